What follows belongs to an exercise in optimizing a design on an open flow for small area and a short achievable clock period; a production flow would make more cautious choices.
RTL that was checked went through simulation tests only; none was proved equivalent to the original.
Runs are listed by start time; runs that overlapped did not see each other's results, and the first one shown may already differ from the original design.
Some runs may be left out. An edit can pass the tests and still lose a function that they never use.
The RTL of runs 3, 4 and 8 to 15 was laid out without a check of its function.
Power figures rest on the tool's default switching activity, not on a simulated workload. No driver is modelled on the clock port, so clocking that relies on it looks cheaper here than on a real chip.

File: flow/config.mk
export PLATFORM = sky130hd
export DESIGN_NAME = HWA
export DESIGN_NICKNAME = HWA
export VERILOG_FILES = /design/flow/design.v
export SDC_FILE = /design/flow/constraint.sdc
export NUM_CORES = 4
export LEC_CHECK = 0
export CAP_MARGIN = 20
export CORE_MARGIN = 2
export CORE_UTILIZATION = 40
export SLEW_MARGIN = 20
export SYNTH_MEMORY_MAX_BITS = 32768
File: flow/constraint.sdc
create_clock -name core_clock -period 6.5 [get_ports {clock_d}]
set_input_delay 1.3000 -clock core_clock [delete_from_list [all_inputs] [get_ports {clock_d}]]
set_output_delay 1.3000 -clock core_clock [all_outputs]
set_load 0.01 [all_outputs]
File: flow/design.v
module VDC(
    input                   reset,
    input                   clock,
    output logic [12-1: 0]  out_re, 
    output logic [12-1: 0]  out  
);
logic [12-1:0]    count,next_count;
assign next_count = count + 1;
always_comb begin
    for (int i = 0; i < 12; ++i) begin
        out_re[i] = count[12-1-i];
    end
end
assign out = count;
always_ff @(posedge clock) begin
    if(reset) begin
        count <= 0;
    end 
    else begin
        count <= next_count;
    end
end
endmodule
module HWA(
    input [12:0]                in, 
    input                       clock_d, 
    input                       clock_s, 
    output logic [12:0]         out, 
    output logic                done
);
localparam [18:0] sign_b = 19'b0011001100011001100;
logic [5-1:0] mapping [0:4096-1];
initial $readmemh("hwa_mapping.hex", mapping);
logic [12-1:0]       mux_in_large [2*19-1:0];
logic [12-1:0]       next_mux_in_large [2*19-1:0];  
logic [12-1:0]       mux_in [18:0];  
logic [12-1:0]       sel_bits;  
logic [5-1:0] idx;
logic [12-1:0]       R_y;  
logic                reset;  
logic [12:0]         next_out;  
logic                SN_in;
logic                xored_in;
VDC vdc( .reset(reset), .clock(clock_d), .out_re(R_y),.out(sel_bits));
assign idx = mapping[sel_bits];
assign SN_in = (mux_in[idx] > R_y);
assign xored_in = SN_in ^ sign_b[idx];  
always_comb begin
    next_out = out + xored_in;
    for (int i = 1; i < 2*19; i = i + 1)
        next_mux_in_large[i] = mux_in_large[i-1];
    next_mux_in_large[0] = in[12-1:0];
end
genvar gi;
for (gi=0; gi<19; gi=gi+1) begin : genbit
    assign mux_in[gi] = mux_in_large[(gi+1)*2-1];
end
assign done = (sel_bits==4096-1);
assign reset = clock_s;
always_ff @(posedge clock_d) begin
    if(clock_s) begin  
        for (int i = 0; i < 2*19; i = i + 1)
            mux_in_large[i] <= next_mux_in_large[i];
        out         <= 0;
    end
    else begin
        out <= next_out;
    end
end
endmodule
File: flow/hwa_mapping.hex
12
12
12
10
10
10
10
10
10
10
10
10
10
10
10
10
10
10
10
10
10
10
10
10
0e
0e
0e
0e
0e
0e
0e
0e
0e
0e
0e
0e
0e
0e
0e
0e
0e
0e
0e
0e
0e
0e
0e
0e
0e
0e
0e
0e
0e
0e
0e
0e
0e
0e
0e
0e
0e
0e
0e
0e
0e
0e
0e
0e
0e
0e
0e
0e
0e
0e
0e
0e
0e
0e
0e
0e
0e
0e
0e
0e
0e
0e
0e
0e
0e
0e
0e
0e
0e
0e
0e
0e
0e
0e
0e
0e
0e
0e
0c
0c
0c
0c
0c
0c
0c
0c
0c
0c
0c
0c
0c
0c
0c
0c
0c
0c
0c
0c
0c
0c
0c
0c
0c
0c
0c
0c
0c
0c
0c
0c
0c
0c
0c
0c
0c
0c
0c
0c
0c
0c
0c
0c
0c
0c
0c
0c
0c
0c
0c
0c
0c
0c
0c
0c
0c
0c
0c
0c
0c
0c
0c
0c
0c
0c
0c
0c
0c
0c
0c
0c
0c
0c
0c
0c
0c
0c
0c
0c
0c
0c
0c
0c
0c
0c
0c
0c
0c
0c
0c
0c
0c
0c
0c
0c
0c
0c
0c
0c
0c
0c
0c
0c
0c
0c
0c
0c
0c
0c
0c
0c
0c
0c
0c
0c
0c
0c
0c
0c
0c
0c
0c
0c
0c
0c
0c
0c
0c
0c
0c
0c
0c
0c
0c
0c
0c
0c
0c
0c
0c
0c
0c
0c
0c
0c
0c
0c
0c
0c
0c
0c
0c
0c
0c
0c
0c
0c
0c
0c
0c
0c
0c
0c
0c
0c
0c
0c
0c
0c
0c
0c
0c
0c
0c
0c
0c
0c
0c
0c
0c
0c
0c
0c
0c
0c
0c
0c
0c
0c
0c
0c
0c
0c
0c
0c
0c
0c
0c
0c
0c
0c
0c
0c
0c
0c
0c
0c
0c
0c
0c
0c
0c
0c
0c
0c
0c
0c
0c
0c
0c
0c
0c
0c
0c
0c
0c
0c
0c
0c
0c
0c
0c
0c
0c
0c
0c
0a
0a
0a
0a
0a
0a
0a
0a
0a
0a
0a
0a
0a
0a
0a
0a
0a
0a
0a
0a
0a
0a
0a
0a
0a
0a
0a
0a
0a
0a
0a
0a
0a
0a
0a
0a
0a
0a
0a
0a
0a
0a
0a
0a
0a
0a
0a
0a
0a
0a
0a
0a
0a
0a
0a
0a
0a
0a
0a
0a
0a
0a
0a
0a
0a
0a
0a
0a
0a
0a
0a
0a
0a
0a
0a
0a
0a
0a
0a
0a
0a
0a
0a
0a
0a
0a
0a
0a
0a
0a
0a
0a
0a
0a
0a
0a
0a
0a
0a
0a
0a
0a
0a
0a
0a
0a
0a
0a
0a
0a
0a
0a
0a
0a
0a
0a
0a
0a
0a
0a
0a
0a
0a
0a
0a
0a
0a
0a
0a
0a
0a
0a
0a
0a
0a
0a
0a
0a
0a
0a
0a
0a
0a
0a
0a
0a
0a
0a
0a
0a
0a
0a
0a
0a
0a
0a
0a
0a
0a
0a
0a
0a
0a
0a
0a
0a
0a
0a
0a
0a
0a
0a
0a
0a
0a
0a
0a
0a
0a
0a
0a
0a
0a
0a
0a
0a
0a
0a
0a
0a
0a
0a
0a
0a
0a
0a
0a
0a
0a
0a
0a
0a
0a
0a
0a
0a
0a
0a
0a
0a
0a
0a
0a
0a
0a
0a
0a
0a
0a
0a
0a
0a
0a
0a
0a
0a
0a
0a
0a
0a
0a
0a
0a
0a
0a
0a
0a
0a
0a
0a
0a
0a
0a
0a
0a
0a
0a
0a
0a
0a
0a
0a
0a
0a
0a
0a
0a
0a
0a
0a
0a
0a
0a
0a
0a
0a
0a
0a
0a
0a
0a
0a
0a
0a
0a
0a
0a
0a
0a
0a
0a
0a
0a
0a
0a
0a
0a
0a
0a
0a
0a
0a
0a
0a
0a
0a
0a
0a
0a
0a
0a
0a
0a
0a
0a
0a
0a
0a
0a
0a
0a
0a
0a
0a
0a
0a
0a
0a
0a
0a
0a
0a
0a
0a
0a
0a
0a
0a
0a
0a
0a
0a
0a
0a
0a
0a
0a
0a
0a
0a
0a
0a
0a
0a
0a
0a
0a
0a
0a
0a
0a
0a
0a
0a
0a
0a
0a
0a
0a
0a
0a
0a
0a
0a
0a
0a
0a
0a
0a
0a
0a
0a
0a
0a
0a
0a
0a
0a
0a
0a
0a
0a
0a
0a
0a
0a
0a
0a
0a
0a
0a
0a
0a
0a
0a
0a
0a
0a
0a
0a
0a
0a
0a
0a
0a
0a
0a
0a
0a
0a
0a
0a
0a
0a
0a
0a
0a
0a
0a
0a
0a
0a
0a
0a
0a
0a
0a
0a
0a
0a
0a
0a
0a
0a
0a
0a
0a
0a
0a
0a
0a
0a
0a
0a
0a
0a
0a
0a
0a
0a
0a
0a
0a
0a
0a
0a
0a
0a
0a
0a
0a
0a
0a
0a
0a
0a
0a
0a
0a
0a
0a
0a
0a
0a
0a
0a
0a
0a
0a
0a
0a
0a
0a
0a
0a
0a
0a
0a
0a
0a
0a
0a
0a
0a
0a
0a
0a
0a
0a
0a
0a
0a
0a
0a
0a
0a
0a
0a
0a
0a
0a
0a
0a
0a
0a
0a
0a
0a
0a
0a
0a
0a
0a
0a
0a
0a
0a
0a
0a
0a
0a
0a
0a
0a
0a
0a
0a
0a
0a
0a
0a
0a
0a
0a
0a
0a
0a
0a
0a
0a
0a
0a
0a
0a
0a
0a
0a
0a
0a
0a
0a
0a
0a
0a
0a
0a
0a
0a
0a
0a
0a
0a
0a
0a
0a
0a
0a
0a
0a
0a
0a
0a
0a
0a
0a
0a
0a
0a
0a
0a
0a
0a
0a
0a
0a
0a
0a
0a
0a
0a
0a
0a
0a
0a
0a
0a
0a
0a
0a
0a
0a
0a
0a
0a
0a
0a
0a
0a
0a
0a
0a
0a
0a
0a
0a
0a
0a
0a
0a
0a
0a
0a
0a
0a
0a
0a
0a
0a
0a
0a
0a
0a
0a
0a
0a
0a
0a
0a
0a
0a
0a
0a
0a
0a
0a
0a
0a
0a
0a
0a
0a
0a
0a
0a
0a
0a
0a
0a
0a
0a
0a
0a
0a
0a
0a
0a
0a
0a
0a
0a
0a
0a
0a
0a
0a
0a
0a
0a
0a
0a
0a
0a
0a
0a
0a
0a
0a
0a
0a
0a
0a
0a
0a
0a
0a
0a
0a
0a
0a
0a
0a
0a
0a
0a
0a
0a
0a
0a
0a
0a
0a
0a
0a
0a
0a
0a
0a
0a
0a
0a
0a
0a
0a
0a
0a
0a
0a
0a
0a
0a
0a
0a
0a
0a
0a
0a
0a
0a
0a
0a
0a
0a
0a
0a
0a
0a
0a
0a
0a
0a
0a
0a
0a
0a
0a
0a
0a
0a
0a
0a
0a
0a
0a
0a
0a
0a
0a
0a
0a
0a
0a
0a
0a
0a
0a
0a
0a
0a
0a
0a
0a
0a
0a
0a
0a
0a
0a
0a
0a
0a
0a
0a
0a
0a
0a
0a
0a
0a
0a
0a
0a
0a
0a
0a
0a
0a
0a
0a
0a
0a
0a
0a
0a
0a
0a
0a
0a
0a
0a
0a
0a
0a
0a
0a
0a
0a
0a
0a
0a
0a
0a
0a
0a
0a
0a
0a
0a
0a
0a
0a
0a
0a
0a
0a
0a
0a
0a
0a
0a
0a
0a
0a
0a
0a
0a
0a
0a
0a
0a
0a
0a
0a
0a
0a
0a
0a
0a
0a
0a
0a
0a
0a
0a
0a
0a
0a
0a
0a
0a
0a
0a
0a
0a
0a
0a
0a
0a
0a
0a
0a
0a
0a
0a
0a
0a
0a
0a
0a
0a
0a
0a
0a
0a
0a
0a
0a
0a
0a
0a
0a
0a
0a
0a
0a
0a
0a
0a
0a
0a
0a
0a
0a
0a
0a
0a
0a
0a
0a
0a
0a
0a
0a
0a
09
09
09
09
09
09
09
09
09
09
09
09
09
09
09
09
09
09
09
09
09
09
09
09
09
09
09
09
09
09
09
09
09
09
09
09
09
09
09
09
09
09
09
09
09
09
09
09
09
09
09
09
09
09
09
09
09
09
09
09
09
09
09
09
09
09
09
09
09
09
09
09
09
09
09
09
09
09
09
09
09
09
09
09
09
09
09
09
09
09
09
09
09
09
09
09
09
09
09
09
09
09
09
09
09
09
09
09
09
09
09
09
09
09
09
09
09
09
09
09
09
09
09
09
09
09
09
09
09
09
09
09
09
09
09
09
09
09
09
09
09
09
09
09
09
09
09
09
09
09
09
09
09
09
09
09
09
09
09
09
09
09
09
09
09
09
09
09
09
09
09
09
09
09
09
09
09
09
09
09
09
09
09
09
09
09
09
09
09
09
09
09
09
09
09
09
09
09
09
09
09
09
09
09
09
09
09
09
09
09
09
09
09
09
09
09
09
09
09
09
09
09
09
09
09
09
09
09
09
09
09
09
09
09
09
09
09
09
09
09
09
09
09
09
09
09
09
09
09
09
09
09
09
09
09
09
09
09
09
09
09
09
09
09
09
09
09
09
09
09
09
09
09
09
09
09
09
09
09
09
09
09
09
09
09
09
09
09
09
09
09
09
09
09
09
09
09
09
09
09
09
09
09
09
09
09
09
09
09
09
09
09
09
09
09
09
09
09
09
09
09
09
09
09
09
09
09
09
09
09
09
09
09
09
09
09
09
09
09
09
09
09
09
09
09
09
09
09
09
09
09
09
09
09
09
09
09
09
09
09
09
09
09
09
09
09
09
09
09
09
09
09
09
09
09
09
09
09
09
09
09
09
09
09
09
09
09
09
09
09
09
09
09
09
09
09
09
09
09
09
09
09
09
09
09
09
09
09
09
09
09
09
09
09
09
09
09
09
09
09
09
09
09
09
09
09
09
09
09
09
09
09
09
09
09
09
09
09
09
09
09
09
09
09
09
09
09
09
09
09
09
09
09
09
09
09
09
09
09
09
09
09
09
09
09
09
09
09
09
09
09
09
09
09
09
09
09
09
09
09
09
09
09
09
09
09
09
09
09
09
09
09
09
09
09
09
09
09
09
09
09
09
09
09
09
09
09
09
09
09
09
09
09
09
09
09
09
09
09
09
09
09
09
09
09
09
09
09
09
09
09
09
09
09
09
09
09
09
09
09
09
09
09
09
09
09
09
09
09
09
09
09
09
09
09
09
09
09
09
09
09
09
09
09
09
09
09
09
09
09
09
09
09
09
09
09
09
09
09
09
09
09
09
09
09
09
09
09
09
09
09
09
09
09
09
09
09
09
09
09
09
09
09
09
09
09
09
09
09
09
09
09
09
09
09
09
09
09
09
09
09
09
09
09
09
09
09
09
09
09
09
09
09
09
09
09
09
09
09
09
09
09
09
09
09
09
09
09
09
09
09
09
09
09
09
09
09
09
09
09
09
09
09
09
09
09
09
09
09
09
09
09
09
09
09
09
09
09
09
09
09
09
09
09
09
09
09
09
09
09
09
09
09
09
09
09
09
09
09
09
09
09
09
09
09
09
09
09
09
09
09
09
09
09
09
09
09
09
09
09
09
09
09
09
09
09
09
09
09
09
09
09
09
09
09
09
09
09
09
09
09
09
09
09
09
09
09
09
09
09
09
09
09
09
09
09
09
09
09
09
09
09
09
09
09
09
09
09
09
09
09
09
09
09
09
09
09
09
09
09
09
09
09
09
09
09
09
09
09
09
09
09
09
09
09
09
09
09
09
09
09
09
09
09
09
09
09
09
09
09
09
09
09
09
09
09
09
09
09
09
09
09
09
09
09
09
09
09
09
09
09
09
09
09
09
09
09
09
09
09
09
09
09
09
09
09
09
09
09
09
09
09
09
09
09
09
09
09
09
09
09
09
09
09
09
09
09
09
09
09
09
09
09
09
09
09
09
09
09
09
09
09
09
09
09
09
09
09
09
09
09
09
09
09
09
09
09
09
09
09
09
09
09
09
09
09
09
09
09
09
09
09
09
09
09
09
09
09
09
09
09
09
09
09
09
09
09
09
09
09
09
09
09
09
09
09
09
09
09
09
09
09
09
09
09
09
09
09
09
09
09
09
09
09
09
09
09
09
09
09
09
09
09
09
09
09
09
09
09
09
09
09
09
09
09
09
09
09
09
09
09
09
09
09
09
09
09
09
09
09
09
09
09
09
09
09
09
09
09
09
09
09
09
09
09
09
09
09
09
09
09
09
09
09
09
09
09
09
09
09
09
09
09
09
09
09
09
09
09
09
09
09
09
09
09
09
09
09
09
09
09
09
09
09
09
09
09
09
09
09
09
09
09
09
09
09
09
09
09
09
09
09
09
09
09
09
09
09
09
09
09
09
09
09
09
09
09
09
09
09
09
09
09
09
09
09
09
09
09
09
09
09
09
09
09
09
09
09
09
09
09
09
09
09
09
09
09
09
09
09
09
09
09
09
09
09
09
09
09
09
09
09
09
09
09
09
09
09
09
09
09
09
09
09
09
09
09
09
09
09
09
09
09
09
09
09
09
09
09
09
09
09
09
09
09
09
09
09
09
09
09
09
09
09
09
09
09
09
09
09
09
09
09
09
09
09
09
09
09
09
09
09
09
09
09
09
09
09
09
09
09
09
09
09
09
09
09
09
09
09
09
09
09
09
09
09
09
09
09
09
09
09
09
09
09
09
09
09
09
09
09
09
09
09
09
09
09
09
09
09
09
09
09
09
09
09
09
09
09
09
09
09
09
09
09
09
09
09
09
09
09
09
09
09
09
09
09
09
09
09
09
09
09
09
09
09
09
09
09
09
09
09
09
09
09
09
09
09
09
09
09
09
09
09
09
09
09
09
09
09
09
09
09
09
09
09
09
09
09
09
09
09
09
09
09
09
09
09
09
09
09
09
09
09
09
09
09
09
09
09
09
09
09
09
09
09
09
09
09
09
09
09
09
09
09
09
09
09
09
09
09
09
09
09
09
09
09
09
09
09
09
09
09
09
09
09
09
09
09
09
09
09
09
09
09
09
09
09
09
09
09
09
09
09
09
09
09
09
09
09
09
09
09
09
09
09
09
09
09
09
09
09
09
09
09
09
09
09
09
09
09
09
09
09
09
09
09
09
09
09
09
09
09
09
09
09
09
09
09
09
09
09
09
09
09
09
09
09
09
09
09
09
09
09
09
09
09
09
09
09
09
09
09
09
09
09
09
09
09
09
09
09
09
09
09
09
09
09
09
09
09
09
09
09
09
09
09
09
09
09
09
09
09
09
09
09
09
09
09
09
09
09
09
09
09
09
09
09
09
09
09
09
09
09
09
09
09
09
09
09
09
09
09
09
09
09
09
09
09
09
09
09
09
09
09
09
09
09
09
09
09
09
09
09
09
09
09
09
09
09
09
09
09
08
08
08
08
08
08
08
08
08
08
08
08
08
08
08
08
08
08
08
08
08
08
08
08
08
08
08
08
08
08
08
08
08
08
08
08
08
08
08
08
08
08
08
08
08
08
08
08
08
08
08
08
08
08
08
08
08
08
08
08
08
08
08
08
08
08
08
08
08
08
08
08
08
08
08
08
08
08
08
08
08
08
08
08
08
08
08
08
08
08
08
08
08
08
08
08
08
08
08
08
08
08
08
08
08
08
08
08
08
08
08
08
08
08
08
08
08
08
08
08
08
08
08
08
08
08
08
08
08
08
08
08
08
08
08
08
08
08
08
08
08
08
08
08
08
08
08
08
08
08
08
08
08
08
08
08
08
08
08
08
08
08
08
08
08
08
08
08
08
08
08
08
08
08
08
08
08
08
08
08
08
08
08
08
08
08
08
08
08
08
08
08
08
08
08
08
08
08
08
08
08
08
08
08
08
08
08
08
08
08
08
08
08
08
08
08
08
08
08
08
08
08
08
08
08
08
08
08
08
08
08
08
08
08
08
08
08
08
08
08
08
08
08
08
08
08
08
08
08
08
08
08
08
08
08
08
08
08
08
08
08
08
08
08
08
08
08
08
08
08
08
08
08
08
08
08
08
08
08
08
08
08
08
08
08
08
08
08
08
08
08
08
08
08
08
08
08
08
08
08
08
08
08
08
08
08
08
08
08
08
08
08
08
08
08
08
08
08
08
08
08
08
08
08
08
08
08
08
08
08
08
08
08
08
08
08
08
08
08
08
08
08
08
08
08
08
08
08
08
08
08
08
08
08
08
08
08
08
08
08
08
08
08
08
08
08
08
08
08
08
08
08
08
08
08
08
08
08
08
08
08
08
08
08
08
08
08
08
08
08
08
08
08
08
08
08
08
08
08
08
08
08
08
08
08
08
08
08
08
08
08
08
08
08
08
08
08
08
08
08
08
08
08
08
08
08
08
08
08
08
08
08
08
08
08
08
08
08
08
08
08
08
08
08
08
08
08
08
08
08
08
08
08
08
08
08
08
08
08
08
08
08
08
08
08
08
08
08
08
08
08
08
08
08
08
08
08
08
08
08
08
08
08
08
08
08
08
08
08
08
08
08
08
08
08
08
08
08
08
08
08
08
08
08
08
08
08
08
08
08
08
08
08
08
08
08
08
08
08
08
08
08
08
08
08
08
08
08
08
08
08
08
08
08
08
08
08
08
08
08
08
08
08
08
08
08
08
08
08
08
08
08
08
08
08
08
08
08
08
08
08
08
08
08
08
08
08
08
08
08
08
08
08
08
08
08
08
08
08
08
08
08
08
08
08
08
08
08
08
08
08
08
08
08
08
08
08
08
08
08
08
08
08
08
08
08
08
08
08
08
08
08
08
08
08
08
08
08
08
08
08
08
08
08
08
08
08
08
08
08
08
08
08
08
08
08
08
08
08
08
08
08
08
08
08
08
08
08
08
08
08
08
08
08
08
08
08
08
08
08
08
08
08
08
08
08
08
08
08
08
08
08
08
08
08
08
08
08
08
08
08
08
08
08
08
08
08
08
08
08
08
08
08
08
08
08
08
08
08
08
08
08
08
08
08
08
08
08
08
08
08
08
08
08
08
08
08
08
08
08
08
08
08
08
08
08
08
08
08
08
08
08
08
08
08
08
08
08
08
08
08
08
08
08
08
08
08
08
08
08
08
08
08
08
08
08
08
08
08
08
08
08
08
08
08
08
08
08
08
08
08
08
08
08
08
08
08
08
08
08
08
08
08
08
08
08
08
08
08
08
08
08
08
08
08
08
08
08
08
08
08
08
08
08
08
08
08
08
08
08
08
08
08
08
08
08
08
08
08
08
08
08
08
08
08
08
08
08
08
08
08
08
08
08
08
08
08
08
08
08
08
08
08
08
08
08
08
08
08
08
08
08
08
08
08
08
08
08
08
08
08
08
08
08
08
08
08
08
08
08
08
08
08
08
08
08
08
08
08
08
08
08
08
08
08
08
08
08
08
08
08
08
08
08
08
08
08
08
08
08
08
08
08
08
08
08
08
08
08
08
08
08
08
08
08
08
08
08
08
08
08
08
08
08
08
08
08
08
08
08
08
08
08
08
08
08
08
08
08
08
08
08
06
06
06
06
06
06
06
06
06
06
06
06
06
06
06
06
06
06
06
06
06
06
06
06
06
06
06
06
06
06
06
06
06
06
06
06
06
06
06
06
06
06
06
06
06
06
06
06
06
06
06
06
06
06
06
06
06
06
06
06
06
06
06
06
06
06
06
06
06
06
06
06
06
06
06
06
06
06
06
06
06
06
06
06
06
06
06
06
06
06
06
06
06
06
06
06
06
06
06
06
06
06
06
06
06
06
06
06
06
06
06
06
06
06
06
06
06
06
06
06
06
06
06
06
06
06
06
06
06
06
06
06
06
06
06
06
06
06
06
06
06
06
06
06
06
06
06
06
06
06
06
06
06
06
06
06
06
06
06
06
06
06
06
06
06
06
06
06
06
06
06
06
06
06
06
06
06
06
06
06
06
06
06
06
06
06
06
06
06
06
06
06
06
06
06
06
06
06
06
06
06
06
06
06
06
06
06
06
06
06
06
06
06
06
06
06
06
06
06
06
06
06
06
06
06
06
06
06
06
06
06
06
06
06
06
06
06
04
04
04
04
04
04
04
04
04
04
04
04
04
04
04
04
04
04
04
04
04
04
04
04
04
04
04
04
04
04
04
04
04
04
04
04
04
04
04
04
04
04
04
04
04
04
04
04
04
04
04
04
04
04
04
04
04
04
04
04
04
04
04
04
04
04
04
04
04
04
04
04
04
04
04
04
04
04
02
02
02
02
02
02
02
02
02
02
02
02
02
02
02
02
02
02
02
02
02
00
00
00
File: flow/run.sh
#!/bin/bash
# synth_recipe.tcl (not shown) runs the flow's synth.tcl, then flattens the netlist and writes it again
# the make line also repeats each setting of config.mk as NAME=value (left out here)
make -C /OpenROAD-flow-scripts/flow DESIGN_CONFIG=/design/flow/config.mk WORK_HOME=/design/flow/orfs CLKGATE_MAP_FILE= SYNTH_SCRIPT=/design/flow/synth_recipe.tcl finish
==> results of run 1 <==
==> worst max-delay path by stage <==
stage                            startpoint                 end  slack [ns]  cells past startpoint
after CTS                 idx[4]$_SDFF_PP0_  out[12]$_SDFF_PP0_        1.11                     17
final                     idx[4]$_SDFF_PP0_  out[12]$_SDFF_PP0_        1.09                     17
after floorplan              idx[0]$_DFF_P_  out[12]$_SDFF_PP0_        2.67                     20
after detailed placement  idx[4]$_SDFF_PP0_  out[12]$_SDFF_PP0_        1.12                     17
after global placement    idx[4]$_SDFF_PP0_  out[12]$_SDFF_PP0_        1.19                     17
after global routing      idx[4]$_SDFF_PP0_  out[12]$_SDFF_PP0_        0.68                     17
==> per-stage QoR <==
stage               power (W)  area [um2]    util  hold slack, ns
floorplan            0.003854       17430       -          0.4003
detailed placement   0.004028       18560  0.4310          0.4045
global route         0.006913       20110  0.4669          0.4179
global placement     0.004017       18560  0.4310          0.4008
finish               0.006679       20110  0.4669          0.4089
CTS                  0.006758       20110  0.4669          0.4044
==> cells in the mapped netlist, types with 16 or more instances <==
| cell | n |
|---|---|
| sky130_fd_sc_hd__edfxtp_1 | 456 |
| sky130_fd_sc_hd__nor2_1 | 52 |
| sky130_fd_sc_hd__a22oi_1 | 45 |
| sky130_fd_sc_hd__dfxtp_1 | 30 |
| sky130_fd_sc_hd__clkbuf_1 | 27 |
| sky130_fd_sc_hd__a221oi_1 | 23 |
| sky130_fd_sc_hd__nand2_1 | 23 |
| sky130_fd_sc_hd__a21oi_1 | 20 |
| sky130_fd_sc_hd__ha_1 | 19 |
| sky130_fd_sc_hd__o21ai_0 | 17 |
| sky130_fd_sc_hd__a22o_1 | 16 |
| sky130_fd_sc_hd__inv_1 | 16 |
| sky130_fd_sc_hd__nand4_1 | 16 |
==> power groups by stage <==
stage / clock (W) / combinational (W) / sequential (W)
CTS: 0.00279 / 0.000260 / 0.00371
global route: 0.00290 / 0.000287 / 0.00372
global placement: 0 / 0.000254 / 0.00376
finish: 0.00271 / 0.000259 / 0.00371
detailed placement: 0 / 0.000259 / 0.00377
floorplan: 0 / 0.000122 / 0.00373
==> logic make-up (layout without fill, tap and decap cells) <==
kind of cell,after synthesis,in the layout,synth area share
AO/OA/AOI/OAI,173,173,0.07424
XOR/XNOR,17,17,0.008545
adder cells (fa/ha/maj),19,19,0.01364
buffers and inverters,52,160,0.01242
flip-flops,486,486,0.8203
multiplexers,17,17,0.01012
AND/OR/NAND/NOR,185,185,0.06075
==> registers in the layout (all words and copies together) (netlist names) <==
name          flops
out              13
idx               5
vdc.count        12
mux_in_large    456
==> area by class of cell <==
type	instances	area, um2	area share
inverters	16	60.06	0.002986
clock inverters	26	215.2	0.01070
clock buffers	64	1335	0.06637
well taps	585	732.0	0.03639
flip-flops and latches	486	14290	0.7106
repair buffers	54	490.5	0.02438
multi-input cells	411	2988	0.1485
==> worst max-delay path, delay by kind of cell (launching register included) <==
kind	cells	cell delay, ns
xor gates and xnor gates	1	0.27
and+or+nand+nor	6	2.01
AOI/OAI and AO/OA	7	1.57
adders and majority gates	3	0.87
DFF	1	0.60
==> layer usage <==
| metal | up-vias | GRT usage | wire length, um |
|---|---|---|---|
| li1 | 3968 | - | - |
| met1 | 4491 | 0.2370 | 16380 |
| met2 | 303 | 0.2338 | 15870 |
| met3 | 56 | 0.03824 | 2411 |
| met4 | 0 | 0.04244 | 743 |
| met5 | - | 0 | 0 |
==> impl_metrics.tcl, run 1 <==
set metrics [dict create \
    worst-endpoint-required_ns 6.99 \
    worstHoldEndpoint "mux_in_large[21][7]$_DFFE_PP_" \
    yosys_most_used_dff "sky130_fd_sc_hd__edfxtp_1" \
    final_cells 1642 \
    placement.setup.worst_slack_ns 1.116 \
    fp-row-count 76 \
    power.net_switching_w 0.001396 \
    period_minus_slack_ns 5.410 \
    r2r-end "out[12]$_SDFF_PP0_" \
    grt-ovfl-total 0 \
    final_cell_mix "456 x sky130_fd_sc_hd__edfxtp_1, 52 x sky130_fd_sc_hd__nor2_1, 51 x sky130_fd_sc_hd__clkbuf_16" \
    cts.repair.resized 0 \
    cts-buffers-inserted 49 \
    design.final.nets 1052 \
    worstRegToRegCells 17 \
    classification_of_the_worst_setup_path "register to register" \
    drt.antenna.violating_nets 0 \
    worstPathCellList "nand2b_1 -> nor3b_2 -> a222oi_1 -> nand3_1 -> nor3_1 -> a21oi_1 -> ha_1 -> a21o_1 -> a21o_1 -> a21oi_1 -> a31oi_1 -> xnor2_1 -> ha_1 -> ha_1 -> nand3_1 -> or3_1 -> a21oi_1" \
    antenna_found_initial 0 \
    syn_nets 983 \
    clock_pin_slew_worst_setup_and_hold_paths_ns 0.06 \
    power.internal_w 0.005284 \
    mappedNetlistArea_mm2 0.01743 \
    holdBufCountCts 0 \
    placed_cells_incl_taps 1552 \
    total_routing_usage_gr 0.1588 \
    h_tree_levels 2 \
    worst-r2r-setup-slack_ns 1.09 \
    worstSkewPairLatency_ns 0.58 \
    grt_max_degree 170 \
    finalHoldViolCount 0 \
    die_x_um 212.7 \
    finalWeightedCongestion 0.8479 \
    detail_route.wirelength_um 35400 \
    synth.yosys.warnings 5 \
    max_stage_delay_ns 0.96 \
    first_iter_violations 1041 \
    cp-end-kind "register" \
    clock_tree.buffer_depth 3 \
    io_pins 29 \
    timing.rr.start "idx[4]$_SDFF_PP0_" \
    hp-class "register to register" \
    netlist_instances 949 \
    final_min_period_over_clock_period 0.8323 \
    setup_viol 0 \
    drive_gt1_frac 0.1202 \
    timing.fmax_mhz 184.8 \
    cts.repair_timing.setup_buffer_count 0 \
    num_vias 8818 \
    dieHeight_um 212.7 \
    power.combinational.fraction 0.039 \
    synth_top_cells_by_area "sky130_fd_sc_hd__edfxtp_1 79%, sky130_fd_sc_hd__dfxtp_1 3.4%, sky130_fd_sc_hd__a22oi_1 1.9%" \
    timing.critical_path.slowest_stage_cell "sky130_fd_sc_hd__nor3b_2" \
    route.detailed.vias_per_inst 5.370 \
    core_area_mm2 0.04308 \
    route.detailed.drc 0 \
    max_slew.worst_pin.slew_ns 1.126 \
    floorplan.die_area_mm2 0.04525 \
    area_growth_pct 15.43 \
    grt_first_pass_wirelength_um 53080 \
    layout_commonest_cell "sky130_fd_sc_hd__edfxtp_1" \
    tritoncts_num_sinks 486 \
    max-slew-margin-rel 0.2462 \
    hold_path.startpoint "mux_in_large[20][7]$_DFFE_PP_" \
    ys_ff_latch 486 \
    switching_share 0.2089 \
    synthDominantAreaCellType "sky130_fd_sc_hd__edfxtp_1" \
    routedWlPerCell_um 21.56 \
    rsz0062_at_grt "no" \
    synth-edff-count 456 \
    min_path_cells 0 \
    crit_arrival_ns 5.90 \
    max_slew_violations 0 \
    cts_tree "done" \
    pwr_density_cell_mw_per_mm2 332.1 \
    hpwlAfterDp_um 21750 \
    final.setup_skew_ns 0.02529 \
    final.setup.worst_slack_ns 1.090 \
    floorplan.initialDensity 0.4045 \
    synthDistinctLibCells 69 \
    max-vdd-ir-drop_v 0.0002085 \
    synthArstFlopShare 0 \
    clock-root-buffer "sky130_fd_sc_hd__clkbuf_16" \
    netlist.area_leader.share 0.7858 \
    finalSetupTns_ns 0 \
    synth.yosys.seq_area_share 0.8203 \
    drv_cap 0 \
    firstDrtPassIters 5 \
    final.fill_count 3612 \
    leakage_nw 6.610 \
    num_antenna_cells 0 \
    place.port_buffers 27 \
    syn-mean-instance-area_um2 18.36 \
    worstSetupStartpointType "register" \
    worst-path-max-fanout 22 \
    clkPwrFrac 0.406 \
    seqPwrFrac 0.555 \
    via_count_of_the_first_global_routing_pass 8627 \
    outcome "complete, no violations" \
]
==> run 2: changes to the inputs <==
==> flow/design.v (replaced) <==
module VDC(
    input               clock,
    input               reset,    
    output logic [11:0] cnt,
    output logic [11:0] rev
);
always_comb
    for (int i = 0; i < 12; i++) rev[i] = cnt[11-i];
always_ff @(posedge clock)
    if (reset) cnt <= 12'd1;
    else       cnt <= cnt + 12'd1;
endmodule
module HWA(
    input [12:0]        in,
    input               clock_d,
    input               clock_s,
    output logic [12:0] out,
    output logic        done
);
localparam [18:0] sign_b = 19'b0011001100011001100;
logic [11:0] l12 [0:21];
logic [9:0]  l10 [22:25];
logic [7:0]  l8  [26:29];
logic [5:0]  l6  [30:33];
logic [1:0]  l2  [34:37];
logic [11:0] q;       
logic [11:0] rq;      
logic        bit_r;   
VDC vdc(.clock(clock_d), .reset(clock_s), .cnt(q), .rev(rq));
logic       nz10;     
logic [1:0] r34;
assign nz10 = |l6[33][3:0];
assign r34  = (l6[33][5:4] == 2'd3) ? 2'd3 : l6[33][5:4] + {1'b0, nz10};
logic [11:0] tapv;
logic        sgn;
always_comb begin
    if      (q <= 12'd2)    begin tapv = {l2[37], 10'b0};      sgn = sign_b[18]; end
    else if (q <= 12'd23)   begin tapv = {l6[33], 6'b0};       sgn = sign_b[16]; end
    else if (q <= 12'd101)  begin tapv = {l8[29], 4'b0};       sgn = sign_b[14]; end
    else if (q <= 12'd338)  begin tapv = {l10[25], 2'b0};      sgn = sign_b[12]; end
    else if (q <= 12'd1281) begin tapv = l12[21];              sgn = sign_b[10]; end
    else if (q <= 12'd2814) begin tapv = l12[19];              sgn = sign_b[9];  end
    else if (q <= 12'd3756) begin tapv = l12[17];              sgn = sign_b[8];  end
    else if (q <= 12'd3993) begin tapv = l12[13];              sgn = sign_b[6];  end
    else if (q <= 12'd4071) begin tapv = l12[9];               sgn = sign_b[4];  end
    else if (q <= 12'd4092) begin tapv = l12[5];               sgn = sign_b[2];  end
    else                    begin tapv = l12[1];               sgn = sign_b[0];  end
end
always_ff @(posedge clock_d) begin
    if (clock_s) begin
        l12[0] <= in[11:0];
        for (int j = 1; j < 22; j++) l12[j] <= l12[j-1];
        l10[22] <= {l12[21][11:3], |l12[21][2:0]};
        for (int j = 23; j < 26; j++) l10[j] <= l10[j-1];
        l8[26] <= {l10[25][9:3], |l10[25][2:0]};
        for (int j = 27; j < 30; j++) l8[j] <= l8[j-1];
        l6[30] <= {l8[29][7:3], |l8[29][2:0]};
        for (int j = 31; j < 34; j++) l6[j] <= l6[j-1];
        l2[34] <= r34;
        for (int j = 35; j < 38; j++) l2[j] <= l2[j-1];
    end
end
always_ff @(posedge clock_d) begin
    if (clock_s) begin
        out   <= 13'd0;
        done  <= 1'b0;
        bit_r <= |l2[36];                  
    end else begin
        out   <= out + {12'd0, bit_r};
        done  <= (q == 12'd4095);
        bit_r <= (tapv > rq) ^ sgn;
    end
end
endmodule
removed: flow/hwa_mapping.hex
==> run 2 against run 1 <==
  * Synthesized cell count down 24%
  * Critical path type unchanged
  * Synthesized area down 20%
  * Clock power down 18%
  * Die area down 20%
  * Utilization down 0.28 points
  * Routed wire length down 41%
  * Combinational power down 39%
  * Worst setup slack better by 1.3 ns
  * Worst hold slack better by 0.0018 ns
  * Largest cell class unchanged
  * Fmax up 31%
  * Via count down 29%
==> impl_metrics.tcl, run 2 <==
set metrics [dict create \
    timing.fmax_mhz 242.1 \
    dieHeight_um 190.5 \
    cp-end-kind "register" \
    worstPathCellList "nand2_1 -> o311ai_2 -> a2111oi_4 -> nor2_1 -> a221oi_1 -> a32oi_1 -> ha_1 -> nand4_1 -> or3_1 -> o211a_1 -> o31a_1" \
    period_minus_slack_ns 4.130 \
    area_growth_pct 14.69 \
    worstHoldEndpoint "l10[25][4]$_DFFE_PP_" \
    worst-endpoint-required_ns 6.91 \
    antenna_found_initial 0 \
    worst-r2r-setup-slack_ns 2.37 \
    ys_ff_latch 395 \
    grt_first_pass_wirelength_um 32950 \
    max_slew.worst_pin.slew_ns 1.114 \
    synthDistinctLibCells 58 \
    hold_path.startpoint "l10[24][4]$_DFFE_PP_" \
    layout_commonest_cell "sky130_fd_sc_hd__edfxtp_1" \
    final_min_period_over_clock_period 0.6354 \
    yosys_most_used_dff "sky130_fd_sc_hd__edfxtp_1" \
    synth-edff-count 368 \
    netlist_instances 725 \
    max_stage_delay_ns 1.04 \
    hp-class "register to register" \
    clock_tree.buffer_depth 3 \
    setup_viol 0 \
    finalHoldViolCount 0 \
    detail_route.wirelength_um 20980 \
    outcome "complete, no violations" \
    clock_pin_slew_worst_setup_and_hold_paths_ns 0.06 \
    classification_of_the_worst_setup_path "register to register" \
    grt-ovfl-total 0 \
    cts-buffers-inserted 40 \
    synth.yosys.warnings 7 \
    final.setup.worst_slack_ns 2.370 \
    largest-register "l12" \
    final_cell_mix "368 x sky130_fd_sc_hd__edfxtp_1, 41 x sky130_fd_sc_hd__clkbuf_16, 37 x sky130_fd_sc_hd__nor2_1" \
    largest_register_ff_count 264 \
    syn_nets 760 \
    num_vias 6295 \
    max_slew_violations 0 \
    via_count_of_the_first_global_routing_pass 6003 \
    io_pins 29 \
    cts.repair.resized 0 \
    grt_max_degree 181 \
    tritoncts_num_sinks 395 \
    synthArstFlopShare 0 \
    crit_arrival_ns 4.54 \
    finalSetupTns_ns 0 \
    mappedNetlistArea_mm2 0.01391 \
    r2r-end "bit_r$_DFF_P_" \
    fp-row-count 68 \
    floorplan.die_area_mm2 0.03628 \
    cts_tree "done" \
    final.setup_skew_ns 0.01599 \
    pwr_density_cell_mw_per_mm2 337.6 \
    finalWeightedCongestion 0.8136 \
    die_x_um 190.5 \
    synth.yosys.seq_area_share 0.8333 \
    total_routing_usage_gr 0.1155 \
    finalPower_w 0.005385 \
    hpwlAfterDp_um 12220 \
    synth.top_cells.by_count "368 x sky130_fd_sc_hd__edfxtp_1, 37 x sky130_fd_sc_hd__nor2_1, 27 x sky130_fd_sc_hd__dfxtp_1" \
    worstSetupStartpointType "register" \
    max-vdd-ir-drop_v 0.0002000 \
    design.final.nets 807 \
    holdBufCountCts 0 \
    worst-path-max-fanout 13 \
    place.port_buffers 27 \
    worstSkewPairLatency_ns 0.53 \
    first_iter_violations 567 \
    routedWlPerCell_um 16.69 \
    floorplan.initialDensity 0.4047 \
    min_path_cells 0 \
    synth_top_cells_by_area "sky130_fd_sc_hd__edfxtp_1 79%, sky130_fd_sc_hd__dfxtp_1 3.9%, sky130_fd_sc_hd__ha_1 1.8%" \
    num_antenna_cells 0 \
    syn-mean-instance-area_um2 19.19 \
    firstDrtPassIters 5 \
    drive_gt1_frac 0.1072 \
    worstRegToRegCells 11 \
    drt.antenna.violating_nets 0 \
    synthDominantAreaCellType "sky130_fd_sc_hd__edfxtp_1" \
    leakage_nw 5.263 \
    h_tree_levels 2 \
    placement.setup.worst_slack_ns 2.145 \
    route.detailed.drc 0 \
    most_instantiated_library_cell_after_synthesis "sky130_fd_sc_hd__edfxtp_1" \
    clock-root-buffer "sky130_fd_sc_hd__clkbuf_16" \
    timing.rr.start "vdc.cnt[5]$_SDFF_PP0_" \
    netlist.area_leader.share 0.7945 \
    rsz0062_at_grt "no" \
    biggestRegsByFlops "l12: 264 flops, l10: 40 flops, l8: 32 flops" \
    timing.critical_path.slowest_stage_cell "sky130_fd_sc_hd__a2111oi_4" \
    drv_cap 0 \
    max-slew-margin-rel 0.2571 \
    cts.repair_timing.setup_buffer_count 0 \
    core_area_mm2 0.03437 \
    route.detailed.vias_per_inst 5.008 \
]
==> run 2: final cells by class <==
type	count	area, um2
Fill cell	2931	18420
Sequential cell	395	11590
Multi-Input combinational cell	293	2118
Clock buffer	56	1142
Tap cell	455	569.3
Timing Repair Buffer	31	330.3
Clock inverter	16	160.2
Inverter	11	41.29
==> run 2: worst max-delay path, delay by kind of cell, from the launching register on <==
kind | cells | cell delay (ns)
AOI/OAI and AO/OA | 6 | 2.14
and+or+nand+nor | 4 | 1.09
adders and majority gates | 1 | 0.34
DFF | 1 | 0.43
==> run 2: cell families after synthesis <==
| group | after synthesis | share of synthesized area |
|---|---|---|
| muxes | 12 | 0.008636 |
| AOI/OAI and AO/OA | 122 | 0.06792 |
| buffers and inverters | 37 | 0.01520 |
| and+or+nand+nor | 125 | 0.04812 |
| DFF | 395 | 0.8333 |
| adders and majority gates | 20 | 0.01799 |
| xor gates and xnor gates | 14 | 0.008815 |
==> run 2: metrics by stage <==
step	hold slack, ns	std cells	utilization	instance area, um2
6_report	0.4107	1257	0.4641	15950
5_1_grt	0.4192	1257	0.4641	15950
4_1_cts	0.4136	1257	0.4639	15950
3_5_place_dp	0.4045	1185	0.4260	14640
3_3_place_gp	0.4007	1185	0.4260	14640
2_1_floorplan	0.4003	725	-	13910
==> run 2: power by group <==
part           switching (W)  internal [W]
clock               0.000910       0.00132
combinational      0.0000975     0.0000603
sequential         0.0000565       0.00294
==> run 2: how the worst max path moves through the flow <==
stage	start	to	slack, ns	depth (start not counted)
2_1_floorplan	vdc.cnt[0]$_SDFF_PP1_	bit_r$_DFF_P_	3.28	16
3_3_place_gp	vdc.cnt[0]$_SDFF_PP1_	bit_r$_DFF_P_	2.21	14
3_5_place_dp	vdc.cnt[0]$_SDFF_PP1_	bit_r$_DFF_P_	2.14	14
4_1_cts	vdc.cnt[0]$_SDFF_PP1_	bit_r$_DFF_P_	2.11	14
5_1_grt	vdc.cnt[9]$_SDFF_PP0_	bit_r$_DFF_P_	2.00	13
6_report	vdc.cnt[5]$_SDFF_PP0_	bit_r$_DFF_P_	2.37	11
==> run 2: routing by layer <==
metal,track usage,part of all wire
met1,0.1777,0.50
met2,0.1670,0.43
met3,0.02116,0.045
met4,0.03548,0.024
met5,0,0
==> run 3: changes to the inputs <==
==> flow/design.v (replaced) <==
module VDC(
    input               clock,
    input               reset,    
    output logic [11:0] cnt,
    output logic [11:0] rev,
    output logic [11:0] nxt,      
    output logic        last      
);
logic [11:0] carry;
always_comb begin
    for (int i = 0; i < 12; i++) rev[i] = cnt[11-i];
end
assign carry[0] = 1'b1;
for (genvar i = 1; i < 12; i++) begin : g_carry
    assign carry[i] = &cnt[i-1:0];
end
assign nxt  = cnt ^ carry;
assign last = &cnt;
always_ff @(posedge clock)
    if (reset) cnt <= 12'd1;
    else       cnt <= nxt;
endmodule
module HWA(
    input [12:0]        in,
    input               clock_d,
    input               clock_s,
    output logic [12:0] out,
    output logic        done
);
localparam [10:0] SGN = 11'b01010001010;    
logic [11:0] l12 [0:21];
logic [9:0]  l10 [22:25];
logic [7:0]  l8  [26:29];
logic [5:0]  l6  [30:33];
logic [1:0]  l2  [34:37];
logic [11:0] q;       
logic [11:0] rq;      
logic        qlast;   
logic [10:0] seg;     
logic        bit_r;   
VDC vdc(.clock(clock_d), .reset(clock_s), .cnt(q), .rev(rq), .nxt(q1), .last(qlast));
logic       nz10;     
logic [1:0] r34;
assign nz10 = |l6[33][3:0];
assign r34  = (l6[33][5:4] == 2'd3) ? 2'd3 : l6[33][5:4] + {1'b0, nz10};
logic [11:0] q1;
logic [10:0] seg_n;
always_comb begin
    logic [10:0] ge;      
    ge[0]  = 1'b1;
    ge[1]  = q1 >= 12'd3;
    ge[2]  = q1 >= 12'd24;
    ge[3]  = q1 >= 12'd102;
    ge[4]  = q1 >= 12'd339;
    ge[5]  = q1 >= 12'd1282;
    ge[6]  = q1 >= 12'd2815;
    ge[7]  = q1 >= 12'd3757;
    ge[8]  = q1 >= 12'd3994;
    ge[9]  = q1 >= 12'd4072;
    ge[10] = q1 >= 12'd4093;
    for (int s = 0; s < 10; s++) seg_n[s] = ge[s] & ~ge[s+1];
    seg_n[10] = ge[10];
end
logic [11:0] tapv;
always_comb
    tapv = ({12{seg[0]}}  & {l2[37], 10'b0})
         | ({12{seg[1]}}  & {l6[33], 6'b0})
         | ({12{seg[2]}}  & {l8[29], 4'b0})
         | ({12{seg[3]}}  & {l10[25], 2'b0})
         | ({12{seg[4]}}  & l12[21])
         | ({12{seg[5]}}  & l12[19])
         | ({12{seg[6]}}  & l12[17])
         | ({12{seg[7]}}  & l12[13])
         | ({12{seg[8]}}  & l12[9])
         | ({12{seg[9]}}  & l12[5])
         | ({12{seg[10]}} & l12[1]);
logic gt;
always_comb begin
    gt = 1'b0;
    for (int i = 0; i < 12; i++)
        gt = (tapv[i] & ~rq[i]) | ((tapv[i] | ~rq[i]) & gt);
end
logic [12:0] acc_carry;
assign acc_carry[0] = bit_r;
for (genvar i = 1; i < 13; i++) begin : g_acc_carry
    assign acc_carry[i] = bit_r & (&out[i-1:0]);
end
always_ff @(posedge clock_d) begin
    if (clock_s) begin
        l12[0] <= in[11:0];
        for (int j = 1; j < 22; j++) l12[j] <= l12[j-1];
        l10[22] <= {l12[21][11:3], |l12[21][2:0]};
        for (int j = 23; j < 26; j++) l10[j] <= l10[j-1];
        l8[26] <= {l10[25][9:3], |l10[25][2:0]};
        for (int j = 27; j < 30; j++) l8[j] <= l8[j-1];
        l6[30] <= {l8[29][7:3], |l8[29][2:0]};
        for (int j = 31; j < 34; j++) l6[j] <= l6[j-1];
        l2[34] <= r34;
        for (int j = 35; j < 38; j++) l2[j] <= l2[j-1];
    end
end
always_ff @(posedge clock_d) begin
    if (clock_s) begin
        out   <= 13'd0;
        done  <= 1'b0;
        seg   <= 11'd1;                    
        bit_r <= |l2[36];                  
    end else begin
        out   <= out ^ acc_carry;
        done  <= qlast;
        seg   <= seg_n;
        bit_r <= gt ^ |(seg & SGN);
    end
end
endmodule
--- a/flow/config.mk
+++ b/flow/config.mk
@@ -8,5 +8,6 @@
 export CAP_MARGIN = 20
 export CORE_MARGIN = 2
 export CORE_UTILIZATION = 40
+export CTS_BUF_LIST = sky130_fd_sc_hd__clkbuf_4 sky130_fd_sc_hd__clkbuf_8
 export SLEW_MARGIN = 20
 export SYNTH_MEMORY_MAX_BITS = 32768
==> run 3 against run 2 <==
  * Clock power about the same
  * Global-route usage is 0.93 points higher
  * Worst hold slack worse by 0.011 ns
  * Sequential cell count increased by 11
  * Clock skew is 0.0054 ns higher
  * Synthesized cell count down 8.0%
  * Non-clock buffer count stayed put
  * Via count fell by 2.4%
  * First-iteration DRC count fell by 9.5%
  * Critical endpoint unchanged
  * Largest cell class unchanged
==> impl_metrics.tcl, run 3 <==
set metrics [dict create \
    syn-mean-instance-area_um2 20.32 \
    leakage_nw 5.291 \
    clock_tree.buffer_depth 3 \
    synth-edff-count 368 \
    seqPwrFrac 0.570 \
    syn_nets 690 \
    core_area_mm2 0.03345 \
    synth_top_cells_by_area "sky130_fd_sc_hd__edfxtp_1 82%, sky130_fd_sc_hd__dfxtp_1 5.6%, sky130_fd_sc_hd__a22oi_1 1.7%" \
    route.detailed.vias_per_inst 4.904 \
    max_stage_delay_ns 0.93 \
    grt-ovfl-total 0 \
    drive_gt1_frac 0.1578 \
    num_antenna_cells 0 \
    dieHeight_um 188.1 \
    cts-buffers-inserted 67 \
    worst-r2r-setup-slack_ns 3.17 \
    worstRegToRegCells 10 \
    clock_pin_slew_worst_setup_and_hold_paths_ns 0.07 \
    timing.critical_path.slowest_stage_cell "sky130_fd_sc_hd__dfxtp_1" \
    io_pins 29 \
    finalHoldViolCount 0 \
    max_slew_violations 0 \
    final_min_period_over_clock_period 0.5121 \
    power.internal_w 0.004295 \
    min_path_cells 0 \
    seqCellArea_mm2 0.01181 \
    netlist.area_leader.share 0.8154 \
    final.setup_skew_ns 0.02142 \
    timing.rr.start "seg[7]$_SDFF_PP0_" \
    max-vdd-ir-drop_v 0.0001625 \
    max-slew-margin-rel 0.3236 \
    ys_ff_latch 406 \
    synth.yosys.seq_area_share 0.8716 \
    largest-register "l12" \
    cp-end-kind "register" \
    pwr_density_cell_mw_per_mm2 344.2 \
    final.hold.worst_slack_ns 0.3999 \
    routedWlPerCell_um 17.62 \
    synthArstFlopShare 0 \
    largest_register_ff_count 264 \
    floorplan.initialDensity 0.4052 \
    firstDrtPassIters 5 \
    worstHoldEndpoint "l6[32][0]$_DFFE_PP_" \
    multi_input_comb_area_mm2 0.001598 \
    power.net_switching_w 0.001099 \
    worstSetupStartpointType "register" \
    tritoncts_num_sinks 406 \
    design.final.nets 776 \
    finalWeightedCongestion 0.8143 \
    synth.top_cells.by_count "368 x sky130_fd_sc_hd__edfxtp_1, 38 x sky130_fd_sc_hd__dfxtp_1, 38 x sky130_fd_sc_hd__nor2_1" \
    power.combinational.fraction 0.023 \
    num_vias 6145 \
    worstSkewPairLatency_ns 0.56 \
    fp-row-count 67 \
    final_cell_mix "368 x sky130_fd_sc_hd__edfxtp_1, 72 x sky130_fd_sc_hd__clkbuf_8, 38 x sky130_fd_sc_hd__nor2_1, 38 x sky130_fd_sc_hd__dfxtp_1, 31 x sky130_fd_sc_hd__a22oi_1" \
    placed_cells_incl_taps 1132 \
    timing.fmax_mhz 300.4 \
    synthDistinctLibCells 57 \
    final_cells 1253 \
    yosys_most_used_dff "sky130_fd_sc_hd__edfxtp_1" \
    max_slew.worst_pin.slew_ns 1.015 \
    cts.repair_timing.setup_buffer_count 0 \
    biggestRegsByFlops "l12: 264 flops, l10: 40 flops, l8: 32 flops" \
    netlist_instances 667 \
    crit_arrival_ns 3.76 \
    setup_viol 0 \
    via_count_of_the_first_global_routing_pass 6115 \
    h_tree_levels 3 \
    antenna_found_initial 0 \
    layout_commonest_cell "sky130_fd_sc_hd__edfxtp_1" \
    hold_path.startpoint "l6[31][0]$_DFFE_PP_" \
    die_x_um 188.1 \
    grt_max_degree 185 \
    mappedNetlistArea_mm2 0.01355 \
    clkPwrFrac 0.407 \
    cts_tree "done" \
    switching_share 0.2037 \
    most_instantiated_library_cell_after_synthesis "sky130_fd_sc_hd__edfxtp_1" \
    hp-class "register to register" \
    outcome "complete, no violations" \
    rsz0062_at_grt "no" \
    r2r-end "bit_r$_DFF_P_" \
    route.detailed.drc 0 \
    synth.yosys.warnings 7 \
    floorplan.die_area_mm2 0.03537 \
    clock-root-buffer "sky130_fd_sc_hd__clkbuf_8" \
    first_iter_violations 513 \
    detail_route.wirelength_um 22070 \
    worst-path-max-fanout 13 \
    final.fill_count 2810 \
    classification_of_the_worst_setup_path "register to register" \
    drt.antenna.violating_nets 0 \
    grt_first_pass_wirelength_um 33760 \
    worstPathCellList "a222oi_1 -> and3_1 -> maj3_2 -> o211ai_1 -> a21oi_1 -> a2111oi_2 -> a2111oi_1 -> nor4_1 -> or4_1 -> o211ai_2" \
    synthDominantAreaCellType "sky130_fd_sc_hd__edfxtp_1" \
    area_growth_pct 15.64 \
    period_minus_slack_ns 3.329 \
    finalSetupTns_ns 0 \
    total_routing_usage_gr 0.1248 \
    drv_cap 0 \
    cts.repair.resized 0 \
    worst-endpoint-required_ns 6.93 \
    holdBufCountCts 0 \
    hpwlAfterDp_um 11940 \
    finalPower_w 0.005394 \
    place.port_buffers 27 \
]
-- run 3: cell types whose count changed after synthesis, moves of 11 or more --
cell and delta:
sky130_fd_sc_hd__o221ai_1 -13, sky130_fd_sc_hd__a21o_1 -11, sky130_fd_sc_hd__mux2i_1 -12, sky130_fd_sc_hd__a22oi_1 +29, sky130_fd_sc_hd__a21oi_1 -14, sky130_fd_sc_hd__dfxtp_1 +11, sky130_fd_sc_hd__a211oi_1 -14, sky130_fd_sc_hd__ha_1 -12
-- run 3: layer usage --
layer | wire length [um] | vias to the layer above | global-route usage
met1 | 10790 | 3103 | 0.1821
li1 | - | 2850 | -
met2 | 9676 | 153 | 0.1793
met4 | 448 | 0 | 0.04967
met5 | 0 | - | 0
met3 | 1161 | 39 | 0.03238
-- run 3: final cells by class --
cell class                 count  share of cell area
clock buffer                  95             0.07425
clock inverter                26             0.01142
inverter                      11            0.002635
multi-input combinational    236              0.1020
sequential                   406              0.7537
tap                          448             0.03577
timing repair buffer          31             0.02028
-- run 3: worst max path at each step --
stage	from	to	slack (ns)	depth (start not counted)
detailed placement	seg[6]$_SDFF_PP0_	bit_r$_DFF_P_	3.21	10
finish	seg[7]$_SDFF_PP0_	bit_r$_DFF_P_	3.17	10
global placement	seg[7]$_SDFF_PP0_	bit_r$_DFF_P_	3.25	10
CTS	seg[6]$_SDFF_PP0_	bit_r$_DFF_P_	3.20	10
floorplan	seg[5]$_SDFF_PP0_	bit_r$_DFF_P_	4.07	11
global route	seg[7]$_SDFF_PP0_	bit_r$_DFF_P_	2.95	10
-- run 3: cell families (layout without fill, tap and decap cells) --
logic type | count (synthesis) | in the layout | synth area share
AO/OA/AOI/OAI | 90 | 90 | 0.05299
XOR/XNOR | 20 | 20 | 0.01293
adder cells (fa/ha/maj) | 9 | 9 | 0.008217
buffers and inverters | 25 | 163 | 0.01052
flip-flops | 406 | 406 | 0.8716
AND/OR/NAND/NOR | 117 | 117 | 0.04376
-- run 3: worst max-delay path: cells and delay by family, from the launching register on --
| kind | cells | cell delay (ns) |
|---|---|---|
| AOI/OAI and AO/OA | 6 | 1.22 |
| DFF | 1 | 0.93 |
| and+or+nand+nor | 3 | 0.76 |
| adders and majority gates | 1 | 0.30 |
-- run 3: through the flow --
| step | setup WS [ns] | cell area, um2 | utilization |
|---|---|---|---|
| global placement | 3.249 | 14330 | 0.4284 |
| global route | 2.947 | 15670 | 0.4685 |
| floorplan | 4.075 | 13550 | - |
| CTS | 3.197 | 15670 | 0.4685 |
| finish | 3.171 | 15670 | 0.4685 |
| detailed placement | 3.208 | 14330 | 0.4284 |
-- run 3: power groups by stage --
stage | registers, W | logic (W) | clock network (W)
2_1_floorplan | 0.00310 | 0.0000515 | 0
3_3_place_gp | 0.00312 | 0.000122 | 0
3_5_place_dp | 0.00313 | 0.000125 | 0
4_1_cts | 0.00308 | 0.000126 | 0.00228
5_1_grt | 0.00309 | 0.000139 | 0.00239
6_report | 0.00307 | 0.000124 | 0.00220
==> run 4: changes to the inputs <==
--- a/flow/config.mk
+++ b/flow/config.mk
@@ -8,6 +8,5 @@
 export CAP_MARGIN = 20
 export CORE_MARGIN = 2
 export CORE_UTILIZATION = 40
-export CTS_BUF_LIST = sky130_fd_sc_hd__clkbuf_4 sky130_fd_sc_hd__clkbuf_8
 export SLEW_MARGIN = 20
 export SYNTH_MEMORY_MAX_BITS = 32768
==> run 4 against run 3 <==
  * Still clean
  * Worst hold slack improved by 0.0091 ns
  * Routed wire length decreased by 2.4%
  * Critical path type unchanged
  * Clock power about the same
==> impl_metrics.tcl, run 4 <==
set metrics [dict create \
    design.final.nets 750 \
    worstSetupStartpointType "register" \
    grt-ovfl-total 0 \
    tritoncts_num_sinks 406 \
    dieHeight_um 188.1 \
    fraction_of_synthesized_cell_area_in_xor_and_xnor_cells 0.01293 \
    final_cell_mix "368 x sky130_fd_sc_hd__edfxtp_1, 43 x sky130_fd_sc_hd__clkbuf_16, 38 x sky130_fd_sc_hd__nor2_1, 38 x sky130_fd_sc_hd__dfxtp_1, 31 x sky130_fd_sc_hd__a22oi_1" \
    synth_top_cells_by_area "sky130_fd_sc_hd__edfxtp_1 82%, sky130_fd_sc_hd__dfxtp_1 5.6%, sky130_fd_sc_hd__a22oi_1 1.7%" \
    final.setup_skew_ns 0.01058 \
    h_tree_levels 2 \
    synthesized_area_fraction_occupied_by_ao_oa_aoi_and_oai_cells 0.05300 \
    largest-register "l12" \
    hpwlAfterDp_um 11940 \
    worst-endpoint-required_ns 6.89 \
    antenna_found_initial 0 \
    io_pins 29 \
    synth-edff-count 368 \
    netlist_instances 667 \
    drt.antenna.violating_nets 0 \
    layout_commonest_cell "sky130_fd_sc_hd__edfxtp_1" \
    grt_max_degree 185 \
    finalWeightedCongestion 0.8143 \
    pwr_density_cell_mw_per_mm2 345.7 \
    syn-mean-instance-area_um2 20.32 \
    syn_nets 690 \
    ys_ff_latch 406 \
    num_vias 5905 \
    synth.top_cells.by_count "368 x sky130_fd_sc_hd__edfxtp_1, 38 x sky130_fd_sc_hd__dfxtp_1, 38 x sky130_fd_sc_hd__nor2_1" \
    fp-row-count 67 \
    worst-r2r-setup-slack_ns 3.21 \
    cts.repair.resized 0 \
    netlist.area_leader.share 0.8154 \
    worstSkewPairLatency_ns 0.53 \
    finalSetupTns_ns 0 \
    final.hold.worst_slack_ns 0.4090 \
    detail_route.wirelength_um 21540 \
    grt_first_pass_wirelength_um 32990 \
    num_antenna_cells 0 \
    routedWlPerCell_um 17.86 \
    cts-buffers-inserted 41 \
    period_minus_slack_ns 3.294 \
    biggestRegsByFlops "l12: 264 flops, l10: 40 flops, l8: 32 flops" \
    first_iter_violations 586 \
    clock_tree.buffer_depth 3 \
    drv_cap 0 \
    clock-root-buffer "sky130_fd_sc_hd__clkbuf_16" \
    setup_viol 0 \
    yosys_most_used_dff "sky130_fd_sc_hd__edfxtp_1" \
    synth.yosys.seq_area_share 0.8716 \
    route.detailed.vias_per_inst 4.896 \
    firstDrtPassIters 7 \
    largest_register_ff_count 264 \
    max_slew.worst_pin.slew_ns 0.9549 \
    cp-end-kind "register" \
    area_growth_pct 15.01 \
    outcome "complete, no violations" \
    place.port_buffers 27 \
    synthDistinctLibCells 57 \
    adder_cell_fraction_of_synth_area 0.008217 \
    cts_tree "done" \
    timing.critical_path.slowest_stage_cell "sky130_fd_sc_hd__dfxtp_1" \
    mappedNetlistArea_mm2 0.01355 \
    floorplan.initialDensity 0.4052 \
    worst-path-max-fanout 13 \
    hp-class "register to register" \
    clock_pin_slew_worst_setup_and_hold_paths_ns 0.06 \
    max-vdd-ir-drop_v 0.0001998 \
    post_synth_and_or_nand_nor_area_fraction 0.04376 \
    max_slew_violations 0 \
    holdBufCountCts 0 \
    cts.repair_timing.setup_buffer_count 0 \
    classification_of_the_worst_setup_path "register to register" \
    max_stage_delay_ns 0.91 \
    crit_arrival_ns 3.68 \
    synthArstFlopShare 0 \
    drive_gt1_frac 0.09763 \
    total_routing_usage_gr 0.1217 \
    synth_top_family_by_area "compound AO/OA/AOI/OAI gates" \
    core_area_mm2 0.03345 \
    synth.yosys.warnings 7 \
    route.detailed.drc 0 \
    synthMuxAreaShare 0 \
    via_count_of_the_first_global_routing_pass 5848 \
    synthDominantAreaCellType "sky130_fd_sc_hd__edfxtp_1" \
    die_x_um 188.1 \
    finalHoldViolCount 0 \
    final_min_period_over_clock_period 0.5068 \
    timing.fmax_mhz 303.6 \
    most_instantiated_library_cell_after_synthesis "sky130_fd_sc_hd__edfxtp_1" \
    leakage_nw 5.193 \
    rsz0062_at_grt "no" \
    max-slew-margin-rel 0.3634 \
    worstPathCellList "a22oi_1 -> a31o_1 -> maj3_2 -> o211ai_1 -> a21oi_1 -> a2111oi_2 -> a2111oi_1 -> nor4_1 -> or4_1 -> o211ai_2" \
    floorplan.die_area_mm2 0.03537 \
]
## run 4: layout make-up
cell class,count,area [um2]
Clock buffer,56,1145
Inverter,11,41.29
Multi-Input combinational cell,236,1598
Sequential cell,406,11810
Timing Repair Buffer,31,317.8
Fill cell,2794,17860
Clock inverter,18,112.6
Tap cell,448,560.5
## run 4: logic make-up after synthesis
logic type / after synthesis
buffers and inverters: 25
AOI/OAI and AO/OA: 90
xor gates and xnor gates: 20
adders and majority gates: 9
DFF: 406
and+or+nand+nor: 117
## run 4: worst paths after layout
kind                        start                   end  cells after the start
max             seg[7]$_SDFF_PP0_         bit_r$_DFF_P_                     10
min          l10[24][1]$_DFFE_PP_  l10[25][1]$_DFFE_PP_                      0
max reg2reg     seg[7]$_SDFF_PP0_         bit_r$_DFF_P_                     10
min reg2reg  l10[24][1]$_DFFE_PP_  l10[25][1]$_DFFE_PP_                      0
## run 4: worst max-delay path, delay by kind of cell, from the launching register on
family / cells / cell delay (ns)
compound gates: 7 / 1.38
flops: 1 / 0.91
simple gates: 2 / 0.55
fa+ha+maj: 1 / 0.31
## run 4: power breakdown
group	switching, W	total (W)	internal, W
sequential	0.0000607	0.00307	0.00301
clock	0.000920	0.00219	0.00127
combinational	0.0000809	0.000124	0.0000431
## run 4: routing by layer
| layer | up-vias | GRT usage | share of wire |
|---|---|---|---|
| met1 | 2986 | 0.1838 | 0.50 |
| li1 | 2775 | - | - |
| met4 | 0 | 0.04300 | 0.025 |
| met3 | 43 | 0.02508 | 0.045 |
| met2 | 101 | 0.1751 | 0.43 |
| met5 | - | 0 | 0 |
## run 4: through the flow
step / power (W) / setup slack (ns) / instance area, um2 / util / instances
after floorplan: 0.003149 / 4.075 / 13550 / - / 667
after global placement: 0.003243 / 3.249 / 14330 / 0.4284 / 1132
after detailed placement: 0.003251 / 3.208 / 14330 / 0.4284 / 1132
after CTS: 0.005463 / 3.194 / 15590 / 0.4660 / 1206
after global routing: 0.005587 / 2.923 / 15590 / 0.4660 / 1206
final: 0.005388 / 3.206 / 15590 / 0.4660 / 1206
==> run 5: changes to the inputs <==
--- a/flow/design.v
+++ b/flow/design.v
@@ -36,49 +36,64 @@
 logic [11:0] q;       
 logic [11:0] rq;      
 logic        qlast;   
-logic [10:0] seg;     
+logic [10:0] seg2;    
+logic [11:0] tapv;    
+logic        sgn;     
 logic        bit_r;   
-VDC vdc(.clock(clock_d), .reset(clock_s), .cnt(q), .rev(rq), .nxt(q1), .last(qlast));
+VDC vdc(.clock(clock_d), .reset(clock_s), .cnt(q), .rev(rq), .nxt(), .last(qlast));
 logic       nz10;     
 logic [1:0] r34;
 assign nz10 = |l6[33][3:0];
 assign r34  = (l6[33][5:4] == 2'd3) ? 2'd3 : l6[33][5:4] + {1'b0, nz10};
-logic [11:0] q1;
 logic [10:0] seg_n;
 always_comb begin
-    logic [10:0] ge;      
+    logic [11:0] ge;      
     ge[0]  = 1'b1;
-    ge[1]  = q1 >= 12'd3;
-    ge[2]  = q1 >= 12'd24;
-    ge[3]  = q1 >= 12'd102;
-    ge[4]  = q1 >= 12'd339;
-    ge[5]  = q1 >= 12'd1282;
-    ge[6]  = q1 >= 12'd2815;
-    ge[7]  = q1 >= 12'd3757;
-    ge[8]  = q1 >= 12'd3994;
-    ge[9]  = q1 >= 12'd4072;
-    ge[10] = q1 >= 12'd4093;
-    for (int s = 0; s < 10; s++) seg_n[s] = ge[s] & ~ge[s+1];
-    seg_n[10] = ge[10];
+    ge[1]  = q >= 12'd1;
+    ge[2]  = q >= 12'd22;
+    ge[3]  = q >= 12'd100;
+    ge[4]  = q >= 12'd337;
+    ge[5]  = q >= 12'd1280;
+    ge[6]  = q >= 12'd2813;
+    ge[7]  = q >= 12'd3755;
+    ge[8]  = q >= 12'd3992;
+    ge[9]  = q >= 12'd4070;
+    ge[10] = q >= 12'd4091;
+    ge[11] = q >= 12'd4094;   
+    for (int s = 0; s < 11; s++) seg_n[s] = ge[s] & ~ge[s+1];
+    seg_n[0] = seg_n[0] | ge[11];
 end
-logic [11:0] tapv;
+logic [11:0] tapv_n;
 always_comb
-    tapv = ({12{seg[0]}}  & {l2[37], 10'b0})
-         | ({12{seg[1]}}  & {l6[33], 6'b0})
-         | ({12{seg[2]}}  & {l8[29], 4'b0})
-         | ({12{seg[3]}}  & {l10[25], 2'b0})
-         | ({12{seg[4]}}  & l12[21])
-         | ({12{seg[5]}}  & l12[19])
-         | ({12{seg[6]}}  & l12[17])
-         | ({12{seg[7]}}  & l12[13])
-         | ({12{seg[8]}}  & l12[9])
-         | ({12{seg[9]}}  & l12[5])
-         | ({12{seg[10]}} & l12[1]);
+    tapv_n = ({12{seg2[0]}}  & {l2[37], 10'b0})
+           | ({12{seg2[1]}}  & {l6[33], 6'b0})
+           | ({12{seg2[2]}}  & {l8[29], 4'b0})
+           | ({12{seg2[3]}}  & {l10[25], 2'b0})
+           | ({12{seg2[4]}}  & l12[21])
+           | ({12{seg2[5]}}  & l12[19])
+           | ({12{seg2[6]}}  & l12[17])
+           | ({12{seg2[7]}}  & l12[13])
+           | ({12{seg2[8]}}  & l12[9])
+           | ({12{seg2[9]}}  & l12[5])
+           | ({12{seg2[10]}} & l12[1]);
 logic gt;
 always_comb begin
-    gt = 1'b0;
-    for (int i = 0; i < 12; i++)
-        gt = (tapv[i] & ~rq[i]) | ((tapv[i] | ~rq[i]) & gt);
+    logic [11:0] g1, e1;
+    logic [5:0]  g2, e2;
+    logic [2:0]  g3, e3;
+    for (int i = 0; i < 12; i++) begin
+        g1[i] = tapv[i] & ~rq[i];
+        e1[i] = ~(tapv[i] ^ rq[i]);
+    end
+    for (int i = 0; i < 6; i++) begin
+        g2[i] = g1[2*i+1] | (e1[2*i+1] & g1[2*i]);
+        e2[i] = e1[2*i+1] & e1[2*i];
+    end
+    for (int i = 0; i < 3; i++) begin
+        g3[i] = g2[2*i+1] | (e2[2*i+1] & g2[2*i]);
+        e3[i] = e2[2*i+1] & e2[2*i];
+    end
+    gt = g3[2] | (e3[2] & g3[1]) | (e3[2] & e3[1] & g3[0]);
 end
 logic [12:0] acc_carry;
 assign acc_carry[0] = bit_r;
@@ -103,13 +118,17 @@
     if (clock_s) begin
         out   <= 13'd0;
         done  <= 1'b0;
-        seg   <= 11'd1;                    
+        seg2  <= 11'd1;                    
+        tapv  <= {l2[36], 10'b0};          
+        sgn   <= SGN[0];
         bit_r <= |l2[36];                  
     end else begin
         out   <= out ^ acc_carry;
         done  <= qlast;
-        seg   <= seg_n;
-        bit_r <= gt ^ |(seg & SGN);
+        seg2  <= seg_n;
+        tapv  <= tapv_n;
+        sgn   <= |(seg2 & SGN);
+        bit_r <= gt ^ sgn;
     end
 end
 endmodule
--- a/flow/config.mk
+++ b/flow/config.mk
@@ -8,5 +8,7 @@
 export CAP_MARGIN = 20
 export CORE_MARGIN = 2
 export CORE_UTILIZATION = 40
+export CTS_CLUSTER_DIAMETER = 100
+export CTS_CLUSTER_SIZE = 28
 export SLEW_MARGIN = 20
 export SYNTH_MEMORY_MAX_BITS = 32768
==> run 5 against run 4 <==
  * Clock power is 41% lower
  * Combinational power decreased by about 10%
  * Worst hold slack improved by 0.0074 ns
  * Sequential power increased by 3%
  * Cell count down 2.0%
  * First-iteration DRC count rose by 2.4%
  * Clock skew increased by 0.013 ns
  * Worst setup slack better by 0.48 ns
  * Routed wire length shrank 0.60%
  * Power down 15%
  * Cell area decreased by 2.4%
  * Largest power group unchanged
  * Highest routed layer unchanged
==> impl_metrics.tcl, run 5 <==
set metrics [dict create \
    cts.repair_timing.setup_buffer_count 0 \
    worstSkewPairLatency_ns 0.53 \
    grt_first_pass_wirelength_um 32930 \
    finalSetupTns_ns 0 \
    synth_top_family_by_area "compound AO/OA/AOI/OAI gates" \
    max_slew_violations 0 \
    timing.critical_path.slowest_stage_cell "sky130_fd_sc_hd__clkdlybuf4s50_1" \
    drt.antenna.violating_nets 0 \
    yosys_most_used_dff "sky130_fd_sc_hd__edfxtp_1" \
    worst-r2r-setup-slack_ns 4.15 \
    holdBufCountCts 0 \
    route.detailed.vias_per_inst 4.964 \
    timing.critical_path.buf_inv 1 \
    synth.yosys.seq_area_share 0.8693 \
    outcome "complete, no violations" \
    adder_cell_fraction_of_synth_area 0.01802 \
    floorplan.die_area_mm2 0.03622 \
    r2r-end "bit_r$_DFF_P_" \
    most_instantiated_library_cell_after_synthesis "sky130_fd_sc_hd__edfxtp_1" \
    core_area_mm2 0.03437 \
    final.setup_skew_ns 0.02371 \
    finalHoldViolCount 0 \
    clock_pin_slew_worst_setup_and_hold_paths_ns 0.11 \
    post_synth_and_or_nand_nor_area_fraction 0.03892 \
    syn-mean-instance-area_um2 20.30 \
    tritoncts_num_sinks 419 \
    synthMuxAreaShare 0.0007208 \
    cts-buffers-inserted 18 \
    crit_arrival_ns 1.52 \
    antenna_found_initial 0 \
    worstPathCellList "clkdlybuf4s50_1" \
    synthArstFlopShare 0 \
    die_x_um 190.3 \
    biggestRegsByFlops "l12: 264 flops, l10: 40 flops, l8: 32 flops" \
    synth_top_cells_by_area "sky130_fd_sc_hd__edfxtp_1 80%, sky130_fd_sc_hd__dfxtp_1 7.4%, sky130_fd_sc_hd__ha_1 1.8%" \
    max-vdd-ir-drop_v 0.0001942 \
    largest_register_ff_count 264 \
    timing.fmax_mhz 354.7 \
    classification_of_the_worst_setup_path "register to primary output" \
    setup_viol 0 \
    timing.rr.start "vdc.cnt[9]$_SDFF_PP0_" \
    max_stage_delay_ns 0.57 \
    grt_max_degree 159 \
    cp-end-kind "primary output" \
    worstHoldEndpoint "l6[31][3]$_DFFE_PP_" \
    clock-root-buffer "sky130_fd_sc_hd__clkbuf_16" \
    leakage_nw 4.929 \
    cts.repair.resized 0 \
    layout.cell_area.non_filler_mm2 0.01520 \
    fp-row-count 68 \
    drive_gt1_frac 0.04677 \
    largest-register "l12" \
    hpwlAfterDp_um 12010 \
    total_routing_usage_gr 0.1178 \
    max_slew.worst_pin.slew_ns 0.9523 \
    layout_commonest_cell "sky130_fd_sc_hd__edfxtp_1" \
    finalWeightedCongestion 0.8054 \
    netlist.area_leader.share 0.7957 \
    num_antenna_cells 0 \
    floorplan.initialDensity 0.4040 \
    min_path_cells 0 \
    worst-path-max-fanout 6 \
    final.setup.worst_slack_ns 3.681 \
    worstSetupStartpointType "register" \
    period_minus_slack_ns 2.819 \
    place.port_buffers 27 \
    placement.setup.worst_slack_ns 3.440 \
    final.hold.worst_slack_ns 0.4164 \
    crit_family "buffers and inverters" \
    detail_route.wirelength_um 21410 \
    hp-class "register to register" \
    dieHeight_um 190.3 \
    synthDominantAreaCellType "sky130_fd_sc_hd__edfxtp_1" \
    synth-edff-count 368 \
    area_growth_pct 9.487 \
    synthDistinctLibCells 49 \
    cts_tree "done" \
    routedWlPerCell_um 18.11 \
    route.detailed.drc 0 \
    fraction_of_synthesized_cell_area_in_xor_and_xnor_cells 0.01135 \
    syn_nets 719 \
    num_vias 5867 \
    synthesized_area_fraction_occupied_by_ao_oa_aoi_and_oai_cells 0.05154 \
    synth.yosys.warnings 7 \
    final_min_period_over_clock_period 0.4337 \
    ys_ff_latch 419 \
    netlist_instances 684 \
    mappedNetlistArea_mm2 0.01389 \
    hold_path.startpoint "l6[30][3]$_DFFE_PP_" \
    final_cell_mix "368 x sky130_fd_sc_hd__edfxtp_1, 51 x sky130_fd_sc_hd__dfxtp_1, 33 x sky130_fd_sc_hd__nor2_1" \
    grt-ovfl-total 0 \
    firstDrtPassIters 4 \
    design.final.nets 750 \
    worst-endpoint-required_ns 5.20 \
    h_tree_levels 1 \
    clock_tree.buffer_depth 3 \
    placedInstanceArea_mm2 0.01469 \
    post-route-util 0.4423 \
    synth.top_cells.by_count "368 x sky130_fd_sc_hd__edfxtp_1, 51 x sky130_fd_sc_hd__dfxtp_1, 33 x sky130_fd_sc_hd__nor2_1" \
    via_count_of_the_first_global_routing_pass 5624 \
    pwr_density_cell_mw_per_mm2 299.6 \
    io_pins 29 \
    worstRegToRegCells 7 \
    rsz0062_at_grt "no" \
    max-slew-margin-rel 0.3643 \
    first_iter_violations 600 \
    drv_cap 0 \
]
run 5: metrics by stage:
stage	std cells	power, W
2_1_floorplan	684	0.003224
3_3_place_gp	1150	0.003318
3_5_place_dp	1150	0.003326
4_1_cts	1182	0.004618
5_1_grt	1182	0.004727
6_report	1182	0.004555
run 5: routing by layer:
layer / share of wire / GRT usage
met5: 0 / 0
met1: 0.51 / 0.1833
met2: 0.43 / 0.1727
met4: 0.019 / 0.02922
met3: 0.042 / 0.01951
run 5: cell families after synthesis:
logic type | after synthesis
AOI/OAI and AO/OA | 93
xor gates and xnor gates | 18
adders and majority gates | 20
buffers and inverters | 34
DFF | 419
muxes | 1
and+or+nand+nor | 99
run 5: layout make-up:
class	count	area [um2]
Clock inverter	1	16.27
Inverter	14	52.55
Sequential cell	419	12070
Fill cell	2945	19170
Timing Repair Buffer	31	317.8
Clock buffer	31	503.0
Multi-Input combinational cell	231	1674
Tap cell	455	569.3
run 5: worst max-delay path by stage:
stage / from / endpoint / slack (ns) / depth (start not counted)
6_report: out[7]$_SDFF_PP0_ / out[7] / 3.68 / 1
5_1_grt: out[7]$_SDFF_PP0_ / out[7] / 3.61 / 1
4_1_cts: out[7]$_SDFF_PP0_ / out[7] / 3.64 / 1
3_5_place_dp: clock_s / l12[5][11]$_DFFE_PP_ / 3.44 / 2
3_3_place_gp: clock_s / l12[0][10]$_DFFE_PP_ / 3.47 / 2
2_1_floorplan: clock_s / seg2[10]$_SDFF_PP0_ / 4.52 / 3
run 5: report_power, final:
group	internal, W	switching (W)
clock network	0.000541	0.000753
registers	0.00309	0.0000629
logic	0.0000386	0.0000724
total	0.00367	0.000888
==> run 6: changes to the inputs <==
--- a/flow/config.mk
+++ b/flow/config.mk
@@ -10,5 +10,6 @@
 export CORE_UTILIZATION = 40
 export CTS_CLUSTER_DIAMETER = 100
 export CTS_CLUSTER_SIZE = 28
+export SETUP_SLACK_MARGIN = 4.1
 export SLEW_MARGIN = 20
 export SYNTH_MEMORY_MAX_BITS = 32768
==> run 6 against run 5 <==
  * Still clean
  * Synthesized area unchanged
  * Utilization up 0.27 points
  * Critical path depth unchanged
  * Clock power about the same
  * Routed wire length up 0.70%
  * Clock skew down 0.0015 ns
  * Die area unchanged
  * Power about the same
  * Via count up 0.90%
  * Largest cell class unchanged
==> impl_metrics.tcl, run 6 <==
set metrics [dict create \
    worstSetupStartpointType "register" \
    io_pins 29 \
    synth_top_cells_by_area "sky130_fd_sc_hd__edfxtp_1 80%, sky130_fd_sc_hd__dfxtp_1 7.4%, sky130_fd_sc_hd__ha_1 1.8%" \
    h_tree_levels 1 \
    num_antenna_cells 0 \
    worst-path-max-fanout 1 \
    antenna_found_initial 0 \
    tritoncts_num_sinks 419 \
    cts_tree "done" \
    rsz0062_at_grt "no" \
    area_growth_pct 10.16 \
    critPathLaunch "done$_SDFF_PP0_" \
    worst-endpoint-required_ns 5.20 \
    dieHeight_um 190.3 \
    grt_max_degree 159 \
    final_min_period_over_clock_period 0.3569 \
    design.final.nets 766 \
    ys_ff_latch 419 \
    routedWlPerCell_um 18.00 \
    layout_commonest_cell "sky130_fd_sc_hd__edfxtp_1" \
    pwr_density_cell_mw_per_mm2 298.0 \
    timing.rr.start "vdc.cnt[9]$_SDFF_PP0_" \
    final.setup_skew_ns 0.02221 \
    hpwlAfterDp_um 12010 \
    synthDistinctLibCells 49 \
    floorplan.die_area_mm2 0.03622 \
    place.port_buffers 27 \
    finalWeightedCongestion 0.8054 \
    final_cell_mix "368 x sky130_fd_sc_hd__edfxtp_1, 37 x sky130_fd_sc_hd__dfxtp_1, 33 x sky130_fd_sc_hd__nor2_1" \
    largest_register_ff_count 264 \
    drt.antenna.violating_nets 0 \
    multi_input_comb_area_mm2 0.001679 \
    core_area_mm2 0.03437 \
    netlist.area_leader.share 0.7957 \
    clock-root-buffer "sky130_fd_sc_hd__clkbuf_16" \
    hp-class "register to register" \
    layout.cell_area.non_filler_mm2 0.01530 \
    clock_pin_slew_worst_setup_and_hold_paths_ns 0.11 \
    crit_family "flip-flops" \
    synth.yosys.seq_area_share 0.8693 \
    finalHoldViolCount 0 \
    total_routing_usage_gr 0.1188 \
    cp-end-kind "primary output" \
    syn_nets 719 \
    max-vdd-ir-drop_v 0.0001930 \
    route.detailed.vias_per_inst 4.942 \
    min_path_cells 0 \
    worstSkewPairLatency_ns 0.53 \
    num_vias 5920 \
    detail_route.wirelength_um 21560 \
    final.fill_count 2938 \
    grt-ovfl-total 0 \
    period_minus_slack_ns 2.320 \
    route.detailed.drc 0 \
    worstPathCellList "buf_2" \
    max_stage_delay_ns 0.36 \
    max-slew-margin-rel 0.3745 \
    synth-edff-count 368 \
    mappedNetlistArea_mm2 0.01389 \
    synthArstFlopShare 0 \
    grt_first_pass_wirelength_um 33240 \
    placedInstanceArea_mm2 0.01469 \
    timing.fmax_mhz 431.0 \
    finalSetupTns_ns 0 \
    post-route-util 0.4451 \
    worstRegToRegCells 7 \
    via_count_of_the_first_global_routing_pass 5710 \
    netlist_instances 684 \
    classification_of_the_worst_setup_path "register to primary output" \
    synth.top_cells.by_count "368 x sky130_fd_sc_hd__edfxtp_1, 51 x sky130_fd_sc_hd__dfxtp_1, 33 x sky130_fd_sc_hd__nor2_1" \
    worstHoldEndpoint "l6[31][3]$_DFFE_PP_" \
    clock_tree.buffer_depth 3 \
    final.setup.worst_slack_ns 4.180 \
    synthDominantAreaCellType "sky130_fd_sc_hd__edfxtp_1" \
    most_instantiated_library_cell_after_synthesis "sky130_fd_sc_hd__edfxtp_1" \
    largest-register "l12" \
    hold_path.startpoint "l6[30][3]$_DFFE_PP_" \
    fp-row-count 68 \
    placement.setup.worst_slack_ns 3.440 \
    r2r-end "bit_r$_DFF_P_" \
    timing.critical_path.buf_inv 1 \
    cts-buffers-inserted 18 \
    synth.yosys.warnings 7 \
    syn-mean-instance-area_um2 20.30 \
    outcome "complete, no violations" \
    crit_arrival_ns 1.02 \
    first_iter_violations 581 \
    floorplan.initialDensity 0.4040 \
    die_x_um 190.3 \
    drv_cap 0 \
    worst-r2r-setup-slack_ns 4.35 \
    setup_viol 0 \
    biggestRegsByFlops "l12: 264 flops, l10: 40 flops, l8: 32 flops" \
    firstDrtPassIters 5 \
    drive_gt1_frac 0.1063 \
    seqCellArea_mm2 0.01209 \
    max_slew_violations 0 \
    leakage_nw 5.061 \
    timing.critical_path.slowest_stage_cell "sky130_fd_sc_hd__dfxtp_2" \
    yosys_most_used_dff "sky130_fd_sc_hd__edfxtp_1" \
    max_slew.worst_pin.slew_ns 0.9370 \
]
run 6: changes by cell type in the layout (fill, tap and decap cells not counted), sizes merged:
cell	previous run	this run
clkbuf	31	32
buf	5	34
clkdlybuf4s50	26	12
run 6: cells by family (layout without fill, tap and decap cells):
family | after synthesis | count (layout) | share of synthesized area
xor gates and xnor gates | 18 | 18 | 0.01135
buffers and inverters | 34 | 93 | 0.01018
AOI/OAI and AO/OA | 93 | 93 | 0.05154
and+or+nand+nor | 99 | 99 | 0.03892
muxes | 1 | 1 | 0.0007208
adders and majority gates | 20 | 20 | 0.01802
DFF | 419 | 419 | 0.8693
run 6: metrics by stage:
step	power (W)	hold slack, ns	std cells
final	0.004559	0.4168	1198
after global routing	0.004731	0.4242	1198
after CTS	0.004620	0.4175	1195
after detailed placement	0.003326	0.4045	1150
after global placement	0.003318	0.4001	1150
after floorplan	0.003224	0.4002	684
run 6: worst max path at each step:
stage / to / slack (ns) / depth (start not counted)
after global placement: l12[0][10]$_DFFE_PP_ / 3.47 / 2
after global routing: seg2[1]$_SDFF_PP0_ / 4.11 / 4
after detailed placement: l12[5][11]$_DFFE_PP_ / 3.44 / 2
final: done / 4.18 / 1
after floorplan: seg2[10]$_SDFF_PP0_ / 4.52 / 3
after CTS: seg2[1]$_SDFF_PP0_ / 4.02 / 4
run 6: metal layers:
layer / GRT usage / part of all wire / vias to the layer above / wire [um]
met5: 0 / 0 / - / 0
met4: 0.02922 / 0.019 / 0 / 414
met3: 0.01951 / 0.035 / 31 / 765
met2: 0.1761 / 0.44 / 97 / 9453
met1: 0.1834 / 0.51 / 3007 / 10930
li1: - / - / 2785 / -
run 6: where the power goes:
group          leakage [nW]  total [W]  internal [W]  switching, W
clock                 0.247    0.00129      0.000541      0.000753
sequential             4.01    0.00315       0.00309     0.0000607
combinational         0.799   0.000116     0.0000409     0.0000753
total                  5.06    0.00456       0.00367      0.000889
run 6: area by class of cell:
| cell class | instances | share of cell area |
|---|---|---|
| Tap cell | 455 | 0.03721 |
| Inverter | 14 | 0.003435 |
| Clock buffer | 31 | 0.03288 |
| Timing Repair Buffer | 47 | 0.02527 |
| Clock inverter | 1 | 0.001063 |
| Multi-Input combinational cell | 231 | 0.1098 |
| Sequential cell | 419 | 0.7904 |
run 6: what timing repair did:
action	4_1_cts	5_1_grt
setup endpoints to repair	92	221
buffers inserted	13	3
gates resized for setup	61	14
hold buffers	0	0
==> run 7: changes to the inputs <==
--- a/flow/config.mk
+++ b/flow/config.mk
@@ -7,9 +7,9 @@
 export LEC_CHECK = 0
 export CAP_MARGIN = 20
 export CORE_MARGIN = 2
-export CORE_UTILIZATION = 40
+export CORE_UTILIZATION = 65
 export CTS_CLUSTER_DIAMETER = 100
 export CTS_CLUSTER_SIZE = 28
-export SETUP_SLACK_MARGIN = 4.1
+export SETUP_SLACK_MARGIN = 4.2
 export SLEW_MARGIN = 20
 export SYNTH_MEMORY_MAX_BITS = 32768
==> run 7 against run 6 <==
  * Worst setup slack better by 0.018 ns
  * Sequential share of layout area is 0.31 points higher
  * Cell count is 15% lower
  * Utilization is 28 points higher
  * Critical endpoint is now out[8]
==> impl_metrics.tcl, run 7 <==
set metrics [dict create \
    design.final.nets 769 \
    drt.antenna.violating_nets 0 \
    adder_cell_fraction_of_synth_area 0.01802 \
    max_stage_delay_ns 0.36 \
    netlist.area_leader.share 0.7957 \
    place.port_buffers 27 \
    ys_ff_latch 419 \
    max-slew-margin-rel 0.3572 \
    synthDistinctLibCells 49 \
    routedWlPerCell_um 21.37 \
    num_antenna_cells 0 \
    synth_top_family_by_area "compound AO/OA/AOI/OAI gates" \
    grt_max_degree 98 \
    worstSkewPairLatency_ns 0.54 \
    drv_cap 0 \
    mappedNetlistArea_mm2 0.01389 \
    outcome "complete, no violations" \
    worstSetupStartpointType "register" \
    via_count_of_the_first_global_routing_pass 5836 \
    synth.top_cells.by_count "368 x sky130_fd_sc_hd__edfxtp_1, 51 x sky130_fd_sc_hd__dfxtp_1, 33 x sky130_fd_sc_hd__nor2_1" \
    power.net_switching_w 0.0008777 \
    crit_family "flip-flops" \
    drive_gt1_frac 0.1086 \
    layout.cell_area.non_filler_mm2 0.01524 \
    max-vdd-ir-drop_v 0.0002583 \
    clock-root-buffer "sky130_fd_sc_hd__clkbuf_16" \
    period_minus_slack_ns 2.302 \
    crit_arrival_ns 1.00 \
    grt_first_pass_wirelength_um 33470 \
    firstDrtPassIters 5 \
    area_growth_pct 9.749 \
    synthArstFlopShare 0 \
    pwr_density_cell_mw_per_mm2 298.7 \
    final.fill_count 1239 \
    worst-endpoint-required_ns 5.20 \
    hp-class "register to register" \
    syn-mean-instance-area_um2 20.30 \
    synthDominantAreaCellType "sky130_fd_sc_hd__edfxtp_1" \
    placedInstanceArea_mm2 0.01445 \
    largest_register_ff_count 264 \
    core_area_mm2 0.02102 \
    holdBufCountCts 0 \
    synthesized_area_fraction_occupied_by_ao_oa_aoi_and_oai_cells 0.05154 \
    final.setup_skew_ns 0.02179 \
    worstPathCellList "buf_6" \
    num_vias 6120 \
    synth_top_cells_by_area "sky130_fd_sc_hd__edfxtp_1 80%, sky130_fd_sc_hd__dfxtp_1 7.4%, sky130_fd_sc_hd__ha_1 1.8%" \
    rsz0062_at_grt "yes" \
    finalSetupTns_ns 0 \
    yosys_most_used_dff "sky130_fd_sc_hd__edfxtp_1" \
    largest-register "l12" \
    max_slew.worst_pin.slew_ns 0.9629 \
    fraction_of_synthesized_cell_area_in_xor_and_xnor_cells 0.01135 \
    floorplan.die_area_mm2 0.02255 \
    detail_route.wirelength_um 21820 \
    timing.critical_path.buf_inv 1 \
    tritoncts_num_sinks 419 \
    layout_commonest_cell "sky130_fd_sc_hd__edfxtp_1" \
    total_routing_usage_gr 0.2001 \
    floorplan.initialDensity 0.6606 \
    cts-buffers-inserted 18 \
    seqPwrFrac 0.692 \
    syn_nets 719 \
    antenna_found_initial 0 \
    fp-row-count 53 \
    clkPwrFrac 0.280 \
    clock_pin_slew_worst_setup_and_hold_paths_ns 0.10 \
    power.combinational.fraction 0.028 \
    synth.yosys.seq_area_share 0.8693 \
    grt-ovfl-total 0 \
    switching_share 0.1928 \
    dieHeight_um 150.2 \
    finalHoldViolCount 0 \
    final_min_period_over_clock_period 0.3541 \
    setup_viol 0 \
    clock_tree.buffer_depth 3 \
    timing.critical_path.slowest_stage_cell "sky130_fd_sc_hd__dfxtp_4" \
    leakage_nw 5.117 \
    worst-path-max-fanout 2 \
    biggestRegsByFlops "l12: 264 flops, l10: 40 flops, l8: 32 flops" \
    netlist_instances 684 \
    finalWeightedCongestion 0.8174 \
    max_slew_violations 0 \
    most_instantiated_library_cell_after_synthesis "sky130_fd_sc_hd__edfxtp_1" \
    cp-end-kind "primary output" \
    timing.fmax_mhz 434.5 \
    route.detailed.vias_per_inst 5.994 \
    route.detailed.drc 0 \
    die_x_um 150.2 \
    final_cell_mix "368 x sky130_fd_sc_hd__edfxtp_1, 37 x sky130_fd_sc_hd__dfxtp_1, 33 x sky130_fd_sc_hd__nor2_1" \
    hpwlAfterDp_um 11870 \
    synth.yosys.warnings 7 \
    synth-edff-count 368 \
    post_synth_and_or_nand_nor_area_fraction 0.03892 \
    io_pins 29 \
    synthMuxAreaShare 0.0007208 \
    first_iter_violations 623 \
    h_tree_levels 1 \
    cts_tree "done" \
    classification_of_the_worst_setup_path "register to primary output" \
    power.internal_w 0.003675 \
]
==> run 7: cell counts after synthesis <==
No cell type changed its count.
==> run 7: repair_timing <==
action | in CTS | in global routing
endpoints found under the setup margin | 295 | 15
cloned | 2 | 0
setup buffers | 13 | 6
pin swaps | 0 | 1
resized for setup | 86 | 7
==> run 7: per-stage QoR <==
stage / util / std cells / total power (W) / hold WS (ns) / worst slack (ns)
5_1_grt: 0.7250 / 1021 / 0.004713 / 0.4321 / 4.168
3_5_place_dp: 0.6872 / 968 / 0.003324 / 0.4045 / 3.093
4_1_cts: 0.7211 / 1015 / 0.004595 / 0.4249 / 4.173
2_1_floorplan: - / 684 / 0.003224 / 0.4002 / 4.524
3_3_place_gp: 0.6872 / 968 / 0.003311 / 0.4007 / 3.201
6_report: 0.7250 / 1021 / 0.004553 / 0.4139 / 4.198
==> run 7: logic make-up (layout without fill, tap and decap cells) <==
group                      after synthesis  count (layout)
DFF                                    419             419
and+or+nand+nor                         99              99
AOI/OAI and AO/OA                       93              93
adders and majority gates               20              20
muxes                                    1               1
xor gates and xnor gates                18              18
buffers and inverters                   34              96
==> run 7: cell type report <==
class	count	area [um2]	area share
clock buffers	31	499.2	0.03276
clock inverters	1	16.27	0.001067
inverters	14	52.55	0.003448
multi-input cells	231	1679	0.1102
flip-flops and latches	419	12090	0.7935
well taps	275	344.1	0.02258
repair buffers	50	555.5	0.03645
==> run 7: per-layer routing <==
metal | track usage | wire length (um) | vias to the layer above | share of wire
met1 | 0.3094 | 9890 | 3115 | 0.45
met3 | 0.02697 | 1228 | 37 | 0.056
met2 | 0.3066 | 10120 | 184 | 0.46
met4 | 0.05943 | 579 | 0 | 0.027
li1 | - | - | 2784 | -
met5 | 0 | 0 | - | 0
==> run 7: worst paths after layout <==
kind	slack [ns]	cells after the start	to	start
worst max-delay path	4.20	1	out[8]	out[8]$_SDFF_PP0_
worst min register to register	0.41	0	l12[8][6]$_DFFE_PP_	l12[7][6]$_DFFE_PP_
worst max register to register	4.41	7	bit_r$_DFF_P_	vdc.cnt[6]$_SDFF_PP0_
worst min-delay path	0.41	0	l12[8][6]$_DFFE_PP_	l12[7][6]$_DFFE_PP_
==> run 7: power groups by stage <==
stage | clock, W | combinational (W) | sequential (W)
after global routing | 0.00140 | 0.000144 | 0.00317
after global placement | 0 | 0.000105 | 0.00321
after CTS | 0.00131 | 0.000129 | 0.00315
after detailed placement | 0 | 0.000112 | 0.00321
after floorplan | 0 | 0.0000416 | 0.00318
final | 0.00127 | 0.000130 | 0.00315
==> run 8: changes to the inputs <==
--- a/flow/design.v
+++ b/flow/design.v
@@ -40,6 +40,8 @@
 logic [11:0] tapv;    
 logic        sgn;     
 logic        bit_r;   
+logic        s_r;     
+logic [11:0] in_r;    
 VDC vdc(.clock(clock_d), .reset(clock_s), .cnt(q), .rev(rq), .nxt(), .last(qlast));
 logic       nz10;     
 logic [1:0] r34;
@@ -64,8 +66,12 @@
     seg_n[0] = seg_n[0] | ge[11];
 end
 logic [11:0] tapv_n;
+logic [1:0] l37;      
+logic [1:0] l36;      
+assign l37 = s_r ? l2[36] : l2[37];
+assign l36 = s_r ? l2[35] : l2[36];
 always_comb
-    tapv_n = ({12{seg2[0]}}  & {l2[37], 10'b0})
+    tapv_n = ({12{seg2[0]}}  & {l37, 10'b0})
            | ({12{seg2[1]}}  & {l6[33], 6'b0})
            | ({12{seg2[2]}}  & {l8[29], 4'b0})
            | ({12{seg2[3]}}  & {l10[25], 2'b0})
@@ -101,8 +107,12 @@
     assign acc_carry[i] = bit_r & (&out[i-1:0]);
 end
 always_ff @(posedge clock_d) begin
-    if (clock_s) begin
-        l12[0] <= in[11:0];
+    s_r  <= clock_s;
+    in_r <= in[11:0];
+end
+always_ff @(posedge clock_d) begin
+    if (s_r) begin
+        l12[0] <= in_r;
         for (int j = 1; j < 22; j++) l12[j] <= l12[j-1];
         l10[22] <= {l12[21][11:3], |l12[21][2:0]};
         for (int j = 23; j < 26; j++) l10[j] <= l10[j-1];
@@ -119,9 +129,9 @@
         out   <= 13'd0;
         done  <= 1'b0;
         seg2  <= 11'd1;                    
-        tapv  <= {l2[36], 10'b0};          
+        tapv  <= {l36, 10'b0};             
         sgn   <= SGN[0];
-        bit_r <= |l2[36];                  
+        bit_r <= |l36;                     
     end else begin
         out   <= out ^ acc_carry;
         done  <= qlast;
==> flow/config.mk (replaced) <==
export PLATFORM = sky130hd
export DESIGN_NAME = HWA
export DESIGN_NICKNAME = HWA
export VERILOG_FILES = /design/flow/design.v
export SDC_FILE = /design/flow/constraint.sdc
export NUM_CORES = 4
export LEC_CHECK = 0
export CAP_MARGIN = 20
export CORE_MARGIN = 2
export CORE_UTILIZATION = 40
export CTS_CLUSTER_DIAMETER = 80
export CTS_CLUSTER_SIZE = 20
export SETUP_SLACK_MARGIN = 4.4
export SLEW_MARGIN = 20
export SYNTH_MEMORY_MAX_BITS = 32768
==> run 8 against run 7 <==
  * Still clean on timing, DRC and antenna
  * Power is 8.2% higher
  * First-iteration DRC count is 0.80% lower
  * Combinational power hardly changed
  * Utilization is 27 points lower
  * Clock-buffer cell count is 13 higher
  * Worst hold slack worse by 0.0055 ns
  * Sequential power is 3% higher
  * Global-route usage is 8.0 points lower
  * Sequential cell count is 13 higher
  * Die area is 64% higher
  * Register-to-register slack better by 0.11 ns
  * Critical path depth stayed put
  * Largest cell class unchanged
==> impl_metrics.tcl, run 8 <==
set metrics [dict create \
    outcome "complete, no violations" \
    classification_of_the_worst_setup_path "register to primary output" \
    setup_viol 0 \
    worst-r2r-setup-slack_ns 4.52 \
    grt-ovfl-total 0 \
    route.detailed.vias_per_inst 4.977 \
    rsz0062_at_grt "yes" \
    synthDominantAreaCellType "sky130_fd_sc_hd__edfxtp_1" \
    syn-mean-instance-area_um2 19.99 \
    via_count_of_the_first_global_routing_pass 5785 \
    route.detailed.drc 0 \
    detail_route.wirelength_um 22120 \
    floorplan.die_area_mm2 0.03689 \
    drv_cap 0 \
    clock_tree.buffer_depth 3 \
    synthDistinctLibCells 52 \
    synthMuxAreaShare 0.003714 \
    final_cell_mix "364 x sky130_fd_sc_hd__edfxtp_1, 51 x sky130_fd_sc_hd__dfxtp_1, 34 x sky130_fd_sc_hd__nor2_1" \
    synthArstFlopShare 0 \
    max-slew-margin-rel 0.2995 \
    most_instantiated_library_cell_after_synthesis "sky130_fd_sc_hd__edfxtp_1" \
    core_area_mm2 0.03471 \
    worst-path-max-fanout 2 \
    design.final.nets 798 \
    yosys_most_used_dff "sky130_fd_sc_hd__edfxtp_1" \
    io_pins 29 \
    ys_ff_latch 432 \
    timing.critical_path.slowest_stage_cell "sky130_fd_sc_hd__dfxtp_4" \
    hp-class "register to register" \
    worstSetupStartpointType "register" \
    crit_family "flip-flops" \
    clock_pin_slew_worst_setup_and_hold_paths_ns 0.08 \
    netlist.area_leader.share 0.7725 \
    fraction_of_synthesized_cell_area_in_xor_and_xnor_cells 0.009904 \
    largest_register_ff_count 264 \
    total_routing_usage_gr 0.1204 \
    antenna_found_initial 0 \
    clock-root-buffer "sky130_fd_sc_hd__clkbuf_16" \
    worstSkewPairLatency_ns 0.55 \
    max_slew_violations 0 \
    holdBufCountCts 0 \
    tritoncts_num_sinks 432 \
    hpwlAfterDp_um 12130 \
    finalPower_w 0.004928 \
    crit_arrival_ns 1.00 \
    h_tree_levels 1 \
    pwr_density_cell_mw_per_mm2 310.0 \
    finalSetupTns_ns 0 \
    max_stage_delay_ns 0.35 \
    synthesized_area_fraction_occupied_by_ao_oa_aoi_and_oai_cells 0.04872 \
    grt_max_degree 181 \
    first_iter_violations 618 \
    place.port_buffers 27 \
    floorplan.initialDensity 0.4076 \
    final.setup_skew_ns 0.01882 \
    num_antenna_cells 0 \
    synth_top_cells_by_area "sky130_fd_sc_hd__edfxtp_1 77%, sky130_fd_sc_hd__dfxtp_1 9.6%, sky130_fd_sc_hd__ha_1 1.8%" \
    area_growth_pct 12.33 \
    final_min_period_over_clock_period 0.3537 \
    synth.yosys.warnings 7 \
    netlist_instances 708 \
    syn_nets 743 \
    mappedNetlistArea_mm2 0.01415 \
    period_minus_slack_ns 2.299 \
    cp-end-kind "primary output" \
    biggestRegsByFlops "l12: 264 flops, l10: 40 flops, l8: 32 flops" \
    num_vias 6157 \
    cts-buffers-inserted 25 \
    synth.yosys.seq_area_share 0.8687 \
    grt_first_pass_wirelength_um 33870 \
    die_x_um 192.1 \
    post_synth_and_or_nand_nor_area_fraction 0.04147 \
    final.hold.worst_slack_ns 0.4085 \
    synth_top_family_by_area "compound AO/OA/AOI/OAI gates" \
    leakage_nw 5.301 \
    firstDrtPassIters 4 \
    worstPathCellList "buf_6" \
    fp-row-count 68 \
    cts_tree "done" \
    max_slew.worst_pin.slew_ns 1.051 \
    synth.top_cells.by_count "364 x sky130_fd_sc_hd__edfxtp_1, 68 x sky130_fd_sc_hd__dfxtp_1, 34 x sky130_fd_sc_hd__nor2_1" \
    drt.antenna.violating_nets 0 \
    dieHeight_um 192.1 \
    routedWlPerCell_um 17.89 \
    finalHoldViolCount 0 \
    adder_cell_fraction_of_synth_area 0.01769 \
    drive_gt1_frac 0.1164 \
    timing.critical_path.buf_inv 1 \
    synth-edff-count 364 \
    layout_commonest_cell "sky130_fd_sc_hd__edfxtp_1" \
    largest-register "l12" \
    worst-endpoint-required_ns 5.20 \
    timing.fmax_mhz 435.0 \
    max-vdd-ir-drop_v 0.0002876 \
    finalWeightedCongestion 0.8147 \
]
## run 8: timing repair
item,CTS,global route
cloned,0,0
setup buffers,11,5
pin swaps,1,0
setup endpoints to repair,15,15
resized for setup,88,10
## run 8: cell type report
| class | count | area (um2) |
|---|---|---|
| fillers | 2969 | 18820 |
| flip-flops and latches | 432 | 12330 |
| multi-input cells | 239 | 1768 |
| clock buffers | 44 | 696.9 |
| well taps | 455 | 569.3 |
| repair buffers | 47 | 445.4 |
| inverters | 18 | 71.32 |
| clock inverters | 2 | 17.52 |
## run 8: cells by family (layout without fill, tap and decap cells)
logic type               count (synthesis)  after routing
flip-flops                             432            432
adder cells (fa/ha/maj)                 20             20
AO/OA/AOI/OAI                           93             93
multiplexers                             5              5
buffers and inverters                   37            111
XOR/XNOR                                16             16
AND/OR/NAND/NOR                        105            105
## run 8: stage by stage
stage | setup slack, ns | instance area (um2) | util | instances
finish | 4.201 | 15890 | 0.4579 | 1237
global route | 4.161 | 15890 | 0.4579 | 1237
CTS | 4.181 | 15810 | 0.4553 | 1232
detailed placement | 3.937 | 14970 | 0.4311 | 1175
global placement | 3.961 | 14970 | 0.4311 | 1175
floorplan | 2.782 | 14160 | - | 708
## run 8: path summary, 6_finish.rpt
kind	start	end	cells past startpoint
hold / removal	in_r[3]$_DFF_P_	l12[0][3]$_DFFE_PP_	0
setup reg to reg	vdc.cnt[8]$_SDFF_PP0_	bit_r$_DFF_P_	7
hold reg to reg	in_r[3]$_DFF_P_	l12[0][3]$_DFFE_PP_	0
setup / recovery	out[0]$_SDFF_PP0_	out[0]	1
## run 8: power by group
group / internal, W / total, W / switching, W / leakage, nW
sequential: 0.00317 / 0.00324 / 0.0000691 / 4.12
combinational: 0.0000513 / 0.000132 / 0.0000811 / 0.841
clock: 0.000734 / 0.00155 / 0.000820 / 0.340
## run 8: routing by layer
layer,share of wire,global-route usage,vias to the layer above
li1,-,-,2885
met1,0.49,0.1885,3092
met2,0.43,0.1708,138
met3,0.051,0.02174,42
met4,0.028,0.03670,0
met5,0,0,-
==> run 9: changes to the inputs <==
--- a/flow/config.mk
+++ b/flow/config.mk
@@ -8,8 +8,8 @@
 export CAP_MARGIN = 20
 export CORE_MARGIN = 2
 export CORE_UTILIZATION = 40
-export CTS_CLUSTER_DIAMETER = 80
-export CTS_CLUSTER_SIZE = 20
-export SETUP_SLACK_MARGIN = 4.4
+export CTS_CLUSTER_DIAMETER = 100
+export CTS_CLUSTER_SIZE = 28
+export SETUP_SLACK_MARGIN = 4.3
 export SLEW_MARGIN = 20
 export SYNTH_MEMORY_MAX_BITS = 32768
==> run 9 against run 8 <==
  * Sequential share of layout area rose by 1.1 points
  * Worst hold slack improved by 0.0054 ns
  * Sequential cell count did not move
  * Synthesized cell count did not move
  * Critical path type unchanged
  * Non-clock buffer count fell by 5
  * Critical endpoint unchanged
  * Critical path depth did not move
  * Clock-buffer cell count fell by 12
  * Clock skew rose by 0.00066 ns
  * Utilization fell by 0.65 points
  * Routed wire length fell by 1.0%
  * Via count fell by 0.89%
  * Worst setup slack got worse by 0.0033 ns
  * Still clean
==> impl_metrics.tcl, run 9 <==
set metrics [dict create \
    outcome "complete, no violations" \
    worst-r2r-setup-slack_ns 4.44 \
    grt_max_degree 181 \
    detail_route.wirelength_um 21900 \
    first_iter_violations 633 \
    power.combinational.fraction 0.028 \
    grt_first_pass_wirelength_um 33560 \
    setup_viol 0 \
    netlist_instances 708 \
    holdBufCountCts 0 \
    floorplan.die_area_mm2 0.03689 \
    route.detailed.drc 0 \
    multi_input_comb_area_mm2 0.001750 \
    antenna_found_initial 0 \
    synth_top_cells_by_area "sky130_fd_sc_hd__edfxtp_1 77%, sky130_fd_sc_hd__dfxtp_1 9.6%, sky130_fd_sc_hd__ha_1 1.8%" \
    timing.critical_path.slowest_stage_cell "sky130_fd_sc_hd__dfxtp_4" \
    drt.antenna.violating_nets 0 \
    routedWlPerCell_um 17.95 \
    power.net_switching_w 0.0009395 \
    synth.yosys.warnings 7 \
    r2r-end "bit_r$_DFF_P_" \
    max_stage_delay_ns 0.36 \
    max-slew-margin-rel 0.3035 \
    largest-register "l12" \
    worst-endpoint-required_ns 5.20 \
    max_slew.worst_pin.slew_ns 1.045 \
    die_x_um 192.1 \
    cts_tree "done" \
    synthDistinctLibCells 52 \
    timing.critical_path.buf_inv 1 \
    mappedNetlistArea_mm2 0.01415 \
    syn-mean-instance-area_um2 19.99 \
    final.setup_skew_ns 0.01948 \
    synthDominantAreaCellType "sky130_fd_sc_hd__edfxtp_1" \
    clock-root-buffer "sky130_fd_sc_hd__clkbuf_16" \
    switching_share 0.1985 \
    syn_nets 743 \
    synth.yosys.seq_area_share 0.8687 \
    num_vias 6102 \
    largest_register_ff_count 264 \
    cp-end-kind "primary output" \
    hp-class "register to register" \
    placed_cells_incl_taps 1175 \
    worst_setup_path_endpoint "out[0]" \
    clock_tree.buffer_depth 3 \
    final_cells 1220 \
    leakage_nw 5.199 \
    dieHeight_um 192.1 \
    design.final.nets 787 \
    worstSetupStartpointType "register" \
    place.port_buffers 27 \
    netlist.area_leader.share 0.7725 \
    classification_of_the_worst_setup_path "register to primary output" \
    worst-path-max-fanout 2 \
    total_routing_usage_gr 0.1191 \
    crit_family "flip-flops" \
    max-vdd-ir-drop_v 0.0001934 \
    grt-ovfl-total 0 \
    final.fill_count 2974 \
    placement.setup.worst_slack_ns 3.937 \
    clkPwrFrac 0.287 \
    num_antenna_cells 0 \
    yosys_most_used_dff "sky130_fd_sc_hd__edfxtp_1" \
    timing.fmax_mhz 434.4 \
    most_instantiated_library_cell_after_synthesis "sky130_fd_sc_hd__edfxtp_1" \
    critPathLaunch "out[0]$_SDFF_PP0_" \
    hpwlAfterDp_um 12130 \
    pwr_density_cell_mw_per_mm2 302.0 \
    critical_path_depth 1 \
    finalWeightedCongestion 0.8147 \
    period_minus_slack_ns 2.302 \
    timing.rr.start "vdc.cnt[9]$_SDFF_PP0_" \
    final_min_period_over_clock_period 0.3542 \
    finalPower_w 0.004732 \
    floorplan.initialDensity 0.4076 \
    fp-row-count 68 \
    rsz0062_at_grt "yes" \
    drv_cap 0 \
    biggestRegsByFlops "l12: 264 flops, l10: 40 flops, l8: 32 flops" \
    layout_commonest_cell "sky130_fd_sc_hd__edfxtp_1" \
    finalHoldViolCount 0 \
    clock_pin_slew_worst_setup_and_hold_paths_ns 0.10 \
    area_growth_pct 10.73 \
    synth-edff-count 364 \
    route.detailed.vias_per_inst 5.002 \
    synth.top_cells.by_count "364 x sky130_fd_sc_hd__edfxtp_1, 68 x sky130_fd_sc_hd__dfxtp_1, 34 x sky130_fd_sc_hd__nor2_1" \
    power.internal_w 0.003793 \
    firstDrtPassIters 5 \
    ys_ff_latch 432 \
    max_slew_violations 0 \
    seqCellArea_mm2 0.01232 \
    io_pins 29 \
    worstRegToRegCells 7 \
    synthArstFlopShare 0 \
    tritoncts_num_sinks 432 \
    drive_gt1_frac 0.09935 \
    finalSetupTns_ns 0 \
    crit_arrival_ns 1.00 \
    h_tree_levels 1 \
    final_cell_mix "364 x sky130_fd_sc_hd__edfxtp_1, 53 x sky130_fd_sc_hd__dfxtp_1, 34 x sky130_fd_sc_hd__nor2_1" \
    final.setup.worst_slack_ns 4.198 \
    seqPwrFrac 0.685 \
    via_count_of_the_first_global_routing_pass 5729 \
    cts-buffers-inserted 19 \
    worstSkewPairLatency_ns 0.54 \
    worstPathCellList "buf_6" \
    core_area_mm2 0.03471 \
]
[run 9: timing repair]
| action | CTS | global route |
|---|---|---|
| gates resized for setup | 87 | 6 |
| buffers inserted | 11 | 0 |
| pin swaps | 0 | 1 |
| cloned | 0 | 0 |
| endpoints found under the setup margin | 15 | 15 |
[run 9: area by class of cell]
cell class,count,area share
flip-flops and latches,432,0.7865
clock inverters,2,0.001597
multi-input cells,239,0.1117
inverters,18,0.004312
well taps,455,0.03634
repair buffers,42,0.02603
clock buffers,32,0.03346
[run 9: stage by stage]
| step | util | instance area, um2 | hold WS, ns |
|---|---|---|---|
| after global placement | 0.4311 | 14970 | 0.3863 |
| after CTS | 0.4504 | 15640 | 0.4058 |
| final | 0.4513 | 15670 | 0.4139 |
| after global routing | 0.4513 | 15670 | 0.4080 |
| after floorplan | - | 14160 | 0.3855 |
| after detailed placement | 0.4311 | 14970 | 0.3906 |
[run 9: kinds of logic (layout without fill, tap and decap cells)]
family                   count (synthesis)  count (layout)  share of synthesized area
multiplexers                             5               5                   0.003714
XOR/XNOR                                16              16                   0.009903
AND/OR/NAND/NOR                        105             105                    0.04147
AO/OA/AOI/OAI                           93              93                    0.04872
flip-flops                             432             432                     0.8687
adder cells (fa/ha/maj)                 20              20                    0.01769
buffers and inverters                   37              94                   0.009815
[run 9: how the worst min path moves through the flow]
stage,startpoint,endpoint,slack [ns],cells past startpoint
after detailed placement,in_r[9]$_DFF_P_,l12[0][9]$_DFFE_PP_,0.39,0
after floorplan,in_r[0]$_DFF_P_,l12[0][0]$_DFFE_PP_,0.39,0
final,l12[2][1]$_DFFE_PP_,l12[3][1]$_DFFE_PP_,0.41,0
after global placement,in_r[6]$_DFF_P_,l12[0][6]$_DFFE_PP_,0.39,0
after global routing,l12[2][1]$_DFFE_PP_,l12[3][1]$_DFFE_PP_,0.41,0
after CTS,l12[16][1]$_DFFE_PP_,l12[17][1]$_DFFE_PP_,0.41,0
[run 9: power by group through the flow]
stage,clock (W),sequential (W),combinational [W]
final,0.00136,0.00324,0.000132
after global routing,0.00151,0.00326,0.000150
after CTS,0.00143,0.00324,0.000131
after detailed placement,0,0.00331,0.000120
after global placement,0,0.00330,0.000118
after floorplan,0,0.00331,0.0000508
[run 9: layer usage]
layer,track usage,up-vias,routed length (um)
met1,0.1856,3087,10780
met4,0.03259,0,468
li1,-,2856,-
met5,0,-,0
met2,0.1731,129,9481
met3,0.01955,30,1161
==> run 10: changes to the inputs <==
--- a/flow/design.v
+++ b/flow/design.v
@@ -36,42 +36,35 @@
 logic [11:0] q;       
 logic [11:0] rq;      
 logic        qlast;   
-logic [10:0] seg2;    
 logic [11:0] tapv;    
 logic        sgn;     
 logic        bit_r;   
-logic        s_r;     
-logic [11:0] in_r;    
 VDC vdc(.clock(clock_d), .reset(clock_s), .cnt(q), .rev(rq), .nxt(), .last(qlast));
 logic       nz10;     
 logic [1:0] r34;
 assign nz10 = |l6[33][3:0];
 assign r34  = (l6[33][5:4] == 2'd3) ? 2'd3 : l6[33][5:4] + {1'b0, nz10};
-logic [10:0] seg_n;
+logic [10:0] seg2;
 always_comb begin
     logic [11:0] ge;      
     ge[0]  = 1'b1;
-    ge[1]  = q >= 12'd1;
-    ge[2]  = q >= 12'd22;
-    ge[3]  = q >= 12'd100;
-    ge[4]  = q >= 12'd337;
-    ge[5]  = q >= 12'd1280;
-    ge[6]  = q >= 12'd2813;
-    ge[7]  = q >= 12'd3755;
-    ge[8]  = q >= 12'd3992;
-    ge[9]  = q >= 12'd4070;
-    ge[10] = q >= 12'd4091;
-    ge[11] = q >= 12'd4094;   
-    for (int s = 0; s < 11; s++) seg_n[s] = ge[s] & ~ge[s+1];
-    seg_n[0] = seg_n[0] | ge[11];
+    ge[1]  = q >= 12'd2;
+    ge[2]  = q >= 12'd23;
+    ge[3]  = q >= 12'd101;
+    ge[4]  = q >= 12'd338;
+    ge[5]  = q >= 12'd1281;
+    ge[6]  = q >= 12'd2814;
+    ge[7]  = q >= 12'd3756;
+    ge[8]  = q >= 12'd3993;
+    ge[9]  = q >= 12'd4071;
+    ge[10] = q >= 12'd4092;
+    ge[11] = q == 12'd4095;   
+    for (int s = 0; s < 11; s++) seg2[s] = ge[s] & ~ge[s+1];
+    seg2[0] = seg2[0] | ge[11];
 end
 logic [11:0] tapv_n;
-logic [1:0] l37;      
-logic [1:0] l36;      
-assign l37 = s_r ? l2[36] : l2[37];
-assign l36 = s_r ? l2[35] : l2[36];
 always_comb
-    tapv_n = ({12{seg2[0]}}  & {l37, 10'b0})
+    tapv_n = ({12{seg2[0]}}  & {l2[37], 10'b0})
            | ({12{seg2[1]}}  & {l6[33], 6'b0})
            | ({12{seg2[2]}}  & {l8[29], 4'b0})
            | ({12{seg2[3]}}  & {l10[25], 2'b0})
@@ -107,12 +100,8 @@
     assign acc_carry[i] = bit_r & (&out[i-1:0]);
 end
 always_ff @(posedge clock_d) begin
-    s_r  <= clock_s;
-    in_r <= in[11:0];
-end
-always_ff @(posedge clock_d) begin
-    if (s_r) begin
-        l12[0] <= in_r;
+    if (clock_s) begin
+        l12[0] <= in[11:0];
         for (int j = 1; j < 22; j++) l12[j] <= l12[j-1];
         l10[22] <= {l12[21][11:3], |l12[21][2:0]};
         for (int j = 23; j < 26; j++) l10[j] <= l10[j-1];
@@ -128,14 +117,12 @@
     if (clock_s) begin
         out   <= 13'd0;
         done  <= 1'b0;
-        seg2  <= 11'd1;                    
-        tapv  <= {l36, 10'b0};             
+        tapv  <= {l2[36], 10'b0};          
         sgn   <= SGN[0];
-        bit_r <= |l36;                     
+        bit_r <= |l2[36];                  
     end else begin
         out   <= out ^ acc_carry;
         done  <= qlast;
-        seg2  <= seg_n;
         tapv  <= tapv_n;
         sgn   <= |(seg2 & SGN);
         bit_r <= gt ^ sgn;
--- a/flow/config.mk
+++ b/flow/config.mk
@@ -10,6 +10,6 @@
 export CORE_UTILIZATION = 40
 export CTS_CLUSTER_DIAMETER = 100
 export CTS_CLUSTER_SIZE = 28
-export SETUP_SLACK_MARGIN = 4.3
+export SETUP_SLACK_MARGIN = 4.1
 export SLEW_MARGIN = 20
 export SYNTH_MEMORY_MAX_BITS = 32768
==> run 10 against run 9 <==
  * Non-clock buffer count rose by 18
  * Worst hold slack is essentially flat
  * Register-to-register slack got worse by 0.22 ns
  * Fmax shrank 1.1%
  * Via count rose by 2.1%
  * Die area down 2.0%
  * Clock-buffer cell count is 2 lower
  * Synthesized area shrank 2.0%
  * Critical path type unchanged
  * Largest cell class unchanged
  * Highest routed layer unchanged
==> impl_metrics.tcl, run 10 <==
set metrics [dict create \
    outcome "complete, no violations" \
    syn_nets 733 \
    holdBufCountCts 0 \
    clock_pin_slew_worst_setup_and_hold_paths_ns 0.10 \
    die_x_um 190.2 \
    synthDistinctLibCells 56 \
    fp-row-count 68 \
    hold_path.startpoint "l10[22][8]$_DFFE_PP_" \
    final_cell_mix "368 x sky130_fd_sc_hd__edfxtp_1, 33 x sky130_fd_sc_hd__nor2_1, 27 x sky130_fd_sc_hd__buf_4" \
    crit_arrival_ns 1.03 \
    finalSetupTns_ns 0 \
    area_growth_pct 12.31 \
    timing.rr.start "vdc.cnt[5]$_SDFF_PP0_" \
    pwr_density_cell_mw_per_mm2 290.2 \
    firstDrtPassIters 6 \
    routedWlPerCell_um 18.24 \
    timing.critical_path.buf_inv 1 \
    drt.antenna.violating_nets 0 \
    tritoncts_num_sinks 408 \
    rsz0062_at_grt "no" \
    synth_top_cells_by_area "sky130_fd_sc_hd__edfxtp_1 80%, sky130_fd_sc_hd__dfxtp_1 5.8%, sky130_fd_sc_hd__ha_1 1.7%" \
    layout_commonest_cell "sky130_fd_sc_hd__edfxtp_1" \
    worst-endpoint-required_ns 5.20 \
    grt_first_pass_wirelength_um 33490 \
    drive_gt1_frac 0.1582 \
    placed_cells_incl_taps 1168 \
    grt-ovfl-total 0 \
    via_count_of_the_first_global_routing_pass 5844 \
    finalPower_w 0.004518 \
    total_routing_usage_gr 0.1203 \
    design.final.nets 793 \
    syn-mean-instance-area_um2 19.83 \
    dieHeight_um 190.2 \
    clock_tree.buffer_depth 3 \
    synth.top_cells.by_count "368 x sky130_fd_sc_hd__edfxtp_1, 40 x sky130_fd_sc_hd__dfxtp_1, 33 x sky130_fd_sc_hd__nor2_1" \
    final.setup_skew_ns 0.01875 \
    place.port_buffers 27 \
    synth.yosys.warnings 7 \
    crit_family "flip-flops" \
    detail_route.wirelength_um 22360 \
    worstHoldEndpoint "l10[23][8]$_DFFE_PP_" \
    num_vias 6232 \
    floorplan.initialDensity 0.4034 \
    synthArstFlopShare 0 \
    max-vdd-ir-drop_v 0.0002298 \
    max-slew-margin-rel 0.5412 \
    largest_register_ff_count 264 \
    max_slew.worst_pin.slew_ns 0.6882 \
    antenna_found_initial 0 \
    io_pins 29 \
    drv_cap 0 \
    hp-class "register to register" \
    finalWeightedCongestion 0.8333 \
    worstRegToRegCells 6 \
    min_path_cells 0 \
    mappedNetlistArea_mm2 0.01386 \
    timing.critical_path.slowest_stage_cell "sky130_fd_sc_hd__dfxtp_2" \
    r2r-end "tapv[11]$_DFF_P_" \
    route.detailed.vias_per_inst 5.083 \
    leakage_nw 5.174 \
    hpwlAfterDp_um 13030 \
    worstPathCellList "buf_2" \
    cp-end-kind "primary output" \
    biggestRegsByFlops "l12: 264 flops, l10: 40 flops, l8: 32 flops" \
    worst-r2r-setup-slack_ns 4.22 \
    worstSetupStartpointType "register" \
    finalHoldViolCount 0 \
    cts_tree "done" \
    period_minus_slack_ns 2.329 \
    final.setup.worst_slack_ns 4.171 \
    netlist.area_leader.share 0.7970 \
    synth-edff-count 368 \
    final_min_period_over_clock_period 0.3583 \
    h_tree_levels 1 \
    netlist_instances 699 \
    cts-buffers-inserted 18 \
    synth.yosys.seq_area_share 0.8548 \
    setup_viol 0 \
    classification_of_the_worst_setup_path "register to primary output" \
    max_slew_violations 0 \
    first_iter_violations 794 \
    final_cells 1226 \
    num_antenna_cells 0 \
    largest-register "l12" \
    worstSkewPairLatency_ns 0.53 \
    ys_ff_latch 408 \
    placement.setup.worst_slack_ns 3.207 \
    floorplan.die_area_mm2 0.03617 \
    most_instantiated_library_cell_after_synthesis "sky130_fd_sc_hd__edfxtp_1" \
    timing.fmax_mhz 429.4 \
    worst-path-max-fanout 4 \
    max_stage_delay_ns 0.37 \
    synthDominantAreaCellType "sky130_fd_sc_hd__edfxtp_1" \
    core_area_mm2 0.03437 \
    grt_max_degree 80 \
    yosys_most_used_dff "sky130_fd_sc_hd__edfxtp_1" \
    route.detailed.drc 0 \
    clock-root-buffer "sky130_fd_sc_hd__clkbuf_16" \
]
==> run 10: cell count changes after synthesis, sizes merged, moves of 6 or more <==
cell,previous run,this run
and3,1,10
a22oi,26,4
buf,2,12
clkbuf,17,8
dfxtp,68,40
nand2,15,21
==> run 10: where the power goes <==
| group | internal (W) | switching [W] |
|---|---|---|
| Combinational | 0.0000570 | 0.0000925 |
| Clock | 0.000539 | 0.000749 |
| Sequential | 0.00302 | 0.0000621 |
==> run 10: cell type report <==
class | instances | area, um2
Clock buffer | 30 | 495.5
Clock inverter | 2 | 32.53
Fill cell | 2958 | 18800
Inverter | 16 | 62.56
Multi-Input combinational cell | 255 | 2009
Sequential cell | 408 | 11880
Tap cell | 455 | 569.3
Timing Repair Buffer | 60 | 518.0
==> run 10: worst max-delay path by stage <==
stage,start,to,cells past startpoint
after floorplan,clock_s,tapv[10]$_DFF_P_,4
after global placement,clock_s,bit_r$_DFF_P_,6
after detailed placement,clock_s,bit_r$_DFF_P_,6
after CTS,vdc.cnt[1]$_SDFF_PP0_,tapv[11]$_DFF_P_,9
after global routing,vdc.cnt[5]$_SDFF_PP0_,tapv[11]$_DFF_P_,6
final,out[4]$_SDFF_PP0_,out[4],1
==> run 10: repair_timing <==
action,4_1_cts,5_1_grt
setup endpoints to repair,106,21
buffers inserted,18,7
endpoints found under the hold margin,0,0
pin swaps,6,8
gates cloned,1,0
resized for setup,84,30
==> run 10: cell families after synthesis <==
| logic type | synth area share |
|---|---|
| buf+inv | 0.01281 |
| compound gates | 0.05722 |
| fa+ha+maj | 0.01715 |
| xor+xnor | 0.01137 |
| flops | 0.8548 |
| simple gates | 0.04666 |
==> run 10: metrics by stage <==
step | area [um2] | hold WS (ns) | utilization
finish | 15570 | 0.4136 | 0.4530
global route | 15570 | 0.4115 | 0.4530
CTS | 15490 | 0.4138 | 0.4508
detailed placement | 14670 | 0.4045 | 0.4267
global placement | 14670 | 0.4004 | 0.4267
floorplan | 13860 | 0.4003 | -
==> run 10: metal layers <==
metal | vias up | GRT usage | share of wire
li1 | 2867 | - | -
met1 | 3186 | 0.1801 | 0.47
met2 | 145 | 0.1830 | 0.45
met3 | 34 | 0.02011 | 0.055
met4 | 0 | 0.03309 | 0.022
met5 | - | 0 | 0
==> run 11: changes to the inputs <==
--- a/flow/design.v
+++ b/flow/design.v
@@ -70,11 +70,11 @@
            | ({12{seg2[3]}}  & {l10[25], 2'b0})
            | ({12{seg2[4]}}  & l12[21])
            | ({12{seg2[5]}}  & l12[19])
-           | ({12{seg2[6]}}  & l12[17])
-           | ({12{seg2[7]}}  & l12[13])
-           | ({12{seg2[8]}}  & l12[9])
-           | ({12{seg2[9]}}  & l12[5])
-           | ({12{seg2[10]}} & l12[1]);
+           | ({12{seg2[6]}}  & {l12[17][11:1], 1'b0})
+           | ({12{seg2[7]}}  & {l12[13][11:3], 3'b0})
+           | ({12{seg2[8]}}  & {l12[9][11:5], 5'b0})
+           | ({12{seg2[9]}}  & {l12[5][11:7], 7'b0})
+           | ({12{seg2[10]}} & {l12[1][11:10], 10'b0});
 logic gt;
 always_comb begin
     logic [11:0] g1, e1;
==> run 11 against run 10 <==
  * Clock skew down 0.0087 ns
  * Worst hold slack better by 0.0045 ns
  * Highest routed layer unchanged
  * Cell area down 1.6%
  * Routed wire length down 13%
  * First-iteration DRC count down 19%
  * Sequential cell count unchanged
  * Utilization up 0.15 points
  * Cell count down 2.9%
  * Fmax down 1.4%
  * Still clean on timing, DRC and antenna
  * Critical path depth unchanged
==> impl_metrics.tcl, run 11 <==
set metrics [dict create \
    route.detailed.vias_per_inst 4.897 \
    io_pins 29 \
    cts_tree "done" \
    via_count_of_the_first_global_routing_pass 5513 \
    crit_family "flip-flops" \
    worstSetupStartpointType "register" \
    cp-end-kind "primary output" \
    first_iter_violations 641 \
    yosys_most_used_dff "sky130_fd_sc_hd__edfxtp_1" \
    seqPwrFrac 0.678 \
    antenna_found_initial 0 \
    num_antenna_cells 0 \
    setup_viol 0 \
    rsz0062_at_grt "no" \
    final_cell_mix "368 x sky130_fd_sc_hd__edfxtp_1, 28 x sky130_fd_sc_hd__nor2_1, 22 x sky130_fd_sc_hd__nand2_1, 22 x sky130_fd_sc_hd__dfxtp_1, 22 x sky130_fd_sc_hd__buf_4" \
    grt_first_pass_wirelength_um 30730 \
    largest_register_ff_count 264 \
    switching_share 0.1927 \
    synth_top_cells_by_area "sky130_fd_sc_hd__edfxtp_1 80%, sky130_fd_sc_hd__dfxtp_1 5.8%, sky130_fd_sc_hd__ha_1 1.8%" \
    clock_pin_slew_worst_setup_and_hold_paths_ns 0.10 \
    clock_tree.buffer_depth 3 \
    layout.cell_area.non_filler_mm2 0.01532 \
    final.setup_skew_ns 0.01007 \
    max_stage_delay_ns 0.34 \
    design.final.nets 765 \
    drt.antenna.violating_nets 0 \
    ys_ff_latch 408 \
    tritoncts_num_sinks 408 \
    crit_arrival_ns 1.06 \
    drive_gt1_frac 0.1415 \
    total_routing_usage_gr 0.1081 \
    synthArstFlopShare 0 \
    biggestRegsByFlops "l12: 264 flops, l10: 40 flops, l8: 32 flops" \
    synthDistinctLibCells 66 \
    timing.critical_path.buf_inv 1 \
    cts-buffers-inserted 18 \
    final.setup.worst_slack_ns 4.139 \
    worstPathCellList "clkdlybuf4s15_2" \
    timing.critical_path.slowest_stage_cell "sky130_fd_sc_hd__dfxtp_2" \
    floorplan.die_area_mm2 0.03592 \
    synth.top_cells.by_count "368 x sky130_fd_sc_hd__edfxtp_1, 40 x sky130_fd_sc_hd__dfxtp_1, 28 x sky130_fd_sc_hd__nor2_1" \
    syn_nets 709 \
    power.combinational.fraction 0.029 \
    firstDrtPassIters 7 \
    max_slew_violations 0 \
    largest-register "l12" \
    grt-ovfl-total 0 \
    place.port_buffers 27 \
    pwr_density_cell_mw_per_mm2 296.3 \
    worst-path-max-fanout 2 \
    synth-edff-count 368 \
    power.internal_w 0.003664 \
    dieHeight_um 189.5 \
    synth.yosys.warnings 7 \
    worst-endpoint-required_ns 5.20 \
    syn-mean-instance-area_um2 20.43 \
    placement.setup.worst_slack_ns 3.477 \
    core_area_mm2 0.03370 \
    hpwlAfterDp_um 11150 \
    finalWeightedCongestion 0.7745 \
    netlist.area_leader.share 0.8026 \
    max-slew-margin-rel 0.5156 \
    leakage_nw 5.089 \
    period_minus_slack_ns 2.361 \
    finalHoldViolCount 0 \
    hp-class "register to register" \
    drv_cap 0 \
    most_instantiated_library_cell_after_synthesis "sky130_fd_sc_hd__edfxtp_1" \
    classification_of_the_worst_setup_path "register to primary output" \
    max-vdd-ir-drop_v 0.0001993 \
    placedInstanceArea_mm2 0.01455 \
    worstSkewPairLatency_ns 0.52 \
    grt_max_degree 134 \
    floorplan.initialDensity 0.4086 \
    final_min_period_over_clock_period 0.3633 \
    finalSetupTns_ns 0 \
    die_x_um 189.5 \
    clkPwrFrac 0.293 \
    netlist_instances 674 \
    area_growth_pct 11.24 \
    mappedNetlistArea_mm2 0.01377 \
    fp-row-count 67 \
    layout_commonest_cell "sky130_fd_sc_hd__edfxtp_1" \
    route.detailed.drc 0 \
    power.net_switching_w 0.0008748 \
    h_tree_levels 1 \
    max_slew.worst_pin.slew_ns 0.7266 \
    num_vias 5827 \
    post-route-util 0.4545 \
    routedWlPerCell_um 16.38 \
    synthDominantAreaCellType "sky130_fd_sc_hd__edfxtp_1" \
    detail_route.wirelength_um 19490 \
    synth.yosys.seq_area_share 0.8608 \
    clock-root-buffer "sky130_fd_sc_hd__clkbuf_16" \
    timing.fmax_mhz 423.5 \
    outcome "complete, no violations" \
]
## run 11: changes by cell type after synthesis, moves of 4 or more
cell and delta:
sky130_fd_sc_hd__a22o_1 -5, sky130_fd_sc_hd__and2_1 -5, sky130_fd_sc_hd__a22oi_1 +7, sky130_fd_sc_hd__a31oi_1 -4, sky130_fd_sc_hd__buf_6 +4, sky130_fd_sc_hd__nand4_1 -4
sky130_fd_sc_hd__clkbuf_1 -5, sky130_fd_sc_hd__nor2_1 -5, sky130_fd_sc_hd__a41oi_1 -4, sky130_fd_sc_hd__and3_1 -5
## run 11: layout make-up
| type | instances | area [um2] |
|---|---|---|
| clock buffer | 30 | 516.7 |
| clock inverter | 2 | 38.79 |
| fill | 2881 | 18380 |
| inverter | 15 | 56.30 |
| multi-input combinational | 234 | 1792 |
| sequential | 408 | 11880 |
| tap | 448 | 560.5 |
| timing repair buffer | 53 | 475.5 |
## run 11: logic make-up after synthesis
kind of cell | Yosys count | share of synthesized area
flops | 408 | 0.8608
simple gates | 110 | 0.04544
buf+inv | 32 | 0.01345
mux | 1 | 0.0007270
fa+ha+maj | 20 | 0.01818
xor+xnor | 15 | 0.009542
compound gates | 88 | 0.05189
## run 11: final timing paths
check	from	to	slack [ns]	depth (start not counted)
hold reg to reg	l12[8][6]$_DFFE_PP_	l12[9][6]$_DFFE_PP_	0.42	0
setup / recovery	out[12]$_SDFF_PP0_	out[12]	4.14	1
hold / removal	l12[8][6]$_DFFE_PP_	l12[9][6]$_DFFE_PP_	0.42	0
setup reg to reg	vdc.cnt[5]$_SDFF_PP0_	tapv[6]$_SDFF_PP0_	4.26	6
## run 11: metal layers
layer	GRT usage	part of all wire	vias up
met5	0	0	-
met4	0.03637	0.027	0
met3	0.01705	0.038	30
met2	0.1589	0.44	115
met1	0.1645	0.49	2919
li1	-	-	2763
## run 11: power by group through the flow
stage	combinational [W]	sequential (W)	clock, W
after floorplan	0.0000582	0.00311	0
after global placement	0.000128	0.00313	0
after detailed placement	0.000131	0.00314	0
after CTS	0.000134	0.00308	0.00140
after global routing	0.000150	0.00309	0.00148
final	0.000133	0.00308	0.00133
## run 11: what timing repair did
| item | CTS | global route |
|---|---|---|
| pin swaps | 1 | 2 |
| resized for setup | 60 | 21 |
| hold buffers | 0 | 0 |
| buffers inserted | 11 | 9 |
| endpoints found under the setup margin | 188 | 22 |
## run 11: metrics by stage
stage | std cells | hold WS, ns | power, W
floorplan | 674 | 0.4003 | 0.003169
global placement | 1138 | 0.4000 | 0.003260
detailed placement | 1138 | 0.4045 | 0.003270
CTS | 1181 | 0.4195 | 0.004613
global route | 1190 | 0.4319 | 0.004724
finish | 1190 | 0.4181 | 0.004539
==> run 12: changes to the inputs <==
==> flow/config.mk (replaced) <==
export PLATFORM = sky130hd
export DESIGN_NAME = HWA
export DESIGN_NICKNAME = HWA
export VERILOG_FILES = /design/flow/design.v
export SDC_FILE = /design/flow/constraint.sdc
export NUM_CORES = 4
export LEC_CHECK = 0
export CAP_MARGIN = 0
export CORE_MARGIN = 2
export CORE_UTILIZATION = 40
export CTS_CLUSTER_DIAMETER = 100
export CTS_CLUSTER_SIZE = 28
export SETUP_SLACK_MARGIN = 4.2
export SLEW_MARGIN = 0
export SYNTH_MEMORY_MAX_BITS = 32768
==> run 12 against run 11 <==
  * Still clean
  * Clock-buffer cell count is 1 higher
  * Utilization is 0.30 points higher
  * Clock skew up 0.0073 ns
  * Sequential power about the same
  * First-iteration DRC count shrank 19%
  * Cell area is 0.65% higher
  * Synthesized area unchanged
  * Sequential share of layout area down 0.47 points
  * Combinational power grew 12%
  * Global-route usage is 0.28 points higher
  * Critical path depth unchanged
  * Fmax increased by 2.7%
  * Largest power group unchanged
==> impl_metrics.tcl, run 12 <==
set metrics [dict create \
    area_growth_pct 11.97 \
    setup_viol 0 \
    drt.antenna.violating_nets 0 \
    first_iter_violations 522 \
    floorplan.die_area_mm2 0.03592 \
    floorplan.initialDensity 0.4086 \
    cts-buffers-inserted 18 \
    min_path_cells 0 \
    finalSetupTns_ns 0 \
    worstPathCellList "buf_6" \
    max_slew_violations 0 \
    netlist.area_leader.share 0.8026 \
    leakage_nw 5.119 \
    maxUsedRoutingLayer "met4" \
    worst-endpoint-required_ns 5.20 \
    total_routing_usage_gr 0.1109 \
    io_pins 29 \
    final_min_period_over_clock_period 0.3536 \
    crit_arrival_ns 1.00 \
    outcome "complete, no violations" \
    route.met2.wl_um 8948 \
    synthDistinctLibCells 66 \
    cts_tree "done" \
    worstSkewPairLatency_ns 0.52 \
    timing.fmax_mhz 435.1 \
    critical_path_depth 1 \
    max-slew-margin-rel 0.6273 \
    synth.yosys.warnings 7 \
    worstRegToRegCells 6 \
    worstSetupStartpointType "register" \
    clock_pin_slew_worst_setup_and_hold_paths_ns 0.11 \
    synth_top_cells_by_area "sky130_fd_sc_hd__edfxtp_1 80%, sky130_fd_sc_hd__dfxtp_1 5.8%, sky130_fd_sc_hd__ha_1 1.8%" \
    final.setup.worst_slack_ns 4.201 \
    ys_ff_latch 408 \
    clock_tree.buffer_depth 3 \
    timing.critical_path.buf_inv 1 \
    core_area_mm2 0.03370 \
    rsz0062_at_grt "yes" \
    syn_nets 709 \
    drive_gt1_frac 0.1530 \
    largest-register "l12" \
    m1WireLength_um 9560 \
    timing.critical_path.slowest_stage_cell "sky130_fd_sc_hd__dfxtp_4" \
    dieHeight_um 189.5 \
    fraction_of_synthesized_cell_area_in_xor_and_xnor_cells 0.009542 \
    layout_commonest_cell "sky130_fd_sc_hd__edfxtp_1" \
    max_stage_delay_ns 0.37 \
    syn-mean-instance-area_um2 20.43 \
    final_cell_mix "368 x sky130_fd_sc_hd__edfxtp_1, 28 x sky130_fd_sc_hd__nor2_1, 25 x sky130_fd_sc_hd__buf_4" \
    pwr_density_cell_mw_per_mm2 293.1 \
    netlist_instances 674 \
    fp-row-count 67 \
    die_x_um 189.5 \
    grt-ovfl-total 0 \
    firstDrtPassIters 7 \
    grt_first_pass_wirelength_um 31260 \
    num_antenna_cells 0 \
    route.detailed.drc 0 \
    clock-root-buffer "sky130_fd_sc_hd__clkbuf_16" \
    antenna_found_initial 0 \
    route.detailed.vias_per_inst 4.946 \
    crit_family "flip-flops" \
    synth-edff-count 368 \
    routedWlPerCell_um 16.71 \
    cp-end-kind "primary output" \
    place.port_buffers 27 \
    final.setup_skew_ns 0.01732 \
    drv_cap 0 \
    detail_route.wirelength_um 19940 \
    period_minus_slack_ns 2.299 \
    finalWeightedCongestion 0.7939 \
    biggestRegsByFlops "l12: 264 flops, l10: 40 flops, l8: 32 flops" \
    classification_of_the_worst_setup_path "register to primary output" \
    tritoncts_num_sinks 408 \
    met3RoutedLength_um 1076 \
    hp-class "register to register" \
    yosys_most_used_dff "sky130_fd_sc_hd__edfxtp_1" \
    synthArstFlopShare 0 \
    final.fill_count 2892 \
    max-vdd-ir-drop_v 0.0002262 \
    max_slew.worst_pin.slew_ns 0.5591 \
    mappedNetlistArea_mm2 0.01377 \
    post_synth_and_or_nand_nor_area_fraction 0.04544 \
    adder_cell_fraction_of_synth_area 0.01818 \
    via_count_of_the_first_global_routing_pass 5665 \
    finalHoldViolCount 0 \
    synth.yosys.seq_area_share 0.8608 \
    largest_register_ff_count 264 \
    finalPower_w 0.004518 \
    design.final.nets 768 \
    synth_top_family_by_area "compound AO/OA/AOI/OAI gates" \
    synthDominantAreaCellType "sky130_fd_sc_hd__edfxtp_1" \
    synthesized_area_fraction_occupied_by_ao_oa_aoi_and_oai_cells 0.05189 \
    h_tree_levels 1 \
    worst-path-max-fanout 4 \
    hpwlAfterDp_um 11260 \
    grt_max_degree 100 \
    most_instantiated_library_cell_after_synthesis "sky130_fd_sc_hd__edfxtp_1" \
    num_vias 5900 \
    synth.top_cells.by_count "368 x sky130_fd_sc_hd__edfxtp_1, 40 x sky130_fd_sc_hd__dfxtp_1, 28 x sky130_fd_sc_hd__nor2_1" \
    synthMuxAreaShare 0.0007270 \
    placement.setup.worst_slack_ns 3.348 \
]
run 12: final timing paths:
path | from | endpoint | slack, ns
min reg2reg | l12[2][1]$_DFFE_PP_ | l12[3][1]$_DFFE_PP_ | 0.42
max | out[1]$_SDFF_PP0_ | out[1] | 4.20
max reg2reg | vdc.cnt[2]$_SDFF_PP0_ | tapv[6]$_SDFF_PP0_ | 4.34
min | l12[2][1]$_DFFE_PP_ | l12[3][1]$_DFFE_PP_ | 0.42
run 12: what timing repair did:
action	4_1_cts	5_1_grt
pin swaps	3	4
endpoints found under the setup margin	218	41
buffers inserted	15	7
hold buffers	0	0
gates cloned	1	0
resized for setup	82	27
run 12: cell families (layout without fill, tap and decap cells):
logic type,count (synthesis),in the layout
fa+ha+maj,20,20
compound gates,88,88
simple gates,110,110
flops,408,408
mux,1,1
xor+xnor,15,15
buf+inv,32,103
run 12: final cells by class:
type                    instances  area [um2]  share of cell area
inverters                      15       56.30            0.003652
multi-input cells             234        1804              0.1170
clock inverters                 1       16.27            0.001055
repair buffers                 56       576.8             0.03742
clock buffers                  31       520.5             0.03376
flip-flops and latches        408       11880              0.7707
well taps                     448       560.5             0.03636
run 12: metal layers:
layer  up-vias  GRT usage
met3        26    0.01909
met2       146     0.1636
met1      2975     0.1697
met5         -          0
met4         0    0.03160
li1       2753          -
run 12: where the power goes:
| part | internal [W] | switching (W) |
|---|---|---|
| clock | 0.000560 | 0.000731 |
| combinational | 0.0000590 | 0.0000899 |
| sequential | 0.00302 | 0.0000580 |
| total | 0.00364 | 0.000879 |
run 12: metrics by stage:
stage | cells | util | instance area (um2) | hold WS [ns]
floorplan | 674 | - | 13770 | 0.4003
global placement | 1138 | 0.4312 | 14530 | 0.4005
detailed placement | 1138 | 0.4312 | 14530 | 0.4045
CTS | 1186 | 0.4533 | 15270 | 0.4216
global route | 1193 | 0.4575 | 15420 | 0.4230
finish | 1193 | 0.4575 | 15420 | 0.4166
==> run 13: changes to the inputs <==
--- a/flow/design.v
+++ b/flow/design.v
@@ -36,6 +36,7 @@
 logic [11:0] q;       
 logic [11:0] rq;      
 logic        qlast;   
+logic [10:0] seg2;    
 logic [11:0] tapv;    
 logic        sgn;     
 logic        bit_r;   
@@ -44,23 +45,23 @@
 logic [1:0] r34;
 assign nz10 = |l6[33][3:0];
 assign r34  = (l6[33][5:4] == 2'd3) ? 2'd3 : l6[33][5:4] + {1'b0, nz10};
-logic [10:0] seg2;
+logic [10:0] seg_n;
 always_comb begin
     logic [11:0] ge;      
     ge[0]  = 1'b1;
-    ge[1]  = q >= 12'd2;
-    ge[2]  = q >= 12'd23;
-    ge[3]  = q >= 12'd101;
-    ge[4]  = q >= 12'd338;
-    ge[5]  = q >= 12'd1281;
-    ge[6]  = q >= 12'd2814;
-    ge[7]  = q >= 12'd3756;
-    ge[8]  = q >= 12'd3993;
-    ge[9]  = q >= 12'd4071;
-    ge[10] = q >= 12'd4092;
-    ge[11] = q == 12'd4095;   
-    for (int s = 0; s < 11; s++) seg2[s] = ge[s] & ~ge[s+1];
-    seg2[0] = seg2[0] | ge[11];
+    ge[1]  = q >= 12'd1;
+    ge[2]  = q >= 12'd22;
+    ge[3]  = q >= 12'd100;
+    ge[4]  = q >= 12'd337;
+    ge[5]  = q >= 12'd1280;
+    ge[6]  = q >= 12'd2813;
+    ge[7]  = q >= 12'd3755;
+    ge[8]  = q >= 12'd3992;
+    ge[9]  = q >= 12'd4070;
+    ge[10] = q >= 12'd4091;
+    ge[11] = q >= 12'd4094;   
+    for (int s = 0; s < 11; s++) seg_n[s] = ge[s] & ~ge[s+1];
+    seg_n[0] = seg_n[0] | ge[11];
 end
 logic [11:0] tapv_n;
 always_comb
@@ -117,12 +118,14 @@
     if (clock_s) begin
         out   <= 13'd0;
         done  <= 1'b0;
+        seg2  <= 11'd1;                    
         tapv  <= {l2[36], 10'b0};          
         sgn   <= SGN[0];
         bit_r <= |l2[36];                  
     end else begin
         out   <= out ^ acc_carry;
         done  <= qlast;
+        seg2  <= seg_n;
         tapv  <= tapv_n;
         sgn   <= |(seg2 & SGN);
         bit_r <= gt ^ sgn;
==> flow/config.mk (replaced) <==
export PLATFORM = sky130hd
export DESIGN_NAME = HWA
export DESIGN_NICKNAME = HWA
export VERILOG_FILES = /design/flow/design.v
export SDC_FILE = /design/flow/constraint.sdc
export NUM_CORES = 4
export LEC_CHECK = 0
export CAP_MARGIN = 20
export CORE_MARGIN = 2
export CORE_UTILIZATION = 40
export CTS_CLUSTER_DIAMETER = 100
export CTS_CLUSTER_SIZE = 28
export SETUP_SLACK_MARGIN = 4.1
export SLEW_MARGIN = 20
export SYNTH_MEMORY_MAX_BITS = 32768
==> run 13 against run 12 <==
  * Fmax decreased by 1.7%
  * Still clean on timing, DRC and antenna
  * Worst setup slack lost 0.039 ns
  * Critical path depth unchanged
  * Utilization fell by 0.81 points
  * Synthesized area decreased by 0.30%
  * Worst hold slack better by 0.0022 ns
  * Non-clock buffer count decreased by 12
  * Highest routed layer unchanged
  * Routed wire length shrank 2.3%
  * Sequential power rose by 2%
  * Sequential cell count rose by 11
  * Combinational power is 17% lower
==> impl_metrics.tcl, run 13 <==
set metrics [dict create \
    final.setup_skew_ns 0.01157 \
    timing.rr.start "vdc.cnt[9]$_SDFF_PP0_" \
    finalWeightedCongestion 0.8285 \
    hpwlAfterDp_um 10850 \
    io_pins 29 \
    synthDistinctLibCells 47 \
    crit_family "flip-flops" \
    crit_arrival_ns 1.04 \
    most_instantiated_library_cell_after_synthesis "sky130_fd_sc_hd__edfxtp_1" \
    biggestRegsByFlops "l12: 264 flops, l10: 40 flops, l8: 32 flops" \
    post-route-util 0.4493 \
    timing.fmax_mhz 427.7 \
    ys_ff_latch 419 \
    critPathLaunch "out[3]$_SDFF_PP0_" \
    max_slew.worst_pin.slew_ns 0.7521 \
    cp-end-kind "primary output" \
    drv_cap 0 \
    design.final.nets 756 \
    h_tree_levels 1 \
    firstDrtPassIters 5 \
    first_iter_violations 568 \
    synthDominantAreaCellType "sky130_fd_sc_hd__edfxtp_1" \
    pwr_density_cell_mw_per_mm2 301.8 \
    detail_route.wirelength_um 19480 \
    synth.yosys.seq_area_share 0.8794 \
    mappedNetlistArea_mm2 0.01373 \
    synth_top_cells_by_area "sky130_fd_sc_hd__edfxtp_1 81%, sky130_fd_sc_hd__dfxtp_1 7.4%, sky130_fd_sc_hd__ha_1 1.8%" \
    floorplan.die_area_mm2 0.03582 \
    timing.critical_path.buf_inv 1 \
    route.detailed.drc 0 \
    placedInstanceArea_mm2 0.01456 \
    synthArstFlopShare 0 \
    dieHeight_um 189.3 \
    fp-row-count 67 \
    largest-register "l12" \
    grt-ovfl-total 0 \
    timing.critical_path.slowest_stage_cell "sky130_fd_sc_hd__dfxtp_4" \
    largest_register_ff_count 264 \
    cts_tree "done" \
    worst-path-max-fanout 6 \
    antenna_found_initial 0 \
    max-slew-margin-rel 0.4979 \
    cts-buffers-inserted 18 \
    core_area_mm2 0.03370 \
    clock-root-buffer "sky130_fd_sc_hd__clkbuf_16" \
    synth.top_cells.by_count "368 x sky130_fd_sc_hd__edfxtp_1, 51 x sky130_fd_sc_hd__dfxtp_1, 36 x sky130_fd_sc_hd__nor2_1" \
    grt_max_degree 117 \
    outcome "complete, no violations" \
    max-vdd-ir-drop_v 0.0002321 \
    setup_viol 0 \
    die_x_um 189.3 \
    final_cells 1181 \
    yosys_most_used_dff "sky130_fd_sc_hd__edfxtp_1" \
    worstSetupStartpointType "register" \
    area_growth_pct 10.31 \
    max_slew_violations 0 \
    min_path_cells 0 \
    synth-edff-count 368 \
    leakage_nw 5.038 \
    placement.setup.worst_slack_ns 3.388 \
    worstPathCellList "clkbuf_2" \
    routedWlPerCell_um 16.49 \
    num_vias 5716 \
    worst-r2r-setup-slack_ns 4.20 \
    floorplan.initialDensity 0.4073 \
    clock_pin_slew_worst_setup_and_hold_paths_ns 0.10 \
    placed_cells_incl_taps 1136 \
    worstRegToRegCells 7 \
    final_min_period_over_clock_period 0.3597 \
    drt.antenna.violating_nets 0 \
    total_routing_usage_gr 0.1075 \
    worst_setup_path_endpoint "out[3]" \
    tritoncts_num_sinks 419 \
    holdBufCountCts 0 \
    rsz0062_at_grt "yes" \
    num_antenna_cells 0 \
    final_cell_mix "368 x sky130_fd_sc_hd__edfxtp_1, 38 x sky130_fd_sc_hd__dfxtp_1, 36 x sky130_fd_sc_hd__nor2_1" \
    period_minus_slack_ns 2.338 \
    drive_gt1_frac 0.09277 \
    finalHoldViolCount 0 \
    r2r-end "bit_r$_DFF_P_" \
    layout.cell_area.non_filler_mm2 0.01514 \
    hp-class "register to register" \
    syn-mean-instance-area_um2 20.46 \
    worstSkewPairLatency_ns 0.52 \
    clock_tree.buffer_depth 3 \
    max_stage_delay_ns 0.39 \
    final.setup.worst_slack_ns 4.162 \
    netlist.area_leader.share 0.8050 \
    via_count_of_the_first_global_routing_pass 5587 \
    route.detailed.vias_per_inst 4.840 \
    worst-endpoint-required_ns 5.20 \
    critical_path_depth 1 \
    classification_of_the_worst_setup_path "register to primary output" \
    place.port_buffers 27 \
    finalSetupTns_ns 0 \
    netlist_instances 671 \
    syn_nets 706 \
    synth.yosys.warnings 7 \
    layout_commonest_cell "sky130_fd_sc_hd__edfxtp_1" \
    grt_first_pass_wirelength_um 30500 \
]
## run 13: cell types whose count changed after synthesis, sizes merged, moves of 5 or more
cell / previous run / this run
buf: 14 / 6
nor2: 30 / 36
clkbuf: 3 / 8
nand3: 11 / 5
a22oi: 11 / 26
nand2: 23 / 13
dfxtp: 40 / 51
## run 13: power breakdown
| part | internal, W | switching [W] | total, W | leakage, nW |
|---|---|---|---|---|
| Combinational | 0.0000442 | 0.0000783 | 0.000123 | 0.775 |
| Sequential | 0.00309 | 0.0000552 | 0.00314 | 4.01 |
| Clock | 0.000557 | 0.000749 | 0.00131 | 0.249 |
| Total | 0.00369 | 0.000882 | 0.00457 | 5.04 |
## run 13: layout make-up
class	count	area (um2)
inverter	14	52.55
clock buffer	32	524.3
multi-input combinational	224	1548
fill	2891	18560
tap	448	560.5
timing repair buffer	44	366.6
sequential	419	12090
## run 13: kinds of logic after synthesis
group | count (synthesis) | share of synthesized area
fa+ha+maj | 20 | 0.01823
buf+inv | 28 | 0.008386
compound gates | 78 | 0.04056
xor+xnor | 19 | 0.01212
simple gates | 106 | 0.04056
flops | 419 | 0.8794
mux | 1 | 0.0007292
## run 13: worst min-delay path by stage
stage                              start              endpoint  slack [ns]
floorplan           l10[22][0]$_DFFE_PP_  l10[23][0]$_DFFE_PP_        0.40
global placement    l12[12][7]$_DFFE_PP_  l12[13][7]$_DFFE_PP_        0.40
detailed placement  l10[22][1]$_DFFE_PP_  l10[23][1]$_DFFE_PP_        0.40
CTS                 l12[18][7]$_DFFE_PP_  l12[19][7]$_DFFE_PP_        0.41
global route         l8[28][1]$_DFFE_PP_   l8[29][1]$_DFFE_PP_        0.42
finish              l12[18][7]$_DFFE_PP_  l12[19][7]$_DFFE_PP_        0.42
## run 13: what timing repair did
item,CTS,global route
cloned,0,0
gates resized for setup,68,6
buffers inserted,12,1
endpoints found under the setup margin,75,4
## run 13: stage by stage
stage	power (W)	hold WS, ns
after global routing	0.004757	0.4232
after detailed placement	0.003325	0.4045
after global placement	0.003316	0.4006
after floorplan	0.003226	0.4003
final	0.004570	0.4188
after CTS	0.004637	0.4135
## run 13: metal layers
layer / track usage / share of wire
met3: 0.01909 / 0.038
met5: 0 / 0
met1: 0.1589 / 0.49
met2: 0.1644 / 0.45
met4: 0.03131 / 0.025
==> run 14: changes to the inputs <==
--- a/flow/design.v
+++ b/flow/design.v
@@ -36,9 +36,8 @@
 logic [11:0] q;       
 logic [11:0] rq;      
 logic        qlast;   
-logic [10:0] seg2;    
+logic [10:0] seg1;    
 logic [11:0] tapv;    
-logic        sgn;     
 logic        bit_r;   
 VDC vdc(.clock(clock_d), .reset(clock_s), .cnt(q), .rev(rq), .nxt(), .last(qlast));
 logic       nz10;     
@@ -49,33 +48,32 @@
 always_comb begin
     logic [11:0] ge;      
     ge[0]  = 1'b1;
-    ge[1]  = q >= 12'd1;
-    ge[2]  = q >= 12'd22;
-    ge[3]  = q >= 12'd100;
-    ge[4]  = q >= 12'd337;
-    ge[5]  = q >= 12'd1280;
-    ge[6]  = q >= 12'd2813;
-    ge[7]  = q >= 12'd3755;
-    ge[8]  = q >= 12'd3992;
-    ge[9]  = q >= 12'd4070;
-    ge[10] = q >= 12'd4091;
-    ge[11] = q >= 12'd4094;   
+    ge[1]  = q >= 12'd2;
+    ge[2]  = q >= 12'd23;
+    ge[3]  = q >= 12'd101;
+    ge[4]  = q >= 12'd338;
+    ge[5]  = q >= 12'd1281;
+    ge[6]  = q >= 12'd2814;
+    ge[7]  = q >= 12'd3756;
+    ge[8]  = q >= 12'd3993;
+    ge[9]  = q >= 12'd4071;
+    ge[10] = q >= 12'd4092;
+    ge[11] = q == 12'd4095;   
     for (int s = 0; s < 11; s++) seg_n[s] = ge[s] & ~ge[s+1];
     seg_n[0] = seg_n[0] | ge[11];
 end
-logic [11:0] tapv_n;
 always_comb
-    tapv_n = ({12{seg2[0]}}  & {l2[37], 10'b0})
-           | ({12{seg2[1]}}  & {l6[33], 6'b0})
-           | ({12{seg2[2]}}  & {l8[29], 4'b0})
-           | ({12{seg2[3]}}  & {l10[25], 2'b0})
-           | ({12{seg2[4]}}  & l12[21])
-           | ({12{seg2[5]}}  & l12[19])
-           | ({12{seg2[6]}}  & {l12[17][11:1], 1'b0})
-           | ({12{seg2[7]}}  & {l12[13][11:3], 3'b0})
-           | ({12{seg2[8]}}  & {l12[9][11:5], 5'b0})
-           | ({12{seg2[9]}}  & {l12[5][11:7], 7'b0})
-           | ({12{seg2[10]}} & {l12[1][11:10], 10'b0});
+    tapv   = ({12{seg1[0]}}  & {l2[37], 10'b0})
+           | ({12{seg1[1]}}  & {l6[33], 6'b0})
+           | ({12{seg1[2]}}  & {l8[29], 4'b0})
+           | ({12{seg1[3]}}  & {l10[25], 2'b0})
+           | ({12{seg1[4]}}  & l12[21])
+           | ({12{seg1[5]}}  & l12[19])
+           | ({12{seg1[6]}}  & {l12[17][11:1], 1'b0})
+           | ({12{seg1[7]}}  & {l12[13][11:3], 3'b0})
+           | ({12{seg1[8]}}  & {l12[9][11:5], 5'b0})
+           | ({12{seg1[9]}}  & {l12[5][11:7], 7'b0})
+           | ({12{seg1[10]}} & {l12[1][11:10], 10'b0});
 logic gt;
 always_comb begin
     logic [11:0] g1, e1;
@@ -118,17 +116,13 @@
     if (clock_s) begin
         out   <= 13'd0;
         done  <= 1'b0;
-        seg2  <= 11'd1;                    
-        tapv  <= {l2[36], 10'b0};          
-        sgn   <= SGN[0];
+        seg1  <= 11'd1;                    
         bit_r <= |l2[36];                  
     end else begin
         out   <= out ^ acc_carry;
         done  <= qlast;
-        seg2  <= seg_n;
-        tapv  <= tapv_n;
-        sgn   <= |(seg2 & SGN);
-        bit_r <= gt ^ sgn;
+        seg1  <= seg_n;
+        bit_r <= gt ^ |(seg1 & SGN);
     end
 end
 endmodule
==> run 14 against run 13 <==
  * Utilization is 0.19 points higher
  * Sequential cell count is 13 lower
  * Fmax is 7.0% lower
  * Clock skew is 0.0027 ns higher
  * Combinational power is 6% higher
  * Clock power hardly changed
  * Synthesized cell count is 3.7% lower
  * Cell area is 0.82% lower
  * Critical path type is now register to register
==> impl_metrics.tcl, run 14 <==
set metrics [dict create \
    outcome "complete, no violations" \
    syn_nets 680 \
    clkPwrFrac 0.289 \
    ys_ff_latch 406 \
    route.detailed.vias_per_inst 4.943 \
    max-slew-margin-rel 0.4680 \
    max_slew.worst_pin.slew_ns 0.7979 \
    grt_max_degree 202 \
    finalSetupTns_ns 0 \
    detail_route.wirelength_um 20110 \
    power.net_switching_w 0.0008769 \
    layout_commonest_cell "sky130_fd_sc_hd__edfxtp_1" \
    grt-ovfl-total 0 \
    switching_share 0.1954 \
    die_x_um 187.1 \
    largest-register "l12" \
    synth.top_cells.by_count "368 x sky130_fd_sc_hd__edfxtp_1, 38 x sky130_fd_sc_hd__dfxtp_1, 28 x sky130_fd_sc_hd__nor2_1" \
    synth_top_cells_by_area "sky130_fd_sc_hd__edfxtp_1 82%, sky130_fd_sc_hd__dfxtp_1 5.7%, sky130_fd_sc_hd__ha_1 1.8%" \
    pwr_density_cell_mw_per_mm2 298.8 \
    cts-buffers-inserted 18 \
    layout.cell_area.non_filler_mm2 0.01502 \
    clock_pin_slew_worst_setup_and_hold_paths_ns 0.11 \
    clock-root-buffer "sky130_fd_sc_hd__clkbuf_16" \
    timing.rr.start "seg1[5]$_SDFF_PP0_" \
    via_count_of_the_first_global_routing_pass 5640 \
    drt.antenna.violating_nets 0 \
    cp-end-kind "register" \
    max-vdd-ir-drop_v 0.0001466 \
    drive_gt1_frac 0.1309 \
    r2r-end "bit_r$_DFF_P_" \
    netlist_instances 646 \
    classification_of_the_worst_setup_path "register to register" \
    period_minus_slack_ns 2.514 \
    setup_viol 0 \
    worstRegToRegCells 10 \
    worstSetupStartpointType "register" \
    area_growth_pct 11.95 \
    worst-r2r-setup-slack_ns 3.99 \
    final_min_period_over_clock_period 0.3868 \
    syn-mean-instance-area_um2 20.77 \
    timing.fmax_mhz 397.8 \
    seqPwrFrac 0.681 \
    floorplan.initialDensity 0.4031 \
    yosys_most_used_dff "sky130_fd_sc_hd__edfxtp_1" \
    holdBufCountCts 0 \
    finalHoldViolCount 0 \
    worstHoldEndpoint "l12[4][6]$_DFFE_PP_" \
    synth.yosys.seq_area_share 0.8804 \
    max_stage_delay_ns 0.44 \
    place.port_buffers 27 \
    route.detailed.drc 0 \
    worstPathCellList "a22o_1 -> a221oi_1 -> and3_1 -> nand2_1 -> ha_1 -> nand4_1 -> nor3_2 -> a221oi_2 -> and3_2 -> o31a_1" \
    num_vias 5764 \
    worst-endpoint-required_ns 6.90 \
    io_pins 29 \
    final.hold.worst_slack_ns 0.4147 \
    dieHeight_um 187.1 \
    worst-path-max-fanout 12 \
    hpwlAfterDp_um 10750 \
    netlist.area_leader.share 0.8237 \
    synth.yosys.warnings 7 \
    placedInstanceArea_mm2 0.01424 \
    cts_tree "done" \
    synth-edff-count 368 \
    total_routing_usage_gr 0.1117 \
    power.internal_w 0.003611 \
    first_iter_violations 564 \
    final_cell_mix "368 x sky130_fd_sc_hd__edfxtp_1, 28 x sky130_fd_sc_hd__nor2_1, 23 x sky130_fd_sc_hd__buf_4" \
    worstSkewPairLatency_ns 0.52 \
    crit_arrival_ns 2.91 \
    placement.setup.worst_slack_ns 3.571 \
    routedWlPerCell_um 17.24 \
    design.final.nets 740 \
    synthDominantAreaCellType "sky130_fd_sc_hd__edfxtp_1" \
    drv_cap 0 \
    hold_path.startpoint "l12[3][6]$_DFFE_PP_" \
    final.setup_skew_ns 0.01430 \
    placed_cells_incl_taps 1109 \
    rsz0062_at_grt "yes" \
    h_tree_levels 1 \
    most_instantiated_library_cell_after_synthesis "sky130_fd_sc_hd__edfxtp_1" \
    finalWeightedCongestion 0.8402 \
    leakage_nw 5.069 \
    tritoncts_num_sinks 406 \
    mappedNetlistArea_mm2 0.01342 \
    clock_tree.buffer_depth 3 \
    firstDrtPassIters 5 \
    grt_first_pass_wirelength_um 31310 \
    num_antenna_cells 0 \
    antenna_found_initial 0 \
    final_cells 1166 \
    final.fill_count 2810 \
    biggestRegsByFlops "l12: 264 flops, l10: 40 flops, l8: 32 flops" \
    synthArstFlopShare 0 \
    min_path_cells 0 \
    final.setup.worst_slack_ns 3.986 \
    hp-class "register to register" \
    floorplan.die_area_mm2 0.03502 \
    largest_register_ff_count 264 \
    max_slew_violations 0 \
    fp-row-count 67 \
    synthDistinctLibCells 49 \
    core_area_mm2 0.03328 \
    power.combinational.fraction 0.029 \
    timing.critical_path.slowest_stage_cell "sky130_fd_sc_hd__dfxtp_4" \
]
run 14: changes by cell type after synthesis, sizes merged, moves of 4 or more:
cell | previous run | this run
a31oi | 7 | 1
nand2 | 13 | 19
dfxtp | 51 | 38
a22oi | 26 | 19
o21ai | 9 | 5
nand3 | 5 | 12
nor2 | 36 | 28
run 14: logic make-up after synthesis:
logic type | share of synthesized area
DFF | 0.8804
AOI/OAI and AO/OA | 0.04020
adders and majority gates | 0.01772
and+or+nand+nor | 0.04160
xor gates and xnor gates | 0.01175
buffers and inverters | 0.008300
run 14: final cells by class:
class                      instances  area, um2  share of cell area
clock buffer                      31      520.5             0.03466
clock inverter                     1      16.27            0.001083
inverter                          15      56.30            0.003749
multi-input combinational        211       1535              0.1022
sequential                       406      11850              0.7892
tap                              448      560.5             0.03732
timing repair buffer              54      476.7             0.03174
run 14: how the worst max path moves through the flow:
stage | startpoint | to | slack (ns) | depth (start not counted)
after global placement | clock_s | l12[17][7]$_DFFE_PP_ | 3.65 | 2
final | seg1[5]$_SDFF_PP0_ | bit_r$_DFF_P_ | 3.99 | 10
after global routing | seg1[6]$_SDFF_PP0_ | bit_r$_DFF_P_ | 3.86 | 9
after detailed placement | clock_s | l8[28][3]$_DFFE_PP_ | 3.57 | 2
after CTS | seg1[6]$_SDFF_PP0_ | bit_r$_DFF_P_ | 3.96 | 9
after floorplan | seg1[4]$_SDFF_PP0_ | bit_r$_DFF_P_ | 4.14 | 9
run 14: repair_timing:
action | in CTS | in global routing
resized for setup | 74 | 11
buffers inserted | 24 | 0
endpoints found under the hold margin | 0 | 0
pin swaps | 7 | 2
endpoints found under the setup margin | 15 | 160
cloned | 0 | 1
run 14: stage by stage:
stage | utilization | total power (W)
after detailed placement | 0.4278 | 0.003244
after global routing | 0.4513 | 0.004654
after CTS | 0.4513 | 0.004550
after floorplan | - | 0.003144
final | 0.4513 | 0.004488
after global placement | 0.4278 | 0.003232
run 14: power groups by stage:
stage          registers (W)  clock network, W   logic, W
6_report             0.00306           0.00130   0.000130
5_1_grt              0.00307           0.00143   0.000145
4_1_cts              0.00306           0.00136   0.000130
3_5_place_dp         0.00312                 0   0.000120
3_3_place_gp         0.00312                 0   0.000115
2_1_floorplan        0.00310                 0  0.0000479
run 14: worst max-delay path: cells and delay by family (launching register included):
kind	cells	cell delay [ns]
compound gates	4	0.87
simple gates	5	0.75
flops	1	0.44
fa+ha+maj	1	0.33
run 14: metal layers:
layer  part of all wire  routed length, um  global-route usage  vias up
met5                  0                  0                   0        -
met4              0.020                395             0.02564        0
met3              0.050               1000             0.01670       34
met2               0.47               9456              0.1753      154
met1               0.46               9253              0.1663     2923
li1                   -                  -                   -     2653
==> run 15: changes to the inputs <==
--- a/flow/design.v
+++ b/flow/design.v
@@ -36,8 +36,9 @@
 logic [11:0] q;       
 logic [11:0] rq;      
 logic        qlast;   
-logic [10:0] seg1;    
+logic [10:0] seg2;    
 logic [11:0] tapv;    
+logic        sgn;     
 logic        bit_r;   
 VDC vdc(.clock(clock_d), .reset(clock_s), .cnt(q), .rev(rq), .nxt(), .last(qlast));
 logic       nz10;     
@@ -48,50 +49,51 @@
 always_comb begin
     logic [11:0] ge;      
     ge[0]  = 1'b1;
-    ge[1]  = q >= 12'd2;
-    ge[2]  = q >= 12'd23;
-    ge[3]  = q >= 12'd101;
-    ge[4]  = q >= 12'd338;
-    ge[5]  = q >= 12'd1281;
-    ge[6]  = q >= 12'd2814;
-    ge[7]  = q >= 12'd3756;
-    ge[8]  = q >= 12'd3993;
-    ge[9]  = q >= 12'd4071;
-    ge[10] = q >= 12'd4092;
-    ge[11] = q == 12'd4095;   
+    ge[1]  = q >= 12'd1;
+    ge[2]  = q >= 12'd22;
+    ge[3]  = q >= 12'd100;
+    ge[4]  = q >= 12'd337;
+    ge[5]  = q >= 12'd1280;
+    ge[6]  = q >= 12'd2813;
+    ge[7]  = q >= 12'd3755;
+    ge[8]  = q >= 12'd3992;
+    ge[9]  = q >= 12'd4070;
+    ge[10] = q >= 12'd4091;
+    ge[11] = q >= 12'd4094;   
     for (int s = 0; s < 11; s++) seg_n[s] = ge[s] & ~ge[s+1];
     seg_n[0] = seg_n[0] | ge[11];
 end
+logic [11:0] tapv_n;
 always_comb
-    tapv   = ({12{seg1[0]}}  & {l2[37], 10'b0})
-           | ({12{seg1[1]}}  & {l6[33], 6'b0})
-           | ({12{seg1[2]}}  & {l8[29], 4'b0})
-           | ({12{seg1[3]}}  & {l10[25], 2'b0})
-           | ({12{seg1[4]}}  & l12[21])
-           | ({12{seg1[5]}}  & l12[19])
-           | ({12{seg1[6]}}  & {l12[17][11:1], 1'b0})
-           | ({12{seg1[7]}}  & {l12[13][11:3], 3'b0})
-           | ({12{seg1[8]}}  & {l12[9][11:5], 5'b0})
-           | ({12{seg1[9]}}  & {l12[5][11:7], 7'b0})
-           | ({12{seg1[10]}} & {l12[1][11:10], 10'b0});
+    tapv_n = ({12{seg2[0]}}  & {l2[37], 10'b0})
+           | ({12{seg2[1]}}  & {l6[33], 6'b0})
+           | ({12{seg2[2]}}  & {l8[29], 4'b0})
+           | ({12{seg2[3]}}  & {l10[25], 2'b0})
+           | ({12{seg2[4]}}  & l12[21])
+           | ({12{seg2[5]}}  & l12[19])
+           | ({12{seg2[6]}}  & {l12[17][11:1], 1'b0})
+           | ({12{seg2[7]}}  & {l12[13][11:3], 3'b0})
+           | ({12{seg2[8]}}  & {l12[9][11:5], 5'b0})
+           | ({12{seg2[9]}}  & {l12[5][11:7], 7'b0})
+           | ({12{seg2[10]}} & {l12[1][11:10], 10'b0});
 logic gt;
 always_comb begin
-    logic [11:0] g1, e1;
-    logic [5:0]  g2, e2;
-    logic [2:0]  g3, e3;
+    logic [11:0] g1, p1;
+    logic [5:0]  g2, p2;
+    logic [2:0]  g3, p3;
     for (int i = 0; i < 12; i++) begin
         g1[i] = tapv[i] & ~rq[i];
-        e1[i] = ~(tapv[i] ^ rq[i]);
+        p1[i] = tapv[i] | ~rq[i];
     end
     for (int i = 0; i < 6; i++) begin
-        g2[i] = g1[2*i+1] | (e1[2*i+1] & g1[2*i]);
-        e2[i] = e1[2*i+1] & e1[2*i];
+        g2[i] = g1[2*i+1] | (p1[2*i+1] & g1[2*i]);
+        p2[i] = g1[2*i+1] | (p1[2*i+1] & p1[2*i]);
     end
     for (int i = 0; i < 3; i++) begin
-        g3[i] = g2[2*i+1] | (e2[2*i+1] & g2[2*i]);
-        e3[i] = e2[2*i+1] & e2[2*i];
+        g3[i] = g2[2*i+1] | (p2[2*i+1] & g2[2*i]);
+        p3[i] = g2[2*i+1] | (p2[2*i+1] & p2[2*i]);
     end
-    gt = g3[2] | (e3[2] & g3[1]) | (e3[2] & e3[1] & g3[0]);
+    gt = g3[2] | (p3[2] & g3[1]) | (p3[2] & p3[1] & g3[0]);
 end
 logic [12:0] acc_carry;
 assign acc_carry[0] = bit_r;
@@ -116,13 +118,17 @@
     if (clock_s) begin
         out   <= 13'd0;
         done  <= 1'b0;
-        seg1  <= 11'd1;                    
+        seg2  <= 11'd1;                    
+        tapv  <= {l2[36], 10'b0};          
+        sgn   <= SGN[0];
         bit_r <= |l2[36];                  
     end else begin
         out   <= out ^ acc_carry;
         done  <= qlast;
-        seg1  <= seg_n;
-        bit_r <= gt ^ |(seg1 & SGN);
+        seg2  <= seg_n;
+        tapv  <= tapv_n;
+        sgn   <= |(seg2 & SGN);
+        bit_r <= gt ^ sgn;
     end
 end
 endmodule
==> flow/config.mk (replaced) <==
export PLATFORM = sky130hd
export DESIGN_NAME = HWA
export DESIGN_NICKNAME = HWA
export VERILOG_FILES = /design/flow/design.v
export SDC_FILE = /design/flow/constraint.sdc
export NUM_CORES = 4
export LEC_CHECK = 0
export CAP_MARGIN = 0
export CORE_MARGIN = 2
export CORE_UTILIZATION = 40
export CTS_CLUSTER_DIAMETER = 100
export CTS_CLUSTER_SIZE = 28
export SETUP_SLACK_MARGIN = 4.2
export SLEW_MARGIN = 0
export SYNTH_MEMORY_MAX_BITS = 32768
==> run 15 against run 14 <==
  * Sequential power is 3% higher
  * Clock-buffer cell count is 5 lower
  * Routed wire length fell by 1.2%
  * Register-to-register slack gained 0.69 ns
  * Critical endpoint is now out[7]
  * Highest routed layer unchanged
==> impl_metrics.tcl, run 15 <==
set metrics [dict create \
    timing.rr.start "vdc.cnt[0]$_SDFF_PP1_" \
    finalPower_w 0.004588 \
    first_iter_violations 581 \
    mappedNetlistArea_mm2 0.01373 \
    clkPwrFrac 0.288 \
    finalWeightedCongestion 0.7525 \
    syn-mean-instance-area_um2 20.34 \
    clock_tree.buffer_depth 3 \
    max-vdd-ir-drop_v 0.0002265 \
    drt.antenna.violating_nets 0 \
    core_area_mm2 0.03370 \
    die_x_um 189.3 \
    power.net_switching_w 0.0008959 \
    max_slew.worst_pin.slew_ns 0.7264 \
    classification_of_the_worst_setup_path "register to primary output" \
    worstSkewPairLatency_ns 0.51 \
    max_stage_delay_ns 0.33 \
    via_count_of_the_first_global_routing_pass 5477 \
    seqPwrFrac 0.685 \
    layout_commonest_cell "sky130_fd_sc_hd__edfxtp_1" \
    detail_route.wirelength_um 19870 \
    timing.critical_path.buf_inv 1 \
    cts_tree "done" \
    holdBufCountCts 0 \
    netlist_instances 675 \
    use_met1 0.1665 \
    total_routing_usage_gr 0.1090 \
    io_pins 29 \
    rsz0062_at_grt "yes" \
    antenna_found_initial 0 \
    netlist.area_leader.share 0.8048 \
    outcome "complete, no violations" \
    route.detailed.drc 0 \
    floorplan.initialDensity 0.4074 \
    worstHoldEndpoint "l12[5][0]$_DFFE_PP_" \
    synth.yosys.warnings 7 \
    grt-ovfl-total 0 \
    final_min_period_over_clock_period 0.3514 \
    h_tree_levels 1 \
    leakage_nw 5.065 \
    synthArstFlopShare 0 \
    timing.critical_path.slowest_stage_cell "sky130_fd_sc_hd__dfxtp_2" \
    worstSetupStartpointType "register" \
    ys_ff_latch 419 \
    clock-root-buffer "sky130_fd_sc_hd__clkbuf_16" \
    power.internal_w 0.003692 \
    crit_family "flip-flops" \
    synth.yosys.seq_area_share 0.8792 \
    finalSetupTns_ns 0 \
    crit_arrival_ns 0.98 \
    num_antenna_cells 0 \
    period_minus_slack_ns 2.284 \
    hold_path.startpoint "l12[4][0]$_DFFE_PP_" \
    grt_use_met3 0.01928 \
    worstPathCellList "buf_2" \
    clock_pin_slew_worst_setup_and_hold_paths_ns 0.10 \
    max_slew_violations 0 \
    synth-edff-count 368 \
    busiest_layer "met1" \
    hpwlAfterDp_um 10600 \
    num_vias 5821 \
    finalHoldViolCount 0 \
    largest_register_ff_count 264 \
    pwr_density_cell_mw_per_mm2 300.1 \
    final.setup_skew_ns 0.01761 \
    yosys_most_used_dff "sky130_fd_sc_hd__edfxtp_1" \
    synth_top_cells_by_area "sky130_fd_sc_hd__edfxtp_1 80%, sky130_fd_sc_hd__dfxtp_1 7.4%, sky130_fd_sc_hd__a22oi_1 1.5%" \
    r2r-end "vdc.cnt[8]$_SDFF_PP0_" \
    design.final.nets 749 \
    place.port_buffers 27 \
    routedWlPerCell_um 16.84 \
    worst-endpoint-required_ns 5.20 \
    cp-end-kind "primary output" \
    floorplan.die_area_mm2 0.03583 \
    firstDrtPassIters 5 \
    hp-class "register to register" \
    most_instantiated_library_cell_after_synthesis "sky130_fd_sc_hd__edfxtp_1" \
    placement.setup.worst_slack_ns 3.292 \
    final.fill_count 2860 \
    worstRegToRegCells 6 \
    worst-path-max-fanout 2 \
    setup_viol 0 \
    cts-buffers-inserted 19 \
    synthDistinctLibCells 54 \
    grt_max_degree 135 \
    area_growth_pct 11.34 \
    fp-row-count 67 \
    min_path_cells 0 \
    tritoncts_num_sinks 419 \
    timing.fmax_mhz 437.8 \
    drive_gt1_frac 0.1093 \
    power.combinational.fraction 0.027 \
    syn_nets 699 \
    grt_first_pass_wirelength_um 30860 \
    synth.top_cells.by_count "368 x sky130_fd_sc_hd__edfxtp_1, 51 x sky130_fd_sc_hd__dfxtp_1, 36 x sky130_fd_sc_hd__nor2_1" \
    biggestRegsByFlops "l12: 264 flops, l10: 40 flops, l8: 32 flops" \
    grt_util_met2 0.1613 \
    final.setup.worst_slack_ns 4.216 \
    synthDominantAreaCellType "sky130_fd_sc_hd__edfxtp_1" \
    largest-register "l12" \
    max-slew-margin-rel 0.5151 \
    final_cell_mix "368 x sky130_fd_sc_hd__edfxtp_1, 37 x sky130_fd_sc_hd__dfxtp_1, 36 x sky130_fd_sc_hd__nor2_1" \
    route.detailed.vias_per_inst 4.933 \
    switching_share 0.1953 \
    dieHeight_um 189.3 \
    drv_cap 0 \
    worst-r2r-setup-slack_ns 4.68 \
]
run 15: cell families (layout without fill, tap and decap cells):
logic type | after synthesis | after routing | share of synthesized area
XOR/XNOR | 19 | 19 | 0.01212
buffers and inverters | 29 | 86 | 0.009841
flip-flops | 419 | 419 | 0.8792
adder cells (fa/ha/maj) | 13 | 13 | 0.01121
AND/OR/NAND/NOR | 115 | 115 | 0.04483
AO/OA/AOI/OAI | 80 | 80 | 0.04283
run 15: metrics by stage:
stage	util	hold WS (ns)	instance area, um2	instances
global route	0.4536	0.4110	15290	1180
CTS	0.4522	0.4069	15240	1176
finish	0.4536	0.4045	15290	1180
detailed placement	0.4308	0.4045	14520	1134
floorplan	-	0.4003	13730	675
global placement	0.4308	0.4004	14520	1134
run 15: worst reg2reg max path, cell delays in order, from the launching register on:
cell	delay, ns
sky130_fd_sc_hd__dfxtp_1	0.45
sky130_fd_sc_hd__ha_1	0.25
sky130_fd_sc_hd__nand3_1	0.14
sky130_fd_sc_hd__nor2_1	0.33
sky130_fd_sc_hd__and3_1	0.21
sky130_fd_sc_hd__ha_1	0.22
sky130_fd_sc_hd__nor2b_1	0.12
run 15: routing by layer:
metal | vias to the layer above | share of wire
met4 | 0 | 0.024
met1 | 2968 | 0.49
met2 | 117 | 0.44
met3 | 27 | 0.046
met5 | - | 0
li1 | 2709 | -
run 15: cell type report:
class                           instances  area (um2)  share of cell area
Clock inverter                          2       31.28            0.002046
Clock buffer                           26       501.7             0.03282
Inverter                               10       37.54            0.002455
Multi-Input combinational cell        227        1524             0.09969
Timing Repair Buffer                   48       543.0             0.03552
Tap cell                              448       560.5             0.03667
Sequential cell                       419       12090              0.7908
run 15: what timing repair did:
action,CTS,global route
resized for setup,86,2
buffers inserted,13,3
cloned,1,1
endpoints found under the setup margin,302,76
run 15: power groups by stage:
stage          clock, W  sequential [W]  combinational [W]
6_report        0.00132         0.00314           0.000123
5_1_grt         0.00148         0.00316           0.000137
4_1_cts         0.00138         0.00315           0.000122
3_5_place_dp          0         0.00321           0.000110
3_3_place_gp          0         0.00320           0.000106
2_1_floorplan         0         0.00318          0.0000394
run 15: worst max path at each step:
| stage | from | endpoint | slack [ns] | depth (start not counted) |
|---|---|---|---|---|
| global route | out[10]$_SDFF_PP0_ | out[10] | 4.17 | 1 |
| global placement | clock_s | bit_r$_DFF_P_ | 3.33 | 5 |
| detailed placement | clock_s | bit_r$_DFF_P_ | 3.29 | 5 |
| CTS | out[7]$_SDFF_PP0_ | out[7] | 4.10 | 1 |
| finish | out[7]$_SDFF_PP0_ | out[7] | 4.22 | 1 |
| floorplan | clock_s | out[10]$_SDFF_PP0_ | 4.22 | 4 |
==> run 16: changes to the inputs <==
--- a/flow/design.v
+++ b/flow/design.v
@@ -36,9 +36,8 @@
 logic [11:0] q;       
 logic [11:0] rq;      
 logic        qlast;   
-logic [10:0] seg2;    
+logic [10:0] seg1;    
 logic [11:0] tapv;    
-logic        sgn;     
 logic        bit_r;   
 VDC vdc(.clock(clock_d), .reset(clock_s), .cnt(q), .rev(rq), .nxt(), .last(qlast));
 logic       nz10;     
@@ -49,33 +48,32 @@
 always_comb begin
     logic [11:0] ge;      
     ge[0]  = 1'b1;
-    ge[1]  = q >= 12'd1;
-    ge[2]  = q >= 12'd22;
-    ge[3]  = q >= 12'd100;
-    ge[4]  = q >= 12'd337;
-    ge[5]  = q >= 12'd1280;
-    ge[6]  = q >= 12'd2813;
-    ge[7]  = q >= 12'd3755;
-    ge[8]  = q >= 12'd3992;
-    ge[9]  = q >= 12'd4070;
-    ge[10] = q >= 12'd4091;
-    ge[11] = q >= 12'd4094;   
+    ge[1]  = q >= 12'd2;
+    ge[2]  = q >= 12'd23;
+    ge[3]  = q >= 12'd101;
+    ge[4]  = q >= 12'd338;
+    ge[5]  = q >= 12'd1281;
+    ge[6]  = q >= 12'd2814;
+    ge[7]  = q >= 12'd3756;
+    ge[8]  = q >= 12'd3993;
+    ge[9]  = q >= 12'd4071;
+    ge[10] = q >= 12'd4092;
+    ge[11] = q == 12'd4095;   
     for (int s = 0; s < 11; s++) seg_n[s] = ge[s] & ~ge[s+1];
     seg_n[0] = seg_n[0] | ge[11];
 end
-logic [11:0] tapv_n;
 always_comb
-    tapv_n = ({12{seg2[0]}}  & {l2[37], 10'b0})
-           | ({12{seg2[1]}}  & {l6[33], 6'b0})
-           | ({12{seg2[2]}}  & {l8[29], 4'b0})
-           | ({12{seg2[3]}}  & {l10[25], 2'b0})
-           | ({12{seg2[4]}}  & l12[21])
-           | ({12{seg2[5]}}  & l12[19])
-           | ({12{seg2[6]}}  & {l12[17][11:1], 1'b0})
-           | ({12{seg2[7]}}  & {l12[13][11:3], 3'b0})
-           | ({12{seg2[8]}}  & {l12[9][11:5], 5'b0})
-           | ({12{seg2[9]}}  & {l12[5][11:7], 7'b0})
-           | ({12{seg2[10]}} & {l12[1][11:10], 10'b0});
+    tapv   = ({12{seg1[0]}}  & {l2[37], 10'b0})
+           | ({12{seg1[1]}}  & {l6[33], 6'b0})
+           | ({12{seg1[2]}}  & {l8[29], 4'b0})
+           | ({12{seg1[3]}}  & {l10[25], 2'b0})
+           | ({12{seg1[4]}}  & l12[21])
+           | ({12{seg1[5]}}  & l12[19])
+           | ({12{seg1[6]}}  & {l12[17][11:1], 1'b0})
+           | ({12{seg1[7]}}  & {l12[13][11:3], 3'b0})
+           | ({12{seg1[8]}}  & {l12[9][11:5], 5'b0})
+           | ({12{seg1[9]}}  & {l12[5][11:7], 7'b0})
+           | ({12{seg1[10]}} & {l12[1][11:10], 10'b0});
 logic gt;
 always_comb begin
     logic [11:0] g1, p1;
@@ -118,17 +116,13 @@
     if (clock_s) begin
         out   <= 13'd0;
         done  <= 1'b0;
-        seg2  <= 11'd1;                    
-        tapv  <= {l2[36], 10'b0};          
-        sgn   <= SGN[0];
+        seg1  <= 11'd1;                    
         bit_r <= |l2[36];                  
     end else begin
         out   <= out ^ acc_carry;
         done  <= qlast;
-        seg2  <= seg_n;
-        tapv  <= tapv_n;
-        sgn   <= |(seg2 & SGN);
-        bit_r <= gt ^ sgn;
+        seg1  <= seg_n;
+        bit_r <= gt ^ |(seg1 & SGN);
     end
 end
 endmodule
==> run 16 against run 15 <==
  * Still clean
  * Power down 2.6%
  * Global-route usage about the same
  * First-iteration DRC count up 12%
  * Worst setup slack worse by 0.023 ns
  * Clock skew about the same
  * Combinational power up 11%
  * Critical path type unchanged
==> impl_metrics.tcl, run 16 <==
set metrics [dict create \
    finalSetupTns_ns 0 \
    grt_first_pass_wirelength_um 30520 \
    finalPower_w 0.004470 \
    clock-root-buffer "sky130_fd_sc_hd__clkbuf_16" \
    synthArstFlopShare 0 \
    num_antenna_cells 0 \
    syn-mean-instance-area_um2 20.33 \
    synth.yosys.warnings 7 \
    fp-row-count 67 \
    leakage_nw 4.930 \
    layout_commonest_cell "sky130_fd_sc_hd__edfxtp_1" \
    worstPathCellList "buf_6" \
    clock_tree.buffer_depth 3 \
    ys_ff_latch 406 \
    syn_nets 682 \
    biggestRegsByFlops "l12: 264 flops, l10: 40 flops, l8: 32 flops" \
    timing.fmax_mhz 433.3 \
    crit_arrival_ns 1.01 \
    final_min_period_over_clock_period 0.3551 \
    hpwlAfterDp_um 10780 \
    largest-register "l12" \
    synth_top_cells_by_area "sky130_fd_sc_hd__edfxtp_1 82%, sky130_fd_sc_hd__dfxtp_1 5.7%, sky130_fd_sc_hd__a22oi_1 1.3%" \
    max-vdd-ir-drop_v 0.0001438 \
    cp-end-kind "primary output" \
    firstDrtPassIters 6 \
    rsz0062_at_grt "yes" \
    worst-path-max-fanout 5 \
    hp-class "register to register" \
    finalHoldViolCount 0 \
    worst-endpoint-required_ns 5.20 \
    timing.critical_path.buf_inv 1 \
    floorplan.die_area_mm2 0.03498 \
    max_stage_delay_ns 0.38 \
    synth.yosys.seq_area_share 0.8814 \
    cts_tree "done" \
    h_tree_levels 1 \
    max-slew-margin-rel 0.5900 \
    timing.critical_path.slowest_stage_cell "sky130_fd_sc_hd__dfxtp_4" \
    max_slew_violations 0 \
    route.detailed.drc 0 \
    via_count_of_the_first_global_routing_pass 5481 \
    synth.top_cells.by_count "368 x sky130_fd_sc_hd__edfxtp_1, 39 x sky130_fd_sc_hd__nor2_1, 38 x sky130_fd_sc_hd__dfxtp_1" \
    dieHeight_um 187.0 \
    clock_pin_slew_worst_setup_and_hold_paths_ns 0.10 \
    tritoncts_num_sinks 406 \
    netlist.area_leader.share 0.8246 \
    setup_viol 0 \
    synthDistinctLibCells 48 \
    routedWlPerCell_um 16.59 \
    finalWeightedCongestion 0.8873 \
    first_iter_violations 653 \
    grt-ovfl-total 0 \
    most_instantiated_library_cell_after_synthesis "sky130_fd_sc_hd__edfxtp_1" \
    grt_max_degree 99 \
    pwr_density_cell_mw_per_mm2 299.4 \
    detail_route.wirelength_um 19310 \
    drive_gt1_frac 0.1187 \
    final_cell_mix "368 x sky130_fd_sc_hd__edfxtp_1, 39 x sky130_fd_sc_hd__nor2_1, 23 x sky130_fd_sc_hd__a22oi_1, 23 x sky130_fd_sc_hd__nand2_1" \
    netlist_instances 659 \
    max_slew.worst_pin.slew_ns 0.6149 \
    yosys_most_used_dff "sky130_fd_sc_hd__edfxtp_1" \
    area_growth_pct 11.44 \
    synthDominantAreaCellType "sky130_fd_sc_hd__edfxtp_1" \
    core_area_mm2 0.03328 \
    final.setup_skew_ns 0.01795 \
    antenna_found_initial 0 \
    design.final.nets 727 \
    io_pins 29 \
    holdBufCountCts 0 \
    classification_of_the_worst_setup_path "register to primary output" \
    place.port_buffers 27 \
    route.detailed.vias_per_inst 4.913 \
    period_minus_slack_ns 2.308 \
    drt.antenna.violating_nets 0 \
    die_x_um 187.0 \
    synth-edff-count 368 \
    floorplan.initialDensity 0.4026 \
    cts-buffers-inserted 18 \
    drv_cap 0 \
    worstSkewPairLatency_ns 0.53 \
    mappedNetlistArea_mm2 0.01340 \
    num_vias 5719 \
    worstSetupStartpointType "register" \
    outcome "complete, no violations" \
    crit_family "flip-flops" \
    total_routing_usage_gr 0.1092 \
    largest_register_ff_count 264 \
]
-- run 16: final timing paths --
| kind | start | to | slack [ns] | cells past startpoint |
|---|---|---|---|---|
| max reg2reg | l6[33][2]$_DFFE_PP_ | bit_r$_DFF_P_ | 4.31 | 9 |
| min reg2reg | l12[15][5]$_DFFE_PP_ | l12[16][5]$_DFFE_PP_ | 0.40 | 0 |
| min | l12[15][5]$_DFFE_PP_ | l12[16][5]$_DFFE_PP_ | 0.40 | 0 |
| max | out[3]$_SDFF_PP0_ | out[3] | 4.19 | 1 |
-- run 16: where the power goes --
| part | internal (W) | switching (W) | leakage [nW] |
|---|---|---|---|
| Sequential | 0.00300 | 0.0000603 | 3.91 |
| Combinational | 0.0000534 | 0.0000836 | 0.769 |
| Clock | 0.000539 | 0.000730 | 0.250 |
| Total | 0.00360 | 0.000874 | 4.93 |
-- run 16: cell type report --
| class | count | area (um2) |
|---|---|---|
| sequential | 406 | 11850 |
| clock inverter | 2 | 32.53 |
| multi-input combinational | 226 | 1498 |
| inverter | 7 | 26.28 |
| clock buffer | 30 | 495.5 |
| tap | 448 | 560.5 |
| timing repair buffer | 45 | 475.5 |
| fill | 2822 | 18350 |
-- run 16: layer usage --
metal  track usage  vias to the layer above  wire length (um)
met1        0.1636                     2897              9115
met3       0.01764                       28               881
met4       0.03053                        0               429
met5             0                        -                 0
met2        0.1666                      124              8885
li1              -                     2670                 -
-- run 16: worst register-to-register path: cells and delay by family (launching register included) --
kind | cells | cell delay, ns
AND/OR/NAND/NOR | 2 | 0.25
buffers and inverters | 1 | 0.17
flip-flops | 1 | 0.44
AO/OA/AOI/OAI | 6 | 1.28
-- run 16: repair_timing --
item / in CTS / in global routing
gates resized for setup: 82 / 23
gates cloned: 1 / 0
pin swaps: 1 / 4
buffers inserted: 10 / 4
endpoints found under the setup margin: 303 / 14
-- run 16: per-stage QoR --
stage / instances / instance area, um2 / hold slack (ns) / setup slack, ns / utilization
final: 1164 / 14930 / 0.4022 / 4.192 / 0.4487
after global routing: 1164 / 14930 / 0.4166 / 4.152 / 0.4487
after detailed placement: 1117 / 14170 / 0.4045 / 3.410 / 0.4257
after floorplan: 659 / 13400 / 0.4003 / 4.484 / -
after CTS: 1160 / 14820 / 0.4035 / 4.028 / 0.4454
after global placement: 1117 / 14170 / 0.4006 / 3.490 / 0.4257
-- run 16: cell families after synthesis --
logic type,share of synthesized area
flip-flops,0.8814
AND/OR/NAND/NOR,0.04314
AO/OA/AOI/OAI,0.04594
buffers and inverters,0.009617
XOR/XNOR,0.01242
adder cells (fa/ha/maj),0.007470
==> run 17: changes to the inputs <==
--- a/flow/config.mk
+++ b/flow/config.mk
@@ -5,6 +5,7 @@
 export SDC_FILE = /design/flow/constraint.sdc
 export NUM_CORES = 4
 export LEC_CHECK = 0
+export ABC_AREA = 1
 export CAP_MARGIN = 0
 export CORE_MARGIN = 2
 export CORE_UTILIZATION = 40
==> run 17 against run 16 <==
  * Synthesized area is 2.2% higher
  * Sequential cell count stayed put
  * Fmax is 0.27% higher
  * Critical endpoint is now done
  * Largest cell class unchanged
==> impl_metrics.tcl, run 17 <==
set metrics [dict create \
    outcome "complete, no violations" \
    design.final.nets 879 \
    routedWlPerCell_um 14.47 \
    synth.yosys.seq_area_share 0.8628 \
    placed_cells_incl_taps 1271 \
    seqCellArea_mm2 0.01183 \
    worstPathCellList "buf_6" \
    yosys_most_used_dff "sky130_fd_sc_hd__edfxtp_1" \
    synthArstFlopShare 0 \
    multi_input_comb_area_mm2 0.001587 \
    layout_commonest_cell "sky130_fd_sc_hd__edfxtp_1" \
    first_iter_violations 391 \
    place.port_buffers 27 \
    num_vias 6075 \
    clock_pin_slew_worst_setup_and_hold_paths_ns 0.10 \
    rsz0062_at_grt "yes" \
    fp-row-count 67 \
    synth-edff-count 368 \
    largest-register "l12" \
    placement.setup.worst_slack_ns 3.430 \
    max_stage_delay_ns 0.37 \
    timing.fmax_mhz 434.5 \
    biggestRegsByFlops "l12: 264 flops, l10: 40 flops, l8: 32 flops" \
    cts_tree "done" \
    grt-ovfl-total 0 \
    finalWeightedCongestion 0.8733 \
    worst-path-max-fanout 1 \
    layout.cell_area.non_filler_mm2 0.01519 \
    final_min_period_over_clock_period 0.3541 \
    final.setup.worst_slack_ns 4.198 \
    synth.top_cells.by_count "368 x sky130_fd_sc_hd__edfxtp_1, 172 x sky130_fd_sc_hd__nand2_1, 50 x sky130_fd_sc_hd__nor2_1" \
    maxUsedRoutingLayer "met4" \
    worst-endpoint-required_ns 5.20 \
    pwr_density_cell_mw_per_mm2 295.9 \
    route.met2.wl_um 8292 \
    total_routing_usage_gr 0.1070 \
    cp-end-kind "primary output" \
    via_count_of_the_first_global_routing_pass 5777 \
    syn_nets 829 \
    cts-buffers-inserted 18 \
    netlist_instances 806 \
    max_slew.worst_pin.slew_ns 0.6967 \
    m1WireLength_um 9666 \
    dieHeight_um 189.0 \
    num_antenna_cells 0 \
    floorplan.initialDensity 0.4072 \
    leakage_nw 5.381 \
    setup_viol 0 \
    detail_route.wirelength_um 19040 \
    classification_of_the_worst_setup_path "register to primary output" \
    grt_first_pass_wirelength_um 30650 \
    h_tree_levels 1 \
    timing.critical_path.buf_inv 1 \
    drv_cap 0 \
    hpwlAfterDp_um 11110 \
    synthDominantAreaCellType "sky130_fd_sc_hd__edfxtp_1" \
    finalSetupTns_ns 0 \
    drive_gt1_frac 0.09793 \
    holdBufCountCts 0 \
    netlist.area_leader.share 0.8072 \
    antenna_found_initial 0 \
    ys_ff_latch 406 \
    period_minus_slack_ns 2.302 \
    synthDistinctLibCells 36 \
    final_cells 1316 \
    max-vdd-ir-drop_v 0.0001991 \
    syn-mean-instance-area_um2 16.98 \
    final.fill_count 2901 \
    largest_register_ff_count 264 \
    route.detailed.vias_per_inst 4.616 \
    timing.critical_path.slowest_stage_cell "sky130_fd_sc_hd__dfxtp_2" \
    critPathLaunch "done$_SDFF_PP0_" \
    finalHoldViolCount 0 \
    worstSkewPairLatency_ns 0.53 \
    max-slew-margin-rel 0.5349 \
    grt_max_degree 88 \
    met3RoutedLength_um 639 \
    worstSetupStartpointType "register" \
    most_instantiated_library_cell_after_synthesis "sky130_fd_sc_hd__edfxtp_1" \
    hp-class "register to register" \
    drt.antenna.violating_nets 0 \
    clock_tree.buffer_depth 3 \
    tritoncts_num_sinks 406 \
    route.detailed.drc 0 \
    area_growth_pct 10.93 \
    synth_top_cells_by_area "sky130_fd_sc_hd__edfxtp_1 81%, sky130_fd_sc_hd__dfxtp_1 5.6%, sky130_fd_sc_hd__nand2_1 4.7%" \
    placedInstanceArea_mm2 0.01445 \
    io_pins 29 \
    finalPower_w 0.004494 \
    max_slew_violations 0 \
    firstDrtPassIters 5 \
    final_cell_mix "368 x sky130_fd_sc_hd__edfxtp_1, 172 x sky130_fd_sc_hd__nand2_1, 50 x sky130_fd_sc_hd__nor2_1" \
    hold_path.startpoint "l12[14][1]$_DFFE_PP_" \
    final.setup_skew_ns 0.02175 \
    crit_arrival_ns 1.00 \
    crit_family "flip-flops" \
    die_x_um 189.0 \
    synth.yosys.warnings 7 \
    mappedNetlistArea_mm2 0.01369 \
    floorplan.die_area_mm2 0.03572 \
    clock-root-buffer "sky130_fd_sc_hd__clkbuf_16" \
    core_area_mm2 0.03362 \
    timing.rr.start "seg1[7]$_SDFF_PP0_" \
]
-- run 17: cell types whose count changed after synthesis, moves of 7 or more --
cell                       change
sky130_fd_sc_hd__a21oi_1       +9
sky130_fd_sc_hd__a222oi_1      -7
sky130_fd_sc_hd__a22oi_1      -24
sky130_fd_sc_hd__clkbuf_1     -14
sky130_fd_sc_hd__inv_1        +40
sky130_fd_sc_hd__nand2_1     +149
sky130_fd_sc_hd__nand3_1      +14
sky130_fd_sc_hd__nor2_1       +11
sky130_fd_sc_hd__xor2_1        -8
-- run 17: report_power, final --
group	switching, W	internal [W]
sequential	0.0000513	0.00300
combinational	0.0000874	0.0000464
clock	0.000729	0.000577
total	0.000868	0.00363
-- run 17: per-stage QoR --
| step | util | hold WS [ns] |
|---|---|---|
| after global placement | 0.4298 | 0.4005 |
| after floorplan | - | 0.4003 |
| after detailed placement | 0.4298 | 0.4045 |
| after global routing | 0.4517 | 0.4112 |
| final | 0.4517 | 0.4150 |
| after CTS | 0.4491 | 0.4124 |
-- run 17: routing by layer --
metal,vias up,global-route usage
met5,-,0
met4,0,0.02945
met3,31,0.01520
met2,93,0.1599
met1,2983,0.1643
li1,2968,-
-- run 17: timing repair --
item	in CTS	in global routing
gates resized for setup	77	16
buffers inserted	8	4
endpoints found under the setup margin	317	113
cloned	1	0
-- run 17: worst paths after layout --
kind / endpoint / slack, ns / cells past startpoint
setup / recovery: done / 4.20 / 1
hold / removal: l12[15][1]$_DFFE_PP_ / 0.41 / 0
setup reg to reg: bit_r$_DFF_P_ / 4.61 / 13
hold reg to reg: l12[15][1]$_DFFE_PP_ / 0.41 / 0
-- run 17: cell type report --
class                   instances  area share
well taps                     448     0.03691
clock inverters                 3    0.003790
clock buffers                  29     0.03238
inverters                      48     0.01186
repair buffers                 43     0.03147
flip-flops and latches        406      0.7791
multi-input cells             339      0.1045
-- run 17: worst register-to-register path, stage by stage (launching register included) --
cell	delay [ns]
sky130_fd_sc_hd__dfxtp_1	0.74
sky130_fd_sc_hd__nand2_2	0.08
sky130_fd_sc_hd__nand3_1	0.19
sky130_fd_sc_hd__nor2_2	0.06
sky130_fd_sc_hd__nand3_1	0.11
sky130_fd_sc_hd__nand2_1	0.06
sky130_fd_sc_hd__nand2_1	0.08
sky130_fd_sc_hd__nand2_1	0.05
sky130_fd_sc_hd__nand2_1	0.08
sky130_fd_sc_hd__nand3_1	0.10
sky130_fd_sc_hd__nand2_1	0.08
sky130_fd_sc_hd__nand2_1	0.05
sky130_fd_sc_hd__nand3_1	0.06
sky130_fd_sc_hd__nand2_1	0.06
-- run 17: cell families after synthesis --
family / count (synthesis) / synth area share
simple gates: 287 / 0.08829
xor+xnor: 5 / 0.003199
fa+ha+maj: 8 / 0.007312
compound gates: 39 / 0.01709
buf+inv: 61 / 0.02129
flops: 406 / 0.8628
==> run 18: changes to the inputs <==
==> flow/config.mk (replaced) <==
export PLATFORM = sky130hd
export DESIGN_NAME = HWA
export DESIGN_NICKNAME = HWA
export VERILOG_FILES = /design/flow/design.v
export SDC_FILE = /design/flow/constraint.sdc
export NUM_CORES = 4
export LEC_CHECK = 0
export CAP_MARGIN = 0
export CORE_MARGIN = 2
export CORE_UTILIZATION = 40
export CTS_CLUSTER_DIAMETER = 100
export CTS_CLUSTER_SIZE = 32
export SETUP_SLACK_MARGIN = 4.15
export SLEW_MARGIN = 0
export SYNTH_MEMORY_MAX_BITS = 32768
==> run 18 against run 17 <==
  * Still clean
  * Cell area is 3.0% lower
  * Fmax decreased by 0.19%
  * Critical path depth unchanged
  * First-iteration DRC count is 78% higher
  * Largest power group unchanged
  * Highest routed layer unchanged
==> impl_metrics.tcl, run 18 <==
set metrics [dict create \
    outcome "complete, no violations" \
    h_tree_levels 1 \
    hp-class "register to register" \
    post-route-util 0.4427 \
    finalPower_w 0.004402 \
    leakage_nw 4.874 \
    worstRegToRegCells 8 \
    syn-mean-instance-area_um2 20.33 \
    drv_cap 0 \
    floorplan.die_area_mm2 0.03498 \
    place.port_buffers 27 \
    synthArstFlopShare 0 \
    worstPathCellList "buf_6" \
    grt-ovfl-total 0 \
    num_antenna_cells 0 \
    design.final.nets 721 \
    period_minus_slack_ns 2.306 \
    synthDominantAreaCellType "sky130_fd_sc_hd__edfxtp_1" \
    cp-end-kind "primary output" \
    holdBufCountCts 0 \
    cts_tree "done" \
    clock_tree.buffer_depth 3 \
    io_pins 29 \
    worstSetupStartpointType "register" \
    max_slew.worst_pin.slew_ns 0.5877 \
    worst-r2r-setup-slack_ns 4.20 \
    mappedNetlistArea_mm2 0.01340 \
    finalSetupTns_ns 0 \
    yosys_most_used_dff "sky130_fd_sc_hd__edfxtp_1" \
    tritoncts_num_sinks 406 \
    final.setup_skew_ns 0.01409 \
    max_slew_violations 0 \
    biggestRegsByFlops "l12: 264 flops, l10: 40 flops, l8: 32 flops" \
    cts-buffers-inserted 16 \
    synth_top_cells_by_area "sky130_fd_sc_hd__edfxtp_1 82%, sky130_fd_sc_hd__dfxtp_1 5.7%, sky130_fd_sc_hd__a22oi_1 1.3%" \
    grt_max_degree 99 \
    floorplan.initialDensity 0.4026 \
    placement.setup.worst_slack_ns 3.410 \
    critical_path_depth 1 \
    area_growth_pct 9.944 \
    rsz0062_at_grt "yes" \
    routedWlPerCell_um 16.59 \
    core_area_mm2 0.03328 \
    route.detailed.drc 0 \
    first_iter_violations 696 \
    total_routing_usage_gr 0.1080 \
    layout_commonest_cell "sky130_fd_sc_hd__edfxtp_1" \
    worst-path-max-fanout 5 \
    drt.antenna.violating_nets 0 \
    setup_viol 0 \
    largest_register_ff_count 264 \
    largest-register "l12" \
    synth.yosys.seq_area_share 0.8814 \
    final_min_period_over_clock_period 0.3548 \
    crit_arrival_ns 1.01 \
    netlist_instances 659 \
    pwr_density_cell_mw_per_mm2 298.8 \
    num_vias 5726 \
    antenna_found_initial 0 \
    syn_nets 682 \
    synth.top_cells.by_count "368 x sky130_fd_sc_hd__edfxtp_1, 39 x sky130_fd_sc_hd__nor2_1, 38 x sky130_fd_sc_hd__dfxtp_1" \
    die_x_um 187.0 \
    route.detailed.vias_per_inst 4.953 \
    crit_family "flip-flops" \
    worst_setup_path_endpoint "out[3]" \
    timing.critical_path.buf_inv 1 \
    clock-root-buffer "sky130_fd_sc_hd__clkbuf_16" \
    worst-endpoint-required_ns 5.20 \
    worstSkewPairLatency_ns 0.51 \
    clock_pin_slew_worst_setup_and_hold_paths_ns 0.11 \
    hpwlAfterDp_um 10780 \
    timing.fmax_mhz 433.7 \
    classification_of_the_worst_setup_path "register to primary output" \
    final_cell_mix "368 x sky130_fd_sc_hd__edfxtp_1, 39 x sky130_fd_sc_hd__nor2_1, 24 x sky130_fd_sc_hd__a22oi_1" \
    layout.cell_area.non_filler_mm2 0.01473 \
    drive_gt1_frac 0.1017 \
    detail_route.wirelength_um 19180 \
    finalHoldViolCount 0 \
    placedInstanceArea_mm2 0.01417 \
    synthDistinctLibCells 48 \
    most_instantiated_library_cell_after_synthesis "sky130_fd_sc_hd__edfxtp_1" \
    synth.yosys.warnings 7 \
    via_count_of_the_first_global_routing_pass 5461 \
    max-slew-margin-rel 0.6082 \
    timing.rr.start "seg1[4]$_SDFF_PP0_" \
    ys_ff_latch 406 \
    final.fill_count 2830 \
    critPathLaunch "out[3]$_SDFF_PP0_" \
    grt_first_pass_wirelength_um 30260 \
    max-vdd-ir-drop_v 0.0002043 \
    final.setup.worst_slack_ns 4.194 \
    netlist.area_leader.share 0.8246 \
    max_stage_delay_ns 0.38 \
    r2r-end "bit_r$_DFF_P_" \
    synth-edff-count 368 \
    fp-row-count 67 \
    timing.critical_path.slowest_stage_cell "sky130_fd_sc_hd__dfxtp_4" \
    dieHeight_um 187.0 \
    finalWeightedCongestion 0.8873 \
    firstDrtPassIters 6 \
]
==> run 18: cell count changes after synthesis, moves of 5 or more <==
cell / before / now
sky130_fd_sc_hd__nor2b_1: 0 / 6
sky130_fd_sc_hd__nand2_1: 172 / 23
sky130_fd_sc_hd__and3_1: 1 / 6
sky130_fd_sc_hd__clkbuf_1: 1 / 15
sky130_fd_sc_hd__nand3_1: 27 / 13
sky130_fd_sc_hd__xor2_1: 0 / 8
sky130_fd_sc_hd__nor2_2: 6 / 0
sky130_fd_sc_hd__nand2_2: 6 / 0
sky130_fd_sc_hd__a222oi_1: 0 / 7
sky130_fd_sc_hd__xnor2_1: 5 / 11
sky130_fd_sc_hd__inv_1: 47 / 7
sky130_fd_sc_hd__nor2_1: 50 / 39
sky130_fd_sc_hd__a21oi_1: 18 / 9
sky130_fd_sc_hd__a22oi_1: 0 / 24
==> run 18: worst min path at each step <==
stage | start | to | slack (ns) | cells after the start
2_1_floorplan | l10[22][0]$_DFFE_PP_ | l10[23][0]$_DFFE_PP_ | 0.40 | 0
3_3_place_gp | l12[16][10]$_DFFE_PP_ | l12[17][10]$_DFFE_PP_ | 0.40 | 0
3_5_place_dp | l10[24][8]$_DFFE_PP_ | l10[25][8]$_DFFE_PP_ | 0.40 | 0
4_1_cts | l12[4][3]$_DFFE_PP_ | l12[5][3]$_DFFE_PP_ | 0.43 | 0
5_1_grt | l12[2][10]$_DFFE_PP_ | l12[3][10]$_DFFE_PP_ | 0.43 | 0
6_report | l10[24][8]$_DFFE_PP_ | l10[25][8]$_DFFE_PP_ | 0.42 | 0
==> run 18: area by class of cell <==
cell class / instances / area [um2] / area share
Inverter: 7 / 26.28 / 0.001783
Clock inverter: 1 / 11.26 / 0.0007643
Multi-Input combinational cell: 226 / 1460 / 0.09911
Clock buffer: 27 / 462.9 / 0.03142
Sequential cell: 406 / 11840 / 0.8035
Timing Repair Buffer: 41 / 374.1 / 0.02539
Tap cell: 448 / 560.5 / 0.03805
==> run 18: metrics by stage <==
stage          cells  hold slack [ns]
6_report        1156           0.4200
5_1_grt         1156           0.4336
4_1_cts         1156           0.4311
3_5_place_dp    1117           0.4045
3_3_place_gp    1117           0.4006
2_1_floorplan    659           0.4003
==> run 18: layer usage <==
layer / track usage / vias up / routed length [um]
li1: - / 2654 / -
met4: 0.02625 / 0 / 430
met1: 0.1627 / 2927 / 9153
met5: 0 / - / 0
met2: 0.1660 / 121 / 8760
met3: 0.01689 / 24 / 830
==> run 18: power by group <==
group / total, W / leakage [nW] / switching, W / internal, W
clock: 0.00121 / 0.227 / 0.000708 / 0.000502
sequential: 0.00306 / 3.91 / 0.0000587 / 0.00301
combinational: 0.000128 / 0.737 / 0.0000823 / 0.0000457
==> run 18: cell families (layout without fill, tap and decap cells) <==
kind of cell,Yosys count,in the layout,share of synthesized area
flip-flops,406,406,0.8814
AND/OR/NAND/NOR,118,118,0.04314
AO/OA/AOI/OAI,81,81,0.04594
buffers and inverters,27,76,0.009617
XOR/XNOR,19,19,0.01242
adder cells (fa/ha/maj),8,8,0.007470
==> run 18: timing repair <==
action                                 CTS  global route
gates resized for setup                 73             8
setup endpoints to repair              271           151
cloned                                   1             0
setup buffers                           10             0
endpoints found under the hold margin    0             0
==> run 19: changes to the inputs <==
==> flow/flow/run.sh (new file) <==
#!/bin/bash
# The standard layout (standard.sh), with the port buffers placed as the
# smallest buffer; timing repair upsizes the ones on critical paths.
# ORFS writes each step's log under orfs/logs/; the make output goes to standard.log.
set -o pipefail
bash standard.sh "BUFFER_PORTS_ARGS=-buffer_cell sky130_fd_sc_hd__buf_1" finish > standard.log 2>&1
==> flow/standard.sh (new file) <==
#!/bin/bash
# synth_recipe.tcl (not shown) runs the flow's synth.tcl, then flattens the netlist and writes it again
# the make line also repeats each setting of config.mk as NAME=value (left out here)
make -C /OpenROAD-flow-scripts/flow DESIGN_CONFIG=/design/flow/config.mk WORK_HOME=/design/flow/orfs CLKGATE_MAP_FILE= SYNTH_SCRIPT=/design/flow/synth_recipe.tcl "${@:-finish}"
--- a/flow/config.mk
+++ b/flow/config.mk
@@ -9,7 +9,7 @@
 export CORE_MARGIN = 2
 export CORE_UTILIZATION = 40
 export CTS_CLUSTER_DIAMETER = 100
-export CTS_CLUSTER_SIZE = 32
-export SETUP_SLACK_MARGIN = 4.15
+export CTS_CLUSTER_SIZE = 28
+export SETUP_SLACK_MARGIN = 4.2
 export SLEW_MARGIN = 0
 export SYNTH_MEMORY_MAX_BITS = 32768
removed: flow/run.sh
==> run 19 against run 18 <==
  * Cell area is 0.87% higher
  * Synthesized cell count stayed put
  * Clock power is 5% higher
  * Routed wire length hardly changed
  * Die area stayed put
==> impl_metrics.tcl, run 19 <==
set metrics [dict create \
    outcome "complete, no violations" \
    max-slew-margin-rel 0.5659 \
    floorplan.die_area_mm2 0.03498 \
    tritoncts_num_sinks 406 \
    syn_nets 682 \
    antenna_found_initial 0 \
    route.met2.wl_um 8409 \
    cts_tree "done" \
    place.port_buffers 27 \
    adder_cell_fraction_of_synth_area 0.007470 \
    worstSetupStartpointType "register" \
    fp-row-count 67 \
    core_area_mm2 0.03328 \
    classification_of_the_worst_setup_path "register to primary output" \
    drive_gt1_frac 0.1155 \
    synthArstFlopShare 0 \
    num_vias 5760 \
    via_count_of_the_first_global_routing_pass 5399 \
    crit_arrival_ns 1.00 \
    timing.fmax_mhz 434.3 \
    seqCellArea_mm2 0.01185 \
    max_slew_violations 0 \
    detail_route.wirelength_um 19160 \
    clock-root-buffer "sky130_fd_sc_hd__clkbuf_16" \
    hpwlAfterDp_um 10440 \
    synth.top_cells.by_count "368 x sky130_fd_sc_hd__edfxtp_1, 39 x sky130_fd_sc_hd__nor2_1, 38 x sky130_fd_sc_hd__dfxtp_1" \
    crit_family "flip-flops" \
    die_x_um 187.0 \
    pwr_density_cell_mw_per_mm2 300.4 \
    placement.setup.worst_slack_ns 3.480 \
    met3RoutedLength_um 821 \
    finalHoldViolCount 0 \
    layout_commonest_cell "sky130_fd_sc_hd__edfxtp_1" \
    grt_first_pass_wirelength_um 29500 \
    largest-register "l12" \
    finalSetupTns_ns 0 \
    route.detailed.drc 0 \
    clock_tree.buffer_depth 3 \
    synth_top_family_by_area "compound AO/OA/AOI/OAI gates" \
    cp-end-kind "primary output" \
    fraction_of_synthesized_cell_area_in_xor_and_xnor_cells 0.01242 \
    final.fill_count 2844 \
    synthesized_area_fraction_occupied_by_ao_oa_aoi_and_oai_cells 0.04594 \
    leakage_nw 4.898 \
    synth.yosys.seq_area_share 0.8814 \
    worstSkewPairLatency_ns 0.52 \
    holdBufCountCts 0 \
    worst-endpoint-required_ns 5.20 \
    grt-ovfl-total 0 \
    multi_input_comb_area_mm2 0.001488 \
    max_slew.worst_pin.slew_ns 0.6512 \
    final_cell_mix "368 x sky130_fd_sc_hd__edfxtp_1, 39 x sky130_fd_sc_hd__nor2_1, 24 x sky130_fd_sc_hd__a22oi_1" \
    rsz0062_at_grt "yes" \
    design.final.nets 727 \
    dieHeight_um 187.0 \
    synthDominantAreaCellType "sky130_fd_sc_hd__edfxtp_1" \
    worstPathCellList "buf_6" \
    max-vdd-ir-drop_v 0.0002600 \
    setup_viol 0 \
    num_antenna_cells 0 \
    synthDistinctLibCells 48 \
    drv_cap 0 \
    hp-class "register to register" \
    final.setup.worst_slack_ns 4.198 \
    drt.antenna.violating_nets 0 \
    routedWlPerCell_um 16.54 \
    cts-buffers-inserted 18 \
    synthMuxAreaShare 0 \
    largest_register_ff_count 264 \
    synth-edff-count 368 \
    post_synth_and_or_nand_nor_area_fraction 0.04314 \
    most_instantiated_library_cell_after_synthesis "sky130_fd_sc_hd__edfxtp_1" \
    final.hold.worst_slack_ns 0.4078 \
    grt_max_degree 170 \
    m1WireLength_um 9492 \
    area_growth_pct 10.91 \
    finalWeightedCongestion 0.8139 \
    h_tree_levels 1 \
    yosys_most_used_dff "sky130_fd_sc_hd__edfxtp_1" \
    timing.critical_path.buf_inv 1 \
    mappedNetlistArea_mm2 0.01340 \
    route.detailed.vias_per_inst 4.974 \
    maxUsedRoutingLayer "met4" \
    worst-path-max-fanout 4 \
    io_pins 29 \
    final_min_period_over_clock_period 0.3542 \
    floorplan.initialDensity 0.4026 \
    ys_ff_latch 406 \
    clock_pin_slew_worst_setup_and_hold_paths_ns 0.10 \
    period_minus_slack_ns 2.302 \
    final.setup_skew_ns 0.01806 \
    synth_top_cells_by_area "sky130_fd_sc_hd__edfxtp_1 82%, sky130_fd_sc_hd__dfxtp_1 5.7%, sky130_fd_sc_hd__a22oi_1 1.3%" \
    total_routing_usage_gr 0.1055 \
    max_stage_delay_ns 0.37 \
    netlist_instances 659 \
    first_iter_violations 676 \
    syn-mean-instance-area_um2 20.33 \
    netlist.area_leader.share 0.8246 \
    synth.yosys.warnings 7 \
    timing.critical_path.slowest_stage_cell "sky130_fd_sc_hd__dfxtp_4" \
    firstDrtPassIters 5 \
    biggestRegsByFlops "l12: 264 flops, l10: 40 flops, l8: 32 flops" \
]
run 19: cell counts after synthesis:
No cell type changed its count.
run 19: per-layer routing:
layer,vias up,track usage
met2,112,0.1551
met5,-,0
met3,29,0.01764
met4,0,0.02839
met1,2946,0.1629
li1,2673,-
run 19: logic make-up (layout without fill, tap and decap cells):
logic type | count (synthesis) | in the layout
xor+xnor | 19 | 19
fa+ha+maj | 8 | 8
buf+inv | 27 | 78
flops | 406 | 406
simple gates | 118 | 118
compound gates | 81 | 81
run 19: repair_timing:
| item | CTS | global route |
|---|---|---|
| gates resized for setup | 43 | 19 |
| pin swaps | 1 | 5 |
| setup endpoints to repair | 256 | 316 |
| setup buffers | 11 | 2 |
| gates cloned | 0 | 2 |
run 19: final timing paths:
kind	cells after the start	from	slack [ns]	endpoint
worst max-delay path	1	out[7]$_SDFF_PP0_	4.20	out[7]
worst min-delay path	0	l8[27][3]$_DFFE_PP_	0.41	l8[28][3]$_DFFE_PP_
worst max register to register	8	l6[33][4]$_DFFE_PP_	4.21	bit_r$_DFF_P_
worst min register to register	0	l8[27][3]$_DFFE_PP_	0.41	l8[28][3]$_DFFE_PP_
run 19: report_power, final:
group / total [W] / internal, W / switching (W)
logic: 0.000131 / 0.0000479 / 0.0000832
clock network: 0.00127 / 0.000547 / 0.000724
registers: 0.00306 / 0.00300 / 0.0000574
total: 0.00446 / 0.00360 / 0.000865
run 19: layout make-up:
| class | instances | share of cell area |
|---|---|---|
| Clock inverter | 1 | 0.001094 |
| Multi-Input combinational cell | 226 | 0.1001 |
| Clock buffer | 25 | 0.03351 |
| Tap cell | 448 | 0.03772 |
| Sequential cell | 406 | 0.7970 |
| Inverter | 7 | 0.001768 |
| Timing Repair Buffer | 45 | 0.02879 |
run 19: through the flow:
step	power [W]	utilization	std cells	area (um2)
5_1_grt	0.004650	0.4466	1158	14860
3_5_place_dp	0.003234	0.4210	1117	14010
6_report	0.004464	0.4466	1158	14860
3_3_place_gp	0.003225	0.4210	1117	14010
2_1_floorplan	0.003146	-	659	13400
4_1_cts	0.004533	0.4423	1154	14720
==> run 20: changes to the inputs <==
--- a/flow/design.v
+++ b/flow/design.v
@@ -31,7 +31,7 @@
 logic [11:0] l12 [0:21];
 logic [9:0]  l10 [22:25];
 logic [7:0]  l8  [26:29];
-logic [5:0]  l6  [30:33];
+logic [4:0]  l5  [30:33];
 logic [1:0]  l2  [34:37];
 logic [11:0] q;       
 logic [11:0] rq;      
@@ -40,10 +40,10 @@
 logic [11:0] tapv;    
 logic        bit_r;   
 VDC vdc(.clock(clock_d), .reset(clock_s), .cnt(q), .rev(rq), .nxt(), .last(qlast));
-logic       nz10;     
+logic [4:0] e30;
+assign e30 = (&l8[29][7:3]) ? 5'd31 : l8[29][7:3] + {4'd0, |l8[29][2:0]};
 logic [1:0] r34;
-assign nz10 = |l6[33][3:0];
-assign r34  = (l6[33][5:4] == 2'd3) ? 2'd3 : l6[33][5:4] + {1'b0, nz10};
+assign r34 = (&l5[33][4:3]) ? 2'd3 : l5[33][4:3] + {1'b0, |l5[33][2:0]};
 logic [10:0] seg_n;
 always_comb begin
     logic [11:0] ge;      
@@ -64,7 +64,7 @@
 end
 always_comb
     tapv   = ({12{seg1[0]}}  & {l2[37], 10'b0})
-           | ({12{seg1[1]}}  & {l6[33], 6'b0})
+           | ({12{seg1[1]}}  & {l5[33], 7'b0})
            | ({12{seg1[2]}}  & {l8[29], 4'b0})
            | ({12{seg1[3]}}  & {l10[25], 2'b0})
            | ({12{seg1[4]}}  & l12[21])
@@ -106,8 +106,8 @@
         for (int j = 23; j < 26; j++) l10[j] <= l10[j-1];
         l8[26] <= {l10[25][9:3], |l10[25][2:0]};
         for (int j = 27; j < 30; j++) l8[j] <= l8[j-1];
-        l6[30] <= {l8[29][7:3], |l8[29][2:0]};
-        for (int j = 31; j < 34; j++) l6[j] <= l6[j-1];
+        l5[30] <= e30;
+        for (int j = 31; j < 34; j++) l5[j] <= l5[j-1];
         l2[34] <= r34;
         for (int j = 35; j < 38; j++) l2[j] <= l2[j-1];
     end
==> flow/run.sh (new file) <==
#!/bin/bash
# synth_recipe.tcl (not shown) runs the flow's synth.tcl, then flattens the netlist and writes it again
# the make line also repeats each setting of config.mk as NAME=value (left out here)
make -C /OpenROAD-flow-scripts/flow DESIGN_CONFIG=/design/flow/config.mk WORK_HOME=/design/flow/orfs CLKGATE_MAP_FILE= SYNTH_SCRIPT=/design/flow/synth_recipe.tcl finish
removed: flow/flow/run.sh
removed: flow/standard.sh
==> run 20 against run 19 <==
  * Worst setup slack worse by 0.038 ns
  * Largest cell class unchanged
  * Fmax is 1.6% lower
  * Die area is 0.63% lower
  * Non-clock buffer count is 9 higher
  * Synthesized cell count is 1.4% lower
  * Synthesized area is 0.64% lower
  * Routed wire length is 2.4% higher
  * Sequential share of layout area is 1.0 points lower
  * Clock power is 3% higher
  * Clock skew is 0.010 ns higher
==> impl_metrics.tcl, run 20 <==
set metrics [dict create \
    timing.critical_path.slowest_stage_cell "sky130_fd_sc_hd__dfxtp_2" \
    tritoncts_num_sinks 402 \
    finalSetupTns_ns 0 \
    timing.fmax_mhz 427.2 \
    floorplan.die_area_mm2 0.03476 \
    placed_cells_incl_taps 1104 \
    route.detailed.drc 0 \
    antenna_found_initial 0 \
    ys_ff_latch 402 \
    synth_top_family_by_area "compound AO/OA/AOI/OAI gates" \
    fraction_of_synthesized_cell_area_in_xor_and_xnor_cells 0.01250 \
    clock-root-buffer "sky130_fd_sc_hd__clkbuf_16" \
    clock_tree.buffer_depth 3 \
    io_pins 29 \
    hp-class "register to register" \
    worstSkewPairLatency_ns 0.52 \
    place.port_buffers 27 \
    worstHoldEndpoint "l12[15][8]$_DFFE_PP_" \
    period_minus_slack_ns 2.341 \
    hpwlAfterDp_um 10960 \
    synth.top_cells.by_count "364 x sky130_fd_sc_hd__edfxtp_1, 38 x sky130_fd_sc_hd__dfxtp_1, 37 x sky130_fd_sc_hd__nor2_1" \
    post_synth_and_or_nand_nor_area_fraction 0.04285 \
    syn-mean-instance-area_um2 20.48 \
    holdBufCountCts 0 \
    drv_cap 0 \
    final.setup_skew_ns 0.02854 \
    synth-edff-count 364 \
    classification_of_the_worst_setup_path "register to primary output" \
    worstSetupStartpointType "register" \
    finalHoldViolCount 0 \
    timing.rr.start "seg1[3]$_SDFF_PP0_" \
    route.detailed.vias_per_inst 4.991 \
    fp-row-count 66 \
    first_iter_violations 556 \
    netlist.area_leader.share 0.8210 \
    syn_nets 675 \
    leakage_nw 4.973 \
    die_x_um 186.4 \
    crit_arrival_ns 1.04 \
    adder_cell_fraction_of_synth_area 0.01250 \
    synth.yosys.seq_area_share 0.8781 \
    pwr_density_cell_mw_per_mm2 299.8 \
    synthDominantAreaCellType "sky130_fd_sc_hd__edfxtp_1" \
    final_min_period_over_clock_period 0.3601 \
    grt_max_degree 110 \
    setup_viol 0 \
    worst-endpoint-required_ns 5.20 \
    num_antenna_cells 0 \
    synthDistinctLibCells 55 \
    largest-register "l12" \
    final.fill_count 2714 \
    rsz0062_at_grt "yes" \
    cts_tree "done" \
    final_cell_mix "364 x sky130_fd_sc_hd__edfxtp_1, 37 x sky130_fd_sc_hd__nor2_1, 21 x sky130_fd_sc_hd__buf_4" \
    drive_gt1_frac 0.1297 \
    most_instantiated_library_cell_after_synthesis "sky130_fd_sc_hd__edfxtp_1" \
    routedWlPerCell_um 16.93 \
    design.final.nets 730 \
    biggestRegsByFlops "l12: 264 flops, l10: 40 flops, l8: 32 flops" \
    worstRegToRegCells 8 \
    synth.yosys.warnings 7 \
    synth_top_cells_by_area "sky130_fd_sc_hd__edfxtp_1 82%, sky130_fd_sc_hd__dfxtp_1 5.7%, sky130_fd_sc_hd__nor2_1 1.0%" \
    min_path_cells 0 \
    yosys_most_used_dff "sky130_fd_sc_hd__edfxtp_1" \
    cts-buffers-inserted 18 \
    floorplan.initialDensity 0.4082 \
    timing.critical_path.buf_inv 1 \
    layout_commonest_cell "sky130_fd_sc_hd__edfxtp_1" \
    grt_first_pass_wirelength_um 30550 \
    crit_family "flip-flops" \
    r2r-end "bit_r$_DFF_P_" \
    max_slew_violations 0 \
    hold_path.startpoint "l12[14][8]$_DFFE_PP_" \
    core_area_mm2 0.03262 \
    max_stage_delay_ns 0.38 \
    max-vdd-ir-drop_v 0.0002178 \
    worstPathCellList "clkbuf_2" \
    detail_route.wirelength_um 19620 \
    mappedNetlistArea_mm2 0.01331 \
    clock_pin_slew_worst_setup_and_hold_paths_ns 0.10 \
    num_vias 5784 \
    worst-r2r-setup-slack_ns 4.27 \
    synthMuxAreaShare 0 \
    final_cells 1159 \
    worst-path-max-fanout 5 \
    finalWeightedCongestion 0.8859 \
    total_routing_usage_gr 0.1087 \
    h_tree_levels 1 \
    largest_register_ff_count 264 \
    via_count_of_the_first_global_routing_pass 5560 \
    firstDrtPassIters 6 \
    drt.antenna.violating_nets 0 \
    synthArstFlopShare 0 \
    synthesized_area_fraction_occupied_by_ao_oa_aoi_and_oai_cells 0.04483 \
    netlist_instances 650 \
    dieHeight_um 186.4 \
    outcome "complete, no violations" \
    area_growth_pct 12.01 \
    grt-ovfl-total 0 \
    max_slew.worst_pin.slew_ns 0.6133 \
    cp-end-kind "primary output" \
    max-slew-margin-rel 0.5912 \
]
## run 20: changes by cell type after synthesis, moves of 4 or more
| cell | previous run | this run |
|---|---|---|
| sky130_fd_sc_hd__a22oi_1 | 24 | 15 |
| sky130_fd_sc_hd__and3_1 | 6 | 12 |
| sky130_fd_sc_hd__clkbuf_1 | 15 | 10 |
| sky130_fd_sc_hd__nand2_1 | 23 | 18 |
| sky130_fd_sc_hd__a221oi_1 | 2 | 6 |
| sky130_fd_sc_hd__buf_2 | 1 | 5 |
| sky130_fd_sc_hd__edfxtp_1 | 368 | 364 |
| sky130_fd_sc_hd__nand3_1 | 13 | 9 |
| sky130_fd_sc_hd__nand4_1 | 7 | 3 |
| sky130_fd_sc_hd__o21ai_0 | 7 | 3 |
## run 20: power by group
part	total [W]	leakage (nW)	switching (W)	internal [W]
clock	0.00131	0.262	0.000734	0.000572
combinational	0.000131	0.835	0.0000789	0.0000525
sequential	0.00303	3.88	0.0000592	0.00297
total	0.00447	4.97	0.000872	0.00360
## run 20: final cells by class
type,instances,area (um2),area share
clock buffers,31,530.5,0.03557
clock inverters,1,16.27,0.001091
inverters,7,26.28,0.001762
multi-input cells,222,1529,0.1025
flip-flops and latches,402,11730,0.7866
well taps,442,553.0,0.03708
repair buffers,54,528.0,0.03541
## run 20: cell families after synthesis
group | Yosys count
flops | 402
simple gates | 113
compound gates | 76
buf+inv | 26
xor+xnor | 19
fa+ha+maj | 14
## run 20: timing repair
action / in CTS / in global routing
buffers inserted: 12 / 11
gates cloned: 0 / 0
setup endpoints to repair: 199 / 144
resized for setup: 91 / 16
pin swaps: 0 / 8
## run 20: layer usage
metal / wire (um) / GRT usage / up-vias
met1: 9249 / 0.1584 / 2923
met5: 0 / 0 / -
met2: 8936 / 0.1676 / 169
met3: 953 / 0.01975 / 32
met4: 477 / 0.03262 / 0
li1: - / - / 2660
## run 20: per-stage QoR
stage / area [um2] / power [W] / hold slack (ns) / setup WS [ns] / util
2_1_floorplan: 13310 / 0.003117 / 0.4003 / 4.394 / -
3_3_place_gp: 14090 / 0.003201 / 0.4008 / 3.342 / 0.4319
3_5_place_dp: 14090 / 0.003215 / 0.4045 / 3.268 / 0.4319
5_1_grt: 14910 / 0.004637 / 0.4196 / 4.119 / 0.4572
6_report: 14910 / 0.004471 / 0.4073 / 4.159 / 0.4572
4_1_cts: 14760 / 0.004519 / 0.4110 / 4.037 / 0.4525
## run 20: worst max path at each step
stage	from	endpoint	slack, ns	cells past startpoint
2_1_floorplan	clock_s	bit_r$_DFF_P_	4.39	4
6_report	out[5]$_SDFF_PP0_	out[5]	4.16	1
5_1_grt	out[5]$_SDFF_PP0_	out[5]	4.12	1
3_3_place_gp	clock_s	l10[25][9]$_DFFE_PP_	3.34	2
3_5_place_dp	clock_s	l12[12][9]$_DFFE_PP_	3.27	2
4_1_cts	out[5]$_SDFF_PP0_	out[5]	4.04	1
==> run 21: changes to the inputs <==
--- a/flow/config.mk
+++ b/flow/config.mk
@@ -7,7 +7,7 @@
 export LEC_CHECK = 0
 export CAP_MARGIN = 0
 export CORE_MARGIN = 2
-export CORE_UTILIZATION = 40
+export CORE_UTILIZATION = 50
 export CTS_CLUSTER_DIAMETER = 100
 export CTS_CLUSTER_SIZE = 28
 export SETUP_SLACK_MARGIN = 4.2
==> run 21 against run 20 <==
  * Worst hold slack improved by 0.0055 ns
  * Via count is 0.86% lower
  * Utilization rose by 11 points
  * Die area fell by 20%
  * Sequential share of layout area grew 0.94 points
  * First-iteration DRC count is 6.7% higher
  * Clock-buffer cell count is the same
  * Power down 0.41%
  * Routed wire length up 0.47%
  * Clock skew down 0.0082 ns
  * Critical endpoint is now bit_r$_DFF_P_
  * Largest cell class unchanged
  * Highest routed layer unchanged
==> impl_metrics.tcl, run 21 <==
set metrics [dict create \
    outcome "complete, no violations" \
    final.setup.worst_slack_ns 4.208 \
    max-slew-margin-rel 0.6369 \
    design.final.nets 725 \
    grt_first_pass_wirelength_um 30560 \
    hpwlAfterDp_um 10790 \
    num_vias 5734 \
    layout_commonest_cell "sky130_fd_sc_hd__edfxtp_1" \
    floorplan.die_area_mm2 0.02795 \
    worst-r2r-setup-slack_ns 4.21 \
    final.setup_skew_ns 0.02036 \
    final_min_period_over_clock_period 0.3526 \
    netlist.area_leader.share 0.8210 \
    syn_nets 675 \
    mappedNetlistArea_mm2 0.01331 \
    largest-register "l12" \
    finalWeightedCongestion 0.7726 \
    cts_tree "done" \
    area_growth_pct 10.69 \
    final.fill_count 1985 \
    fp-row-count 59 \
    most_instantiated_library_cell_after_synthesis "sky130_fd_sc_hd__edfxtp_1" \
    worstPathCellList "a222oi_1 -> nand3_1 -> a221o_1 -> maj3_2 -> o2111a_1 -> o31ai_2 -> a21oi_2 -> o31a_1" \
    total_routing_usage_gr 0.1386 \
    io_pins 29 \
    worst-endpoint-required_ns 6.92 \
    final_cell_mix "364 x sky130_fd_sc_hd__edfxtp_1, 37 x sky130_fd_sc_hd__nor2_1, 21 x sky130_fd_sc_hd__clkbuf_16" \
    clock_tree.buffer_depth 3 \
    first_iter_violations 593 \
    yosys_most_used_dff "sky130_fd_sc_hd__edfxtp_1" \
    worstSetupStartpointType "register" \
    firstDrtPassIters 15 \
    drive_gt1_frac 0.1194 \
    clock-root-buffer "sky130_fd_sc_hd__clkbuf_16" \
    setup_viol 0 \
    classification_of_the_worst_setup_path "register to register" \
    grt-ovfl-total 0 \
    worst-path-max-fanout 2 \
    crit_family "compound AO/OA/AOI/OAI gates" \
    floorplan.initialDensity 0.5095 \
    period_minus_slack_ns 2.292 \
    grt_max_degree 188 \
    synthArstFlopShare 0 \
    timing.critical_path.slowest_stage_cell "sky130_fd_sc_hd__edfxtp_1" \
    routedWlPerCell_um 18.82 \
    max-vdd-ir-drop_v 0.0001994 \
    antenna_found_initial 0 \
    syn-mean-instance-area_um2 20.48 \
    cts-buffers-inserted 18 \
    drt.antenna.violating_nets 0 \
    synth.yosys.seq_area_share 0.8781 \
    synth-edff-count 364 \
    leakage_nw 4.955 \
    worstSkewPairLatency_ns 0.52 \
    max_slew.worst_pin.slew_ns 0.5447 \
    finalHoldViolCount 0 \
    detail_route.wirelength_um 19710 \
    hp-class "register to register" \
    cp-end-kind "register" \
    route.detailed.vias_per_inst 5.477 \
    placement.setup.worst_slack_ns 3.578 \
    synth_top_cells_by_area "sky130_fd_sc_hd__edfxtp_1 82%, sky130_fd_sc_hd__dfxtp_1 5.7%, sky130_fd_sc_hd__nor2_1 1.0%" \
    synth.top_cells.by_count "364 x sky130_fd_sc_hd__edfxtp_1, 38 x sky130_fd_sc_hd__dfxtp_1, 37 x sky130_fd_sc_hd__nor2_1" \
    timing.critical_path.buf_inv 0 \
    crit_arrival_ns 2.71 \
    route.detailed.drc 0 \
    max_slew_violations 0 \
    synth.yosys.warnings 7 \
    max_stage_delay_ns 0.40 \
    num_antenna_cells 0 \
    biggestRegsByFlops "l12: 264 flops, l10: 40 flops, l8: 32 flops" \
    h_tree_levels 1 \
    netlist_instances 650 \
    drv_cap 0 \
    clock_pin_slew_worst_setup_and_hold_paths_ns 0.11 \
    place.port_buffers 27 \
    finalSetupTns_ns 0 \
    dieHeight_um 167.2 \
    pwr_density_cell_mw_per_mm2 302.1 \
    rsz0062_at_grt "yes" \
    via_count_of_the_first_global_routing_pass 5630 \
    largest_register_ff_count 264 \
    tritoncts_num_sinks 402 \
    core_area_mm2 0.02613 \
    timing.fmax_mhz 436.3 \
    synthDominantAreaCellType "sky130_fd_sc_hd__edfxtp_1" \
    synthDistinctLibCells 55 \
    ys_ff_latch 402 \
    die_x_um 167.2 \
    holdBufCountCts 0 \
]
-- run 21: final timing paths --
path,from,end,depth (start not counted)
setup / recovery,l10[25][5]$_DFFE_PP_,bit_r$_DFF_P_,8
hold / removal,l12[7][6]$_DFFE_PP_,l12[8][6]$_DFFE_PP_,0
setup reg to reg,l10[25][5]$_DFFE_PP_,bit_r$_DFF_P_,8
hold reg to reg,l12[7][6]$_DFFE_PP_,l12[8][6]$_DFFE_PP_,0
-- run 21: per-stage QoR --
step	total power (W)	hold slack (ns)	instances	cell area, um2	util
2_1_floorplan	0.003117	0.4003	650	13310	-
3_3_place_gp	0.003201	0.4005	995	13950	0.5339
3_5_place_dp	0.003215	0.4045	995	13950	0.5339
4_1_cts	0.004517	0.4154	1044	14650	0.5605
5_1_grt	0.004627	0.4219	1047	14740	0.5640
6_report	0.004453	0.4129	1047	14740	0.5640
-- run 21: layer usage --
layer	share of wire	wire, um	up-vias	track usage
met5	0	0	-	0
met4	0.026	515	0	0.04423
met3	0.044	864	41	0.02269
met2	0.47	9239	149	0.2147
met1	0.46	9090	2900	0.2051
li1	-	-	2644	-
-- run 21: logic make-up (layout without fill, tap and decap cells) --
kind of cell / Yosys count / after routing / synth area share
flops: 402 / 402 / 0.8781
simple gates: 113 / 113 / 0.04285
compound gates: 76 / 76 / 0.04483
buf+inv: 26 / 88 / 0.009210
xor+xnor: 19 / 19 / 0.01250
fa+ha+maj: 14 / 14 / 0.01250
-- run 21: layout make-up --
type	count	area (um2)	area share
Sequential cell	402	11730	0.7960
Multi-Input combinational cell	222	1506	0.1022
Clock buffer	31	520.5	0.03532
Timing Repair Buffer	49	514.2	0.03489
Tap cell	335	419.2	0.02844
Inverter	7	26.28	0.001783
Clock inverter	1	20.02	0.001358
-- run 21: power by group --
part           total, W  internal [W]  switching, W
Clock           0.00129      0.000563      0.000725
Combinational  0.000131     0.0000523     0.0000784
Sequential      0.00303       0.00297     0.0000590
-- run 21: repair_timing --
item / 4_1_cts / 5_1_grt
gates cloned: 0 / 2
buffers inserted: 17 / 1
pin swaps: 1 / 3
endpoints found under the hold margin: 0 / 0
setup endpoints to repair: 204 / 207
resized for setup: 91 / 6
==> run 22: changes to the inputs <==
--- a/flow/config.mk
+++ b/flow/config.mk
@@ -7,7 +7,7 @@
 export LEC_CHECK = 0
 export CAP_MARGIN = 0
 export CORE_MARGIN = 2
-export CORE_UTILIZATION = 50
+export CORE_UTILIZATION = 45
 export CTS_CLUSTER_DIAMETER = 100
 export CTS_CLUSTER_SIZE = 28
 export SETUP_SLACK_MARGIN = 4.2
==> run 22 against run 21 <==
  * Still clean on timing, DRC and antenna
  * Sequential power is essentially flat
  * Synthesized area is the same
  * Sequential cell count is the same
  * Clock skew grew 0.00085 ns
  * Synthesized cell count is the same
  * Worst setup slack lost 0.017 ns
  * Global-route usage shrank 1.5 points
  * Cell area grew 0.61%
  * Non-clock buffer count grew 2
==> impl_metrics.tcl, run 22 <==
set metrics [dict create \
    netlist_instances 650 \
    power.internal_w 0.003573 \
    worst-r2r-setup-slack_ns 4.19 \
    biggestRegsByFlops "l12: 264 flops, l10: 40 flops, l8: 32 flops" \
    pwr_density_cell_mw_per_mm2 300.8 \
    period_minus_slack_ns 2.309 \
    final.setup.worst_slack_ns 4.191 \
    max-vdd-ir-drop_v 0.0002295 \
    final.setup_skew_ns 0.02121 \
    timing.fmax_mhz 433.1 \
    total_routing_usage_gr 0.1232 \
    setup_viol 0 \
    holdBufCountCts 0 \
    hold_path.startpoint "l12[10][7]$_DFFE_PP_" \
    finalPower_w 0.004460 \
    max_slew.worst_pin.slew_ns 0.4791 \
    tritoncts_num_sinks 402 \
    final.hold.worst_slack_ns 0.4098 \
    switching_share 0.1988 \
    timing.rr.start "seg1[4]$_SDFF_PP0_" \
    classification_of_the_worst_setup_path "register to register" \
    die_x_um 176.0 \
    finalSetupTns_ns 0 \
    io_pins 29 \
    synthDominantAreaCellType "sky130_fd_sc_hd__edfxtp_1" \
    rsz0062_at_grt "yes" \
    hp-class "register to register" \
    drt.antenna.violating_nets 0 \
    h_tree_levels 1 \
    crit_arrival_ns 2.71 \
    worstSkewPairLatency_ns 0.53 \
    floorplan.initialDensity 0.4601 \
    place.port_buffers 27 \
    worstPathCellList "a22o_1 -> a221oi_1 -> and3_1 -> o31ai_1 -> a21oi_1 -> maj3_1 -> and3_1 -> o31a_1" \
    netlist.area_leader.share 0.8210 \
    detail_route.wirelength_um 19550 \
    worstHoldEndpoint "l12[11][7]$_DFFE_PP_" \
    largest-register "l12" \
    fp-row-count 62 \
    max_stage_delay_ns 0.48 \
    timing.critical_path.mode_cell "sky130_fd_sc_hd__and3_1" \
    num_vias 5831 \
    power.combinational.fraction 0.031 \
    design.final.nets 727 \
    most_instantiated_library_cell_after_synthesis "sky130_fd_sc_hd__edfxtp_1" \
    via_count_of_the_first_global_routing_pass 5520 \
    post_synth_and_or_nand_nor_area_fraction 0.04285 \
    drive_gt1_frac 0.1218 \
    synth-edff-count 364 \
    dieHeight_um 176.0 \
    synth.top_cells.by_count "364 x sky130_fd_sc_hd__edfxtp_1, 38 x sky130_fd_sc_hd__dfxtp_1, 37 x sky130_fd_sc_hd__nor2_1" \
    synthDistinctLibCells 55 \
    finalWeightedCongestion 0.8898 \
    cts_tree "done" \
    syn-mean-instance-area_um2 20.48 \
    timing.critical_path.buf_inv 0 \
    min_path_cells 0 \
    routedWlPerCell_um 17.80 \
    clock_pin_slew_worst_setup_and_hold_paths_ns 0.10 \
    grt_max_degree 185 \
    grt_first_pass_wirelength_um 30070 \
    r2r-end "bit_r$_DFF_P_" \
    synthMuxAreaShare 0 \
    synthArstFlopShare 0 \
    first_iter_violations 586 \
    firstDrtPassIters 5 \
    floorplan.die_area_mm2 0.03098 \
    antenna_found_initial 0 \
    num_antenna_cells 0 \
    grt-ovfl-total 0 \
    fraction_of_synthesized_cell_area_in_xor_and_xnor_cells 0.01250 \
    timing.critical_path.slowest_stage_cell "sky130_fd_sc_hd__dfxtp_4" \
    largest_register_ff_count 264 \
    worstSetupStartpointType "register" \
    cts-buffers-inserted 18 \
    syn_nets 675 \
    area_growth_pct 11.37 \
    max-slew-margin-rel 0.6806 \
    crit_family "compound AO/OA/AOI/OAI gates" \
    route.detailed.vias_per_inst 5.311 \
    adder_cell_fraction_of_synth_area 0.01250 \
    synth.yosys.warnings 7 \
    worstRegToRegCells 8 \
    outcome "complete, no violations" \
    worst-path-max-fanout 12 \
    leakage_nw 4.960 \
    synth.yosys.seq_area_share 0.8781 \
    synth_top_cells_by_area "sky130_fd_sc_hd__edfxtp_1 82%, sky130_fd_sc_hd__dfxtp_1 5.7%, sky130_fd_sc_hd__nor2_1 1.0%" \
    yosys_most_used_dff "sky130_fd_sc_hd__edfxtp_1" \
    clkPwrFrac 0.289 \
    drv_cap 0 \
    layout_commonest_cell "sky130_fd_sc_hd__edfxtp_1" \
    core_area_mm2 0.02894 \
    placement.setup.worst_slack_ns 3.635 \
    ys_ff_latch 402 \
    max_slew_violations 0 \
    synth_top_family_by_area "compound AO/OA/AOI/OAI gates" \
    power.net_switching_w 0.0008867 \
    finalHoldViolCount 0 \
    final_min_period_over_clock_period 0.3552 \
    mappedNetlistArea_mm2 0.01331 \
    route.detailed.drc 0 \
    final_cell_mix "364 x sky130_fd_sc_hd__edfxtp_1, 37 x sky130_fd_sc_hd__nor2_1, 20 x sky130_fd_sc_hd__clkbuf_16, 20 x sky130_fd_sc_hd__buf_4, 18 x sky130_fd_sc_hd__nand2_1" \
    synthesized_area_fraction_occupied_by_ao_oa_aoi_and_oai_cells 0.04483 \
    cp-end-kind "register" \
    worst-endpoint-required_ns 6.90 \
    hpwlAfterDp_um 10720 \
    post-route-util 0.5125 \
    clock_tree.buffer_depth 3 \
    clock-root-buffer "sky130_fd_sc_hd__clkbuf_16" \
    seqPwrFrac 0.680 \
]
==> run 22: routing by layer <==
layer	part of all wire	wire length, um	GRT usage	vias to the layer above
met4	0.033	653	0.04339	0
li1	-	-	-	2659
met5	0	0	0	-
met3	0.039	757	0.01938	44
met1	0.47	9209	0.1786	2990
met2	0.46	8927	0.1923	138
==> run 22: metrics by stage <==
stage          instances  area (um2)
4_1_cts             1091       14660
2_1_floorplan        650       13310
6_report            1098       14830
5_1_grt             1098       14830
3_5_place_dp        1044       14010
3_3_place_gp        1044       14010
==> run 22: how the worst max path moves through the flow <==
stage                     slack [ns]  depth (start not counted)                    to                  from
final                           4.19                          8         bit_r$_DFF_P_    seg1[4]$_SDFF_PP0_
after global routing            4.10                          8         bit_r$_DFF_P_  l10[25][5]$_DFFE_PP_
after CTS                       4.12                          1                out[5]     out[5]$_SDFF_PP0_
after detailed placement        3.63                          2  l12[5][10]$_DFFE_PP_               clock_s
after global placement          3.71                          2   l8[27][6]$_DFFE_PP_               clock_s
after floorplan                 4.39                          4         bit_r$_DFF_P_               clock_s
==> run 22: cell families after synthesis <==
group | after synthesis
buffers and inverters | 26
AND/OR/NAND/NOR | 113
AO/OA/AOI/OAI | 76
XOR/XNOR | 19
flip-flops | 402
adder cells (fa/ha/maj) | 14
==> run 22: layout make-up <==
type	instances	area (um2)
fillers	2266	14110
repair buffers	51	548.0
multi-input cells	222	1510
inverters	7	26.28
well taps	384	480.5
clock inverters	2	36.28
clock buffers	30	495.5
flip-flops and latches	402	11730
==> run 22: power groups by stage <==
stage,clock (W),sequential [W],combinational [W]
final,0.00129,0.00303,0.000137
after global routing,0.00143,0.00305,0.000150
after CTS,0.00134,0.00304,0.000124
after detailed placement,0,0.00310,0.000119
after global placement,0,0.00309,0.000113
after floorplan,0,0.00307,0.0000487
==> run 22: timing repair <==
item | CTS | global route
cloned | 0 | 2
setup endpoints to repair | 15 | 230
buffers inserted | 15 | 5
gates resized for setup | 85 | 16
pin swaps | 3 | 5
==> run 23: changes to the inputs <==
--- a/flow/config.mk
+++ b/flow/config.mk
@@ -7,7 +7,7 @@
 export LEC_CHECK = 0
 export CAP_MARGIN = 0
 export CORE_MARGIN = 2
-export CORE_UTILIZATION = 45
+export CORE_UTILIZATION = 55
 export CTS_CLUSTER_DIAMETER = 100
 export CTS_CLUSTER_SIZE = 28
 export SETUP_SLACK_MARGIN = 4.2
==> run 23 against run 22 <==
  * Fmax is 1.1% higher
  * Synthesized cell count stayed put
  * Sequential share of layout area up 0.23 points
  * First-iteration DRC count is 1.9% higher
  * Die area is 18% lower
  * Cell area fell by 0.30%
  * Synthesized area unchanged
==> impl_metrics.tcl, run 23 <==
set metrics [dict create \
    final_min_period_over_clock_period 0.3514 \
    netlist_instances 650 \
    netlist.area_leader.share 0.8210 \
    finalWeightedCongestion 0.7906 \
    synth.top_cells.by_count "364 x sky130_fd_sc_hd__edfxtp_1, 38 x sky130_fd_sc_hd__dfxtp_1, 37 x sky130_fd_sc_hd__nor2_1" \
    yosys_most_used_dff "sky130_fd_sc_hd__edfxtp_1" \
    pwr_density_cell_mw_per_mm2 302.1 \
    biggestRegsByFlops "l12: 264 flops, l10: 40 flops, l8: 32 flops" \
    tritoncts_num_sinks 402 \
    routedWlPerCell_um 18.90 \
    max_slew.worst_pin.slew_ns 0.6751 \
    synth-edff-count 364 \
    total_routing_usage_gr 0.1523 \
    route.detailed.drc 0 \
    layout.cell_area.non_filler_mm2 0.01478 \
    first_iter_violations 597 \
    detail_route.wirelength_um 19640 \
    num_vias 5787 \
    finalHoldViolCount 0 \
    area_growth_pct 11.04 \
    io_pins 29 \
    layout_commonest_cell "sky130_fd_sc_hd__edfxtp_1" \
    cts-buffers-inserted 18 \
    place.port_buffers 27 \
    route.detailed.vias_per_inst 5.570 \
    grt_first_pass_wirelength_um 30300 \
    hp-class "register to register" \
    max_slew_violations 0 \
    most_instantiated_library_cell_after_synthesis "sky130_fd_sc_hd__edfxtp_1" \
    final_cells 1039 \
    synth_top_cells_by_area "sky130_fd_sc_hd__edfxtp_1 82%, sky130_fd_sc_hd__dfxtp_1 5.7%, sky130_fd_sc_hd__nor2_1 1.0%" \
    worst-endpoint-required_ns 6.90 \
    design.final.nets 732 \
    floorplan.initialDensity 0.5639 \
    crit_arrival_ns 2.69 \
    period_minus_slack_ns 2.284 \
    synthDistinctLibCells 55 \
    grt_max_degree 136 \
    final.setup_skew_ns 0.01964 \
    classification_of_the_worst_setup_path "register to register" \
    largest_register_ff_count 264 \
    floorplan.die_area_mm2 0.02547 \
    syn-mean-instance-area_um2 20.48 \
    ys_ff_latch 402 \
    timing.fmax_mhz 437.9 \
    firstDrtPassIters 5 \
    h_tree_levels 1 \
    via_count_of_the_first_global_routing_pass 5391 \
    finalSetupTns_ns 0 \
    dieHeight_um 159.6 \
    hpwlAfterDp_um 10480 \
    grt-ovfl-total 0 \
    max-vdd-ir-drop_v 0.0001990 \
    drv_cap 0 \
    final.hold.worst_slack_ns 0.4162 \
    core_area_mm2 0.02361 \
    placed_cells_incl_taps 979 \
    drt.antenna.violating_nets 0 \
    synthDominantAreaCellType "sky130_fd_sc_hd__edfxtp_1" \
    final_cell_mix "364 x sky130_fd_sc_hd__edfxtp_1, 37 x sky130_fd_sc_hd__nor2_1, 25 x sky130_fd_sc_hd__buf_4" \
    fp-row-count 56 \
    drive_gt1_frac 0.1280 \
    outcome "complete, no violations" \
    synth.yosys.seq_area_share 0.8781 \
    antenna_found_initial 1 \
    mappedNetlistArea_mm2 0.01331 \
    synthArstFlopShare 0 \
    post-route-util 0.6261 \
    largest-register "l12" \
    max-slew-margin-rel 0.5500 \
    rsz0062_at_grt "yes" \
    synth.yosys.warnings 7 \
    placedInstanceArea_mm2 0.01393 \
    syn_nets 675 \
    clock_tree.buffer_depth 3 \
    worstSkewPairLatency_ns 0.53 \
    worst-path-max-fanout 8 \
    setup_viol 0 \
    cp-end-kind "register" \
    worstSetupStartpointType "register" \
    leakage_nw 4.996 \
    clock-root-buffer "sky130_fd_sc_hd__clkbuf_16" \
    die_x_um 159.6 \
    clock_pin_slew_worst_setup_and_hold_paths_ns 0.10 \
    cts_tree "done" \
]
==> run 23: cell counts after synthesis <==
No cell type changed its count.
==> run 23: path summary, 6_finish.rpt <==
kind / from / cells past startpoint / slack (ns) / endpoint
worst min register to register: l12[20][3]$_DFFE_PP_ / 0 / 0.42 / l12[21][3]$_DFFE_PP_
worst max-delay path: seg1[2]$_SDFF_PP0_ / 8 / 4.22 / bit_r$_DFF_P_
worst max register to register: seg1[2]$_SDFF_PP0_ / 8 / 4.22 / bit_r$_DFF_P_
worst min-delay path: l12[20][3]$_DFFE_PP_ / 0 / 0.42 / l12[21][3]$_DFFE_PP_
==> run 23: area by class of cell <==
cell class / instances / area [um2]
tap: 319 / 399.1
timing repair buffer: 56 / 579.3
antenna: 1 / 2.502
clock buffer: 29 / 513.0
sequential: 402 / 11730
fill: 1680 / 8828
clock inverter: 3 / 25.02
inverter: 7 / 26.28
multi-input combinational: 222 / 1509
==> run 23: worst max-delay path: stages, from the launching register on <==
cell	delay, ns
sky130_fd_sc_hd__dfxtp_2	0.50
sky130_fd_sc_hd__a22oi_1	0.13
sky130_fd_sc_hd__and3_1	0.22
sky130_fd_sc_hd__maj3_1	0.33
sky130_fd_sc_hd__a41oi_1	0.18
sky130_fd_sc_hd__o31a_1	0.25
sky130_fd_sc_hd__o31ai_4	0.10
sky130_fd_sc_hd__and3_1	0.18
sky130_fd_sc_hd__o31a_1	0.28
==> run 23: metal layers <==
metal | vias to the layer above | GRT usage | wire (um)
met1 | 2965 | 0.2376 | 9457
met4 | 0 | 0.05083 | 520
met2 | 128 | 0.2204 | 8737
li1 | 2664 | - | -
met5 | - | 0 | 0
met3 | 30 | 0.02761 | 924
==> run 23: where the power goes <==
group	internal, W	total (W)	leakage [nW]	switching [W]
Clock	0.000558	0.00130	0.255	0.000738
Combinational	0.0000574	0.000137	0.865	0.0000794
Sequential	0.00297	0.00303	3.88	0.0000590
==> run 23: stage by stage <==
| stage | total power, W | setup WS, ns |
|---|---|---|
| finish | 0.004466 | 4.216 |
| global route | 0.004630 | 4.152 |
| CTS | 0.004511 | 4.119 |
| detailed placement | 0.003213 | 3.381 |
| global placement | 0.003201 | 3.455 |
| floorplan | 0.003117 | 4.394 |
==> run 23: timing repair <==
item                       CTS  global route
setup endpoints to repair  294           107
cloned                       1             1
resized for setup           85            12
setup buffers               18             7
hold buffers                 0             0
pin swaps                    2             6
==> run 23: cell families after synthesis <==
kind of cell	Yosys count	share of synthesized area
and+or+nand+nor	113	0.04285
adders and majority gates	14	0.01250
buffers and inverters	26	0.009210
DFF	402	0.8781
xor gates and xnor gates	19	0.01250
AOI/OAI and AO/OA	76	0.04483
==> run 24: changes to the inputs <==
--- a/flow/config.mk
+++ b/flow/config.mk
@@ -7,9 +7,9 @@
 export LEC_CHECK = 0
 export CAP_MARGIN = 0
 export CORE_MARGIN = 2
-export CORE_UTILIZATION = 55
+export CORE_UTILIZATION = 50
 export CTS_CLUSTER_DIAMETER = 100
 export CTS_CLUSTER_SIZE = 28
-export SETUP_SLACK_MARGIN = 4.2
+export SETUP_SLACK_MARGIN = 4.3
 export SLEW_MARGIN = 0
 export SYNTH_MEMORY_MAX_BITS = 32768
==> run 24 against run 23 <==
  * Still clean
  * Utilization is 5.9 points lower
  * Clock power hardly changed
  * Routed wire length is 0.36% higher
  * Largest cell class unchanged
  * Largest power group unchanged
==> impl_metrics.tcl, run 24 <==
set metrics [dict create \
    total_routing_usage_gr 0.1412 \
    timing.critical_path.slowest_stage_cell "sky130_fd_sc_hd__dfxtp_4" \
    largest_register_ff_count 264 \
    crit_arrival_ns 0.99 \
    setup_viol 0 \
    switching_share 0.1943 \
    synth.yosys.warnings 7 \
    tritoncts_num_sinks 402 \
    final.setup_skew_ns 0.02064 \
    max_stage_delay_ns 0.37 \
    netlist_instances 650 \
    timing.critical_path.buf_inv 1 \
    via_count_of_the_first_global_routing_pass 5643 \
    synth-edff-count 364 \
    leakage_nw 4.993 \
    max_slew_violations 0 \
    crit_family "flip-flops" \
    clock-root-buffer "sky130_fd_sc_hd__clkbuf_16" \
    classification_of_the_worst_setup_path "register to primary output" \
    layout_commonest_cell "sky130_fd_sc_hd__edfxtp_1" \
    seqPwrFrac 0.680 \
    final_min_period_over_clock_period 0.3525 \
    max_slew.worst_pin.slew_ns 0.5398 \
    syn_nets 675 \
    power.internal_w 0.003592 \
    final_cells 1052 \
    grt_first_pass_wirelength_um 31030 \
    holdBufCountCts 0 \
    synth_top_cells_by_area "sky130_fd_sc_hd__edfxtp_1 82%, sky130_fd_sc_hd__dfxtp_1 5.7%, sky130_fd_sc_hd__nor2_1 1.0%" \
    max-slew-margin-rel 0.6401 \
    route.detailed.vias_per_inst 5.488 \
    final.fill_count 1979 \
    clkPwrFrac 0.290 \
    drt.antenna.violating_nets 0 \
    core_area_mm2 0.02613 \
    hpwlAfterDp_um 10790 \
    first_iter_violations 539 \
    worst-endpoint-required_ns 5.20 \
    drive_gt1_frac 0.1311 \
    floorplan.die_area_mm2 0.02795 \
    mappedNetlistArea_mm2 0.01331 \
    hp-class "register to register" \
    cts-buffers-inserted 18 \
    synth.yosys.seq_area_share 0.8781 \
    num_antenna_cells 0 \
    synthDominantAreaCellType "sky130_fd_sc_hd__edfxtp_1" \
    power.combinational.fraction 0.030 \
    worstSetupStartpointType "register" \
    grt-ovfl-total 0 \
    design.final.nets 730 \
    area_growth_pct 11.34 \
    cts_tree "done" \
    place.port_buffers 27 \
    worstSkewPairLatency_ns 0.52 \
    routedWlPerCell_um 18.74 \
    finalHoldViolCount 0 \
    num_vias 5773 \
    placed_cells_incl_taps 995 \
    max-vdd-ir-drop_v 0.0001993 \
    detail_route.wirelength_um 19710 \
    worst-path-max-fanout 2 \
    synth.top_cells.by_count "364 x sky130_fd_sc_hd__edfxtp_1, 38 x sky130_fd_sc_hd__dfxtp_1, 37 x sky130_fd_sc_hd__nor2_1" \
    biggestRegsByFlops "l12: 264 flops, l10: 40 flops, l8: 32 flops" \
    fp-row-count 59 \
    period_minus_slack_ns 2.291 \
    largest-register "l12" \
    worstPathCellList "buf_6" \
    clock_pin_slew_worst_setup_and_hold_paths_ns 0.11 \
    finalWeightedCongestion 0.7726 \
    outcome "complete, no violations" \
    die_x_um 167.2 \
    route.detailed.drc 0 \
    most_instantiated_library_cell_after_synthesis "sky130_fd_sc_hd__edfxtp_1" \
    firstDrtPassIters 16 \
    drv_cap 0 \
    io_pins 29 \
    syn-mean-instance-area_um2 20.48 \
    h_tree_levels 1 \
    power.net_switching_w 0.0008663 \
    floorplan.initialDensity 0.5095 \
    rsz0062_at_grt "yes" \
    netlist.area_leader.share 0.8210 \
    antenna_found_initial 0 \
    synthArstFlopShare 0 \
    dieHeight_um 167.2 \
    worst-r2r-setup-slack_ns 4.26 \
    synthDistinctLibCells 55 \
    ys_ff_latch 402 \
    clock_tree.buffer_depth 3 \
    grt_max_degree 95 \
    cp-end-kind "primary output" \
    yosys_most_used_dff "sky130_fd_sc_hd__edfxtp_1" \
    post-route-util 0.5673 \
    final_cell_mix "364 x sky130_fd_sc_hd__edfxtp_1, 36 x sky130_fd_sc_hd__nor2_1, 23 x sky130_fd_sc_hd__buf_4" \
    pwr_density_cell_mw_per_mm2 300.8 \
    timing.fmax_mhz 436.4 \
    finalSetupTns_ns 0 \
]
-- run 24: path summary, 6_finish.rpt --
kind / startpoint / end / depth (start not counted)
setup / recovery: out[5]$_SDFF_PP0_ / out[5] / 1
hold / removal: l12[7][6]$_DFFE_PP_ / l12[8][6]$_DFFE_PP_ / 0
setup reg to reg: seg1[3]$_SDFF_PP0_ / bit_r$_DFF_P_ / 9
hold reg to reg: l12[7][6]$_DFFE_PP_ / l12[8][6]$_DFFE_PP_ / 0
-- run 24: per-stage QoR --
step	setup slack, ns	area (um2)	power (W)	hold WS (ns)
6_report	4.209	14820	0.004458	0.4131
5_1_grt	4.151	14820	0.004629	0.4219
4_1_cts	4.187	14770	0.004522	0.4154
3_5_place_dp	3.578	13950	0.003215	0.4045
3_3_place_gp	3.643	13950	0.003201	0.4005
2_1_floorplan	4.394	13310	0.003117	0.4003
-- run 24: metal layers --
metal,GRT usage,vias to the layer above,part of all wire
met3,0.02033,33,0.037
met1,0.2085,2949,0.47
met4,0.04045,0,0.022
li1,-,2659,-
met2,0.2233,132,0.47
met5,0,-,0
-- run 24: cell type report --
cell class,instances,area (um2),area share
clock buffer,31,520.5,0.03511
clock inverter,1,20.02,0.001350
inverter,7,26.28,0.001772
multi-input combinational,222,1519,0.1025
sequential,402,11740,0.7919
tap,335,419.2,0.02827
timing repair buffer,54,580.6,0.03916
-- run 24: cell families after synthesis --
logic type	count (synthesis)	share of synthesized area
buffers and inverters	26	0.009210
AOI/OAI and AO/OA	76	0.04483
DFF	402	0.8781
and+or+nand+nor	113	0.04285
adders and majority gates	14	0.01250
xor gates and xnor gates	19	0.01250
-- run 24: what timing repair did --
item                       CTS  global route
setup endpoints to repair  275           110
buffers inserted            19             4
gates resized for setup     99             9
pin swaps                    6             3
cloned                       2             0
-- run 24: power groups by stage --
stage	registers [W]	clock network [W]	logic, W
CTS	0.00304	0.00135	0.000134
global route	0.00305	0.00143	0.000148
detailed placement	0.00310	0	0.000118
floorplan	0.00307	0	0.0000487
global placement	0.00309	0	0.000113
finish	0.00303	0.00129	0.000134
==> run 25: changes to the inputs <==
--- a/flow/config.mk
+++ b/flow/config.mk
@@ -7,7 +7,7 @@
 export LEC_CHECK = 0
 export CAP_MARGIN = 0
 export CORE_MARGIN = 2
-export CORE_UTILIZATION = 50
+export CORE_UTILIZATION = 40
 export CTS_CLUSTER_DIAMETER = 100
 export CTS_CLUSTER_SIZE = 28
 export SETUP_SLACK_MARGIN = 4.3
==> run 25 against run 24 <==
  * First-iteration DRC count grew 13%
  * Critical path depth is the same
  * Via count up 0.57%
  * Register-to-register slack better by 0.02 ns
  * Clock skew is 0.0079 ns higher
  * Critical endpoint is now out[0]
  * Combinational power decreased by 3%
  * Critical path type unchanged
  * Highest routed layer unchanged
  * Sequential share of layout area is 0.69 points lower
  * Cell count rose by 10%
  * Still clean
  * Sequential cell count unchanged
  * Cell area grew 0.85%
  * Non-clock buffer count rose by 3
  * Synthesized cell count is the same
==> impl_metrics.tcl, run 25 <==
set metrics [dict create \
    outcome "complete, no violations" \
    synthArstFlopShare 0 \
    max_slew.worst_pin.slew_ns 0.5727 \
    grt-ovfl-total 0 \
    most_instantiated_library_cell_after_synthesis "sky130_fd_sc_hd__edfxtp_1" \
    worstSkewPairLatency_ns 0.52 \
    switching_share 0.1946 \
    layout.cell_area.non_filler_mm2 0.01495 \
    syn_nets 675 \
    detail_route.wirelength_um 19670 \
    ys_ff_latch 402 \
    grt_use_met3 0.02200 \
    place.port_buffers 27 \
    worstSetupStartpointType "register" \
    max_slew_violations 0 \
    clock_pin_slew_worst_setup_and_hold_paths_ns 0.11 \
    grt_first_pass_wirelength_um 30770 \
    yosys_most_used_dff "sky130_fd_sc_hd__edfxtp_1" \
    clock_tree.buffer_depth 3 \
    largest-register "l12" \
    firstDrtPassIters 5 \
    synthDistinctLibCells 55 \
    busiest_layer "met2" \
    netlist.area_leader.share 0.8210 \
    power.net_switching_w 0.0008691 \
    via_count_of_the_first_global_routing_pass 5615 \
    layout_commonest_cell "sky130_fd_sc_hd__edfxtp_1" \
    synth_top_cells_by_area "sky130_fd_sc_hd__edfxtp_1 82%, sky130_fd_sc_hd__dfxtp_1 5.7%, sky130_fd_sc_hd__nor2_1 1.0%" \
    floorplan.die_area_mm2 0.03476 \
    max-slew-margin-rel 0.6182 \
    mappedNetlistArea_mm2 0.01331 \
    netlist_instances 650 \
    total_routing_usage_gr 0.1098 \
    holdBufCountCts 0 \
    synth.top_cells.by_count "364 x sky130_fd_sc_hd__edfxtp_1, 38 x sky130_fd_sc_hd__dfxtp_1, 37 x sky130_fd_sc_hd__nor2_1" \
    classification_of_the_worst_setup_path "register to primary output" \
    worst-endpoint-required_ns 5.20 \
    design.final.nets 733 \
    placed_cells_incl_taps 1104 \
    antenna_found_initial 0 \
    clkPwrFrac 0.292 \
    power.combinational.fraction 0.029 \
    final_cells 1162 \
    rsz0062_at_grt "yes" \
    final.fill_count 2703 \
    worstHoldEndpoint "l12[15][8]$_DFFE_PP_" \
    dieHeight_um 186.4 \
    synthDominantAreaCellType "sky130_fd_sc_hd__edfxtp_1" \
    route.detailed.drc 0 \
    die_x_um 186.4 \
    core_area_mm2 0.03262 \
    finalWeightedCongestion 0.8859 \
    synth.yosys.warnings 7 \
    biggestRegsByFlops "l12: 264 flops, l10: 40 flops, l8: 32 flops" \
    grt_max_degree 110 \
    io_pins 29 \
    min_path_cells 0 \
    crit_arrival_ns 0.98 \
    power.internal_w 0.003598 \
    setup_viol 0 \
    syn-mean-instance-area_um2 20.48 \
    pwr_density_cell_mw_per_mm2 298.8 \
    max-vdd-ir-drop_v 0.0002178 \
    synth-edff-count 364 \
    seqPwrFrac 0.679 \
    synth.yosys.seq_area_share 0.8781 \
    final_cell_mix "364 x sky130_fd_sc_hd__edfxtp_1, 37 x sky130_fd_sc_hd__nor2_1, 25 x sky130_fd_sc_hd__buf_4" \
    h_tree_levels 1 \
    cp-end-kind "primary output" \
    hp-class "register to register" \
    use_met1 0.1577 \
    num_antenna_cells 0 \
    fp-row-count 66 \
    num_vias 5806 \
    r2r-end "bit_r$_DFF_P_" \
    cts-buffers-inserted 18 \
    final.setup_skew_ns 0.02852 \
    timing.critical_path.slowest_stage_cell "sky130_fd_sc_hd__dfxtp_2" \
    route.detailed.vias_per_inst 4.997 \
    first_iter_violations 607 \
    crit_family "flip-flops" \
    final_min_period_over_clock_period 0.3505 \
    largest_register_ff_count 264 \
    multi_input_comb_area_mm2 0.001518 \
    worst-path-max-fanout 2 \
    hold_path.startpoint "l12[14][8]$_DFFE_PP_" \
    timing.critical_path.buf_inv 1 \
    worstPathCellList "buf_6" \
    timing.rr.start "seg1[3]$_SDFF_PP0_" \
    area_growth_pct 12.29 \
    clock-root-buffer "sky130_fd_sc_hd__clkbuf_16" \
    seqCellArea_mm2 0.01174 \
    floorplan.initialDensity 0.4082 \
    period_minus_slack_ns 2.278 \
    drv_cap 0 \
    finalHoldViolCount 0 \
    grt_util_met2 0.1685 \
    worst-r2r-setup-slack_ns 4.28 \
    hpwlAfterDp_um 10960 \
    drive_gt1_frac 0.1375 \
    leakage_nw 4.994 \
    drt.antenna.violating_nets 0 \
    routedWlPerCell_um 16.92 \
    finalSetupTns_ns 0 \
    tritoncts_num_sinks 402 \
    cts_tree "done" \
    worstRegToRegCells 8 \
    placedInstanceArea_mm2 0.01409 \
    timing.fmax_mhz 439.0 \
    max_stage_delay_ns 0.35 \
]
==> run 25: kinds of logic (layout without fill, tap and decap cells) <==
kind of cell             after synthesis  count (layout)  share of synthesized area
adder cells (fa/ha/maj)               14              14                    0.01250
AND/OR/NAND/NOR                      113             113                    0.04285
XOR/XNOR                              19              19                    0.01250
AO/OA/AOI/OAI                         76              76                    0.04483
flip-flops                           402             402                     0.8781
buffers and inverters                 26              96                   0.009210
==> run 25: final cells by class <==
type | count | share of cell area
tap | 442 | 0.03699
timing repair buffer | 57 | 0.03816
clock inverter | 1 | 0.001088
multi-input combinational | 222 | 0.1015
inverter | 7 | 0.001757
clock buffer | 31 | 0.03548
sequential | 402 | 0.7850
==> run 25: how the worst max path moves through the flow <==
stage,startpoint,end,cells after the start
finish,out[0]$_SDFF_PP0_,out[0],1
detailed placement,clock_s,l12[12][9]$_DFFE_PP_,2
global route,seg1[5]$_SDFF_PP0_,bit_r$_DFF_P_,10
floorplan,clock_s,bit_r$_DFF_P_,4
global placement,clock_s,l10[25][9]$_DFFE_PP_,2
CTS,out[5]$_SDFF_PP0_,out[5],1
==> run 25: routing by layer <==
layer,wire (um),share of wire
met3,1038,0.053
met2,8838,0.45
met1,9190,0.47
met4,598,0.030
met5,0,0
==> run 25: metrics by stage <==
stage	worst slack, ns	hold WS (ns)	utilization	total power, W
final	4.222	0.4074	0.4583	0.004467
after global routing	4.153	0.4196	0.4583	0.004635
after CTS	4.201	0.4110	0.4575	0.004521
after detailed placement	3.268	0.4045	0.4319	0.003215
after global placement	3.342	0.4008	0.4319	0.003201
after floorplan	4.394	0.4003	-	0.003117
==> run 25: repair_timing <==
action,4_1_cts,5_1_grt
setup endpoints to repair,307,27
gates resized for setup,109,6
buffers inserted,25,1
pin swaps,10,1
==> run 25: power groups by stage <==
stage | Clock (W) | Sequential [W] | Combinational [W]
2_1_floorplan | 0 | 0.00307 | 0.0000487
3_3_place_gp | 0 | 0.00309 | 0.000113
3_5_place_dp | 0 | 0.00310 | 0.000119
4_1_cts | 0.00136 | 0.00304 | 0.000130
5_1_grt | 0.00144 | 0.00305 | 0.000143
6_report | 0.00130 | 0.00303 | 0.000130
==> run 26: changes to the inputs <==
--- a/flow/config.mk
+++ b/flow/config.mk
@@ -10,6 +10,6 @@
 export CORE_UTILIZATION = 40
 export CTS_CLUSTER_DIAMETER = 100
 export CTS_CLUSTER_SIZE = 28
-export SETUP_SLACK_MARGIN = 4.3
+export SETUP_SLACK_MARGIN = 4.4
 export SLEW_MARGIN = 0
 export SYNTH_MEMORY_MAX_BITS = 32768
==> run 26 against run 25 <==
  * Still clean
  * Synthesized cell count is the same
  * Utilization grew 0.12 points
  * Worst hold slack gained 0.0076 ns
  * Sequential share of layout area shrank 0.18 points
  * Worst setup slack lost 0.033 ns
  * Fmax shrank 1.4%
  * Clock power is essentially flat
  * Sequential cell count is the same
==> impl_metrics.tcl, run 26 <==
set metrics [dict create \
    synthDominantAreaCellType "sky130_fd_sc_hd__edfxtp_1" \
    worst-path-max-fanout 4 \
    grt-ovfl-total 0 \
    netlist.area_leader.share 0.8210 \
    tritoncts_num_sinks 402 \
    final.hold.worst_slack_ns 0.4149 \
    max-vdd-ir-drop_v 0.0001813 \
    routedWlPerCell_um 17.28 \
    via_count_of_the_first_global_routing_pass 5785 \
    clock-root-buffer "sky130_fd_sc_hd__clkbuf_16" \
    detail_route.wirelength_um 20030 \
    final.fill_count 2701 \
    outcome "complete, no violations" \
    rsz0062_at_grt "yes" \
    num_antenna_cells 0 \
    route.detailed.drc 0 \
    first_iter_violations 651 \
    cts-buffers-inserted 18 \
    clock_tree.buffer_depth 3 \
    total_routing_usage_gr 0.1130 \
    worstPathCellList "buf_6" \
    timing.critical_path.buf_inv 1 \
    drive_gt1_frac 0.1353 \
    finalPower_w 0.004477 \
    mappedNetlistArea_mm2 0.01331 \
    grt_first_pass_wirelength_um 31750 \
    placedInstanceArea_mm2 0.01408 \
    route.detailed.vias_per_inst 4.993 \
    cp-end-kind "primary output" \
    yosys_most_used_dff "sky130_fd_sc_hd__edfxtp_1" \
    setup_viol 0 \
    core_area_mm2 0.03262 \
    cts_tree "done" \
    finalHoldViolCount 0 \
    holdBufCountCts 0 \
    worstSetupStartpointType "register" \
    place.port_buffers 27 \
    crit_arrival_ns 1.01 \
    synth.top_cells.by_count "364 x sky130_fd_sc_hd__edfxtp_1, 38 x sky130_fd_sc_hd__dfxtp_1, 37 x sky130_fd_sc_hd__nor2_1" \
    synth-edff-count 364 \
    syn_nets 675 \
    synthArstFlopShare 0 \
    largest-register "l12" \
    finalSetupTns_ns 0 \
    syn-mean-instance-area_um2 20.48 \
    fp-row-count 66 \
    max_slew_violations 0 \
    synth.yosys.warnings 7 \
    drt.antenna.violating_nets 0 \
    final.setup_skew_ns 0.01893 \
    timing.critical_path.slowest_stage_cell "sky130_fd_sc_hd__dfxtp_4" \
    biggestRegsByFlops "l12: 264 flops, l10: 40 flops, l8: 32 flops" \
    design.final.nets 730 \
    synth_top_cells_by_area "sky130_fd_sc_hd__edfxtp_1 82%, sky130_fd_sc_hd__dfxtp_1 5.7%, sky130_fd_sc_hd__nor2_1 1.0%" \
    firstDrtPassIters 5 \
    most_instantiated_library_cell_after_synthesis "sky130_fd_sc_hd__edfxtp_1" \
    leakage_nw 5.003 \
    clock_pin_slew_worst_setup_and_hold_paths_ns 0.10 \
    area_growth_pct 12.59 \
    io_pins 29 \
    worstSkewPairLatency_ns 0.53 \
    timing.fmax_mhz 432.7 \
    max_slew.worst_pin.slew_ns 0.4690 \
    h_tree_levels 1 \
    hpwlAfterDp_um 10920 \
    classification_of_the_worst_setup_path "register to primary output" \
    antenna_found_initial 0 \
    hp-class "register to register" \
    largest_register_ff_count 264 \
    num_vias 5787 \
    layout_commonest_cell "sky130_fd_sc_hd__edfxtp_1" \
    max-slew-margin-rel 0.6873 \
    floorplan.die_area_mm2 0.03476 \
    drv_cap 0 \
    seqCellArea_mm2 0.01174 \
    multi_input_comb_area_mm2 0.001531 \
    dieHeight_um 186.4 \
    pwr_density_cell_mw_per_mm2 298.7 \
    post-route-util 0.4596 \
    final_min_period_over_clock_period 0.3556 \
    floorplan.initialDensity 0.4082 \
    period_minus_slack_ns 2.311 \
    crit_family "flip-flops" \
    layout.cell_area.non_filler_mm2 0.01499 \
    synth.yosys.seq_area_share 0.8781 \
    grt_max_degree 76 \
    worst-endpoint-required_ns 5.20 \
    ys_ff_latch 402 \
    netlist_instances 650 \
    finalWeightedCongestion 0.8928 \
    die_x_um 186.4 \
    synthDistinctLibCells 55 \
    max_stage_delay_ns 0.37 \
    final_cell_mix "364 x sky130_fd_sc_hd__edfxtp_1, 36 x sky130_fd_sc_hd__nor2_1, 22 x sky130_fd_sc_hd__buf_4" \
]
==> run 26: changes by cell type in the layout (fill, tap and decap cells not counted), sizes merged <==
cell,previous run,this run
bufbuf,0,2
buf,45,40
==> run 26: cells by family after synthesis <==
family / count (synthesis) / synth area share
xor gates and xnor gates: 19 / 0.01250
buffers and inverters: 26 / 0.009210
AOI/OAI and AO/OA: 76 / 0.04483
and+or+nand+nor: 113 / 0.04285
DFF: 402 / 0.8781
adders and majority gates: 14 / 0.01250
==> run 26: what timing repair did <==
action                                  4_1_cts  5_1_grt
cloned                                        2        0
endpoints found under the setup margin      294       19
pin swaps                                     7        4
gates resized for setup                     105       12
setup buffers                                20        2
==> run 26: worst paths after layout <==
path                  startpoint             endpoint  slack (ns)  depth (start not counted)
max            out[6]$_SDFF_PP0_               out[6]        4.19                          1
min          l12[7][7]$_DFFE_PP_  l12[8][7]$_DFFE_PP_        0.41                          0
max reg2reg   seg1[3]$_SDFF_PP0_        bit_r$_DFF_P_        4.28                          9
min reg2reg  l12[7][7]$_DFFE_PP_  l12[8][7]$_DFFE_PP_        0.41                          0
==> run 26: area by class of cell <==
| type | instances | share of cell area |
|---|---|---|
| sequential | 402 | 0.7832 |
| multi-input combinational | 222 | 0.1022 |
| timing repair buffer | 54 | 0.03990 |
| tap | 442 | 0.03689 |
| clock buffer | 31 | 0.03472 |
| inverter | 7 | 0.001753 |
| clock inverter | 1 | 0.001335 |
==> run 26: per-stage QoR <==
step                      worst slack, ns  instances
after floorplan                     4.462        650
final                               4.189       1159
after CTS                           4.173       1157
after global placement              3.379       1103
after detailed placement            3.278       1103
after global routing                4.148       1159
==> run 26: report_power, final <==
group | total, W | internal [W] | switching, W
combinational | 0.000138 | 0.0000584 | 0.0000799
clock | 0.00131 | 0.000563 | 0.000743
sequential | 0.00303 | 0.00297 | 0.0000590
total | 0.00448 | 0.00360 | 0.000882
==> run 26: routing by layer <==
| layer | track usage | share of wire |
|---|---|---|
| met4 | 0.03354 | 0.025 |
| met1 | 0.1614 | 0.47 |
| met2 | 0.1777 | 0.47 |
| met5 | 0 | 0 |
| met3 | 0.02144 | 0.038 |
==> run 27: changes to the inputs <==
--- a/flow/config.mk
+++ b/flow/config.mk
@@ -10,6 +10,6 @@
 export CORE_UTILIZATION = 40
 export CTS_CLUSTER_DIAMETER = 100
 export CTS_CLUSTER_SIZE = 28
-export SETUP_SLACK_MARGIN = 4.4
+export SETUP_SLACK_MARGIN = 4.5
 export SLEW_MARGIN = 0
 export SYNTH_MEMORY_MAX_BITS = 32768
==> run 27 against run 26 <==
  * Still clean on timing, DRC and antenna
  * Worst setup slack improved by 0.033 ns
  * Cell area rose by 0.58%
  * Power barely moved
  * Utilization rose by 0.26 points
  * Cell count rose by 0.43%
  * Sequential cell count did not move
  * Critical path depth did not move
  * First-iteration DRC count fell by 3.2%
  * Critical endpoint is now out[7]
==> impl_metrics.tcl, run 27 <==
set metrics [dict create \
    cp-end-kind "primary output" \
    first_iter_violations 630 \
    period_minus_slack_ns 2.278 \
    firstDrtPassIters 5 \
    clock_tree.buffer_depth 3 \
    finalHoldViolCount 0 \
    grt_first_pass_wirelength_um 32150 \
    cts-buffers-inserted 18 \
    clock_pin_slew_worst_setup_and_hold_paths_ns 0.11 \
    final_min_period_over_clock_period 0.3505 \
    crit_arrival_ns 0.98 \
    most_instantiated_library_cell_after_synthesis "sky130_fd_sc_hd__edfxtp_1" \
    max_slew_violations 0 \
    finalSetupTns_ns 0 \
    setup_viol 0 \
    critical_path_depth 1 \
    synthDistinctLibCells 55 \
    final.hold.worst_slack_ns 0.4183 \
    netlist.area_leader.share 0.8210 \
    synth.top_cells.by_count "364 x sky130_fd_sc_hd__edfxtp_1, 38 x sky130_fd_sc_hd__dfxtp_1, 37 x sky130_fd_sc_hd__nor2_1" \
    crit_family "flip-flops" \
    yosys_most_used_dff "sky130_fd_sc_hd__edfxtp_1" \
    cts_tree "done" \
    rsz0062_at_grt "yes" \
    layout_commonest_cell "sky130_fd_sc_hd__edfxtp_1" \
    leakage_nw 5.050 \
    max_slew.worst_pin.slew_ns 0.4982 \
    timing.rr.start "seg1[4]$_SDFF_PP0_" \
    synthArstFlopShare 0 \
    largest_register_ff_count 264 \
    worst-r2r-setup-slack_ns 4.23 \
    synth-edff-count 364 \
    drv_cap 0 \
    worst_setup_path_endpoint "out[7]" \
    synth.yosys.seq_area_share 0.8781 \
    grt-ovfl-total 0 \
    max-slew-margin-rel 0.6679 \
    synthDominantAreaCellType "sky130_fd_sc_hd__edfxtp_1" \
    clock-root-buffer "sky130_fd_sc_hd__clkbuf_16" \
    drt.antenna.violating_nets 0 \
    synth.yosys.warnings 7 \
    largest-register "l12" \
    worstSkewPairLatency_ns 0.53 \
    fp-row-count 66 \
    routedWlPerCell_um 17.69 \
    finalWeightedCongestion 0.8527 \
    pwr_density_cell_mw_per_mm2 297.0 \
    dieHeight_um 186.4 \
    syn_nets 675 \
    floorplan.die_area_mm2 0.03476 \
    core_area_mm2 0.03262 \
    r2r-end "bit_r$_DFF_P_" \
    design.final.nets 735 \
    critPathLaunch "out[7]$_SDFF_PP0_" \
    timing.critical_path.slowest_stage_cell "sky130_fd_sc_hd__dfxtp_2" \
    detail_route.wirelength_um 20590 \
    worst-endpoint-required_ns 5.20 \
    final_cell_mix "364 x sky130_fd_sc_hd__edfxtp_1, 36 x sky130_fd_sc_hd__nor2_1, 24 x sky130_fd_sc_hd__buf_4" \
    final.setup_skew_ns 0.02163 \
    syn-mean-instance-area_um2 20.48 \
    classification_of_the_worst_setup_path "register to primary output" \
    biggestRegsByFlops "l12: 264 flops, l10: 40 flops, l8: 32 flops" \
    die_x_um 186.4 \
    worstSetupStartpointType "register" \
    final.setup.worst_slack_ns 4.222 \
    holdBufCountCts 0 \
    num_antenna_cells 0 \
    worst-path-max-fanout 2 \
    total_routing_usage_gr 0.1161 \
    netlist_instances 650 \
    h_tree_levels 1 \
    grt_max_degree 78 \
    via_count_of_the_first_global_routing_pass 5684 \
    max_stage_delay_ns 0.34 \
    antenna_found_initial 0 \
    worstRegToRegCells 8 \
    route.detailed.vias_per_inst 5.009 \
    hp-class "register to register" \
    drive_gt1_frac 0.1537 \
    io_pins 29 \
    synth_top_cells_by_area "sky130_fd_sc_hd__edfxtp_1 82%, sky130_fd_sc_hd__dfxtp_1 5.7%, sky130_fd_sc_hd__nor2_1 1.0%" \
    max-vdd-ir-drop_v 0.0001789 \
    ys_ff_latch 402 \
    area_growth_pct 13.24 \
    tritoncts_num_sinks 402 \
    timing.fmax_mhz 439.0 \
    mappedNetlistArea_mm2 0.01331 \
    place.port_buffers 27 \
    outcome "complete, no violations" \
    num_vias 5831 \
    timing.critical_path.buf_inv 1 \
    floorplan.initialDensity 0.4082 \
    worstPathCellList "buf_6" \
    route.detailed.drc 0 \
    placement.setup.worst_slack_ns 3.301 \
    hpwlAfterDp_um 10650 \
]
## run 27: cell counts after synthesis
Identical to the previous run, type by type.
## run 27: cell families after synthesis
kind of cell / share of synthesized area
adders and majority gates: 0.01250
AOI/OAI and AO/OA: 0.04483
DFF: 0.8781
buffers and inverters: 0.009210
xor gates and xnor gates: 0.01250
and+or+nand+nor: 0.04285
## run 27: area by class of cell
type / count / area, um2
fill: 2684 / 17540
sequential: 402 / 11740
multi-input combinational: 222 / 1551
timing repair buffer: 59 / 669.4
tap: 442 / 553.0
clock buffer: 30 / 516.7
inverter: 7 / 26.28
clock inverter: 2 / 22.52
## run 27: how the worst min path moves through the flow
stage,depth (start not counted),slack [ns],to,from
floorplan,0,0.40,l10[23][0]$_DFFE_PP_,l10[22][0]$_DFFE_PP_
finish,0,0.42,l10[23][7]$_DFFE_PP_,l10[22][7]$_DFFE_PP_
global placement,0,0.40,l12[5][3]$_DFFE_PP_,l12[4][3]$_DFFE_PP_
CTS,0,0.42,l10[23][7]$_DFFE_PP_,l10[22][7]$_DFFE_PP_
global route,0,0.43,l5[32][0]$_DFFE_PP_,l5[31][0]$_DFFE_PP_
detailed placement,0,0.40,l10[25][6]$_DFFE_PP_,l10[24][6]$_DFFE_PP_
## run 27: per-layer routing
metal  part of all wire  up-vias  track usage  wire length (um)
met5                  0        -            0                 0
met4              0.024        0      0.03046               488
met3              0.051       37      0.02012              1055
met2               0.46      155       0.1814              9409
met1               0.47     2975       0.1699              9636
li1                   -     2664            -                 -
## run 27: repair_timing
item,in CTS,in global routing
endpoints found under the setup margin,268,48
hold endpoints to repair,0,0
cloned,3,0
setup buffers,27,0
pin swaps,12,3
resized for setup,109,13
## run 27: metrics by stage
stage / cell area, um2 / total power (W) / std cells / util
floorplan: 13330 / 0.003118 / 650 / -
global placement: 14090 / 0.003200 / 1102 / 0.4318
detailed placement: 14090 / 0.003215 / 1102 / 0.4318
CTS: 15050 / 0.004539 / 1164 / 0.4613
global route: 15080 / 0.004648 / 1164 / 0.4622
finish: 15080 / 0.004478 / 1164 / 0.4622
## run 27: where the power goes
part | total, W | internal [W] | switching, W
clock network | 0.00131 | 0.000562 | 0.000744
registers | 0.00303 | 0.00297 | 0.0000595
logic | 0.000138 | 0.0000580 | 0.0000800
==> run 28: changes to the inputs <==
==> flow/flow/run.sh (new file) <==
#!/bin/bash
# The standard layout (standard.sh) with two changes: the port buffers are
# placed as the smallest buffer (timing repair upsizes the ones that need it),
# and clock tree synthesis adds no dummy loads.
# ORFS writes each step's log under orfs/logs/; the make output goes to standard.log.
set -o pipefail
bash standard.sh \
  "BUFFER_PORTS_ARGS=-buffer_cell sky130_fd_sc_hd__buf_1" \
  "CTS_ARGS=-sink_clustering_enable -repair_clock_nets -sink_clustering_size 28 -sink_clustering_max_diameter 100 -dont_use_dummy_load" \
  finish > standard.log 2>&1
==> flow/standard.sh (new file) <==
#!/bin/bash
# synth_recipe.tcl (not shown) runs the flow's synth.tcl, then flattens the netlist and writes it again
# the make line also repeats each setting of config.mk as NAME=value (left out here)
make -C /OpenROAD-flow-scripts/flow DESIGN_CONFIG=/design/flow/config.mk WORK_HOME=/design/flow/orfs CLKGATE_MAP_FILE= SYNTH_SCRIPT=/design/flow/synth_recipe.tcl "${@:-finish}"
--- a/flow/config.mk
+++ b/flow/config.mk
@@ -10,6 +10,6 @@
 export CORE_UTILIZATION = 40
 export CTS_CLUSTER_DIAMETER = 100
 export CTS_CLUSTER_SIZE = 28
-export SETUP_SLACK_MARGIN = 4.5
+export SETUP_SLACK_MARGIN = 4.3
 export SLEW_MARGIN = 0
 export SYNTH_MEMORY_MAX_BITS = 32768
removed: flow/run.sh
==> run 28 against run 27 <==
  * Cell count fell by 1.6%
  * Still clean on timing, DRC and antenna
  * Die area did not move
  * Worst setup slack improved by 0.0072 ns
  * Non-clock buffer count fell by 5
  * Largest cell class unchanged
  * Clock power fell by 8%
  * Worst hold slack got worse by 0.052 ns
==> impl_metrics.tcl, run 28 <==
set metrics [dict create \
    fp-row-count 66 \
    dieHeight_um 186.4 \
    timing.critical_path.slowest_stage_cell "sky130_fd_sc_hd__dfxtp_2" \
    timing.rr.start "seg1[5]$_SDFF_PP0_" \
    clock-root-buffer "sky130_fd_sc_hd__clkbuf_16" \
    max_stage_delay_ns 0.37 \
    classification_of_the_worst_setup_path "register to primary output" \
    worstSetupStartpointType "register" \
    layout_commonest_cell "sky130_fd_sc_hd__edfxtp_1" \
    setup_viol 0 \
    synth_top_cells_by_area "sky130_fd_sc_hd__edfxtp_1 82%, sky130_fd_sc_hd__dfxtp_1 5.7%, sky130_fd_sc_hd__nor2_1 1.0%" \
    grt_first_pass_wirelength_um 30950 \
    floorplan.die_area_mm2 0.03476 \
    grt_max_degree 88 \
    placedInstanceArea_mm2 0.01392 \
    largest_register_ff_count 264 \
    drt.antenna.violating_nets 0 \
    cp-end-kind "primary output" \
    worst-endpoint-required_ns 5.20 \
    outcome "complete, no violations" \
    total_routing_usage_gr 0.1112 \
    final_cell_mix "364 x sky130_fd_sc_hd__edfxtp_1, 36 x sky130_fd_sc_hd__nor2_1, 23 x sky130_fd_sc_hd__buf_4" \
    min_path_cells 0 \
    max_slew.worst_pin.slew_ns 0.4797 \
    finalHoldViolCount 0 \
    place.port_buffers 27 \
    worst-r2r-setup-slack_ns 4.28 \
    h_tree_levels 1 \
    synth.yosys.seq_area_share 0.8781 \
    tritoncts_num_sinks 402 \
    synth.top_cells.by_count "364 x sky130_fd_sc_hd__edfxtp_1, 38 x sky130_fd_sc_hd__dfxtp_1, 37 x sky130_fd_sc_hd__nor2_1" \
    crit_arrival_ns 0.97 \
    hold_path.startpoint "l12[2][8]$_DFFE_PP_" \
    hp-class "register to register" \
    synthDistinctLibCells 55 \
    finalSetupTns_ns 0 \
    timing.fmax_mhz 440.4 \
    finalWeightedCongestion 0.8583 \
    syn_nets 675 \
    biggestRegsByFlops "l12: 264 flops, l10: 40 flops, l8: 32 flops" \
    largest-register "l12" \
    final_min_period_over_clock_period 0.3494 \
    timing.critical_path.buf_inv 1 \
    via_count_of_the_first_global_routing_pass 5640 \
    r2r-end "bit_r$_DFF_P_" \
    max-slew-margin-rel 0.6802 \
    synth-edff-count 364 \
    routedWlPerCell_um 17.09 \
    worstHoldEndpoint "l12[3][8]$_DFFE_PP_" \
    drv_cap 0 \
    area_growth_pct 11.11 \
    pwr_density_cell_mw_per_mm2 294.8 \
    final.setup_skew_ns 0.04391 \
    worstSkewPairLatency_ns 0.53 \
    netlist.area_leader.share 0.8210 \
    rsz0062_at_grt "yes" \
    synthArstFlopShare 0 \
    synth.yosys.warnings 7 \
    io_pins 29 \
    layout.cell_area.non_filler_mm2 0.01479 \
    clock_pin_slew_worst_setup_and_hold_paths_ns 0.10 \
    synthDominantAreaCellType "sky130_fd_sc_hd__edfxtp_1" \
    most_instantiated_library_cell_after_synthesis "sky130_fd_sc_hd__edfxtp_1" \
    core_area_mm2 0.03262 \
    crit_family "flip-flops" \
    num_antenna_cells 0 \
    route.detailed.drc 0 \
    hpwlAfterDp_um 10600 \
    firstDrtPassIters 6 \
    route.detailed.vias_per_inst 5.010 \
    ys_ff_latch 402 \
    grt-ovfl-total 0 \
    period_minus_slack_ns 2.271 \
    cts_tree "done" \
    num_vias 5736 \
    netlist_instances 650 \
    mappedNetlistArea_mm2 0.01331 \
    max_slew_violations 0 \
    worst-path-max-fanout 3 \
    syn-mean-instance-area_um2 20.48 \
    design.final.nets 730 \
    first_iter_violations 628 \
    die_x_um 186.4 \
    detail_route.wirelength_um 19570 \
    clock_tree.buffer_depth 3 \
    drive_gt1_frac 0.1280 \
    worstPathCellList "buf_6" \
    leakage_nw 4.925 \
    cts-buffers-inserted 18 \
    antenna_found_initial 0 \
    worstRegToRegCells 8 \
    yosys_most_used_dff "sky130_fd_sc_hd__edfxtp_1" \
    max-vdd-ir-drop_v 0.0001624 \
    floorplan.initialDensity 0.4082 \
]
-- run 28: cells by family after synthesis --
kind of cell | synth area share
and+or+nand+nor | 0.04285
AOI/OAI and AO/OA | 0.04483
buffers and inverters | 0.009210
adders and majority gates | 0.01250
DFF | 0.8781
xor gates and xnor gates | 0.01250
-- run 28: metal layers --
layer | vias up | global-route usage | wire length, um
li1 | 2637 | - | -
met1 | 2921 | 0.1585 | 9019
met2 | 143 | 0.1742 | 9034
met3 | 35 | 0.02106 | 1002
met4 | 0 | 0.03477 | 515
met5 | - | 0 | 0
-- run 28: timing repair --
action / in CTS / in global routing
cloned: 2 / 0
pin swaps: 6 / 3
endpoints found under the hold margin: 0 / 0
resized for setup: 61 / 4
setup endpoints to repair: 348 / 17
hold buffers: 0 / 0
buffers inserted: 21 / 2
-- run 28: final cells by class --
cell class,instances,area (um2)
Multi-Input combinational cell,222,1513
Fill cell,2688,17830
Inverter,7,26.28
Clock buffer,18,450.4
Timing Repair Buffer,54,515.5
Sequential cell,402,11740
Tap cell,442,553.0
-- run 28: where the power goes --
group | switching (W) | internal, W | total (W)
registers | 0.0000586 | 0.00297 | 0.00303
logic | 0.0000787 | 0.0000512 | 0.000130
clock network | 0.000698 | 0.000500 | 0.00120
total | 0.000835 | 0.00353 | 0.00436
-- run 28: worst max-delay path by stage --
| stage | startpoint | to | slack, ns | cells past startpoint |
|---|---|---|---|---|
| final | out[9]$_SDFF_PP0_ | out[9] | 4.23 | 1 |
| after global routing | l10[25][5]$_DFFE_PP_ | bit_r$_DFF_P_ | 4.13 | 8 |
| after CTS | out[9]$_SDFF_PP0_ | out[9] | 4.21 | 1 |
| after detailed placement | clock_s | seg1[9]$_SDFF_PP0_ | 3.16 | 4 |
| after global placement | clock_s | seg1[9]$_SDFF_PP0_ | 3.32 | 4 |
| after floorplan | clock_s | bit_r$_DFF_P_ | 4.39 | 4 |
-- run 28: stage by stage --
step                      setup WS [ns]  utilization  hold WS [ns]  cells  total power [W]
final                             4.229       0.4535        0.3667   1145         0.004361
after global routing              4.127       0.4535        0.3813   1145         0.004529
after CTS                         4.209       0.4529        0.3649   1143         0.004421
after floorplan                   4.394            -        0.4003    650         0.003117
after detailed placement          3.163       0.4266        0.4045   1102         0.003205
after global placement            3.319       0.4266        0.4008   1102         0.003190
==> run 29: changes to the inputs <==
--- a/flow/config.mk
+++ b/flow/config.mk
@@ -7,7 +7,7 @@
 export LEC_CHECK = 0
 export CAP_MARGIN = 0
 export CORE_MARGIN = 2
-export CORE_UTILIZATION = 40
+export CORE_UTILIZATION = 50
 export CTS_CLUSTER_DIAMETER = 100
 export CTS_CLUSTER_SIZE = 28
 export SETUP_SLACK_MARGIN = 4.3
==> run 29 against run 28 <==
  * Worst hold slack gained 0.0053 ns
  * First-iteration DRC count down 6.5%
  * Sequential share of layout area grew 0.53 points
  * Clock-buffer cell count is the same
  * Via count shrank 0.49%
  * Critical path type unchanged
  * Critical endpoint is now out[4]
==> impl_metrics.tcl, run 29 <==
set metrics [dict create \
    outcome "complete, no violations" \
    multi_input_comb_area_mm2 0.001531 \
    cts-buffers-inserted 18 \
    floorplan.initialDensity 0.5095 \
    final_min_period_over_clock_period 0.3499 \
    dieHeight_um 167.2 \
    io_pins 29 \
    pwr_density_cell_mw_per_mm2 296.6 \
    place.port_buffers 27 \
    hp-class "register to register" \
    drt.antenna.violating_nets 0 \
    netlist_instances 650 \
    max_slew.worst_pin.slew_ns 0.4554 \
    drive_gt1_frac 0.1392 \
    die_x_um 167.2 \
    route.detailed.vias_per_inst 5.488 \
    final.fill_count 1992 \
    timing.fmax_mhz 439.7 \
    rsz0062_at_grt "yes" \
    via_count_of_the_first_global_routing_pass 5541 \
    crit_arrival_ns 0.97 \
    netlist.area_leader.share 0.8210 \
    ys_ff_latch 402 \
    syn-mean-instance-area_um2 20.48 \
    design.final.nets 731 \
    hpwlAfterDp_um 10470 \
    worstSkewPairLatency_ns 0.52 \
    largest_register_ff_count 264 \
    route.detailed.drc 0 \
    classification_of_the_worst_setup_path "register to primary output" \
    finalPower_w 0.004359 \
    synthArstFlopShare 0 \
    routedWlPerCell_um 18.84 \
    synthDistinctLibCells 55 \
    mappedNetlistArea_mm2 0.01331 \
    holdBufCountCts 0 \
    switching_share 0.1912 \
    max_stage_delay_ns 0.34 \
    syn_nets 675 \
    area_growth_pct 10.38 \
    layout_commonest_cell "sky130_fd_sc_hd__edfxtp_1" \
    first_iter_violations 587 \
    grt_max_degree 88 \
    grt_first_pass_wirelength_um 30570 \
    timing.critical_path.slowest_stage_cell "sky130_fd_sc_hd__dfxtp_2" \
    clock_pin_slew_worst_setup_and_hold_paths_ns 0.10 \
    largest-register "l12" \
    synthDominantAreaCellType "sky130_fd_sc_hd__edfxtp_1" \
    total_routing_usage_gr 0.1393 \
    synth_top_cells_by_area "sky130_fd_sc_hd__edfxtp_1 82%, sky130_fd_sc_hd__dfxtp_1 5.7%, sky130_fd_sc_hd__nor2_1 1.0%" \
    worst-endpoint-required_ns 5.20 \
    cts_tree "done" \
    finalWeightedCongestion 0.7808 \
    cp-end-kind "primary output" \
    final.setup_skew_ns 0.04120 \
    power.net_switching_w 0.0008332 \
    seqPwrFrac 0.696 \
    worstPathCellList "buf_6" \
    detail_route.wirelength_um 19590 \
    grt-ovfl-total 0 \
    timing.critical_path.buf_inv 1 \
    leakage_nw 4.939 \
    final_cell_mix "364 x sky130_fd_sc_hd__edfxtp_1, 36 x sky130_fd_sc_hd__nor2_1, 22 x sky130_fd_sc_hd__buf_4" \
    finalSetupTns_ns 0 \
    synth.yosys.warnings 7 \
    worst-r2r-setup-slack_ns 4.32 \
    finalHoldViolCount 0 \
    power.combinational.fraction 0.030 \
    max-slew-margin-rel 0.6964 \
    worst-path-max-fanout 2 \
    worstSetupStartpointType "register" \
    drv_cap 0 \
    final_cells 1040 \
    biggestRegsByFlops "l12: 264 flops, l10: 40 flops, l8: 32 flops" \
    max_slew_violations 0 \
    max-vdd-ir-drop_v 0.0002095 \
    most_instantiated_library_cell_after_synthesis "sky130_fd_sc_hd__edfxtp_1" \
    core_area_mm2 0.02613 \
    synth.yosys.seq_area_share 0.8781 \
    seqCellArea_mm2 0.01174 \
    fp-row-count 59 \
    tritoncts_num_sinks 402 \
    h_tree_levels 1 \
    placed_cells_incl_taps 995 \
    antenna_found_initial 1 \
    clkPwrFrac 0.274 \
    num_vias 5708 \
    clock_tree.buffer_depth 3 \
    clock-root-buffer "sky130_fd_sc_hd__clkbuf_16" \
    period_minus_slack_ns 2.274 \
    floorplan.die_area_mm2 0.02795 \
    synth.top_cells.by_count "364 x sky130_fd_sc_hd__edfxtp_1, 38 x sky130_fd_sc_hd__dfxtp_1, 37 x sky130_fd_sc_hd__nor2_1" \
    crit_family "flip-flops" \
    power.internal_w 0.003526 \
    setup_viol 0 \
    synth-edff-count 364 \
    yosys_most_used_dff "sky130_fd_sc_hd__edfxtp_1" \
    firstDrtPassIters 16 \
]
[run 29: power by group through the flow]
stage / Clock, W / Sequential [W] / Combinational, W
3_3_place_gp: 0 / 0.00309 / 0.000104
4_1_cts: 0.00126 / 0.00304 / 0.000131
3_5_place_dp: 0 / 0.00310 / 0.000108
5_1_grt: 0.00134 / 0.00305 / 0.000145
6_report: 0.00120 / 0.00303 / 0.000130
2_1_floorplan: 0 / 0.00307 / 0.0000487
[run 29: final cells by class]
| class | count | area share |
|---|---|---|
| Timing Repair Buffer | 55 | 0.03610 |
| Multi-Input combinational cell | 222 | 0.1042 |
| Clock buffer | 18 | 0.03065 |
| Sequential cell | 402 | 0.7986 |
| Tap cell | 335 | 0.02852 |
| Inverter | 7 | 0.001788 |
| Antenna cell | 1 | 0.0001703 |
[run 29: worst paths after layout]
path	start	to	cells past startpoint
setup reg to reg	seg1[3]$_SDFF_PP0_	bit_r$_DFF_P_	8
hold reg to reg	l12[18][7]$_DFFE_PP_	l12[19][7]$_DFFE_PP_	0
setup / recovery	out[4]$_SDFF_PP0_	out[4]	1
hold / removal	l12[18][7]$_DFFE_PP_	l12[19][7]$_DFFE_PP_	0
[run 29: repair_timing]
| item | CTS | global route |
|---|---|---|
| pin swaps | 9 | 6 |
| resized for setup | 63 | 11 |
| cloned | 2 | 0 |
| setup buffers | 23 | 1 |
| endpoints found under the setup margin | 357 | 18 |
[run 29: logic make-up after synthesis]
kind of cell	share of synthesized area
DFF	0.8781
xor gates and xnor gates	0.01250
adders and majority gates	0.01250
and+or+nand+nor	0.04285
AOI/OAI and AO/OA	0.04483
buffers and inverters	0.009210
[run 29: stage by stage]
step / hold WS [ns] / setup WS (ns) / instance area [um2] / utilization
floorplan: 0.4003 / 4.394 / 13310 / -
global placement: 0.4007 / 3.354 / 13780 / 0.5274
detailed placement: 0.4045 / 3.258 / 13780 / 0.5274
CTS: 0.3714 / 4.197 / 14660 / 0.5610
global route: 0.3877 / 4.175 / 14690 / 0.5623
finish: 0.3720 / 4.226 / 14700 / 0.5624
[run 29: routing by layer]
layer | vias up | track usage | wire length [um]
met2 | 138 | 0.2143 | 8993
met5 | - | 0 | 0
met3 | 28 | 0.02789 | 1159
met4 | 0 | 0.04234 | 431
li1 | 2642 | - | -
met1 | 2900 | 0.2045 | 9006
==> run 30: changes to the inputs <==
--- a/flow/design.v
+++ b/flow/design.v
@@ -38,6 +38,8 @@
 logic        qlast;   
 logic [10:0] seg1;    
 logic [11:0] tapv;    
+logic        gt_r;    
+logic        sgn_r;   
 logic        bit_r;   
 VDC vdc(.clock(clock_d), .reset(clock_s), .cnt(q), .rev(rq), .nxt(), .last(qlast));
 logic [4:0] e30;
@@ -93,6 +95,7 @@
     end
     gt = g3[2] | (p3[2] & g3[1]) | (p3[2] & p3[1] & g3[0]);
 end
+assign bit_r = gt_r ^ sgn_r;
 logic [12:0] acc_carry;
 assign acc_carry[0] = bit_r;
 for (genvar i = 1; i < 13; i++) begin : g_acc_carry
@@ -117,12 +120,14 @@
         out   <= 13'd0;
         done  <= 1'b0;
         seg1  <= 11'd1;                    
-        bit_r <= |l2[36];                  
+        gt_r  <= |l2[36];                  
+        sgn_r <= SGN[0];
     end else begin
         out   <= out ^ acc_carry;
         done  <= qlast;
         seg1  <= seg_n;
-        bit_r <= gt ^ |(seg1 & SGN);
+        gt_r  <= gt;
+        sgn_r <= |(seg1 & SGN);
     end
 end
 endmodule
--- a/flow/config.mk
+++ b/flow/config.mk
@@ -7,7 +7,7 @@
 export LEC_CHECK = 0
 export CAP_MARGIN = 0
 export CORE_MARGIN = 2
-export CORE_UTILIZATION = 50
+export CORE_UTILIZATION = 40
 export CTS_CLUSTER_DIAMETER = 100
 export CTS_CLUSTER_SIZE = 28
 export SETUP_SLACK_MARGIN = 4.3
==> run 30 against run 29 <==
  * Via count shrank 0.12%
  * Clock skew is essentially flat
  * First-iteration DRC count shrank 6.6%
==> impl_metrics.tcl, run 30 <==
set metrics [dict create \
    outcome "complete, no violations" \
    worstSetupStartpointType "register" \
    cts-buffers-inserted 18 \
    num_antenna_cells 0 \
    num_vias 5701 \
    hold_path.startpoint "l12[0][11]$_DFFE_PP_" \
    route.detailed.drc 0 \
    final_cell_mix "364 x sky130_fd_sc_hd__edfxtp_1, 33 x sky130_fd_sc_hd__nor2_1, 21 x sky130_fd_sc_hd__a22oi_1" \
    dieHeight_um 186.8 \
    route.detailed.vias_per_inst 4.988 \
    synth.yosys.seq_area_share 0.8758 \
    leakage_nw 4.890 \
    worstRegToRegCells 7 \
    floorplan.die_area_mm2 0.03491 \
    largest_register_ff_count 264 \
    fp-row-count 66 \
    timing.critical_path.buf_inv 1 \
    floorplan.initialDensity 0.4089 \
    max_slew.worst_pin.slew_ns 0.9483 \
    hp-class "register to register" \
    detail_route.wirelength_um 19400 \
    hpwlAfterDp_um 10870 \
    use_met1 0.1588 \
    grt_first_pass_wirelength_um 30730 \
    placed_cells_incl_taps 1109 \
    routedWlPerCell_um 16.97 \
    place.port_buffers 27 \
    mappedNetlistArea_mm2 0.01337 \
    clock_pin_slew_worst_setup_and_hold_paths_ns 0.10 \
    grt-ovfl-total 0 \
    first_iter_violations 548 \
    cp-end-kind "primary output" \
    via_count_of_the_first_global_routing_pass 5731 \
    setup_viol 0 \
    tritoncts_num_sinks 403 \
    synth.yosys.warnings 7 \
    max_stage_delay_ns 0.34 \
    drv_cap 0 \
    drive_gt1_frac 0.1127 \
    design.final.nets 728 \
    crit_arrival_ns 0.96 \
    h_tree_levels 1 \
    final_min_period_over_clock_period 0.3482 \
    worst-path-max-fanout 2 \
    grt_max_degree 188 \
    synth-edff-count 364 \
    final.fill_count 2772 \
    layout_commonest_cell "sky130_fd_sc_hd__edfxtp_1" \
    syn_nets 679 \
    max_slew_violations 0 \
    synthDistinctLibCells 50 \
    worst-r2r-setup-slack_ns 4.38 \
    grt_use_met3 0.01820 \
    largest-register "l12" \
    synthDominantAreaCellType "sky130_fd_sc_hd__edfxtp_1" \
    synth.top_cells.by_count "364 x sky130_fd_sc_hd__edfxtp_1, 39 x sky130_fd_sc_hd__dfxtp_1, 33 x sky130_fd_sc_hd__nor2_1" \
    max-vdd-ir-drop_v 0.0001756 \
    crit_family "flip-flops" \
    finalHoldViolCount 0 \
    total_routing_usage_gr 0.1089 \
    ys_ff_latch 403 \
    antenna_found_initial 0 \
    busiest_layer "met2" \
    timing.rr.start "seg1[3]$_SDFF_PP0_" \
    min_path_cells 0 \
    biggestRegsByFlops "l12: 264 flops, l10: 40 flops, l8: 32 flops" \
    synthArstFlopShare 0 \
    period_minus_slack_ns 2.264 \
    finalWeightedCongestion 0.8407 \
    final_cells 1143 \
    max-slew-margin-rel 0.3678 \
    worstSkewPairLatency_ns 0.52 \
    pwr_density_cell_mw_per_mm2 297.7 \
    final.setup_skew_ns 0.04110 \
    placement.setup.worst_slack_ns 3.478 \
    synth_top_cells_by_area "sky130_fd_sc_hd__edfxtp_1 82%, sky130_fd_sc_hd__dfxtp_1 5.8%, sky130_fd_sc_hd__a22oi_1 1.2%" \
    syn-mean-instance-area_um2 20.45 \
    classification_of_the_worst_setup_path "register to primary output" \
    worstPathCellList "buf_6" \
    cts_tree "done" \
    drt.antenna.violating_nets 0 \
    netlist.area_leader.share 0.8174 \
    die_x_um 186.8 \
    yosys_most_used_dff "sky130_fd_sc_hd__edfxtp_1" \
    r2r-end "gt_r$_DFF_P_" \
    clock_tree.buffer_depth 3 \
    area_growth_pct 9.806 \
    finalPower_w 0.004371 \
    timing.critical_path.slowest_stage_cell "sky130_fd_sc_hd__dfxtp_2" \
    core_area_mm2 0.03270 \
    most_instantiated_library_cell_after_synthesis "sky130_fd_sc_hd__edfxtp_1" \
    worstHoldEndpoint "l12[1][11]$_DFFE_PP_" \
    firstDrtPassIters 5 \
    grt_util_met2 0.1691 \
    io_pins 29 \
    netlist_instances 654 \
    clock-root-buffer "sky130_fd_sc_hd__clkbuf_16" \
    finalSetupTns_ns 0 \
    timing.fmax_mhz 441.8 \
    final.setup.worst_slack_ns 4.236 \
    rsz0062_at_grt "yes" \
    worst-endpoint-required_ns 5.20 \
]
[run 30: cell types whose count changed after synthesis, moves of 4 or more]
cell,change
sky130_fd_sc_hd__a22oi_1,+6
sky130_fd_sc_hd__clkbuf_8,+4
sky130_fd_sc_hd__nor2_1,-4
sky130_fd_sc_hd__and3_1,-6
sky130_fd_sc_hd__buf_2,-4
sky130_fd_sc_hd__nand4_1,+5
[run 30: report_power, final]
part | internal (W) | switching (W)
registers | 0.00298 | 0.0000578
logic | 0.0000468 | 0.0000772
clock network | 0.000500 | 0.000704
total | 0.00353 | 0.000839
[run 30: final cells by class]
class	instances	area, um2	area share
sequential	403	11740	0.7996
timing repair buffer	48	412.9	0.02812
clock buffer	18	450.4	0.03068
tap	442	553.0	0.03767
inverter	10	37.54	0.002556
multi-input combinational	222	1489	0.1014
[run 30: timing repair]
item | CTS | global route
setup buffers | 12 | 4
pin swaps | 0 | 1
endpoints found under the setup margin | 85 | 87
hold buffers | 0 | 0
endpoints found under the hold margin | 0 | 0
cloned | 0 | 0
gates resized for setup | 49 | 8
[run 30: metrics by stage]
stage                 util  instance area, um2  hold slack [ns]
global route        0.4490               14680           0.3830
finish              0.4490               14680           0.3790
floorplan                -               13370           0.3918
global placement    0.4263               13940           0.4006
CTS                 0.4470               14620           0.3908
detailed placement  0.4263               13940           0.4045
[run 30: cells by family (layout without fill, tap and decap cells)]
family / Yosys count / count (layout) / share of synthesized area
DFF: 403 / 403 / 0.8758
AOI/OAI and AO/OA: 76 / 76 / 0.04323
adders and majority gates: 14 / 14 / 0.01235
buffers and inverters: 29 / 76 / 0.01329
xor gates and xnor gates: 20 / 20 / 0.01310
and+or+nand+nor: 112 / 112 / 0.04220
[run 30: how the worst max path moves through the flow]
stage | start | end | cells past startpoint | slack, ns
finish | out[2]$_SDFF_PP0_ | out[2] | 1 | 4.24
global route | out[9]$_SDFF_PP0_ | out[9] | 1 | 4.19
CTS | done$_SDFF_PP0_ | done | 1 | 4.21
detailed placement | clock_s | gt_r$_DFF_P_ | 6 | 3.48
global placement | clock_s | gt_r$_DFF_P_ | 6 | 3.54
floorplan | clock_s | gt_r$_DFF_P_ | 4 | 4.62
[run 30: per-layer routing]
metal  part of all wire  vias up
met1               0.47     2879
met5                  0        -
met4              0.030        0
met2               0.45      151
met3              0.051       33
li1                   -     2638
==> run 31: changes to the inputs <==
--- a/flow/config.mk
+++ b/flow/config.mk
@@ -10,6 +10,6 @@
 export CORE_UTILIZATION = 40
 export CTS_CLUSTER_DIAMETER = 100
 export CTS_CLUSTER_SIZE = 28
-export SETUP_SLACK_MARGIN = 4.3
+export SETUP_SLACK_MARGIN = 4.25
 export SLEW_MARGIN = 0
 export SYNTH_MEMORY_MAX_BITS = 32768
==> run 31 against run 30 <==
  * Sequential cell count stayed put
  * Worst setup slack worse by 0.0020 ns
  * Die area stayed put
  * Register-to-register slack worse by 0.06 ns
  * Cell count hardly changed
  * Synthesized area stayed put
  * Combinational power hardly changed
  * Clock power hardly changed
  * Sequential share of layout area is 0.14 points higher
==> impl_metrics.tcl, run 31 <==
set metrics [dict create \
    outcome "complete, no violations" \
    grt_use_met3 0.01820 \
    timing.critical_path.slowest_stage_cell "sky130_fd_sc_hd__dfxtp_2" \
    synth_top_cells_by_area "sky130_fd_sc_hd__edfxtp_1 82%, sky130_fd_sc_hd__dfxtp_1 5.8%, sky130_fd_sc_hd__a22oi_1 1.2%" \
    grt_first_pass_wirelength_um 30750 \
    max_stage_delay_ns 0.34 \
    timing.critical_path.buf_inv 1 \
    routedWlPerCell_um 16.96 \
    synthDistinctLibCells 50 \
    synthArstFlopShare 0 \
    total_routing_usage_gr 0.1090 \
    busiest_layer "met2" \
    largest_register_ff_count 264 \
    layout_commonest_cell "sky130_fd_sc_hd__edfxtp_1" \
    synth.top_cells.by_count "364 x sky130_fd_sc_hd__edfxtp_1, 39 x sky130_fd_sc_hd__dfxtp_1, 33 x sky130_fd_sc_hd__nor2_1" \
    core_area_mm2 0.03270 \
    finalSetupTns_ns 0 \
    ys_ff_latch 403 \
    num_vias 5732 \
    classification_of_the_worst_setup_path "register to primary output" \
    worst-endpoint-required_ns 5.20 \
    netlist_instances 654 \
    finalWeightedCongestion 0.8407 \
    use_met1 0.1590 \
    synth.yosys.warnings 7 \
    final.setup_skew_ns 0.03959 \
    grt_util_met2 0.1691 \
    synth-edff-count 364 \
    drt.antenna.violating_nets 0 \
    final_cells 1142 \
    first_iter_violations 603 \
    rsz0062_at_grt "yes" \
    syn_nets 679 \
    pwr_density_cell_mw_per_mm2 298.5 \
    max-slew-margin-rel 0.3586 \
    hp-class "register to register" \
    clock_pin_slew_worst_setup_and_hold_paths_ns 0.10 \
    io_pins 29 \
    design.final.nets 727 \
    drive_gt1_frac 0.1100 \
    synth.yosys.seq_area_share 0.8758 \
    final.fill_count 2774 \
    firstDrtPassIters 6 \
    most_instantiated_library_cell_after_synthesis "sky130_fd_sc_hd__edfxtp_1" \
    final.hold.worst_slack_ns 0.3804 \
    clock-root-buffer "sky130_fd_sc_hd__clkbuf_16" \
    antenna_found_initial 0 \
    floorplan.die_area_mm2 0.03491 \
    place.port_buffers 27 \
    fp-row-count 66 \
    worst-path-max-fanout 2 \
    leakage_nw 4.877 \
    netlist.area_leader.share 0.8174 \
    floorplan.initialDensity 0.4089 \
    multi_input_comb_area_mm2 0.001483 \
    final_min_period_over_clock_period 0.3485 \
    seqCellArea_mm2 0.01174 \
    max-vdd-ir-drop_v 0.0001968 \
    cts-buffers-inserted 18 \
    cts_tree "done" \
    worstSetupStartpointType "register" \
    route.detailed.drc 0 \
    grt-ovfl-total 0 \
    die_x_um 186.8 \
    num_antenna_cells 0 \
    synthDominantAreaCellType "sky130_fd_sc_hd__edfxtp_1" \
    placed_cells_incl_taps 1109 \
    route.detailed.vias_per_inst 5.019 \
    area_growth_pct 9.563 \
    max_slew.worst_pin.slew_ns 0.9620 \
    cp-end-kind "primary output" \
    holdBufCountCts 0 \
    biggestRegsByFlops "l12: 264 flops, l10: 40 flops, l8: 32 flops" \
    period_minus_slack_ns 2.266 \
    worstSkewPairLatency_ns 0.52 \
    syn-mean-instance-area_um2 20.45 \
    yosys_most_used_dff "sky130_fd_sc_hd__edfxtp_1" \
    largest-register "l12" \
    tritoncts_num_sinks 403 \
    setup_viol 0 \
    dieHeight_um 186.8 \
    clock_tree.buffer_depth 3 \
    worstPathCellList "buf_6" \
    detail_route.wirelength_um 19370 \
    crit_family "flip-flops" \
    drv_cap 0 \
    max_slew_violations 0 \
    via_count_of_the_first_global_routing_pass 5733 \
    timing.fmax_mhz 441.4 \
    finalHoldViolCount 0 \
    crit_arrival_ns 0.97 \
    hpwlAfterDp_um 10870 \
    mappedNetlistArea_mm2 0.01337 \
    final_cell_mix "364 x sky130_fd_sc_hd__edfxtp_1, 33 x sky130_fd_sc_hd__nor2_1, 21 x sky130_fd_sc_hd__a22oi_1" \
    grt_max_degree 188 \
    h_tree_levels 1 \
    placedInstanceArea_mm2 0.01394 \
    layout.cell_area.non_filler_mm2 0.01465 \
]
run 31: final timing paths:
path,start,endpoint,slack [ns],cells past startpoint
setup / recovery,out[2]$_SDFF_PP0_,out[2],4.23,1
hold / removal,l12[0][11]$_DFFE_PP_,l12[1][11]$_DFFE_PP_,0.38,0
setup reg to reg,seg1[8]$_SDFF_PP0_,gt_r$_DFF_P_,4.32,7
hold reg to reg,l12[0][11]$_DFFE_PP_,l12[1][11]$_DFFE_PP_,0.38,0
run 31: cells by family after synthesis:
family,count (synthesis),synth area share
compound gates,76,0.04323
xor+xnor,20,0.01310
fa+ha+maj,14,0.01235
buf+inv,29,0.01329
flops,403,0.8758
simple gates,112,0.04220
run 31: area by class of cell:
type | count | area share
clock buffer | 18 | 0.03075
inverter | 10 | 0.002562
multi-input combinational | 222 | 0.1012
sequential | 403 | 0.8010
tap | 442 | 0.03775
timing repair buffer | 47 | 0.02673
run 31: repair_timing:
action,in CTS,in global routing
setup endpoints to repair,82,56
buffers inserted,12,3
gates resized for setup,48,4
run 31: report_power, final:
group	internal (W)	switching [W]	leakage, nW	total, W
clock	0.000500	0.000706	0.222	0.00121
sequential	0.00299	0.0000572	3.88	0.00304
combinational	0.0000455	0.0000776	0.774	0.000123
total	0.00353	0.000841	4.88	0.00437
run 31: stage by stage:
| step | power (W) | utilization | setup slack (ns) |
|---|---|---|---|
| floorplan | 0.003121 | - | 4.617 |
| global placement | 0.003195 | 0.4263 | 3.545 |
| detailed placement | 0.003212 | 0.4263 | 3.478 |
| CTS | 0.004431 | 0.4469 | 4.212 |
| global route | 0.004541 | 0.4480 | 4.186 |
| finish | 0.004373 | 0.4480 | 4.234 |
run 31: routing by layer:
layer  vias up  part of all wire  wire length, um
met5         -                 0                0
met1      2919              0.47             9138
met3        33             0.044              860
li1       2637                 -                -
met2       143              0.45             8808
met4         0             0.029              563
==> run 32: changes to the inputs <==
--- a/flow/config.mk
+++ b/flow/config.mk
@@ -7,9 +7,9 @@
 export LEC_CHECK = 0
 export CAP_MARGIN = 0
 export CORE_MARGIN = 2
-export CORE_UTILIZATION = 40
+export CORE_UTILIZATION = 35
 export CTS_CLUSTER_DIAMETER = 100
 export CTS_CLUSTER_SIZE = 28
-export SETUP_SLACK_MARGIN = 4.25
+export SETUP_SLACK_MARGIN = 4.3
 export SLEW_MARGIN = 0
 export SYNTH_MEMORY_MAX_BITS = 32768
==> run 32 against run 31 <==
  * Clock skew up 0.014 ns
  * Routed wire length down 0.94%
  * Register-to-register slack better by 0.11 ns
  * Still clean on timing, DRC and antenna
  * Cell count up 5.8%
  * Die area up 14%
  * Sequential cell count unchanged
  * First-iteration DRC count down 14%
  * Critical path depth unchanged
  * Utilization down 5.6 points
  * Clock power about the same
  * Cell area up 0.70%
==> impl_metrics.tcl, run 32 <==
set metrics [dict create \
    crit_family "flip-flops" \
    timing.fmax_mhz 440.2 \
    yosys_most_used_dff "sky130_fd_sc_hd__edfxtp_1" \
    grt_first_pass_wirelength_um 29170 \
    finalHoldViolCount 0 \
    first_iter_violations 516 \
    worstSetupStartpointType "register" \
    worst-r2r-setup-slack_ns 4.43 \
    largest-register "l12" \
    h_tree_levels 1 \
    worstRegToRegCells 7 \
    multi_input_comb_area_mm2 0.001508 \
    detail_route.wirelength_um 19190 \
    grt_max_degree 116 \
    final.fill_count 3374 \
    max_slew_violations 0 \
    timing.critical_path.buf_inv 1 \
    placedInstanceArea_mm2 0.01402 \
    core_area_mm2 0.03767 \
    final.hold.worst_slack_ns 0.3795 \
    firstDrtPassIters 5 \
    place.port_buffers 27 \
    worst-path-max-fanout 2 \
    finalSetupTns_ns 0 \
    drv_cap 0 \
    antenna_found_initial 0 \
    syn_nets 679 \
    min_path_cells 0 \
    grt-ovfl-total 0 \
    layout_commonest_cell "sky130_fd_sc_hd__edfxtp_1" \
    synth_top_cells_by_area "sky130_fd_sc_hd__edfxtp_1 82%, sky130_fd_sc_hd__dfxtp_1 5.8%, sky130_fd_sc_hd__a22oi_1 1.2%" \
    ys_ff_latch 403 \
    pwr_density_cell_mw_per_mm2 296.3 \
    max-vdd-ir-drop_v 0.0001658 \
    synth-edff-count 364 \
    clock-root-buffer "sky130_fd_sc_hd__clkbuf_16" \
    route.detailed.vias_per_inst 4.686 \
    leakage_nw 4.878 \
    mappedNetlistArea_mm2 0.01337 \
    netlist.area_leader.share 0.8174 \
    layout.cell_area.non_filler_mm2 0.01475 \
    seqCellArea_mm2 0.01174 \
    rsz0062_at_grt "yes" \
    final_min_period_over_clock_period 0.3495 \
    hp-class "register to register" \
    synthArstFlopShare 0 \
    max_slew.worst_pin.slew_ns 0.6512 \
    cp-end-kind "primary output" \
    synth.yosys.warnings 7 \
    worstPathCellList "buf_6" \
    finalPower_w 0.004372 \
    clock_pin_slew_worst_setup_and_hold_paths_ns 0.10 \
    floorplan.initialDensity 0.3550 \
    final.setup_skew_ns 0.05357 \
    hpwlAfterDp_um 10960 \
    floorplan.die_area_mm2 0.03978 \
    largest_register_ff_count 264 \
    timing.critical_path.slowest_stage_cell "sky130_fd_sc_hd__dfxtp_2" \
    via_count_of_the_first_global_routing_pass 5290 \
    max-slew-margin-rel 0.5659 \
    critical_path_depth 1 \
    area_growth_pct 10.33 \
    synthDominantAreaCellType "sky130_fd_sc_hd__edfxtp_1" \
    synthDistinctLibCells 50 \
    num_antenna_cells 0 \
    num_vias 5661 \
    classification_of_the_worst_setup_path "register to primary output" \
    crit_arrival_ns 0.97 \
    routedWlPerCell_um 15.88 \
    setup_viol 0 \
    most_instantiated_library_cell_after_synthesis "sky130_fd_sc_hd__edfxtp_1" \
    route.detailed.drc 0 \
    finalWeightedCongestion 0.7369 \
    tritoncts_num_sinks 403 \
    biggestRegsByFlops "l12: 264 flops, l10: 40 flops, l8: 32 flops" \
    synth.top_cells.by_count "364 x sky130_fd_sc_hd__edfxtp_1, 39 x sky130_fd_sc_hd__dfxtp_1, 33 x sky130_fd_sc_hd__nor2_1" \
    syn-mean-instance-area_um2 20.45 \
    io_pins 29 \
    final_cell_mix "364 x sky130_fd_sc_hd__edfxtp_1, 33 x sky130_fd_sc_hd__nor2_1, 21 x sky130_fd_sc_hd__a22oi_1" \
    cts-buffers-inserted 18 \
    total_routing_usage_gr 0.09385 \
    worstSkewPairLatency_ns 0.52 \
    drive_gt1_frac 0.1119 \
    fp-row-count 71 \
    die_x_um 199.5 \
    dieHeight_um 199.5 \
    clock_tree.buffer_depth 3 \
    drt.antenna.violating_nets 0 \
    design.final.nets 724 \
    outcome "complete, no violations" \
    worst-endpoint-required_ns 5.20 \
    max_stage_delay_ns 0.36 \
    netlist_instances 654 \
    period_minus_slack_ns 2.272 \
    synth.yosys.seq_area_share 0.8758 \
    cts_tree "done" \
]
==> run 32: cells by family after synthesis <==
group                    share of synthesized area
AO/OA/AOI/OAI                              0.04323
XOR/XNOR                                   0.01310
adder cells (fa/ha/maj)                    0.01235
buffers and inverters                      0.01329
flip-flops                                  0.8758
AND/OR/NAND/NOR                            0.04220
==> run 32: path summary, 6_finish.rpt <==
check                            from                   to
setup / recovery    out[3]$_SDFF_PP0_               out[3]
hold / removal    l12[3][9]$_DFFE_PP_  l12[4][9]$_DFFE_PP_
setup reg to reg   seg1[5]$_SDFF_PP0_         gt_r$_DFF_P_
hold reg to reg   l12[3][9]$_DFFE_PP_  l12[4][9]$_DFFE_PP_
==> run 32: power by group <==
group	leakage, nW	total (W)	internal (W)	switching, W
clock	0.222	0.00121	0.000501	0.000706
combinational	0.774	0.000123	0.0000466	0.0000763
sequential	3.88	0.00304	0.00298	0.0000577
==> run 32: through the flow <==
stage,setup slack (ns),utilization,cells
after CTS,4.199,0.3906,1207
after detailed placement,3.118,0.3722,1177
after global routing,4.177,0.3917,1208
after global placement,3.171,0.3722,1177
final,4.228,0.3917,1208
after floorplan,4.617,-,654
==> run 32: cell type report <==
class                      instances  share of cell area
sequential                       403              0.7954
clock buffer                      18             0.03053
timing repair buffer              44             0.02595
inverter                          10            0.002544
multi-input combinational        222              0.1022
tap                              511             0.04334
==> run 32: per-layer routing <==
layer  routed length, um  up-vias  global-route usage
li1                    -     2628                   -
met1                9235     2883              0.1381
met2                8548      124              0.1434
met3                 938       26             0.01755
met4                 466        0             0.02551
met5                   0        -                   0
==> run 32: timing repair <==
| action | in CTS | in global routing |
|---|---|---|
| endpoints found under the setup margin | 352 | 216 |
| resized for setup | 52 | 7 |
| pin swaps | 0 | 1 |
| hold buffers | 0 | 0 |
| buffers inserted | 12 | 1 |
==> run 33: changes to the inputs <==
--- a/flow/config.mk
+++ b/flow/config.mk
@@ -7,7 +7,7 @@
 export LEC_CHECK = 0
 export CAP_MARGIN = 0
 export CORE_MARGIN = 2
-export CORE_UTILIZATION = 35
+export CORE_UTILIZATION = 45
 export CTS_CLUSTER_DIAMETER = 100
 export CTS_CLUSTER_SIZE = 28
 export SETUP_SLACK_MARGIN = 4.3
==> run 33 against run 32 <==
  * Non-clock buffer count is 1 higher
  * Clock skew is 0.015 ns lower
  * Sequential power hardly changed
  * Register-to-register slack worse by 0.06 ns
  * Still clean
  * Routed wire length is 2.2% higher
  * Critical path depth stayed put
==> impl_metrics.tcl, run 33 <==
set metrics [dict create \
    pwr_density_cell_mw_per_mm2 298.3 \
    max_slew_violations 0 \
    route.detailed.drc 0 \
    num_antenna_cells 0 \
    power.internal_w 0.003535 \
    final.fill_count 2371 \
    cp-end-kind "primary output" \
    largest-register "l12" \
    setup_viol 0 \
    worst-r2r-setup-slack_ns 4.37 \
    dieHeight_um 176.4 \
    synth.top_cells.by_count "364 x sky130_fd_sc_hd__edfxtp_1, 39 x sky130_fd_sc_hd__dfxtp_1, 33 x sky130_fd_sc_hd__nor2_1" \
    yosys_most_used_dff "sky130_fd_sc_hd__edfxtp_1" \
    max_stage_delay_ns 0.34 \
    timing.critical_path.slowest_stage_cell "sky130_fd_sc_hd__dfxtp_2" \
    drt.antenna.violating_nets 0 \
    tritoncts_num_sinks 403 \
    holdBufCountCts 0 \
    io_pins 29 \
    floorplan.die_area_mm2 0.03111 \
    clkPwrFrac 0.275 \
    leakage_nw 4.902 \
    place.port_buffers 27 \
    layout.cell_area.non_filler_mm2 0.01465 \
    crit_arrival_ns 0.96 \
    busiest_layer "met2" \
    classification_of_the_worst_setup_path "register to primary output" \
    grt_first_pass_wirelength_um 30880 \
    hp-class "register to register" \
    grt_use_met3 0.01895 \
    crit_family "flip-flops" \
    period_minus_slack_ns 2.263 \
    biggestRegsByFlops "l12: 264 flops, l10: 40 flops, l8: 32 flops" \
    timing.fmax_mhz 441.8 \
    max_slew.worst_pin.slew_ns 0.5866 \
    clock_pin_slew_worst_setup_and_hold_paths_ns 0.11 \
    most_instantiated_library_cell_after_synthesis "sky130_fd_sc_hd__edfxtp_1" \
    power.combinational.fraction 0.029 \
    floorplan.initialDensity 0.4536 \
    routedWlPerCell_um 18.02 \
    synthDistinctLibCells 50 \
    layout_commonest_cell "sky130_fd_sc_hd__edfxtp_1" \
    core_area_mm2 0.02948 \
    synth-edff-count 364 \
    h_tree_levels 1 \
    seqPwrFrac 0.696 \
    timing.critical_path.buf_inv 1 \
    final.setup_skew_ns 0.03885 \
    drv_cap 0 \
    finalSetupTns_ns 0 \
    worstPathCellList "buf_6" \
    design.final.nets 725 \
    detail_route.wirelength_um 19610 \
    antenna_found_initial 0 \
    ys_ff_latch 403 \
    die_x_um 176.4 \
    drive_gt1_frac 0.1103 \
    netlist.area_leader.share 0.8174 \
    synth.yosys.warnings 7 \
    route.detailed.vias_per_inst 5.300 \
    final_cell_mix "364 x sky130_fd_sc_hd__edfxtp_1, 33 x sky130_fd_sc_hd__nor2_1, 21 x sky130_fd_sc_hd__a22oi_1" \
    total_routing_usage_gr 0.1272 \
    placedInstanceArea_mm2 0.01386 \
    worst-path-max-fanout 1 \
    fp-row-count 63 \
    cts-buffers-inserted 18 \
    firstDrtPassIters 6 \
    num_vias 5766 \
    final_min_period_over_clock_period 0.3482 \
    hpwlAfterDp_um 10430 \
    synthArstFlopShare 0 \
    max-vdd-ir-drop_v 0.0001980 \
    use_met1 0.1875 \
    power.net_switching_w 0.0008355 \
    clock-root-buffer "sky130_fd_sc_hd__clkbuf_16" \
    area_growth_pct 9.573 \
    cts_tree "done" \
    grt-ovfl-total 0 \
    first_iter_violations 622 \
    finalWeightedCongestion 0.7601 \
    outcome "complete, no violations" \
    syn-mean-instance-area_um2 20.45 \
    synthDominantAreaCellType "sky130_fd_sc_hd__edfxtp_1" \
    switching_share 0.1912 \
    max-slew-margin-rel 0.6089 \
    netlist_instances 654 \
    largest_register_ff_count 264 \
    worstSkewPairLatency_ns 0.51 \
    via_count_of_the_first_global_routing_pass 5709 \
    synth_top_cells_by_area "sky130_fd_sc_hd__edfxtp_1 82%, sky130_fd_sc_hd__dfxtp_1 5.8%, sky130_fd_sc_hd__a22oi_1 1.2%" \
    worstSetupStartpointType "register" \
    syn_nets 679 \
    grt_max_degree 221 \
    synth.yosys.seq_area_share 0.8758 \
    finalHoldViolCount 0 \
    mappedNetlistArea_mm2 0.01337 \
    grt_util_met2 0.1982 \
    worst-endpoint-required_ns 5.20 \
    rsz0062_at_grt "yes" \
    clock_tree.buffer_depth 3 \
]
-- run 33: cell counts after synthesis --
Identical to the previous run, type by type.
-- run 33: path summary, 6_finish.rpt --
kind                                           start                   end  cells after the start
worst max-delay path                 done$_SDFF_PP0_                  done                      1
worst min-delay path            l12[14][9]$_DFFE_PP_  l12[15][9]$_DFFE_PP_                      0
worst max register to register    seg1[8]$_SDFF_PP0_          gt_r$_DFF_P_                      7
worst min register to register  l12[14][9]$_DFFE_PP_  l12[15][9]$_DFFE_PP_                      0
-- run 33: worst reg2reg max path: cells and delay by family (launching register included) --
family,cells,cell delay [ns]
AO/OA/AOI/OAI,5,1.14
flip-flops,1,0.47
adder cells (fa/ha/maj),1,0.23
AND/OR/NAND/NOR,1,0.19
-- run 33: area by class of cell --
cell class	instances	area (um2)	share of cell area
repair buffers	45	445.4	0.03040
clock buffers	18	450.4	0.03074
multi-input cells	222	1495	0.1020
well taps	390	488.0	0.03330
flip-flops and latches	403	11740	0.8009
inverters	10	37.54	0.002562
-- run 33: repair_timing --
| action | in CTS | in global routing |
|---|---|---|
| setup buffers | 12 | 1 |
| setup endpoints to repair | 240 | 239 |
| cloned | 1 | 2 |
| gates resized for setup | 48 | 3 |
-- run 33: metrics by stage --
stage | power, W | utilization | instances | hold slack [ns] | setup slack [ns]
after floorplan | 0.003121 | - | 654 | 0.3918 | 4.617
after global placement | 0.003194 | 0.4703 | 1054 | 0.4004 | 3.381
after global routing | 0.004549 | 0.4970 | 1088 | 0.3833 | 4.194
after detailed placement | 0.003208 | 0.4703 | 1054 | 0.4045 | 3.303
after CTS | 0.004423 | 0.4946 | 1085 | 0.3865 | 4.172
final | 0.004370 | 0.4970 | 1088 | 0.3852 | 4.237
-- run 33: cell families after synthesis --
family | Yosys count | synth area share
buffers and inverters | 29 | 0.01329
AOI/OAI and AO/OA | 76 | 0.04323
and+or+nand+nor | 112 | 0.04220
xor gates and xnor gates | 20 | 0.01310
adders and majority gates | 14 | 0.01235
DFF | 403 | 0.8758
-- run 33: power groups by stage --
stage                     Combinational [W]  Sequential, W  Clock [W]
final                              0.000127        0.00304    0.00120
after global routing               0.000144        0.00306    0.00135
after CTS                          0.000124        0.00305    0.00125
after detailed placement           0.000105        0.00310          0
after global placement            0.0000993        0.00309          0
after floorplan                   0.0000455        0.00308          0
-- run 33: metal layers --
layer,wire (um),share of wire
met5,0,0
met2,8955,0.46
met4,568,0.029
met1,9187,0.47
met3,893,0.046
==> run 34: changes to the inputs <==
--- a/flow/flow/run.sh
+++ b/flow/flow/run.sh
@@ -6,5 +6,5 @@
 set -o pipefail
 bash standard.sh \
   "BUFFER_PORTS_ARGS=-buffer_cell sky130_fd_sc_hd__buf_1" \
-  "CTS_ARGS=-sink_clustering_enable -repair_clock_nets -sink_clustering_size 28 -sink_clustering_max_diameter 100 -dont_use_dummy_load" \
+  "CTS_ARGS=-sink_clustering_enable -repair_clock_nets -sink_clustering_size 24 -sink_clustering_max_diameter 100 -dont_use_dummy_load" \
   finish > standard.log 2>&1
--- a/flow/config.mk
+++ b/flow/config.mk
@@ -7,9 +7,9 @@
 export LEC_CHECK = 0
 export CAP_MARGIN = 0
 export CORE_MARGIN = 2
-export CORE_UTILIZATION = 45
+export CORE_UTILIZATION = 40
 export CTS_CLUSTER_DIAMETER = 100
-export CTS_CLUSTER_SIZE = 28
+export CTS_CLUSTER_SIZE = 24
 export SETUP_SLACK_MARGIN = 4.3
 export SLEW_MARGIN = 0
 export SYNTH_MEMORY_MAX_BITS = 32768
==> run 34 against run 33 <==
  * Sequential cell count unchanged
  * Global-route usage decreased by 1.8 points
  * Cell area grew 0.59%
  * Clock-buffer cell count up 2
  * Critical path type unchanged
  * Largest power group unchanged
==> impl_metrics.tcl, run 34 <==
set metrics [dict create \
    hold_path.startpoint "l12[4][7]$_DFFE_PP_" \
    timing.critical_path.buf_inv 1 \
    max-vdd-ir-drop_v 0.0001871 \
    crit_family "flip-flops" \
    max-slew-margin-rel 0.3649 \
    rsz0062_at_grt "yes" \
    finalSetupTns_ns 0 \
    io_pins 29 \
    largest-register "l12" \
    synth.top_cells.by_count "364 x sky130_fd_sc_hd__edfxtp_1, 39 x sky130_fd_sc_hd__dfxtp_1, 33 x sky130_fd_sc_hd__nor2_1" \
    floorplan.initialDensity 0.4089 \
    tritoncts_num_sinks 403 \
    final.setup_skew_ns 0.01726 \
    design.final.nets 730 \
    worst-path-max-fanout 2 \
    synth_top_cells_by_area "sky130_fd_sc_hd__edfxtp_1 82%, sky130_fd_sc_hd__dfxtp_1 5.8%, sky130_fd_sc_hd__a22oi_1 1.2%" \
    crit_arrival_ns 0.97 \
    clock_pin_slew_worst_setup_and_hold_paths_ns 0.10 \
    classification_of_the_worst_setup_path "register to primary output" \
    hp-class "register to register" \
    synth-edff-count 364 \
    worstSkewPairLatency_ns 0.52 \
    mappedNetlistArea_mm2 0.01337 \
    finalHoldViolCount 0 \
    timing.fmax_mhz 440.1 \
    netlist.area_leader.share 0.8174 \
    max_slew.worst_pin.slew_ns 0.9527 \
    placement.setup.worst_slack_ns 3.478 \
    pwr_density_cell_mw_per_mm2 301.0 \
    first_iter_violations 602 \
    place.port_buffers 27 \
    finalWeightedCongestion 0.8407 \
    drive_gt1_frac 0.1181 \
    area_growth_pct 10.22 \
    leakage_nw 4.914 \
    num_antenna_cells 0 \
    final.setup.worst_slack_ns 4.228 \
    layout_commonest_cell "sky130_fd_sc_hd__edfxtp_1" \
    drv_cap 0 \
    total_routing_usage_gr 0.1097 \
    grt_first_pass_wirelength_um 30910 \
    floorplan.die_area_mm2 0.03491 \
    h_tree_levels 1 \
    cp-end-kind "primary output" \
    route.detailed.drc 0 \
    critPathLaunch "out[5]$_SDFF_PP0_" \
    timing.critical_path.slowest_stage_cell "sky130_fd_sc_hd__dfxtp_2" \
    biggestRegsByFlops "l12: 264 flops, l10: 40 flops, l8: 32 flops" \
    yosys_most_used_dff "sky130_fd_sc_hd__edfxtp_1" \
    final_min_period_over_clock_period 0.3495 \
    route.detailed.vias_per_inst 5.023 \
    final_cell_mix "364 x sky130_fd_sc_hd__edfxtp_1, 33 x sky130_fd_sc_hd__nor2_1, 21 x sky130_fd_sc_hd__a22oi_1" \
    syn-mean-instance-area_um2 20.45 \
    synth.yosys.seq_area_share 0.8758 \
    synthDistinctLibCells 50 \
    clock_tree.buffer_depth 3 \
    grt-ovfl-total 0 \
    worst-endpoint-required_ns 5.20 \
    worstPathCellList "buf_6" \
    drt.antenna.violating_nets 0 \
    hpwlAfterDp_um 10870 \
    ys_ff_latch 403 \
    num_vias 5751 \
    die_x_um 186.8 \
    synthArstFlopShare 0 \
    worstSetupStartpointType "register" \
    firstDrtPassIters 7 \
    max_slew_violations 0 \
    max_stage_delay_ns 0.34 \
    clock-root-buffer "sky130_fd_sc_hd__clkbuf_16" \
    dieHeight_um 186.8 \
    grt_max_degree 188 \
    period_minus_slack_ns 2.272 \
    cts_tree "done" \
    setup_viol 0 \
    synthDominantAreaCellType "sky130_fd_sc_hd__edfxtp_1" \
    netlist_instances 654 \
    outcome "complete, no violations" \
    via_count_of_the_first_global_routing_pass 5757 \
    fp-row-count 66 \
    finalPower_w 0.004436 \
    detail_route.wirelength_um 19510 \
    antenna_found_initial 0 \
    most_instantiated_library_cell_after_synthesis "sky130_fd_sc_hd__edfxtp_1" \
    final.hold.worst_slack_ns 0.4109 \
    routedWlPerCell_um 17.04 \
    core_area_mm2 0.03270 \
    cts-buffers-inserted 20 \
    syn_nets 679 \
    largest_register_ff_count 264 \
    timing.rr.start "seg1[2]$_SDFF_PP0_" \
    synth.yosys.warnings 7 \
]
[run 34: cell counts after synthesis]
No cell type changed its count.
[run 34: path summary, 6_finish.rpt]
path	cells past startpoint	slack, ns	to
worst max-delay path	1	4.23	out[5]
worst min-delay path	0	0.41	l12[5][7]$_DFFE_PP_
worst max register to register	7	4.40	gt_r$_DFF_P_
worst min register to register	0	0.41	l12[5][7]$_DFFE_PP_
[run 34: cell type report]
type,count,area [um2]
Inverter,10,37.54
Fill cell,2765,17960
Tap cell,442,553.0
Timing Repair Buffer,48,405.4
Clock buffer,20,500.5
Sequential cell,403,11740
Multi-Input combinational cell,222,1501
[run 34: power breakdown]
group          internal [W]  total [W]  switching (W)
Combinational     0.0000472   0.000125      0.0000779
Sequential          0.00298    0.00304      0.0000578
Clock              0.000552    0.00127       0.000716
[run 34: cell families after synthesis]
kind of cell,Yosys count,synth area share
adder cells (fa/ha/maj),14,0.01235
buffers and inverters,29,0.01329
AO/OA/AOI/OAI,76,0.04323
flip-flops,403,0.8758
AND/OR/NAND/NOR,112,0.04220
XOR/XNOR,20,0.01310
[run 34: per-stage QoR]
stage               utilization  cell area [um2]  instances
floorplan                     -            13370        654
global placement         0.4263            13940       1109
detailed placement       0.4263            13940       1109
CTS                      0.4485            14670       1141
global route             0.4507            14740       1145
finish                   0.4507            14740       1145
[run 34: what timing repair did]
action,4_1_cts,5_1_grt
pin swaps,0,1
resized for setup,49,9
hold buffers,0,0
setup buffers,12,4
setup endpoints to repair,85,60
cloned,0,0
[run 34: layer usage]
layer  share of wire  vias up  wire [um]  GRT usage
met5               0        -          0          0
met4           0.030        0        579    0.03510
met3           0.058       33       1137    0.01932
met2            0.46      182       8892     0.1707
met1            0.46     2899       8904     0.1582
li1                -     2637          -          -
==> run 35: changes to the inputs <==
--- a/flow/flow/run.sh
+++ b/flow/flow/run.sh
@@ -6,5 +6,5 @@
 set -o pipefail
 bash standard.sh \
   "BUFFER_PORTS_ARGS=-buffer_cell sky130_fd_sc_hd__buf_1" \
-  "CTS_ARGS=-sink_clustering_enable -repair_clock_nets -sink_clustering_size 24 -sink_clustering_max_diameter 100 -dont_use_dummy_load" \
+  "CTS_ARGS=-sink_clustering_enable -repair_clock_nets -sink_clustering_size 32 -sink_clustering_max_diameter 100 -dont_use_dummy_load" \
   finish > standard.log 2>&1
--- a/flow/config.mk
+++ b/flow/config.mk
@@ -9,7 +9,7 @@
 export CORE_MARGIN = 2
 export CORE_UTILIZATION = 40
 export CTS_CLUSTER_DIAMETER = 100
-export CTS_CLUSTER_SIZE = 24
+export CTS_CLUSTER_SIZE = 32
 export SETUP_SLACK_MARGIN = 4.3
 export SLEW_MARGIN = 0
 export SYNTH_MEMORY_MAX_BITS = 32768
==> run 35 against run 34 <==
  * Sequential power about the same
  * Highest routed layer unchanged
  * Register-to-register slack worse by 0.02 ns
  * Largest power group unchanged
  * Die area unchanged
  * Fmax up 0.65%
  * Via count down 0.94%
  * Sequential share of layout area up 0.58 points
  * Still clean
  * Power down 2.9%
  * Worst hold slack worse by 0.027 ns
==> impl_metrics.tcl, run 35 <==
set metrics [dict create \
    hp-class "register to register" \
    worstRegToRegCells 7 \
    routedWlPerCell_um 17.01 \
    netlist_instances 654 \
    final_min_period_over_clock_period 0.3473 \
    synth_top_cells_by_area "sky130_fd_sc_hd__edfxtp_1 82%, sky130_fd_sc_hd__dfxtp_1 5.8%, sky130_fd_sc_hd__a22oi_1 1.2%" \
    synth.yosys.warnings 7 \
    cts-buffers-inserted 16 \
    mappedNetlistArea_mm2 0.01337 \
    most_instantiated_library_cell_after_synthesis "sky130_fd_sc_hd__edfxtp_1" \
    fp-row-count 66 \
    crit_arrival_ns 0.96 \
    biggestRegsByFlops "l12: 264 flops, l10: 40 flops, l8: 32 flops" \
    cp-end-kind "primary output" \
    drt.antenna.violating_nets 0 \
    synthDominantAreaCellType "sky130_fd_sc_hd__edfxtp_1" \
    synthArstFlopShare 0 \
    max-vdd-ir-drop_v 0.0001473 \
    finalSetupTns_ns 0 \
    power.combinational.fraction 0.029 \
    clock_pin_slew_worst_setup_and_hold_paths_ns 0.12 \
    clock-root-buffer "sky130_fd_sc_hd__clkbuf_16" \
    classification_of_the_worst_setup_path "register to primary output" \
    first_iter_violations 647 \
    core_area_mm2 0.03270 \
    largest_register_ff_count 264 \
    leakage_nw 4.862 \
    floorplan.die_area_mm2 0.03491 \
    max_slew_violations 0 \
    design.final.nets 725 \
    die_x_um 186.8 \
    period_minus_slack_ns 2.257 \
    synth.yosys.seq_area_share 0.8758 \
    synth.top_cells.by_count "364 x sky130_fd_sc_hd__edfxtp_1, 39 x sky130_fd_sc_hd__dfxtp_1, 33 x sky130_fd_sc_hd__nor2_1" \
    max-slew-margin-rel 0.3872 \
    num_antenna_cells 0 \
    drive_gt1_frac 0.1117 \
    switching_share 0.1925 \
    total_routing_usage_gr 0.1086 \
    via_count_of_the_first_global_routing_pass 5738 \
    route.detailed.drc 0 \
    clkPwrFrac 0.265 \
    min_path_cells 0 \
    synthDistinctLibCells 50 \
    outcome "complete, no violations" \
    timing.critical_path.buf_inv 1 \
    antenna_found_initial 0 \
    layout_commonest_cell "sky130_fd_sc_hd__edfxtp_1" \
    hpwlAfterDp_um 10870 \
    synth-edff-count 364 \
    max_slew.worst_pin.slew_ns 0.9193 \
    dieHeight_um 186.8 \
    rsz0062_at_grt "yes" \
    crit_family "flip-flops" \
    firstDrtPassIters 5 \
    clock_tree.buffer_depth 3 \
    worst-endpoint-required_ns 5.20 \
    final.setup.worst_slack_ns 4.243 \
    critical_path_depth 1 \
    tritoncts_num_sinks 403 \
    timing.critical_path.slowest_stage_cell "sky130_fd_sc_hd__dfxtp_2" \
    largest-register "l12" \
    syn-mean-instance-area_um2 20.45 \
    place.port_buffers 27 \
    cts_tree "done" \
    final_cell_mix "364 x sky130_fd_sc_hd__edfxtp_1, 33 x sky130_fd_sc_hd__nor2_1, 21 x sky130_fd_sc_hd__a22oi_1" \
    final.hold.worst_slack_ns 0.3844 \
    pwr_density_cell_mw_per_mm2 294.5 \
    power.net_switching_w 0.0008293 \
    netlist.area_leader.share 0.8174 \
    grt-ovfl-total 0 \
    grt_first_pass_wirelength_um 30680 \
    max_stage_delay_ns 0.33 \
    floorplan.initialDensity 0.4089 \
    power.internal_w 0.003480 \
    worstPathCellList "buf_2" \
    finalHoldViolCount 0 \
    timing.fmax_mhz 443.0 \
    io_pins 29 \
    holdBufCountCts 0 \
    route.detailed.vias_per_inst 4.997 \
    setup_viol 0 \
    num_vias 5697 \
    ys_ff_latch 403 \
    h_tree_levels 1 \
    final.setup_skew_ns 0.04869 \
    drv_cap 0 \
    detail_route.wirelength_um 19390 \
    worstSkewPairLatency_ns 0.53 \
    placement.setup.worst_slack_ns 3.478 \
    grt_max_degree 188 \
    worstSetupStartpointType "register" \
    worst-path-max-fanout 1 \
    syn_nets 679 \
    seqPwrFrac 0.706 \
    yosys_most_used_dff "sky130_fd_sc_hd__edfxtp_1" \
    area_growth_pct 9.422 \
    finalWeightedCongestion 0.8407 \
]
run 35: cell counts after synthesis:
No cell type changed its count.
run 35: repair_timing:
item | in CTS | in global routing
gates resized for setup | 50 | 8
gates cloned | 0 | 0
setup buffers | 12 | 3
endpoints found under the setup margin | 86 | 34
pin swaps | 0 | 1
run 35: through the flow:
stage	instances	utilization	area [um2]	total power, W
after floorplan	654	-	13370	0.003121
after global placement	1109	0.4263	13940	0.003195
after detailed placement	1109	0.4263	13940	0.003212
after CTS	1137	0.4456	14570	0.004367
after global routing	1140	0.4474	14630	0.004464
final	1140	0.4474	14630	0.004309
run 35: routing by layer:
layer	share of wire	global-route usage
met5	0	0
met3	0.040	0.01726
met2	0.46	0.1706
met1	0.47	0.1564
met4	0.031	0.03480
run 35: cells by family (layout without fill, tap and decap cells):
family | Yosys count | count (layout) | synth area share
AO/OA/AOI/OAI | 76 | 76 | 0.04323
adder cells (fa/ha/maj) | 14 | 14 | 0.01235
XOR/XNOR | 20 | 20 | 0.01310
flip-flops | 403 | 403 | 0.8758
AND/OR/NAND/NOR | 112 | 112 | 0.04220
buffers and inverters | 29 | 73 | 0.01329
run 35: final cells by class:
| type | instances | area (um2) |
|---|---|---|
| clock buffer | 16 | 400.4 |
| timing repair buffer | 47 | 399.1 |
| sequential | 403 | 11740 |
| tap | 442 | 553.0 |
| multi-input combinational | 222 | 1501 |
| fill | 2769 | 18070 |
| inverter | 10 | 37.54 |
run 35: final timing paths:
path | startpoint | end | slack, ns
worst max-delay path | done$_SDFF_PP0_ | done | 4.24
worst min register to register | l12[4][7]$_DFFE_PP_ | l12[5][7]$_DFFE_PP_ | 0.38
worst max register to register | seg1[3]$_SDFF_PP0_ | gt_r$_DFF_P_ | 4.38
worst min-delay path | l12[4][7]$_DFFE_PP_ | l12[5][7]$_DFFE_PP_ | 0.38
run 35: power groups by stage:
| stage | logic [W] | clock network [W] | registers [W] |
|---|---|---|---|
| floorplan | 0.0000455 | 0 | 0.00308 |
| global placement | 0.000100 | 0 | 0.00309 |
| detailed placement | 0.000109 | 0 | 0.00310 |
| CTS | 0.000125 | 0.00120 | 0.00305 |
| global route | 0.000140 | 0.00126 | 0.00306 |
| finish | 0.000125 | 0.00114 | 0.00304 |

==> static timing again, ports no longer ideal <==
In the flow no input, the clock included, has a driving cell. The finished layouts below were timed again as built, in two steps.
Step 1: set_driving_cell puts a clkbuf_16 on clock_d and a buf_2 on each other input, an assumption about the parent block.
Step 2, shift: input delay + t, output delay - t, t = (earliest + latest rising clock arrival at the registers) / 2. This alone moves slack from input paths to output paths.
a / b / c = no drivers / after step 1 / after step 2; a / b = the first two.
| run | t, ns | slack for setup (ns) | hold slack, ns |
|---|---|---|---|
| run 1 | 0.620 | 1.090 / 1.090 / 1.090 | 0.409 / 0.409 / 0.409 |
| run 2 | 0.572 | 2.370 / 2.370 / 2.370 | 0.411 / 0.411 / 0.411 |
| run 3 | 0.591 | 3.171 / 3.172 / 3.172 | 0.400 / 0.400 / 0.400 |
| run 4 | 0.569 | 3.206 / 3.206 / 3.206 | 0.409 / 0.409 / 0.409 |
| run 5 | 0.567 | 3.681 / 3.632 / 3.419 | 0.416 / 0.416 / 0.416 |
| run 6 | 0.570 | 4.180 / 4.131 / 3.624 | 0.417 / 0.417 / 0.417 |
| run 7 | 0.570 | 4.198 / 4.154 / 3.794 | 0.414 / 0.414 / 0.414 |
| run 8 | 0.585 | 4.201 / 4.160 / 3.975 | 0.408 / 0.408 / 0.408 |
| run 9 | 0.570 | 4.198 / 4.155 / 3.962 | 0.414 / 0.414 / 0.414 |
| run 10 | 0.567 | 4.171 / 4.127 / 3.696 | 0.414 / 0.414 / 0.414 |
| run 11 | 0.557 | 4.139 / 4.091 / 3.593 | 0.418 / 0.418 / 0.418 |
| run 12 | 0.557 | 4.201 / 4.153 / 3.681 | 0.417 / 0.417 / 0.417 |
| run 13 | 0.559 | 4.162 / 4.115 / 3.668 | 0.419 / 0.419 / 0.419 |
| run 14 | 0.560 | 3.986 / 3.986 / 3.650 | 0.415 / 0.415 / 0.415 |
| run 15 | 0.555 | 4.216 / 4.171 / 3.759 | 0.404 / 0.404 / 0.404 |
| run 16 | 0.567 | 4.192 / 4.145 / 3.737 | 0.402 / 0.402 / 0.402 |
| run 17 | 0.564 | 4.198 / 4.152 / 3.689 | 0.415 / 0.415 / 0.415 |
| run 18 | 0.552 | 4.194 / 4.149 / 3.814 | 0.420 / 0.420 / 0.420 |
| run 19 | 0.555 | 4.198 / 4.153 / 3.729 | 0.408 / 0.408 / 0.408 |
| run 20 | 0.552 | 4.159 / 4.114 / 3.796 | 0.407 / 0.407 / 0.407 |
| run 21 | 0.555 | 4.208 / 4.162 / 3.814 | 0.413 / 0.413 / 0.413 |
| run 22 | 0.566 | 4.191 / 4.160 / 3.941 | 0.410 / 0.410 / 0.410 |
| run 23 | 0.561 | 4.216 / 4.186 / 3.711 | 0.416 / 0.416 / 0.416 |
| run 24 | 0.553 | 4.209 / 4.160 / 3.800 | 0.413 / 0.413 / 0.413 |
| run 25 | 0.552 | 4.222 / 4.175 / 3.842 | 0.407 / 0.407 / 0.407 |
| run 26 | 0.560 | 4.189 / 4.143 / 3.901 | 0.415 / 0.415 / 0.415 |
| run 27 | 0.562 | 4.222 / 4.176 / 3.854 | 0.418 / 0.418 / 0.418 |
| run 28 | 0.553 | 4.229 / 4.183 / 3.873 | 0.367 / 0.367 / 0.367 |
| run 29 | 0.548 | 4.226 / 4.179 / 3.909 | 0.372 / 0.372 / 0.372 |
| run 30 | 0.540 | 4.236 / 4.191 / 3.849 | 0.379 / 0.379 / 0.379 |
| run 31 | 0.542 | 4.234 / 4.189 / 3.745 | 0.380 / 0.380 / 0.380 |
| run 32 | 0.538 | 4.228 / 4.181 / 3.811 | 0.379 / 0.379 / 0.379 |
| run 33 | 0.538 | 4.237 / 4.190 / 3.771 | 0.385 / 0.385 / 0.385 |
| run 34 | 0.556 | 4.228 / 4.181 / 3.831 | 0.411 / 0.411 / 0.411 |
| run 35 | 0.552 | 4.243 / 4.196 / 3.822 | 0.384 / 0.384 / 0.384 |
After both steps every run listed still meets setup and hold. For run 6, which loses most, drivers alone change the setup slack by -0.049 ns; drivers and shift together by -0.556 ns.
